What follows belongs to an exercise in optimizing a design on an open flow for small area and a short achievable clock period; a production flow would make more cautious choices. RTL that was checked went through simulation tests only; none was proved equivalent to the original. Runs are listed by start time; runs that overlapped did not see each other's results, and the first one shown may already differ from the original design. Not every run is shown, and edits may drop behaviour that the tests do not exercise. Function not checked in runs 3, 5 to 7, 19, 27, 28, 30, 32, 36 and 37: the RTL went through the layout flow alone.

$ cat flow/design.v
module clk_ctrl
(
	input				wire				clk_i					,
	input				wire				rstn_i				,	
	input				wire	[15:0]	freq						,
	output			reg				dds1_o					,
	output			reg				dds_o						
);
reg	[31:0]	cnt;
wire	[63:0]	add;
assign add =freq*32'd4294967295/16'd30000;
always@(posedge clk_i or negedge rstn_i)
	if(rstn_i ==1'b0)
		cnt <=32'd0;
	else
		cnt <=cnt +add; 
always@(posedge clk_i or negedge rstn_i)
	if(rstn_i ==1'b0)
		dds_o <=1'b0;
	else if(cnt >=32'd2147483648)
		dds_o <=1'b1;
	else
		dds_o <=1'b0;		
reg	[31:0]	cnt1;
wire	[63:0]	add1;
assign add1 =(freq/8'd36)*32'd4294967295/16'd3000;
always@(posedge clk_i or negedge rstn_i)
	if(rstn_i ==1'b0)
		cnt1 <=32'd0;
	else
		cnt1 <=cnt1 +add1; 
always@(posedge clk_i or negedge rstn_i)
	if(rstn_i ==1'b0)
		dds1_o <=1'b0;
	else if(cnt1 >=32'd2147483648)
		dds1_o <=1'b1;
	else
		dds1_o <=1'b0;		
endmodule
$ cat flow/run.sh
#!/bin/bash
# synth_recipe.tcl (not shown) runs the flow's synth.tcl, then flattens the netlist and writes it again
# the make line also repeats each setting of config.mk as NAME=value (left out here)
make -C /OpenROAD-flow-scripts/flow DESIGN_CONFIG=/design/flow/config.mk WORK_HOME=/design/flow/orfs CLKGATE_MAP_FILE= SYNTH_SCRIPT=/design/flow/synth_recipe.tcl finish
$ cat flow/config.mk
export PLATFORM = sky130hd
export DESIGN_NAME = clk_ctrl
export DESIGN_NICKNAME = clk_ctrl
export VERILOG_FILES = /design/flow/design.v
export SDC_FILE = /design/flow/constraint.sdc
export NUM_CORES = 4
export LEC_CHECK = 0
export CAP_MARGIN = 20
export CORE_MARGIN = 2
export CORE_UTILIZATION = 40
export SLEW_MARGIN = 20
$ cat flow/constraint.sdc
create_clock -name core_clock -period 70.0 [get_ports {clk_i}]
set_input_delay 14.0000 -clock core_clock [delete_from_list [all_inputs] [get_ports {clk_i}]]
set_output_delay 14.0000 -clock core_clock [all_outputs]
set_load 0.01 [all_outputs]
==> results of run 1 <==
synth_stat cells, types with 70 or more instances:
cell type / number
a21oi_1: 513
o21ai_0: 346
fa_1: 260
o21bai_1: 98
inv_1: 539
nand3_1: 202
mux2i_1: 104
o21a_1: 70
xor2_1: 150
o21ai_1: 95
o211ai_1: 92
nand2_1: 525
a31oi_1: 97
nor2_1: 516
buf_6: 82
ha_1: 395
nor3_1: 203
xnor2_1: 390
a211oi_1: 75
how the worst min path moves through the flow:
stage,to,cells past startpoint
finish,dds1_o,0
global route,dds1_o,0
CTS,dds1_o,0
floorplan,dds1_o,1
global placement,dds1_o,0
detailed placement,dds1_o,0
per-layer routing:
layer  global-route usage  wire length [um]  vias to the layer above
li1                     -                 -                    26800
met1                0.298             75500                    26800
met2                0.373             78500                     1329
met3               0.0150              6490                      153
met4               0.0414              2820                        0
met5                    0                 0                        -
layout make-up:
cell class                 count  area [um^2]
clock buffer                   9          225
inverter                     582         2280
antenna                        2         5.00
multi-input combinational   6202        51100
tap                         1876         2350
timing repair buffer         386         2970
sequential                    66         1650
clock inverter                 7         60.1
fill                       14000        78400
sequential cells by signal, summed over array words and instances, names as in the netlist:
signal and flops:
cnt 32, cnt1 32, dds_o 1, dds1_o 1
kinds of logic after synthesis:
kind of cell             Yosys count
multiplexers                     174
buffers and inverters            828
adder cells (fa/ha/maj)          703
AO/OA/AOI/OAI                   2530
flip-flops                        66
XOR/XNOR                         592
AND/OR/NAND/NOR                 2200
cells in the final DEF, fill, tap and decap left out, types with 47 or more instances in the layout:
master and instances:
a211oi_1 60, a21o_1 66, a21oi_1 485, a21oi_2 79
a31oi_1 95, buf_4 364, dfrtp_1 66, fa_1 257
ha_1 393, inv_1 538, mux2i_1 94, nand2_1 520
nand3_1 200, nand4_1 64, nor2_1 507, nor3_1 192
o211ai_1 92, o21a_1 65, o21ai_0 331, o21ai_1 98
o21bai_1 92, o31ai_1 56, or2_2 47, or3_1 49
xnor2_1 371, xnor2_2 47, xor2_1 140
worst max-delay path: cells and delay by family:
family / cells / cell delay, ns
xor gates and xnor gates: 14 / 2.73
AOI/OAI and AO/OA: 126 / 26.22
adders and majority gates: 14 / 5.44
and+or+nand+nor: 62 / 13.31
buffers and inverters: 30 / 4.24
muxes: 6 / 1.78
through the flow:
| step | hold slack, ns | std cells | setup TNS (ns) | setup slack [ns] | util |
|---|---|---|---|---|---|
| final | 0.403 | 9130 | 0 | 2.40 | 0.436 |
| after global routing | 0.418 | 9129 | -2.40 | -0.652 | 0.436 |
| after detailed placement | 0.384 | 8998 | -8.03 | -1.41 | 0.416 |
| after global placement | 0.387 | 8998 | -0.414 | -0.238 | 0.416 |
| after CTS | 0.401 | 9022 | 0 | 0.0830 | 0.420 |
| after floorplan | 0.449 | 7093 | 0 | 0.759 | - |
what timing repair did:
action | 4_1_cts | 5_1_grt
pin swaps | 4 | 112
gates resized for setup | 29 | 285
setup endpoints to repair | 9 | 46
buffers inserted | 8 | 103
gates cloned | 0 | 3
==> impl_metrics.env, run 1 <==
export IMPL_status="finished clean"
export IMPL_postSynthCellCount=7093
export IMPL_hold_start="cnt1[31]"
export IMPL_worstPathRequired_ns=70.27
export IMPL_grt_pass1_vias=51200
export IMPL_cp_arrival_ns=67.87
export IMPL_ys_ff_latch=66
export IMPL_portBuffers=19
export IMPL_period_needed_ns=67.60
export IMPL_cp_endpoint="cnt1[30]"
export IMPL_grt_overflow_total=0
export IMPL_r2r_cells=31
export IMPL_ctsHoldBuffers=0
export IMPL_post_route_period_util=0.966
export IMPL_finalSetupViolations=0
export IMPL_synth_fa_ha_area_frac=0.191
export IMPL_clkLatencyLatePin_ns=0.40
export IMPL_synthDistinctLibCells=223
export IMPL_cts_htree_levels=3
export IMPL_synth_xor_area_frac=0.102
export IMPL_critPathMostFrequentCell="a21oi_1"
export IMPL_dp_hpwl_um=131000
export IMPL_r2r_start="cnt[0]"
export IMPL_synth_edf_count=0
export IMPL_worstSetupStartpointType="primary input"
export IMPL_grt_max_degree=55
export IMPL_ant_nets=0
export IMPL_area_delta_synth_final_pct=8.75
export IMPL_post_drt_wl_per_cell_um=17.9
export IMPL_synthFlopType="dfrtp_1"
export IMPL_grt_pass1_wl_um=263000
export IMPL_path_clk_slew_ns=0.07
export IMPL_maxCapViolations=0
export IMPL_via_per_inst=6.03
export IMPL_muxShareOfSynthArea=0.0354
export IMPL_syn_nets=7766
export IMPL_max_freq_mhz=14.8
export IMPL_clock_skew_final_ns=0.0262
export IMPL_crit_slowest_cell="fa_2"
export IMPL_vias=55100
export IMPL_crit_path_max_fanout=9
export IMPL_cts_root_buf="clkbuf_16"
export IMPL_drc=0
export IMPL_synth_top_area_cell="fa_1"
export IMPL_track_usage=0.217
export IMPL_r2r_slack_ns=63.42
export IMPL_drt_pass1_iterations=6
export IMPL_drv_slew=0
export IMPL_io_pins=20
export IMPL_drive_above_1_share=0.220
export IMPL_critPathMaxStageDelay_ns=0.59
export IMPL_die_h_um=377
export IMPL_cts_sinks=66
export IMPL_fin_nets=7920
export IMPL_initial_core_util=0.401
export IMPL_routed_wl_um=163000
export IMPL_rsz0062_at_grt="true"
export IMPL_synth_warnings=1
export IMPL_synth_top_family_by_area="compound AO/OA/AOI/OAI gates"
export IMPL_rows=137
export IMPL_final_cell_area_mm2=0.0607
export IMPL_r2r_end="cnt[30]"
export IMPL_hold_class="flop to flop"
export IMPL_startpoint="freq[4]"
export IMPL_synth_compound_area_share=0.351
export IMPL_slew_headroom=0.248
export IMPL_antenna_found_initial=2
export IMPL_yosysSeqAreaShare=0.0296
export IMPL_clk_path_buf_depth=2
export IMPL_cp_end_kind="flop"
export IMPL_place_congestion=0.990
export IMPL_async_flop_share=1.00
export IMPL_cts_buffers=9
export IMPL_drt_iter0_markers=4154
export IMPL_synth_simple_area_share=0.207
export IMPL_fp_dieArea_mm2=0.142
export IMPL_core_mm2=0.139
export IMPL_cts_tree="yes"
export IMPL_worst_slew_pin_slew_ns=1.12
export IMPL_post_synth_cell_area_avg_um2=7.86
export IMPL_yosysTopAreaCellShare=0.0933
export IMPL_syn_cell_area_mm2=0.0558
export IMPL_ys_top_cells_by_area="fa_1, ha_1, xnor2_1"
export IMPL_criticalPathCategory="primary input to flop"
export IMPL_dpl_cell_area_mm2=0.0578
export IMPL_hold_viol=0
export IMPL_die_width_um=377
Power of run 1 is left out: the tool's default activity adds up to more than one toggle a clock period on the data nets, which glitch-free logic cannot reach.
==> run 2, diff against run 1 <==
==> flow/design.v (replaced) <==
module clk_ctrl
(
	input  wire        clk_i,
	input  wire        rstn_i,
	input  wire [15:0] freq,
	output wire        dds1_o,
	output wire        dds_o
);
reg  [15:0] fr;
reg  [31:0] cnt;
reg  [31:0] cnt1;
wire [31:0] cnt_n;
wire [31:0] cnt1_n;
wire [10:0] gq;
always @(posedge clk_i or negedge rstn_i)
	if (rstn_i == 1'b0) begin
		fr   <= 16'd0;
		cnt  <= 32'd0;
		cnt1 <= 32'd0;
	end else begin
		fr   <= freq;
		cnt  <= cnt_n;
		cnt1 <= cnt1_n;
	end
assign dds_o  = cnt[31];
assign dds1_o = cnt1[31];
wire as_1;
wire ac_2;
wire as_3;
wire ac_4;
wire as_5;
wire ac_6;
wire as_7;
wire ac_8;
wire as_9;
wire ac_10;
wire as_11;
wire ac_12;
wire as_13;
wire ac_14;
wire as_15;
wire ac_16;
wire as_17;
wire ac_18;
wire as_19;
wire ac_20;
wire as_21;
wire ac_22;
wire as_23;
wire ac_24;
wire as_25;
wire ac_26;
wire as_27;
wire ac_28;
wire as_29;
wire ac_30;
wire as_31;
wire ac_32;
wire as_33;
wire ac_34;
wire as_35;
wire ac_36;
wire as_37;
wire ac_38;
wire as_39;
wire ac_40;
wire as_41;
wire ac_42;
wire as_43;
wire ac_44;
wire as_45;
wire ac_46;
wire as_47;
wire ac_48;
wire as_49;
wire ac_50;
wire as_51;
wire ac_52;
wire as_53;
wire ac_54;
wire as_55;
wire ac_56;
wire as_57;
wire ac_58;
wire as_59;
wire ac_60;
wire as_61;
wire ac_62;
wire as_63;
wire ac_64;
wire as_65;
wire ac_66;
wire as_67;
wire ac_68;
wire as_69;
wire ac_70;
wire as_71;
wire ac_72;
wire as_73;
wire ac_74;
wire as_75;
wire ac_76;
wire as_77;
wire ac_78;
wire as_79;
wire ac_80;
wire as_81;
wire ac_82;
wire as_83;
wire ac_84;
wire as_85;
wire ac_86;
wire as_87;
wire ac_88;
wire as_89;
wire ac_90;
wire as_91;
wire ac_92;
wire as_93;
wire ac_94;
wire as_95;
wire ac_96;
wire as_97;
wire ac_98;
wire as_99;
wire ac_100;
wire as_101;
wire ac_102;
wire as_103;
wire ac_104;
wire as_105;
wire ac_106;
wire as_107;
wire ac_108;
wire as_109;
wire ac_110;
wire as_111;
wire ac_112;
wire as_113;
wire ac_114;
wire as_115;
wire ac_116;
wire as_117;
wire ac_118;
wire as_119;
wire ac_120;
wire as_121;
wire ac_122;
wire as_123;
wire ac_124;
wire as_125;
wire ac_126;
wire as_127;
wire ac_128;
wire as_129;
wire ac_130;
wire as_131;
wire ac_132;
wire as_133;
wire ac_134;
wire as_135;
wire ac_136;
wire as_137;
wire ac_138;
wire as_139;
wire ac_140;
wire as_141;
wire ac_142;
wire as_143;
wire ac_144;
wire as_145;
wire ac_146;
wire as_147;
wire ac_148;
wire as_149;
wire ac_150;
wire as_151;
wire ac_152;
wire as_153;
wire ac_154;
wire as_155;
wire ac_156;
wire as_157;
wire ac_158;
wire as_159;
wire ac_160;
wire as_161;
wire ac_162;
wire as_163;
wire ac_164;
wire as_165;
wire ac_166;
wire as_167;
wire ac_168;
wire as_169;
wire ac_170;
wire as_171;
wire ac_172;
wire as_173;
wire ac_174;
wire as_175;
wire ac_176;
wire as_177;
wire ac_178;
wire as_179;
wire ac_180;
wire as_181;
wire ac_182;
wire as_183;
wire ac_184;
wire as_185;
wire ac_186;
wire as_187;
wire ac_188;
wire as_189;
wire ac_190;
wire as_191;
wire ac_192;
wire as_193;
wire ac_194;
wire as_195;
wire ac_196;
wire as_197;
wire ac_198;
wire as_199;
wire ac_200;
wire as_201;
wire ac_202;
wire as_203;
wire ac_204;
wire as_205;
wire ac_206;
wire as_207;
wire ac_208;
wire as_209;
wire ac_210;
wire as_211;
wire ac_212;
wire as_213;
wire ac_214;
wire as_215;
wire ac_216;
wire as_217;
wire ac_218;
wire as_219;
wire ac_220;
wire as_221;
wire ac_222;
wire as_223;
wire ac_224;
wire as_225;
wire ac_226;
wire as_227;
wire ac_228;
wire as_229;
wire ac_230;
wire as_231;
wire ac_232;
wire as_233;
wire ac_234;
wire as_235;
wire ac_236;
wire as_237;
wire ac_238;
wire as_239;
wire ac_240;
wire as_241;
wire ac_242;
wire as_243;
wire ac_244;
wire as_245;
wire ac_246;
wire as_247;
wire ac_248;
wire as_249;
wire ac_250;
wire as_251;
wire ac_252;
wire as_253;
wire ac_254;
wire as_255;
wire ac_256;
wire as_257;
wire ac_258;
wire as_259;
wire ac_260;
wire as_261;
wire ac_262;
wire as_263;
wire ac_264;
wire as_265;
wire ac_266;
wire as_267;
wire ac_268;
wire as_269;
wire ac_270;
wire as_271;
wire ac_272;
wire as_273;
wire ac_274;
wire as_275;
wire ac_276;
wire as_277;
wire ac_278;
wire as_279;
wire ac_280;
wire as_281;
wire ac_282;
wire as_283;
wire ac_284;
wire as_285;
wire ac_286;
wire as_287;
wire ac_288;
wire as_289;
wire ac_290;
wire as_291;
wire ac_292;
wire as_293;
wire ac_294;
wire as_295;
wire ac_296;
wire as_297;
wire ac_298;
wire as_299;
wire ac_300;
wire as_301;
wire ac_302;
wire as_303;
wire ac_304;
wire as_305;
wire ac_306;
wire as_307;
wire ac_308;
wire as_309;
wire ac_310;
wire as_311;
wire ac_312;
wire as_313;
wire ac_314;
wire as_315;
wire ac_316;
wire as_317;
wire ac_318;
wire as_319;
wire ac_320;
wire as_321;
wire ac_322;
wire as_323;
wire ac_324;
wire as_325;
wire ac_326;
wire as_327;
wire ac_328;
wire as_329;
wire ac_330;
wire as_331;
wire ac_332;
wire as_333;
wire ac_334;
wire as_335;
wire ac_336;
wire as_337;
wire ac_338;
wire as_339;
wire ac_340;
wire as_341;
wire ac_342;
wire as_343;
wire ac_344;
wire as_345;
wire ac_346;
wire as_347;
wire ac_348;
wire as_349;
wire ac_350;
wire as_351;
wire ac_352;
wire as_353;
wire ac_354;
wire as_355;
wire ac_356;
wire as_357;
wire ac_358;
wire as_359;
wire ac_360;
wire as_361;
wire ac_362;
wire as_363;
wire ac_364;
wire as_365;
wire ac_366;
wire as_367;
wire ac_368;
wire as_369;
wire ac_370;
wire as_371;
wire ac_372;
wire as_373;
wire ac_374;
wire as_375;
wire ac_376;
wire as_377;
wire ac_378;
wire as_379;
wire ac_380;
wire as_381;
wire ac_382;
wire as_383;
wire ac_384;
wire as_385;
wire ac_386;
wire as_387;
wire ac_388;
wire as_389;
wire ac_390;
wire as_391;
wire ac_392;
wire as_393;
wire ac_394;
wire as_395;
wire ac_396;
wire as_397;
wire ac_398;
wire as_399;
wire ac_400;
wire as_401;
wire ac_402;
wire as_403;
wire ac_404;
wire as_405;
wire ac_406;
wire as_407;
wire ac_408;
wire qs_409;
wire qc_410;
wire qs_411;
wire qc_412;
wire qs_413;
wire qc_414;
wire qs_415;
wire qc_416;
wire qs_417;
wire qc_418;
wire qs_419;
wire qc_420;
wire qs_421;
wire qc_422;
wire qs_423;
wire qc_424;
wire qs_425;
wire qc_426;
wire qs_427;
wire qc_428;
wire qs_429;
wire qc_430;
wire qs_431;
wire qc_432;
wire qs_433;
wire qc_434;
wire qs_435;
wire qc_436;
wire qs_437;
wire qc_438;
wire qs_439;
wire qc_440;
wire qs_441;
wire qc_442;
wire qs_443;
wire qc_444;
wire qs_445;
wire qc_446;
wire qs_447;
wire qc_448;
wire qs_449;
wire qc_450;
wire qs_451;
wire qc_452;
wire qs_453;
wire qc_454;
wire qs_455;
wire qc_456;
wire qs_457;
wire qc_458;
wire qs_459;
wire qc_460;
wire qs_461;
wire qc_462;
wire qs_463;
wire qc_464;
wire qs_465;
wire qc_466;
wire qs_467;
wire qc_468;
wire qs_469;
wire qc_470;
wire qs_471;
wire qc_472;
wire qs_473;
wire qc_474;
wire qs_475;
wire qc_476;
wire qs_477;
wire qc_478;
wire qs_479;
wire qc_480;
wire qs_481;
wire qc_482;
wire qs_483;
wire qc_484;
wire qs_485;
wire qc_486;
wire qs_487;
wire qc_488;
wire qs_489;
wire qc_490;
wire qs_491;
wire qc_492;
wire qs_493;
wire qc_494;
wire qs_495;
wire qc_496;
wire qs_497;
wire qc_498;
wire qs_499;
wire qc_500;
wire qs_501;
wire qc_502;
wire qs_503;
wire qc_504;
wire qs_505;
wire qc_506;
wire qs_507;
wire qc_508;
wire qs_509;
wire qc_510;
wire qs_511;
wire qc_512;
wire qs_513;
wire qc_514;
wire qs_515;
wire qc_516;
wire qs_517;
wire qc_518;
wire qs_519;
wire qc_520;
wire bs_521;
wire bc_522;
wire bs_523;
wire bc_524;
wire bs_525;
wire bc_526;
wire bs_527;
wire bc_528;
wire bs_529;
wire bc_530;
wire bs_531;
wire bc_532;
wire bs_533;
wire bc_534;
wire bs_535;
wire bc_536;
wire bs_537;
wire bc_538;
wire bs_539;
wire bc_540;
wire bs_541;
wire bc_542;
wire bs_543;
wire bc_544;
wire bs_545;
wire bc_546;
wire bs_547;
wire bc_548;
wire bs_549;
wire bc_550;
wire bs_551;
wire bc_552;
wire bs_553;
wire bc_554;
wire bs_555;
wire bc_556;
wire bs_557;
wire bc_558;
wire bs_559;
wire bc_560;
wire bs_561;
wire bc_562;
wire bs_563;
wire bc_564;
wire bs_565;
wire bc_566;
wire bs_567;
wire bc_568;
wire bs_569;
wire bc_570;
wire bs_571;
wire bc_572;
wire bs_573;
wire bc_574;
wire bs_575;
wire bc_576;
wire bs_577;
wire bc_578;
wire bs_579;
wire bc_580;
wire bs_581;
wire bc_582;
wire bs_583;
wire bc_584;
wire bs_585;
wire bc_586;
wire bs_587;
wire bc_588;
wire bs_589;
wire bc_590;
wire bs_591;
wire bc_592;
wire bs_593;
wire bc_594;
wire bs_595;
wire bc_596;
wire bs_597;
wire bc_598;
wire bs_599;
wire bc_600;
wire bs_601;
wire bc_602;
wire bs_603;
wire bc_604;
wire bs_605;
wire bc_606;
wire bs_607;
wire bc_608;
wire bs_609;
wire bc_610;
wire bs_611;
wire bc_612;
wire bs_613;
wire bc_614;
wire bs_615;
wire bc_616;
wire bs_617;
wire bc_618;
wire bs_619;
wire bc_620;
wire bs_621;
wire bc_622;
wire bs_623;
wire bc_624;
wire bs_625;
wire bc_626;
wire bs_627;
wire bc_628;
wire bs_629;
wire bc_630;
wire bs_631;
wire bc_632;
wire bs_633;
wire bc_634;
wire bs_635;
wire bc_636;
wire bs_637;
wire bc_638;
wire bs_639;
wire bc_640;
wire bs_641;
wire bc_642;
wire bs_643;
wire bc_644;
wire bs_645;
wire bc_646;
wire bs_647;
wire bc_648;
wire bs_649;
wire bc_650;
wire bs_651;
wire bc_652;
wire bs_653;
wire bc_654;
wire bs_655;
wire bc_656;
wire bs_657;
wire bc_658;
wire bs_659;
wire bc_660;
wire bs_661;
wire bc_662;
wire bs_663;
wire bc_664;
wire bs_665;
wire bc_666;
wire bs_667;
wire bc_668;
wire bs_669;
wire bc_670;
wire bs_671;
wire bc_672;
wire bs_673;
wire bc_674;
wire bs_675;
wire bc_676;
wire bs_677;
wire bc_678;
wire bs_679;
wire bc_680;
wire bs_681;
wire bc_682;
wire bs_683;
wire bc_684;
wire bs_685;
wire bc_686;
wire bs_687;
wire bc_688;
wire bs_689;
wire bc_690;
wire bs_691;
wire bc_692;
wire bs_693;
wire bc_694;
wire bs_695;
wire bc_696;
wire bs_697;
wire bc_698;
wire bs_699;
wire bc_700;
wire bs_701;
wire bc_702;
wire bs_703;
wire bc_704;
wire bs_705;
wire bc_706;
wire bs_707;
wire bc_708;
wire bs_709;
wire bc_710;
wire bs_711;
wire bc_712;
wire bs_713;
wire bc_714;
wire bs_715;
wire bc_716;
wire bs_717;
wire bc_718;
wire bs_719;
wire bc_720;
wire bs_721;
wire bc_722;
wire bs_723;
wire bc_724;
wire bs_725;
wire bc_726;
wire bs_727;
wire bc_728;
wire bs_729;
wire bc_730;
wire bs_731;
wire bc_732;
wire bs_733;
wire bc_734;
wire bs_735;
wire bc_736;
wire bs_737;
wire bc_738;
wire bs_739;
wire bc_740;
wire bs_741;
wire bc_742;
wire bs_743;
wire bc_744;
wire bs_745;
wire bc_746;
wire bs_747;
wire bc_748;
wire bs_749;
wire bc_750;
wire bs_751;
wire bc_752;
wire ark_753;
wire ark_754;
wire ark_755;
wire ark_756;
wire ark_757;
wire ark_758;
wire ark_759;
wire ark_760;
wire ark_761;
wire ark_762;
wire ark_763;
wire ark_764;
wire ark_765;
wire ars_766;
wire arc_767;
wire ars_768;
wire arc_769;
wire ars_770;
wire arc_771;
wire ars_772;
wire arc_773;
wire ars_774;
wire arc_775;
wire ars_776;
wire arc_777;
wire ars_778;
wire arc_779;
wire ars_780;
wire arc_781;
wire ars_782;
wire arc_783;
wire ars_784;
wire arc_785;
wire ars_786;
wire arc_787;
wire ars_788;
wire arc_789;
wire ars_790;
wire arc_791;
wire ars_792;
wire arc_793;
wire ars_794;
wire arc_795;
wire ars_796;
wire arc_797;
wire ars_798;
wire arc_799;
wire ars_800;
wire arc_801;
wire ars_802;
wire arc_803;
wire ars_804;
wire arc_805;
wire ars_806;
wire arc_807;
wire ars_808;
wire arc_809;
wire ars_810;
wire arc_811;
wire ars_812;
wire arc_813;
wire ars_814;
wire arc_815;
wire ars_816;
wire arc_817;
wire ars_818;
wire arc_819;
wire ars_820;
wire arc_821;
wire ars_822;
wire arc_823;
wire ars_824;
wire arc_825;
wire ars_826;
wire arc_827;
wire ars_828;
wire arc_829;
wire qrk_830;
wire qrk_831;
wire qrk_832;
wire qrk_833;
wire qrk_834;
wire qrk_835;
wire qrk_836;
wire qrs_837;
wire qrc_838;
wire qrs_839;
wire qrc_840;
wire qrs_841;
wire qrc_842;
wire qrs_843;
wire qrc_844;
wire qrs_845;
wire qrc_846;
wire qrs_847;
wire qrc_848;
wire qrs_849;
wire qrc_850;
wire qrs_851;
wire qrc_852;
wire qrs_853;
wire qrc_854;
wire qrs_855;
wire qrc_856;
wire qrs_857;
wire qrc_858;
wire brk_859;
wire brk_860;
wire brk_861;
wire brk_862;
wire brk_863;
wire brk_864;
wire brk_865;
wire brk_866;
wire brk_867;
wire brk_868;
wire brs_869;
wire brc_870;
wire brs_871;
wire brc_872;
wire brs_873;
wire brc_874;
wire brs_875;
wire brc_876;
wire brs_877;
wire brc_878;
wire brs_879;
wire brc_880;
wire brs_881;
wire brc_882;
wire brs_883;
wire brc_884;
wire brs_885;
wire brc_886;
wire brs_887;
wire brc_888;
wire brs_889;
wire brc_890;
wire brs_891;
wire brc_892;
wire brs_893;
wire brc_894;
wire brs_895;
wire brc_896;
wire brs_897;
wire brc_898;
wire brs_899;
wire brc_900;
wire brs_901;
wire brc_902;
wire brs_903;
wire brc_904;
wire brs_905;
wire brc_906;
wire brs_907;
wire brc_908;
wire brs_909;
wire brc_910;
wire brs_911;
wire brc_912;
wire brs_913;
wire brc_914;
wire brs_915;
wire brc_916;
wire brs_917;
wire brc_918;
wire brs_919;
wire brc_920;
wire brs_921;
wire brc_922;
wire brs_923;
wire brc_924;
wire brs_925;
wire brc_926;
wire brs_927;
wire brc_928;
wire brs_929;
wire brc_930;
wire brs_931;
wire brc_932;
assign as_1 = 1'b1 ^ fr[15];
assign ac_2 = 1'b1 & fr[15];
assign as_3 = fr[0] ^ fr[2];
assign ac_4 = fr[0] & fr[2];
assign as_5 = fr[1] ^ fr[3] ^ fr[8];
assign ac_6 = (fr[1] & fr[3]) | (fr[1] & fr[8]) | (fr[3] & fr[8]);
assign as_7 = fr[2] ^ fr[4] ^ fr[9];
assign ac_8 = (fr[2] & fr[4]) | (fr[2] & fr[9]) | (fr[4] & fr[9]);
assign as_9 = fr[10] ^ fr[3] ^ fr[5];
assign ac_10 = (fr[10] & fr[3]) | (fr[10] & fr[5]) | (fr[3] & fr[5]);
assign as_11 = cnt[0] ^ fr[11] ^ fr[4];
assign ac_12 = (cnt[0] & fr[11]) | (cnt[0] & fr[4]) | (fr[11] & fr[4]);
assign as_13 = fr[6] ^ ~fr[13];
assign ac_14 = fr[6] & ~fr[13];
assign as_15 = cnt[1] ^ fr[12] ^ fr[5];
assign ac_16 = (cnt[1] & fr[12]) | (cnt[1] & fr[5]) | (fr[12] & fr[5]);
assign as_17 = fr[7] ^ ~fr[0] ^ ~fr[10];
assign ac_18 = (fr[7] & ~fr[0]) | (fr[7] & ~fr[10]) | (~fr[0] & ~fr[10]);
assign as_19 = cnt[2] ^ fr[13] ^ fr[6];
assign ac_20 = (cnt[2] & fr[13]) | (cnt[2] & fr[6]) | (fr[13] & fr[6]);
assign as_21 = fr[8] ^ ~fr[11] ^ ~fr[15];
assign ac_22 = (fr[8] & ~fr[11]) | (fr[8] & ~fr[15]) | (~fr[11] & ~fr[15]);
assign as_23 = 1'b1 ^ cnt[3] ^ fr[14];
assign ac_24 = (1'b1 & cnt[3]) | (1'b1 & fr[14]) | (cnt[3] & fr[14]);
assign as_25 = fr[7] ^ fr[9] ^ ~fr[12];
assign ac_26 = (fr[7] & fr[9]) | (fr[7] & ~fr[12]) | (fr[9] & ~fr[12]);
assign as_27 = 1'b1 ^ cnt[4] ^ fr[10];
assign ac_28 = (1'b1 & cnt[4]) | (1'b1 & fr[10]) | (cnt[4] & fr[10]);
assign as_29 = fr[15] ^ fr[8] ^ ~fr[13];
assign ac_30 = (fr[15] & fr[8]) | (fr[15] & ~fr[13]) | (fr[8] & ~fr[13]);
assign as_31 = 1'b1 ^ cnt[5] ^ fr[11];
assign ac_32 = (1'b1 & cnt[5]) | (1'b1 & fr[11]) | (cnt[5] & fr[11]);
assign as_33 = fr[9] ^ ~fr[14];
assign ac_34 = fr[9] & ~fr[14];
assign as_35 = 1'b1 ^ cnt[6] ^ fr[0];
assign ac_36 = (1'b1 & cnt[6]) | (1'b1 & fr[0]) | (cnt[6] & fr[0]);
assign as_37 = fr[10] ^ fr[12] ^ ~fr[15];
assign ac_38 = (fr[10] & fr[12]) | (fr[10] & ~fr[15]) | (fr[12] & ~fr[15]);
assign as_39 = cnt[7] ^ fr[11] ^ fr[13];
assign ac_40 = (cnt[7] & fr[11]) | (cnt[7] & fr[13]) | (fr[11] & fr[13]);
assign as_41 = cnt[8] ^ fr[12] ^ fr[14];
assign ac_42 = (cnt[8] & fr[12]) | (cnt[8] & fr[14]) | (fr[12] & fr[14]);
assign as_43 = cnt[9] ^ fr[13] ^ fr[15];
assign ac_44 = (cnt[9] & fr[13]) | (cnt[9] & fr[15]) | (fr[13] & fr[15]);
assign as_45 = cnt[10] ^ fr[14];
assign ac_46 = cnt[10] & fr[14];
assign as_47 = cnt[11] ^ fr[15];
assign ac_48 = cnt[11] & fr[15];
assign as_49 = 1'b1 ^ cnt[12] ^ fr[6];
assign ac_50 = (1'b1 & cnt[12]) | (1'b1 & fr[6]) | (cnt[12] & fr[6]);
assign as_51 = cnt[13] ^ fr[7];
assign ac_52 = cnt[13] & fr[7];
assign as_53 = cnt[14] ^ fr[0] ^ fr[8];
assign ac_54 = (cnt[14] & fr[0]) | (cnt[14] & fr[8]) | (fr[0] & fr[8]);
assign as_55 = 1'b1 ^ cnt[15] ^ fr[1];
assign ac_56 = (1'b1 & cnt[15]) | (1'b1 & fr[1]) | (cnt[15] & fr[1]);
assign as_57 = 1'b1 ^ cnt[16] ^ fr[10];
assign ac_58 = (1'b1 & cnt[16]) | (1'b1 & fr[10]) | (cnt[16] & fr[10]);
assign as_59 = cnt[17] ^ fr[0];
assign ac_60 = cnt[17] & fr[0];
assign as_61 = 1'b1 ^ cnt[18] ^ fr[12];
assign ac_62 = (1'b1 & cnt[18]) | (1'b1 & fr[12]) | (cnt[18] & fr[12]);
assign as_63 = 1'b1 ^ cnt[19] ^ fr[13];
assign ac_64 = (1'b1 & cnt[19]) | (1'b1 & fr[13]) | (cnt[19] & fr[13]);
assign as_65 = 1'b1 ^ cnt[20] ^ fr[14];
assign ac_66 = (1'b1 & cnt[20]) | (1'b1 & fr[14]) | (cnt[20] & fr[14]);
assign as_67 = 1'b1 ^ cnt[21] ^ fr[15];
assign ac_68 = (1'b1 & cnt[21]) | (1'b1 & fr[15]) | (cnt[21] & fr[15]);
assign as_69 = 1'b1 ^ cnt[22];
assign ac_70 = 1'b1 & cnt[22];
assign as_71 = 1'b1 ^ cnt[23];
assign ac_72 = 1'b1 & cnt[23];
assign as_73 = 1'b1 ^ fr[0] ^ fr[13];
assign ac_74 = (1'b1 & fr[0]) | (1'b1 & fr[13]) | (fr[0] & fr[13]);
assign as_75 = fr[14] ^ fr[1] ^ ~fr[3];
assign ac_76 = (fr[14] & fr[1]) | (fr[14] & ~fr[3]) | (fr[1] & ~fr[3]);
assign as_77 = fr[2] ^ ~fr[0] ^ ~fr[4];
assign ac_78 = (fr[2] & ~fr[0]) | (fr[2] & ~fr[4]) | (~fr[0] & ~fr[4]);
assign as_79 = ~fr[6] ^ ~fr[8];
assign ac_80 = ~fr[6] & ~fr[8];
assign as_81 = fr[3] ^ ~fr[1] ^ ~fr[5];
assign ac_82 = (fr[3] & ~fr[1]) | (fr[3] & ~fr[5]) | (~fr[1] & ~fr[5]);
assign as_83 = ~fr[7] ^ ~fr[9] ^ ac_2;
assign ac_84 = (~fr[7] & ~fr[9]) | (~fr[7] & ac_2) | (~fr[9] & ac_2);
assign as_85 = fr[4] ^ ~fr[10] ^ ~fr[2];
assign ac_86 = (fr[4] & ~fr[10]) | (fr[4] & ~fr[2]) | (~fr[10] & ~fr[2]);
assign as_87 = ~fr[6] ^ ~fr[8];
assign ac_88 = ~fr[6] & ~fr[8];
assign as_89 = fr[0] ^ fr[5] ^ ~fr[11];
assign ac_90 = (fr[0] & fr[5]) | (fr[0] & ~fr[11]) | (fr[5] & ~fr[11]);
assign as_91 = ~fr[3] ^ ~fr[7] ^ ~fr[9];
assign ac_92 = (~fr[3] & ~fr[7]) | (~fr[3] & ~fr[9]) | (~fr[7] & ~fr[9]);
assign as_93 = fr[1] ^ fr[6] ^ ~fr[10];
assign ac_94 = (fr[1] & fr[6]) | (fr[1] & ~fr[10]) | (fr[6] & ~fr[10]);
assign as_95 = ~fr[12] ^ ~fr[4] ^ ~fr[8];
assign ac_96 = (~fr[12] & ~fr[4]) | (~fr[12] & ~fr[8]) | (~fr[4] & ~fr[8]);
assign as_97 = fr[7] ^ ~fr[11] ^ ~fr[13];
assign ac_98 = (fr[7] & ~fr[11]) | (fr[7] & ~fr[13]) | (~fr[11] & ~fr[13]);
assign as_99 = ~fr[5] ^ ~fr[9] ^ as_3;
assign ac_100 = (~fr[5] & ~fr[9]) | (~fr[5] & as_3) | (~fr[9] & as_3);
assign as_101 = ~fr[10] ^ ~fr[12] ^ ~fr[14];
assign ac_102 = (~fr[10] & ~fr[12]) | (~fr[10] & ~fr[14]) | (~fr[12] & ~fr[14]);
assign as_103 = ~fr[6] ^ ac_4 ^ as_5;
assign ac_104 = (~fr[6] & ac_4) | (~fr[6] & as_5) | (ac_4 & as_5);
assign as_105 = ~fr[11] ^ ~fr[13] ^ ~fr[15];
assign ac_106 = (~fr[11] & ~fr[13]) | (~fr[11] & ~fr[15]) | (~fr[13] & ~fr[15]);
assign as_107 = ~fr[7] ^ ac_6 ^ as_7;
assign ac_108 = (~fr[7] & ac_6) | (~fr[7] & as_7) | (ac_6 & as_7);
assign as_109 = ~fr[0] ^ ~fr[12] ^ ~fr[14];
assign ac_110 = (~fr[0] & ~fr[12]) | (~fr[0] & ~fr[14]) | (~fr[12] & ~fr[14]);
assign as_111 = ~fr[8] ^ ac_8 ^ as_9;
assign ac_112 = (~fr[8] & ac_8) | (~fr[8] & as_9) | (ac_8 & as_9);
assign as_113 = ~fr[15] ^ ~fr[1] ^ ~fr[9];
assign ac_114 = (~fr[15] & ~fr[1]) | (~fr[15] & ~fr[9]) | (~fr[1] & ~fr[9]);
assign as_115 = as_13 ^ ac_10 ^ as_11;
assign ac_116 = (as_13 & ac_10) | (as_13 & as_11) | (ac_10 & as_11);
assign as_117 = ~fr[14] ^ ~fr[2] ^ ac_14;
assign ac_118 = (~fr[14] & ~fr[2]) | (~fr[14] & ac_14) | (~fr[2] & ac_14);
assign as_119 = ac_12 ^ as_15 ^ as_17;
assign ac_120 = (ac_12 & as_15) | (ac_12 & as_17) | (as_15 & as_17);
assign as_121 = ~fr[1] ^ ~fr[3] ^ ac_16;
assign ac_122 = (~fr[1] & ~fr[3]) | (~fr[1] & ac_16) | (~fr[3] & ac_16);
assign as_123 = ac_18 ^ as_19 ^ as_21;
assign ac_124 = (ac_18 & as_19) | (ac_18 & as_21) | (as_19 & as_21);
assign as_125 = ~fr[2] ^ ~fr[4] ^ ac_20;
assign ac_126 = (~fr[2] & ~fr[4]) | (~fr[2] & ac_20) | (~fr[4] & ac_20);
assign as_127 = ac_22 ^ as_23 ^ as_25;
assign ac_128 = (ac_22 & as_23) | (ac_22 & as_25) | (as_23 & as_25);
assign as_129 = ~fr[3] ^ ~fr[5] ^ ac_24;
assign ac_130 = (~fr[3] & ~fr[5]) | (~fr[3] & ac_24) | (~fr[5] & ac_24);
assign as_131 = ac_26 ^ as_27 ^ as_29;
assign ac_132 = (ac_26 & as_27) | (ac_26 & as_29) | (as_27 & as_29);
assign as_133 = ~fr[4] ^ ~fr[6] ^ as_33;
assign ac_134 = (~fr[4] & ~fr[6]) | (~fr[4] & as_33) | (~fr[6] & as_33);
assign as_135 = ac_28 ^ ac_30 ^ as_31;
assign ac_136 = (ac_28 & ac_30) | (ac_28 & as_31) | (ac_30 & as_31);
assign as_137 = ~fr[5] ^ ~fr[7] ^ ac_34;
assign ac_138 = (~fr[5] & ~fr[7]) | (~fr[5] & ac_34) | (~fr[7] & ac_34);
assign as_139 = ac_32 ^ as_35 ^ as_37;
assign ac_140 = (ac_32 & as_35) | (ac_32 & as_37) | (as_35 & as_37);
assign as_141 = fr[1] ^ ~fr[6] ^ ~fr[8];
assign ac_142 = (fr[1] & ~fr[6]) | (fr[1] & ~fr[8]) | (~fr[6] & ~fr[8]);
assign as_143 = ac_36 ^ ac_38 ^ as_39;
assign ac_144 = (ac_36 & ac_38) | (ac_36 & as_39) | (ac_38 & as_39);
assign as_145 = fr[2] ^ ~fr[0] ^ ~fr[7];
assign ac_146 = (fr[2] & ~fr[0]) | (fr[2] & ~fr[7]) | (~fr[0] & ~fr[7]);
assign as_147 = ~fr[9] ^ ac_40 ^ as_41;
assign ac_148 = (~fr[9] & ac_40) | (~fr[9] & as_41) | (ac_40 & as_41);
assign as_149 = fr[3] ^ ~fr[10] ^ ~fr[1];
assign ac_150 = (fr[3] & ~fr[10]) | (fr[3] & ~fr[1]) | (~fr[10] & ~fr[1]);
assign as_151 = ~fr[8] ^ ac_42 ^ as_43;
assign ac_152 = (~fr[8] & ac_42) | (~fr[8] & as_43) | (ac_42 & as_43);
assign as_153 = fr[4] ^ ~fr[11] ^ ~fr[2];
assign ac_154 = (fr[4] & ~fr[11]) | (fr[4] & ~fr[2]) | (~fr[11] & ~fr[2]);
assign as_155 = ~fr[9] ^ as_45 ^ ac_44;
assign ac_156 = (~fr[9] & as_45) | (~fr[9] & ac_44) | (as_45 & ac_44);
assign as_157 = fr[5] ^ ~fr[10] ^ ~fr[12];
assign ac_158 = (fr[5] & ~fr[10]) | (fr[5] & ~fr[12]) | (~fr[10] & ~fr[12]);
assign as_159 = ~fr[3] ^ ac_46 ^ as_47;
assign ac_160 = (~fr[3] & ac_46) | (~fr[3] & as_47) | (ac_46 & as_47);
assign as_161 = ~fr[0] ^ ~fr[11] ^ ~fr[13];
assign ac_162 = (~fr[0] & ~fr[11]) | (~fr[0] & ~fr[13]) | (~fr[11] & ~fr[13]);
assign as_163 = ~fr[4] ^ ac_48 ^ as_49;
assign ac_164 = (~fr[4] & ac_48) | (~fr[4] & as_49) | (ac_48 & as_49);
assign as_165 = ~fr[12] ^ ~fr[14] ^ ~fr[1];
assign ac_166 = (~fr[12] & ~fr[14]) | (~fr[12] & ~fr[1]) | (~fr[14] & ~fr[1]);
assign as_167 = ~fr[5] ^ as_51 ^ ac_50;
assign ac_168 = (~fr[5] & as_51) | (~fr[5] & ac_50) | (as_51 & ac_50);
assign as_169 = ~fr[13] ^ ~fr[15] ^ ~fr[2];
assign ac_170 = (~fr[13] & ~fr[15]) | (~fr[13] & ~fr[2]) | (~fr[15] & ~fr[2]);
assign as_171 = ~fr[6] ^ ac_52 ^ as_53;
assign ac_172 = (~fr[6] & ac_52) | (~fr[6] & as_53) | (ac_52 & as_53);
assign as_173 = fr[9] ^ ~fr[14] ^ ~fr[3];
assign ac_174 = (fr[9] & ~fr[14]) | (fr[9] & ~fr[3]) | (~fr[14] & ~fr[3]);
assign as_175 = ~fr[7] ^ ac_54 ^ as_55;
assign ac_176 = (~fr[7] & ac_54) | (~fr[7] & as_55) | (ac_54 & as_55);
assign as_177 = fr[2] ^ ~fr[15] ^ ~fr[4];
assign ac_178 = (fr[2] & ~fr[15]) | (fr[2] & ~fr[4]) | (~fr[15] & ~fr[4]);
assign as_179 = ~fr[8] ^ ac_56 ^ as_57;
assign ac_180 = (~fr[8] & ac_56) | (~fr[8] & as_57) | (ac_56 & as_57);
assign as_181 = fr[11] ^ fr[3] ^ ~fr[5];
assign ac_182 = (fr[11] & fr[3]) | (fr[11] & ~fr[5]) | (fr[3] & ~fr[5]);
assign as_183 = ~fr[9] ^ as_59 ^ ac_58;
assign ac_184 = (~fr[9] & as_59) | (~fr[9] & ac_58) | (as_59 & ac_58);
assign as_185 = fr[1] ^ fr[4] ^ ~fr[10];
assign ac_186 = (fr[1] & fr[4]) | (fr[1] & ~fr[10]) | (fr[4] & ~fr[10]);
assign as_187 = ~fr[6] ^ ac_60 ^ as_61;
assign ac_188 = (~fr[6] & ac_60) | (~fr[6] & as_61) | (ac_60 & as_61);
assign as_189 = fr[2] ^ fr[5] ^ ~fr[11];
assign ac_190 = (fr[2] & fr[5]) | (fr[2] & ~fr[11]) | (fr[5] & ~fr[11]);
assign as_191 = ~fr[7] ^ ac_62 ^ as_63;
assign ac_192 = (~fr[7] & ac_62) | (~fr[7] & as_63) | (ac_62 & as_63);
assign as_193 = fr[3] ^ fr[6] ^ ~fr[12];
assign ac_194 = (fr[3] & fr[6]) | (fr[3] & ~fr[12]) | (fr[6] & ~fr[12]);
assign as_195 = ~fr[8] ^ ac_64 ^ as_65;
assign ac_196 = (~fr[8] & ac_64) | (~fr[8] & as_65) | (ac_64 & as_65);
assign as_197 = fr[4] ^ fr[7] ^ ~fr[13];
assign ac_198 = (fr[4] & fr[7]) | (fr[4] & ~fr[13]) | (fr[7] & ~fr[13]);
assign as_199 = ~fr[9] ^ ac_66 ^ as_67;
assign ac_200 = (~fr[9] & ac_66) | (~fr[9] & as_67) | (ac_66 & as_67);
assign as_201 = fr[5] ^ fr[8] ^ ~fr[10];
assign ac_202 = (fr[5] & fr[8]) | (fr[5] & ~fr[10]) | (fr[8] & ~fr[10]);
assign as_203 = ~fr[14] ^ as_69 ^ ac_68;
assign ac_204 = (~fr[14] & as_69) | (~fr[14] & ac_68) | (as_69 & ac_68);
assign as_205 = fr[6] ^ fr[9] ^ ~fr[11];
assign ac_206 = (fr[6] & fr[9]) | (fr[6] & ~fr[11]) | (fr[9] & ~fr[11]);
assign as_207 = ~fr[15] ^ ac_70 ^ as_71;
assign ac_208 = (~fr[15] & ac_70) | (~fr[15] & as_71) | (ac_70 & as_71);
assign as_209 = cnt[24] ^ fr[10] ^ fr[7];
assign ac_210 = (cnt[24] & fr[10]) | (cnt[24] & fr[7]) | (fr[10] & fr[7]);
assign as_211 = ~fr[12] ^ ac_72;
assign ac_212 = ~fr[12] & ac_72;
assign as_213 = 1'b1 ^ cnt[25] ^ fr[11];
assign ac_214 = (1'b1 & cnt[25]) | (1'b1 & fr[11]) | (cnt[25] & fr[11]);
assign as_215 = fr[8] ^ ~fr[13];
assign ac_216 = fr[8] & ~fr[13];
assign as_217 = 1'b1 ^ cnt[26] ^ fr[12];
assign ac_218 = (1'b1 & cnt[26]) | (1'b1 & fr[12]) | (cnt[26] & fr[12]);
assign as_219 = fr[9] ^ ~fr[14];
assign ac_220 = fr[9] & ~fr[14];
assign as_221 = 1'b1 ^ cnt[27] ^ fr[10];
assign ac_222 = (1'b1 & cnt[27]) | (1'b1 & fr[10]) | (cnt[27] & fr[10]);
assign as_223 = fr[13] ^ ~fr[15];
assign ac_224 = fr[13] & ~fr[15];
assign as_225 = cnt[28] ^ fr[11];
assign ac_226 = cnt[28] & fr[11];
assign as_227 = 1'b1 ^ cnt[29];
assign ac_228 = 1'b1 & cnt[29];
assign as_229 = fr[11] ^ ~fr[0];
assign ac_230 = fr[11] & ~fr[0];
assign as_231 = fr[12] ^ ~fr[1] ^ ~fr[3];
assign ac_232 = (fr[12] & ~fr[1]) | (fr[12] & ~fr[3]) | (~fr[1] & ~fr[3]);
assign as_233 = ~fr[2] ^ ~fr[4] ^ ~fr[6];
assign ac_234 = (~fr[2] & ~fr[4]) | (~fr[2] & ~fr[6]) | (~fr[4] & ~fr[6]);
assign as_235 = ~fr[5] ^ ~fr[7] ^ ac_74;
assign ac_236 = (~fr[5] & ~fr[7]) | (~fr[5] & ac_74) | (~fr[7] & ac_74);
assign as_237 = as_1 ^ as_79 ^ ac_76;
assign ac_238 = (as_1 & as_79) | (as_1 & ac_76) | (as_79 & ac_76);
assign as_239 = ac_80 ^ ac_78 ^ as_81;
assign ac_240 = (ac_80 & ac_78) | (ac_80 & as_81) | (ac_78 & as_81);
assign as_241 = as_87 ^ ac_82 ^ as_85;
assign ac_242 = (as_87 & ac_82) | (as_87 & as_85) | (ac_82 & as_85);
assign as_243 = ac_88 ^ ac_86 ^ as_89;
assign ac_244 = (ac_88 & ac_86) | (ac_88 & as_89) | (ac_86 & as_89);
assign as_245 = ac_90 ^ ac_92 ^ as_93;
assign ac_246 = (ac_90 & ac_92) | (ac_90 & as_93) | (ac_92 & as_93);
assign as_247 = ac_94 ^ ac_96 ^ as_97;
assign ac_248 = (ac_94 & ac_96) | (ac_94 & as_97) | (ac_96 & as_97);
assign as_249 = ac_98 ^ as_101 ^ ac_100;
assign ac_250 = (ac_98 & as_101) | (ac_98 & ac_100) | (as_101 & ac_100);
assign as_251 = ac_102 ^ as_105 ^ ac_104;
assign ac_252 = (ac_102 & as_105) | (ac_102 & ac_104) | (as_105 & ac_104);
assign as_253 = ac_106 ^ as_109 ^ ac_108;
assign ac_254 = (ac_106 & as_109) | (ac_106 & ac_108) | (as_109 & ac_108);
assign as_255 = ac_110 ^ as_113 ^ ac_112;
assign ac_256 = (ac_110 & as_113) | (ac_110 & ac_112) | (as_113 & ac_112);
assign as_257 = ac_114 ^ as_117 ^ ac_116;
assign ac_258 = (ac_114 & as_117) | (ac_114 & ac_116) | (as_117 & ac_116);
assign as_259 = ac_118 ^ ac_120 ^ as_121;
assign ac_260 = (ac_118 & ac_120) | (ac_118 & as_121) | (ac_120 & as_121);
assign as_261 = ac_122 ^ ac_124 ^ as_125;
assign ac_262 = (ac_122 & ac_124) | (ac_122 & as_125) | (ac_124 & as_125);
assign as_263 = ac_126 ^ ac_128 ^ as_129;
assign ac_264 = (ac_126 & ac_128) | (ac_126 & as_129) | (ac_128 & as_129);
assign as_265 = ac_130 ^ as_133 ^ ac_132;
assign ac_266 = (ac_130 & as_133) | (ac_130 & ac_132) | (as_133 & ac_132);
assign as_267 = ac_134 ^ as_137 ^ ac_136;
assign ac_268 = (ac_134 & as_137) | (ac_134 & ac_136) | (as_137 & ac_136);
assign as_269 = as_141 ^ ac_138 ^ ac_140;
assign ac_270 = (as_141 & ac_138) | (as_141 & ac_140) | (ac_138 & ac_140);
assign as_271 = ac_142 ^ as_145 ^ ac_144;
assign ac_272 = (ac_142 & as_145) | (ac_142 & ac_144) | (as_145 & ac_144);
assign as_273 = ac_146 ^ as_149 ^ ac_148;
assign ac_274 = (ac_146 & as_149) | (ac_146 & ac_148) | (as_149 & ac_148);
assign as_275 = ac_150 ^ as_153 ^ ac_152;
assign ac_276 = (ac_150 & as_153) | (ac_150 & ac_152) | (as_153 & ac_152);
assign as_277 = ac_154 ^ as_157 ^ ac_156;
assign ac_278 = (ac_154 & as_157) | (ac_154 & ac_156) | (as_157 & ac_156);
assign as_279 = ac_158 ^ as_161 ^ ac_160;
assign ac_280 = (ac_158 & as_161) | (ac_158 & ac_160) | (as_161 & ac_160);
assign as_281 = ac_162 ^ as_165 ^ ac_164;
assign ac_282 = (ac_162 & as_165) | (ac_162 & ac_164) | (as_165 & ac_164);
assign as_283 = ac_166 ^ as_169 ^ ac_168;
assign ac_284 = (ac_166 & as_169) | (ac_166 & ac_168) | (as_169 & ac_168);
assign as_285 = ac_170 ^ as_173 ^ ac_172;
assign ac_286 = (ac_170 & as_173) | (ac_170 & ac_172) | (as_173 & ac_172);
assign as_287 = ac_174 ^ as_177 ^ ac_176;
assign ac_288 = (ac_174 & as_177) | (ac_174 & ac_176) | (as_177 & ac_176);
assign as_289 = ac_178 ^ as_181 ^ ac_180;
assign ac_290 = (ac_178 & as_181) | (ac_178 & ac_180) | (as_181 & ac_180);
assign as_291 = ac_182 ^ as_185 ^ ac_184;
assign ac_292 = (ac_182 & as_185) | (ac_182 & ac_184) | (as_185 & ac_184);
assign as_293 = ac_186 ^ as_189 ^ ac_188;
assign ac_294 = (ac_186 & as_189) | (ac_186 & ac_188) | (as_189 & ac_188);
assign as_295 = ac_190 ^ as_193 ^ ac_192;
assign ac_296 = (ac_190 & as_193) | (ac_190 & ac_192) | (as_193 & ac_192);
assign as_297 = ac_194 ^ as_197 ^ ac_196;
assign ac_298 = (ac_194 & as_197) | (ac_194 & ac_196) | (as_197 & ac_196);
assign as_299 = ac_198 ^ as_201 ^ ac_200;
assign ac_300 = (ac_198 & as_201) | (ac_198 & ac_200) | (as_201 & ac_200);
assign as_301 = ac_202 ^ as_205 ^ ac_204;
assign ac_302 = (ac_202 & as_205) | (ac_202 & ac_204) | (as_205 & ac_204);
assign as_303 = ac_206 ^ as_209 ^ as_211;
assign ac_304 = (ac_206 & as_209) | (ac_206 & as_211) | (as_209 & as_211);
assign as_305 = as_215 ^ ac_210 ^ ac_212;
assign ac_306 = (as_215 & ac_210) | (as_215 & ac_212) | (ac_210 & ac_212);
assign as_307 = ac_216 ^ as_219 ^ ac_214;
assign ac_308 = (ac_216 & as_219) | (ac_216 & ac_214) | (as_219 & ac_214);
assign as_309 = ac_220 ^ as_223 ^ ac_218;
assign ac_310 = (ac_220 & as_223) | (ac_220 & ac_218) | (as_223 & ac_218);
assign as_311 = fr[14] ^ ac_224 ^ as_225;
assign ac_312 = (fr[14] & ac_224) | (fr[14] & as_225) | (ac_224 & as_225);
assign as_313 = fr[12] ^ fr[15] ^ ac_226;
assign ac_314 = (fr[12] & fr[15]) | (fr[12] & ac_226) | (fr[15] & ac_226);
assign as_315 = 1'b1 ^ cnt[30] ^ fr[13];
assign ac_316 = (1'b1 & cnt[30]) | (1'b1 & fr[13]) | (cnt[30] & fr[13]);
assign as_317 = 1'b1 ^ cnt[31];
assign ac_318 = 1'b1 & cnt[31];
assign as_319 = ~fr[2] ^ ~fr[4];
assign ac_320 = ~fr[2] & ~fr[4];
assign as_321 = ~fr[5] ^ ac_230 ^ as_231;
assign ac_322 = (~fr[5] & ac_230) | (~fr[5] & as_231) | (ac_230 & as_231);
assign as_323 = ac_232 ^ as_233 ^ as_73;
assign ac_324 = (ac_232 & as_233) | (ac_232 & as_73) | (as_233 & as_73);
assign as_325 = ac_234 ^ as_75 ^ as_235;
assign ac_326 = (ac_234 & as_75) | (ac_234 & as_235) | (as_75 & as_235);
assign as_327 = as_77 ^ ac_236 ^ as_237;
assign ac_328 = (as_77 & ac_236) | (as_77 & as_237) | (ac_236 & as_237);
assign as_329 = as_83 ^ ac_238 ^ as_239;
assign ac_330 = (as_83 & ac_238) | (as_83 & as_239) | (ac_238 & as_239);
assign as_331 = ac_84 ^ ac_240 ^ as_241;
assign ac_332 = (ac_84 & ac_240) | (ac_84 & as_241) | (ac_240 & as_241);
assign as_333 = as_91 ^ ac_242 ^ as_243;
assign ac_334 = (as_91 & ac_242) | (as_91 & as_243) | (ac_242 & as_243);
assign as_335 = as_95 ^ ac_244 ^ as_245;
assign ac_336 = (as_95 & ac_244) | (as_95 & as_245) | (ac_244 & as_245);
assign as_337 = as_99 ^ ac_246 ^ as_247;
assign ac_338 = (as_99 & ac_246) | (as_99 & as_247) | (ac_246 & as_247);
assign as_339 = ac_248 ^ as_103 ^ as_249;
assign ac_340 = (ac_248 & as_103) | (ac_248 & as_249) | (as_103 & as_249);
assign as_341 = as_107 ^ ac_250 ^ as_251;
assign ac_342 = (as_107 & ac_250) | (as_107 & as_251) | (ac_250 & as_251);
assign as_343 = as_111 ^ ac_252 ^ as_253;
assign ac_344 = (as_111 & ac_252) | (as_111 & as_253) | (ac_252 & as_253);
assign as_345 = as_115 ^ ac_254 ^ as_255;
assign ac_346 = (as_115 & ac_254) | (as_115 & as_255) | (ac_254 & as_255);
assign as_347 = as_119 ^ ac_256 ^ as_257;
assign ac_348 = (as_119 & ac_256) | (as_119 & as_257) | (ac_256 & as_257);
assign as_349 = as_123 ^ ac_258 ^ as_259;
assign ac_350 = (as_123 & ac_258) | (as_123 & as_259) | (ac_258 & as_259);
assign as_351 = as_127 ^ ac_260 ^ as_261;
assign ac_352 = (as_127 & ac_260) | (as_127 & as_261) | (ac_260 & as_261);
assign as_353 = as_131 ^ ac_262 ^ as_263;
assign ac_354 = (as_131 & ac_262) | (as_131 & as_263) | (ac_262 & as_263);
assign as_355 = as_135 ^ ac_264 ^ as_265;
assign ac_356 = (as_135 & ac_264) | (as_135 & as_265) | (ac_264 & as_265);
assign as_357 = as_139 ^ ac_266 ^ as_267;
assign ac_358 = (as_139 & ac_266) | (as_139 & as_267) | (ac_266 & as_267);
assign as_359 = as_143 ^ ac_268 ^ as_269;
assign ac_360 = (as_143 & ac_268) | (as_143 & as_269) | (ac_268 & as_269);
assign as_361 = as_147 ^ ac_270 ^ as_271;
assign ac_362 = (as_147 & ac_270) | (as_147 & as_271) | (ac_270 & as_271);
assign as_363 = as_151 ^ ac_272 ^ as_273;
assign ac_364 = (as_151 & ac_272) | (as_151 & as_273) | (ac_272 & as_273);
assign as_365 = as_155 ^ ac_274 ^ as_275;
assign ac_366 = (as_155 & ac_274) | (as_155 & as_275) | (ac_274 & as_275);
assign as_367 = as_159 ^ ac_276 ^ as_277;
assign ac_368 = (as_159 & ac_276) | (as_159 & as_277) | (ac_276 & as_277);
assign as_369 = as_163 ^ as_279 ^ ac_278;
assign ac_370 = (as_163 & as_279) | (as_163 & ac_278) | (as_279 & ac_278);
assign as_371 = as_167 ^ ac_280 ^ as_281;
assign ac_372 = (as_167 & ac_280) | (as_167 & as_281) | (ac_280 & as_281);
assign as_373 = as_171 ^ ac_282 ^ as_283;
assign ac_374 = (as_171 & ac_282) | (as_171 & as_283) | (ac_282 & as_283);
assign as_375 = as_175 ^ ac_284 ^ as_285;
assign ac_376 = (as_175 & ac_284) | (as_175 & as_285) | (ac_284 & as_285);
assign as_377 = as_179 ^ ac_286 ^ as_287;
assign ac_378 = (as_179 & ac_286) | (as_179 & as_287) | (ac_286 & as_287);
assign as_379 = as_183 ^ ac_288 ^ as_289;
assign ac_380 = (as_183 & ac_288) | (as_183 & as_289) | (ac_288 & as_289);
assign as_381 = as_187 ^ ac_290 ^ as_291;
assign ac_382 = (as_187 & ac_290) | (as_187 & as_291) | (ac_290 & as_291);
assign as_383 = as_191 ^ ac_292 ^ as_293;
assign ac_384 = (as_191 & ac_292) | (as_191 & as_293) | (ac_292 & as_293);
assign as_385 = as_195 ^ ac_294 ^ as_295;
assign ac_386 = (as_195 & ac_294) | (as_195 & as_295) | (ac_294 & as_295);
assign as_387 = as_199 ^ ac_296 ^ as_297;
assign ac_388 = (as_199 & ac_296) | (as_199 & as_297) | (ac_296 & as_297);
assign as_389 = as_203 ^ ac_298 ^ as_299;
assign ac_390 = (as_203 & ac_298) | (as_203 & as_299) | (ac_298 & as_299);
assign as_391 = as_207 ^ ac_300 ^ as_301;
assign ac_392 = (as_207 & ac_300) | (as_207 & as_301) | (ac_300 & as_301);
assign as_393 = ac_208 ^ as_303 ^ ac_302;
assign ac_394 = (ac_208 & as_303) | (ac_208 & ac_302) | (as_303 & ac_302);
assign as_395 = as_213 ^ ac_304 ^ as_305;
assign ac_396 = (as_213 & ac_304) | (as_213 & as_305) | (ac_304 & as_305);
assign as_397 = as_217 ^ ac_306 ^ as_307;
assign ac_398 = (as_217 & ac_306) | (as_217 & as_307) | (ac_306 & as_307);
assign as_399 = as_221 ^ ac_308 ^ as_309;
assign ac_400 = (as_221 & ac_308) | (as_221 & as_309) | (ac_308 & as_309);
assign as_401 = ac_222 ^ ac_310 ^ as_311;
assign ac_402 = (ac_222 & ac_310) | (ac_222 & as_311) | (ac_310 & as_311);
assign as_403 = as_227 ^ ac_312 ^ as_313;
assign ac_404 = (as_227 & ac_312) | (as_227 & as_313) | (ac_312 & as_313);
assign as_405 = ac_228 ^ as_315 ^ ac_314;
assign ac_406 = (ac_228 & as_315) | (ac_228 & ac_314) | (as_315 & ac_314);
assign as_407 = fr[14] ^ as_317 ^ ac_316;
assign ac_408 = (fr[14] & as_317) | (fr[14] & ac_316) | (as_317 & ac_316);
assign qs_409 = 1'b1 ^ fr[0];
assign qc_410 = 1'b1 & fr[0];
assign qs_411 = 1'b1 ^ fr[13];
assign qc_412 = 1'b1 & fr[13];
assign qs_413 = 1'b1 ^ fr[14];
assign qc_414 = 1'b1 & fr[14];
assign qs_415 = 1'b1 ^ fr[15];
assign qc_416 = 1'b1 & fr[15];
assign qs_417 = fr[10] ^ fr[15] ^ fr[4];
assign qc_418 = (fr[10] & fr[15]) | (fr[10] & fr[4]) | (fr[15] & fr[4]);
assign qs_419 = fr[11] ^ fr[5] ^ ~fr[14];
assign qc_420 = (fr[11] & fr[5]) | (fr[11] & ~fr[14]) | (fr[5] & ~fr[14]);
assign qs_421 = fr[12] ^ fr[6] ^ ~fr[15];
assign qc_422 = (fr[12] & fr[6]) | (fr[12] & ~fr[15]) | (fr[6] & ~fr[15]);
assign qs_423 = ~fr[3] ^ ~fr[9];
assign qc_424 = ~fr[3] & ~fr[9];
assign qs_425 = fr[1] ^ fr[7] ^ ~fr[10];
assign qc_426 = (fr[1] & fr[7]) | (fr[1] & ~fr[10]) | (fr[7] & ~fr[10]);
assign qs_427 = ~fr[4] ^ qc_410 ^ qs_411;
assign qc_428 = (~fr[4] & qc_410) | (~fr[4] & qs_411) | (qc_410 & qs_411);
assign qs_429 = fr[2] ^ fr[8] ^ ~fr[11];
assign qc_430 = (fr[2] & fr[8]) | (fr[2] & ~fr[11]) | (fr[8] & ~fr[11]);
assign qs_431 = ~fr[5] ^ qc_412 ^ qs_413;
assign qc_432 = (~fr[5] & qc_412) | (~fr[5] & qs_413) | (qc_412 & qs_413);
assign qs_433 = fr[3] ^ fr[9] ^ ~fr[12];
assign qc_434 = (fr[3] & fr[9]) | (fr[3] & ~fr[12]) | (fr[9] & ~fr[12]);
assign qs_435 = ~fr[6] ^ qc_414 ^ qs_415;
assign qc_436 = (~fr[6] & qc_414) | (~fr[6] & qs_415) | (qc_414 & qs_415);
assign qs_437 = 1'b1 ^ fr[10] ^ fr[4];
assign qc_438 = (1'b1 & fr[10]) | (1'b1 & fr[4]) | (fr[10] & fr[4]);
assign qs_439 = ~fr[13] ^ ~fr[7] ^ qc_416;
assign qc_440 = (~fr[13] & ~fr[7]) | (~fr[13] & qc_416) | (~fr[7] & qc_416);
assign qs_441 = 1'b1 ^ fr[11] ^ fr[5];
assign qc_442 = (1'b1 & fr[11]) | (1'b1 & fr[5]) | (fr[11] & fr[5]);
assign qs_443 = ~fr[14] ^ ~fr[8];
assign qc_444 = ~fr[14] & ~fr[8];
assign qs_445 = 1'b1 ^ fr[12] ^ fr[6];
assign qc_446 = (1'b1 & fr[12]) | (1'b1 & fr[6]) | (fr[12] & fr[6]);
assign qs_447 = ~fr[15] ^ ~fr[9];
assign qc_448 = ~fr[15] & ~fr[9];
assign qs_449 = fr[13] ^ fr[7];
assign qc_450 = fr[13] & fr[7];
assign qs_451 = 1'b1 ^ fr[14];
assign qc_452 = 1'b1 & fr[14];
assign qs_453 = 1'b1 ^ fr[15];
assign qc_454 = 1'b1 & fr[15];
assign qs_455 = ~fr[13] ^ ~fr[1];
assign qc_456 = ~fr[13] & ~fr[1];
assign qs_457 = ~fr[2] ^ ~fr[8] ^ qc_418;
assign qc_458 = (~fr[2] & ~fr[8]) | (~fr[2] & qc_418) | (~fr[8] & qc_418);
assign qs_459 = qs_409 ^ qs_423 ^ qc_420;
assign qc_460 = (qs_409 & qs_423) | (qs_409 & qc_420) | (qs_423 & qc_420);
assign qs_461 = qc_424 ^ qc_422 ^ qs_425;
assign qc_462 = (qc_424 & qc_422) | (qc_424 & qs_425) | (qc_422 & qs_425);
assign qs_463 = qc_426 ^ qs_429 ^ qc_428;
assign qc_464 = (qc_426 & qs_429) | (qc_426 & qc_428) | (qs_429 & qc_428);
assign qs_465 = qc_430 ^ qs_433 ^ qc_432;
assign qc_466 = (qc_430 & qs_433) | (qc_430 & qc_432) | (qs_433 & qc_432);
assign qs_467 = qc_434 ^ qs_437 ^ qc_436;
assign qc_468 = (qc_434 & qs_437) | (qc_434 & qc_436) | (qs_437 & qc_436);
assign qs_469 = qs_443 ^ qc_438 ^ qs_441;
assign qc_470 = (qs_443 & qc_438) | (qs_443 & qs_441) | (qc_438 & qs_441);
assign qs_471 = qc_444 ^ qs_447 ^ qc_442;
assign qc_472 = (qc_444 & qs_447) | (qc_444 & qc_442) | (qs_447 & qc_442);
assign qs_473 = ~fr[10] ^ qc_448 ^ qs_449;
assign qc_474 = (~fr[10] & qc_448) | (~fr[10] & qs_449) | (qc_448 & qs_449);
assign qs_475 = fr[8] ^ ~fr[11] ^ qc_450;
assign qc_476 = (fr[8] & ~fr[11]) | (fr[8] & qc_450) | (~fr[11] & qc_450);
assign qs_477 = fr[9] ^ ~fr[12] ^ qc_452;
assign qc_478 = (fr[9] & ~fr[12]) | (fr[9] & qc_452) | (~fr[12] & qc_452);
assign qs_479 = 1'b1 ^ fr[10] ^ ~fr[13];
assign qc_480 = (1'b1 & fr[10]) | (1'b1 & ~fr[13]) | (fr[10] & ~fr[13]);
assign qs_481 = 1'b1 ^ fr[11];
assign qc_482 = 1'b1 & fr[11];
assign qs_483 = 1'b1 ^ fr[12];
assign qc_484 = 1'b1 & fr[12];
assign qs_485 = ~fr[7] ^ qs_455;
assign qc_486 = ~fr[7] & qs_455;
assign qs_487 = qc_456 ^ qs_419 ^ qs_457;
assign qc_488 = (qc_456 & qs_419) | (qc_456 & qs_457) | (qs_419 & qs_457);
assign qs_489 = qs_421 ^ qc_458 ^ qs_459;
assign qc_490 = (qs_421 & qc_458) | (qs_421 & qs_459) | (qc_458 & qs_459);
assign qs_491 = qc_460 ^ qs_427 ^ qs_461;
assign qc_492 = (qc_460 & qs_427) | (qc_460 & qs_461) | (qs_427 & qs_461);
assign qs_493 = qs_431 ^ qc_462 ^ qs_463;
assign qc_494 = (qs_431 & qc_462) | (qs_431 & qs_463) | (qc_462 & qs_463);
assign qs_495 = qs_435 ^ qc_464 ^ qs_465;
assign qc_496 = (qs_435 & qc_464) | (qs_435 & qs_465) | (qc_464 & qs_465);
assign qs_497 = qs_439 ^ qc_466 ^ qs_467;
assign qc_498 = (qs_439 & qc_466) | (qs_439 & qs_467) | (qc_466 & qs_467);
assign qs_499 = qc_440 ^ qs_469 ^ qc_468;
assign qc_500 = (qc_440 & qs_469) | (qc_440 & qc_468) | (qs_469 & qc_468);
assign qs_501 = qs_445 ^ qc_470 ^ qs_471;
assign qc_502 = (qs_445 & qc_470) | (qs_445 & qs_471) | (qc_470 & qs_471);
assign qs_503 = qc_446 ^ qc_472 ^ qs_473;
assign qc_504 = (qc_446 & qc_472) | (qc_446 & qs_473) | (qc_472 & qs_473);
assign qs_505 = qs_451 ^ qc_474 ^ qs_475;
assign qc_506 = (qs_451 & qc_474) | (qs_451 & qs_475) | (qc_474 & qs_475);
assign qs_507 = qs_453 ^ qc_476 ^ qs_477;
assign qc_508 = (qs_453 & qc_476) | (qs_453 & qs_477) | (qc_476 & qs_477);
assign qs_509 = qc_454 ^ qs_479 ^ qc_478;
assign qc_510 = (qc_454 & qs_479) | (qc_454 & qc_478) | (qs_479 & qc_478);
assign qs_511 = ~fr[14] ^ qs_481 ^ qc_480;
assign qc_512 = (~fr[14] & qs_481) | (~fr[14] & qc_480) | (qs_481 & qc_480);
assign qs_513 = ~fr[15] ^ qc_482 ^ qs_483;
assign qc_514 = (~fr[15] & qc_482) | (~fr[15] & qs_483) | (qc_482 & qs_483);
assign qs_515 = fr[13] ^ qc_484;
assign qc_516 = fr[13] & qc_484;
assign qs_517 = 1'b1 ^ fr[14];
assign qc_518 = 1'b1 & fr[14];
assign qs_519 = 1'b1 ^ fr[15];
assign qc_520 = 1'b1 & fr[15];
assign bs_521 = 1'b1 ^ cnt1[13];
assign bc_522 = 1'b1 & cnt1[13];
assign bs_523 = 1'b1 ^ cnt1[3];
assign bc_524 = 1'b1 & cnt1[3];
assign bs_525 = 1'b1 ^ cnt1[4] ^ gq[10];
assign bc_526 = (1'b1 & cnt1[4]) | (1'b1 & gq[10]) | (cnt1[4] & gq[10]);
assign bs_527 = cnt1[5] ^ gq[2];
assign bc_528 = cnt1[5] & gq[2];
assign bs_529 = cnt1[6] ^ gq[3];
assign bc_530 = cnt1[6] & gq[3];
assign bs_531 = cnt1[7] ^ gq[0] ^ gq[4];
assign bc_532 = (cnt1[7] & gq[0]) | (cnt1[7] & gq[4]) | (gq[0] & gq[4]);
assign bs_533 = cnt1[8] ^ gq[1] ^ gq[5];
assign bc_534 = (cnt1[8] & gq[1]) | (cnt1[8] & gq[5]) | (gq[1] & gq[5]);
assign bs_535 = 1'b1 ^ cnt1[9] ^ gq[2];
assign bc_536 = (1'b1 & cnt1[9]) | (1'b1 & gq[2]) | (cnt1[9] & gq[2]);
assign bs_537 = 1'b1 ^ cnt1[10] ^ gq[3];
assign bc_538 = (1'b1 & cnt1[10]) | (1'b1 & gq[3]) | (cnt1[10] & gq[3]);
assign bs_539 = cnt1[11] ^ gq[4] ^ gq[8];
assign bc_540 = (cnt1[11] & gq[4]) | (cnt1[11] & gq[8]) | (gq[4] & gq[8]);
assign bs_541 = cnt1[12] ^ gq[5] ^ gq[9];
assign bc_542 = (cnt1[12] & gq[5]) | (cnt1[12] & gq[9]) | (gq[5] & gq[9]);
assign bs_543 = gq[10] ^ gq[6] ^ ~gq[0];
assign bc_544 = (gq[10] & gq[6]) | (gq[10] & ~gq[0]) | (gq[6] & ~gq[0]);
assign bs_545 = ~gq[2] ^ ~gq[8];
assign bc_546 = ~gq[2] & ~gq[8];
assign bs_547 = cnt1[14] ^ gq[7] ^ ~gq[1];
assign bc_548 = (cnt1[14] & gq[7]) | (cnt1[14] & ~gq[1]) | (gq[7] & ~gq[1]);
assign bs_549 = ~gq[3] ^ ~gq[9] ^ bc_522;
assign bc_550 = (~gq[3] & ~gq[9]) | (~gq[3] & bc_522) | (~gq[9] & bc_522);
assign bs_551 = cnt1[15] ^ gq[8] ^ ~gq[10];
assign bc_552 = (cnt1[15] & gq[8]) | (cnt1[15] & ~gq[10]) | (gq[8] & ~gq[10]);
assign bs_553 = ~gq[2] ^ ~gq[4];
assign bc_554 = ~gq[2] & ~gq[4];
assign bs_555 = 1'b1 ^ cnt1[16] ^ gq[9];
assign bc_556 = (1'b1 & cnt1[16]) | (1'b1 & gq[9]) | (cnt1[16] & gq[9]);
assign bs_557 = ~gq[3] ^ ~gq[5];
assign bc_558 = ~gq[3] & ~gq[5];
assign bs_559 = cnt1[17] ^ gq[10] ^ ~gq[0];
assign bc_560 = (cnt1[17] & gq[10]) | (cnt1[17] & ~gq[0]) | (gq[10] & ~gq[0]);
assign bs_561 = ~gq[4] ^ ~gq[6];
assign bc_562 = ~gq[4] & ~gq[6];
assign bs_563 = cnt1[18] ^ ~gq[1] ^ ~gq[5];
assign bc_564 = (cnt1[18] & ~gq[1]) | (cnt1[18] & ~gq[5]) | (~gq[1] & ~gq[5]);
assign bs_565 = 1'b1 ^ cnt1[19] ^ ~gq[0];
assign bc_566 = (1'b1 & cnt1[19]) | (1'b1 & ~gq[0]) | (cnt1[19] & ~gq[0]);
assign bs_567 = ~gq[2] ^ ~gq[6];
assign bc_568 = ~gq[2] & ~gq[6];
assign bs_569 = cnt1[20] ^ ~gq[1] ^ ~gq[3];
assign bc_570 = (cnt1[20] & ~gq[1]) | (cnt1[20] & ~gq[3]) | (~gq[1] & ~gq[3]);
assign bs_571 = ~gq[7] ^ ~gq[9];
assign bc_572 = ~gq[7] & ~gq[9];
assign bs_573 = cnt1[21] ^ gq[0] ^ ~gq[10];
assign bc_574 = (cnt1[21] & gq[0]) | (cnt1[21] & ~gq[10]) | (gq[0] & ~gq[10]);
assign bs_575 = ~gq[2] ^ ~gq[4] ^ ~gq[8];
assign bc_576 = (~gq[2] & ~gq[4]) | (~gq[2] & ~gq[8]) | (~gq[4] & ~gq[8]);
assign bs_577 = 1'b1 ^ cnt1[22] ^ gq[1];
assign bc_578 = (1'b1 & cnt1[22]) | (1'b1 & gq[1]) | (cnt1[22] & gq[1]);
assign bs_579 = ~gq[3] ^ ~gq[5] ^ ~gq[9];
assign bc_580 = (~gq[3] & ~gq[5]) | (~gq[3] & ~gq[9]) | (~gq[5] & ~gq[9]);
assign bs_581 = 1'b1 ^ cnt1[23] ^ gq[2];
assign bc_582 = (1'b1 & cnt1[23]) | (1'b1 & gq[2]) | (cnt1[23] & gq[2]);
assign bs_583 = ~gq[10] ^ ~gq[4] ^ ~gq[6];
assign bc_584 = (~gq[10] & ~gq[4]) | (~gq[10] & ~gq[6]) | (~gq[4] & ~gq[6]);
assign bs_585 = cnt1[24] ^ gq[3] ^ ~gq[5];
assign bc_586 = (cnt1[24] & gq[3]) | (cnt1[24] & ~gq[5]) | (gq[3] & ~gq[5]);
assign bs_587 = 1'b1 ^ cnt1[25] ^ gq[4];
assign bc_588 = (1'b1 & cnt1[25]) | (1'b1 & gq[4]) | (cnt1[25] & gq[4]);
assign bs_589 = 1'b1 ^ cnt1[26] ^ gq[5];
assign bc_590 = (1'b1 & cnt1[26]) | (1'b1 & gq[5]) | (cnt1[26] & gq[5]);
assign bs_591 = 1'b1 ^ cnt1[27] ^ gq[6];
assign bc_592 = (1'b1 & cnt1[27]) | (1'b1 & gq[6]) | (cnt1[27] & gq[6]);
assign bs_593 = 1'b1 ^ ~gq[3];
assign bc_594 = 1'b1 & ~gq[3];
assign bs_595 = ~gq[4] ^ ~gq[6];
assign bc_596 = ~gq[4] & ~gq[6];
assign bs_597 = gq[0] ^ ~gq[10] ^ ~gq[5];
assign bc_598 = (gq[0] & ~gq[10]) | (gq[0] & ~gq[5]) | (~gq[10] & ~gq[5]);
assign bs_599 = 1'b1 ^ gq[1] ^ ~gq[6];
assign bc_600 = (1'b1 & gq[1]) | (1'b1 & ~gq[6]) | (gq[1] & ~gq[6]);
assign bs_601 = 1'b1 ^ gq[2] ^ ~gq[7];
assign bc_602 = (1'b1 & gq[2]) | (1'b1 & ~gq[7]) | (gq[2] & ~gq[7]);
assign bs_603 = 1'b1 ^ gq[3] ^ ~gq[10];
assign bc_604 = (1'b1 & gq[3]) | (1'b1 & ~gq[10]) | (gq[3] & ~gq[10]);
assign bs_605 = 1'b1 ^ gq[4] ^ ~gq[0];
assign bc_606 = (1'b1 & gq[4]) | (1'b1 & ~gq[0]) | (gq[4] & ~gq[0]);
assign bs_607 = 1'b1 ^ gq[5] ^ ~gq[10];
assign bc_608 = (1'b1 & gq[5]) | (1'b1 & ~gq[10]) | (gq[5] & ~gq[10]);
assign bs_609 = cnt1[0] ^ gq[6];
assign bc_610 = cnt1[0] & gq[6];
assign bs_611 = 1'b1 ^ cnt1[1] ^ gq[7];
assign bc_612 = (1'b1 & cnt1[1]) | (1'b1 & gq[7]) | (cnt1[1] & gq[7]);
assign bs_613 = 1'b1 ^ cnt1[2] ^ gq[8];
assign bc_614 = (1'b1 & cnt1[2]) | (1'b1 & gq[8]) | (cnt1[2] & gq[8]);
assign bs_615 = gq[0] ^ gq[9] ^ ~gq[5];
assign bc_616 = (gq[0] & gq[9]) | (gq[0] & ~gq[5]) | (gq[9] & ~gq[5]);
assign bs_617 = gq[1] ^ ~gq[6] ^ bc_524;
assign bc_618 = (gq[1] & ~gq[6]) | (gq[1] & bc_524) | (~gq[6] & bc_524);
assign bs_619 = ~gq[0] ^ ~gq[7] ^ bs_527;
assign bc_620 = (~gq[0] & ~gq[7]) | (~gq[0] & bs_527) | (~gq[7] & bs_527);
assign bs_621 = ~gq[1] ^ ~gq[8] ^ bc_528;
assign bc_622 = (~gq[1] & ~gq[8]) | (~gq[1] & bc_528) | (~gq[8] & bc_528);
assign bs_623 = ~gq[2] ^ ~gq[9] ^ bc_530;
assign bc_624 = (~gq[2] & ~gq[9]) | (~gq[2] & bc_530) | (~gq[9] & bc_530);
assign bs_625 = ~gq[10] ^ ~gq[3] ^ bc_532;
assign bc_626 = (~gq[10] & ~gq[3]) | (~gq[10] & bc_532) | (~gq[3] & bc_532);
assign bs_627 = gq[6] ^ ~gq[4] ^ bc_534;
assign bc_628 = (gq[6] & ~gq[4]) | (gq[6] & bc_534) | (~gq[4] & bc_534);
assign bs_629 = gq[7] ^ ~gq[5] ^ bc_536;
assign bc_630 = (gq[7] & ~gq[5]) | (gq[7] & bc_536) | (~gq[5] & bc_536);
assign bs_631 = ~gq[0] ^ ~gq[6] ^ bc_538;
assign bc_632 = (~gq[0] & ~gq[6]) | (~gq[0] & bc_538) | (~gq[6] & bc_538);
assign bs_633 = ~gq[1] ^ ~gq[7] ^ bc_540;
assign bc_634 = (~gq[1] & ~gq[7]) | (~gq[1] & bc_540) | (~gq[7] & bc_540);
assign bs_635 = bs_521 ^ bs_545 ^ bc_542;
assign bc_636 = (bs_521 & bs_545) | (bs_521 & bc_542) | (bs_545 & bc_542);
assign bs_637 = bc_546 ^ bc_544 ^ bs_547;
assign bc_638 = (bc_546 & bc_544) | (bc_546 & bs_547) | (bc_544 & bs_547);
assign bs_639 = bs_553 ^ bc_548 ^ bs_551;
assign bc_640 = (bs_553 & bc_548) | (bs_553 & bs_551) | (bc_548 & bs_551);
assign bs_641 = bc_554 ^ bs_557 ^ bc_552;
assign bc_642 = (bc_554 & bs_557) | (bc_554 & bc_552) | (bs_557 & bc_552);
assign bs_643 = bc_558 ^ bs_561 ^ bc_556;
assign bc_644 = (bc_558 & bs_561) | (bc_558 & bc_556) | (bs_561 & bc_556);
assign bs_645 = ~gq[7] ^ bc_562 ^ bc_560;
assign bc_646 = (~gq[7] & bc_562) | (~gq[7] & bc_560) | (bc_562 & bc_560);
assign bs_647 = ~gq[8] ^ bs_567 ^ bc_564;
assign bc_648 = (~gq[8] & bs_567) | (~gq[8] & bc_564) | (bs_567 & bc_564);
assign bs_649 = bc_568 ^ bs_571 ^ bc_566;
assign bc_650 = (bc_568 & bs_571) | (bc_568 & bc_566) | (bs_571 & bc_566);
assign bs_651 = bc_572 ^ bc_570 ^ bs_573;
assign bc_652 = (bc_572 & bc_570) | (bc_572 & bs_573) | (bc_570 & bs_573);
assign bs_653 = bc_574 ^ bc_576 ^ bs_577;
assign bc_654 = (bc_574 & bc_576) | (bc_574 & bs_577) | (bc_576 & bs_577);
assign bs_655 = bc_578 ^ bc_580 ^ bs_581;
assign bc_656 = (bc_578 & bc_580) | (bc_578 & bs_581) | (bc_580 & bs_581);
assign bs_657 = ~gq[7] ^ bc_582 ^ bc_584;
assign bc_658 = (~gq[7] & bc_582) | (~gq[7] & bc_584) | (bc_582 & bc_584);
assign bs_659 = ~gq[6] ^ ~gq[8] ^ bc_586;
assign bc_660 = (~gq[6] & ~gq[8]) | (~gq[6] & bc_586) | (~gq[8] & bc_586);
assign bs_661 = ~gq[7] ^ ~gq[9] ^ bc_588;
assign bc_662 = (~gq[7] & ~gq[9]) | (~gq[7] & bc_588) | (~gq[9] & bc_588);
assign bs_663 = ~gq[10] ^ ~gq[8] ^ bc_590;
assign bc_664 = (~gq[10] & ~gq[8]) | (~gq[10] & bc_590) | (~gq[8] & bc_590);
assign bs_665 = cnt1[28] ^ gq[7] ^ ~gq[9];
assign bc_666 = (cnt1[28] & gq[7]) | (cnt1[28] & ~gq[9]) | (gq[7] & ~gq[9]);
assign bs_667 = 1'b1 ^ cnt1[29] ^ gq[8];
assign bc_668 = (1'b1 & cnt1[29]) | (1'b1 & gq[8]) | (cnt1[29] & gq[8]);
assign bs_669 = ~gq[1] ^ ~gq[3];
assign bc_670 = ~gq[1] & ~gq[3];
assign bs_671 = ~gq[2] ^ ~gq[4] ^ ~gq[7];
assign bc_672 = (~gq[2] & ~gq[4]) | (~gq[2] & ~gq[7]) | (~gq[4] & ~gq[7]);
assign bs_673 = ~gq[5] ^ ~gq[8] ^ bs_593;
assign bc_674 = (~gq[5] & ~gq[8]) | (~gq[5] & bs_593) | (~gq[8] & bs_593);
assign bs_675 = ~gq[9] ^ bc_594 ^ bs_595;
assign bc_676 = (~gq[9] & bc_594) | (~gq[9] & bs_595) | (bc_594 & bs_595);
assign bs_677 = ~gq[7] ^ bc_596 ^ bs_597;
assign bc_678 = (~gq[7] & bc_596) | (~gq[7] & bs_597) | (bc_596 & bs_597);
assign bs_679 = ~gq[8] ^ bc_598 ^ bs_599;
assign bc_680 = (~gq[8] & bc_598) | (~gq[8] & bs_599) | (bc_598 & bs_599);
assign bs_681 = ~gq[9] ^ bc_600 ^ bs_601;
assign bc_682 = (~gq[9] & bc_600) | (~gq[9] & bs_601) | (bc_600 & bs_601);
assign bs_683 = ~gq[8] ^ bc_602 ^ bs_603;
assign bc_684 = (~gq[8] & bc_602) | (~gq[8] & bs_603) | (bc_602 & bs_603);
assign bs_685 = ~gq[9] ^ bc_604 ^ bs_605;
assign bc_686 = (~gq[9] & bc_604) | (~gq[9] & bs_605) | (bc_604 & bs_605);
assign bs_687 = ~gq[1] ^ bc_606 ^ bs_607;
assign bc_688 = (~gq[1] & bc_606) | (~gq[1] & bs_607) | (bc_606 & bs_607);
assign bs_689 = ~gq[2] ^ bs_609 ^ bc_608;
assign bc_690 = (~gq[2] & bs_609) | (~gq[2] & bc_608) | (bs_609 & bc_608);
assign bs_691 = ~gq[3] ^ bc_610 ^ bs_611;
assign bc_692 = (~gq[3] & bc_610) | (~gq[3] & bs_611) | (bc_610 & bs_611);
assign bs_693 = ~gq[4] ^ bc_612 ^ bs_613;
assign bc_694 = (~gq[4] & bc_612) | (~gq[4] & bs_613) | (bc_612 & bs_613);
assign bs_695 = bs_523 ^ bc_614 ^ bs_615;
assign bc_696 = (bs_523 & bc_614) | (bs_523 & bs_615) | (bc_614 & bs_615);
assign bs_697 = bc_616 ^ bs_525 ^ bs_617;
assign bc_698 = (bc_616 & bs_525) | (bc_616 & bs_617) | (bs_525 & bs_617);
assign bs_699 = bc_526 ^ bc_618 ^ bs_619;
assign bc_700 = (bc_526 & bc_618) | (bc_526 & bs_619) | (bc_618 & bs_619);
assign bs_701 = bs_529 ^ bc_620 ^ bs_621;
assign bc_702 = (bs_529 & bc_620) | (bs_529 & bs_621) | (bc_620 & bs_621);
assign bs_703 = bs_531 ^ bc_622 ^ bs_623;
assign bc_704 = (bs_531 & bc_622) | (bs_531 & bs_623) | (bc_622 & bs_623);
assign bs_705 = bs_533 ^ bc_624 ^ bs_625;
assign bc_706 = (bs_533 & bc_624) | (bs_533 & bs_625) | (bc_624 & bs_625);
assign bs_707 = bs_535 ^ bc_626 ^ bs_627;
assign bc_708 = (bs_535 & bc_626) | (bs_535 & bs_627) | (bc_626 & bs_627);
assign bs_709 = bs_537 ^ bc_628 ^ bs_629;
assign bc_710 = (bs_537 & bc_628) | (bs_537 & bs_629) | (bc_628 & bs_629);
assign bs_711 = bs_539 ^ bc_630 ^ bs_631;
assign bc_712 = (bs_539 & bc_630) | (bs_539 & bs_631) | (bc_630 & bs_631);
assign bs_713 = bs_541 ^ bc_632 ^ bs_633;
assign bc_714 = (bs_541 & bc_632) | (bs_541 & bs_633) | (bc_632 & bs_633);
assign bs_715 = bs_543 ^ bc_634 ^ bs_635;
assign bc_716 = (bs_543 & bc_634) | (bs_543 & bs_635) | (bc_634 & bs_635);
assign bs_717 = bs_549 ^ bc_636 ^ bs_637;
assign bc_718 = (bs_549 & bc_636) | (bs_549 & bs_637) | (bc_636 & bs_637);
assign bs_719 = bc_550 ^ bc_638 ^ bs_639;
assign bc_720 = (bc_550 & bc_638) | (bc_550 & bs_639) | (bc_638 & bs_639);
assign bs_721 = bs_555 ^ bc_640 ^ bs_641;
assign bc_722 = (bs_555 & bc_640) | (bs_555 & bs_641) | (bc_640 & bs_641);
assign bs_723 = bs_559 ^ bc_642 ^ bs_643;
assign bc_724 = (bs_559 & bc_642) | (bs_559 & bs_643) | (bc_642 & bs_643);
assign bs_725 = bs_563 ^ bc_644 ^ bs_645;
assign bc_726 = (bs_563 & bc_644) | (bs_563 & bs_645) | (bc_644 & bs_645);
assign bs_727 = bs_565 ^ bc_646 ^ bs_647;
assign bc_728 = (bs_565 & bc_646) | (bs_565 & bs_647) | (bc_646 & bs_647);
assign bs_729 = bs_569 ^ bc_648 ^ bs_649;
assign bc_730 = (bs_569 & bc_648) | (bs_569 & bs_649) | (bc_648 & bs_649);
assign bs_731 = bs_575 ^ bc_650 ^ bs_651;
assign bc_732 = (bs_575 & bc_650) | (bs_575 & bs_651) | (bc_650 & bs_651);
assign bs_733 = bs_579 ^ bc_652 ^ bs_653;
assign bc_734 = (bs_579 & bc_652) | (bs_579 & bs_653) | (bc_652 & bs_653);
assign bs_735 = bs_583 ^ bc_654 ^ bs_655;
assign bc_736 = (bs_583 & bc_654) | (bs_583 & bs_655) | (bc_654 & bs_655);
assign bs_737 = bs_585 ^ bc_656 ^ bs_657;
assign bc_738 = (bs_585 & bc_656) | (bs_585 & bs_657) | (bc_656 & bs_657);
assign bs_739 = bs_587 ^ bc_658 ^ bs_659;
assign bc_740 = (bs_587 & bc_658) | (bs_587 & bs_659) | (bc_658 & bs_659);
assign bs_741 = bs_589 ^ bc_660 ^ bs_661;
assign bc_742 = (bs_589 & bc_660) | (bs_589 & bs_661) | (bc_660 & bs_661);
assign bs_743 = bs_591 ^ bc_662 ^ bs_663;
assign bc_744 = (bs_591 & bc_662) | (bs_591 & bs_663) | (bc_662 & bs_663);
assign bs_745 = bc_592 ^ bs_665 ^ bc_664;
assign bc_746 = (bc_592 & bs_665) | (bc_592 & bc_664) | (bs_665 & bc_664);
assign bs_747 = ~gq[10] ^ bc_666 ^ bs_667;
assign bc_748 = (~gq[10] & bc_666) | (~gq[10] & bs_667) | (bc_666 & bs_667);
assign bs_749 = cnt1[30] ^ gq[9] ^ bc_668;
assign bc_750 = (cnt1[30] & gq[9]) | (cnt1[30] & bc_668) | (gq[9] & bc_668);
assign bs_751 = 1'b1 ^ cnt1[31] ^ gq[10];
assign bc_752 = (1'b1 & cnt1[31]) | (1'b1 & gq[10]) | (cnt1[31] & gq[10]);
assign ark_753 = as_229 & as_319;
assign ark_754 = (ac_320 & as_321) | (ac_320 & ark_753) | (as_321 & ark_753);
assign ark_755 = (ac_322 & as_323) | (ac_322 & ark_754) | (as_323 & ark_754);
assign ark_756 = (ac_324 & as_325) | (ac_324 & ark_755) | (as_325 & ark_755);
assign ark_757 = (ac_326 & as_327) | (ac_326 & ark_756) | (as_327 & ark_756);
assign ark_758 = (ac_328 & as_329) | (ac_328 & ark_757) | (as_329 & ark_757);
assign ark_759 = (ac_330 & as_331) | (ac_330 & ark_758) | (as_331 & ark_758);
assign ark_760 = (ac_332 & as_333) | (ac_332 & ark_759) | (as_333 & ark_759);
assign ark_761 = (ac_334 & as_335) | (ac_334 & ark_760) | (as_335 & ark_760);
assign ark_762 = (ac_336 & as_337) | (ac_336 & ark_761) | (as_337 & ark_761);
assign ark_763 = (ac_338 & as_339) | (ac_338 & ark_762) | (as_339 & ark_762);
assign ark_764 = (ac_340 & as_341) | (ac_340 & ark_763) | (as_341 & ark_763);
assign ark_765 = (ac_342 & as_343) | (ac_342 & ark_764) | (as_343 & ark_764);
assign ars_766 = ac_344 ^ as_345 ^ ark_765;
assign arc_767 = (ac_344 & as_345) | (ac_344 & ark_765) | (as_345 & ark_765);
assign cnt_n[0] = ars_766;
assign ars_768 = ac_346 ^ as_347 ^ arc_767;
assign arc_769 = (ac_346 & as_347) | (ac_346 & arc_767) | (as_347 & arc_767);
assign cnt_n[1] = ars_768;
assign ars_770 = ac_348 ^ as_349 ^ arc_769;
assign arc_771 = (ac_348 & as_349) | (ac_348 & arc_769) | (as_349 & arc_769);
assign cnt_n[2] = ars_770;
assign ars_772 = ac_350 ^ as_351 ^ arc_771;
assign arc_773 = (ac_350 & as_351) | (ac_350 & arc_771) | (as_351 & arc_771);
assign cnt_n[3] = ars_772;
assign ars_774 = ac_352 ^ as_353 ^ arc_773;
assign arc_775 = (ac_352 & as_353) | (ac_352 & arc_773) | (as_353 & arc_773);
assign cnt_n[4] = ars_774;
assign ars_776 = ac_354 ^ as_355 ^ arc_775;
assign arc_777 = (ac_354 & as_355) | (ac_354 & arc_775) | (as_355 & arc_775);
assign cnt_n[5] = ars_776;
assign ars_778 = ac_356 ^ as_357 ^ arc_777;
assign arc_779 = (ac_356 & as_357) | (ac_356 & arc_777) | (as_357 & arc_777);
assign cnt_n[6] = ars_778;
assign ars_780 = ac_358 ^ as_359 ^ arc_779;
assign arc_781 = (ac_358 & as_359) | (ac_358 & arc_779) | (as_359 & arc_779);
assign cnt_n[7] = ars_780;
assign ars_782 = ac_360 ^ as_361 ^ arc_781;
assign arc_783 = (ac_360 & as_361) | (ac_360 & arc_781) | (as_361 & arc_781);
assign cnt_n[8] = ars_782;
assign ars_784 = ac_362 ^ as_363 ^ arc_783;
assign arc_785 = (ac_362 & as_363) | (ac_362 & arc_783) | (as_363 & arc_783);
assign cnt_n[9] = ars_784;
assign ars_786 = ac_364 ^ as_365 ^ arc_785;
assign arc_787 = (ac_364 & as_365) | (ac_364 & arc_785) | (as_365 & arc_785);
assign cnt_n[10] = ars_786;
assign ars_788 = ac_366 ^ as_367 ^ arc_787;
assign arc_789 = (ac_366 & as_367) | (ac_366 & arc_787) | (as_367 & arc_787);
assign cnt_n[11] = ars_788;
assign ars_790 = ac_368 ^ as_369 ^ arc_789;
assign arc_791 = (ac_368 & as_369) | (ac_368 & arc_789) | (as_369 & arc_789);
assign cnt_n[12] = ars_790;
assign ars_792 = ac_370 ^ as_371 ^ arc_791;
assign arc_793 = (ac_370 & as_371) | (ac_370 & arc_791) | (as_371 & arc_791);
assign cnt_n[13] = ars_792;
assign ars_794 = ac_372 ^ as_373 ^ arc_793;
assign arc_795 = (ac_372 & as_373) | (ac_372 & arc_793) | (as_373 & arc_793);
assign cnt_n[14] = ars_794;
assign ars_796 = ac_374 ^ as_375 ^ arc_795;
assign arc_797 = (ac_374 & as_375) | (ac_374 & arc_795) | (as_375 & arc_795);
assign cnt_n[15] = ars_796;
assign ars_798 = ac_376 ^ as_377 ^ arc_797;
assign arc_799 = (ac_376 & as_377) | (ac_376 & arc_797) | (as_377 & arc_797);
assign cnt_n[16] = ars_798;
assign ars_800 = ac_378 ^ as_379 ^ arc_799;
assign arc_801 = (ac_378 & as_379) | (ac_378 & arc_799) | (as_379 & arc_799);
assign cnt_n[17] = ars_800;
assign ars_802 = ac_380 ^ as_381 ^ arc_801;
assign arc_803 = (ac_380 & as_381) | (ac_380 & arc_801) | (as_381 & arc_801);
assign cnt_n[18] = ars_802;
assign ars_804 = ac_382 ^ as_383 ^ arc_803;
assign arc_805 = (ac_382 & as_383) | (ac_382 & arc_803) | (as_383 & arc_803);
assign cnt_n[19] = ars_804;
assign ars_806 = ac_384 ^ as_385 ^ arc_805;
assign arc_807 = (ac_384 & as_385) | (ac_384 & arc_805) | (as_385 & arc_805);
assign cnt_n[20] = ars_806;
assign ars_808 = ac_386 ^ as_387 ^ arc_807;
assign arc_809 = (ac_386 & as_387) | (ac_386 & arc_807) | (as_387 & arc_807);
assign cnt_n[21] = ars_808;
assign ars_810 = ac_388 ^ as_389 ^ arc_809;
assign arc_811 = (ac_388 & as_389) | (ac_388 & arc_809) | (as_389 & arc_809);
assign cnt_n[22] = ars_810;
assign ars_812 = ac_390 ^ as_391 ^ arc_811;
assign arc_813 = (ac_390 & as_391) | (ac_390 & arc_811) | (as_391 & arc_811);
assign cnt_n[23] = ars_812;
assign ars_814 = ac_392 ^ as_393 ^ arc_813;
assign arc_815 = (ac_392 & as_393) | (ac_392 & arc_813) | (as_393 & arc_813);
assign cnt_n[24] = ars_814;
assign ars_816 = as_395 ^ ac_394 ^ arc_815;
assign arc_817 = (as_395 & ac_394) | (as_395 & arc_815) | (ac_394 & arc_815);
assign cnt_n[25] = ars_816;
assign ars_818 = ac_396 ^ as_397 ^ arc_817;
assign arc_819 = (ac_396 & as_397) | (ac_396 & arc_817) | (as_397 & arc_817);
assign cnt_n[26] = ars_818;
assign ars_820 = ac_398 ^ as_399 ^ arc_819;
assign arc_821 = (ac_398 & as_399) | (ac_398 & arc_819) | (as_399 & arc_819);
assign cnt_n[27] = ars_820;
assign ars_822 = ac_400 ^ as_401 ^ arc_821;
assign arc_823 = (ac_400 & as_401) | (ac_400 & arc_821) | (as_401 & arc_821);
assign cnt_n[28] = ars_822;
assign ars_824 = as_403 ^ ac_402 ^ arc_823;
assign arc_825 = (as_403 & ac_402) | (as_403 & arc_823) | (ac_402 & arc_823);
assign cnt_n[29] = ars_824;
assign ars_826 = ac_404 ^ as_405 ^ arc_825;
assign arc_827 = (ac_404 & as_405) | (ac_404 & arc_825) | (as_405 & arc_825);
assign cnt_n[30] = ars_826;
assign ars_828 = as_407 ^ ac_406 ^ arc_827;
assign arc_829 = (as_407 & ac_406) | (as_407 & arc_827) | (ac_406 & arc_827);
assign cnt_n[31] = ars_828;
assign qrk_830 = qs_417 & qs_485;
assign qrk_831 = (qc_486 & qs_487) | (qc_486 & qrk_830) | (qs_487 & qrk_830);
assign qrk_832 = (qc_488 & qs_489) | (qc_488 & qrk_831) | (qs_489 & qrk_831);
assign qrk_833 = (qc_490 & qs_491) | (qc_490 & qrk_832) | (qs_491 & qrk_832);
assign qrk_834 = (qc_492 & qs_493) | (qc_492 & qrk_833) | (qs_493 & qrk_833);
assign qrk_835 = (qc_494 & qs_495) | (qc_494 & qrk_834) | (qs_495 & qrk_834);
assign qrk_836 = (qc_496 & qs_497) | (qc_496 & qrk_835) | (qs_497 & qrk_835);
assign qrs_837 = qc_498 ^ qs_499 ^ qrk_836;
assign qrc_838 = (qc_498 & qs_499) | (qc_498 & qrk_836) | (qs_499 & qrk_836);
assign gq[0] = qrs_837;
assign qrs_839 = qs_501 ^ qc_500 ^ qrc_838;
assign qrc_840 = (qs_501 & qc_500) | (qs_501 & qrc_838) | (qc_500 & qrc_838);
assign gq[1] = qrs_839;
assign qrs_841 = qc_502 ^ qs_503 ^ qrc_840;
assign qrc_842 = (qc_502 & qs_503) | (qc_502 & qrc_840) | (qs_503 & qrc_840);
assign gq[2] = qrs_841;
assign qrs_843 = qs_505 ^ qc_504 ^ qrc_842;
assign qrc_844 = (qs_505 & qc_504) | (qs_505 & qrc_842) | (qc_504 & qrc_842);
assign gq[3] = qrs_843;
assign qrs_845 = qc_506 ^ qs_507 ^ qrc_844;
assign qrc_846 = (qc_506 & qs_507) | (qc_506 & qrc_844) | (qs_507 & qrc_844);
assign gq[4] = qrs_845;
assign qrs_847 = qc_508 ^ qs_509 ^ qrc_846;
assign qrc_848 = (qc_508 & qs_509) | (qc_508 & qrc_846) | (qs_509 & qrc_846);
assign gq[5] = qrs_847;
assign qrs_849 = qs_511 ^ qc_510 ^ qrc_848;
assign qrc_850 = (qs_511 & qc_510) | (qs_511 & qrc_848) | (qc_510 & qrc_848);
assign gq[6] = qrs_849;
assign qrs_851 = qc_512 ^ qs_513 ^ qrc_850;
assign qrc_852 = (qc_512 & qs_513) | (qc_512 & qrc_850) | (qs_513 & qrc_850);
assign gq[7] = qrs_851;
assign qrs_853 = qs_515 ^ qc_514 ^ qrc_852;
assign qrc_854 = (qs_515 & qc_514) | (qs_515 & qrc_852) | (qc_514 & qrc_852);
assign gq[8] = qrs_853;
assign qrs_855 = qs_517 ^ qc_516 ^ qrc_854;
assign qrc_856 = (qs_517 & qc_516) | (qs_517 & qrc_854) | (qc_516 & qrc_854);
assign gq[9] = qrs_855;
assign qrs_857 = qc_518 ^ qs_519 ^ qrc_856;
assign qrc_858 = (qc_518 & qs_519) | (qc_518 & qrc_856) | (qs_519 & qrc_856);
assign gq[10] = qrs_857;
assign brk_859 = ~gq[6] & bs_669;
assign brk_860 = (bc_670 & bs_671) | (bc_670 & brk_859) | (bs_671 & brk_859);
assign brk_861 = (bc_672 & bs_673) | (bc_672 & brk_860) | (bs_673 & brk_860);
assign brk_862 = (bc_674 & bs_675) | (bc_674 & brk_861) | (bs_675 & brk_861);
assign brk_863 = (bc_676 & bs_677) | (bc_676 & brk_862) | (bs_677 & brk_862);
assign brk_864 = (bc_678 & bs_679) | (bc_678 & brk_863) | (bs_679 & brk_863);
assign brk_865 = (bc_680 & bs_681) | (bc_680 & brk_864) | (bs_681 & brk_864);
assign brk_866 = (bc_682 & bs_683) | (bc_682 & brk_865) | (bs_683 & brk_865);
assign brk_867 = (bc_684 & bs_685) | (bc_684 & brk_866) | (bs_685 & brk_866);
assign brk_868 = (bc_686 & bs_687) | (bc_686 & brk_867) | (bs_687 & brk_867);
assign brs_869 = bc_688 ^ bs_689 ^ brk_868;
assign brc_870 = (bc_688 & bs_689) | (bc_688 & brk_868) | (bs_689 & brk_868);
assign cnt1_n[0] = brs_869;
assign brs_871 = bc_690 ^ bs_691 ^ brc_870;
assign brc_872 = (bc_690 & bs_691) | (bc_690 & brc_870) | (bs_691 & brc_870);
assign cnt1_n[1] = brs_871;
assign brs_873 = bc_692 ^ bs_693 ^ brc_872;
assign brc_874 = (bc_692 & bs_693) | (bc_692 & brc_872) | (bs_693 & brc_872);
assign cnt1_n[2] = brs_873;
assign brs_875 = bc_694 ^ bs_695 ^ brc_874;
assign brc_876 = (bc_694 & bs_695) | (bc_694 & brc_874) | (bs_695 & brc_874);
assign cnt1_n[3] = brs_875;
assign brs_877 = bc_696 ^ bs_697 ^ brc_876;
assign brc_878 = (bc_696 & bs_697) | (bc_696 & brc_876) | (bs_697 & brc_876);
assign cnt1_n[4] = brs_877;
assign brs_879 = bc_698 ^ bs_699 ^ brc_878;
assign brc_880 = (bc_698 & bs_699) | (bc_698 & brc_878) | (bs_699 & brc_878);
assign cnt1_n[5] = brs_879;
assign brs_881 = bs_701 ^ bc_700 ^ brc_880;
assign brc_882 = (bs_701 & bc_700) | (bs_701 & brc_880) | (bc_700 & brc_880);
assign cnt1_n[6] = brs_881;
assign brs_883 = bc_702 ^ bs_703 ^ brc_882;
assign brc_884 = (bc_702 & bs_703) | (bc_702 & brc_882) | (bs_703 & brc_882);
assign cnt1_n[7] = brs_883;
assign brs_885 = bc_704 ^ bs_705 ^ brc_884;
assign brc_886 = (bc_704 & bs_705) | (bc_704 & brc_884) | (bs_705 & brc_884);
assign cnt1_n[8] = brs_885;
assign brs_887 = bc_706 ^ bs_707 ^ brc_886;
assign brc_888 = (bc_706 & bs_707) | (bc_706 & brc_886) | (bs_707 & brc_886);
assign cnt1_n[9] = brs_887;
assign brs_889 = bc_708 ^ bs_709 ^ brc_888;
assign brc_890 = (bc_708 & bs_709) | (bc_708 & brc_888) | (bs_709 & brc_888);
assign cnt1_n[10] = brs_889;
assign brs_891 = bc_710 ^ bs_711 ^ brc_890;
assign brc_892 = (bc_710 & bs_711) | (bc_710 & brc_890) | (bs_711 & brc_890);
assign cnt1_n[11] = brs_891;
assign brs_893 = bc_712 ^ bs_713 ^ brc_892;
assign brc_894 = (bc_712 & bs_713) | (bc_712 & brc_892) | (bs_713 & brc_892);
assign cnt1_n[12] = brs_893;
assign brs_895 = bc_714 ^ bs_715 ^ brc_894;
assign brc_896 = (bc_714 & bs_715) | (bc_714 & brc_894) | (bs_715 & brc_894);
assign cnt1_n[13] = brs_895;
assign brs_897 = bc_716 ^ bs_717 ^ brc_896;
assign brc_898 = (bc_716 & bs_717) | (bc_716 & brc_896) | (bs_717 & brc_896);
assign cnt1_n[14] = brs_897;
assign brs_899 = bc_718 ^ bs_719 ^ brc_898;
assign brc_900 = (bc_718 & bs_719) | (bc_718 & brc_898) | (bs_719 & brc_898);
assign cnt1_n[15] = brs_899;
assign brs_901 = bc_720 ^ bs_721 ^ brc_900;
assign brc_902 = (bc_720 & bs_721) | (bc_720 & brc_900) | (bs_721 & brc_900);
assign cnt1_n[16] = brs_901;
assign brs_903 = bc_722 ^ bs_723 ^ brc_902;
assign brc_904 = (bc_722 & bs_723) | (bc_722 & brc_902) | (bs_723 & brc_902);
assign cnt1_n[17] = brs_903;
assign brs_905 = bc_724 ^ bs_725 ^ brc_904;
assign brc_906 = (bc_724 & bs_725) | (bc_724 & brc_904) | (bs_725 & brc_904);
assign cnt1_n[18] = brs_905;
assign brs_907 = bc_726 ^ bs_727 ^ brc_906;
assign brc_908 = (bc_726 & bs_727) | (bc_726 & brc_906) | (bs_727 & brc_906);
assign cnt1_n[19] = brs_907;
assign brs_909 = bc_728 ^ bs_729 ^ brc_908;
assign brc_910 = (bc_728 & bs_729) | (bc_728 & brc_908) | (bs_729 & brc_908);
assign cnt1_n[20] = brs_909;
assign brs_911 = bc_730 ^ bs_731 ^ brc_910;
assign brc_912 = (bc_730 & bs_731) | (bc_730 & brc_910) | (bs_731 & brc_910);
assign cnt1_n[21] = brs_911;
assign brs_913 = bc_732 ^ bs_733 ^ brc_912;
assign brc_914 = (bc_732 & bs_733) | (bc_732 & brc_912) | (bs_733 & brc_912);
assign cnt1_n[22] = brs_913;
assign brs_915 = bc_734 ^ bs_735 ^ brc_914;
assign brc_916 = (bc_734 & bs_735) | (bc_734 & brc_914) | (bs_735 & brc_914);
assign cnt1_n[23] = brs_915;
assign brs_917 = bc_736 ^ bs_737 ^ brc_916;
assign brc_918 = (bc_736 & bs_737) | (bc_736 & brc_916) | (bs_737 & brc_916);
assign cnt1_n[24] = brs_917;
assign brs_919 = bc_738 ^ bs_739 ^ brc_918;
assign brc_920 = (bc_738 & bs_739) | (bc_738 & brc_918) | (bs_739 & brc_918);
assign cnt1_n[25] = brs_919;
assign brs_921 = bc_740 ^ bs_741 ^ brc_920;
assign brc_922 = (bc_740 & bs_741) | (bc_740 & brc_920) | (bs_741 & brc_920);
assign cnt1_n[26] = brs_921;
assign brs_923 = bc_742 ^ bs_743 ^ brc_922;
assign brc_924 = (bc_742 & bs_743) | (bc_742 & brc_922) | (bs_743 & brc_922);
assign cnt1_n[27] = brs_923;
assign brs_925 = bc_744 ^ bs_745 ^ brc_924;
assign brc_926 = (bc_744 & bs_745) | (bc_744 & brc_924) | (bs_745 & brc_924);
assign cnt1_n[28] = brs_925;
assign brs_927 = bs_747 ^ bc_746 ^ brc_926;
assign brc_928 = (bs_747 & bc_746) | (bs_747 & brc_926) | (bc_746 & brc_926);
assign cnt1_n[29] = brs_927;
assign brs_929 = bc_748 ^ bs_749 ^ brc_928;
assign brc_930 = (bc_748 & bs_749) | (bc_748 & brc_928) | (bs_749 & brc_928);
assign cnt1_n[30] = brs_929;
assign brs_931 = bs_751 ^ bc_750 ^ brc_930;
assign brc_932 = (bs_751 & bc_750) | (bs_751 & brc_930) | (bc_750 & brc_930);
assign cnt1_n[31] = brs_931;
endmodule
==> impl_metrics.env, run 2 <==
export IMPL_status="finished clean"
export IMPL_diodes=0
export IMPL_crit_slowest_cell="dfrtp_1"
export IMPL_grtUsageMet1=0.246
export IMPL_ys_ff_latch=80
export IMPL_core_mm2=0.0296
export IMPL_via_per_inst=4.51
export IMPL_final_setup_tns_ns=0
export IMPL_dp_hpwl_um=20100
export IMPL_post_route_period_util=0.313
export IMPL_drv_slew=0
export IMPL_cp_arrival_ns=22.18
export IMPL_hold_class="flop to flop"
export IMPL_final_cell_mix="inv_1, fa_1, dfrtp_1"
export IMPL_max_freq_mhz=45.7
export IMPL_synth_commonest_cells="inv_1, fa_1, dfrtp_1"
export IMPL_r2r_cells=66
export IMPL_r2r_start="fr[3]"
export IMPL_post_drt_wl_per_cell_um=17.9
export IMPL_cts_sinks=80
export IMPL_dp_cells=1380
export IMPL_rsz0062_at_grt="false"
export IMPL_cts_root_buf="clkbuf_16"
export IMPL_ant_nets=0
export IMPL_place_congestion=0.828
export IMPL_grt_max_degree=51
export IMPL_period_needed_ns=21.89
export IMPL_hold_viol=0
export IMPL_r2r_slack_ns=48.11
export IMPL_drt_pass1_iterations=4
export IMPL_reg_top3="cnt1 x32, cnt x32, fr x16"
export IMPL_cp_endpoint="cnt1[31]"
export IMPL_critPathMostFrequentCell="fa_1"
export IMPL_cts_htree_levels=3
export IMPL_postSynthCellCount=957
export IMPL_worst_slew_pin_slew_ns=0.837
export IMPL_synth_edf_count=0
export IMPL_use_met2=0.322
export IMPL_die_width_um=177
export IMPL_synthDistinctLibCells=37
export IMPL_path_clk_slew_ns=0.06
export IMPL_rows=63
export IMPL_slew_headroom=0.442
export IMPL_clk_path_buf_depth=2
export IMPL_synthFlopType="dfrtp_1"
export IMPL_async_flop_share=1.00
export IMPL_nFillCells=2799
export IMPL_worst_hold_slack_ns=0.482
export IMPL_yosysSeqAreaShare=0.167
export IMPL_initial_core_util=0.405
export IMPL_synth_top_area_cell="fa_1"
export IMPL_drt_iter0_markers=287
export IMPL_fin_nets=1454
export IMPL_grt_use_met3=0.0309
export IMPL_syn_nets=1410
export IMPL_synth_warnings=1
export IMPL_finalSetupViolations=0
export IMPL_criticalPathCategory="flop to flop"
export IMPL_drive_above_1_share=0.0338
export IMPL_portBuffers=19
export IMPL_syn_cell_area_mm2=0.0120
export IMPL_crit_path_max_fanout=11
export IMPL_area_delta_synth_final_pct=9.19
export IMPL_critPathMaxStageDelay_ns=0.76
export IMPL_routed_wl_um=25000
export IMPL_hold_depth=1
export IMPL_track_usage=0.185
export IMPL_r2r_end="cnt1[31]"
export IMPL_ctsHoldBuffers=0
export IMPL_antenna_found_initial=0
export IMPL_busiest_layer="met2"
export IMPL_startpoint="fr[3]"
export IMPL_maxCapViolations=0
export IMPL_clock_skew_final_ns=0.00822
export IMPL_grt_pass1_wl_um=42800
export IMPL_worstPathRequired_ns=70.28
export IMPL_postCtsResizedCells=0
export IMPL_ys_top_cells_by_area="fa_1, dfrtp_1, inv_1"
export IMPL_cp_end_kind="flop"
export IMPL_cts_setup_buffers=0
export IMPL_worstSetupStartpointType="flop"
export IMPL_yosysTopAreaCellShare=0.593
export IMPL_clkLatencyLatePin_ns=0.36
export IMPL_cts_tree="yes"
export IMPL_synth_most_common_cell="inv_1"
export IMPL_die_h_um=177
export IMPL_io_pins=20
export IMPL_instances_no_fill=1396
export IMPL_hold_start="cnt[31]"
export IMPL_layout_commonest_cell="inv_1"
export IMPL_drc=0
export IMPL_vias=6300
export IMPL_fp_dieArea_mm2=0.0314
export IMPL_post_synth_cell_area_avg_um2=12.5
export IMPL_cts_buffers=9
export IMPL_grt_pass1_vias=7773
export IMPL_grt_overflow_total=0
[run 2: cell count changes after synthesis, sizes merged, moves of 120 or more]
| cell | before | now |
|---|---|---|
| nand2 | 543 | 3 |
| xor2 | 166 | 1 |
| inv | 575 | 368 |
| xnor2 | 425 | 7 |
| nor3 | 223 | 1 |
| a21oi | 579 | 4 |
| nor2 | 562 | 5 |
| o21ai | 479 | 3 |
| buf | 130 | 0 |
| ha | 395 | 79 |
| a31oi | 122 | 2 |
| nand3 | 205 | 5 |
[run 2: kinds of logic after synthesis]
logic type / after synthesis / share of synthesized area
xor+xnor: 8 / 0.00583
buf+inv: 368 / 0.115
fa+ha+maj: 438 / 0.678
flops: 80 / 0.167
compound gates: 31 / 0.0190
simple gates: 32 / 0.0151
[run 2: per-stage QoR]
step                setup slack, ns  cell area (um^2)  utilization
global placement              48.34             12800        0.432
detailed placement            48.10             12800        0.432
global route                  47.20             13100        0.442
floorplan                     48.61             12000            -
CTS                           48.09             13100        0.442
finish                        48.11             13100        0.442
[run 2: how the worst min path moves through the flow]
stage,end,slack [ns]
after CTS,cnt[31],0.48
final,cnt[31],0.48
after global placement,cnt[31],0.47
after detailed placement,cnt[31],0.47
after global routing,cnt[31],0.51
after floorplan,cnt[31],0.51
[run 2: metal layers]
layer	vias to the layer above	part of all wire	routed length (um)
li1	2740	-	-
met1	3442	0.43	10800
met2	97	0.53	13300
met3	21	0.030	747
met4	0	0.011	274
met5	-	0	0
[run 2: final cells by class]
class                      instances  area (um^2)  share of cell area
clock inverter                     5         80.1             0.00611
sequential                        80         2000               0.153
tap                              390          488              0.0372
timing repair buffer              33          293              0.0223
multi-input combinational        509         8630               0.658
inverter                         368         1380               0.105
clock buffer                      11          243              0.0185
[run 2: critical path: cells and delay by family, from the launching register on]
family / cells / cell delay, ns
compound gates: 3 / 0.40
xor+xnor: 4 / 0.64
buf+inv: 6 / 0.85
simple gates: 4 / 0.57
flops: 1 / 0.76
fa+ha+maj: 49 / 18.59
Power of run 2 is left out for the same reason.
## Run 3: large edit since run 2, in outline
flow/design.v: 1966 -> 2761 lines; modules unchanged: 0
  clk_ctrl: edited, 1966 -> 2761 lines, not shown
==> impl_metrics.env, run 3 <==
export IMPL_grt_max_degree=67
export IMPL_hold_start="cnt1[31]"
export IMPL_drt_iter0_markers=353
export IMPL_rows=65
export IMPL_diodes=0
export IMPL_place_congestion=0.827
export IMPL_cts_sinks=87
export IMPL_cp_end_kind="flop"
export IMPL_postCtsResizedCells=0
export IMPL_crit_buf_inv=11
export IMPL_rsz0062_at_grt="false"
export IMPL_ctsHoldBuffers=0
export IMPL_core_mm2=0.0316
export IMPL_nFillCells=2916
export IMPL_vias=7096
export IMPL_dp_hpwl_um=22800
export IMPL_clk_path_buf_depth=2
export IMPL_synth_edf_count=0
export IMPL_grt_pass1_vias=8577
export IMPL_r2r_start="fr[14]"
export IMPL_r2r_cells=50
export IMPL_ant_nets=0
export IMPL_grt_pass1_wl_um=48000
export IMPL_drt_pass1_iterations=4
export IMPL_critPathMaxStageDelay_ns=0.88
export IMPL_clock_skew_final_ns=0.00774
export IMPL_synth_most_common_cell="inv_1"
export IMPL_cts_buffers=9
export IMPL_postSynthCellCount=1087
export IMPL_drive_above_1_share=0.0546
export IMPL_crit_path_max_fanout=12
export IMPL_synth_warnings=1
export IMPL_cts_setup_buffers=0
export IMPL_post_route_period_util=0.225
export IMPL_fp_dieArea_mm2=0.0336
export IMPL_final_cell_mix="inv_1, fa_1, ha_1"
export IMPL_r2r_slack_ns=54.28
export IMPL_path_delay_family="adder cells"
export IMPL_finalSetupViolations=0
export IMPL_criticalPathCategory="flop to flop"
export IMPL_synth_commonest_cells="inv_1, fa_1, ha_1"
export IMPL_max_freq_mhz=63.6
export IMPL_worstPathRequired_ns=70.24
export IMPL_status="finished clean"
export IMPL_area_delta_synth_final_pct=8.59
export IMPL_syn_nets=1552
export IMPL_fin_nets=1596
export IMPL_cts_tree="yes"
export IMPL_cts_htree_levels=3
export IMPL_track_usage=0.192
export IMPL_ys_ff_latch=87
export IMPL_syn_cell_area_mm2=0.0129
export IMPL_clkLatencyLatePin_ns=0.37
export IMPL_critPathMostFrequentCell="fa_1"
export IMPL_post_synth_cell_area_avg_um2=11.8
export IMPL_period_needed_ns=15.72
export IMPL_die_h_um=183
export IMPL_synthDistinctLibCells=36
export IMPL_reg_top3="cnt1 x32, cnt x32, fr x16"
export IMPL_r2r_end="dds1"
export IMPL_worstSetupStartpointType="flop"
export IMPL_slew_headroom=0.372
export IMPL_synthFlopType="dfrtp_1"
export IMPL_die_width_um=183
export IMPL_worst_slew_pin_slew_ns=0.942
export IMPL_initial_core_util=0.406
export IMPL_io_pins=20
export IMPL_cts_root_buf="clkbuf_16"
export IMPL_cp_arrival_ns=15.96
export IMPL_antenna_found_initial=0
export IMPL_hold_depth=3
export IMPL_path_clk_slew_ns=0.06
export IMPL_crit_slowest_cell="dfrtp_1"
export IMPL_synth_top_area_cell="fa_1"
export IMPL_async_flop_share=1.00
export IMPL_yosysTopAreaCellShare=0.557
export IMPL_yosysSeqAreaShare=0.172
export IMPL_portBuffers=19
export IMPL_drc=0
export IMPL_hold_viol=0
export IMPL_via_per_inst=4.61
export IMPL_hold_class="flop to flop"
export IMPL_layout_commonest_cell="inv_1"
export IMPL_maxCapViolations=0
export IMPL_drv_slew=0
export IMPL_final_setup_tns_ns=0
export IMPL_post_drt_wl_per_cell_um=18.3
export IMPL_routed_wl_um=28200
export IMPL_min_delay_worst_endpoint="cnt1[31]"
export IMPL_grt_overflow_total=0
export IMPL_ys_top_cells_by_area="fa_1, inv_1, dfrtp_1"
-- run 3: final cells by class --
cell class | instances | area, um^2 | area share
timing repair buffer | 33 | 293 | 0.0210
clock buffer | 12 | 236 | 0.0169
inverter | 453 | 1700 | 0.122
multi-input combinational | 547 | 8940 | 0.641
clock inverter | 4 | 72.6 | 0.00520
tap | 402 | 503 | 0.0360
sequential | 87 | 2210 | 0.159
-- run 3: worst reg2reg max path: cells and delay by family, from the launching register on --
kind / cells / cell delay [ns]
compound gates: 2 / 0.25
xor+xnor: 3 / 0.48
fa+ha+maj: 28 / 11.18
buf+inv: 11 / 1.51
flops: 1 / 0.88
simple gates: 6 / 1.31
-- run 3: worst max-delay path by stage --
stage,startpoint,end,slack (ns),cells after the start
floorplan,fr[5],dds1,54.88,50
global placement,fr[14],dds1,54.46,50
detailed placement,fr[14],dds1,54.23,50
CTS,fr[14],dds1,54.24,50
global route,fr[14],dds1,53.54,50
finish,fr[14],dds1,54.28,50
-- run 3: routing by layer --
layer  track usage  share of wire  up-vias
met5             0              0        -
met3        0.0332          0.039       23
met1         0.269           0.46     3862
li1              -              -     3091
met4        0.0429          0.013        0
met2         0.316           0.49      120
-- run 3: stage by stage --
stage	area (um^2)	setup slack [ns]	hold slack, ns	cells	util
3_5_place_dp	13700	54.23	0.782	1522	0.432
2_1_floorplan	12900	54.88	0.680	1087	-
5_1_grt	14000	53.54	0.807	1538	0.441
3_3_place_gp	13700	54.46	0.781	1522	0.432
6_report	14000	54.28	0.791	1538	0.441
4_1_cts	14000	54.24	0.797	1538	0.441
-- run 3: kinds of logic after synthesis --
group,after synthesis,share of synthesized area
buffers and inverters,453,0.132
adders and majority gates,453,0.649
DFF,87,0.172
and+or+nand+nor,50,0.0204
AOI/OAI and AO/OA,32,0.0181
xor gates and xnor gates,12,0.00817
Power of run 3 is left out for the same reason.
--- run 4: outline of the changes from run 3 ---
flow/design.v: 2761 -> 2402 lines; modules unchanged: 0
  clk_ctrl: edited, 2761 -> 2398 lines, not shown
  cc_fa: new, 4 lines
==> module cc_fa as of run 4 <==
module cc_fa (input wire a, input wire b, input wire c, output wire s, output wire co);
assign s  = a ^ b ^ c;
assign co = (a & b) | (a & c) | (b & c);
endmodule
--- a/flow/config.mk
+++ b/flow/config.mk
@@ -9,3 +9,4 @@
 export CORE_MARGIN = 2
 export CORE_UTILIZATION = 40
 export SLEW_MARGIN = 20
+export SYNTH_HIERARCHICAL = 1
==> impl_metrics.env, run 4 <==
export IMPL_postSynthCellCount=878
export IMPL_io_pins=20
export IMPL_synth_top_area_cell="fa_1"
export IMPL_routed_wl_um=24400
export IMPL_drc=0
export IMPL_worst_slew_pin_slew_ns=0.950
export IMPL_path_delay_family="buffers and inverters"
export IMPL_drive_above_1_share=0.0761
export IMPL_portBuffers=19
export IMPL_vias=6222
export IMPL_layout_commonest_cell="fa_1"
export IMPL_status="finished clean"
export IMPL_final_cell_area_mm2=0.0132
export IMPL_grt_overflow_total=0
export IMPL_cts_buffers=9
export IMPL_reg_top3="cnt1 x32, cnt x32, fr x16"
export IMPL_yosysSeqAreaShare=0.184
export IMPL_synthFlopType="dfrtp_1"
export IMPL_ant_nets=0
export IMPL_final_cell_mix="fa_1, inv_1, ha_1"
export IMPL_worstSetupStartpointType="flop"
export IMPL_yosysTopAreaCellShare=0.604
export IMPL_drt_iter0_markers=223
export IMPL_criticalPathCategory="flop to output port"
export IMPL_dp_hpwl_um=19000
export IMPL_fp_dieArea_mm2=0.0315
export IMPL_crit_slowest_cell="clkdlybuf4s50_1"
export IMPL_finalSetupViolations=0
export IMPL_slew_headroom=0.367
export IMPL_synth_edf_count=0
export IMPL_die_h_um=177
export IMPL_path_clk_slew_ns=0.06
export IMPL_die_width_um=177
export IMPL_fin_nets=1389
export IMPL_cts_sinks=87
export IMPL_async_flop_share=1.00
export IMPL_ctsHoldBuffers=0
export IMPL_synth_commonest_cells="fa_1, inv_1, ha_1"
export IMPL_grt_pass1_vias=7479
export IMPL_cp_arrival_ns=1.21
export IMPL_drt_pass1_iterations=4
export IMPL_synth_warnings=7
export IMPL_place_congestion=0.827
export IMPL_cts_htree_levels=3
export IMPL_cts_tree="yes"
export IMPL_cp_end_kind="output port"
export IMPL_grt_max_degree=57
export IMPL_hold_class="flop to flop"
export IMPL_diodes=0
export IMPL_crit_buf_inv=1
export IMPL_cts_setup_buffers=0
export IMPL_synthDistinctLibCells=38
export IMPL_worstPathRequired_ns=56.00
export IMPL_postCtsResizedCells=0
export IMPL_critPathMaxStageDelay_ns=0.53
export IMPL_clkLatencyLatePin_ns=0.36
export IMPL_cts_root_buf="clkbuf_16"
export IMPL_ys_top_cells_by_area="fa_1, dfrtp_1, inv_1"
export IMPL_syn_cell_area_mm2=0.0120
export IMPL_synth_most_common_cell="fa_1"
export IMPL_dpl_cell_area_mm2=0.0129
export IMPL_initial_core_util=0.406
export IMPL_drv_slew=0
export IMPL_post_drt_wl_per_cell_um=18.4
export IMPL_area_delta_synth_final_pct=9.30
export IMPL_rows=63
export IMPL_cp_cell_sequence="clkdlybuf4s50_1"
export IMPL_clk_path_buf_depth=2
export IMPL_rsz0062_at_grt="false"
export IMPL_grt_pass1_wl_um=41900
export IMPL_period_needed_ns=15.21
export IMPL_antenna_found_initial=0
export IMPL_post_route_period_util=0.217
export IMPL_ys_ff_latch=87
export IMPL_maxCapViolations=0
export IMPL_crit_path_max_fanout=1
export IMPL_max_freq_mhz=65.7
export IMPL_track_usage=0.181
export IMPL_hold_viol=0
export IMPL_final_setup_tns_ns=0
export IMPL_post_synth_cell_area_avg_um2=13.7
export IMPL_via_per_inst=4.70
export IMPL_syn_nets=1339
export IMPL_clock_skew_final_ns=0.0114
export IMPL_core_mm2=0.0296
## run 4: worst paths after layout
| path | start | depth (start not counted) | to | slack, ns |
|---|---|---|---|---|
| hold / removal | cnt1[29] | 2 | cnt1[30] | 0.81 |
| setup / recovery | dds | 1 | dds_o | 54.79 |
| hold reg to reg | cnt1[29] | 2 | cnt1[30] | 0.81 |
| max in group asynchronous | rstn_i | 2 | fr[6] | 55.27 |
| min in group asynchronous | rstn_i | 1 | dds1 | 13.59 |
| setup reg to reg | fr[11] | 43 | dds1 | 55.58 |
## run 4: kinds of logic after synthesis
family,Yosys count,synth area share
AND/OR/NAND/NOR,33,0.0167
XOR/XNOR,2,0.00146
buffers and inverters,268,0.0836
adder cells (fa/ha/maj),449,0.693
flip-flops,87,0.184
AO/OA/AOI/OAI,39,0.0216
## run 4: cell type report
type / count / area, um^2
Fill cell: 2753 / 16500
Multi-Input combinational cell: 523 / 8810
Sequential cell: 87 / 2210
Inverter: 268 / 1010
Tap cell: 390 / 488
Timing Repair Buffer: 39 / 338
Clock buffer: 13 / 250
Clock inverter: 3 / 42.5
## run 4: per-layer routing
| layer | GRT usage | wire length (um) |
|---|---|---|
| met1 | 0.269 | 11400 |
| met2 | 0.283 | 11800 |
| met3 | 0.0221 | 830 |
| met4 | 0.0464 | 380 |
| met5 | 0 | 0 |
## run 4: through the flow
stage | util | hold WS (ns) | setup slack (ns) | std cells
final | 0.444 | 0.806 | 54.79 | 1323
after global routing | 0.444 | 0.874 | 54.74 | 1323
after CTS | 0.444 | 0.822 | 54.77 | 1323
after detailed placement | 0.434 | 0.810 | 54.82 | 1307
after global placement | 0.434 | 0.786 | 54.84 | 1307
after floorplan | - | 0.754 | 55.62 | 878
## run 4: modules after synthesis (local to each module, per instance)
module    flops+latches  cells inside  times used  cell area, um^2
cc_fa                 0             1         363             20.0
clk_ctrl             87           515           1             4770
Power of run 4 is left out for the same reason.
## Run 5: large edit since run 4, in outline
flow/design.v: 2402 -> 2203 lines; modules unchanged: 1
  clk_ctrl: edited, 2398 -> 2199 lines, not shown
==> impl_metrics.env, run 5 <==
export IMPL_synth_most_common_cell="fa_1"
export IMPL_cts_buffers=9
export IMPL_regArea_mm2=0.00219
export IMPL_worst_slew_pin_slew_ns=0.791
export IMPL_period_needed_ns=15.28
export IMPL_area_delta_synth_final_pct=8.51
export IMPL_crit_path_max_fanout=10
export IMPL_status="finished clean"
export IMPL_cts_sinks=87
export IMPL_drv_slew=0
export IMPL_criticalPathCategory="flop to flop"
export IMPL_crit_slowest_cell="fa_1"
export IMPL_cts_htree_levels=3
export IMPL_dp_hpwl_um=19800
export IMPL_nFillCells=2506
export IMPL_clock_skew_final_ns=0.00928
export IMPL_grt_pass1_vias=7084
export IMPL_postCtsResizedCells=0
export IMPL_final_cell_mix="fa_1, inv_1, ha_1"
export IMPL_grt_max_degree=48
export IMPL_maxCapViolations=0
export IMPL_synth_edf_count=0
export IMPL_diodes=0
export IMPL_post_route_period_util=0.218
export IMPL_ys_ff_latch=87
export IMPL_core_mm2=0.0276
export IMPL_synth_commonest_cells="fa_1, inv_1, ha_1"
export IMPL_vias=5848
export IMPL_hold_class="flop to flop"
export IMPL_cts_tree="yes"
export IMPL_syn_cell_area_mm2=0.0111
export IMPL_portBuffers=19
export IMPL_synth_warnings=7
export IMPL_track_usage=0.189
export IMPL_clkLatencyLatePin_ns=0.37
export IMPL_cts_setup_buffers=0
export IMPL_async_flop_share=1.00
export IMPL_routed_wl_um=23700
export IMPL_syn_nets=1260
export IMPL_place_congestion=0.870
export IMPL_multi_input_area_mm2=0.00796
export IMPL_hold_viol=0
export IMPL_drt_iter0_markers=225
export IMPL_layout_commonest_cell="fa_1"
export IMPL_pre_cts_ws_ns=54.73
export IMPL_ctsHoldBuffers=0
export IMPL_fin_ws_ns=54.72
export IMPL_initial_core_util=0.403
export IMPL_critPathMostFrequentCell="fa_1"
export IMPL_via_per_inst=4.68
export IMPL_drive_above_1_share=0.0333
export IMPL_clk_path_buf_depth=2
export IMPL_worstSetupStartpointType="flop"
export IMPL_cts_root_buf="clkbuf_16"
export IMPL_fin_nets=1291
export IMPL_synth_top_area_cell="fa_1"
export IMPL_max_freq_mhz=65.4
export IMPL_synthDistinctLibCells=35
export IMPL_slew_headroom=0.472
export IMPL_rows=61
export IMPL_post_drt_wl_per_cell_um=19.0
export IMPL_grt_pass1_wl_um=40400
export IMPL_worstPathRequired_ns=70.30
export IMPL_path_clk_slew_ns=0.07
export IMPL_fp_dieArea_mm2=0.0291
export IMPL_yosysSeqAreaShare=0.197
export IMPL_final_setup_tns_ns=0
export IMPL_critPathMaxStageDelay_ns=0.89
export IMPL_cp_arrival_ns=15.58
export IMPL_rsz0062_at_grt="false"
export IMPL_yosysTopAreaCellShare=0.558
export IMPL_io_pins=20
export IMPL_ys_top_cells_by_area="fa_1, dfrtp_1, ha_1"
export IMPL_grt_overflow_total=0
export IMPL_drt_pass1_iterations=5
export IMPL_post_synth_cell_area_avg_um2=13.3
export IMPL_antenna_found_initial=0
export IMPL_reg_top3="cnt1 x32, cnt x32, fr x16"
export IMPL_cp_end_kind="flop"
export IMPL_drc=0
export IMPL_die_h_um=171
export IMPL_postSynthCellCount=835
export IMPL_synthFlopType="dfrtp_1"
export IMPL_finalSetupViolations=0
export IMPL_die_width_um=171
export IMPL_ant_nets=0
==> run 5: changes by cell type after synthesis, sizes merged, moves of 5 or more <==
cell	change
dfrtp	+20
dfstp	-20
fa	-53
ha	+17
inv	-10
nand4	+5
==> run 5: per-stage QoR <==
step / std cells / area [um^2] / hold slack (ns) / util
finish: 1249 / 12100 / 0.848 / 0.438
global route: 1249 / 12100 / 0.903 / 0.438
CTS: 1249 / 12100 / 0.865 / 0.438
detailed placement: 1233 / 11800 / 0.835 / 0.428
global placement: 1233 / 11800 / 0.854 / 0.428
floorplan: 835 / 11100 / 0.765 / -
==> run 5: worst max-delay path: cells and delay by family (launching register included) <==
family,cells,cell delay [ns]
xor+xnor,1,0.17
flops,1,0.79
compound gates,3,0.24
simple gates,5,0.89
buf+inv,3,0.76
fa+ha+maj,31,12.36
==> run 5: kinds of logic (layout without fill, tap and decap cells) <==
| logic type | count (synthesis) | count (layout) | synth area share |
|---|---|---|---|
| compound gates | 35 | 35 | 0.0218 |
| xor+xnor | 2 | 2 | 0.00158 |
| flops | 87 | 87 | 0.197 |
| fa+ha+maj | 413 | 413 | 0.673 |
| simple gates | 40 | 40 | 0.0191 |
| buf+inv | 258 | 294 | 0.0871 |
==> run 5: modules after synthesis (local to each module, per instance) <==
module	flops+latches	cells inside	times used
clk_ctrl	87	525	1
cc_fa	0	1	310
==> run 5: layout make-up <==
cell class / instances / share of cell area
Inverter: 258 / 0.0803
Timing Repair Buffer: 20 / 0.0162
Sequential cell: 87 / 0.182
Clock buffer: 12 / 0.0204
Multi-Input combinational cell: 490 / 0.660
Clock inverter: 4 / 0.00259
Tap cell: 378 / 0.0392
==> run 5: worst paths after layout <==
check | slack, ns | startpoint | cells after the start | end
worst min-delay path | 0.85 | cnt[30] | 2 | cnt[31]
worst min register to register | 0.85 | cnt[30] | 2 | cnt[31]
worst max register to register | 54.72 | fr[11] | 43 | dds1
worst max-delay path | 54.72 | fr[11] | 43 | dds1
min in group asynchronous | 13.63 | rstn_i | 1 | cnt1[22]
max in group asynchronous | 55.35 | rstn_i | 2 | pa[0]
==> run 5: layer usage <==
metal  vias up  GRT usage  routed length, um
met5         -          0                  0
met2       131      0.290              11100
met3        28     0.0352               1340
li1       2544          -                  -
met1      3145      0.278              10900
met4         0     0.0528                392
Power of run 5 is left out for the same reason.
==> run 6: too many edits to list; what changed since run 5 <==
flow/design.v: 2203 -> 2189 lines; modules unchanged: 1
  clk_ctrl: edited, 2199 -> 2185 lines, not shown
==> impl_metrics.env, run 6 <==
export IMPL_synth_most_common_cell="fa_1"
export IMPL_grt_overflow_total=0
export IMPL_drt_iter0_markers=262
export IMPL_worstPathRequired_ns=56.00
export IMPL_drive_above_1_share=0.0718
export IMPL_fin_util=0.442
export IMPL_critPathMaxStageDelay_ns=0.53
export IMPL_drt_pass1_iterations=4
export IMPL_reg_top3="cnt1 x32, cnt x32, fr x16"
export IMPL_die_width_um=171
export IMPL_drc=0
export IMPL_synth_top_family_by_area="adder cells"
export IMPL_synth_top_area_cell="fa_1"
export IMPL_rsz0062_at_grt="false"
export IMPL_track_usage=0.189
export IMPL_clkLatencyLatePin_ns=0.36
export IMPL_status="finished clean"
export IMPL_clk_path_buf_depth=2
export IMPL_syn_nets=1233
export IMPL_crit_slowest_cell="clkdlybuf4s50_1"
export IMPL_muxShareOfSynthArea=0
export IMPL_drv_slew=0
export IMPL_final_setup_tns_ns=0
export IMPL_crit_buf_inv=1
export IMPL_synth_edf_count=0
export IMPL_yosysSeqAreaShare=0.202
export IMPL_worstSetupStartpointType="flop"
export IMPL_worst_slew_pin_slew_ns=0.741
export IMPL_max_freq_mhz=65.7
export IMPL_slew_headroom=0.505
export IMPL_cts_htree_levels=3
export IMPL_synthFlopType="dfrtp_1"
export IMPL_diodes=0
export IMPL_synth_simple_area_share=0.0284
export IMPL_layout_commonest_cell="fa_1"
export IMPL_rows=61
export IMPL_grt_max_degree=53
export IMPL_path_delay_family="buffers and inverters"
export IMPL_io_pins=20
export IMPL_cts_buffers=9
export IMPL_cp_cell_sequence="clkdlybuf4s50_1"
export IMPL_cts_root_buf="clkbuf_16"
export IMPL_die_h_um=171
export IMPL_final_cell_mix="fa_1, inv_1, ha_1"
export IMPL_ys_ff_latch=89
export IMPL_fin_nets=1268
export IMPL_routed_wl_um=24100
export IMPL_hold_class="flop to flop"
export IMPL_yosysTopAreaCellShare=0.568
export IMPL_post_drt_wl_per_cell_um=19.6
export IMPL_clock_skew_final_ns=0.00868
export IMPL_postCtsResizedCells=0
export IMPL_synth_commonest_cells="fa_1, inv_1, ha_1"
export IMPL_antenna_found_initial=0
export IMPL_ctsHoldBuffers=0
export IMPL_initial_core_util=0.404
export IMPL_area_delta_synth_final_pct=9.24
export IMPL_crit_path_max_fanout=1
export IMPL_synth_fa_ha_area_frac=0.676
export IMPL_portBuffers=19
export IMPL_cts_sinks=89
export IMPL_ant_nets=0
export IMPL_synthDistinctLibCells=40
export IMPL_period_needed_ns=15.21
export IMPL_postSynthCellCount=810
export IMPL_vias=5853
export IMPL_grt_pass1_vias=7126
export IMPL_maxCapViolations=0
export IMPL_async_flop_share=1.00
export IMPL_fp_dieArea_mm2=0.0294
export IMPL_post_route_period_util=0.217
export IMPL_grt_pass1_wl_um=40200
export IMPL_path_clk_slew_ns=0.07
export IMPL_cp_arrival_ns=1.21
export IMPL_cts_setup_buffers=0
export IMPL_cts_tree="yes"
export IMPL_synth_warnings=7
export IMPL_cp_end_kind="output port"
export IMPL_place_congestion=0.819
export IMPL_syn_cell_area_mm2=0.0112
export IMPL_finalSetupViolations=0
export IMPL_dp_hpwl_um=19600
export IMPL_synth_compound_area_share=0.0201
export IMPL_synth_xor_area_frac=0.00156
export IMPL_via_per_inst=4.77
export IMPL_criticalPathCategory="flop to output port"
export IMPL_ys_top_cells_by_area="fa_1, dfrtp_1, ha_1"
export IMPL_core_mm2=0.0277
export IMPL_post_synth_cell_area_avg_um2=13.8
export IMPL_hold_viol=0
## run 6: cell families (layout without fill, tap and decap cells)
kind of cell,count (synthesis),in the layout
fa+ha+maj,416,416
xor+xnor,2,2
flops,89,89
buf+inv,215,255
compound gates,31,31
simple gates,57,57
## run 6: layer usage
layer	up-vias	part of all wire	GRT usage
met1	3239	0.46	0.277
li1	2489	-	-
met5	-	0	0
met2	103	0.47	0.295
met3	22	0.054	0.0345
met4	0	0.013	0.0424
## run 6: path summary, 6_finish.rpt
check,slack [ns],depth (start not counted),from,to
worst max-delay path,54.79,1,dds,dds_o
worst min-delay path,0.82,2,cnt[29],cnt[30]
max in group asynchronous,55.27,2,rstn_i,cnt1[16]
worst max register to register,55.26,41,fr[0],dds
worst min register to register,0.82,2,cnt[29],cnt[30]
min in group asynchronous,13.61,1,rstn_i,cnt1[31]
## run 6: area by class of cell
cell class / instances / area (um^2)
fillers: 2490 / 15500
multi-input cells: 506 / 8130
flip-flops and latches: 89 / 2260
inverters: 215 / 807
well taps: 378 / 473
clock buffers: 10 / 239
repair buffers: 24 / 225
clock inverters: 6 / 97.6
## run 6: through the flow
step / cell area, um^2 / hold WS [ns] / setup WS, ns / instances
2_1_floorplan: 11200 / 0.765 / 55.62 / 810
3_3_place_gp: 11900 / 0.795 / 54.81 / 1212
3_5_place_dp: 11900 / 0.807 / 54.78 / 1212
4_1_cts: 12200 / 0.824 / 54.76 / 1228
5_1_grt: 12200 / 0.881 / 54.71 / 1228
6_report: 12200 / 0.817 / 54.79 / 1228
## run 6: per-module statistics from Yosys (local to each module, per instance)
module,area (um^2),copies in the design,cells inside
cc_fa,20.0,318,1
clk_ctrl,4830,1,492
Power of run 6 is left out for the same reason.
--- run 7: outline of the changes from run 6 ---
flow/design.v: 2189 -> 2155 lines; modules unchanged: 1
  clk_ctrl: edited, 2185 -> 2151 lines, shown in part
==> module clk_ctrl, changes in run 7, first 65 of 3248 lines <==
@@ -9,18 +9,18 @@
 reg  [15:0] fr;
 reg  [31:0] cnt;      
 reg  [31:0] cnt1;     
-reg  [2:0]  pa;       
+reg  [1:0]  pa;       
 reg  [3:0]  pb;       
 reg         dds;
 reg         dds1;
 wire [31:0] cnt_n;
 wire [31:0] cnt1_n;
-wire [2:0]  pa_n;
+wire [1:0]  pa_n;
 wire [3:0]  pb_n;
 wire        dds_n;
 wire        dds1_n;
 wire [10:0] gq;       
-localparam [31:0] CNT_INV  = 32'h000ff7fe;
+localparam [31:0] CNT_INV  = 32'h0006fffe;
 localparam [31:0] CNT1_INV = 32'h01fe0000;
 always @(posedge clk_i or negedge rstn_i)
 	if (rstn_i == 1'b0) begin
@@ -222,143 +222,143 @@
 wire ac_178;
 wire as_179;
 wire ac_180;
-wire as_181;
-wire ac_182;
-wire as_183;
-wire ac_184;
+wire n_181;
+wire as_182;
+wire ac_183;
+wire n_184;
 wire as_185;
 wire ac_186;
-wire as_187;
-wire ac_188;
-wire as_189;
-wire ac_190;
-wire as_191;
-wire ac_192;
-wire as_193;
-wire ac_194;
-wire n_195;
-wire as_196;
-wire ac_197;
-wire n_198;
-wire as_199;
-wire ac_200;
-wire n_201;
-wire as_202;
-wire ac_203;
+wire n_187;
+wire as_188;
+wire ac_189;
+wire as_190;
+wire ac_191;
+wire as_192;
+wire ac_193;
+wire n_194;
+wire as_195;
+wire ac_196;
+wire n_197;
+wire as_198;
==> impl_metrics.env, run 7 <==
export IMPL_status="finished clean"
export IMPL_postCtsResizedCells=0
export IMPL_cts_buffers=9
export IMPL_via_per_inst=4.87
export IMPL_synth_fa_ha_area_frac=0.678
export IMPL_cts_sinks=88
export IMPL_drt_iter0_markers=344
export IMPL_worstSetupStartpointType="flop"
export IMPL_fp_dieArea_mm2=0.0289
export IMPL_synth_commonest_cells="fa_1, inv_1, ha_1"
export IMPL_final_cell_mix="fa_1, inv_1, ha_1"
export IMPL_cts_setup_buffers=0
export IMPL_area_delta_synth_final_pct=9.22
export IMPL_period_needed_ns=15.56
export IMPL_max_freq_mhz=64.3
export IMPL_diodes=0
export IMPL_layout_commonest_cell="fa_1"
export IMPL_synth_simple_area_share=0.0220
export IMPL_die_h_um=170
export IMPL_worst_hold_slack_ns=0.836
export IMPL_regArea_mm2=0.00223
export IMPL_portBuffers=19
export IMPL_worstPathRequired_ns=70.27
export IMPL_cp_arrival_ns=15.84
export IMPL_drv_slew=0
export IMPL_dp_hpwl_um=19900
export IMPL_final_setup_tns_ns=0
export IMPL_critPathMaxStageDelay_ns=0.51
export IMPL_async_flop_share=1.00
export IMPL_antenna_found_initial=0
export IMPL_postSynthCellCount=796
export IMPL_crit_slowest_cell="fa_1"
export IMPL_maxCapViolations=0
export IMPL_ant_nets=0
export IMPL_reg_top3="cnt1 x32, cnt x32, fr x16"
export IMPL_hold_class="flop to flop"
export IMPL_rsz0062_at_grt="false"
export IMPL_multi_input_area_mm2=0.00796
export IMPL_drive_above_1_share=0.0656
export IMPL_yosysTopAreaCellShare=0.572
export IMPL_ys_top_cells_by_area="fa_1, dfrtp_1, ha_1"
export IMPL_hold_viol=0
export IMPL_track_usage=0.190
export IMPL_grt_max_degree=74
export IMPL_grt_overflow_total=0
export IMPL_drc=0
export IMPL_path_clk_slew_ns=0.08
export IMPL_synth_top_family_by_area="adder cells"
export IMPL_fin_nets=1253
export IMPL_finalSetupViolations=0
export IMPL_routed_wl_um=23800
export IMPL_cts_tree="yes"
export IMPL_synth_warnings=7
export IMPL_synth_top_area_cell="fa_1"
export IMPL_drt_pass1_iterations=6
export IMPL_cts_root_buf="clkbuf_16"
export IMPL_muxShareOfSynthArea=0
export IMPL_grt_pass1_vias=6879
export IMPL_syn_cell_area_mm2=0.0110
export IMPL_nFillCells=2486
export IMPL_post_route_period_util=0.222
export IMPL_post_synth_cell_area_avg_um2=13.8
export IMPL_cts_htree_levels=3
export IMPL_die_width_um=170
export IMPL_clkLatencyLatePin_ns=0.36
export IMPL_clock_skew_final_ns=0.0147
export IMPL_ctsHoldBuffers=0
export IMPL_io_pins=20
export IMPL_synthFlopType="dfrtp_1"
export IMPL_slew_headroom=0.453
export IMPL_synth_edf_count=0
export IMPL_criticalPathCategory="flop to flop"
export IMPL_critPathMostFrequentCell="fa_1"
export IMPL_yosysSeqAreaShare=0.203
export IMPL_clk_path_buf_depth=2
export IMPL_synth_xor_area_frac=0.00159
export IMPL_synth_compound_area_share=0.0210
export IMPL_cp_end_kind="flop"
export IMPL_rows=60
export IMPL_synthDistinctLibCells=39
export IMPL_core_mm2=0.0270
export IMPL_ys_ff_latch=88
export IMPL_initial_core_util=0.408
export IMPL_syn_nets=1215
export IMPL_post_drt_wl_per_cell_um=20.2
export IMPL_place_congestion=0.870
export IMPL_vias=5746
export IMPL_synth_most_common_cell="fa_1"
export IMPL_crit_path_max_fanout=6
export IMPL_worst_slew_pin_slew_ns=0.820
export IMPL_grt_pass1_wl_um=40100
==> run 7: cell count changes in the layout (fill, tap and decap cells not counted), sizes merged, moves of 3 or more <==
cell	change
a22oi	-3
inv	+4
a21oi	+4
nor3	-6
nand2b	-4
maj3	-3
fa	-3
buf	+3
o211ai	-3
==> run 7: metrics by stage <==
| step | worst slack, ns | std cells | cell area [um^2] | util |
|---|---|---|---|---|
| after detailed placement | 54.50 | 1163 | 11700 | 0.432 |
| after CTS | 54.45 | 1179 | 12000 | 0.444 |
| after global routing | 53.88 | 1180 | 12000 | 0.445 |
| final | 54.44 | 1180 | 12000 | 0.445 |
| after global placement | 54.76 | 1163 | 11700 | 0.432 |
| after floorplan | 55.06 | 796 | 11000 | - |
==> run 7: worst paths after layout <==
kind                       startpoint  endpoint  slack, ns  depth (start not counted)
setup reg to reg                fr[1]       dds      54.44                         45
max in group asynchronous      rstn_i    cnt[7]      55.54                          3
min in group asynchronous      rstn_i  cnt1[26]      13.49                          1
hold / removal                cnt[30]   cnt[31]       0.84                          2
setup / recovery                fr[1]       dds      54.44                         45
hold reg to reg               cnt[30]   cnt[31]       0.84                          2
==> run 7: critical path: cells and delay by family, from the launching register on <==
family	cells	cell delay [ns]
xor gates and xnor gates	1	0.19
buffers and inverters	3	0.28
DFF	1	0.44
adders and majority gates	36	13.55
and+or+nand+nor	4	0.97
AOI/OAI and AO/OA	1	0.07
==> run 7: per-module statistics from Yosys (local to each module, per instance) <==
module | flops+latches | copies in the design | cell area, um^2 | cells inside
cc_fa | 0 | 315 | 20.0 | 1
clk_ctrl | 88 | 1 | 4710 | 481
==> run 7: metal layers <==
| metal | GRT usage | vias to the layer above | wire [um] |
|---|---|---|---|
| met5 | 0 | - | 0 |
| met4 | 0.0383 | 0 | 243 |
| met3 | 0.0281 | 17 | 1180 |
| met2 | 0.297 | 111 | 11500 |
| met1 | 0.287 | 3172 | 10900 |
| li1 | - | 2446 | - |
==> run 7: kinds of logic after synthesis <==
family	count (synthesis)
and+or+nand+nor	43
AOI/OAI and AO/OA	34
buffers and inverters	220
adders and majority gates	409
DFF	88
xor gates and xnor gates	2
==> run 7: layout make-up <==
cell class / count / share of cell area
well taps: 341 / 0.0355
repair buffers: 27 / 0.0223
clock inverters: 6 / 0.00770
clock buffers: 10 / 0.0190
inverters: 220 / 0.0686
multi-input cells: 488 / 0.661
flip-flops and latches: 88 / 0.186
Power of run 7 is left out for the same reason.
## Run 8: large edit since run 7, in outline
flow/design.v: 2155 -> 1795 lines; modules unchanged: 1
  clk_ctrl: edited, 2151 -> 1787 lines, not shown
  cc_ha: new, 4 lines
==> module cc_ha as of run 8 <==
module cc_ha (input wire a, input wire b, output wire s, output wire co);
assign s  = a ^ b;
assign co = a & b;
endmodule
==> impl_metrics.env, run 8 <==
export IMPL_status="finished clean"
export IMPL_postCtsResizedCells=0
export IMPL_min_delay_worst_endpoint="cnt1[31]"
export IMPL_cts_sinks=89
export IMPL_cp_arrival_ns=1.22
export IMPL_drc=0
export IMPL_cp_end_kind="output port"
export IMPL_die_h_um=168
export IMPL_final_cell_mix="fa_1, dfrtp_1, ha_1"
export IMPL_r2r_end="dds1"
export IMPL_synth_commonest_cells="fa_1, dfrtp_1, ha_1"
export IMPL_r2r_slack_ns=54.97
export IMPL_criticalPathCategory="flop to output port"
export IMPL_via_per_inst=5.39
export IMPL_crit_path_max_fanout=1
export IMPL_drv_slew=0
export IMPL_die_width_um=168
export IMPL_layout_commonest_cell="fa_1"
export IMPL_synth_top_area_cell="fa_1"
export IMPL_syn_nets=1067
export IMPL_crit_buf_inv=1
export IMPL_cts_root_buf="clkbuf_16"
export IMPL_period_needed_ns=15.22
export IMPL_core_mm2=0.0267
export IMPL_cts_tree="yes"
export IMPL_synthDistinctLibCells=39
export IMPL_grt_max_degree=47
export IMPL_fin_util=0.439
export IMPL_ant_nets=0
export IMPL_clock_skew_final_ns=0.0131
export IMPL_routed_wl_um=24600
export IMPL_met2_length_um=12100
export IMPL_wl_met1_um=10600
export IMPL_ctsHoldBuffers=0
export IMPL_slew_headroom=0.493
export IMPL_crit_slowest_cell="clkdlybuf4s50_1"
export IMPL_reg_top3="cnt1 x32, cnt x32, fr x16"
export IMPL_final_setup_tns_ns=0
export IMPL_synthFlopType="dfrtp_1"
export IMPL_ys_top_cells_by_area="fa_1, dfrtp_1, ha_1"
export IMPL_drt_iter0_markers=310
export IMPL_cp_cell_sequence="clkdlybuf4s50_1"
export IMPL_cts_htree_levels=3
export IMPL_worst_slew_pin_slew_ns=0.759
export IMPL_ys_ff_latch=89
export IMPL_synth_most_common_cell="fa_1"
export IMPL_path_delay_family="buffers and inverters"
export IMPL_synth_edf_count=0
export IMPL_r2r_cells=40
export IMPL_dp_hpwl_um=20300
export IMPL_rsz0062_at_grt="false"
export IMPL_grt_pass1_wl_um=41700
export IMPL_vias=5505
export IMPL_grt_pass1_vias=7038
export IMPL_r2r_start="fr[15]"
export IMPL_post_drt_wl_per_cell_um=24.1
export IMPL_fp_dieArea_mm2=0.0283
export IMPL_async_flop_share=1.00
export IMPL_drive_above_1_share=0.0456
export IMPL_yosysTopAreaCellShare=0.651
export IMPL_hold_depth=2
export IMPL_worstSetupStartpointType="flop"
export IMPL_post_route_period_util=0.217
export IMPL_yosysSeqAreaShare=0.206
export IMPL_maxCapViolations=0
export IMPL_io_pins=20
export IMPL_clkLatencyLatePin_ns=0.36
export IMPL_worstPathRequired_ns=56.00
export IMPL_portBuffers=19
export IMPL_initial_core_util=0.404
export IMPL_track_usage=0.199
export IMPL_grt_overflow_total=0
export IMPL_diodes=0
export IMPL_critPathMaxStageDelay_ns=0.53
export IMPL_post_synth_cell_area_avg_um2=16.8
export IMPL_highest_layer="met4"
export IMPL_cts_setup_buffers=0
export IMPL_postSynthCellCount=643
export IMPL_synth_warnings=7
export IMPL_antenna_found_initial=0
export IMPL_drt_pass1_iterations=5
export IMPL_finalSetupViolations=0
export IMPL_cts_buffers=9
export IMPL_wl_met3_um=1300
export IMPL_area_delta_synth_final_pct=8.73
export IMPL_clk_path_buf_depth=2
export IMPL_hold_start="cnt1[31]"
export IMPL_fin_nets=1099
export IMPL_hold_class="flop to flop"
export IMPL_path_clk_slew_ns=0.08
export IMPL_syn_cell_area_mm2=0.0108
export IMPL_hold_viol=0
export IMPL_rows=60
export IMPL_max_freq_mhz=65.7
export IMPL_place_congestion=0.881
export IMPL_nFillCells=2358
## run 8: cell count changes after synthesis, sizes merged, moves of 5 or more
| cell | delta |
|---|---|
| o211ai | +7 |
| maj3 | -6 |
| fa | +36 |
| nor3 | +5 |
| nand3 | +5 |
| dfstp | -25 |
| nor2 | +7 |
| nand4 | +5 |
| inv | -175 |
| dfrtp | +26 |
| ha | -31 |
## run 8: cell type report
type                            instances  area, um^2  share of cell area
Multi-Input combinational cell        508        8400               0.715
Clock buffer                           10         239              0.0204
Clock inverter                          6        73.8             0.00629
Inverter                               46         173              0.0147
Timing Repair Buffer                   21         203              0.0173
Sequential cell                        89        2230               0.190
Tap cell                              341         427              0.0363
## run 8: worst register-to-register path: cells and delay by family, from the launching register on
| kind | cells | cell delay (ns) |
|---|---|---|
| AND/OR/NAND/NOR | 5 | 0.62 |
| AO/OA/AOI/OAI | 4 | 0.71 |
| XOR/XNOR | 1 | 0.14 |
| flip-flops | 1 | 0.74 |
| adder cells (fa/ha/maj) | 28 | 11.76 |
| buffers and inverters | 2 | 0.98 |
## run 8: layer usage
layer  vias up  GRT usage
met5         -          0
met4         0     0.0543
met3        39     0.0357
met2       154      0.312
met1      3163      0.290
li1       2149          -
## run 8: worst max-delay path by stage
stage,startpoint,to,slack (ns),depth (start not counted)
global placement,rstn_i,cnt1[4],54.86,2
detailed placement,rstn_i,cnt1[17],54.81,2
CTS,dds,dds_o,54.76,1
finish,dds1,dds1_o,54.78,1
global route,fr[15],dds1,54.35,40
floorplan,dds1,dds1_o,55.62,0
## run 8: logic make-up (layout without fill, tap and decap cells)
family,after synthesis,in the layout,synth area share
flip-flops,89,89,0.206
adder cells (fa/ha/maj),408,408,0.717
buffers and inverters,46,83,0.0160
XOR/XNOR,2,2,0.00162
AO/OA/AOI/OAI,45,45,0.0335
AND/OR/NAND/NOR,53,53,0.0260
## run 8: per-module statistics from Yosys (local to each module, per instance)
module | flops+latches | cells
cc_fa | 0 | 1
cc_ha | 0 | 1
clk_ctrl | 89 | 239
## run 8: metrics by stage
step,area (um^2),worst slack (ns),hold slack [ns],cells
detailed placement,11400,54.81,0.849,1005
global route,11700,54.35,0.909,1021
floorplan,10800,55.62,0.753,643
finish,11700,54.78,0.855,1021
global placement,11400,54.86,0.829,1005
CTS,11700,54.76,0.876,1021
Power of run 8 is left out for the same reason.
--- run 9: outline of the changes from run 8 ---
flow/design.v: 1795 -> 1769 lines; modules unchanged: 2
  clk_ctrl: edited, 1787 -> 1761 lines, not shown
==> impl_metrics.env, run 9 <==
export IMPL_rows=59
export IMPL_initial_core_util=0.405
export IMPL_cp_depth=1
export IMPL_area_delta_synth_final_pct=8.58
export IMPL_core_mm2=0.0260
export IMPL_cp_arrival_ns=1.25
export IMPL_yosysSeqAreaShare=0.214
export IMPL_cts_htree_levels=3
export IMPL_die_h_um=166
export IMPL_place_congestion=0.876
export IMPL_ctsHoldBuffers=0
export IMPL_critPathMaxStageDelay_ns=0.54
export IMPL_synth_top_area_cell="fa_1"
export IMPL_cts_sinks=90
export IMPL_ant_nets=0
export IMPL_fin_nets=1071
export IMPL_grt_max_degree=50
export IMPL_post_route_period_util=0.218
export IMPL_status="finished clean"
export IMPL_post_synth_cell_area_avg_um2=16.9
export IMPL_clock_skew_final_ns=0.0118
export IMPL_synth_commonest_cells="fa_1, dfrtp_1, ha_1"
export IMPL_synth_simple_area_share=0.0187
export IMPL_post_drt_wl_per_cell_um=23.9
export IMPL_hold_start="cnt1[31]"
export IMPL_drc=0
export IMPL_finalSetupViolations=0
export IMPL_postSynthCellCount=623
export IMPL_grt_pass1_vias=6781
export IMPL_worstPathRequired_ns=56.00
export IMPL_ys_top_cells_by_area="fa_1, dfrtp_1, ha_1"
export IMPL_synthDistinctLibCells=28
export IMPL_synth_warnings=7
export IMPL_routed_wl_um=23800
export IMPL_track_usage=0.194
export IMPL_clkLatencyLatePin_ns=0.37
export IMPL_dp_hpwl_um=19600
export IMPL_synth_most_common_cell="fa_1"
export IMPL_nFillCells=2301
export IMPL_diodes=0
export IMPL_fp_dieArea_mm2=0.0276
export IMPL_final_setup_tns_ns=0
export IMPL_synth_top_family_by_area="adder cells"
export IMPL_slew_headroom=0.462
export IMPL_cts_setup_buffers=0
export IMPL_startpoint="dds1"
export IMPL_synth_fa_ha_area_frac=0.723
export IMPL_fin_util=0.440
export IMPL_hold_class="flop to flop"
export IMPL_cp_cell_sequence="clkdlybuf4s50_1"
export IMPL_layout_commonest_cell="fa_1"
export IMPL_cts_tree="yes"
export IMPL_postCtsResizedCells=0
export IMPL_hold_depth=2
export IMPL_max_freq_mhz=65.6
export IMPL_criticalPathCategory="flop to output port"
export IMPL_dpl_cell_area_mm2=0.0111
export IMPL_synth_compound_area_share=0.0269
export IMPL_crit_path_max_fanout=1
export IMPL_crit_slowest_cell="clkdlybuf4s50_1"
export IMPL_pre_cts_ws_ns=54.82
export IMPL_final_cell_mix="fa_1, dfrtp_1, ha_1"
export IMPL_cts_buffers=9
export IMPL_fin_ws_ns=54.75
export IMPL_drt_pass1_iterations=4
export IMPL_die_width_um=166
export IMPL_synthFlopType="dfrtp_1"
export IMPL_syn_cell_area_mm2=0.0105
export IMPL_drive_above_1_share=0.0288
export IMPL_path_clk_slew_ns=0.07
export IMPL_drt_iter0_markers=396
export IMPL_muxShareOfSynthArea=0
export IMPL_reg_top3="cnt1 x32, cnt x32, fr x16"
export IMPL_rsz0062_at_grt="false"
export IMPL_final_cell_area_mm2=0.0114
export IMPL_yosysTopAreaCellShare=0.652
export IMPL_path_delay_family="buffers and inverters"
export IMPL_portBuffers=19
export IMPL_synth_xor_area_frac=0.00166
export IMPL_period_needed_ns=15.25
export IMPL_ys_ff_latch=90
export IMPL_r2r_cells=38
export IMPL_clk_path_buf_depth=2
export IMPL_vias=5296
export IMPL_r2r_start="fr[14]"
export IMPL_grt_overflow_total=0
export IMPL_worstSetupStartpointType="flop"
export IMPL_crit_buf_inv=1
export IMPL_via_per_inst=5.33
export IMPL_cp_end_kind="output port"
export IMPL_hold_viol=0
export IMPL_maxCapViolations=0
export IMPL_antenna_found_initial=0
export IMPL_grt_pass1_wl_um=39700
export IMPL_drv_slew=0
export IMPL_io_pins=20
export IMPL_syn_nets=1040
export IMPL_async_flop_share=1.00
export IMPL_synth_edf_count=0
export IMPL_cts_root_buf="clkbuf_16"
export IMPL_worst_slew_pin_slew_ns=0.806
[run 9: final timing paths]
path	end	slack, ns
min in group asynchronous	cnt1[20]	13.63
setup / recovery	dds1_o	54.75
setup reg to reg	dds1	55.46
max in group asynchronous	cnt1[22]	55.25
hold reg to reg	cnt1[31]	0.86
hold / removal	cnt1[31]	0.86
[run 9: logic make-up (layout without fill, tap and decap cells)]
kind of cell               Yosys count  in the layout
DFF                                 90             90
xor gates and xnor gates             2              2
AOI/OAI and AO/OA                   43             43
and+or+nand+nor                     41             41
buffers and inverters               44             80
adders and majority gates          403            403
[run 9: cell type report]
class | count | area (um^2) | area share
clock inverter | 4 | 52.6 | 0.00460
multi-input combinational | 489 | 8110 | 0.709
timing repair buffer | 20 | 195 | 0.0171
inverter | 44 | 165 | 0.0144
clock buffer | 12 | 236 | 0.0207
tap | 335 | 419 | 0.0367
sequential | 90 | 2250 | 0.197
[run 9: Yosys stat by module (local to each module, per instance)]
| module | copies in the design | cell area [um^2] | cells | flip-flops and latches |
|---|---|---|---|---|
| cc_ha | 54 | 12.5 | 1 | 0 |
| cc_fa | 343 | 20.0 | 1 | 0 |
| clk_ctrl | 1 | 2980 | 226 | 90 |
[run 9: stage by stage]
step                      std cells  hold slack [ns]
after floorplan                 623            0.753
after global placement          978            0.847
after detailed placement        978            0.840
after CTS                       994            0.866
after global routing            994            0.897
final                           994            0.855
[run 9: layer usage]
layer  share of wire  global-route usage  wire length (um)  vias up
li1                -                   -                 -     2069
met1            0.42               0.278             10000     3029
met2            0.50               0.312             11900      170
met3           0.062              0.0360              1480       28
met4           0.016              0.0487               386        0
met5               0                   0                 0        -
Power of run 9 is left out for the same reason.
==> run 10, diff against run 9 <==
--- a/flow/config.mk
+++ b/flow/config.mk
@@ -8,5 +8,6 @@
 export CAP_MARGIN = 20
 export CORE_MARGIN = 2
 export CORE_UTILIZATION = 40
+export CTS_BUF_LIST = sky130_fd_sc_hd__clkbuf_8
 export SLEW_MARGIN = 20
 export SYNTH_HIERARCHICAL = 1
==> impl_metrics.env, run 10 <==
export IMPL_synth_compound_area_share=0.0269
export IMPL_synth_simple_area_share=0.0187
export IMPL_layout_commonest_cell="fa_1"
export IMPL_synth_top_area_cell="fa_1"
export IMPL_antenna_found_initial=0
export IMPL_hold_start="cnt1[31]"
export IMPL_period_needed_ns=15.28
export IMPL_min_delay_worst_endpoint="cnt1[31]"
export IMPL_dp_hpwl_um=19600
export IMPL_cts_root_buf="clkbuf_8"
export IMPL_busiest_layer="met2"
export IMPL_async_flop_share=1.00
export IMPL_die_width_um=166
export IMPL_muxShareOfSynthArea=0
export IMPL_place_congestion=0.876
export IMPL_drc=0
export IMPL_cts_buffers=9
export IMPL_portBuffers=19
export IMPL_area_delta_synth_final_pct=7.62
export IMPL_finalSetupViolations=0
export IMPL_worstPathRequired_ns=56.00
export IMPL_synth_edf_count=0
export IMPL_drt_iter0_markers=418
export IMPL_synth_top_family_by_area="adder cells"
export IMPL_maxCapViolations=0
export IMPL_post_route_period_util=0.218
export IMPL_r2r_cells=38
export IMPL_synthDistinctLibCells=28
export IMPL_synth_most_common_cell="fa_1"
export IMPL_hold_depth=2
export IMPL_rows=59
export IMPL_worst_hold_slack_ns=0.860
export IMPL_critPathMaxStageDelay_ns=0.54
export IMPL_path_delay_family="buffers and inverters"
export IMPL_r2r_slack_ns=55.46
export IMPL_grt_overflow_total=0
export IMPL_drt_pass1_iterations=6
export IMPL_core_mm2=0.0260
export IMPL_postCtsResizedCells=0
export IMPL_clk_path_buf_depth=2
export IMPL_cts_tree="yes"
export IMPL_grt_pass1_vias=6758
export IMPL_drive_above_1_share=0.0288
export IMPL_r2r_end="dds1"
export IMPL_vias=5294
export IMPL_worst_slew_pin_slew_ns=0.816
export IMPL_clkLatencyLatePin_ns=0.40
export IMPL_cts_sinks=90
export IMPL_synth_xor_area_frac=0.00166
export IMPL_cts_htree_levels=3
export IMPL_initial_core_util=0.405
export IMPL_ys_top_cells_by_area="fa_1, dfrtp_1, ha_1"
export IMPL_crit_path_max_fanout=1
export IMPL_diodes=0
export IMPL_die_h_um=166
export IMPL_ant_nets=0
export IMPL_post_drt_wl_per_cell_um=23.8
export IMPL_yosysSeqAreaShare=0.214
export IMPL_path_clk_slew_ns=0.10
export IMPL_yosysTopAreaCellShare=0.652
export IMPL_nFillCells=2317
export IMPL_final_setup_tns_ns=0
export IMPL_syn_nets=1040
export IMPL_hold_class="flop to flop"
export IMPL_cp_arrival_ns=1.28
export IMPL_reg_top3="cnt1 x32, cnt x32, fr x16"
export IMPL_synth_fa_ha_area_frac=0.723
export IMPL_fin_util=0.436
export IMPL_via_per_inst=5.33
export IMPL_crit_slowest_cell="clkdlybuf4s50_1"
export IMPL_final_cell_mix="fa_1, dfrtp_1, ha_1"
export IMPL_r2r_start="fr[14]"
export IMPL_status="finished clean"
export IMPL_worstSetupStartpointType="flop"
export IMPL_synth_warnings=7
export IMPL_drv_slew=0
export IMPL_routed_wl_um=23700
export IMPL_synthFlopType="dfrtp_1"
export IMPL_postSynthCellCount=623
export IMPL_grtUsageMet1=0.277
export IMPL_io_pins=20
export IMPL_use_met2=0.311
export IMPL_rsz0062_at_grt="false"
export IMPL_slew_headroom=0.455
export IMPL_ys_ff_latch=90
export IMPL_hold_viol=0
export IMPL_post_synth_cell_area_avg_um2=16.9
export IMPL_track_usage=0.193
export IMPL_max_freq_mhz=65.5
export IMPL_synth_commonest_cells="fa_1, dfrtp_1, ha_1"
export IMPL_fp_dieArea_mm2=0.0276
export IMPL_cp_end_kind="output port"
export IMPL_cp_cell_sequence="clkdlybuf4s50_1"
export IMPL_crit_buf_inv=1
export IMPL_fin_nets=1071
export IMPL_syn_cell_area_mm2=0.0105
export IMPL_clock_skew_final_ns=0.0228
export IMPL_grt_use_met3=0.0343
export IMPL_grt_pass1_wl_um=39600
export IMPL_cts_setup_buffers=0
export IMPL_grt_max_degree=50
export IMPL_ctsHoldBuffers=0
export IMPL_criticalPathCategory="flop to output port"
## run 10: cell types whose count changed in the layout (fill, tap and decap cells not counted)
cell | previous run | this run
clkbuf_16 | 9 | 0
inv_1 | 44 | 47
clkbuf_8 | 0 | 9
clkbuf_1 | 3 | 0
## run 10: routing by layer
layer	wire length [um]	part of all wire
met1	9840	0.42
met2	11900	0.50
met4	341	0.014
met5	0	0
met3	1650	0.070
## run 10: final cells by class
class,instances,area (um^2),area share
Clock buffer,9,124,0.0109
Multi-Input combinational cell,489,8110,0.716
Clock inverter,7,63.8,0.00563
Timing Repair Buffer,20,195,0.0172
Sequential cell,90,2250,0.199
Tap cell,335,419,0.0370
Inverter,44,165,0.0146
## run 10: stage by stage
stage / std cells / worst slack (ns) / area [um^2]
final: 994 / 54.72 / 11300
after CTS: 994 / 54.70 / 11300
after global routing: 994 / 54.69 / 11300
after floorplan: 623 / 55.62 / 10500
after detailed placement: 978 / 54.82 / 11100
after global placement: 978 / 54.89 / 11100
## run 10: how the worst max path moves through the flow
stage | startpoint | endpoint | cells after the start
2_1_floorplan | dds1 | dds1_o | 0
3_3_place_gp | rstn_i | cnt1[22] | 2
3_5_place_dp | rstn_i | cnt1[22] | 2
4_1_cts | dds1 | dds1_o | 1
5_1_grt | dds1 | dds1_o | 1
6_report | dds1 | dds1_o | 1
## run 10: logic make-up (layout without fill, tap and decap cells)
logic type,count (synthesis),count (layout)
AO/OA/AOI/OAI,43,43
XOR/XNOR,2,2
adder cells (fa/ha/maj),403,403
buffers and inverters,44,80
flip-flops,90,90
AND/OR/NAND/NOR,41,41
## run 10: per-module statistics from Yosys, one instance, submodules excluded
module    flops+latches  area [um^2]  cells  copies in the design
cc_fa                 0         20.0      1                   343
cc_ha                 0         12.5      1                    54
clk_ctrl             90         2980    226                     1
Power of run 10 is left out for the same reason.
==> run 11, diff against run 10 <==
==> flow/flow/run.sh (new file) <==
#!/bin/bash
# The standard layout (standard.sh, all ORFS steps unchanged), except that the
# port buffers that buffer_ports inserts are plain sky130_fd_sc_hd__buf_1 cells
# instead of the delay buffers it picks by default. Every port is still buffered.
set -euo pipefail
export BUFFER_PORTS_ARGS="-buffer_cell sky130_fd_sc_hd__buf_1"
bash standard.sh finish > standard_make.log 2>&1
==> flow/standard.sh (new file) <==
#!/bin/bash
# synth_recipe.tcl (not shown) runs the flow's synth.tcl, then flattens the netlist and writes it again
# the make line also repeats each setting of config.mk as NAME=value (left out here)
make -C /OpenROAD-flow-scripts/flow DESIGN_CONFIG=/design/flow/config.mk WORK_HOME=/design/flow/orfs CLKGATE_MAP_FILE= SYNTH_SCRIPT=/design/flow/synth_recipe.tcl "${@:-finish}"
--- a/flow/config.mk
+++ b/flow/config.mk
@@ -8,6 +8,5 @@
 export CAP_MARGIN = 20
 export CORE_MARGIN = 2
 export CORE_UTILIZATION = 40
-export CTS_BUF_LIST = sky130_fd_sc_hd__clkbuf_8
 export SLEW_MARGIN = 20
 export SYNTH_HIERARCHICAL = 1
removed: flow/run.sh
==> impl_metrics.env, run 11 <==
export IMPL_post_route_period_util=0.212
export IMPL_grt_pass1_wl_um=39400
export IMPL_clk_path_buf_depth=2
export IMPL_met2_length_um=11800
export IMPL_syn_nets=1040
export IMPL_criticalPathCategory="flop to output port"
export IMPL_postSynthCellCount=623
export IMPL_hold_viol=0
export IMPL_drt_pass1_iterations=7
export IMPL_grt_pass1_vias=6719
export IMPL_worstPathRequired_ns=56.00
export IMPL_maxCapViolations=0
export IMPL_rsz0062_at_grt="false"
export IMPL_worstSetupStartpointType="flop"
export IMPL_muxShareOfSynthArea=0
export IMPL_synth_warnings=7
export IMPL_slew_headroom=0.479
export IMPL_postCtsResizedCells=0
export IMPL_synth_commonest_cells="fa_1, dfrtp_1, ha_1"
export IMPL_ant_nets=0
export IMPL_finalSetupViolations=0
export IMPL_vias=5261
export IMPL_path_clk_slew_ns=0.07
export IMPL_drive_above_1_share=0.0348
export IMPL_dp_hpwl_um=19300
export IMPL_cts_setup_buffers=0
export IMPL_fp_dieArea_mm2=0.0276
export IMPL_final_setup_tns_ns=0
export IMPL_diodes=0
export IMPL_synth_top_family_by_area="adder cells"
export IMPL_drt_iter0_markers=300
export IMPL_via_per_inst=5.29
export IMPL_async_flop_share=1.00
export IMPL_hold_class="flop to flop"
export IMPL_worst_slew_pin_slew_ns=0.781
export IMPL_cts_tree="yes"
export IMPL_cp_arrival_ns=0.84
export IMPL_nFillCells=2326
export IMPL_crit_path_max_fanout=1
export IMPL_ctsHoldBuffers=0
export IMPL_rows=59
export IMPL_grt_max_degree=48
export IMPL_yosysSeqAreaShare=0.214
export IMPL_wl_met3_um=1170
export IMPL_yosysTopAreaCellShare=0.652
export IMPL_status="finished clean"
export IMPL_wl_met1_um=10100
export IMPL_cts_root_buf="clkbuf_16"
export IMPL_path_delay_family="flip-flops"
export IMPL_post_synth_cell_area_avg_um2=16.9
export IMPL_fin_nets=1072
export IMPL_ys_ff_latch=90
export IMPL_clkLatencyLatePin_ns=0.36
export IMPL_layout_commonest_cell="fa_1"
export IMPL_post_drt_wl_per_cell_um=23.5
export IMPL_syn_cell_area_mm2=0.0105
export IMPL_track_usage=0.191
export IMPL_critPathMaxStageDelay_ns=0.36
export IMPL_routed_wl_um=23400
export IMPL_grt_overflow_total=0
export IMPL_synthDistinctLibCells=28
export IMPL_synth_xor_area_frac=0.00166
export IMPL_drc=0
export IMPL_synth_fa_ha_area_frac=0.723
export IMPL_period_needed_ns=14.84
export IMPL_place_congestion=0.877
export IMPL_synth_top_area_cell="fa_1"
export IMPL_die_width_um=166
export IMPL_core_mm2=0.0260
export IMPL_reg_top3="cnt1 x32, cnt x32, fr x16"
export IMPL_antenna_found_initial=0
export IMPL_ys_top_cells_by_area="fa_1, dfrtp_1, ha_1"
export IMPL_highest_layer="met4"
export IMPL_io_pins=20
export IMPL_cts_htree_levels=3
export IMPL_synth_edf_count=0
export IMPL_cts_sinks=90
export IMPL_synthFlopType="dfrtp_1"
export IMPL_synth_compound_area_share=0.0269
export IMPL_clock_skew_final_ns=0.0107
export IMPL_synth_most_common_cell="fa_1"
export IMPL_portBuffers=19
export IMPL_crit_buf_inv=1
export IMPL_area_delta_synth_final_pct=7.64
export IMPL_cp_end_kind="output port"
export IMPL_initial_core_util=0.405
export IMPL_max_freq_mhz=67.4
export IMPL_crit_slowest_cell="dfrtp_1"
export IMPL_drv_slew=0
export IMPL_cts_buffers=9
export IMPL_synth_simple_area_share=0.0187
export IMPL_cp_cell_sequence="buf_1"
export IMPL_final_cell_mix="fa_1, dfrtp_1, ha_1"
export IMPL_die_h_um=166
-- run 11: cells by family (layout without fill, tap and decap cells) --
group / Yosys count / after routing
buffers and inverters: 44 / 81
and+or+nand+nor: 41 / 41
DFF: 90 / 90
adders and majority gates: 403 / 403
AOI/OAI and AO/OA: 43 / 43
xor gates and xnor gates: 2 / 2
-- run 11: per-module statistics from Yosys (local to each module, per instance) --
module,area (um^2),flops+latches,cells,times used
cc_fa,20.0,0,1,343
clk_ctrl,2980,90,226,1
cc_ha,12.5,0,1,54
-- run 11: worst paths after layout --
kind / to / start / slack, ns / cells past startpoint
max in group asynchronous: cnt[10] / rstn_i / 55.23 / 2
min reg2reg: cnt1[31] / cnt1[31] / 0.82 / 2
min: cnt1[31] / cnt1[31] / 0.82 / 2
max: dds1_o / dds1 / 55.16 / 1
max reg2reg: dds / fr[0] / 55.55 / 36
min in group asynchronous: cnt1[30] / rstn_i / 13.69 / 1
-- run 11: layout make-up --
cell class | count | area [um^2] | area share
clock inverters | 5 | 42.5 | 0.00375
repair buffers | 21 | 90.1 | 0.00795
multi-input cells | 489 | 8110 | 0.716
flip-flops and latches | 90 | 2250 | 0.199
inverters | 44 | 165 | 0.0146
clock buffers | 11 | 253 | 0.0223
well taps | 335 | 419 | 0.0370
-- run 11: stage by stage --
stage	utilization	setup slack (ns)	instances	instance area, um^2	hold WS [ns]
2_1_floorplan	-	55.62	623	10500	0.753
3_3_place_gp	0.425	54.82	979	11000	0.790
3_5_place_dp	0.425	54.77	979	11000	0.795
4_1_cts	0.436	55.14	995	11300	0.824
5_1_grt	0.436	54.93	995	11300	0.895
6_report	0.436	55.16	995	11300	0.817
-- run 11: per-layer routing --
metal,track usage,vias to the layer above
met4,0.0427,0
met5,0,-
met1,0.272,3020
met2,0.305,142
met3,0.0450,20
li1,-,2079
Power of run 11 is left out for the same reason.
==> run 12, diff against run 11 <==
==> flow/flow/run.sh (replaced) <==
#!/bin/bash
# The standard layout (standard.sh, all ORFS steps unchanged), except that the
# port buffers that buffer_ports inserts are plain sky130_fd_sc_hd__buf_2 cells
# instead of the delay buffers it picks by default. Every port is still buffered.
set -euo pipefail
export BUFFER_PORTS_ARGS="-buffer_cell sky130_fd_sc_hd__buf_2"
bash standard.sh finish > standard_make.log 2>&1
--- a/flow/config.mk
+++ b/flow/config.mk
@@ -8,5 +8,6 @@
 export CAP_MARGIN = 20
 export CORE_MARGIN = 2
 export CORE_UTILIZATION = 40
+export CTS_BUF_LIST = sky130_fd_sc_hd__clkbuf_8
 export SLEW_MARGIN = 20
 export SYNTH_HIERARCHICAL = 1
==> impl_metrics.env, run 12 <==
export IMPL_r2r_slack_ns=55.51
export IMPL_slew_headroom=0.431
export IMPL_area_delta_synth_final_pct=7.00
export IMPL_synth_edf_count=0
export IMPL_synth_most_common_cell="fa_1"
export IMPL_initial_core_util=0.405
export IMPL_grt_overflow_total=0
export IMPL_post_synth_cell_area_avg_um2=16.9
export IMPL_path_delay_family="flip-flops"
export IMPL_cp_depth=1
export IMPL_cts_buffers=9
export IMPL_antenna_found_initial=0
export IMPL_final_cell_mix="fa_1, dfrtp_1, ha_1"
export IMPL_drive_above_1_share=0.0607
export IMPL_synth_commonest_cells="fa_1, dfrtp_1, ha_1"
export IMPL_cp_end_kind="output port"
export IMPL_cts_root_buf="clkbuf_8"
export IMPL_cts_tree="yes"
export IMPL_routed_wl_um=23800
export IMPL_clock_skew_final_ns=0.0152
export IMPL_hold_class="flop to flop"
export IMPL_hold_depth=2
export IMPL_worst_slew_pin_slew_ns=0.852
export IMPL_cp_cell_sequence="buf_2"
export IMPL_clk_path_buf_depth=2
export IMPL_maxCapViolations=0
export IMPL_hold_viol=0
export IMPL_status="finished clean"
export IMPL_synth_top_area_cell="fa_1"
export IMPL_post_drt_wl_per_cell_um=23.9
export IMPL_rows=59
export IMPL_core_mm2=0.0260
export IMPL_crit_path_max_fanout=1
export IMPL_clkLatencyLatePin_ns=0.40
export IMPL_cts_htree_levels=3
export IMPL_drt_pass1_iterations=4
export IMPL_ctsHoldBuffers=0
export IMPL_ys_top_cells_by_area="fa_1, dfrtp_1, ha_1"
export IMPL_fin_nets=1071
export IMPL_finalSetupViolations=0
export IMPL_post_route_period_util=0.213
export IMPL_syn_cell_area_mm2=0.0105
export IMPL_via_per_inst=5.34
export IMPL_criticalPathCategory="flop to output port"
export IMPL_worst_hold_slack_ns=0.809
export IMPL_ys_ff_latch=90
export IMPL_rsz0062_at_grt="false"
export IMPL_layout_commonest_cell="fa_1"
export IMPL_crit_buf_inv=1
export IMPL_final_cell_area_mm2=0.0113
export IMPL_grt_pass1_wl_um=40100
export IMPL_final_setup_tns_ns=0
export IMPL_place_congestion=0.881
export IMPL_die_h_um=166
export IMPL_period_needed_ns=14.90
export IMPL_synthFlopType="dfrtp_1"
export IMPL_critPathMaxStageDelay_ns=0.37
export IMPL_io_pins=20
export IMPL_max_freq_mhz=67.1
export IMPL_dp_hpwl_um=19500
export IMPL_drv_slew=0
export IMPL_vias=5310
export IMPL_die_width_um=166
export IMPL_grt_max_degree=50
export IMPL_dpl_cell_area_mm2=0.0111
export IMPL_reg_top3="cnt1 x32, cnt x32, fr x16"
export IMPL_cts_setup_buffers=0
export IMPL_postCtsResizedCells=0
export IMPL_yosysSeqAreaShare=0.214
export IMPL_track_usage=0.194
export IMPL_yosysTopAreaCellShare=0.652
export IMPL_async_flop_share=1.00
export IMPL_fp_dieArea_mm2=0.0276
export IMPL_grt_pass1_vias=6854
export IMPL_worstPathRequired_ns=56.00
export IMPL_crit_slowest_cell="dfrtp_1"
export IMPL_path_clk_slew_ns=0.10
export IMPL_postSynthCellCount=623
export IMPL_syn_nets=1040
export IMPL_portBuffers=19
export IMPL_worstSetupStartpointType="flop"
export IMPL_drt_iter0_markers=318
export IMPL_cts_sinks=90
export IMPL_ant_nets=0
export IMPL_synthDistinctLibCells=28
export IMPL_diodes=0
export IMPL_cp_arrival_ns=0.90
export IMPL_synth_warnings=7
export IMPL_r2r_cells=36
export IMPL_drc=0
run 12: cell families after synthesis:
logic type,after synthesis,share of synthesized area
adder cells (fa/ha/maj),403,0.723
AO/OA/AOI/OAI,43,0.0269
XOR/XNOR,2,0.00166
flip-flops,90,0.214
AND/OR/NAND/NOR,41,0.0187
buffers and inverters,44,0.0157
run 12: per-module statistics from Yosys, one instance, submodules excluded:
module	flip-flops and latches	copies in the design	area (um^2)	cells inside
clk_ctrl	90	1	2980	226
cc_fa	0	343	20.0	1
cc_ha	0	54	12.5	1
run 12: worst paths after layout:
kind,start,endpoint
worst max-delay path,dds,dds_o
worst min-delay path,cnt1[31],cnt1[31]
worst max register to register,fr[0],dds
worst min register to register,cnt1[31],cnt1[31]
max in group asynchronous,rstn_i,cnt1[22]
min in group asynchronous,rstn_i,cnt1[18]
run 12: layer usage:
| metal | up-vias | GRT usage | share of wire |
|---|---|---|---|
| li1 | 2069 | - | - |
| met1 | 3051 | 0.274 | 0.41 |
| met2 | 160 | 0.310 | 0.50 |
| met3 | 30 | 0.0450 | 0.066 |
| met4 | 0 | 0.0476 | 0.020 |
| met5 | - | 0 | 0 |
run 12: layout make-up:
type	count	area (um^2)
Clock buffer	9	124
Fill cell	2301	14700
Timing Repair Buffer	20	105
Tap cell	335	419
Multi-Input combinational cell	489	8110
Clock inverter	7	88.8
Sequential cell	90	2250
Inverter	44	165
run 12: metrics by stage:
step	cells	setup slack (ns)	util
finish	994	55.10	0.433
global placement	978	54.85	0.425
CTS	994	55.08	0.433
global route	994	54.76	0.433
floorplan	623	55.62	-
detailed placement	978	54.80	0.425
Power of run 12 is left out for the same reason.
==> run 13, diff against run 12 <==
==> flow/flow/run.sh (replaced) <==
#!/bin/bash
# The standard layout (standard.sh, all ORFS steps unchanged), except that the
# port buffers that buffer_ports inserts are plain sky130_fd_sc_hd__buf_1 cells
# instead of the delay buffers it picks by default. Every port is still buffered.
set -euo pipefail
export BUFFER_PORTS_ARGS="-buffer_cell sky130_fd_sc_hd__buf_1"
bash standard.sh finish > standard_make.log 2>&1
==> impl_metrics.env, run 13 <==
export IMPL_status="finished clean"
export IMPL_cts_htree_levels=3
export IMPL_track_usage=0.191
export IMPL_drc=0
export IMPL_pre_cts_ws_ns=54.77
export IMPL_synth_top_family_by_area="adder cells"
export IMPL_synth_fa_ha_area_frac=0.723
export IMPL_cp_end_kind="output port"
export IMPL_async_flop_share=1.00
export IMPL_worst_slew_pin_slew_ns=0.797
export IMPL_hold_class="flop to flop"
export IMPL_post_synth_cell_area_avg_um2=16.9
export IMPL_fin_nets=1072
export IMPL_drt_iter0_markers=291
export IMPL_path_clk_slew_ns=0.10
export IMPL_io_pins=20
export IMPL_synth_most_common_cell="fa_1"
export IMPL_cts_buffers=9
export IMPL_ys_top_cells_by_area="fa_1, dfrtp_1, ha_1"
export IMPL_yosysTopAreaCellShare=0.652
export IMPL_clk_path_buf_depth=2
export IMPL_fp_dieArea_mm2=0.0276
export IMPL_path_delay_family="flip-flops"
export IMPL_dp_hpwl_um=19300
export IMPL_drive_above_1_share=0.0348
export IMPL_synth_xor_area_frac=0.00166
export IMPL_die_h_um=166
export IMPL_grt_pass1_vias=6720
export IMPL_synth_edf_count=0
export IMPL_synthFlopType="dfrtp_1"
export IMPL_critPathMaxStageDelay_ns=0.38
export IMPL_cp_cell_sequence="buf_1"
export IMPL_ctsHoldBuffers=0
export IMPL_crit_slowest_cell="dfrtp_1"
export IMPL_rsz0062_at_grt="false"
export IMPL_area_delta_synth_final_pct=6.68
export IMPL_cts_setup_buffers=0
export IMPL_worstPathRequired_ns=56.00
export IMPL_grt_max_degree=48
export IMPL_syn_cell_area_mm2=0.0105
export IMPL_grt_overflow_total=0
export IMPL_rows=59
export IMPL_cts_root_buf="clkbuf_8"
export IMPL_synth_commonest_cells="fa_1, dfrtp_1, ha_1"
export IMPL_cts_sinks=90
export IMPL_hold_viol=0
export IMPL_criticalPathCategory="flop to output port"
export IMPL_portBuffers=19
export IMPL_synth_warnings=7
export IMPL_via_per_inst=5.25
export IMPL_postSynthCellCount=623
export IMPL_routed_wl_um=23300
export IMPL_drv_slew=0
export IMPL_drt_pass1_iterations=6
export IMPL_clock_skew_final_ns=0.0232
export IMPL_ys_ff_latch=90
export IMPL_layout_commonest_cell="fa_1"
export IMPL_initial_core_util=0.405
export IMPL_post_drt_wl_per_cell_um=23.4
export IMPL_slew_headroom=0.468
export IMPL_finalSetupViolations=0
export IMPL_syn_nets=1040
export IMPL_final_setup_tns_ns=0
export IMPL_antenna_found_initial=0
export IMPL_core_mm2=0.0260
export IMPL_cts_tree="yes"
export IMPL_worstSetupStartpointType="flop"
export IMPL_synthDistinctLibCells=28
export IMPL_reg_top3="cnt1 x32, cnt x32, fr x16"
export IMPL_final_cell_mix="fa_1, dfrtp_1, ha_1"
export IMPL_ant_nets=0
export IMPL_maxCapViolations=0
export IMPL_crit_buf_inv=1
export IMPL_synth_top_area_cell="fa_1"
export IMPL_synth_compound_area_share=0.0269
export IMPL_yosysSeqAreaShare=0.214
export IMPL_vias=5222
export IMPL_crit_path_max_fanout=1
export IMPL_muxShareOfSynthArea=0
export IMPL_fin_ws_ns=55.12
export IMPL_diodes=0
export IMPL_synth_simple_area_share=0.0187
export IMPL_max_freq_mhz=67.2
export IMPL_clkLatencyLatePin_ns=0.40
export IMPL_cp_arrival_ns=0.88
export IMPL_post_route_period_util=0.213
export IMPL_die_width_um=166
export IMPL_place_congestion=0.877
export IMPL_grt_pass1_wl_um=39300
export IMPL_postCtsResizedCells=0
export IMPL_period_needed_ns=14.88
[run 13: cell counts after synthesis]
Identical to the previous run, type by type.
[run 13: final cells by class]
cell class	count	area, um^2
Fill cell	2328	14800
Multi-Input combinational cell	489	8110
Sequential cell	90	2250
Tap cell	335	419
Inverter	44	165
Clock buffer	11	151
Timing Repair Buffer	21	90.1
Clock inverter	5	42.5
[run 13: cell families after synthesis]
kind of cell               after synthesis
buffers and inverters                   44
AOI/OAI and AO/OA                       43
and+or+nand+nor                         41
DFF                                     90
xor gates and xnor gates                 2
adders and majority gates              403
[run 13: per-module statistics from Yosys, one instance, submodules excluded]
| module | times used | cell area [um^2] | cells | flops+latches |
|---|---|---|---|---|
| clk_ctrl | 1 | 2980 | 226 | 90 |
| cc_fa | 343 | 20.0 | 1 | 0 |
| cc_ha | 54 | 12.5 | 1 | 0 |
[run 13: per-stage QoR]
stage | utilization | hold WS [ns] | instances | cell area, um^2
after floorplan | - | 0.753 | 623 | 10500
after global placement | 0.425 | 0.790 | 979 | 11000
after detailed placement | 0.425 | 0.795 | 979 | 11000
after CTS | 0.432 | 0.831 | 995 | 11200
after global routing | 0.432 | 0.904 | 995 | 11200
final | 0.432 | 0.824 | 995 | 11200
[run 13: metal layers]
layer / track usage / share of wire / routed length (um)
met1: 0.271 / 0.42 / 9870
met2: 0.305 / 0.50 / 11700
met3: 0.0455 / 0.055 / 1280
met4: 0.0416 / 0.016 / 382
met5: 0 / 0 / 0
[run 13: worst paths after layout]
path                             to  slack, ns  depth (start not counted)  startpoint
min in group asynchronous  cnt1[30]      13.64                          1      rstn_i
max reg2reg                     dds      55.56                         36       fr[0]
min                        cnt1[31]       0.82                          2    cnt1[31]
max in group asynchronous   cnt[10]      55.28                          2      rstn_i
min reg2reg                cnt1[31]       0.82                          2    cnt1[31]
max                           dds_o      55.12                          1         dds
Power of run 13 is left out for the same reason.
==> run 14, diff against run 13 <==
--- a/flow/config.mk
+++ b/flow/config.mk
@@ -5,6 +5,7 @@
 export SDC_FILE = /design/flow/constraint.sdc
 export NUM_CORES = 4
 export LEC_CHECK = 0
+export ABC_AREA = 1
 export CAP_MARGIN = 20
 export CORE_MARGIN = 2
 export CORE_UTILIZATION = 40
==> impl_metrics.env, run 14 <==
export IMPL_vias=5383
export IMPL_synthDistinctLibCells=28
export IMPL_place_congestion=0.874
export IMPL_syn_nets=1095
export IMPL_muxShareOfSynthArea=0
export IMPL_highest_layer="met4"
export IMPL_clk_path_buf_depth=2
export IMPL_syn_cell_area_mm2=0.0106
export IMPL_synth_commonest_cells="fa_1, dfrtp_1, nand2_1"
export IMPL_grt_pass1_vias=6724
export IMPL_drt_pass1_iterations=4
export IMPL_ys_ff_latch=90
export IMPL_hold_depth=2
export IMPL_cp_arrival_ns=0.89
export IMPL_cts_buffers=9
export IMPL_antenna_found_initial=0
export IMPL_slew_headroom=0.423
export IMPL_fin_util=0.437
export IMPL_synth_edf_count=0
export IMPL_ant_nets=0
export IMPL_hold_class="flop to flop"
export IMPL_crit_slowest_cell="dfrtp_1"
export IMPL_r2r_end="dds"
export IMPL_worstSetupStartpointType="flop"
export IMPL_path_delay_family="flip-flops"
export IMPL_synth_top_family_by_area="adder cells"
export IMPL_worstPathRequired_ns=56.00
export IMPL_via_per_inst=5.11
export IMPL_hold_start="cnt1[31]"
export IMPL_die_h_um=167
export IMPL_reg_top3="cnt1 x32, cnt x32, fr x16"
export IMPL_max_freq_mhz=67.1
export IMPL_hold_viol=0
export IMPL_wl_met3_um=1370
export IMPL_track_usage=0.188
export IMPL_ys_top_cells_by_area="fa_1, dfrtp_1, ha_1"
export IMPL_cts_setup_buffers=0
export IMPL_diodes=0
export IMPL_wl_met1_um=10000
export IMPL_initial_core_util=0.408
export IMPL_drt_iter0_markers=285
export IMPL_cts_root_buf="clkbuf_8"
export IMPL_pre_cts_ws_ns=54.70
export IMPL_fin_nets=1130
export IMPL_io_pins=20
export IMPL_grt_overflow_total=0
export IMPL_worst_slew_pin_slew_ns=0.865
export IMPL_drv_slew=0
export IMPL_synth_compound_area_share=0.0121
export IMPL_fp_dieArea_mm2=0.0279
export IMPL_async_flop_share=1.00
export IMPL_drive_above_1_share=0.0348
export IMPL_r2r_slack_ns=55.65
export IMPL_portBuffers=19
export IMPL_yosysTopAreaCellShare=0.646
export IMPL_period_needed_ns=14.89
export IMPL_cts_htree_levels=3
export IMPL_critPathMaxStageDelay_ns=0.38
export IMPL_clock_skew_final_ns=0.0193
export IMPL_synth_top_area_cell="fa_1"
export IMPL_yosysSeqAreaShare=0.212
export IMPL_criticalPathCategory="flop to output port"
export IMPL_cp_cell_sequence="buf_1"
export IMPL_drc=0
export IMPL_min_delay_worst_endpoint="cnt1[31]"
export IMPL_layout_commonest_cell="fa_1"
export IMPL_area_delta_synth_final_pct=6.98
export IMPL_path_clk_slew_ns=0.11
export IMPL_postSynthCellCount=678
export IMPL_core_mm2=0.0261
export IMPL_fin_ws_ns=55.11
export IMPL_maxCapViolations=0
export IMPL_post_route_period_util=0.213
export IMPL_ctsHoldBuffers=0
export IMPL_synth_simple_area_share=0.0419
export IMPL_dpl_cell_area_mm2=0.0112
export IMPL_rsz0062_at_grt="false"
export IMPL_postCtsResizedCells=0
export IMPL_r2r_cells=38
export IMPL_final_cell_area_mm2=0.0114
export IMPL_synth_warnings=7
export IMPL_crit_path_max_fanout=1
export IMPL_finalSetupViolations=0
export IMPL_r2r_start="fr[0]"
export IMPL_status="finished clean"
export IMPL_die_width_um=167
export IMPL_met2_length_um=11000
export IMPL_synth_xor_area_frac=0.00165
export IMPL_grt_pass1_wl_um=38900
export IMPL_post_drt_wl_per_cell_um=21.8
export IMPL_cts_sinks=90
export IMPL_synthFlopType="dfrtp_1"
export IMPL_final_setup_tns_ns=0
export IMPL_post_synth_cell_area_avg_um2=15.7
export IMPL_rows=59
export IMPL_crit_buf_inv=1
export IMPL_synth_most_common_cell="fa_1"
export IMPL_cts_tree="yes"
export IMPL_dp_hpwl_um=19400
export IMPL_final_cell_mix="fa_1, dfrtp_1, nand2_1"
export IMPL_cp_end_kind="output port"
export IMPL_grt_max_degree=61
export IMPL_clkLatencyLatePin_ns=0.39
export IMPL_synth_fa_ha_area_frac=0.711
export IMPL_routed_wl_um=23000
run 14: cell types whose count changed after synthesis, sizes merged, moves of 4 or more:
cell | before | now
maj3 | 4 | 0
a22oi | 4 | 0
inv | 44 | 59
nor2 | 10 | 25
nand2 | 11 | 61
o22ai | 7 | 1
run 14: cells by family after synthesis:
| kind of cell | Yosys count |
|---|---|
| flip-flops | 90 |
| buffers and inverters | 60 |
| XOR/XNOR | 2 |
| adder cells (fa/ha/maj) | 399 |
| AO/OA/AOI/OAI | 20 |
| AND/OR/NAND/NOR | 107 |
run 14: layout make-up:
cell class / count / area, um^2
timing repair buffer: 24 / 113
fill: 2332 / 14700
sequential: 90 / 2250
inverter: 60 / 225
multi-input combinational: 528 / 8160
clock buffer: 10 / 138
clock inverter: 6 / 72.6
tap: 335 / 419
run 14: Yosys stat by module, one instance, submodules excluded:
module	times used	cells
cc_fa	343	1
cc_ha	54	1
clk_ctrl	1	281
run 14: through the flow:
stage	hold slack, ns	std cells
final	0.825	1053
after global routing	0.875	1053
after CTS	0.836	1053
after detailed placement	0.799	1037
after global placement	0.816	1037
after floorplan	0.754	678
run 14: worst max-delay path by stage:
stage          startpoint     end  cells past startpoint
6_report              dds   dds_o                      1
5_1_grt            rstn_i  cnt[0]                      2
4_1_cts               dds   dds_o                      1
3_5_place_dp       rstn_i  cnt[3]                      2
3_3_place_gp       rstn_i  cnt[0]                      2
2_1_floorplan        dds1  dds1_o                      0
run 14: metal layers:
layer | up-vias | track usage
li1 | 2176 | -
met1 | 3039 | 0.279
met2 | 142 | 0.286
met3 | 26 | 0.0390
met4 | 0 | 0.0510
met5 | - | 0
Power of run 14 is left out for the same reason.
==> run 15, diff against run 14 <==
==> flow/config.mk (replaced) <==
export PLATFORM = sky130hd
export DESIGN_NAME = clk_ctrl
export DESIGN_NICKNAME = clk_ctrl
export VERILOG_FILES = /design/flow/design.v
export SDC_FILE = /design/flow/constraint.sdc
export NUM_CORES = 4
export LEC_CHECK = 0
export CAP_MARGIN = 20
export CORE_MARGIN = 2
export CORE_UTILIZATION = 40
export CTS_BUF_LIST = sky130_fd_sc_hd__clkbuf_16
export CTS_CLUSTER_SIZE = 30
export SLEW_MARGIN = 20
export SYNTH_HIERARCHICAL = 1
==> impl_metrics.env, run 15 <==
export IMPL_track_usage=0.191
export IMPL_slew_headroom=0.471
export IMPL_ctsHoldBuffers=0
export IMPL_cp_arrival_ns=0.84
export IMPL_finalSetupViolations=0
export IMPL_cts_sinks=90
export IMPL_worst_slew_pin_slew_ns=0.792
export IMPL_hold_class="flop to flop"
export IMPL_place_congestion=0.877
export IMPL_worstPathRequired_ns=56.00
export IMPL_crit_path_max_fanout=1
export IMPL_synthFlopType="dfrtp_1"
export IMPL_synth_top_area_cell="fa_1"
export IMPL_criticalPathCategory="flop to output port"
export IMPL_synth_fa_ha_area_frac=0.723
export IMPL_crit_slowest_cell="dfrtp_1"
export IMPL_postCtsResizedCells=0
export IMPL_crit_buf_inv=1
export IMPL_routed_wl_um=23400
export IMPL_layout_commonest_cell="fa_1"
export IMPL_via_per_inst=5.27
export IMPL_worstSetupStartpointType="flop"
export IMPL_r2r_start="fr[0]"
export IMPL_rsz0062_at_grt="false"
export IMPL_ys_ff_latch=90
export IMPL_synth_warnings=7
export IMPL_fin_nets=1072
export IMPL_yosysSeqAreaShare=0.214
export IMPL_synth_top_family_by_area="adder cells"
export IMPL_nFillCells=2330
export IMPL_reg_top3="cnt1 x32, cnt x32, fr x16"
export IMPL_area_delta_synth_final_pct=7.45
export IMPL_path_clk_slew_ns=0.07
export IMPL_syn_cell_area_mm2=0.0105
export IMPL_die_h_um=166
export IMPL_post_synth_cell_area_avg_um2=16.9
export IMPL_rows=59
export IMPL_cts_setup_buffers=0
export IMPL_post_route_period_util=0.212
export IMPL_ant_nets=0
export IMPL_diodes=0
export IMPL_max_freq_mhz=67.4
export IMPL_ys_top_cells_by_area="fa_1, dfrtp_1, ha_1"
export IMPL_syn_nets=1040
export IMPL_pre_cts_ws_ns=54.77
export IMPL_synth_compound_area_share=0.0269
export IMPL_async_flop_share=1.00
export IMPL_startpoint="dds1"
export IMPL_path_delay_family="flip-flops"
export IMPL_drc=0
export IMPL_hold_start="cnt1[31]"
export IMPL_final_cell_mix="fa_1, dfrtp_1, ha_1"
export IMPL_synth_edf_count=0
export IMPL_cp_end_kind="output port"
export IMPL_initial_core_util=0.405
export IMPL_post_drt_wl_per_cell_um=23.5
export IMPL_maxCapViolations=0
export IMPL_grt_pass1_wl_um=39400
export IMPL_yosysTopAreaCellShare=0.652
export IMPL_hold_viol=0
export IMPL_io_pins=20
export IMPL_grt_overflow_total=0
export IMPL_critPathMaxStageDelay_ns=0.36
export IMPL_final_setup_tns_ns=0
export IMPL_cts_root_buf="clkbuf_16"
export IMPL_die_width_um=166
export IMPL_synthDistinctLibCells=28
export IMPL_cts_htree_levels=3
export IMPL_cts_buffers=9
export IMPL_period_needed_ns=14.84
export IMPL_synth_most_common_cell="fa_1"
export IMPL_dp_hpwl_um=19300
export IMPL_synth_commonest_cells="fa_1, dfrtp_1, ha_1"
export IMPL_drive_above_1_share=0.0318
export IMPL_fin_ws_ns=55.16
export IMPL_synth_xor_area_frac=0.00166
export IMPL_vias=5244
export IMPL_portBuffers=19
export IMPL_cp_cell_sequence="buf_1"
export IMPL_grt_pass1_vias=6719
export IMPL_clkLatencyLatePin_ns=0.36
export IMPL_worst_hold_slack_ns=0.818
export IMPL_drt_iter0_markers=309
export IMPL_status="finished clean"
export IMPL_muxShareOfSynthArea=0
export IMPL_cts_tree="yes"
export IMPL_postSynthCellCount=623
export IMPL_synth_simple_area_share=0.0187
export IMPL_antenna_found_initial=0
export IMPL_clock_skew_final_ns=0.0111
export IMPL_drt_pass1_iterations=6
export IMPL_grt_max_degree=48
export IMPL_core_mm2=0.0260
export IMPL_drv_slew=0
export IMPL_fp_dieArea_mm2=0.0276
export IMPL_clk_path_buf_depth=2
run 15: cell count changes after synthesis, moves of 4 or more:
cell and delta:
nand2_1 -49, nor2_1 -15, inv_1 -14, o22ai_1 +6, a22oi_1 +4, maj3_2 +4
run 15: modules after synthesis (local to each module, per instance):
module	cells	times used	flops+latches
cc_fa	1	343	0
cc_ha	1	54	0
clk_ctrl	226	1	90
run 15: final cells by class:
type | instances | area [um^2] | share of cell area
inverters | 44 | 165 | 0.0146
multi-input cells | 489 | 8110 | 0.717
repair buffers | 21 | 90.1 | 0.00796
well taps | 335 | 419 | 0.0371
clock buffers | 9 | 225 | 0.0199
clock inverters | 7 | 50.0 | 0.00442
flip-flops and latches | 90 | 2250 | 0.199
run 15: cells by family (layout without fill, tap and decap cells):
logic type	Yosys count	after routing
XOR/XNOR	2	2
flip-flops	90	90
AO/OA/AOI/OAI	43	43
AND/OR/NAND/NOR	41	41
adder cells (fa/ha/maj)	403	403
buffers and inverters	44	81
run 15: through the flow:
stage,area [um^2],utilization,cells
3_5_place_dp,11000,0.425,979
5_1_grt,11300,0.435,995
4_1_cts,11300,0.435,995
6_report,11300,0.435,995
3_3_place_gp,11000,0.425,979
2_1_floorplan,10500,-,623
run 15: final timing paths:
path,end,slack (ns),cells after the start
max in group asynchronous,cnt[10],55.24,2
worst min-delay path,cnt1[31],0.82,2
min in group asynchronous,cnt1[30],13.69,1
worst max-delay path,dds1_o,55.16,1
worst max register to register,dds,55.55,36
worst min register to register,cnt1[31],0.82,2
run 15: metal layers:
| layer | vias to the layer above | GRT usage | part of all wire |
|---|---|---|---|
| met4 | 0 | 0.0427 | 0.016 |
| met5 | - | 0 | 0 |
| met3 | 24 | 0.0434 | 0.053 |
| li1 | 2077 | - | - |
| met1 | 3001 | 0.273 | 0.42 |
| met2 | 142 | 0.306 | 0.51 |
Power of run 15 is left out for the same reason.
==> run 16, diff against run 15 <==
--- a/flow/config.mk
+++ b/flow/config.mk
@@ -8,7 +8,7 @@
 export CAP_MARGIN = 20
 export CORE_MARGIN = 2
 export CORE_UTILIZATION = 40
-export CTS_BUF_LIST = sky130_fd_sc_hd__clkbuf_16
+export CTS_BUF_LIST = sky130_fd_sc_hd__clkbuf_8
 export CTS_CLUSTER_SIZE = 30
 export SLEW_MARGIN = 20
 export SYNTH_HIERARCHICAL = 1
==> impl_metrics.env, run 16 <==
export IMPL_path_delay_family="flip-flops"
export IMPL_post_synth_cell_area_avg_um2=16.9
export IMPL_max_freq_mhz=67.2
export IMPL_grt_pass1_vias=6720
export IMPL_criticalPathCategory="flop to output port"
export IMPL_synthFlopType="dfrtp_1"
export IMPL_crit_path_max_fanout=1
export IMPL_via_per_inst=5.25
export IMPL_syn_cell_area_mm2=0.0105
export IMPL_postSynthCellCount=623
export IMPL_cts_buffers=9
export IMPL_cts_htree_levels=3
export IMPL_drt_pass1_iterations=6
export IMPL_status="finished clean"
export IMPL_drive_above_1_share=0.0348
export IMPL_io_pins=20
export IMPL_fp_dieArea_mm2=0.0276
export IMPL_hold_class="flop to flop"
export IMPL_syn_nets=1040
export IMPL_period_needed_ns=14.88
export IMPL_layout_commonest_cell="fa_1"
export IMPL_place_congestion=0.877
export IMPL_critPathMaxStageDelay_ns=0.38
export IMPL_post_drt_wl_per_cell_um=23.4
export IMPL_core_mm2=0.0260
export IMPL_worstSetupStartpointType="flop"
export IMPL_drt_iter0_markers=291
export IMPL_die_h_um=166
export IMPL_diodes=0
export IMPL_slew_headroom=0.468
export IMPL_drv_slew=0
export IMPL_worst_slew_pin_slew_ns=0.797
export IMPL_worstPathRequired_ns=56.00
export IMPL_track_usage=0.191
export IMPL_yosysSeqAreaShare=0.214
export IMPL_cp_end_kind="output port"
export IMPL_clkLatencyLatePin_ns=0.40
export IMPL_grt_max_degree=48
export IMPL_yosysTopAreaCellShare=0.652
export IMPL_clk_path_buf_depth=2
export IMPL_rsz0062_at_grt="false"
export IMPL_synth_top_area_cell="fa_1"
export IMPL_grt_overflow_total=0
export IMPL_async_flop_share=1.00
export IMPL_ys_top_cells_by_area="fa_1, dfrtp_1, ha_1"
export IMPL_finalSetupViolations=0
export IMPL_cts_sinks=90
export IMPL_synth_most_common_cell="fa_1"
export IMPL_drc=0
export IMPL_vias=5222
export IMPL_cts_tree="yes"
export IMPL_cp_cell_sequence="buf_1"
export IMPL_dp_hpwl_um=19300
export IMPL_cts_setup_buffers=0
export IMPL_crit_buf_inv=1
export IMPL_ant_nets=0
export IMPL_grt_pass1_wl_um=39300
export IMPL_maxCapViolations=0
export IMPL_post_route_period_util=0.213
export IMPL_postCtsResizedCells=0
export IMPL_synth_commonest_cells="fa_1, dfrtp_1, ha_1"
export IMPL_final_cell_mix="fa_1, dfrtp_1, ha_1"
export IMPL_rows=59
export IMPL_antenna_found_initial=0
export IMPL_synth_warnings=7
export IMPL_portBuffers=19
export IMPL_fin_nets=1072
export IMPL_area_delta_synth_final_pct=6.68
export IMPL_cp_arrival_ns=0.88
export IMPL_routed_wl_um=23300
export IMPL_hold_viol=0
export IMPL_final_setup_tns_ns=0
export IMPL_clock_skew_final_ns=0.0232
export IMPL_reg_top3="cnt1 x32, cnt x32, fr x16"
export IMPL_ys_ff_latch=90
export IMPL_ctsHoldBuffers=0
export IMPL_cts_root_buf="clkbuf_8"
export IMPL_path_clk_slew_ns=0.10
export IMPL_crit_slowest_cell="dfrtp_1"
export IMPL_die_width_um=166
export IMPL_synthDistinctLibCells=28
export IMPL_synth_edf_count=0
export IMPL_initial_core_util=0.405
[run 16: tightest hold or removal path, stage by stage (launching register included)]
cell     delay, ns
dfrtp_1       0.37
fa_1          0.21
fa_1          0.21
[run 16: cell families after synthesis]
kind of cell,after synthesis,synth area share
xor gates and xnor gates,2,0.00166
and+or+nand+nor,41,0.0187
adders and majority gates,403,0.723
buffers and inverters,44,0.0157
DFF,90,0.214
AOI/OAI and AO/OA,43,0.0269
[run 16: area by class of cell]
type	count	area, um^2
fill	2328	14800
multi-input combinational	489	8110
sequential	90	2250
tap	335	419
inverter	44	165
clock buffer	11	151
timing repair buffer	21	90.1
clock inverter	5	42.5
[run 16: modules after synthesis (local to each module, per instance)]
module / flip-flops and latches / cells inside / times used / area, um^2
clk_ctrl: 90 / 226 / 1 / 2980
cc_fa: 0 / 1 / 343 / 20.0
cc_ha: 0 / 1 / 54 / 12.5
[run 16: worst paths after layout]
path                       cells past startpoint       end  slack, ns      from
max in group asynchronous                      2   cnt[10]      55.28    rstn_i
min in group asynchronous                      1  cnt1[30]      13.64    rstn_i
setup / recovery                               1     dds_o      55.12       dds
hold / removal                                 2  cnt1[31]       0.82  cnt1[31]
hold reg to reg                                2  cnt1[31]       0.82  cnt1[31]
setup reg to reg                              36       dds      55.56     fr[0]
[run 16: stage by stage]
step           hold slack, ns  cells  instance area, um^2  setup WS (ns)  utilization
2_1_floorplan           0.753    623                10500          55.62            -
3_3_place_gp            0.790    979                11000          54.82        0.425
3_5_place_dp            0.795    979                11000          54.77        0.425
4_1_cts                 0.831    995                11200          55.10        0.432
5_1_grt                 0.904    995                11200          54.91        0.432
6_report                0.824    995                11200          55.12        0.432
[run 16: routing by layer]
layer  vias to the layer above  wire length (um)  GRT usage
met5                         -                 0          0
met4                         0               382     0.0416
met3                        24              1280     0.0455
met2                       138             11700      0.305
met1                      2986              9870      0.271
li1                       2074                 -          -
Power of run 16 is left out for the same reason.
==> run 17, diff against run 16 <==
--- a/flow/config.mk
+++ b/flow/config.mk
@@ -9,6 +9,6 @@
 export CORE_MARGIN = 2
 export CORE_UTILIZATION = 40
 export CTS_BUF_LIST = sky130_fd_sc_hd__clkbuf_8
-export CTS_CLUSTER_SIZE = 30
+export CTS_CLUSTER_DIAMETER = 100
 export SLEW_MARGIN = 20
 export SYNTH_HIERARCHICAL = 1
==> impl_metrics.env, run 17 <==
export IMPL_cp_arrival_ns=0.88
export IMPL_drive_above_1_share=0.0348
export IMPL_final_cell_mix="fa_1, dfrtp_1, ha_1"
export IMPL_area_delta_synth_final_pct=6.68
export IMPL_crit_path_max_fanout=1
export IMPL_die_width_um=166
export IMPL_track_usage=0.191
export IMPL_rows=59
export IMPL_postSynthCellCount=623
export IMPL_synthFlopType="dfrtp_1"
export IMPL_drt_iter0_markers=291
export IMPL_portBuffers=19
export IMPL_period_needed_ns=14.88
export IMPL_clk_path_buf_depth=2
export IMPL_layout_commonest_cell="fa_1"
export IMPL_criticalPathCategory="flop to output port"
export IMPL_hold_class="flop to flop"
export IMPL_crit_buf_inv=1
export IMPL_io_pins=20
export IMPL_post_synth_cell_area_avg_um2=16.9
export IMPL_synth_top_family_by_area="adder cells"
export IMPL_synth_simple_area_share=0.0187
export IMPL_cts_tree="yes"
export IMPL_path_clk_slew_ns=0.10
export IMPL_ant_nets=0
export IMPL_slew_headroom=0.468
export IMPL_cts_root_buf="clkbuf_8"
export IMPL_fp_dieArea_mm2=0.0276
export IMPL_synthDistinctLibCells=28
export IMPL_die_h_um=166
export IMPL_ys_ff_latch=90
export IMPL_grt_pass1_wl_um=39300
export IMPL_fin_nets=1072
export IMPL_cts_setup_buffers=0
export IMPL_drt_pass1_iterations=6
export IMPL_initial_core_util=0.405
export IMPL_finalSetupViolations=0
export IMPL_synth_compound_area_share=0.0269
export IMPL_postCtsResizedCells=0
export IMPL_muxShareOfSynthArea=0
export IMPL_drc=0
export IMPL_hold_viol=0
export IMPL_final_setup_tns_ns=0
export IMPL_yosysSeqAreaShare=0.214
export IMPL_vias=5222
export IMPL_cts_htree_levels=3
export IMPL_worst_slew_pin_slew_ns=0.797
export IMPL_rsz0062_at_grt="false"
export IMPL_critPathMaxStageDelay_ns=0.38
export IMPL_antenna_found_initial=0
export IMPL_cts_sinks=90
export IMPL_worstSetupStartpointType="flop"
export IMPL_drv_slew=0
export IMPL_async_flop_share=1.00
export IMPL_ctsHoldBuffers=0
export IMPL_nFillCells=2328
export IMPL_synth_warnings=7
export IMPL_place_congestion=0.877
export IMPL_synth_edf_count=0
export IMPL_r2r_start="fr[0]"
export IMPL_grt_overflow_total=0
export IMPL_cts_buffers=9
export IMPL_max_freq_mhz=67.2
export IMPL_maxCapViolations=0
export IMPL_grt_pass1_vias=6720
export IMPL_via_per_inst=5.25
export IMPL_worstPathRequired_ns=56.00
export IMPL_cp_cell_sequence="buf_1"
export IMPL_reg_top3="cnt1 x32, cnt x32, fr x16"
export IMPL_yosysTopAreaCellShare=0.652
export IMPL_post_route_period_util=0.213
export IMPL_path_delay_family="flip-flops"
export IMPL_grt_max_degree=48
export IMPL_synth_most_common_cell="fa_1"
export IMPL_synth_top_area_cell="fa_1"
export IMPL_status="finished clean"
export IMPL_dp_hpwl_um=19300
export IMPL_clock_skew_final_ns=0.0232
export IMPL_syn_cell_area_mm2=0.0105
export IMPL_synth_commonest_cells="fa_1, dfrtp_1, ha_1"
export IMPL_synth_fa_ha_area_frac=0.723
export IMPL_diodes=0
export IMPL_instances_no_fill=995
export IMPL_crit_slowest_cell="dfrtp_1"
export IMPL_synth_xor_area_frac=0.00166
export IMPL_core_mm2=0.0260
export IMPL_routed_wl_um=23300
export IMPL_post_drt_wl_per_cell_um=23.4
export IMPL_startpoint="dds"
export IMPL_dp_cells=979
export IMPL_ys_top_cells_by_area="fa_1, dfrtp_1, ha_1"
export IMPL_hold_start="cnt1[31]"
export IMPL_clkLatencyLatePin_ns=0.40
export IMPL_cp_end_kind="output port"
export IMPL_syn_nets=1040
==> run 17: kinds of logic after synthesis <==
kind of cell,count (synthesis)
fa+ha+maj,403
flops,90
buf+inv,44
compound gates,43
simple gates,41
xor+xnor,2
==> run 17: cell type report <==
class                           count  area (um^2)  area share
Multi-Input combinational cell    489         8110       0.722
Sequential cell                    90         2250       0.201
Tap cell                          335          419      0.0373
Inverter                           44          165      0.0147
Clock buffer                       11          151      0.0135
Timing Repair Buffer               21         90.1     0.00802
Clock inverter                      5         42.5     0.00379
==> run 17: per-module statistics from Yosys, one instance, submodules excluded <==
module | cells inside | times used | flops+latches | cell area [um^2]
cc_fa | 1 | 343 | 0 | 20.0
cc_ha | 1 | 54 | 0 | 12.5
clk_ctrl | 226 | 1 | 90 | 2980
==> run 17: worst reg2reg max path: cells and delay by family, from the launching register on <==
| family | cells | cell delay (ns) |
|---|---|---|
| xor+xnor | 1 | 0.14 |
| flops | 1 | 0.48 |
| buf+inv | 1 | 0.43 |
| compound gates | 2 | 0.71 |
| simple gates | 2 | 0.21 |
| fa+ha+maj | 30 | 12.34 |
==> run 17: worst paths after layout <==
kind,slack [ns],cells past startpoint,end
setup / recovery,55.12,1,dds_o
hold / removal,0.82,2,cnt1[31]
setup reg to reg,55.56,36,dds
hold reg to reg,0.82,2,cnt1[31]
max in group asynchronous,55.28,2,cnt[10]
min in group asynchronous,13.64,1,cnt1[30]
==> run 17: per-stage QoR <==
stage	cell area [um^2]	utilization	setup WS [ns]	hold slack (ns)
5_1_grt	11200	0.432	54.91	0.904
4_1_cts	11200	0.432	55.10	0.831
2_1_floorplan	10500	-	55.62	0.753
6_report	11200	0.432	55.12	0.824
3_3_place_gp	11000	0.425	54.82	0.790
3_5_place_dp	11000	0.425	54.77	0.795
==> run 17: layer usage <==
metal  up-vias  global-route usage  routed length [um]
met4         0              0.0416                 382
met3        24              0.0455                1280
met2       138               0.305               11700
met5         -                   0                   0
li1       2074                   -                   -
met1      2986               0.271                9870
Power of run 17 is left out for the same reason.
==> run 18, diff against run 17 <==
==> flow/config.mk (replaced) <==
export PLATFORM = sky130hd
export DESIGN_NAME = clk_ctrl
export DESIGN_NICKNAME = clk_ctrl
export VERILOG_FILES = /design/flow/design.v
export SDC_FILE = /design/flow/constraint.sdc
export NUM_CORES = 4
export LEC_CHECK = 0
export CAP_MARGIN = 0
export CORE_MARGIN = 2
export CORE_UTILIZATION = 40
export CTS_BUF_LIST = sky130_fd_sc_hd__clkbuf_8
export SLEW_MARGIN = 0
export SYNTH_HIERARCHICAL = 1
==> impl_metrics.env, run 18 <==
export IMPL_die_width_um=166
export IMPL_pre_cts_ws_ns=54.77
export IMPL_synth_top_family_by_area="adder cells"
export IMPL_area_delta_synth_final_pct=6.68
export IMPL_rows=59
export IMPL_clkLatencyLatePin_ns=0.40
export IMPL_hold_class="flop to flop"
export IMPL_grt_overflow_total=0
export IMPL_final_setup_tns_ns=0
export IMPL_cts_sinks=90
export IMPL_drv_slew=0
export IMPL_hold_start="cnt1[31]"
export IMPL_initial_core_util=0.405
export IMPL_track_usage=0.191
export IMPL_antenna_found_initial=0
export IMPL_cts_htree_levels=3
export IMPL_cts_setup_buffers=0
export IMPL_synthDistinctLibCells=28
export IMPL_status="finished clean"
export IMPL_post_synth_cell_area_avg_um2=16.9
export IMPL_reg_top3="cnt1 x32, cnt x32, fr x16"
export IMPL_fin_nets=1072
export IMPL_clk_path_buf_depth=2
export IMPL_core_mm2=0.0260
export IMPL_muxShareOfSynthArea=0
export IMPL_synth_top_area_cell="fa_1"
export IMPL_postCtsResizedCells=0
export IMPL_portBuffers=19
export IMPL_synth_most_common_cell="fa_1"
export IMPL_ys_ff_latch=90
export IMPL_criticalPathCategory="flop to output port"
export IMPL_fp_dieArea_mm2=0.0276
export IMPL_clock_skew_final_ns=0.0232
export IMPL_crit_path_max_fanout=1
export IMPL_grt_pass1_wl_um=39300
export IMPL_rsz0062_at_grt="false"
export IMPL_r2r_start="fr[0]"
export IMPL_cp_end_kind="output port"
export IMPL_die_h_um=166
export IMPL_slew_headroom=0.468
export IMPL_cp_cell_sequence="buf_1"
export IMPL_worstSetupStartpointType="flop"
export IMPL_finalSetupViolations=0
export IMPL_drc=0
export IMPL_async_flop_share=1.00
export IMPL_worstPathRequired_ns=56.00
export IMPL_path_clk_slew_ns=0.10
export IMPL_vias=5222
export IMPL_synth_commonest_cells="fa_1, dfrtp_1, ha_1"
export IMPL_crit_slowest_cell="dfrtp_1"
export IMPL_maxCapViolations=0
export IMPL_synthFlopType="dfrtp_1"
export IMPL_nFillCells=2328
export IMPL_cp_arrival_ns=0.88
export IMPL_crit_buf_inv=1
export IMPL_layout_commonest_cell="fa_1"
export IMPL_startpoint="dds"
export IMPL_ant_nets=0
export IMPL_drive_above_1_share=0.0348
export IMPL_postSynthCellCount=623
export IMPL_yosysTopAreaCellShare=0.652
export IMPL_ctsHoldBuffers=0
export IMPL_synth_fa_ha_area_frac=0.723
export IMPL_period_needed_ns=14.88
export IMPL_ys_top_cells_by_area="fa_1, dfrtp_1, ha_1"
export IMPL_grt_pass1_vias=6720
export IMPL_via_per_inst=5.25
export IMPL_synth_edf_count=0
export IMPL_cts_buffers=9
export IMPL_synth_warnings=7
export IMPL_drt_iter0_markers=291
export IMPL_post_drt_wl_per_cell_um=23.4
export IMPL_io_pins=20
export IMPL_grt_max_degree=48
export IMPL_routed_wl_um=23300
export IMPL_syn_cell_area_mm2=0.0105
export IMPL_path_delay_family="flip-flops"
export IMPL_drt_pass1_iterations=6
export IMPL_critPathMaxStageDelay_ns=0.38
export IMPL_diodes=0
export IMPL_final_cell_mix="fa_1, dfrtp_1, ha_1"
export IMPL_synth_xor_area_frac=0.00166
export IMPL_worst_slew_pin_slew_ns=0.797
export IMPL_syn_nets=1040
export IMPL_place_congestion=0.877
export IMPL_dp_hpwl_um=19300
export IMPL_cts_root_buf="clkbuf_8"
export IMPL_synth_compound_area_share=0.0269
export IMPL_yosysSeqAreaShare=0.214
export IMPL_max_freq_mhz=67.2
export IMPL_post_route_period_util=0.213
export IMPL_synth_simple_area_share=0.0187
export IMPL_fin_ws_ns=55.12
export IMPL_cts_tree="yes"
export IMPL_hold_viol=0
[run 18: final cells by class]
cell class,count,area [um^2],area share
inverters,44,165,0.0147
well taps,335,419,0.0373
clock buffers,11,151,0.0135
flip-flops and latches,90,2250,0.201
clock inverters,5,42.5,0.00379
multi-input cells,489,8110,0.722
repair buffers,21,90.1,0.00802
[run 18: stage by stage]
stage / util / area (um^2) / instances / hold slack [ns]
final: 0.432 / 11200 / 995 / 0.824
after global placement: 0.425 / 11000 / 979 / 0.790
after global routing: 0.432 / 11200 / 995 / 0.904
after CTS: 0.432 / 11200 / 995 / 0.831
after floorplan: - / 10500 / 623 / 0.753
after detailed placement: 0.425 / 11000 / 979 / 0.795
[run 18: logic make-up after synthesis]
logic type	count (synthesis)
xor gates and xnor gates	2
buffers and inverters	44
and+or+nand+nor	41
adders and majority gates	403
DFF	90
AOI/OAI and AO/OA	43
[run 18: tightest hold or removal path: cells and delay by family (launching register included)]
kind / cells / cell delay (ns)
flops: 1 / 0.37
fa+ha+maj: 2 / 0.42
[run 18: per-module statistics from Yosys (local to each module, per instance)]
| module | cells inside | flip-flops and latches |
|---|---|---|
| clk_ctrl | 226 | 90 |
| cc_fa | 1 | 0 |
| cc_ha | 1 | 0 |
[run 18: worst paths after layout]
| check | end | slack (ns) | cells after the start |
|---|---|---|---|
| worst max-delay path | dds_o | 55.12 | 1 |
| worst min-delay path | cnt1[31] | 0.82 | 2 |
| worst min register to register | cnt1[31] | 0.82 | 2 |
| max in group asynchronous | cnt[10] | 55.28 | 2 |
| worst max register to register | dds | 55.56 | 36 |
| min in group asynchronous | cnt1[30] | 13.64 | 1 |
[run 18: per-layer routing]
metal	up-vias	track usage	part of all wire
met5	-	0	0
met4	0	0.0416	0.016
met2	138	0.305	0.50
met1	2986	0.271	0.42
li1	2074	-	-
met3	24	0.0455	0.055
Power of run 18 is left out for the same reason.
## Run 19: large edit since run 18, in outline
flow/design.v: 1769 -> 1741 lines; modules unchanged: 2
  clk_ctrl: edited, 1761 -> 1733 lines, not shown
--- a/flow/config.mk
+++ b/flow/config.mk
@@ -5,9 +5,9 @@
 export SDC_FILE = /design/flow/constraint.sdc
 export NUM_CORES = 4
 export LEC_CHECK = 0
-export CAP_MARGIN = 0
+export CAP_MARGIN = 20
 export CORE_MARGIN = 2
 export CORE_UTILIZATION = 40
 export CTS_BUF_LIST = sky130_fd_sc_hd__clkbuf_8
-export SLEW_MARGIN = 0
+export SLEW_MARGIN = 20
 export SYNTH_HIERARCHICAL = 1
==> impl_metrics.env, run 19 <==
export IMPL_finalSetupViolations=0
export IMPL_final_setup_tns_ns=0
export IMPL_crit_buf_inv=1
export IMPL_drc=0
export IMPL_fin_nets=1061
export IMPL_synth_commonest_cells="fa_1, dfrtp_1, ha_1"
export IMPL_cts_tree="yes"
export IMPL_post_synth_cell_area_avg_um2=17.0
export IMPL_crit_slowest_cell="dfrtp_1"
export IMPL_cts_buffers=9
export IMPL_io_pins=20
export IMPL_cp_arrival_ns=0.92
export IMPL_max_freq_mhz=67.0
export IMPL_yosysSeqAreaShare=0.216
export IMPL_reg_top3="cnt1 x32, cnt x32, fr x16"
export IMPL_worstPathRequired_ns=56.00
export IMPL_drt_iter0_markers=308
export IMPL_synth_most_common_cell="fa_1"
export IMPL_synth_top_area_cell="fa_1"
export IMPL_hold_viol=0
export IMPL_clk_path_buf_depth=2
export IMPL_status="finished clean"
export IMPL_grt_pass1_vias=6779
export IMPL_via_per_inst=5.35
export IMPL_layout_commonest_cell="fa_1"
export IMPL_place_congestion=0.936
export IMPL_area_delta_synth_final_pct=7.20
export IMPL_hold_class="flop to flop"
export IMPL_synth_warnings=7
export IMPL_cp_cell_sequence="buf_1"
export IMPL_ys_ff_latch=90
export IMPL_synthDistinctLibCells=28
export IMPL_cts_setup_buffers=0
export IMPL_final_cell_mix="fa_1, dfrtp_1, ha_1"
export IMPL_clkLatencyLatePin_ns=0.41
export IMPL_cts_sinks=90
export IMPL_portBuffers=19
export IMPL_cts_htree_levels=3
export IMPL_initial_core_util=0.403
export IMPL_grt_pass1_wl_um=40800
export IMPL_critPathMaxStageDelay_ns=0.40
export IMPL_worst_slew_pin_slew_ns=0.866
export IMPL_ctsHoldBuffers=0
export IMPL_routed_wl_um=24400
export IMPL_path_delay_family="flip-flops"
export IMPL_fin_ws_ns=55.08
export IMPL_pre_cts_ws_ns=54.67
export IMPL_drt_pass1_iterations=4
export IMPL_ys_top_cells_by_area="fa_1, dfrtp_1, ha_1"
export IMPL_drive_above_1_share=0.0322
export IMPL_maxCapViolations=0
export IMPL_post_route_period_util=0.213
export IMPL_cts_root_buf="clkbuf_8"
export IMPL_fp_dieArea_mm2=0.0273
export IMPL_crit_path_max_fanout=1
export IMPL_rsz0062_at_grt="false"
export IMPL_clock_skew_final_ns=0.0216
export IMPL_die_h_um=165
export IMPL_synthFlopType="dfrtp_1"
export IMPL_dp_hpwl_um=20400
export IMPL_syn_nets=1027
export IMPL_yosysTopAreaCellShare=0.648
export IMPL_async_flop_share=1.00
export IMPL_track_usage=0.209
export IMPL_die_width_um=165
export IMPL_synth_edf_count=0
export IMPL_slew_headroom=0.423
export IMPL_postCtsResizedCells=0
export IMPL_syn_cell_area_mm2=0.0104
export IMPL_postSynthCellCount=614
export IMPL_post_drt_wl_per_cell_um=24.7
export IMPL_ant_nets=0
export IMPL_period_needed_ns=14.92
export IMPL_path_clk_slew_ns=0.11
export IMPL_grt_overflow_total=0
export IMPL_worstSetupStartpointType="flop"
export IMPL_antenna_found_initial=0
export IMPL_cp_end_kind="output port"
export IMPL_rows=59
export IMPL_core_mm2=0.0258
export IMPL_grt_max_degree=63
export IMPL_drv_slew=0
export IMPL_diodes=0
export IMPL_criticalPathCategory="flop to output port"
export IMPL_vias=5283
run 19: cell types whose count changed in the layout (fill, tap and decap cells not counted), moves of 4 or more:
cell,before,now
nand2_1,11,4
maj3_1,0,6
o22ai_1,7,3
maj3_2,4,0
fa_1,343,337
run 19: through the flow:
| step | util | instances | cell area (um^2) | hold WS [ns] |
|---|---|---|---|---|
| finish | 0.432 | 988 | 11200 | 0.847 |
| global route | 0.432 | 988 | 11200 | 0.897 |
| CTS | 0.432 | 988 | 11200 | 0.862 |
| detailed placement | 0.423 | 972 | 10900 | 0.826 |
| global placement | 0.423 | 972 | 10900 | 0.792 |
| floorplan | - | 614 | 10400 | 0.753 |
run 19: area by class of cell:
cell class              instances  area (um^2)
fillers                      2303        14700
multi-input cells             477         7980
flip-flops and latches         90         2250
well taps                     335          419
inverters                      47          176
clock buffers                   9          124
repair buffers                 23          105
clock inverters                 7          101
run 19: path summary, 6_finish.rpt:
path                          start  depth (start not counted)       end  slack [ns]
min in group asynchronous    rstn_i                          1    fr[15]       13.57
setup reg to reg              fr[0]                         40       dds       55.40
setup / recovery                dds                          1     dds_o       55.08
max in group asynchronous    rstn_i                          2   cnt[22]       55.22
hold reg to reg            cnt1[31]                          2  cnt1[31]        0.85
hold / removal             cnt1[31]                          2  cnt1[31]        0.85
run 19: worst min-delay path: cells and delay by family (launching register included):
family                   cells  cell delay [ns]
adder cells (fa/ha/maj)      2             0.43
flip-flops                   1             0.38
run 19: cell families (layout without fill, tap and decap cells):
family / count (synthesis) / after routing / share of synthesized area
compound gates: 41 / 41 / 0.0255
xor+xnor: 2 / 2 / 0.00168
fa+ha+maj: 401 / 401 / 0.723
buf+inv: 47 / 86 / 0.0169
flops: 90 / 90 / 0.216
simple gates: 33 / 33 / 0.0161
run 19: per-module statistics from Yosys, one instance, submodules excluded:
| module | cells inside | flops+latches |
|---|---|---|
| cc_ha | 1 | 0 |
| clk_ctrl | 221 | 90 |
| cc_fa | 1 | 0 |
run 19: layer usage:
| metal | vias to the layer above | wire [um] | GRT usage |
|---|---|---|---|
| met5 | - | 0 | 0 |
| met4 | 0 | 501 | 0.0650 |
| met3 | 31 | 1220 | 0.0442 |
| met2 | 125 | 12200 | 0.326 |
| met1 | 3090 | 10500 | 0.299 |
| li1 | 2037 | - | - |
Power of run 19 is left out for the same reason.
==> run 20, diff against run 19 <==
--- a/flow/design.v
+++ b/flow/design.v
@@ -10,13 +10,13 @@
 reg  [31:0] cnt;      
 reg  [31:0] cnt1;     
 reg  [2:0]  pa;       
-reg  [4:0]  pb;       
+reg  [3:0]  pb;       
 reg         dds;
 reg         dds1;
 wire [31:0] cnt_n;
 wire [31:0] cnt1_n;
 wire [2:0]  pa_n;
-wire [4:0]  pb_n;
+wire [3:0]  pb_n;
 wire        dds_n;
 wire        dds1_n;
 wire [10:0] gq;       
@@ -1039,7 +1039,6 @@
 wire dc_931;
 wire dc_932;
 wire dc_933;
-wire dc_934;
 assign n_1 = ~fr[0];
 assign n_2 = ~fr[1];
 assign n_3 = ~fr[2];
@@ -1402,37 +1401,37 @@
 cc_ha ubs_591 (.a(cnt1[3]), .b(gq[0]), .s(bs_591), .co(bc_592));
 cc_fa ubs_593 (.a(cnt1[4]), .b(gq[1]), .c(n_584), .s(bs_593), .co(bc_594));
 cc_fa ubs_595 (.a(cnt1[5]), .b(n_578), .c(gq[2]), .s(bs_595), .co(bc_596));
-cc_fa ubs_597 (.a(cnt1[6]), .b(pb[1]), .c(n_579), .s(bs_597), .co(bc_598));
+cc_ha ubs_597 (.a(cnt1[6]), .b(n_579), .s(bs_597), .co(bc_598));
 cc_fa ubs_599 (.a(cnt1[7]), .b(gq[0]), .c(n_580), .s(bs_599), .co(bc_600));
-cc_fa ubs_601 (.a(cnt1[8]), .b(gq[1]), .c(n_581), .s(bs_601), .co(bc_602));
-cc_ha ubs_603 (.a(cnt1[9]), .b(gq[2]), .s(bs_603), .co(bc_604));
-cc_fa ubs_605 (.a(cnt1[10]), .b(gq[3]), .c(n_583), .s(bs_605), .co(bc_606));
-cc_fa ubs_607 (.a(cnt1[11]), .b(n_578), .c(gq[4]), .s(bs_607), .co(bc_608));
-cc_ha ubs_609 (.a(n_584), .b(gq[7]), .s(bs_609), .co(bc_610));
-cc_fa ubs_611 (.a(cnt1[12]), .b(pb[2]), .c(n_579), .s(bs_611), .co(bc_612));
-cc_fa ubs_613 (.a(gq[5]), .b(n_585), .c(gq[9]), .s(bs_613), .co(bc_614));
-cc_fa ubs_615 (.a(cnt1[13]), .b(n_578), .c(n_580), .s(bs_615), .co(bc_616));
-cc_fa ubs_617 (.a(gq[6]), .b(n_586), .c(n_588), .s(bs_617), .co(bc_618));
-cc_fa ubs_619 (.a(cnt1[14]), .b(n_579), .c(n_581), .s(bs_619), .co(bc_620));
-cc_fa ubs_621 (.a(gq[7]), .b(n_587), .c(gq[10]), .s(bs_621), .co(bc_622));
-cc_fa ubs_623 (.a(cnt1[15]), .b(n_580), .c(n_582), .s(bs_623), .co(bc_624));
-cc_ha ubs_625 (.a(gq[8]), .b(n_588), .s(bs_625), .co(bc_626));
-cc_fa ubs_627 (.a(cnt1[16]), .b(n_581), .c(n_583), .s(bs_627), .co(bc_628));
-cc_fa ubs_629 (.a(cnt1[17]), .b(n_578), .c(n_582), .s(bs_629), .co(bc_630));
-cc_ha ubs_631 (.a(n_584), .b(gq[9]), .s(bs_631), .co(bc_632));
-cc_fa ubs_633 (.a(cnt1[18]), .b(pb[3]), .c(n_579), .s(bs_633), .co(bc_634));
-cc_ha ubs_635 (.a(n_583), .b(n_585), .s(bs_635), .co(bc_636));
-cc_fa ubs_637 (.a(cnt1[19]), .b(n_578), .c(n_580), .s(bs_637), .co(bc_638));
-cc_ha ubs_639 (.a(n_584), .b(gq[8]), .s(bs_639), .co(bc_640));
+cc_fa ubs_601 (.a(cnt1[8]), .b(pb[1]), .c(gq[1]), .s(bs_601), .co(bc_602));
+cc_ha ubs_603 (.a(n_581), .b(gq[5]), .s(bs_603), .co(bc_604));
+cc_fa ubs_605 (.a(cnt1[9]), .b(gq[2]), .c(n_582), .s(bs_605), .co(bc_606));
+cc_fa ubs_607 (.a(cnt1[10]), .b(gq[3]), .c(n_583), .s(bs_607), .co(bc_608));
+cc_fa ubs_609 (.a(cnt1[11]), .b(n_578), .c(gq[4]), .s(bs_609), .co(bc_610));
+cc_ha ubs_611 (.a(n_584), .b(gq[7]), .s(bs_611), .co(bc_612));
+cc_fa ubs_613 (.a(cnt1[12]), .b(n_579), .c(gq[5]), .s(bs_613), .co(bc_614));
+cc_ha ubs_615 (.a(n_585), .b(gq[9]), .s(bs_615), .co(bc_616));
+cc_fa ubs_617 (.a(cnt1[13]), .b(n_578), .c(n_580), .s(bs_617), .co(bc_618));
+cc_fa ubs_619 (.a(gq[6]), .b(n_586), .c(n_588), .s(bs_619), .co(bc_620));
+cc_fa ubs_621 (.a(cnt1[14]), .b(n_579), .c(n_581), .s(bs_621), .co(bc_622));
+cc_fa ubs_623 (.a(gq[7]), .b(n_587), .c(gq[10]), .s(bs_623), .co(bc_624));
+cc_fa ubs_625 (.a(cnt1[15]), .b(n_580), .c(n_582), .s(bs_625), .co(bc_626));
+cc_ha ubs_627 (.a(gq[8]), .b(n_588), .s(bs_627), .co(bc_628));
+cc_fa ubs_629 (.a(cnt1[16]), .b(pb[2]), .c(n_581), .s(bs_629), .co(bc_630));
+cc_ha ubs_631 (.a(n_583), .b(n_587), .s(bs_631), .co(bc_632));
+cc_fa ubs_633 (.a(cnt1[17]), .b(n_578), .c(n_582), .s(bs_633), .co(bc_634));
+cc_fa ubs_635 (.a(n_584), .b(gq[9]), .c(gq[10]), .s(bs_635), .co(bc_636));
+cc_fa ubs_637 (.a(cnt1[18]), .b(n_579), .c(n_583), .s(bs_637), .co(bc_638));
+cc_fa ubs_639 (.a(cnt1[19]), .b(n_578), .c(n_580), .s(bs_639), .co(bc_640));
 cc_fa ubs_641 (.a(cnt1[20]), .b(n_579), .c(n_581), .s(bs_641), .co(bc_642));
-cc_fa ubs_643 (.a(n_585), .b(n_586), .c(n_587), .s(bs_643), .co(bc_644));
+cc_ha ubs_643 (.a(n_585), .b(n_586), .s(bs_643), .co(bc_644));
 cc_fa ubs_645 (.a(cnt1[21]), .b(gq[0]), .c(n_580), .s(bs_645), .co(bc_646));
 cc_fa ubs_647 (.a(n_582), .b(n_586), .c(n_588), .s(bs_647), .co(bc_648));
 cc_fa ubs_649 (.a(cnt1[22]), .b(gq[1]), .c(n_581), .s(bs_649), .co(bc_650));
 cc_ha ubs_651 (.a(n_583), .b(gq[9]), .s(bs_651), .co(bc_652));
 cc_fa ubs_653 (.a(cnt1[23]), .b(gq[2]), .c(n_582), .s(bs_653), .co(bc_654));
 cc_fa ubs_655 (.a(n_584), .b(n_587), .c(gq[10]), .s(bs_655), .co(bc_656));
-cc_fa ubs_657 (.a(cnt1[24]), .b(pb[4]), .c(gq[3]), .s(bs_657), .co(bc_658));
+cc_fa ubs_657 (.a(cnt1[24]), .b(pb[3]), .c(gq[3]), .s(bs_657), .co(bc_658));
 cc_fa ubs_659 (.a(n_583), .b(n_585), .c(n_588), .s(bs_659), .co(bc_660));
 cc_fa ubs_661 (.a(cnt1[25]), .b(gq[4]), .c(n_584), .s(bs_661), .co(bc_662));
 cc_fa ubs_663 (.a(cnt1[26]), .b(gq[5]), .c(n_585), .s(bs_663), .co(bc_664));
@@ -1454,19 +1453,19 @@
 cc_fa ubs_695 (.a(bs_595), .b(bc_594), .c(n_585), .s(bs_695), .co(bc_696));
 cc_fa ubs_697 (.a(bs_597), .b(bc_596), .c(gq[3]), .s(bs_697), .co(bc_698));
 cc_fa ubs_699 (.a(bc_598), .b(bs_599), .c(gq[4]), .s(bs_699), .co(bc_700));
-cc_fa ubs_701 (.a(bc_600), .b(bs_601), .c(gq[5]), .s(bs_701), .co(bc_702));
-cc_fa ubs_703 (.a(bs_603), .b(n_582), .c(bc_602), .s(bs_703), .co(bc_704));
-cc_fa ubs_705 (.a(bc_604), .b(gq[6]), .c(bs_605), .s(bs_705), .co(bc_706));
-cc_fa ubs_707 (.a(bs_607), .b(bc_606), .c(gq[8]), .s(bs_707), .co(bc_708));
-cc_fa ubs_709 (.a(bs_611), .b(bc_608), .c(bc_610), .s(bs_709), .co(bc_710));
-cc_fa ubs_711 (.a(bc_612), .b(bs_615), .c(bc_614), .s(bs_711), .co(bc_712));
-cc_fa ubs_713 (.a(bc_616), .b(bs_619), .c(bc_618), .s(bs_713), .co(bc_714));
-cc_fa ubs_715 (.a(bc_620), .b(bs_623), .c(bc_622), .s(bs_715), .co(bc_716));
-cc_fa ubs_717 (.a(bc_624), .b(bs_627), .c(n_587), .s(bs_717), .co(bc_718));
-cc_fa ubs_719 (.a(bs_629), .b(bc_628), .c(bs_631), .s(bs_719), .co(bc_720));
-cc_fa ubs_721 (.a(bs_633), .b(bc_630), .c(bs_635), .s(bs_721), .co(bc_722));
-cc_fa ubs_723 (.a(bc_634), .b(bs_637), .c(bc_636), .s(bs_723), .co(bc_724));
-cc_fa ubs_725 (.a(bc_638), .b(bs_641), .c(bc_640), .s(bs_725), .co(bc_726));
+cc_fa ubs_701 (.a(bs_601), .b(bc_600), .c(bs_603), .s(bs_701), .co(bc_702));
+cc_fa ubs_703 (.a(bc_602), .b(bs_605), .c(bc_604), .s(bs_703), .co(bc_704));
+cc_fa ubs_705 (.a(bc_606), .b(gq[6]), .c(bs_607), .s(bs_705), .co(bc_706));
+cc_fa ubs_707 (.a(bs_609), .b(bc_608), .c(gq[8]), .s(bs_707), .co(bc_708));
+cc_fa ubs_709 (.a(bc_610), .b(bs_613), .c(bc_612), .s(bs_709), .co(bc_710));
+cc_fa ubs_711 (.a(bs_617), .b(bc_614), .c(bc_616), .s(bs_711), .co(bc_712));
+cc_fa ubs_713 (.a(bc_618), .b(bs_621), .c(bc_620), .s(bs_713), .co(bc_714));
+cc_fa ubs_715 (.a(bc_622), .b(bs_625), .c(bc_624), .s(bs_715), .co(bc_716));
+cc_fa ubs_717 (.a(bs_629), .b(bc_626), .c(bs_631), .s(bs_717), .co(bc_718));
+cc_fa ubs_719 (.a(bc_630), .b(bs_633), .c(bc_632), .s(bs_719), .co(bc_720));
+cc_fa ubs_721 (.a(bc_634), .b(bs_637), .c(n_585), .s(bs_721), .co(bc_722));
+cc_fa ubs_723 (.a(bs_639), .b(bc_638), .c(n_584), .s(bs_723), .co(bc_724));
+cc_fa ubs_725 (.a(bc_640), .b(bs_641), .c(bs_643), .s(bs_725), .co(bc_726));
 cc_fa ubs_727 (.a(bs_645), .b(bc_642), .c(bc_644), .s(bs_727), .co(bc_728));
 cc_fa ubs_729 (.a(bc_646), .b(bs_649), .c(bs_651), .s(bs_729), .co(bc_730));
 cc_fa ubs_731 (.a(bc_650), .b(bs_653), .c(bc_652), .s(bs_731), .co(bc_732));
@@ -1495,20 +1494,20 @@
 cc_fa ubs_777 (.a(bs_697), .b(n_586), .c(bc_696), .s(bs_777), .co(bc_778));
 cc_fa ubs_779 (.a(bc_698), .b(bs_699), .c(n_587), .s(bs_779), .co(bc_780));
 cc_fa ubs_781 (.a(bc_700), .b(bs_701), .c(n_588), .s(bs_781), .co(bc_782));
-cc_fa ubs_783 (.a(bs_703), .b(bc_702), .c(n_584), .s(bs_783), .co(bc_784));
+cc_fa ubs_783 (.a(n_584), .b(bc_702), .c(bs_703), .s(bs_783), .co(bc_784));
 cc_fa ubs_785 (.a(bc_704), .b(n_585), .c(bs_705), .s(bs_785), .co(bc_786));
-cc_fa ubs_787 (.a(bc_706), .b(bs_609), .c(bs_707), .s(bs_787), .co(bc_788));
-cc_fa ubs_789 (.a(bc_708), .b(bs_709), .c(bs_613), .s(bs_789), .co(bc_790));
-cc_fa ubs_791 (.a(bc_710), .b(bs_617), .c(bs_711), .s(bs_791), .co(bc_792));
-cc_fa ubs_793 (.a(bc_712), .b(bs_621), .c(bs_713), .s(bs_793), .co(bc_794));
-cc_fa ubs_795 (.a(bs_625), .b(bc_714), .c(bs_715), .s(bs_795), .co(bc_796));
-cc_fa ubs_797 (.a(bs_717), .b(bc_626), .c(bc_716), .s(bs_797), .co(bc_798));
-cc_fa ubs_799 (.a(bc_718), .b(gq[10]), .c(bs_719), .s(bs_799), .co(bc_800));
-cc_fa ubs_801 (.a(bs_721), .b(bc_632), .c(bc_720), .s(bs_801), .co(bc_802));
-cc_fa ubs_803 (.a(bs_639), .b(bc_722), .c(bs_723), .s(bs_803), .co(bc_804));
-cc_fa ubs_805 (.a(bc_724), .b(bs_725), .c(bs_643), .s(bs_805), .co(bc_806));
-cc_fa ubs_807 (.a(bc_726), .b(bs_647), .c(bs_727), .s(bs_807), .co(bc_808));
-cc_fa ubs_809 (.a(bc_648), .b(bc_728), .c(bs_729), .s(bs_809), .co(bc_810));
+cc_fa ubs_787 (.a(bc_706), .b(bs_611), .c(bs_707), .s(bs_787), .co(bc_788));
+cc_fa ubs_789 (.a(bc_708), .b(bs_709), .c(bs_615), .s(bs_789), .co(bc_790));
+cc_fa ubs_791 (.a(bc_710), .b(bs_711), .c(bs_619), .s(bs_791), .co(bc_792));
+cc_fa ubs_793 (.a(bc_712), .b(bs_623), .c(bs_713), .s(bs_793), .co(bc_794));
+cc_fa ubs_795 (.a(bs_627), .b(bc_714), .c(bs_715), .s(bs_795), .co(bc_796));
+cc_fa ubs_797 (.a(bc_628), .b(bs_717), .c(bc_716), .s(bs_797), .co(bc_798));
+cc_fa ubs_799 (.a(bc_718), .b(bs_719), .c(bs_635), .s(bs_799), .co(bc_800));
+cc_fa ubs_801 (.a(bs_721), .b(bc_720), .c(bc_636), .s(bs_801), .co(bc_802));
+cc_fa ubs_803 (.a(bs_723), .b(gq[8]), .c(bc_722), .s(bs_803), .co(bc_804));
+cc_fa ubs_805 (.a(bc_724), .b(n_587), .c(bs_725), .s(bs_805), .co(bc_806));
+cc_fa ubs_807 (.a(bc_726), .b(bs_727), .c(bs_647), .s(bs_807), .co(bc_808));
+cc_fa ubs_809 (.a(bc_728), .b(bc_648), .c(bs_729), .s(bs_809), .co(bc_810));
 cc_fa ubs_811 (.a(bc_730), .b(bs_731), .c(bs_655), .s(bs_811), .co(bc_812));
 cc_fa ubs_813 (.a(bc_732), .b(bs_659), .c(bs_733), .s(bs_813), .co(bc_814));
 cc_fa ubs_815 (.a(bs_735), .b(bc_660), .c(bc_734), .s(bs_815), .co(bc_816));
@@ -1560,19 +1559,19 @@
 cc_fa ubrs_871 (.a(bc_770), .b(bs_771), .c(brc_870), .s(brs_871), .co(brc_872));
 cc_fa ubrs_873 (.a(bc_772), .b(bs_773), .c(brc_872), .s(brs_873), .co(brc_874));
 cc_fa ubrs_875 (.a(bc_774), .b(bs_775), .c(brc_874), .s(brs_875), .co(brc_876));
-cc_ha ubrs_877 (.a(bs_777), .b(bc_776), .s(brs_877), .co(brc_878));
+cc_fa ubrs_877 (.a(bs_777), .b(bc_776), .c(brc_876), .s(brs_877), .co(brc_878));
 cc_fa ubrs_879 (.a(bc_778), .b(bs_779), .c(brc_878), .s(brs_879), .co(brc_880));
-cc_fa ubrs_881 (.a(bc_780), .b(bs_781), .c(brc_880), .s(brs_881), .co(brc_882));
+cc_ha ubrs_881 (.a(bc_780), .b(bs_781), .s(brs_881), .co(brc_882));
 cc_fa ubrs_883 (.a(bs_783), .b(bc_782), .c(brc_882), .s(brs_883), .co(brc_884));
 cc_fa ubrs_885 (.a(bc_784), .b(bs_785), .c(brc_884), .s(brs_885), .co(brc_886));
 cc_fa ubrs_887 (.a(bc_786), .b(bs_787), .c(brc_886), .s(brs_887), .co(brc_888));
-cc_ha ubrs_889 (.a(bc_788), .b(bs_789), .s(brs_889), .co(brc_890));
+cc_fa ubrs_889 (.a(bc_788), .b(bs_789), .c(brc_888), .s(brs_889), .co(brc_890));
 cc_fa ubrs_891 (.a(bc_790), .b(bs_791), .c(brc_890), .s(brs_891), .co(brc_892));
 cc_fa ubrs_893 (.a(bc_792), .b(bs_793), .c(brc_892), .s(brs_893), .co(brc_894));
 cc_fa ubrs_895 (.a(bc_794), .b(bs_795), .c(brc_894), .s(brs_895), .co(brc_896));
-cc_fa ubrs_897 (.a(bc_796), .b(bs_797), .c(brc_896), .s(brs_897), .co(brc_898));
+cc_ha ubrs_897 (.a(bc_796), .b(bs_797), .s(brs_897), .co(brc_898));
 cc_fa ubrs_899 (.a(bs_799), .b(bc_798), .c(brc_898), .s(brs_899), .co(brc_900));
-cc_ha ubrs_901 (.a(bc_800), .b(bs_801), .s(brs_901), .co(brc_902));
+cc_fa ubrs_901 (.a(bc_800), .b(bs_801), .c(brc_900), .s(brs_901), .co(brc_902));
 cc_fa ubrs_903 (.a(bs_803), .b(bc_802), .c(brc_902), .s(brs_903), .co(brc_904));
 cc_fa ubrs_905 (.a(bc_804), .b(bs_805), .c(brc_904), .s(brs_905), .co(brc_906));
 cc_fa ubrs_907 (.a(bc_806), .b(bs_807), .c(brc_906), .s(brs_907), .co(brc_908));
@@ -1654,10 +1653,9 @@
 assign pa_n[1] = arc_423;
 assign pa_n[2] = arc_445;
 assign pb_n[0] = bfG_863;
-assign pb_n[1] = brc_876;
-assign pb_n[2] = brc_888;
-assign pb_n[3] = brc_900;
-assign pb_n[4] = brc_912;
+assign pb_n[1] = brc_880;
+assign pb_n[2] = brc_896;
+assign pb_n[3] = brc_912;
 assign tA_0 = cnt_n[0];
 assign tB_0 = cnt1_n[0];
 assign tA_1 = cnt_n[1];
@@ -1725,11 +1723,10 @@
 assign dc_929 = (pa_n[0] & 1'b0 & (&{tA_1,tA_2,tA_3,tA_4,tA_5,tA_6,tA_7,tA_8,tA_9,tA_10})) | ((pa_n[0] | 1'b0) & (&{tA_0,tA_1,tA_2,tA_3,tA_4,tA_5,tA_6,tA_7,tA_8,tA_9,tA_10}));
 assign dc_930 = (pa_n[1] & dc_929 & (&{tA_12,tA_13,tA_14,tA_15,tA_16,tA_17,tA_18,tA_19,tA_20,tA_21})) | ((pa_n[1] | dc_929) & (&{tA_11,tA_12,tA_13,tA_14,tA_15,tA_16,tA_17,tA_18,tA_19,tA_20,tA_21}));
 assign dds_n = tA_31 ^ (((pa_n[2] ^ dc_930) & (&{tA_22,tA_23,tA_24,tA_25,tA_26,tA_27,tA_28,tA_29,tA_30})) | (pa_n[2] & dc_930 & (&{tA_23,tA_24,tA_25,tA_26,tA_27,tA_28,tA_29,tA_30})));
-assign dc_931 = (pb_n[0] & 1'b0 & (&{tB_1,tB_2,tB_3,tB_4,tB_5})) | ((pb_n[0] | 1'b0) & (&{tB_0,tB_1,tB_2,tB_3,tB_4,tB_5}));
-assign dc_932 = (pb_n[1] & dc_931 & (&{tB_7,tB_8,tB_9,tB_10,tB_11})) | ((pb_n[1] | dc_931) & (&{tB_6,tB_7,tB_8,tB_9,tB_10,tB_11}));
-assign dc_933 = (pb_n[2] & dc_932 & (&{tB_13,tB_14,tB_15,tB_16,tB_17})) | ((pb_n[2] | dc_932) & (&{tB_12,tB_13,tB_14,tB_15,tB_16,tB_17}));
-assign dc_934 = (pb_n[3] & dc_933 & (&{tB_19,tB_20,tB_21,tB_22,tB_23})) | ((pb_n[3] | dc_933) & (&{tB_18,tB_19,tB_20,tB_21,tB_22,tB_23}));
-assign dds1_n = tB_31 ^ (((pb_n[4] ^ dc_934) & (&{tB_24,tB_25,tB_26,tB_27,tB_28,tB_29,tB_30})) | (pb_n[4] & dc_934 & (&{tB_25,tB_26,tB_27,tB_28,tB_29,tB_30})));
+assign dc_931 = (pb_n[0] & 1'b0 & (&{tB_1,tB_2,tB_3,tB_4,tB_5,tB_6,tB_7})) | ((pb_n[0] | 1'b0) & (&{tB_0,tB_1,tB_2,tB_3,tB_4,tB_5,tB_6,tB_7}));
+assign dc_932 = (pb_n[1] & dc_931 & (&{tB_9,tB_10,tB_11,tB_12,tB_13,tB_14,tB_15})) | ((pb_n[1] | dc_931) & (&{tB_8,tB_9,tB_10,tB_11,tB_12,tB_13,tB_14,tB_15}));
+assign dc_933 = (pb_n[2] & dc_932 & (&{tB_17,tB_18,tB_19,tB_20,tB_21,tB_22,tB_23})) | ((pb_n[2] | dc_932) & (&{tB_16,tB_17,tB_18,tB_19,tB_20,tB_21,tB_22,tB_23}));
+assign dds1_n = tB_31 ^ (((pb_n[3] ^ dc_933) & (&{tB_24,tB_25,tB_26,tB_27,tB_28,tB_29,tB_30})) | (pb_n[3] & dc_933 & (&{tB_25,tB_26,tB_27,tB_28,tB_29,tB_30})));
 endmodule
 module cc_ha (input wire a, input wire b, output wire s, output wire co);
 assign s  = a ^ b;
==> impl_metrics.env, run 20 <==
export IMPL_worstPathRequired_ns=56.00
export IMPL_ctsHoldBuffers=0
export IMPL_fp_dieArea_mm2=0.0273
export IMPL_instances_no_fill=977
export IMPL_crit_buf_inv=1
export IMPL_area_delta_synth_final_pct=6.43
export IMPL_reg_top3="cnt1 x32, cnt x32, fr x16"
export IMPL_worstSetupStartpointType="flop"
export IMPL_grt_max_degree=52
export IMPL_vias=5243
export IMPL_die_h_um=165
export IMPL_postSynthCellCount=610
export IMPL_drt_pass1_iterations=4
export IMPL_fin_ws_ns=55.11
export IMPL_worst_slew_pin_slew_ns=0.817
export IMPL_path_delay_family="flip-flops"
export IMPL_io_pins=20
export IMPL_hold_start="cnt1[31]"
export IMPL_die_width_um=165
export IMPL_clk_path_buf_depth=2
export IMPL_post_synth_cell_area_avg_um2=17.0
export IMPL_routed_wl_um=23600
export IMPL_max_freq_mhz=67.1
export IMPL_post_drt_wl_per_cell_um=24.2
export IMPL_grt_pass1_vias=6787
export IMPL_regArea_mm2=0.00223
export IMPL_synth_most_common_cell="fa_1"
export IMPL_dp_cells=963
export IMPL_nFillCells=2180
export IMPL_path_clk_slew_ns=0.10
export IMPL_drt_iter0_markers=285
export IMPL_finalSetupViolations=0
export IMPL_syn_cell_area_mm2=0.0104
export IMPL_yosysTopAreaCellShare=0.649
export IMPL_initial_core_util=0.410
export IMPL_via_per_inst=5.37
export IMPL_hold_class="flop to flop"
export IMPL_drive_above_1_share=0.0371
export IMPL_postCtsResizedCells=0
export IMPL_synth_edf_count=0
export IMPL_synthFlopType="dfrtp_1"
export IMPL_slew_headroom=0.455
export IMPL_drc=0
export IMPL_synthDistinctLibCells=30
export IMPL_r2r_start="fr[0]"
export IMPL_cts_tree="yes"
export IMPL_clkLatencyLatePin_ns=0.39
export IMPL_hold_viol=0
export IMPL_antenna_found_initial=0
export IMPL_synth_commonest_cells="fa_1, dfrtp_1, ha_1"
export IMPL_synth_top_area_cell="fa_1"
export IMPL_criticalPathCategory="flop to output port"
export IMPL_ant_nets=0
export IMPL_status="finished clean"
export IMPL_core_mm2=0.0253
export IMPL_worst_hold_slack_ns=0.827
export IMPL_final_cell_mix="fa_1, dfrtp_1, ha_1"
export IMPL_startpoint="dds1"
export IMPL_drv_slew=0
export IMPL_layout_commonest_cell="fa_1"
export IMPL_cts_sinks=89
export IMPL_clock_skew_final_ns=0.0160
export IMPL_track_usage=0.202
export IMPL_syn_nets=1023
export IMPL_pre_cts_ws_ns=54.74
export IMPL_cp_arrival_ns=0.89
export IMPL_fin_nets=1057
export IMPL_rsz0062_at_grt="false"
export IMPL_r2r_slack_ns=55.33
export IMPL_synth_warnings=7
export IMPL_post_route_period_util=0.213
export IMPL_grt_pass1_wl_um=39600
export IMPL_maxCapViolations=0
export IMPL_dp_hpwl_um=19500
export IMPL_critPathMaxStageDelay_ns=0.38
export IMPL_cts_htree_levels=3
export IMPL_multi_input_area_mm2=0.00800
export IMPL_ys_ff_latch=89
export IMPL_cp_end_kind="output port"
export IMPL_async_flop_share=1.00
export IMPL_cts_buffers=9
export IMPL_period_needed_ns=14.89
export IMPL_final_setup_tns_ns=0
export IMPL_ys_top_cells_by_area="fa_1, dfrtp_1, ha_1"
export IMPL_cts_root_buf="clkbuf_8"
export IMPL_place_congestion=0.900
export IMPL_cp_cell_sequence="buf_1"
export IMPL_grt_overflow_total=0
export IMPL_yosysSeqAreaShare=0.214
export IMPL_crit_slowest_cell="dfrtp_1"
export IMPL_crit_path_max_fanout=1
export IMPL_cts_setup_buffers=0
export IMPL_diodes=0
export IMPL_rows=58
export IMPL_portBuffers=19
[run 20: changes by cell type in the layout (fill, tap and decap cells not counted), moves of 3 or more]
cell	change
a2111oi_0	-3
maj3_1	-6
nand3_1	+3
nor2_1	-6
nor3_1	+5
o2111ai_1	+3
o21ai_0	-6
o22a_1	+3
o22ai_1	+3
[run 20: path summary, 6_finish.rpt]
| check | to | depth (start not counted) |
|---|---|---|
| hold / removal | cnt1[31] | 2 |
| setup / recovery | dds1_o | 1 |
| min in group asynchronous | cnt1[18] | 1 |
| hold reg to reg | cnt1[31] | 2 |
| setup reg to reg | dds | 38 |
| max in group asynchronous | pa[1] | 2 |
[run 20: final cells by class]
class                           instances  share of cell area
Sequential cell                        89               0.201
Multi-Input combinational cell        477               0.723
Tap cell                              330              0.0373
Clock inverter                          5             0.00238
Timing Repair Buffer                   23             0.00951
Clock buffer                            9              0.0112
Inverter                               44              0.0149
[run 20: kinds of logic (layout without fill, tap and decap cells)]
family                   count (synthesis)  in the layout  share of synthesized area
adder cells (fa/ha/maj)                395            395                      0.719
buffers and inverters                   44             81                     0.0159
AND/OR/NAND/NOR                         42             42                     0.0224
flip-flops                              89             89                      0.214
AO/OA/AOI/OAI                           38             38                     0.0264
XOR/XNOR                                 2              2                    0.00169
[run 20: routing by layer]
layer | GRT usage | routed length [um] | up-vias
li1 | - | - | 2030
met1 | 0.273 | 9570 | 2985
met2 | 0.321 | 11600 | 188
met3 | 0.0617 | 1980 | 40
met4 | 0.0569 | 505 | 0
met5 | 0 | 0 | -
[run 20: modules after synthesis, one instance, submodules excluded]
module / cells inside / times used
cc_fa: 1 / 337
cc_ha: 1 / 56
clk_ctrl: 217 / 1
[run 20: through the flow]
stage,util,area (um^2)
floorplan,-,10400
global placement,0.431,10900
detailed placement,0.431,10900
CTS,0.437,11100
global route,0.437,11100
finish,0.437,11100
Power of run 20 is left out for the same reason.
==> run 21, diff against run 20 <==
==> flow/flow/run.sh (replaced) <==
#!/bin/bash
# The standard layout (standard.sh, all ORFS steps unchanged), except:
#  - the port buffers that buffer_ports inserts are plain sky130_fd_sc_hd__buf_1 cells
#    instead of the delay buffers it picks by default (every port is still buffered);
#  - clock tree synthesis arguments: -sink_clustering_enable -repair_clock_nets -buf_list sky130_fd_sc_hd__clkbuf_8 -root_buf sky130_fd_sc_hd__clkbuf_16 -sink_clustering_size 30 -sink_clustering_max_diameter 300
set -euo pipefail
export BUFFER_PORTS_ARGS="-buffer_cell sky130_fd_sc_hd__buf_1"
export CTS_ARGS="-sink_clustering_enable -repair_clock_nets -buf_list sky130_fd_sc_hd__clkbuf_8 -root_buf sky130_fd_sc_hd__clkbuf_16 -sink_clustering_size 30 -sink_clustering_max_diameter 300"
bash standard.sh finish > standard_make.log 2>&1
==> impl_metrics.env, run 21 <==
export IMPL_status="finished clean"
export IMPL_max_freq_mhz=67.3
export IMPL_syn_nets=1023
export IMPL_track_usage=0.203
export IMPL_drc=0
export IMPL_rows=58
export IMPL_post_drt_wl_per_cell_um=24.2
export IMPL_fp_dieArea_mm2=0.0273
export IMPL_area_delta_synth_final_pct=7.41
export IMPL_fin_ws_ns=55.15
export IMPL_regArea_mm2=0.00223
export IMPL_post_route_period_util=0.212
export IMPL_ant_nets=0
export IMPL_post_synth_cell_area_avg_um2=17.0
export IMPL_postSynthCellCount=610
export IMPL_dp_hpwl_um=19500
export IMPL_r2r_slack_ns=55.34
export IMPL_cts_sinks=89
export IMPL_drive_above_1_share=0.0371
export IMPL_initial_core_util=0.410
export IMPL_multi_input_area_mm2=0.00800
export IMPL_routed_wl_um=23700
export IMPL_drv_slew=0
export IMPL_final_cell_area_mm2=0.0112
export IMPL_yosysSeqAreaShare=0.214
export IMPL_nFillCells=2169
export IMPL_crit_path_max_fanout=1
export IMPL_hold_class="flop to flop"
export IMPL_path_delay_family="flip-flops"
export IMPL_hold_viol=0
export IMPL_grt_max_degree=52
export IMPL_worstSetupStartpointType="flop"
export IMPL_synth_edf_count=0
export IMPL_worstPathRequired_ns=56.00
export IMPL_cts_htree_levels=3
export IMPL_instances_no_fill=977
export IMPL_cts_root_buf="clkbuf_16"
export IMPL_ys_top_cells_by_area="fa_1, dfrtp_1, ha_1"
export IMPL_io_pins=20
export IMPL_clock_skew_final_ns=0.00893
export IMPL_pre_cts_ws_ns=54.74
export IMPL_r2r_start="fr[0]"
export IMPL_finalSetupViolations=0
export IMPL_crit_buf_inv=1
export IMPL_vias=5215
export IMPL_reg_top3="cnt1 x32, cnt x32, fr x16"
export IMPL_diodes=0
export IMPL_worst_slew_pin_slew_ns=0.790
export IMPL_hold_start="cnt1[31]"
export IMPL_synth_warnings=7
export IMPL_r2r_end="dds"
export IMPL_period_needed_ns=14.85
export IMPL_layout_commonest_cell="fa_1"
export IMPL_antenna_found_initial=0
export IMPL_core_mm2=0.0253
export IMPL_rsz0062_at_grt="false"
export IMPL_ctsHoldBuffers=0
export IMPL_hold_depth=2
export IMPL_crit_slowest_cell="dfrtp_1"
export IMPL_r2r_cells=38
export IMPL_synth_top_area_cell="fa_1"
export IMPL_synthDistinctLibCells=30
export IMPL_die_width_um=165
export IMPL_cts_setup_buffers=0
export IMPL_cp_cell_sequence="buf_1"
export IMPL_via_per_inst=5.34
export IMPL_cts_buffers=9
export IMPL_path_clk_slew_ns=0.07
export IMPL_synth_commonest_cells="fa_1, dfrtp_1, ha_1"
export IMPL_cp_end_kind="output port"
export IMPL_final_cell_mix="fa_1, dfrtp_1, ha_1"
export IMPL_clk_path_buf_depth=2
export IMPL_grt_pass1_wl_um=39700
export IMPL_postCtsResizedCells=0
export IMPL_dp_cells=963
export IMPL_async_flop_share=1.00
export IMPL_slew_headroom=0.473
export IMPL_die_h_um=165
export IMPL_synth_most_common_cell="fa_1"
export IMPL_maxCapViolations=0
export IMPL_critPathMaxStageDelay_ns=0.37
export IMPL_portBuffers=19
export IMPL_cts_tree="yes"
export IMPL_drt_iter0_markers=289
export IMPL_criticalPathCategory="flop to output port"
export IMPL_cp_arrival_ns=0.85
export IMPL_dpl_cell_area_mm2=0.0109
export IMPL_grt_overflow_total=0
export IMPL_final_setup_tns_ns=0
export IMPL_clkLatencyLatePin_ns=0.36
export IMPL_syn_cell_area_mm2=0.0104
export IMPL_place_congestion=0.900
export IMPL_yosysTopAreaCellShare=0.649
export IMPL_min_delay_worst_endpoint="cnt1[31]"
export IMPL_grt_pass1_vias=6824
export IMPL_ys_ff_latch=89
export IMPL_fin_nets=1057
export IMPL_synthFlopType="dfrtp_1"
export IMPL_drt_pass1_iterations=4
run 21: per-layer routing:
| layer | track usage | wire length [um] | share of wire |
|---|---|---|---|
| met1 | 0.272 | 9730 | 0.41 |
| met2 | 0.323 | 11600 | 0.49 |
| met3 | 0.0599 | 1790 | 0.076 |
| met4 | 0.0644 | 571 | 0.024 |
| met5 | 0 | 0 | 0 |
run 21: cell families (layout without fill, tap and decap cells):
kind of cell,after synthesis,after routing,synth area share
AO/OA/AOI/OAI,38,38,0.0264
XOR/XNOR,2,2,0.00169
adder cells (fa/ha/maj),395,395,0.719
buffers and inverters,44,81,0.0159
flip-flops,89,89,0.214
AND/OR/NAND/NOR,42,42,0.0224
run 21: how the worst max path moves through the flow:
stage | from | endpoint | slack, ns | depth (start not counted)
after detailed placement | rstn_i | cnt1[10] | 54.74 | 2
after global placement | rstn_i | cnt1[10] | 54.80 | 2
after global routing | fr[0] | dds | 54.91 | 38
after CTS | rstn_i | pa[1] | 55.12 | 2
after floorplan | dds1 | dds1_o | 55.62 | 0
final | dds1 | dds1_o | 55.15 | 1
run 21: cell type report:
cell class	instances	area share
timing repair buffer	23	0.00942
clock buffer	9	0.0202
tap	330	0.0370
inverter	44	0.0148
clock inverter	5	0.00235
sequential	89	0.200
multi-input combinational	477	0.717
run 21: stage by stage:
stage                     utilization  hold slack (ns)
after global routing            0.441            0.891
after floorplan                     -            0.753
after global placement          0.431            0.793
final                           0.441            0.820
after CTS                       0.441            0.840
after detailed placement        0.431            0.814
run 21: per-module statistics from Yosys, one instance, submodules excluded:
module    times used  flops+latches  area, um^2  cells
cc_ha             56              0        12.5      1
cc_fa            337              0        20.0      1
clk_ctrl           1             89        2940    217
Power of run 21 is left out for the same reason.
==> run 22, diff against run 21 <==
==> flow/flow/run.sh (replaced) <==
#!/bin/bash
# The standard layout (standard.sh, all ORFS steps unchanged), except:
#  - the port buffers that buffer_ports inserts are plain sky130_fd_sc_hd__buf_1 cells
#    instead of the delay buffers it picks by default (every port is still buffered);
#  - clock tree synthesis arguments: -sink_clustering_enable -repair_clock_nets -buf_list sky130_fd_sc_hd__clkbuf_16 -root_buf sky130_fd_sc_hd__clkbuf_16 -sink_clustering_size 45 -sink_clustering_max_diameter 400
set -euo pipefail
export BUFFER_PORTS_ARGS="-buffer_cell sky130_fd_sc_hd__buf_1"
export CTS_ARGS="-sink_clustering_enable -repair_clock_nets -buf_list sky130_fd_sc_hd__clkbuf_16 -root_buf sky130_fd_sc_hd__clkbuf_16 -sink_clustering_size 45 -sink_clustering_max_diameter 400"
bash standard.sh finish > standard_make.log 2>&1
==> impl_metrics.env, run 22 <==
export IMPL_instances_no_fill=977
export IMPL_postSynthCellCount=610
export IMPL_cts_tree="yes"
export IMPL_final_setup_tns_ns=0
export IMPL_path_clk_slew_ns=0.07
export IMPL_fin_nets=1057
export IMPL_worstPathRequired_ns=56.00
export IMPL_crit_slowest_cell="dfrtp_1"
export IMPL_fp_dieArea_mm2=0.0273
export IMPL_r2r_start="fr[0]"
export IMPL_crit_buf_inv=1
export IMPL_period_needed_ns=14.85
export IMPL_startpoint="dds1"
export IMPL_pre_cts_ws_ns=54.74
export IMPL_crit_path_max_fanout=1
export IMPL_ant_nets=0
export IMPL_critPathMaxStageDelay_ns=0.37
export IMPL_nFillCells=2169
export IMPL_maxCapViolations=0
export IMPL_track_usage=0.203
export IMPL_regArea_mm2=0.00223
export IMPL_drt_pass1_iterations=4
export IMPL_finalSetupViolations=0
export IMPL_die_width_um=165
export IMPL_yosysSeqAreaShare=0.214
export IMPL_cp_end_kind="output port"
export IMPL_synthFlopType="dfrtp_1"
export IMPL_clkLatencyLatePin_ns=0.36
export IMPL_io_pins=20
export IMPL_synth_top_area_cell="fa_1"
export IMPL_initial_core_util=0.410
export IMPL_worstSetupStartpointType="flop"
export IMPL_final_cell_mix="fa_1, dfrtp_1, ha_1"
export IMPL_syn_nets=1023
export IMPL_final_cell_area_mm2=0.0112
export IMPL_drt_iter0_markers=289
export IMPL_dp_hpwl_um=19500
export IMPL_hold_start="cnt1[31]"
export IMPL_die_h_um=165
export IMPL_routed_wl_um=23700
export IMPL_synth_edf_count=0
export IMPL_rsz0062_at_grt="false"
export IMPL_place_congestion=0.900
export IMPL_post_route_period_util=0.212
export IMPL_grt_max_degree=52
export IMPL_core_mm2=0.0253
export IMPL_cts_buffers=9
export IMPL_r2r_end="dds"
export IMPL_post_drt_wl_per_cell_um=24.2
export IMPL_synth_warnings=7
export IMPL_rows=58
export IMPL_ys_ff_latch=89
export IMPL_status="finished clean"
export IMPL_grt_pass1_wl_um=39700
export IMPL_grt_overflow_total=0
export IMPL_hold_class="flop to flop"
export IMPL_syn_cell_area_mm2=0.0104
export IMPL_criticalPathCategory="flop to output port"
export IMPL_drc=0
export IMPL_synth_most_common_cell="fa_1"
export IMPL_cts_htree_levels=3
export IMPL_via_per_inst=5.34
export IMPL_portBuffers=19
export IMPL_clock_skew_final_ns=0.00893
export IMPL_ys_top_cells_by_area="fa_1, dfrtp_1, ha_1"
export IMPL_vias=5215
export IMPL_drive_above_1_share=0.0371
export IMPL_synthDistinctLibCells=30
export IMPL_ctsHoldBuffers=0
export IMPL_layout_commonest_cell="fa_1"
export IMPL_multi_input_area_mm2=0.00800
export IMPL_clk_path_buf_depth=2
export IMPL_cp_endpoint="dds1_o"
export IMPL_grt_pass1_vias=6824
export IMPL_hold_viol=0
export IMPL_cp_arrival_ns=0.85
export IMPL_drv_slew=0
export IMPL_cts_setup_buffers=0
export IMPL_dp_cells=963
export IMPL_cp_depth=1
export IMPL_cts_sinks=89
export IMPL_antenna_found_initial=0
export IMPL_worst_slew_pin_slew_ns=0.790
export IMPL_cts_root_buf="clkbuf_16"
export IMPL_synth_commonest_cells="fa_1, dfrtp_1, ha_1"
export IMPL_fin_ws_ns=55.15
export IMPL_slew_headroom=0.473
export IMPL_post_synth_cell_area_avg_um2=17.0
export IMPL_cp_cell_sequence="buf_1"
export IMPL_reg_top3="cnt1 x32, cnt x32, fr x16"
export IMPL_r2r_cells=38
export IMPL_path_delay_family="flip-flops"
export IMPL_area_delta_synth_final_pct=7.41
export IMPL_diodes=0
export IMPL_r2r_slack_ns=55.34
export IMPL_dpl_cell_area_mm2=0.0109
export IMPL_yosysTopAreaCellShare=0.649
export IMPL_postCtsResizedCells=0
export IMPL_async_flop_share=1.00
export IMPL_max_freq_mhz=67.3
run 22: cell counts after synthesis:
No cell type changed its count.
run 22: how the worst min path moves through the flow:
stage	to	slack, ns	cells after the start
2_1_floorplan	cnt1[31]	0.75	2
3_3_place_gp	cnt1[31]	0.79	2
3_5_place_dp	cnt1[31]	0.81	2
4_1_cts	cnt1[31]	0.84	2
5_1_grt	cnt1[31]	0.89	2
6_report	cnt1[31]	0.82	2
run 22: cells by family after synthesis:
family                     share of synthesized area
buffers and inverters                         0.0159
and+or+nand+nor                               0.0224
adders and majority gates                      0.719
AOI/OAI and AO/OA                             0.0264
DFF                                            0.214
xor gates and xnor gates                     0.00169
run 22: per-module statistics from Yosys, one instance, submodules excluded:
module / cells / flops+latches / copies in the design
clk_ctrl: 217 / 89 / 1
cc_ha: 1 / 0 / 56
cc_fa: 1 / 0 / 337
run 22: worst reg2reg max path, delay by kind of cell, from the launching register on:
kind,cells,cell delay [ns]
adders and majority gates,30,12.35
and+or+nand+nor,4,0.77
DFF,1,0.48
buffers and inverters,1,0.39
AOI/OAI and AO/OA,2,0.38
xor gates and xnor gates,1,0.16
run 22: area by class of cell:
type	instances	share of cell area
Sequential cell	89	0.200
Timing Repair Buffer	23	0.00942
Tap cell	330	0.0370
Clock inverter	5	0.00235
Multi-Input combinational cell	477	0.717
Clock buffer	9	0.0202
Inverter	44	0.0148
run 22: stage by stage:
step	hold slack, ns	util
2_1_floorplan	0.753	-
3_3_place_gp	0.793	0.431
3_5_place_dp	0.814	0.431
4_1_cts	0.840	0.441
5_1_grt	0.891	0.441
6_report	0.820	0.441
run 22: layer usage:
layer,GRT usage,up-vias,wire length [um]
met1,0.272,2965,9730
met4,0.0644,0,571
met3,0.0599,40,1790
met5,0,-,0
li1,-,2032,-
met2,0.323,178,11600
Power of run 22 is left out for the same reason.
==> run 23: too many edits to list; what changed since run 22 <==
flow/design.v: 1738 -> 1711 lines; modules unchanged: 2
  clk_ctrl: edited, 1730 -> 1703 lines, shown in part
==> module clk_ctrl, changes in run 23, first 56 of 1453 lines <==
@@ -395,10 +395,10 @@
 wire ac_351;
 wire as_352;
 wire ac_353;
-wire as_354;
-wire ac_355;
-wire as_356;
-wire ac_357;
+wire afg_354;
+wire afp_355;
+wire afg_356;
+wire afp_357;
 wire afg_358;
 wire afp_359;
 wire afg_360;
@@ -415,12 +415,12 @@
 wire afp_371;
 wire afg_372;
 wire afp_373;
-wire afg_374;
-wire afp_375;
-wire afg_376;
-wire afp_377;
-wire afg_378;
-wire afp_379;
+wire afG_374;
+wire afP_375;
+wire afG_376;
+wire afP_377;
+wire afG_378;
+wire afP_379;
 wire afG_380;
 wire afP_381;
 wire afG_382;
@@ -437,12 +437,12 @@
 wire afP_393;
 wire afG_394;
 wire afP_395;
-wire afG_396;
-wire afP_397;
-wire afG_398;
-wire afP_399;
-wire afG_400;
-wire afP_401;
+wire ars_396;
+wire arc_397;
+wire ars_398;
+wire arc_399;
+wire ars_400;
+wire arc_401;
 wire ars_402;
 wire arc_403;
 wire ars_404;
@@ -501,12 +501,12 @@
 wire arc_457;
 wire ars_458;
==> flow/flow/run.sh (replaced) <==
#!/bin/bash
# The standard layout (standard.sh, all ORFS steps unchanged), except that the
# port buffers that buffer_ports inserts are plain sky130_fd_sc_hd__buf_1 cells
# instead of the delay buffers it picks by default. Every port is still buffered.
set -euo pipefail
export BUFFER_PORTS_ARGS="-buffer_cell sky130_fd_sc_hd__buf_1"
bash standard.sh finish > standard_make.log 2>&1
==> impl_metrics.env, run 23 <==
export IMPL_die_h_um=165
export IMPL_postSynthCellCount=603
export IMPL_cts_htree_levels=3
export IMPL_synth_commonest_cells="fa_1, dfrtp_1, ha_1"
export IMPL_path_clk_slew_ns=0.10
export IMPL_worst_slew_pin_slew_ns=0.776
export IMPL_layout_commonest_cell="fa_1"
export IMPL_grt_overflow_total=0
export IMPL_period_needed_ns=14.88
export IMPL_hold_depth=2
export IMPL_diodes=0
export IMPL_worstPathRequired_ns=56.00
export IMPL_crit_buf_inv=1
export IMPL_multi_input_area_mm2=0.00793
export IMPL_path_delay_family="flip-flops"
export IMPL_cts_setup_buffers=0
export IMPL_cts_root_buf="clkbuf_8"
export IMPL_synthFlopType="dfrtp_1"
export IMPL_r2r_end="dds1"
export IMPL_cp_arrival_ns=0.88
export IMPL_status="finished clean"
export IMPL_maxCapViolations=0
export IMPL_die_width_um=165
export IMPL_fin_nets=1044
export IMPL_yosysTopAreaCellShare=0.659
export IMPL_final_setup_tns_ns=0
export IMPL_synth_warnings=7
export IMPL_criticalPathCategory="flop to output port"
export IMPL_drt_iter0_markers=255
export IMPL_slew_headroom=0.482
export IMPL_clk_path_buf_depth=2
export IMPL_synth_edf_count=0
export IMPL_r2r_cells=40
export IMPL_async_flop_share=1.00
export IMPL_busiest_layer="met2"
export IMPL_grt_pass1_vias=6649
export IMPL_antenna_found_initial=0
export IMPL_synth_most_common_cell="fa_1"
export IMPL_postCtsResizedCells=0
export IMPL_r2r_slack_ns=55.56
export IMPL_vias=5175
export IMPL_regArea_mm2=0.00223
export IMPL_hold_viol=0
export IMPL_post_synth_cell_area_avg_um2=17.1
export IMPL_crit_path_max_fanout=1
export IMPL_syn_nets=1011
export IMPL_hold_class="flop to flop"
export IMPL_grt_max_degree=47
export IMPL_place_congestion=0.917
export IMPL_use_met2=0.329
export IMPL_rows=58
export IMPL_ant_nets=0
export IMPL_max_freq_mhz=67.2
export IMPL_grtUsageMet1=0.294
export IMPL_synth_top_area_cell="fa_1"
export IMPL_drive_above_1_share=0.0375
export IMPL_ctsHoldBuffers=0
export IMPL_critPathMaxStageDelay_ns=0.37
export IMPL_area_delta_synth_final_pct=7.05
export IMPL_initial_core_util=0.409
export IMPL_clock_skew_final_ns=0.0164
export IMPL_drc=0
export IMPL_cts_buffers=9
export IMPL_grt_use_met3=0.0422
export IMPL_cp_cell_sequence="buf_1"
export IMPL_grt_pass1_wl_um=40000
export IMPL_cts_tree="yes"
export IMPL_core_mm2=0.0253
export IMPL_clkLatencyLatePin_ns=0.39
export IMPL_reg_top3="cnt1 x32, cnt x32, fr x16"
export IMPL_routed_wl_um=23800
export IMPL_ys_ff_latch=89
export IMPL_hold_start="cnt1[31]"
export IMPL_track_usage=0.205
export IMPL_drv_slew=0
export IMPL_dp_hpwl_um=19700
export IMPL_final_cell_mix="fa_1, dfrtp_1, ha_1"
export IMPL_via_per_inst=5.34
export IMPL_drt_pass1_iterations=4
export IMPL_fp_dieArea_mm2=0.0271
export IMPL_post_route_period_util=0.213
export IMPL_cp_end_kind="output port"
export IMPL_min_delay_worst_endpoint="cnt1[31]"
export IMPL_yosysSeqAreaShare=0.216
export IMPL_synthDistinctLibCells=31
export IMPL_finalSetupViolations=0
export IMPL_post_drt_wl_per_cell_um=24.6
export IMPL_crit_slowest_cell="dfrtp_1"
export IMPL_rsz0062_at_grt="false"
export IMPL_syn_cell_area_mm2=0.0103
export IMPL_ys_top_cells_by_area="fa_1, dfrtp_1, ha_1"
export IMPL_io_pins=20
export IMPL_nFillCells=2242
export IMPL_r2r_start="fr[15]"
export IMPL_portBuffers=19
export IMPL_worstSetupStartpointType="flop"
export IMPL_cts_sinks=89
-- run 23: layout make-up --
cell class / instances / area share
multi-input combinational: 469 / 0.717
sequential: 89 / 0.202
timing repair buffer: 22 / 0.00883
tap: 330 / 0.0374
clock inverter: 6 / 0.00849
inverter: 45 / 0.0153
clock buffer: 9 / 0.0112
-- run 23: stage by stage --
stage / instances / setup WS [ns] / area (um^2) / hold WS, ns / util
6_report: 970 / 55.12 / 11000 / 0.817 / 0.438
4_1_cts: 970 / 55.10 / 11000 / 0.832 / 0.438
3_3_place_gp: 955 / 54.82 / 10800 / 0.781 / 0.429
5_1_grt: 970 / 54.80 / 11000 / 0.889 / 0.438
3_5_place_dp: 955 / 54.75 / 10800 / 0.808 / 0.429
2_1_floorplan: 603 / 55.62 / 10300 / 0.753 / -
-- run 23: per-module statistics from Yosys, one instance, submodules excluded --
module	flops+latches	cell area [um^2]
clk_ctrl	89	2910
cc_fa	0	20.0
cc_ha	0	12.5
-- run 23: kinds of logic after synthesis --
logic type	synth area share
xor+xnor	0.00170
fa+ha+maj	0.723
compound gates	0.0246
simple gates	0.0184
buf+inv	0.0164
flops	0.216
-- run 23: worst max-delay path by stage --
stage | depth (start not counted) | end | startpoint
after floorplan | 0 | dds1_o | dds1
after global placement | 2 | cnt[0] | rstn_i
after detailed placement | 2 | cnt[4] | rstn_i
after CTS | 1 | dds1_o | dds1
after global routing | 40 | dds1 | fr[15]
final | 1 | dds1_o | dds1
-- run 23: routing by layer --
| metal | wire (um) | up-vias | part of all wire |
|---|---|---|---|
| met1 | 9960 | 2976 | 0.42 |
| met2 | 11800 | 179 | 0.50 |
| met4 | 398 | 0 | 0.017 |
| li1 | - | 1993 | - |
| met5 | 0 | - | 0 |
| met3 | 1610 | 27 | 0.068 |
Power of run 23 is left out for the same reason.
==> run 24, diff against run 23 <==
==> flow/flow/run.sh (replaced) <==
#!/bin/bash
# The standard layout (standard.sh, all ORFS steps unchanged), except:
#  - the port buffers that buffer_ports inserts are plain sky130_fd_sc_hd__buf_1 cells
#    instead of the delay buffers it picks by default (every port is still buffered);
#  - clock tree synthesis with clkbuf_8 buffers and without dummy loads.
set -euo pipefail
export BUFFER_PORTS_ARGS="-buffer_cell sky130_fd_sc_hd__buf_1"
export CTS_ARGS="-sink_clustering_enable -repair_clock_nets -buf_list sky130_fd_sc_hd__clkbuf_8 -dont_use_dummy_load"
bash standard.sh finish > standard_make.log 2>&1
==> impl_metrics.env, run 24 <==
export IMPL_max_freq_mhz=67.3
export IMPL_clock_skew_final_ns=0.0293
export IMPL_nFillCells=2249
export IMPL_post_synth_cell_area_avg_um2=17.1
export IMPL_final_cell_mix="fa_1, dfrtp_1, ha_1"
export IMPL_cp_cell_sequence="buf_1"
export IMPL_ys_top_cells_by_area="fa_1, dfrtp_1, ha_1"
export IMPL_drt_pass1_iterations=4
export IMPL_synthFlopType="dfrtp_1"
export IMPL_dp_hpwl_um=19700
export IMPL_die_width_um=165
export IMPL_cts_buffers=9
export IMPL_final_setup_tns_ns=0
export IMPL_synth_top_area_cell="fa_1"
export IMPL_reg_top3="cnt1 x32, cnt x32, fr x16"
export IMPL_slew_headroom=0.471
export IMPL_rsz0062_at_grt="false"
export IMPL_fp_dieArea_mm2=0.0271
export IMPL_ctsHoldBuffers=0
export IMPL_criticalPathCategory="flop to output port"
export IMPL_critPathMaxStageDelay_ns=0.36
export IMPL_antenna_found_initial=0
export IMPL_syn_cell_area_mm2=0.0103
export IMPL_rows=58
export IMPL_place_congestion=0.917
export IMPL_cts_tree="yes"
export IMPL_die_h_um=165
export IMPL_drc=0
export IMPL_core_mm2=0.0253
export IMPL_synth_commonest_cells="fa_1, dfrtp_1, ha_1"
export IMPL_pre_cts_ws_ns=54.75
export IMPL_regArea_mm2=0.00223
export IMPL_track_usage=0.204
export IMPL_clkLatencyLatePin_ns=0.39
export IMPL_maxCapViolations=0
export IMPL_worstPathRequired_ns=56.00
export IMPL_crit_slowest_cell="dfrtp_1"
export IMPL_async_flop_share=1.00
export IMPL_routed_wl_um=23600
export IMPL_crit_buf_inv=1
export IMPL_worstSetupStartpointType="flop"
export IMPL_path_delay_family="flip-flops"
export IMPL_synth_most_common_cell="fa_1"
export IMPL_post_route_period_util=0.212
export IMPL_layout_commonest_cell="fa_1"
export IMPL_cts_sinks=89
export IMPL_fin_ws_ns=55.13
export IMPL_drive_above_1_share=0.0284
export IMPL_grt_overflow_total=0
export IMPL_status="finished clean"
export IMPL_yosysTopAreaCellShare=0.659
export IMPL_postCtsResizedCells=0
export IMPL_period_needed_ns=14.87
export IMPL_synth_edf_count=0
export IMPL_fin_util=0.434
export IMPL_cp_arrival_ns=0.87
export IMPL_fin_nets=1044
export IMPL_cts_setup_buffers=0
export IMPL_diodes=0
export IMPL_clk_path_buf_depth=2
export IMPL_synth_warnings=7
export IMPL_cts_root_buf="clkbuf_8"
export IMPL_worst_slew_pin_slew_ns=0.792
export IMPL_grt_max_degree=47
export IMPL_vias=5111
export IMPL_syn_nets=1011
export IMPL_hold_class="flop to flop"
export IMPL_cts_htree_levels=3
export IMPL_post_drt_wl_per_cell_um=24.5
export IMPL_r2r_slack_ns=55.53
export IMPL_hold_viol=0
export IMPL_drv_slew=0
export IMPL_ant_nets=0
export IMPL_cp_end_kind="output port"
export IMPL_finalSetupViolations=0
export IMPL_io_pins=20
export IMPL_synthDistinctLibCells=31
export IMPL_yosysSeqAreaShare=0.216
export IMPL_portBuffers=19
export IMPL_area_delta_synth_final_pct=6.15
export IMPL_grt_pass1_wl_um=39800
export IMPL_grt_pass1_vias=6639
export IMPL_drt_iter0_markers=284
export IMPL_path_clk_slew_ns=0.09
export IMPL_initial_core_util=0.409
export IMPL_ys_ff_latch=89
export IMPL_via_per_inst=5.30
export IMPL_postSynthCellCount=603
export IMPL_multi_input_area_mm2=0.00793
export IMPL_crit_path_max_fanout=1
## run 24: Yosys stat by module (local to each module, per instance)
module	cells inside	copies in the design
cc_fa	1	340
cc_ha	1	48
clk_ctrl	215	1
## run 24: metal layers
metal / global-route usage / vias up / share of wire
li1: - / 1987 / -
met1: 0.293 / 2930 / 0.41
met2: 0.326 / 170 / 0.50
met3: 0.0432 / 24 / 0.074
met4: 0.0451 / 0 / 0.016
met5: 0 / - / 0
## run 24: cell type report
| type | instances | share of cell area |
|---|---|---|
| clock buffers | 9 | 0.0113 |
| flip-flops and latches | 89 | 0.203 |
| well taps | 330 | 0.0377 |
| inverters | 45 | 0.0154 |
| multi-input cells | 469 | 0.723 |
| repair buffers | 22 | 0.00891 |
## run 24: path summary, 6_finish.rpt
check,startpoint,cells after the start,endpoint
min in group asynchronous,rstn_i,1,cnt1[22]
hold / removal,cnt1[31],2,cnt1[31]
max in group asynchronous,rstn_i,2,cnt[26]
setup / recovery,dds1,1,dds1_o
setup reg to reg,fr[15],40,dds1
hold reg to reg,cnt1[31],2,cnt1[31]
## run 24: through the flow
stage / area (um^2) / hold WS, ns / cells
5_1_grt: 11000 / 0.886 / 964
3_5_place_dp: 10800 / 0.808 / 955
6_report: 11000 / 0.817 / 964
2_1_floorplan: 10300 / 0.753 / 603
4_1_cts: 11000 / 0.829 / 964
3_3_place_gp: 10800 / 0.781 / 955
## run 24: logic make-up after synthesis
group           count (synthesis)  synth area share
simple gates                   35            0.0184
flops                          89             0.216
buf+inv                        45            0.0164
compound gates                 39            0.0246
xor+xnor                        2           0.00170
fa+ha+maj                     393             0.723
Power of run 24 is left out for the same reason.
==> run 25, diff against run 24 <==
--- a/flow/config.mk
+++ b/flow/config.mk
@@ -7,7 +7,7 @@
 export LEC_CHECK = 0
 export CAP_MARGIN = 20
 export CORE_MARGIN = 2
-export CORE_UTILIZATION = 40
+export CORE_UTILIZATION = 55
 export CTS_BUF_LIST = sky130_fd_sc_hd__clkbuf_8
 export SLEW_MARGIN = 20
 export SYNTH_HIERARCHICAL = 1
==> impl_metrics.env, run 25 <==
export IMPL_postSynthCellCount=603
export IMPL_path_clk_slew_ns=0.10
export IMPL_drc=0
export IMPL_track_usage=0.267
export IMPL_crit_path_max_fanout=1
export IMPL_ys_ff_latch=89
export IMPL_final_cell_area_mm2=0.0108
export IMPL_reg_top3="cnt1 x32, cnt x32, fr x16"
export IMPL_cts_buffers=9
export IMPL_synth_edf_count=0
export IMPL_drt_pass1_iterations=4
export IMPL_worstPathRequired_ns=56.00
export IMPL_clk_path_buf_depth=2
export IMPL_layout_commonest_cell="fa_1"
export IMPL_crit_buf_inv=1
export IMPL_period_needed_ns=14.89
export IMPL_drt_iter0_markers=256
export IMPL_finalSetupViolations=0
export IMPL_grtUsageMet1=0.402
export IMPL_maxCapViolations=0
export IMPL_cts_setup_buffers=0
export IMPL_hold_viol=0
export IMPL_ant_nets=0
export IMPL_io_pins=20
export IMPL_worst_slew_pin_slew_ns=0.848
export IMPL_fp_dieArea_mm2=0.0199
export IMPL_synth_top_area_cell="fa_1"
export IMPL_area_delta_synth_final_pct=5.06
export IMPL_final_setup_tns_ns=0
export IMPL_synthDistinctLibCells=31
export IMPL_routed_wl_um=22500
export IMPL_cp_cell_sequence="buf_1"
export IMPL_clock_skew_final_ns=0.0296
export IMPL_grt_pass1_wl_um=37800
export IMPL_syn_cell_area_mm2=0.0103
export IMPL_ctsHoldBuffers=0
export IMPL_portBuffers=19
export IMPL_max_freq_mhz=67.1
export IMPL_die_width_um=141
export IMPL_criticalPathCategory="flop to output port"
export IMPL_rows=50
export IMPL_r2r_slack_ns=55.73
export IMPL_grt_pass1_vias=6593
export IMPL_busiest_layer="met2"
export IMPL_synthFlopType="dfrtp_1"
export IMPL_grt_max_degree=65
export IMPL_async_flop_share=1.00
export IMPL_cts_tree="yes"
export IMPL_synth_commonest_cells="fa_1, dfrtp_1, ha_1"
export IMPL_post_drt_wl_per_cell_um=25.9
export IMPL_grt_use_met3=0.0632
export IMPL_dp_hpwl_um=18900
export IMPL_initial_core_util=0.555
export IMPL_status="finished clean"
export IMPL_via_per_inst=5.84
export IMPL_worstSetupStartpointType="flop"
export IMPL_core_mm2=0.0186
export IMPL_post_route_period_util=0.213
export IMPL_rsz0062_at_grt="false"
export IMPL_critPathMaxStageDelay_ns=0.38
export IMPL_slew_headroom=0.434
export IMPL_fin_nets=1045
export IMPL_postCtsResizedCells=0
export IMPL_synth_warnings=7
export IMPL_yosysSeqAreaShare=0.216
export IMPL_dpl_cell_area_mm2=0.0107
export IMPL_drv_slew=0
export IMPL_vias=5075
export IMPL_antenna_found_initial=0
export IMPL_die_h_um=141
export IMPL_post_synth_cell_area_avg_um2=17.1
export IMPL_synth_most_common_cell="fa_1"
export IMPL_crit_slowest_cell="dfrtp_1"
export IMPL_use_met2=0.410
export IMPL_path_delay_family="flip-flops"
export IMPL_place_congestion=0.891
export IMPL_ys_top_cells_by_area="fa_1, dfrtp_1, ha_1"
export IMPL_final_cell_mix="fa_1, dfrtp_1, ha_1"
export IMPL_cp_end_kind="output port"
export IMPL_drive_above_1_share=0.0299
export IMPL_cts_root_buf="clkbuf_8"
export IMPL_hold_class="flop to flop"
export IMPL_cts_sinks=89
export IMPL_diodes=0
export IMPL_yosysTopAreaCellShare=0.659
export IMPL_clkLatencyLatePin_ns=0.39
export IMPL_cp_arrival_ns=0.89
export IMPL_syn_nets=1011
export IMPL_cts_htree_levels=3
export IMPL_grt_overflow_total=0
## run 25: cell counts after synthesis
Identical to the previous run, type by type.
## run 25: Yosys stat by module (local to each module, per instance)
| module | cells inside | flops+latches |
|---|---|---|
| clk_ctrl | 215 | 89 |
| cc_fa | 1 | 0 |
| cc_ha | 1 | 0 |
## run 25: per-stage QoR
stage	cells	util	setup WS, ns	hold slack [ns]
global placement	860	0.577	54.78	0.787
global route	869	0.584	54.98	0.884
floorplan	603	-	55.62	0.753
detailed placement	860	0.577	54.73	0.821
CTS	869	0.584	55.08	0.856
finish	869	0.584	55.11	0.828
## run 25: final timing paths
path	from	end	depth (start not counted)
setup / recovery	dds	dds_o	1
hold / removal	cnt1[31]	cnt1[31]	2
setup reg to reg	fr[15]	dds1	40
hold reg to reg	cnt1[31]	cnt1[31]	2
max in group asynchronous	rstn_i	cnt[16]	2
min in group asynchronous	rstn_i	cnt1[8]	1
## run 25: worst min-delay path, cell delays in order (launching register included)
cell     delay [ns]
dfrtp_1        0.37
fa_1           0.21
fa_1           0.20
## run 25: logic make-up after synthesis
kind of cell / after synthesis / share of synthesized area
xor gates and xnor gates: 2 / 0.00170
and+or+nand+nor: 35 / 0.0184
DFF: 89 / 0.216
buffers and inverters: 45 / 0.0164
AOI/OAI and AO/OA: 39 / 0.0246
adders and majority gates: 393 / 0.723
## run 25: final cells by class
type	instances	area, um^2
inverter	45	169
sequential	89	2230
multi-input combinational	469	7930
clock buffer	9	124
fill	1426	7740
timing repair buffer	23	105
tap	234	293
## run 25: layer usage
| layer | vias to the layer above | part of all wire |
|---|---|---|
| met1 | 2919 | 0.43 |
| met4 | 0 | 0.012 |
| met2 | 149 | 0.49 |
| li1 | 1986 | - |
| met5 | - | 0 |
| met3 | 21 | 0.067 |
Power of run 25 is left out for the same reason.
==> run 26, diff against run 25 <==
--- a/flow/config.mk
+++ b/flow/config.mk
@@ -7,7 +7,7 @@
 export LEC_CHECK = 0
 export CAP_MARGIN = 20
 export CORE_MARGIN = 2
-export CORE_UTILIZATION = 55
+export CORE_UTILIZATION = 70
 export CTS_BUF_LIST = sky130_fd_sc_hd__clkbuf_8
 export SLEW_MARGIN = 20
 export SYNTH_HIERARCHICAL = 1
==> impl_metrics.env, run 26 <==
export IMPL_syn_nets=1011
export IMPL_syn_cell_area_mm2=0.0103
export IMPL_path_delay_family="flip-flops"
export IMPL_clkLatencyLatePin_ns=0.40
export IMPL_reg_top3="cnt1 x32, cnt x32, fr x16"
export IMPL_drv_slew=0
export IMPL_drt_iter0_markers=269
export IMPL_grt_pass1_vias=6624
export IMPL_crit_buf_inv=1
export IMPL_track_usage=0.330
export IMPL_clk_path_buf_depth=2
export IMPL_cp_cell_sequence="buf_1"
export IMPL_synth_top_area_cell="fa_1"
export IMPL_fp_dieArea_mm2=0.0157
export IMPL_post_synth_cell_area_avg_um2=17.1
export IMPL_finalSetupViolations=0
export IMPL_diodes=0
export IMPL_synth_fa_ha_area_frac=0.723
export IMPL_synth_commonest_cells="fa_1, dfrtp_1, ha_1"
export IMPL_max_freq_mhz=67.1
export IMPL_ctsHoldBuffers=0
export IMPL_core_mm2=0.0145
export IMPL_grt_max_degree=50
export IMPL_worstSetupStartpointType="flop"
export IMPL_synth_top_family_by_area="adder cells"
export IMPL_final_setup_tns_ns=0
export IMPL_final_cell_mix="fa_1, dfrtp_1, ha_1"
export IMPL_die_h_um=125
export IMPL_rows=44
export IMPL_cts_tree="yes"
export IMPL_vias=5147
export IMPL_place_congestion=0.900
export IMPL_worst_slew_pin_slew_ns=0.777
export IMPL_yosysSeqAreaShare=0.216
export IMPL_yosysTopAreaCellShare=0.659
export IMPL_maxCapViolations=0
export IMPL_ys_ff_latch=89
export IMPL_synthDistinctLibCells=31
export IMPL_slew_headroom=0.481
export IMPL_hold_viol=0
export IMPL_grt_pass1_wl_um=37200
export IMPL_rsz0062_at_grt="false"
export IMPL_die_width_um=125
export IMPL_crit_path_max_fanout=1
export IMPL_synth_most_common_cell="fa_1"
export IMPL_synth_edf_count=0
export IMPL_routed_wl_um=21800
export IMPL_hold_class="flop to flop"
export IMPL_ant_nets=0
export IMPL_synth_xor_area_frac=0.00170
export IMPL_layout_commonest_cell="fa_1"
export IMPL_post_route_period_util=0.213
export IMPL_cts_sinks=89
export IMPL_portBuffers=19
export IMPL_initial_core_util=0.713
export IMPL_cts_htree_levels=3
export IMPL_post_drt_wl_per_cell_um=26.6
export IMPL_ys_top_cells_by_area="fa_1, dfrtp_1, ha_1"
export IMPL_hold_depth=2
export IMPL_synthFlopType="dfrtp_1"
export IMPL_worstPathRequired_ns=56.00
export IMPL_synth_warnings=7
export IMPL_area_delta_synth_final_pct=4.45
export IMPL_postCtsResizedCells=0
export IMPL_crit_slowest_cell="dfrtp_1"
export IMPL_via_per_inst=6.28
export IMPL_critPathMaxStageDelay_ns=0.38
export IMPL_drive_above_1_share=0.0299
export IMPL_drt_pass1_iterations=6
export IMPL_grt_overflow_total=0
export IMPL_cts_setup_buffers=0
export IMPL_r2r_cells=41
export IMPL_dp_hpwl_um=18300
export IMPL_criticalPathCategory="flop to output port"
export IMPL_io_pins=20
export IMPL_synth_compound_area_share=0.0246
export IMPL_fin_nets=1045
export IMPL_synth_simple_area_share=0.0184
export IMPL_muxShareOfSynthArea=0
export IMPL_period_needed_ns=14.91
export IMPL_postSynthCellCount=603
export IMPL_cp_depth=1
export IMPL_cts_root_buf="clkbuf_8"
export IMPL_cp_arrival_ns=0.91
export IMPL_cts_buffers=9
export IMPL_async_flop_share=1.00
export IMPL_cp_end_kind="output port"
export IMPL_clock_skew_final_ns=0.0326
export IMPL_path_clk_slew_ns=0.09
export IMPL_drc=0
export IMPL_antenna_found_initial=0
export IMPL_status="finished clean"
## run 26: cell counts after synthesis
No cell type changed its count.
## run 26: per-module statistics from Yosys, one instance, submodules excluded
| module | cell area (um^2) | copies in the design | flip-flops and latches | cells inside |
|---|---|---|---|---|
| cc_fa | 20.0 | 340 | 0 | 1 |
| cc_ha | 12.5 | 48 | 0 | 1 |
| clk_ctrl | 2910 | 1 | 89 | 215 |
## run 26: logic make-up (layout without fill, tap and decap cells)
group / Yosys count / in the layout
buffers and inverters: 45 / 77
adder cells (fa/ha/maj): 393 / 393
XOR/XNOR: 2 / 2
AND/OR/NAND/NOR: 35 / 35
flip-flops: 89 / 89
AO/OA/AOI/OAI: 39 / 39
## run 26: worst paths after layout
path | to | startpoint | slack (ns)
worst max-delay path | dds_o | dds | 55.09
worst min-delay path | cnt1[31] | cnt1[31] | 0.81
worst max register to register | dds1 | fr[15] | 55.57
worst min register to register | cnt1[31] | cnt1[31] | 0.81
max in group asynchronous | fr[1] | rstn_i | 55.27
min in group asynchronous | cnt1[19] | rstn_i | 13.61
## run 26: final cells by class
cell class / count / area (um^2)
Fill cell: 913 / 3700
Timing Repair Buffer: 23 / 105
Multi-Input combinational cell: 469 / 7930
Sequential cell: 89 / 2230
Clock buffer: 9 / 124
Tap cell: 184 / 230
Inverter: 45 / 169
## run 26: stage by stage
stage / util / instances / hold WS [ns] / area (um^2) / setup slack [ns]
6_report: 0.745 / 819 / 0.812 / 10800 / 55.09
5_1_grt: 0.745 / 819 / 0.865 / 10800 / 54.89
4_1_cts: 0.745 / 819 / 0.819 / 10800 / 55.07
3_5_place_dp: 0.736 / 810 / 0.784 / 10700 / 54.78
3_3_place_gp: 0.736 / 810 / 0.786 / 10700 / 54.84
2_1_floorplan: - / 603 / 0.753 / 10300 / 55.62
## run 26: metal layers
| metal | vias to the layer above | wire length [um] | track usage | share of wire |
|---|---|---|---|---|
| li1 | 1989 | - | - | - |
| met1 | 2920 | 8740 | 0.483 | 0.40 |
| met2 | 211 | 10700 | 0.502 | 0.49 |
| met3 | 27 | 2010 | 0.109 | 0.092 |
| met4 | 0 | 382 | 0.0817 | 0.018 |
| met5 | - | 0 | 0 | 0 |
Power of run 26 is left out for the same reason.
==> run 27: too many edits to list; what changed since run 26 <==
flow/design.v: 1711 -> 1642 lines; modules unchanged: 2
  clk_ctrl: edited, 1703 -> 1634 lines, shown in part
==> module clk_ctrl, changes in run 27, first 51 of 1600 lines <==
@@ -10,13 +10,13 @@
 reg  [31:0] cnt;      
 reg  [31:0] cnt1;     
 reg  [2:0]  pa;       
-reg  [3:0]  pb;       
+reg  [2:0]  pb;       
 reg         dds;
 reg         dds1;
 wire [31:0] cnt_n;
 wire [31:0] cnt1_n;
 wire [2:0]  pa_n;
-wire [3:0]  pb_n;
+wire [2:0]  pb_n;
 wire        dds_n;
 wire        dds1_n;
 wire [10:0] gq;       
@@ -403,18 +403,18 @@
 wire afp_359;
 wire afg_360;
 wire afp_361;
-wire afg_362;
-wire afp_363;
-wire afg_364;
-wire afp_365;
-wire afg_366;
-wire afp_367;
-wire afg_368;
-wire afp_369;
-wire afg_370;
-wire afp_371;
-wire afg_372;
-wire afp_373;
+wire afG_362;
+wire afP_363;
+wire afG_364;
+wire afP_365;
+wire afG_366;
+wire afP_367;
+wire afG_368;
+wire afP_369;
+wire afG_370;
+wire afP_371;
+wire afG_372;
+wire afP_373;
 wire afG_374;
 wire afP_375;
 wire afG_376;
@@ -425,18 +425,18 @@
 wire afP_381;
 wire afG_382;
 wire afP_383;
--- a/flow/config.mk
+++ b/flow/config.mk
@@ -7,7 +7,7 @@
 export LEC_CHECK = 0
 export CAP_MARGIN = 20
 export CORE_MARGIN = 2
-export CORE_UTILIZATION = 70
+export CORE_UTILIZATION = 40
 export CTS_BUF_LIST = sky130_fd_sc_hd__clkbuf_8
 export SLEW_MARGIN = 20
 export SYNTH_HIERARCHICAL = 1
==> impl_metrics.env, run 27 <==
export IMPL_path_delay_family="flip-flops"
export IMPL_pre_cts_ws_ns=54.74
export IMPL_ys_ff_latch=88
export IMPL_synth_top_area_cell="fa_1"
export IMPL_muxShareOfSynthArea=0
export IMPL_r2r_start="fr[13]"
export IMPL_hold_start="cnt1[31]"
export IMPL_rows=58
export IMPL_synth_xor_area_frac=0.00173
export IMPL_die_width_um=163
export IMPL_slew_headroom=0.477
export IMPL_synth_fa_ha_area_frac=0.730
export IMPL_synth_simple_area_share=0.0178
export IMPL_yosysTopAreaCellShare=0.690
export IMPL_worstPathRequired_ns=56.00
export IMPL_cts_setup_buffers=0
export IMPL_final_setup_tns_ns=0
export IMPL_post_drt_wl_per_cell_um=24.3
export IMPL_layout_commonest_cell="fa_1"
export IMPL_grt_pass1_wl_um=38900
export IMPL_postCtsResizedCells=0
export IMPL_syn_nets=968
export IMPL_ys_top_cells_by_area="fa_1, dfrtp_1, ha_1"
export IMPL_fin_ws_ns=55.11
export IMPL_synthDistinctLibCells=28
export IMPL_worstSetupStartpointType="flop"
export IMPL_hold_depth=2
export IMPL_drt_pass1_iterations=4
export IMPL_portBuffers=19
export IMPL_area_delta_synth_final_pct=6.34
export IMPL_cts_tree="yes"
export IMPL_synth_edf_count=0
export IMPL_post_synth_cell_area_avg_um2=17.8
export IMPL_postSynthCellCount=570
export IMPL_worst_slew_pin_slew_ns=0.784
export IMPL_criticalPathCategory="flop to output port"
export IMPL_synth_commonest_cells="fa_1, dfrtp_1, inv_1"
export IMPL_synth_most_common_cell="fa_1"
export IMPL_async_flop_share=1.00
export IMPL_clk_path_buf_depth=2
export IMPL_grt_overflow_total=0
export IMPL_period_needed_ns=14.89
export IMPL_cts_sinks=88
export IMPL_drc=0
export IMPL_maxCapViolations=0
export IMPL_io_pins=20
export IMPL_grt_pass1_vias=6531
export IMPL_final_cell_mix="fa_1, dfrtp_1, inv_1"
export IMPL_finalSetupViolations=0
export IMPL_status="finished clean"
export IMPL_cts_buffers=9
export IMPL_yosysSeqAreaShare=0.217
export IMPL_ant_nets=0
export IMPL_place_congestion=0.881
export IMPL_path_clk_slew_ns=0.10
export IMPL_fp_dieArea_mm2=0.0266
export IMPL_instances_no_fill=932
export IMPL_clkLatencyLatePin_ns=0.39
export IMPL_critPathMaxStageDelay_ns=0.38
export IMPL_crit_buf_inv=1
export IMPL_cp_arrival_ns=0.89
export IMPL_die_h_um=163
export IMPL_dp_cells=923
export IMPL_synth_top_family_by_area="adder cells"
export IMPL_startpoint="dds1"
export IMPL_drive_above_1_share=0.0316
export IMPL_min_delay_worst_endpoint="cnt1[31]"
export IMPL_max_freq_mhz=67.2
export IMPL_nFillCells=2241
export IMPL_r2r_slack_ns=56.52
export IMPL_cp_end_kind="output port"
export IMPL_clock_skew_final_ns=0.0322
export IMPL_hold_class="flop to flop"
export IMPL_core_mm2=0.0250
export IMPL_ctsHoldBuffers=0
export IMPL_r2r_cells=38
export IMPL_via_per_inst=5.17
export IMPL_r2r_end="dds1"
export IMPL_crit_path_max_fanout=1
export IMPL_grt_max_degree=50
export IMPL_syn_cell_area_mm2=0.0101
export IMPL_dp_hpwl_um=19100
export IMPL_antenna_found_initial=0
export IMPL_reg_top3="cnt1 x32, cnt x32, fr x16"
export IMPL_cts_root_buf="clkbuf_8"
export IMPL_drt_iter0_markers=249
export IMPL_synthFlopType="dfrtp_1"
export IMPL_cp_cell_sequence="buf_1"
export IMPL_initial_core_util=0.404
export IMPL_synth_compound_area_share=0.0158
export IMPL_hold_viol=0
export IMPL_vias=4820
export IMPL_routed_wl_um=22700
export IMPL_fin_nets=1002
export IMPL_cts_htree_levels=3
export IMPL_synth_warnings=7
export IMPL_diodes=0
export IMPL_track_usage=0.203
export IMPL_rsz0062_at_grt="false"
export IMPL_post_route_period_util=0.213
export IMPL_crit_slowest_cell="dfrtp_1"
export IMPL_drv_slew=0
run 27: how the worst max path moves through the flow:
stage | to | slack, ns | depth (start not counted)
finish | dds1_o | 55.11 | 1
global placement | cnt1[6] | 54.79 | 2
global route | cnt[17] | 55.01 | 2
floorplan | dds1_o | 55.62 | 0
detailed placement | cnt1[8] | 54.74 | 2
CTS | dds1_o | 55.09 | 1
run 27: through the flow:
| stage | cell area, um^2 | hold WS, ns | util |
|---|---|---|---|
| floorplan | 10100 | 0.764 | - |
| global placement | 10600 | 0.799 | 0.425 |
| detailed placement | 10600 | 0.806 | 0.425 |
| CTS | 10800 | 0.842 | 0.430 |
| global route | 10800 | 0.887 | 0.430 |
| finish | 10800 | 0.823 | 0.430 |
run 27: cell type report:
type	count	area, um^2	share of cell area
timing repair buffer	23	105	0.00976
tap	330	413	0.0383
multi-input combinational	437	7750	0.720
clock buffer	9	124	0.0115
sequential	88	2200	0.205
inverter	45	169	0.0157
run 27: modules after synthesis (local to each module, per instance):
module	cells inside	flops+latches
cc_ha	1	0
cc_fa	1	0
clk_ctrl	192	88
run 27: routing by layer:
metal | share of wire | track usage
met4 | 0.013 | 0.0442
met3 | 0.047 | 0.0419
met1 | 0.42 | 0.287
met2 | 0.52 | 0.330
met5 | 0 | 0
run 27: logic make-up (layout without fill, tap and decap cells):
logic type / Yosys count / in the layout
AO/OA/AOI/OAI: 22 / 22
adder cells (fa/ha/maj): 382 / 382
XOR/XNOR: 2 / 2
AND/OR/NAND/NOR: 31 / 31
buffers and inverters: 45 / 77
flip-flops: 88 / 88
Power of run 27 is left out for the same reason.
## Run 28: large edit since run 27, in outline
flow/design.v: 1642 -> 1645 lines; modules unchanged: 2
  clk_ctrl: edited, 1634 -> 1637 lines, not shown
==> impl_metrics.env, run 28 <==
export IMPL_vias=4778
export IMPL_synthDistinctLibCells=26
export IMPL_drive_above_1_share=0.0270
export IMPL_cts_htree_levels=3
export IMPL_ys_top_cells_by_area="fa_1, dfrtp_1, ha_1"
export IMPL_clkLatencyLatePin_ns=0.39
export IMPL_cp_end_kind="output port"
export IMPL_io_pins=20
export IMPL_critPathMaxStageDelay_ns=0.38
export IMPL_path_delay_family="flip-flops"
export IMPL_post_route_period_util=0.213
export IMPL_postSynthCellCount=563
export IMPL_synth_warnings=7
export IMPL_finalSetupViolations=0
export IMPL_dp_cells=914
export IMPL_final_setup_tns_ns=0
export IMPL_criticalPathCategory="flop to output port"
export IMPL_crit_buf_inv=1
export IMPL_grt_overflow_total=0
export IMPL_slew_headroom=0.427
export IMPL_portBuffers=19
export IMPL_drv_slew=0
export IMPL_die_width_um=163
export IMPL_yosysSeqAreaShare=0.219
export IMPL_layout_commonest_cell="fa_1"
export IMPL_area_delta_synth_final_pct=6.26
export IMPL_synthFlopType="dfrtp_1"
export IMPL_yosysTopAreaCellShare=0.694
export IMPL_ctsHoldBuffers=0
export IMPL_cts_setup_buffers=0
export IMPL_period_needed_ns=14.90
export IMPL_hold_class="flop to flop"
export IMPL_cp_arrival_ns=0.90
export IMPL_clock_skew_final_ns=0.0394
export IMPL_crit_slowest_cell="dfrtp_1"
export IMPL_core_mm2=0.0250
export IMPL_post_synth_cell_area_avg_um2=17.9
export IMPL_synth_top_area_cell="fa_1"
export IMPL_ant_nets=0
export IMPL_cts_buffers=9
export IMPL_cts_sinks=88
export IMPL_cts_root_buf="clkbuf_8"
export IMPL_via_per_inst=5.18
export IMPL_rsz0062_at_grt="false"
export IMPL_grt_max_degree=78
export IMPL_post_drt_wl_per_cell_um=24.3
export IMPL_routed_wl_um=22400
export IMPL_fp_dieArea_mm2=0.0265
export IMPL_worst_slew_pin_slew_ns=0.859
export IMPL_nFillCells=2261
export IMPL_fin_nets=993
export IMPL_path_clk_slew_ns=0.11
export IMPL_dp_hpwl_um=18600
export IMPL_hold_viol=0
export IMPL_syn_nets=961
export IMPL_worstPathRequired_ns=56.00
export IMPL_max_freq_mhz=67.1
export IMPL_async_flop_share=1.00
export IMPL_final_cell_mix="fa_1, dfrtp_1, inv_1"
export IMPL_synth_edf_count=0
export IMPL_synth_commonest_cells="fa_1, dfrtp_1, inv_1"
export IMPL_pre_cts_ws_ns=54.75
export IMPL_die_h_um=163
export IMPL_maxCapViolations=0
export IMPL_reg_top3="cnt1 x32, cnt x32, fr x16"
export IMPL_cp_cell_sequence="buf_1"
export IMPL_cts_tree="yes"
export IMPL_antenna_found_initial=0
export IMPL_rows=58
export IMPL_instances_no_fill=923
export IMPL_multi_input_area_mm2=0.00770
export IMPL_fin_ws_ns=55.10
export IMPL_postCtsResizedCells=0
export IMPL_ys_ff_latch=88
export IMPL_place_congestion=0.900
export IMPL_status="finished clean"
export IMPL_drt_iter0_markers=288
export IMPL_drc=0
export IMPL_regArea_mm2=0.00220
export IMPL_drt_pass1_iterations=4
export IMPL_grt_pass1_wl_um=37300
export IMPL_fin_util=0.429
export IMPL_initial_core_util=0.403
export IMPL_worstSetupStartpointType="flop"
export IMPL_syn_cell_area_mm2=0.0101
export IMPL_crit_path_max_fanout=1
export IMPL_grt_pass1_vias=6447
export IMPL_track_usage=0.196
export IMPL_synth_most_common_cell="fa_1"
export IMPL_diodes=0
export IMPL_clk_path_buf_depth=2
run 28: changes by cell type in the layout (fill, tap and decap cells not counted), moves of 2 or more:
cell / previous run / this run
o211a_1: 2 / 0
o211ai_1: 3 / 1
o22ai_1: 1 / 3
a2111oi_2: 2 / 0
buf_4: 4 / 1
nand4_1: 13 / 11
a32oi_1: 0 / 2
run 28: per-layer routing:
| layer | vias up | part of all wire | GRT usage |
|---|---|---|---|
| met5 | - | 0 | 0 |
| met4 | 0 | 0.015 | 0.0390 |
| met3 | 26 | 0.061 | 0.0514 |
| met2 | 137 | 0.50 | 0.310 |
| met1 | 2806 | 0.42 | 0.278 |
| li1 | 1809 | - | - |
run 28: Yosys stat by module (local to each module, per instance):
| module | times used | cells | flops+latches | area (um^2) |
|---|---|---|---|---|
| cc_ha | 29 | 1 | 0 | 12.5 |
| cc_fa | 349 | 1 | 0 | 20.0 |
| clk_ctrl | 1 | 185 | 88 | 2720 |
run 28: path summary, 6_finish.rpt:
path	from	end	slack (ns)	cells past startpoint
worst max-delay path	dds1	dds1_o	55.10	1
worst min-delay path	cnt1[31]	cnt1[31]	0.82	2
worst max register to register	fr[1]	dds	56.53	37
worst min register to register	cnt1[31]	cnt1[31]	0.82	2
max in group asynchronous	rstn_i	cnt1[21]	55.54	2
min in group asynchronous	rstn_i	pa[0]	13.48	1
run 28: layout make-up:
type | instances | area share
inverters | 45 | 0.0158
flip-flops and latches | 88 | 0.206
clock buffers | 9 | 0.0116
well taps | 330 | 0.0386
multi-input cells | 430 | 0.720
repair buffers | 21 | 0.00877
run 28: stage by stage:
stage / instance area (um^2) / hold slack, ns
after global routing: 10700 / 0.897
after detailed placement: 10600 / 0.809
after floorplan: 10100 / 0.764
final: 10700 / 0.820
after global placement: 10600 / 0.795
after CTS: 10700 / 0.841
run 28: cells by family after synthesis:
| family | count (synthesis) | share of synthesized area |
|---|---|---|
| adder cells (fa/ha/maj) | 382 | 0.734 |
| AO/OA/AOI/OAI | 19 | 0.0133 |
| flip-flops | 88 | 0.219 |
| XOR/XNOR | 2 | 0.00174 |
| AND/OR/NAND/NOR | 27 | 0.0152 |
| buffers and inverters | 45 | 0.0168 |
Power of run 28 is left out for the same reason.
==> run 29: too many edits to list; what changed since run 28 <==
flow/design.v: 1645 -> 1645 lines; modules unchanged: 2
  clk_ctrl: edited, 1637 -> 1637 lines, not shown
==> impl_metrics.env, run 29 <==
export IMPL_crit_buf_inv=1
export IMPL_cts_buffers=9
export IMPL_postCtsResizedCells=0
export IMPL_cp_depth=1
export IMPL_grt_pass1_wl_um=39600
export IMPL_cts_setup_buffers=0
export IMPL_fp_dieArea_mm2=0.0267
export IMPL_place_congestion=0.936
export IMPL_rsz0062_at_grt="false"
export IMPL_criticalPathCategory="flop to output port"
export IMPL_track_usage=0.208
export IMPL_drt_iter0_markers=291
export IMPL_ant_nets=0
export IMPL_cp_cell_sequence="buf_1"
export IMPL_antenna_found_initial=0
export IMPL_core_mm2=0.0250
export IMPL_synth_commonest_cells="fa_1, dfrtp_1, inv_1"
export IMPL_ctsHoldBuffers=0
export IMPL_worstPathRequired_ns=56.00
export IMPL_final_cell_mix="fa_1, dfrtp_1, inv_1"
export IMPL_die_width_um=163
export IMPL_cp_arrival_ns=0.88
export IMPL_async_flop_share=1.00
export IMPL_hold_viol=0
export IMPL_synthFlopType="dfrtp_1"
export IMPL_worst_slew_pin_slew_ns=0.777
export IMPL_diodes=0
export IMPL_post_drt_wl_per_cell_um=25.2
export IMPL_hold_depth=2
export IMPL_grt_max_degree=58
export IMPL_max_freq_mhz=67.2
export IMPL_synth_warnings=7
export IMPL_synth_most_common_cell="fa_1"
export IMPL_final_setup_tns_ns=0
export IMPL_nFillCells=2222
export IMPL_crit_slowest_cell="dfrtp_1"
export IMPL_clkLatencyLatePin_ns=0.39
export IMPL_postSynthCellCount=577
export IMPL_post_synth_cell_area_avg_um2=17.6
export IMPL_hold_class="flop to flop"
export IMPL_ys_top_cells_by_area="fa_1, dfrtp_1, ha_1"
export IMPL_drive_above_1_share=0.0344
export IMPL_synthDistinctLibCells=30
export IMPL_slew_headroom=0.482
export IMPL_initial_core_util=0.406
export IMPL_routed_wl_um=23700
export IMPL_cts_sinks=89
export IMPL_grt_pass1_vias=6583
export IMPL_reg_top3="cnt1 x32, cnt x32, fr x16"
export IMPL_crit_path_max_fanout=1
export IMPL_maxCapViolations=0
export IMPL_critPathMaxStageDelay_ns=0.37
export IMPL_portBuffers=19
export IMPL_cts_htree_levels=3
export IMPL_dp_hpwl_um=19400
export IMPL_ys_ff_latch=89
export IMPL_path_clk_slew_ns=0.10
export IMPL_yosysSeqAreaShare=0.219
export IMPL_clock_skew_final_ns=0.0402
export IMPL_grt_overflow_total=0
export IMPL_drv_slew=0
export IMPL_yosysTopAreaCellShare=0.688
export IMPL_cts_tree="yes"
export IMPL_r2r_cells=39
export IMPL_worstSetupStartpointType="flop"
export IMPL_drt_pass1_iterations=4
export IMPL_cp_end_kind="output port"
export IMPL_synth_edf_count=0
export IMPL_rows=58
export IMPL_clk_path_buf_depth=2
export IMPL_via_per_inst=5.25
export IMPL_period_needed_ns=14.88
export IMPL_finalSetupViolations=0
export IMPL_path_delay_family="flip-flops"
export IMPL_drc=0
export IMPL_worst_hold_slack_ns=0.877
export IMPL_status="finished clean"
export IMPL_syn_cell_area_mm2=0.0102
export IMPL_synth_top_area_cell="fa_1"
export IMPL_vias=4933
export IMPL_syn_nets=975
export IMPL_layout_commonest_cell="fa_1"
export IMPL_fin_util=0.432
export IMPL_fin_nets=1010
export IMPL_area_delta_synth_final_pct=6.39
export IMPL_post_route_period_util=0.213
export IMPL_cts_root_buf="clkbuf_8"
export IMPL_io_pins=20
export IMPL_die_h_um=163
==> run 29: logic make-up after synthesis <==
group	share of synthesized area
buffers and inverters	0.0174
xor gates and xnor gates	0.00172
AOI/OAI and AO/OA	0.0129
adders and majority gates	0.729
and+or+nand+nor	0.0198
DFF	0.219
==> run 29: worst paths after layout <==
check / start / to / slack (ns)
hold / removal: cnt1[31] / cnt1[31] / 0.88
setup reg to reg: fr[0] / dds / 55.97
hold reg to reg: cnt1[31] / cnt1[31] / 0.88
min in group asynchronous: rstn_i / cnt1[18] / 13.59
max in group asynchronous: rstn_i / pa[1] / 55.20
setup / recovery: dds / dds_o / 55.12
==> run 29: stage by stage <==
step	setup slack (ns)	instance area, um^2	cells
after CTS	55.10	10800	940
after detailed placement	54.75	10700	931
after global placement	54.81	10700	931
final	55.12	10800	940
after global routing	54.99	10800	940
after floorplan	55.62	10200	577
==> run 29: area by class of cell <==
cell class,instances,area [um^2],share of cell area
clock buffer,9,124,0.0115
inverter,47,176,0.0163
multi-input combinational,441,7760,0.718
sequential,89,2230,0.206
tap,330,413,0.0382
timing repair buffer,24,113,0.0104
==> run 29: routing by layer <==
metal	share of wire	routed length [um]	track usage	up-vias
li1	-	-	-	1852
met1	0.41	9700	0.292	2884
met2	0.50	11900	0.331	164
met3	0.068	1620	0.0505	33
met4	0.017	392	0.0507	0
met5	0	0	0	-
==> run 29: modules after synthesis, one instance, submodules excluded <==
module    cells  cell area, um^2
cc_ha         1             12.5
clk_ctrl    199             2810
cc_fa         1             20.0
Power of run 29 is left out for the same reason.
--- run 30: outline of the changes from run 29 ---
flow/design.v: 1645 -> 1645 lines; modules unchanged: 2
  clk_ctrl: edited, 1637 -> 1637 lines, shown in part
==> module clk_ctrl, changes in run 30, first 76 of 831 lines <==
@@ -391,18 +391,18 @@
 wire ac_347;
 wire as_348;
 wire ac_349;
-wire as_350;
-wire ac_351;
-wire as_352;
-wire ac_353;
+wire afg_350;
+wire afp_351;
+wire afg_352;
+wire afp_353;
 wire afg_354;
 wire afp_355;
 wire afg_356;
 wire afp_357;
-wire afg_358;
-wire afp_359;
-wire afg_360;
-wire afp_361;
+wire afG_358;
+wire afP_359;
+wire afG_360;
+wire afP_361;
 wire afG_362;
 wire afP_363;
 wire afG_364;
@@ -421,10 +421,10 @@
 wire afP_377;
 wire afG_378;
 wire afP_379;
-wire afG_380;
-wire afP_381;
-wire afG_382;
-wire afP_383;
+wire ars_380;
+wire arc_381;
+wire ars_382;
+wire arc_383;
 wire ars_384;
 wire arc_385;
 wire ars_386;
@@ -826,8 +826,8 @@
 wire bc_782;
 wire bs_783;
 wire bc_784;
-wire bs_785;
-wire bc_786;
+wire bfg_785;
+wire bfp_786;
 wire bfg_787;
 wire bfp_788;
 wire bfg_789;
@@ -838,8 +838,8 @@
 wire bfp_794;
 wire bfg_795;
 wire bfp_796;
-wire bfg_797;
-wire bfp_798;
+wire bfG_797;
+wire bfP_798;
 wire bfG_799;
 wire bfP_800;
 wire bfG_801;
@@ -856,8 +856,8 @@
 wire bfP_812;
 wire bfG_813;
 wire bfP_814;
-wire bfG_815;
-wire bfP_816;
+wire brs_815;
+wire brc_816;
 wire brs_817;
 wire brc_818;
 wire brs_819;
@@ -1064,176 +1064,176 @@
==> impl_metrics.env, run 30 <==
export IMPL_worst_hold_slack_ns=0.816
export IMPL_yosysSeqAreaShare=0.217
export IMPL_fp_dieArea_mm2=0.0264
export IMPL_slew_headroom=0.383
export IMPL_area_delta_synth_final_pct=6.39
export IMPL_r2r_slack_ns=56.88
export IMPL_rsz0062_at_grt="false"
export IMPL_synth_commonest_cells="fa_1, dfrtp_1, inv_1"
export IMPL_status="finished clean"
export IMPL_grt_pass1_vias=6168
export IMPL_hold_class="flop to flop"
export IMPL_synth_top_area_cell="fa_1"
export IMPL_cts_tree="yes"
export IMPL_crit_path_max_fanout=1
export IMPL_criticalPathCategory="flop to output port"
export IMPL_synth_edf_count=0
export IMPL_maxCapViolations=0
export IMPL_post_route_period_util=0.212
export IMPL_synth_xor_area_frac=0.00174
export IMPL_cp_cell_sequence="buf_1"
export IMPL_via_per_inst=5.12
export IMPL_worstPathRequired_ns=56.00
export IMPL_ctsHoldBuffers=0
export IMPL_cts_sinks=87
export IMPL_ys_top_cells_by_area="fa_1, dfrtp_1, ha_1"
export IMPL_syn_cell_area_mm2=0.0101
export IMPL_grt_max_degree=48
export IMPL_synth_compound_area_share=0.0123
export IMPL_vias=4757
export IMPL_layout_commonest_cell="fa_1"
export IMPL_crit_buf_inv=1
export IMPL_dp_hpwl_um=18400
export IMPL_clk_path_buf_depth=2
export IMPL_path_delay_family="flip-flops"
export IMPL_die_h_um=163
export IMPL_drt_iter0_markers=234
export IMPL_reg_top3="cnt1 x32, cnt x32, fr x16"
export IMPL_die_width_um=163
export IMPL_r2r_end="dds"
export IMPL_post_drt_wl_per_cell_um=24.0
export IMPL_cts_buffers=9
export IMPL_dp_cells=920
export IMPL_synth_top_family_by_area="adder cells"
export IMPL_synthFlopType="dfrtp_1"
export IMPL_fin_util=0.430
export IMPL_diodes=0
export IMPL_core_mm2=0.0249
export IMPL_drt_pass1_iterations=4
export IMPL_synth_most_common_cell="fa_1"
export IMPL_path_clk_slew_ns=0.09
export IMPL_worstSetupStartpointType="flop"
export IMPL_grt_overflow_total=0
export IMPL_place_congestion=0.891
export IMPL_synthDistinctLibCells=25
export IMPL_yosysTopAreaCellShare=0.695
export IMPL_cp_end_kind="output port"
export IMPL_instances_no_fill=929
export IMPL_muxShareOfSynthArea=0
export IMPL_critPathMaxStageDelay_ns=0.38
export IMPL_cts_root_buf="clkbuf_8"
export IMPL_cts_htree_levels=3
export IMPL_antenna_found_initial=0
export IMPL_post_synth_cell_area_avg_um2=17.7
export IMPL_finalSetupViolations=0
export IMPL_fin_nets=999
export IMPL_clock_skew_final_ns=0.0203
export IMPL_drc=0
export IMPL_initial_core_util=0.404
export IMPL_drv_slew=0
export IMPL_drive_above_1_share=0.0267
export IMPL_hold_depth=2
export IMPL_ys_ff_latch=87
export IMPL_io_pins=20
export IMPL_synth_warnings=7
export IMPL_worst_slew_pin_slew_ns=0.924
export IMPL_async_flop_share=1.00
export IMPL_track_usage=0.197
export IMPL_hold_viol=0
export IMPL_cp_arrival_ns=0.87
export IMPL_ant_nets=0
export IMPL_postSynthCellCount=567
export IMPL_min_delay_worst_endpoint="cnt1[31]"
export IMPL_clkLatencyLatePin_ns=0.38
export IMPL_nFillCells=2195
export IMPL_routed_wl_um=22300
export IMPL_synth_simple_area_share=0.0182
export IMPL_syn_nets=965
export IMPL_hold_start="cnt1[31]"
export IMPL_r2r_cells=37
export IMPL_postCtsResizedCells=0
export IMPL_final_cell_mix="fa_1, dfrtp_1, inv_1"
export IMPL_cts_setup_buffers=0
export IMPL_rows=58
export IMPL_synth_fa_ha_area_frac=0.735
export IMPL_r2r_start="fr[0]"
export IMPL_period_needed_ns=14.87
export IMPL_max_freq_mhz=67.2
export IMPL_crit_slowest_cell="dfrtp_1"
export IMPL_final_setup_tns_ns=0
export IMPL_portBuffers=19
export IMPL_grt_pass1_wl_um=37000
## run 30: worst max path at each step
stage,startpoint,endpoint,slack (ns),cells after the start
2_1_floorplan,dds1,dds1_o,55.62,0
3_3_place_gp,rstn_i,fr[0],54.83,2
3_5_place_dp,rstn_i,fr[2],54.80,2
4_1_cts,dds,dds_o,55.11,1
5_1_grt,rstn_i,fr[1],55.08,2
6_report,dds1,dds1_o,55.13,1
## run 30: Yosys stat by module (local to each module, per instance)
module	cell area [um^2]	flops+latches	times used	cells inside
cc_fa	20.0	0	349	1
cc_ha	12.5	0	29	1
clk_ctrl	2700	87	1	189
## run 30: final cells by class
class                   instances  area, um^2  share of cell area
inverters                      44         165              0.0154
repair buffers                 23         105             0.00983
flip-flops and latches         87        2180               0.204
clock buffers                   9         124              0.0116
well taps                     330         413              0.0386
multi-input cells             436        7710               0.721
## run 30: worst reg2reg max path: cells and delay by family, from the launching register on
family / cells / cell delay [ns]
simple gates: 4 / 0.58
xor+xnor: 1 / 0.17
buf+inv: 1 / 0.41
flops: 1 / 0.48
compound gates: 2 / 0.16
fa+ha+maj: 29 / 11.23
## run 30: per-layer routing
| layer | up-vias | track usage | share of wire |
|---|---|---|---|
| met5 | - | 0 | 0 |
| met4 | 0 | 0.0406 | 0.017 |
| met3 | 28 | 0.0456 | 0.061 |
| met2 | 137 | 0.306 | 0.49 |
| met1 | 2779 | 0.288 | 0.43 |
| li1 | 1813 | - | - |
## run 30: cell families after synthesis
family	Yosys count
flops	87
simple gates	34
xor+xnor	2
fa+ha+maj	381
buf+inv	44
compound gates	19
## run 30: stage by stage
| stage | worst slack, ns | cell area, um^2 |
|---|---|---|
| final | 55.13 | 10700 |
| after global placement | 54.83 | 10600 |
| after detailed placement | 54.80 | 10600 |
| after CTS | 55.11 | 10700 |
| after floorplan | 55.62 | 10100 |
| after global routing | 55.08 | 10700 |
Power of run 30 is left out for the same reason.
==> run 31: too many edits to list; what changed since run 30 <==
flow/design.v: 1645 -> 1642 lines; modules unchanged: 2
  clk_ctrl: edited, 1637 -> 1634 lines, not shown
==> impl_metrics.env, run 31 <==
export IMPL_worst_slew_pin_slew_ns=0.879
export IMPL_cts_sinks=86
export IMPL_grt_max_degree=52
export IMPL_crit_path_max_fanout=1
export IMPL_antenna_found_initial=0
export IMPL_ctsHoldBuffers=0
export IMPL_postSynthCellCount=561
export IMPL_grt_pass1_vias=6269
export IMPL_fin_nets=992
export IMPL_ys_top_cells_by_area="fa_1, dfrtp_1, ha_1"
export IMPL_drc=0
export IMPL_max_freq_mhz=67.1
export IMPL_async_flop_share=1.00
export IMPL_period_needed_ns=14.90
export IMPL_area_delta_synth_final_pct=6.26
export IMPL_criticalPathCategory="flop to output port"
export IMPL_track_usage=0.195
export IMPL_portBuffers=19
export IMPL_diodes=0
export IMPL_dp_hpwl_um=18300
export IMPL_drt_iter0_markers=222
export IMPL_cts_htree_levels=3
export IMPL_place_congestion=0.886
export IMPL_synth_warnings=7
export IMPL_io_pins=20
export IMPL_synth_edf_count=0
export IMPL_crit_slowest_cell="dfrtp_1"
export IMPL_instances_no_fill=916
export IMPL_path_delay_family="flip-flops"
export IMPL_initial_core_util=0.409
export IMPL_crit_buf_inv=1
export IMPL_yosysSeqAreaShare=0.215
export IMPL_fp_dieArea_mm2=0.0263
export IMPL_yosysTopAreaCellShare=0.698
export IMPL_rsz0062_at_grt="false"
export IMPL_critPathMaxStageDelay_ns=0.39
export IMPL_post_route_period_util=0.213
export IMPL_syn_nets=959
export IMPL_grt_overflow_total=0
export IMPL_cts_buffers=9
export IMPL_finalSetupViolations=0
export IMPL_via_per_inst=5.16
export IMPL_ant_nets=0
export IMPL_die_width_um=162
export IMPL_status="finished clean"
export IMPL_drv_slew=0
export IMPL_cp_arrival_ns=0.90
export IMPL_postCtsResizedCells=0
export IMPL_grt_pass1_wl_um=37100
export IMPL_grt_use_met3=0.0386
export IMPL_clk_path_buf_depth=2
export IMPL_cp_cell_sequence="buf_1"
export IMPL_path_clk_slew_ns=0.09
export IMPL_hold_class="flop to flop"
export IMPL_worstPathRequired_ns=56.00
export IMPL_cp_end_kind="output port"
export IMPL_synthDistinctLibCells=24
export IMPL_core_mm2=0.0245
export IMPL_grtUsageMet1=0.287
export IMPL_fin_util=0.435
export IMPL_slew_headroom=0.413
export IMPL_post_synth_cell_area_avg_um2=17.8
export IMPL_worst_hold_slack_ns=0.831
export IMPL_final_cell_mix="fa_1, dfrtp_1, inv_1"
export IMPL_busiest_layer="met2"
export IMPL_syn_cell_area_mm2=0.0100
export IMPL_drt_pass1_iterations=4
export IMPL_final_setup_tns_ns=0
export IMPL_synth_commonest_cells="fa_1, dfrtp_1, inv_1"
export IMPL_cts_setup_buffers=0
export IMPL_routed_wl_um=21900
export IMPL_drive_above_1_share=0.0253
export IMPL_cts_tree="yes"
export IMPL_ys_ff_latch=86
export IMPL_rows=57
export IMPL_worstSetupStartpointType="flop"
export IMPL_maxCapViolations=0
export IMPL_layout_commonest_cell="fa_1"
export IMPL_dp_cells=907
export IMPL_reg_top3="cnt1 x32, cnt x32, fr x16"
export IMPL_synth_top_area_cell="fa_1"
export IMPL_use_met2=0.302
export IMPL_synth_most_common_cell="fa_1"
export IMPL_die_h_um=162
export IMPL_synthFlopType="dfrtp_1"
export IMPL_clock_skew_final_ns=0.0254
export IMPL_vias=4727
export IMPL_hold_viol=0
export IMPL_post_drt_wl_per_cell_um=23.9
export IMPL_clkLatencyLatePin_ns=0.38
export IMPL_cts_root_buf="clkbuf_8"
## run 31: cell types whose count changed in the layout (fill, tap and decap cells not counted)
cell,previous run,this run
a21oi_1,6,5
buf_4,4,3
dfrtp_1,87,86
nand2_1,9,7
nand3_1,4,2
nand4_1,9,11
nor2_1,2,1
nor4_1,1,0
## run 31: metal layers
metal,vias up,routed length (um)
met1,2765,9700
met5,-,0
met2,147,10600
met4,0,333
met3,27,1230
li1,1788,-
## run 31: worst paths after layout
kind                           from  slack [ns]  depth (start not counted)        to
max                            dds1       55.10                          1    dds1_o
max reg2reg                  fr[11]       56.22                         39      dds1
min reg2reg                cnt1[31]        0.83                          2  cnt1[31]
min in group asynchronous    rstn_i       13.60                          1       dds
max in group asynchronous    rstn_i       55.28                          2     fr[2]
min                        cnt1[31]        0.83                          2  cnt1[31]
## run 31: tightest hold or removal path, stage by stage (launching register included)
cell	delay (ns)
dfrtp_1	0.37
fa_1	0.21
fa_1	0.21
## run 31: cells by family (layout without fill, tap and decap cells)
| kind of cell | after synthesis | in the layout | synth area share |
|---|---|---|---|
| AND/OR/NAND/NOR | 30 | 30 | 0.0168 |
| AO/OA/AOI/OAI | 18 | 18 | 0.0119 |
| adder cells (fa/ha/maj) | 381 | 381 | 0.738 |
| flip-flops | 86 | 86 | 0.215 |
| XOR/XNOR | 2 | 2 | 0.00175 |
| buffers and inverters | 44 | 75 | 0.0165 |
## run 31: per-stage QoR
stage | setup WS (ns) | area [um^2]
finish | 55.10 | 10600
global route | 55.01 | 10600
CTS | 55.07 | 10600
detailed placement | 54.78 | 10500
global placement | 54.84 | 10500
floorplan | 55.62 | 10000
## run 31: layout make-up
type                    count  area (um^2)
clock buffers               9          124
fillers                  2135        13800
inverters                  44          165
multi-input cells         431         7690
flip-flops and latches     86         2150
well taps                 324          405
repair buffers             22         97.6
## run 31: modules after synthesis, one instance, submodules excluded
module | times used | flops+latches | cells inside | area [um^2]
clk_ctrl | 1 | 86 | 183 | 2660
cc_ha | 29 | 0 | 1 | 12.5
cc_fa | 349 | 0 | 1 | 20.0
Power of run 31 is left out for the same reason.
--- run 32: outline of the changes from run 31 ---
flow/design.v: 1642 -> 1639 lines; modules unchanged: 2
  clk_ctrl: edited, 1634 -> 1631 lines, shown in part
==> module clk_ctrl, changes in run 32, first 71 of 408 lines <==
@@ -9,13 +9,13 @@
 reg  [15:0] fr;
 reg  [31:0] cnt;      
 reg  [31:0] cnt1;     
-reg  [2:0]  pa;       
+reg  [1:0]  pa;       
 reg  [2:0]  pb;       
 reg         dds;
 reg         dds1;
 wire [31:0] cnt_n;
 wire [31:0] cnt1_n;
-wire [2:0]  pa_n;
+wire [1:0]  pa_n;
 wire [2:0]  pb_n;
 wire        dds_n;
 wire        dds1_n;
@@ -385,20 +385,20 @@
 wire ac_341;
 wire as_342;
 wire ac_343;
-wire as_344;
-wire ac_345;
-wire as_346;
-wire ac_347;
-wire as_348;
-wire ac_349;
+wire afg_344;
+wire afp_345;
+wire afg_346;
+wire afp_347;
+wire afg_348;
+wire afp_349;
 wire afg_350;
 wire afp_351;
-wire afg_352;
-wire afp_353;
-wire afg_354;
-wire afp_355;
-wire afg_356;
-wire afp_357;
+wire afG_352;
+wire afP_353;
+wire afG_354;
+wire afP_355;
+wire afG_356;
+wire afP_357;
 wire afG_358;
 wire afP_359;
 wire afG_360;
@@ -415,12 +415,12 @@
 wire afP_371;
 wire afG_372;
 wire afP_373;
-wire afG_374;
-wire afP_375;
-wire afG_376;
-wire afP_377;
-wire afG_378;
-wire afP_379;
+wire ars_374;
+wire arc_375;
+wire ars_376;
+wire arc_377;
+wire ars_378;
+wire arc_379;
 wire ars_380;
 wire arc_381;
 wire ars_382;
@@ -983,7 +983,6 @@
 wire dc_875;
 wire dc_876;
==> impl_metrics.env, run 32 <==
export IMPL_status="finished clean"
export IMPL_die_width_um=162
export IMPL_synth_edf_count=0
export IMPL_finalSetupViolations=0
export IMPL_place_congestion=0.840
export IMPL_post_drt_wl_per_cell_um=23.5
export IMPL_hold_start="cnt1[31]"
export IMPL_dp_hpwl_um=17800
export IMPL_fin_nets=990
export IMPL_syn_nets=954
export IMPL_layout_commonest_cell="fa_1"
export IMPL_initial_core_util=0.408
export IMPL_ys_top_cells_by_area="fa_1, dfrtp_1, ha_1"
export IMPL_clk_path_buf_depth=2
export IMPL_path_clk_slew_ns=0.09
export IMPL_ant_nets=0
export IMPL_ys_ff_latch=85
export IMPL_crit_slowest_cell="fa_1"
export IMPL_cts_sinks=85
export IMPL_async_flop_share=1.00
export IMPL_portBuffers=19
export IMPL_cts_root_buf="clkbuf_8"
export IMPL_grt_pass1_vias=6242
export IMPL_hold_class="flop to flop"
export IMPL_clock_skew_final_ns=0.0222
export IMPL_r2r_cells=40
export IMPL_cp_arrival_ns=15.37
export IMPL_drv_slew=0
export IMPL_max_freq_mhz=66.2
export IMPL_postCtsResizedCells=0
export IMPL_cts_htree_levels=3
export IMPL_maxCapViolations=0
export IMPL_grt_pass1_wl_um=36500
export IMPL_r2r_end="dds"
export IMPL_hold_viol=0
export IMPL_die_h_um=162
export IMPL_area_delta_synth_final_pct=6.52
export IMPL_final_setup_tns_ns=0
export IMPL_critPathMaxStageDelay_ns=0.90
export IMPL_cts_buffers=9
export IMPL_synthFlopType="dfrtp_1"
export IMPL_startpoint="fr[0]"
export IMPL_clkLatencyLatePin_ns=0.37
export IMPL_grt_max_degree=48
export IMPL_worst_slew_pin_slew_ns=0.769
export IMPL_drt_pass1_iterations=4
export IMPL_slew_headroom=0.487
export IMPL_drive_above_1_share=0.0305
export IMPL_crit_path_max_fanout=7
export IMPL_io_pins=20
export IMPL_synth_warnings=7
export IMPL_drc=0
export IMPL_cp_endpoint="dds"
export IMPL_post_route_period_util=0.216
export IMPL_cp_end_kind="flop"
export IMPL_routed_wl_um=21500
export IMPL_diodes=0
export IMPL_r2r_start="fr[0]"
export IMPL_worstSetupStartpointType="flop"
export IMPL_post_synth_cell_area_avg_um2=17.9
export IMPL_grt_overflow_total=0
export IMPL_cts_setup_buffers=0
export IMPL_final_cell_mix="fa_1, dfrtp_1, inv_1"
export IMPL_syn_cell_area_mm2=0.00996
export IMPL_dp_cells=906
export IMPL_instances_no_fill=915
export IMPL_postSynthCellCount=557
export IMPL_synth_most_common_cell="fa_1"
export IMPL_yosysTopAreaCellShare=0.701
export IMPL_synthDistinctLibCells=26
export IMPL_synth_commonest_cells="fa_1, dfrtp_1, inv_1"
export IMPL_fp_dieArea_mm2=0.0262
export IMPL_ctsHoldBuffers=0
export IMPL_criticalPathCategory="flop to flop"
export IMPL_worstPathRequired_ns=70.27
export IMPL_yosysSeqAreaShare=0.214
export IMPL_synth_top_area_cell="fa_1"
export IMPL_drt_iter0_markers=264
export IMPL_rows=57
export IMPL_via_per_inst=5.11
export IMPL_vias=4675
export IMPL_period_needed_ns=15.10
export IMPL_reg_top3="cnt1 x32, cnt x32, fr x16"
export IMPL_cts_tree="yes"
export IMPL_critPathMostFrequentCell="fa_1"
export IMPL_r2r_slack_ns=54.90
export IMPL_rsz0062_at_grt="false"
export IMPL_track_usage=0.191
export IMPL_core_mm2=0.0244
export IMPL_antenna_found_initial=0
[run 32: changes by cell type in the layout (fill, tap and decap cells not counted), sizes merged]
cell   before  now
dfrtp      86   85
buf        21   24
ha         31   30
a21oi       5    4
xnor2       0    1
and4        0    1
xor2        2    1
nor3        4    3
nand4      11   10
[run 32: cells by family after synthesis]
kind of cell	share of synthesized area
adder cells (fa/ha/maj)	0.740
flip-flops	0.214
buffers and inverters	0.0166
AND/OR/NAND/NOR	0.0166
AO/OA/AOI/OAI	0.0114
XOR/XNOR	0.00176
[run 32: through the flow]
step	cell area [um^2]	worst slack, ns	util	hold WS [ns]
after detailed placement	10500	54.82	0.430	0.797
after CTS	10600	54.83	0.435	0.831
after global placement	10500	54.86	0.430	0.801
final	10600	54.90	0.435	0.817
after global routing	10600	54.25	0.435	0.890
after floorplan	9960	55.62	-	0.764
[run 32: area by class of cell]
class | count | area, um^2
timing repair buffer | 25 | 120
clock buffer | 9 | 124
multi-input combinational | 428 | 7670
inverter | 44 | 165
tap | 324 | 405
fill | 2142 | 13800
sequential | 85 | 2130
[run 32: worst min path at each step]
stage,slack [ns],endpoint,depth (start not counted)
detailed placement,0.80,cnt1[31],2
global placement,0.80,cnt1[31],2
CTS,0.83,cnt1[31],2
floorplan,0.76,cnt1[31],2
finish,0.82,cnt1[31],2
global route,0.89,cnt1[31],2
[run 32: Yosys stat by module (local to each module, per instance)]
module    cells  flops+latches
cc_ha         1              0
cc_fa         1              0
clk_ctrl    179             85
[run 32: critical path: cells and delay by family, from the launching register on]
kind	cells	cell delay, ns
simple gates	3	0.46
xor+xnor	1	0.14
flops	1	0.47
buf+inv	1	0.42
fa+ha+maj	35	13.53
[run 32: layer usage]
metal / share of wire / GRT usage / routed length [um] / up-vias
li1: - / - / - / 1777
met1: 0.43 / 0.268 / 9190 / 2771
met2: 0.51 / 0.314 / 11000 / 102
met3: 0.046 / 0.0396 / 983 / 25
met4: 0.015 / 0.0426 / 312 / 0
met5: 0 / 0 / 0 / -
Power of run 32 is left out for the same reason.
==> run 33, diff against run 32 <==
--- a/flow/design.v
+++ b/flow/design.v
@@ -385,16 +385,16 @@
 wire ac_341;
 wire as_342;
 wire ac_343;
-wire afg_344;
-wire afp_345;
+wire as_344;
+wire ac_345;
 wire afg_346;
 wire afp_347;
 wire afg_348;
 wire afp_349;
 wire afg_350;
 wire afp_351;
-wire afG_352;
-wire afP_353;
+wire afg_352;
+wire afp_353;
 wire afG_354;
 wire afP_355;
 wire afG_356;
@@ -415,8 +415,8 @@
 wire afP_371;
 wire afG_372;
 wire afP_373;
-wire ars_374;
-wire arc_375;
+wire afG_374;
+wire afP_375;
 wire ars_376;
 wire arc_377;
 wire ars_378;
@@ -1121,117 +1121,117 @@
 cc_fa uas_238 (.a(p3s_17), .b(as_236), .c(ac_231), .s(as_238), .co(ac_239));
 cc_fa uas_240 (.a(n_55), .b(as_238), .c(p3s_47), .s(as_240), .co(ac_241));
 cc_fa uas_242 (.a(ac_233), .b(as_240), .c(ac_235), .s(as_242), .co(ac_243));
-cc_fa uas_244 (.a(cnt[14]), .b(n_14), .c(pa[1]), .s(as_244), .co(ac_245));
-cc_fa uas_246 (.a(as_244), .b(ac_237), .c(p3s_19), .s(as_246), .co(ac_247));
-cc_fa uas_248 (.a(as_246), .b(ac_239), .c(n_56), .s(as_248), .co(ac_249));
-cc_fa uas_250 (.a(as_248), .b(p3c_48), .c(n_64), .s(as_250), .co(ac_251));
-cc_fa uas_252 (.a(ac_241), .b(as_250), .c(ac_243), .s(as_252), .co(ac_253));
-cc_fa uas_254 (.a(cnt[15]), .b(n_15), .c(ac_245), .s(as_254), .co(ac_255));
-cc_fa uas_256 (.a(as_254), .b(ac_247), .c(p3s_21), .s(as_256), .co(ac_257));
-cc_fa uas_258 (.a(as_256), .b(ac_249), .c(n_57), .s(as_258), .co(ac_259));
-cc_fa uas_260 (.a(as_258), .b(n_65), .c(ac_251), .s(as_260), .co(ac_261));
-cc_fa uas_262 (.a(cnt[16]), .b(fr[15]), .c(ac_255), .s(as_262), .co(ac_263));
-cc_fa uas_264 (.a(as_262), .b(ac_257), .c(p3s_23), .s(as_264), .co(ac_265));
-cc_fa uas_266 (.a(as_264), .b(ac_259), .c(n_58), .s(as_266), .co(ac_267));
+cc_fa uas_244 (.a(cnt[14]), .b(n_14), .c(ac_237), .s(as_244), .co(ac_245));
+cc_fa uas_246 (.a(p3s_19), .b(as_244), .c(ac_239), .s(as_246), .co(ac_247));
+cc_fa uas_248 (.a(n_56), .b(as_246), .c(p3c_48), .s(as_248), .co(ac_249));
+cc_fa uas_250 (.a(n_64), .b(ac_241), .c(as_248), .s(as_250), .co(ac_251));
+cc_fa uas_252 (.a(cnt[15]), .b(n_15), .c(ac_245), .s(as_252), .co(ac_253));
+cc_fa uas_254 (.a(p3s_21), .b(as_252), .c(ac_247), .s(as_254), .co(ac_255));
+cc_fa uas_256 (.a(n_57), .b(as_254), .c(n_65), .s(as_256), .co(ac_257));
+cc_fa uas_258 (.a(ac_249), .b(as_256), .c(ac_251), .s(as_258), .co(ac_259));
+cc_fa uas_260 (.a(cnt[16]), .b(fr[15]), .c(pa[1]), .s(as_260), .co(ac_261));
+cc_fa uas_262 (.a(as_260), .b(ac_253), .c(p3s_23), .s(as_262), .co(ac_263));
+cc_fa uas_264 (.a(as_262), .b(ac_255), .c(n_58), .s(as_264), .co(ac_265));
+cc_fa uas_266 (.a(as_264), .b(ac_257), .c(ac_259), .s(as_266), .co(ac_267));
 cc_fa uas_268 (.a(cnt[17]), .b(fr[0]), .c(n_16), .s(as_268), .co(ac_269));
-cc_fa uas_270 (.a(as_268), .b(ac_263), .c(ac_265), .s(as_270), .co(ac_271));
+cc_fa uas_270 (.a(ac_261), .b(as_268), .c(ac_263), .s(as_270), .co(ac_271));
 cc_fa uas_272 (.a(p3s_25), .b(as_270), .c(n_59), .s(as_272), .co(ac_273));
-cc_fa uas_274 (.a(cnt[18]), .b(fr[1]), .c(ac_269), .s(as_274), .co(ac_275));
-cc_fa uas_276 (.a(as_274), .b(ac_271), .c(p3s_27), .s(as_276), .co(ac_277));
-cc_fa uas_278 (.a(as_276), .b(ac_273), .c(p3s_39), .s(as_278), .co(ac_279));
-cc_fa uas_280 (.a(cnt[19]), .b(fr[2]), .c(ac_275), .s(as_280), .co(ac_281));
-cc_fa uas_282 (.a(as_280), .b(ac_277), .c(p3s_29), .s(as_282), .co(ac_283));
-cc_fa uas_284 (.a(as_282), .b(n_60), .c(ac_279), .s(as_284), .co(ac_285));
-cc_fa uas_286 (.a(cnt[20]), .b(fr[3]), .c(ac_281), .s(as_286), .co(ac_287));
-cc_fa uas_288 (.a(as_286), .b(ac_283), .c(p3s_31), .s(as_288), .co(ac_289));
-cc_fa uas_290 (.a(as_288), .b(n_61), .c(ac_285), .s(as_290), .co(ac_291));
-cc_fa uas_292 (.a(cnt[21]), .b(fr[4]), .c(ac_287), .s(as_292), .co(ac_293));
-cc_fa uas_294 (.a(as_292), .b(ac_289), .c(p3s_33), .s(as_294), .co(ac_295));
-cc_fa uas_296 (.a(as_294), .b(n_62), .c(ac_291), .s(as_296), .co(ac_297));
-cc_fa uas_298 (.a(cnt[22]), .b(fr[5]), .c(ac_293), .s(as_298), .co(ac_299));
-cc_fa uas_300 (.a(as_298), .b(ac_295), .c(p3s_35), .s(as_300), .co(ac_301));
-cc_fa uas_302 (.a(as_300), .b(n_63), .c(p3s_47), .s(as_302), .co(ac_303));
-cc_fa uas_304 (.a(cnt[23]), .b(fr[6]), .c(ac_299), .s(as_304), .co(ac_305));
-cc_fa uas_306 (.a(as_304), .b(p3s_37), .c(ac_301), .s(as_306), .co(ac_307));
-cc_fa uas_308 (.a(as_306), .b(p3c_48), .c(n_64), .s(as_308), .co(ac_309));
-cc_fa uas_310 (.a(cnt[24]), .b(fr[7]), .c(ac_305), .s(as_310), .co(ac_311));
-cc_fa uas_312 (.a(as_310), .b(p3s_39), .c(ac_307), .s(as_312), .co(ac_313));
-cc_fa uas_314 (.a(as_312), .b(n_65), .c(ac_309), .s(as_314), .co(ac_315));
-cc_fa uas_316 (.a(cnt[25]), .b(fr[8]), .c(ac_311), .s(as_316), .co(ac_317));
-cc_fa uas_318 (.a(as_316), .b(n_61), .c(ac_313), .s(as_318), .co(ac_319));
-cc_fa uas_320 (.a(cnt[26]), .b(fr[9]), .c(ac_317), .s(as_320), .co(ac_321));
-cc_fa uas_322 (.a(as_320), .b(p3s_41), .c(n_62), .s(as_322), .co(ac_323));
-cc_fa uas_324 (.a(cnt[27]), .b(fr[10]), .c(ac_321), .s(as_324), .co(ac_325));
-cc_fa uas_326 (.a(as_324), .b(p3s_43), .c(ac_323), .s(as_326), .co(ac_327));
-cc_fa uas_328 (.a(cnt[28]), .b(fr[11]), .c(ac_325), .s(as_328), .co(ac_329));
-cc_fa uas_330 (.a(as_328), .b(p3s_45), .c(n_64), .s(as_330), .co(ac_331));
-cc_fa uas_332 (.a(cnt[29]), .b(fr[12]), .c(ac_329), .s(as_332), .co(ac_333));
-cc_fa uas_334 (.a(as_332), .b(n_65), .c(p3s_47), .s(as_334), .co(ac_335));
-cc_fa uas_336 (.a(cnt[30]), .b(n_14), .c(ac_333), .s(as_336), .co(ac_337));
-cc_fa uas_338 (.a(as_336), .b(p3c_48), .c(ac_335), .s(as_338), .co(ac_339));
-cc_fa uas_340 (.a(cnt[31]), .b(fr[13]), .c(n_15), .s(as_340), .co(ac_341));
-cc_fa uas_342 (.a(as_340), .b(ac_337), .c(ac_339), .s(as_342), .co(ac_343));
-assign afg_344 = p3s_29 & as_72;
-assign afp_345 = p3s_29 | as_72;
-assign afg_346 = p3s_33 & as_82;
-assign afp_347 = p3s_33 | as_82;
-assign afg_348 = ac_87 & as_90;
-assign afp_349 = ac_87 | as_90;
-assign afg_350 = ac_103 & as_108;
-assign afp_351 = ac_103 | as_108;
-assign afG_352 = 1'b0 | (as_68 & 1'b0);
-assign afP_353 = as_68 & p3s_19;
-assign afG_354 = 1'b0 | (as_78 & afg_344);
-assign afP_355 = as_78 & afp_345;
-assign afG_356 = 1'b0 | (as_86 & afg_346);
-assign afP_357 = as_86 & afp_347;
-assign afG_358 = 1'b0 | (as_96 & afg_348);
-assign afP_359 = as_96 & afp_349;
-assign afG_360 = afg_350 | (afp_351 & 1'b0);
-assign afP_361 = afp_351 & as_102;
-assign afG_362 = 1'b0 | (as_124 & 1'b0);
-assign afP_363 = as_124 & as_116;
-assign afG_364 = afG_354 | (afP_355 & afG_352);
-assign afP_365 = afP_355 & afP_353;
-assign afG_366 = afG_358 | (afP_359 & afG_356);
-assign afP_367 = afP_359 & afP_357;
-assign afG_368 = afG_362 | (afP_363 & afG_360);
-assign afP_369 = afP_363 & afP_361;
-assign afG_370 = afG_366 | (afP_367 & afG_364);
-assign afP_371 = afP_367 & afP_365;
-assign afG_372 = afG_368 | (afP_369 & afG_370);
-assign afP_373 = afP_369 & afP_371;
-cc_fa uars_374 (.a(ac_125), .b(as_132), .c(afG_372), .s(ars_374), .co(arc_375));
-cc_fa uars_376 (.a(as_140), .b(ac_133), .c(arc_375), .s(ars_376), .co(arc_377));
-cc_ha uars_378 (.a(as_150), .b(arc_377), .s(ars_378), .co(arc_379));
-cc_ha uars_380 (.a(as_160), .b(arc_379), .s(ars_380), .co(arc_381));
-cc_fa uars_382 (.a(as_168), .b(ac_161), .c(arc_381), .s(ars_382), .co(arc_383));
-cc_fa uars_384 (.a(ac_169), .b(as_176), .c(arc_383), .s(ars_384), .co(arc_385));
-cc_ha uars_386 (.a(as_186), .b(arc_385), .s(ars_386), .co(arc_387));
-cc_fa uars_388 (.a(as_194), .b(ac_187), .c(arc_387), .s(ars_388), .co(arc_389));
-cc_fa uars_390 (.a(as_202), .b(ac_195), .c(arc_389), .s(ars_390), .co(arc_391));
-cc_fa uars_392 (.a(as_208), .b(as_210), .c(arc_391), .s(ars_392), .co(arc_393));
-cc_fa uars_394 (.a(as_216), .b(as_218), .c(arc_393), .s(ars_394), .co(arc_395));
-cc_fa uars_396 (.a(ac_219), .b(as_226), .c(arc_395), .s(ars_396), .co(arc_397));
-cc_fa uars_398 (.a(ac_227), .b(as_234), .c(arc_397), .s(ars_398), .co(arc_399));
-cc_ha uars_400 (.a(as_242), .b(arc_399), .s(ars_400), .co(arc_401));
-cc_ha uars_402 (.a(as_260), .b(ac_253), .s(ars_402), .co(arc_403));
-cc_fa uars_404 (.a(as_266), .b(ac_261), .c(arc_403), .s(ars_404), .co(arc_405));
-cc_fa uars_406 (.a(ac_267), .b(as_272), .c(arc_405), .s(ars_406), .co(arc_407));
-cc_ha uars_408 (.a(as_278), .b(arc_407), .s(ars_408), .co(arc_409));
-cc_fa uars_410 (.a(p3s_41), .b(as_284), .c(arc_409), .s(ars_410), .co(arc_411));
-cc_fa uars_412 (.a(p3s_43), .b(as_290), .c(arc_411), .s(ars_412), .co(arc_413));
-cc_fa uars_414 (.a(p3s_45), .b(as_296), .c(arc_413), .s(ars_414), .co(arc_415));
-cc_fa uars_416 (.a(ac_297), .b(as_302), .c(arc_415), .s(ars_416), .co(arc_417));
-cc_fa uars_418 (.a(ac_303), .b(as_308), .c(arc_417), .s(ars_418), .co(arc_419));
-cc_ha uars_420 (.a(as_314), .b(arc_419), .s(ars_420), .co(arc_421));
-cc_fa uars_422 (.a(as_318), .b(ac_315), .c(arc_421), .s(ars_422), .co(arc_423));
-cc_fa uars_424 (.a(ac_319), .b(as_322), .c(arc_423), .s(ars_424), .co(arc_425));
-cc_fa uars_426 (.a(n_63), .b(as_326), .c(arc_425), .s(ars_426), .co(arc_427));
-cc_fa uars_428 (.a(ac_327), .b(as_330), .c(arc_427), .s(ars_428), .co(arc_429));
-cc_fa uars_430 (.a(ac_331), .b(as_334), .c(arc_429), .s(ars_430), .co(arc_431));
-cc_ha uars_432 (.a(as_338), .b(arc_431), .s(ars_432), .co(arc_433));
-cc_ha uars_434 (.a(as_342), .b(arc_433), .s(ars_434), .co(arc_435));
+cc_fa uas_274 (.a(ac_265), .b(as_272), .c(ac_267), .s(as_274), .co(ac_275));
+cc_fa uas_276 (.a(cnt[18]), .b(fr[1]), .c(ac_269), .s(as_276), .co(ac_277));
+cc_fa uas_278 (.a(as_276), .b(ac_271), .c(p3s_27), .s(as_278), .co(ac_279));
+cc_fa uas_280 (.a(as_278), .b(ac_273), .c(p3s_39), .s(as_280), .co(ac_281));
+cc_fa uas_282 (.a(cnt[19]), .b(fr[2]), .c(ac_277), .s(as_282), .co(ac_283));
+cc_fa uas_284 (.a(as_282), .b(ac_279), .c(p3s_29), .s(as_284), .co(ac_285));
+cc_fa uas_286 (.a(as_284), .b(n_60), .c(ac_281), .s(as_286), .co(ac_287));
+cc_fa uas_288 (.a(cnt[20]), .b(fr[3]), .c(ac_283), .s(as_288), .co(ac_289));
+cc_fa uas_290 (.a(as_288), .b(ac_285), .c(p3s_31), .s(as_290), .co(ac_291));
+cc_fa uas_292 (.a(as_290), .b(n_61), .c(ac_287), .s(as_292), .co(ac_293));
+cc_fa uas_294 (.a(cnt[21]), .b(fr[4]), .c(ac_289), .s(as_294), .co(ac_295));
+cc_fa uas_296 (.a(as_294), .b(ac_291), .c(p3s_33), .s(as_296), .co(ac_297));
+cc_fa uas_298 (.a(as_296), .b(n_62), .c(ac_293), .s(as_298), .co(ac_299));
+cc_fa uas_300 (.a(cnt[22]), .b(fr[5]), .c(ac_295), .s(as_300), .co(ac_301));
+cc_fa uas_302 (.a(as_300), .b(ac_297), .c(p3s_35), .s(as_302), .co(ac_303));
+cc_fa uas_304 (.a(as_302), .b(n_63), .c(p3s_47), .s(as_304), .co(ac_305));
+cc_fa uas_306 (.a(cnt[23]), .b(fr[6]), .c(ac_301), .s(as_306), .co(ac_307));
+cc_fa uas_308 (.a(as_306), .b(p3s_37), .c(ac_303), .s(as_308), .co(ac_309));
+cc_fa uas_310 (.a(as_308), .b(p3c_48), .c(n_64), .s(as_310), .co(ac_311));
+cc_fa uas_312 (.a(cnt[24]), .b(fr[7]), .c(ac_307), .s(as_312), .co(ac_313));
+cc_fa uas_314 (.a(as_312), .b(p3s_39), .c(ac_309), .s(as_314), .co(ac_315));
+cc_fa uas_316 (.a(as_314), .b(n_65), .c(ac_311), .s(as_316), .co(ac_317));
+cc_fa uas_318 (.a(cnt[25]), .b(fr[8]), .c(ac_313), .s(as_318), .co(ac_319));
+cc_fa uas_320 (.a(as_318), .b(n_61), .c(ac_315), .s(as_320), .co(ac_321));
+cc_fa uas_322 (.a(cnt[26]), .b(fr[9]), .c(ac_319), .s(as_322), .co(ac_323));
+cc_fa uas_324 (.a(as_322), .b(p3s_41), .c(n_62), .s(as_324), .co(ac_325));
+cc_fa uas_326 (.a(cnt[27]), .b(fr[10]), .c(ac_323), .s(as_326), .co(ac_327));
+cc_fa uas_328 (.a(as_326), .b(p3s_43), .c(ac_325), .s(as_328), .co(ac_329));
+cc_fa uas_330 (.a(cnt[28]), .b(fr[11]), .c(ac_327), .s(as_330), .co(ac_331));
+cc_fa uas_332 (.a(as_330), .b(p3s_45), .c(n_64), .s(as_332), .co(ac_333));
+cc_fa uas_334 (.a(cnt[29]), .b(fr[12]), .c(ac_331), .s(as_334), .co(ac_335));
+cc_fa uas_336 (.a(as_334), .b(n_65), .c(p3s_47), .s(as_336), .co(ac_337));
+cc_fa uas_338 (.a(cnt[30]), .b(n_14), .c(ac_335), .s(as_338), .co(ac_339));
+cc_fa uas_340 (.a(as_338), .b(p3c_48), .c(ac_337), .s(as_340), .co(ac_341));
+cc_fa uas_342 (.a(cnt[31]), .b(fr[13]), .c(n_15), .s(as_342), .co(ac_343));
+cc_fa uas_344 (.a(as_342), .b(ac_339), .c(ac_341), .s(as_344), .co(ac_345));
+assign afg_346 = p3s_29 & as_72;
+assign afp_347 = p3s_29 | as_72;
+assign afg_348 = p3s_33 & as_82;
+assign afp_349 = p3s_33 | as_82;
+assign afg_350 = ac_87 & as_90;
+assign afp_351 = ac_87 | as_90;
+assign afg_352 = ac_103 & as_108;
+assign afp_353 = ac_103 | as_108;
+assign afG_354 = 1'b0 | (as_68 & 1'b0);
+assign afP_355 = as_68 & p3s_19;
+assign afG_356 = 1'b0 | (as_78 & afg_346);
+assign afP_357 = as_78 & afp_347;
+assign afG_358 = 1'b0 | (as_86 & afg_348);
+assign afP_359 = as_86 & afp_349;
+assign afG_360 = 1'b0 | (as_96 & afg_350);
+assign afP_361 = as_96 & afp_351;
+assign afG_362 = afg_352 | (afp_353 & 1'b0);
+assign afP_363 = afp_353 & as_102;
+assign afG_364 = 1'b0 | (as_124 & 1'b0);
+assign afP_365 = as_124 & as_116;
+assign afG_366 = afG_356 | (afP_357 & afG_354);
+assign afP_367 = afP_357 & afP_355;
+assign afG_368 = afG_360 | (afP_361 & afG_358);
+assign afP_369 = afP_361 & afP_359;
+assign afG_370 = afG_364 | (afP_365 & afG_362);
+assign afP_371 = afP_365 & afP_363;
+assign afG_372 = afG_368 | (afP_369 & afG_366);
+assign afP_373 = afP_369 & afP_367;
+assign afG_374 = afG_370 | (afP_371 & afG_372);
+assign afP_375 = afP_371 & afP_373;
+cc_fa uars_376 (.a(ac_125), .b(as_132), .c(afG_374), .s(ars_376), .co(arc_377));
+cc_fa uars_378 (.a(as_140), .b(ac_133), .c(arc_377), .s(ars_378), .co(arc_379));
+cc_ha uars_380 (.a(as_150), .b(arc_379), .s(ars_380), .co(arc_381));
+cc_ha uars_382 (.a(as_160), .b(arc_381), .s(ars_382), .co(arc_383));
+cc_fa uars_384 (.a(as_168), .b(ac_161), .c(arc_383), .s(ars_384), .co(arc_385));
+cc_fa uars_386 (.a(ac_169), .b(as_176), .c(arc_385), .s(ars_386), .co(arc_387));
+cc_ha uars_388 (.a(as_186), .b(arc_387), .s(ars_388), .co(arc_389));
+cc_fa uars_390 (.a(as_194), .b(ac_187), .c(arc_389), .s(ars_390), .co(arc_391));
+cc_fa uars_392 (.a(as_202), .b(ac_195), .c(arc_391), .s(ars_392), .co(arc_393));
+cc_fa uars_394 (.a(as_208), .b(as_210), .c(arc_393), .s(ars_394), .co(arc_395));
+cc_fa uars_396 (.a(as_216), .b(as_218), .c(arc_395), .s(ars_396), .co(arc_397));
+cc_fa uars_398 (.a(ac_219), .b(as_226), .c(arc_397), .s(ars_398), .co(arc_399));
+cc_fa uars_400 (.a(ac_227), .b(as_234), .c(arc_399), .s(ars_400), .co(arc_401));
+cc_ha uars_402 (.a(as_242), .b(arc_401), .s(ars_402), .co(arc_403));
+cc_fa uars_404 (.a(as_250), .b(ac_243), .c(arc_403), .s(ars_404), .co(arc_405));
+cc_ha uars_406 (.a(as_258), .b(arc_405), .s(ars_406), .co(arc_407));
+cc_ha uars_408 (.a(as_280), .b(ac_275), .s(ars_408), .co(arc_409));
+cc_fa uars_410 (.a(p3s_41), .b(as_286), .c(arc_409), .s(ars_410), .co(arc_411));
+cc_fa uars_412 (.a(p3s_43), .b(as_292), .c(arc_411), .s(ars_412), .co(arc_413));
+cc_fa uars_414 (.a(p3s_45), .b(as_298), .c(arc_413), .s(ars_414), .co(arc_415));
+cc_fa uars_416 (.a(ac_299), .b(as_304), .c(arc_415), .s(ars_416), .co(arc_417));
+cc_fa uars_418 (.a(ac_305), .b(as_310), .c(arc_417), .s(ars_418), .co(arc_419));
+cc_ha uars_420 (.a(as_316), .b(arc_419), .s(ars_420), .co(arc_421));
+cc_fa uars_422 (.a(as_320), .b(ac_317), .c(arc_421), .s(ars_422), .co(arc_423));
+cc_fa uars_424 (.a(ac_321), .b(as_324), .c(arc_423), .s(ars_424), .co(arc_425));
+cc_fa uars_426 (.a(n_63), .b(as_328), .c(arc_425), .s(ars_426), .co(arc_427));
+cc_fa uars_428 (.a(ac_329), .b(as_332), .c(arc_427), .s(ars_428), .co(arc_429));
+cc_fa uars_430 (.a(ac_333), .b(as_336), .c(arc_429), .s(ars_430), .co(arc_431));
+cc_ha uars_432 (.a(as_340), .b(arc_431), .s(ars_432), .co(arc_433));
+cc_ha uars_434 (.a(as_344), .b(arc_433), .s(ars_434), .co(arc_435));
 cc_fa uqs_436 (.a(fr[12]), .b(n_16), .c(n_4), .s(qs_436), .co(qc_437));
 cc_fa uqs_438 (.a(fr[6]), .b(n_10), .c(qs_436), .s(qs_438), .co(qc_439));
 cc_fa uqs_440 (.a(n_11), .b(n_5), .c(fr[7]), .s(qs_440), .co(qc_441));
@@ -1490,24 +1490,24 @@
 cc_fa ubrs_869 (.a(bs_773), .b(bc_770), .c(brc_868), .s(brs_869), .co(brc_870));
 cc_ha ubrs_871 (.a(bs_777), .b(brc_870), .s(brs_871), .co(brc_872));
 cc_fa ubrs_873 (.a(bs_779), .b(bc_778), .c(brc_872), .s(brs_873), .co(brc_874));
-assign cnt_n[0] = ars_374;
-assign cnt_n[1] = ars_376;
-assign cnt_n[2] = ars_378;
-assign cnt_n[3] = ars_380;
-assign cnt_n[4] = ars_382;
-assign cnt_n[5] = ars_384;
-assign cnt_n[6] = ars_386;
-assign cnt_n[7] = ars_388;
-assign cnt_n[8] = ars_390;
-assign cnt_n[9] = ars_392;
-assign cnt_n[10] = ars_394;
-assign cnt_n[11] = ars_396;
-assign cnt_n[12] = ars_398;
-assign cnt_n[13] = ars_400;
-assign cnt_n[14] = as_252;
-assign cnt_n[15] = ars_402;
-assign cnt_n[16] = ars_404;
-assign cnt_n[17] = ars_406;
+assign cnt_n[0] = ars_376;
+assign cnt_n[1] = ars_378;
+assign cnt_n[2] = ars_380;
+assign cnt_n[3] = ars_382;
+assign cnt_n[4] = ars_384;
+assign cnt_n[5] = ars_386;
+assign cnt_n[6] = ars_388;
+assign cnt_n[7] = ars_390;
+assign cnt_n[8] = ars_392;
+assign cnt_n[9] = ars_394;
+assign cnt_n[10] = ars_396;
+assign cnt_n[11] = ars_398;
+assign cnt_n[12] = ars_400;
+assign cnt_n[13] = ars_402;
+assign cnt_n[14] = ars_404;
+assign cnt_n[15] = ars_406;
+assign cnt_n[16] = as_266;
+assign cnt_n[17] = as_274;
 assign cnt_n[18] = ars_408;
 assign cnt_n[19] = ars_410;
 assign cnt_n[20] = ars_412;
@@ -1555,7 +1555,7 @@
 assign cnt1_n[30] = brs_871;
 assign cnt1_n[31] = brs_873;
 assign pa_n[0] = 1'b0;
-assign pa_n[1] = arc_401;
+assign pa_n[1] = arc_407;
 assign pb_n[0] = 1'b0;
 assign pb_n[1] = brc_832;
 assign pb_n[2] = brc_854;
@@ -1623,8 +1623,8 @@
 assign tB_30 = cnt1_n[30];
 assign tA_31 = cnt_n[31];
 assign tB_31 = cnt1_n[31];
-assign dc_875 = (1'b0 & 1'b0 & (&{tA_1,tA_2,tA_3,tA_4,tA_5,tA_6,tA_7,tA_8,tA_9,tA_10,tA_11,tA_12,tA_13})) | ((1'b0 | 1'b0) & (&{tA_0,tA_1,tA_2,tA_3,tA_4,tA_5,tA_6,tA_7,tA_8,tA_9,tA_10,tA_11,tA_12,tA_13}));
-assign dds_n = tA_31 ^ (((pa_n[1] ^ dc_875) & (&{tA_14,tA_15,tA_16,tA_17,tA_18,tA_19,tA_20,tA_21,tA_22,tA_23,tA_24,tA_25,tA_26,tA_27,tA_28,tA_29,tA_30})) | (pa_n[1] & dc_875 & (&{tA_15,tA_16,tA_17,tA_18,tA_19,tA_20,tA_21,tA_22,tA_23,tA_24,tA_25,tA_26,tA_27,tA_28,tA_29,tA_30})));
+assign dc_875 = (1'b0 & 1'b0 & (&{tA_1,tA_2,tA_3,tA_4,tA_5,tA_6,tA_7,tA_8,tA_9,tA_10,tA_11,tA_12,tA_13,tA_14,tA_15})) | ((1'b0 | 1'b0) & (&{tA_0,tA_1,tA_2,tA_3,tA_4,tA_5,tA_6,tA_7,tA_8,tA_9,tA_10,tA_11,tA_12,tA_13,tA_14,tA_15}));
+assign dds_n = tA_31 ^ (((pa_n[1] ^ dc_875) & (&{tA_16,tA_17,tA_18,tA_19,tA_20,tA_21,tA_22,tA_23,tA_24,tA_25,tA_26,tA_27,tA_28,tA_29,tA_30})) | (pa_n[1] & dc_875 & (&{tA_17,tA_18,tA_19,tA_20,tA_21,tA_22,tA_23,tA_24,tA_25,tA_26,tA_27,tA_28,tA_29,tA_30})));
 assign dc_876 = (1'b0 & 1'b0 & (&{tB_1,tB_2,tB_3,tB_4,tB_5,tB_6,tB_7,tB_8,tB_9,tB_10})) | ((1'b0 | 1'b0) & (&{tB_0,tB_1,tB_2,tB_3,tB_4,tB_5,tB_6,tB_7,tB_8,tB_9,tB_10}));
 assign dc_877 = (pb_n[1] & dc_876 & (&{tB_12,tB_13,tB_14,tB_15,tB_16,tB_17,tB_18,tB_19,tB_20,tB_21})) | ((pb_n[1] | dc_876) & (&{tB_11,tB_12,tB_13,tB_14,tB_15,tB_16,tB_17,tB_18,tB_19,tB_20,tB_21}));
 assign dds1_n = tB_31 ^ (((pb_n[2] ^ dc_877) & (&{tB_22,tB_23,tB_24,tB_25,tB_26,tB_27,tB_28,tB_29,tB_30})) | (pb_n[2] & dc_877 & (&{tB_23,tB_24,tB_25,tB_26,tB_27,tB_28,tB_29,tB_30})));
==> impl_metrics.env, run 33 <==
export IMPL_criticalPathCategory="flop to output port"
export IMPL_synth_most_common_cell="fa_1"
export IMPL_drive_above_1_share=0.0322
export IMPL_synth_top_area_cell="fa_1"
export IMPL_synth_edf_count=0
export IMPL_cts_htree_levels=3
export IMPL_critPathMaxStageDelay_ns=0.38
export IMPL_crit_slowest_cell="dfrtp_1"
export IMPL_startpoint="dds"
export IMPL_ys_top_cells_by_area="fa_1, dfrtp_1, ha_1"
export IMPL_portBuffers=19
export IMPL_final_cell_area_mm2=0.0106
export IMPL_diodes=0
export IMPL_syn_cell_area_mm2=0.00996
export IMPL_yosysSeqAreaShare=0.214
export IMPL_post_route_period_util=0.213
export IMPL_slew_headroom=0.478
export IMPL_async_flop_share=1.00
export IMPL_path_delay_family="flip-flops"
export IMPL_clock_skew_final_ns=0.0180
export IMPL_grt_pass1_vias=6237
export IMPL_worst_hold_slack_ns=0.836
export IMPL_hold_depth=2
export IMPL_initial_core_util=0.408
export IMPL_cts_setup_buffers=0
export IMPL_maxCapViolations=0
export IMPL_grt_overflow_total=0
export IMPL_cts_root_buf="clkbuf_8"
export IMPL_cp_cell_sequence="buf_1"
export IMPL_max_freq_mhz=67.1
export IMPL_cp_endpoint="dds_o"
export IMPL_postCtsResizedCells=0
export IMPL_drv_slew=0
export IMPL_area_delta_synth_final_pct=6.52
export IMPL_cp_arrival_ns=0.90
export IMPL_final_setup_tns_ns=0
export IMPL_synthFlopType="dfrtp_1"
export IMPL_finalSetupViolations=0
export IMPL_hold_viol=0
export IMPL_routed_wl_um=21100
export IMPL_antenna_found_initial=0
export IMPL_drt_iter0_markers=260
export IMPL_synthDistinctLibCells=25
export IMPL_worstSetupStartpointType="flop"
export IMPL_yosysTopAreaCellShare=0.702
export IMPL_reg_top3="cnt1 x32, cnt x32, fr x16"
export IMPL_core_mm2=0.0244
export IMPL_r2r_end="dds"
export IMPL_via_per_inst=5.11
export IMPL_syn_nets=953
export IMPL_drc=0
export IMPL_clkLatencyLatePin_ns=0.38
export IMPL_dpl_cell_area_mm2=0.0105
export IMPL_post_synth_cell_area_avg_um2=17.9
export IMPL_postSynthCellCount=556
export IMPL_cts_buffers=9
export IMPL_drt_pass1_iterations=6
export IMPL_ctsHoldBuffers=0
export IMPL_layout_commonest_cell="fa_1"
export IMPL_cts_tree="yes"
export IMPL_r2r_start="fr[0]"
export IMPL_cts_sinks=85
export IMPL_final_cell_mix="fa_1, dfrtp_1, inv_1"
export IMPL_worstPathRequired_ns=56.00
export IMPL_crit_path_max_fanout=1
export IMPL_vias=4675
export IMPL_grt_max_degree=44
export IMPL_io_pins=20
export IMPL_path_clk_slew_ns=0.09
export IMPL_synth_warnings=7
export IMPL_synth_commonest_cells="fa_1, dfrtp_1, inv_1"
export IMPL_hold_class="flop to flop"
export IMPL_fin_nets=989
export IMPL_ant_nets=0
export IMPL_rows=57
export IMPL_rsz0062_at_grt="false"
export IMPL_r2r_slack_ns=55.78
export IMPL_place_congestion=0.868
export IMPL_fp_dieArea_mm2=0.0262
export IMPL_worst_slew_pin_slew_ns=0.782
export IMPL_ys_ff_latch=85
export IMPL_dp_hpwl_um=17300
export IMPL_cp_depth=1
export IMPL_die_width_um=162
export IMPL_period_needed_ns=14.90
export IMPL_die_h_um=162
export IMPL_fin_util=0.435
export IMPL_r2r_cells=37
export IMPL_post_drt_wl_per_cell_um=23.1
export IMPL_clk_path_buf_depth=2
export IMPL_cp_end_kind="output port"
export IMPL_track_usage=0.190
export IMPL_grt_pass1_wl_um=36000
export IMPL_status="finished clean"
export IMPL_crit_buf_inv=1
export IMPL_nFillCells=2160
[run 33: through the flow]
stage                     std cells  setup WS, ns
after global placement          905         54.85
after CTS                       914         55.08
after detailed placement        905         54.83
after global routing            914         55.06
final                           914         55.10
after floorplan                 556         55.62
[run 33: kinds of logic after synthesis]
group                    count (synthesis)  share of synthesized area
AND/OR/NAND/NOR                         28                     0.0165
adder cells (fa/ha/maj)                380                      0.740
flip-flops                              85                      0.214
AO/OA/AOI/OAI                           17                     0.0114
XOR/XNOR                                 2                    0.00176
buffers and inverters                   44                     0.0166
[run 33: cell type report]
cell class / count / area, um^2 / share of cell area
Inverter: 44 / 165 / 0.0156
Timing Repair Buffer: 25 / 120 / 0.0113
Tap cell: 324 / 405 / 0.0382
Clock buffer: 9 / 124 / 0.0117
Sequential cell: 85 / 2130 / 0.200
Multi-Input combinational cell: 427 / 7670 / 0.723
[run 33: worst min-delay path by stage]
stage | endpoint | startpoint | slack [ns]
3_5_place_dp | cnt1[31] | cnt1[31] | 0.81
2_1_floorplan | cnt1[31] | cnt1[31] | 0.76
4_1_cts | cnt1[31] | cnt1[31] | 0.85
3_3_place_gp | cnt1[31] | cnt1[31] | 0.80
5_1_grt | cnt1[31] | cnt1[31] | 0.89
6_report | cnt1[31] | cnt1[31] | 0.84
[run 33: worst register-to-register path: cells and delay by family (launching register included)]
family,cells,cell delay [ns]
buffers and inverters,1,0.41
adders and majority gates,33,12.63
xor gates and xnor gates,1,0.17
DFF,1,0.51
and+or+nand+nor,2,0.44
[run 33: Yosys stat by module (local to each module, per instance)]
| module | cells | area, um^2 |
|---|---|---|
| clk_ctrl | 178 | 2610 |
| cc_ha | 1 | 12.5 |
| cc_fa | 1 | 20.0 |
[run 33: metal layers]
metal | vias to the layer above | GRT usage | wire (um)
met2 | 118 | 0.301 | 10500
met5 | - | 0 | 0
met1 | 2752 | 0.269 | 8990
met4 | 0 | 0.0563 | 433
met3 | 28 | 0.0406 | 1110
li1 | 1777 | - | -
Power of run 33 is left out for the same reason.
==> run 34: too many edits to list; what changed since run 33 <==
flow/design.v: 1639 -> 1636 lines; modules unchanged: 2
  clk_ctrl: edited, 1631 -> 1628 lines, not shown
==> impl_metrics.env, run 34 <==
export IMPL_status="finished clean"
export IMPL_synthFlopType="dfrtp_1"
export IMPL_r2r_cells=36
export IMPL_grt_overflow_total=0
export IMPL_cts_tree="yes"
export IMPL_cts_htree_levels=3
export IMPL_synth_warnings=7
export IMPL_die_h_um=161
export IMPL_cts_sinks=84
export IMPL_postCtsResizedCells=0
export IMPL_synth_edf_count=0
export IMPL_crit_path_max_fanout=1
export IMPL_maxCapViolations=0
export IMPL_place_congestion=0.872
export IMPL_vias=4569
export IMPL_layout_commonest_cell="fa_1"
export IMPL_drt_pass1_iterations=4
export IMPL_hold_class="flop to flop"
export IMPL_synth_most_common_cell="fa_1"
export IMPL_path_clk_slew_ns=0.08
export IMPL_yosysSeqAreaShare=0.213
export IMPL_ant_nets=0
export IMPL_core_mm2=0.0242
export IMPL_ctsHoldBuffers=0
export IMPL_diodes=0
export IMPL_syn_nets=937
export IMPL_cts_root_buf="clkbuf_8"
export IMPL_area_delta_synth_final_pct=6.44
export IMPL_worstPathRequired_ns=56.00
export IMPL_async_flop_share=1.00
export IMPL_crit_slowest_cell="dfrtp_1"
export IMPL_cp_cell_sequence="buf_1"
export IMPL_ys_ff_latch=84
export IMPL_cts_buffers=9
export IMPL_worstSetupStartpointType="flop"
export IMPL_io_pins=20
export IMPL_cp_arrival_ns=0.86
export IMPL_grt_max_degree=49
export IMPL_post_drt_wl_per_cell_um=23.6
export IMPL_finalSetupViolations=0
export IMPL_dp_hpwl_um=17400
export IMPL_die_width_um=161
export IMPL_post_synth_cell_area_avg_um2=18.2
export IMPL_postSynthCellCount=541
export IMPL_critPathMaxStageDelay_ns=0.36
export IMPL_slew_headroom=0.421
export IMPL_hold_viol=0
export IMPL_crit_buf_inv=1
export IMPL_r2r_end="dds1"
export IMPL_clk_path_buf_depth=2
export IMPL_syn_cell_area_mm2=0.00986
export IMPL_grt_pass1_vias=6107
export IMPL_cp_end_kind="output port"
export IMPL_r2r_slack_ns=55.49
export IMPL_synthDistinctLibCells=25
export IMPL_synth_top_area_cell="fa_1"
export IMPL_drive_above_1_share=0.0262
export IMPL_fp_dieArea_mm2=0.0259
export IMPL_r2r_start="fr[13]"
export IMPL_yosysTopAreaCellShare=0.709
export IMPL_ys_top_cells_by_area="fa_1, dfrtp_1, ha_1"
export IMPL_antenna_found_initial=0
export IMPL_grt_pass1_wl_um=35500
export IMPL_fin_nets=971
export IMPL_clock_skew_final_ns=0.0246
export IMPL_max_freq_mhz=67.3
export IMPL_reg_top3="cnt1 x32, cnt x32, fr x16"
export IMPL_final_setup_tns_ns=0
export IMPL_via_per_inst=5.09
export IMPL_worst_slew_pin_slew_ns=0.868
export IMPL_cts_setup_buffers=0
export IMPL_rsz0062_at_grt="false"
export IMPL_nFillCells=2187
export IMPL_post_route_period_util=0.212
export IMPL_initial_core_util=0.407
export IMPL_portBuffers=19
export IMPL_track_usage=0.190
export IMPL_criticalPathCategory="flop to output port"
export IMPL_fin_util=0.433
export IMPL_hold_depth=2
export IMPL_period_needed_ns=14.86
export IMPL_drt_iter0_markers=248
export IMPL_min_delay_worst_endpoint="cnt1[31]"
export IMPL_final_cell_mix="fa_1, dfrtp_1, inv_1"
export IMPL_hold_start="cnt1[31]"
export IMPL_path_delay_family="flip-flops"
export IMPL_rows=57
export IMPL_drc=0
export IMPL_clkLatencyLatePin_ns=0.39
export IMPL_routed_wl_um=21200
export IMPL_synth_commonest_cells="fa_1, dfrtp_1, inv_1"
export IMPL_drv_slew=0
-- run 34: cell count changes after synthesis, moves of 2 or more --
cell,before,now
nand2_1,7,2
nand3_1,2,0
nand4_1,10,8
nor4_1,0,2
o21ai_0,4,2
-- run 34: cells by family after synthesis --
group           Yosys count  share of synthesized area
flops                    84                      0.213
xor+xnor                  2                    0.00178
simple gates             16                    0.00952
fa+ha+maj               381                      0.749
buf+inv                  44                     0.0168
compound gates           14                    0.00990
-- run 34: routing by layer --
metal / part of all wire / wire (um) / vias up / GRT usage
met3: 0.049 / 1030 / 30 / 0.0339
li1: - / - / 1722 / -
met4: 0.016 / 332 / 0 / 0.0455
met2: 0.50 / 10700 / 106 / 0.311
met1: 0.43 / 9170 / 2711 / 0.269
met5: 0 / 0 / - / 0
-- run 34: through the flow --
stage	setup WS [ns]	cell area [um^2]	hold slack, ns	std cells
after CTS	55.12	10500	0.880	897
after detailed placement	54.81	10400	0.852	888
after global routing	54.92	10500	0.932	897
after floorplan	55.62	9860	0.764	541
final	55.14	10500	0.851	897
after global placement	54.86	10400	0.796	888
-- run 34: worst min-delay path, cell delays in order (launching register included) --
cell	delay [ns]
dfrtp_1	0.36
fa_1	0.22
fa_1	0.22
-- run 34: worst max-delay path by stage --
stage	from	endpoint	slack (ns)	depth (start not counted)
after CTS	dds1	dds1_o	55.12	1
after floorplan	dds1	dds1_o	55.62	0
after detailed placement	rstn_i	cnt1[26]	54.81	2
final	dds	dds_o	55.14	1
after global routing	fr[13]	dds1	54.92	36
after global placement	rstn_i	cnt1[26]	54.86	2
-- run 34: final cells by class --
type | instances | area (um^2) | area share
inverters | 44 | 165 | 0.0157
well taps | 324 | 405 | 0.0386
clock buffers | 9 | 124 | 0.0118
multi-input cells | 413 | 7590 | 0.723
flip-flops and latches | 84 | 2100 | 0.200
repair buffers | 23 | 105 | 0.0100
-- run 34: modules after synthesis, one instance, submodules excluded --
module    cells inside  area (um^2)  times used
cc_ha                1         12.5          29
cc_fa                1         20.0         349
clk_ctrl           163         2510           1
Power of run 34 is left out for the same reason.
==> run 35, diff against run 34 <==
==> flow/flow/run.sh (replaced) <==
#!/bin/bash
# The standard layout (standard.sh, all ORFS steps unchanged), except:
#  - the port buffers that buffer_ports inserts are plain sky130_fd_sc_hd__buf_1 cells
#    instead of the delay buffers it picks by default (every port is still buffered);
#  - clock tree synthesis arguments: -sink_clustering_enable -repair_clock_nets -buf_list {sky130_fd_sc_hd__clkbuf_4 sky130_fd_sc_hd__clkbuf_8} -dont_use_dummy_load
set -euo pipefail
export BUFFER_PORTS_ARGS="-buffer_cell sky130_fd_sc_hd__buf_1"
export CTS_ARGS="-sink_clustering_enable -repair_clock_nets -buf_list {sky130_fd_sc_hd__clkbuf_4 sky130_fd_sc_hd__clkbuf_8} -dont_use_dummy_load"
bash standard.sh finish > standard_make.log 2>&1
==> impl_metrics.env, run 35 <==
export IMPL_antenna_found_initial=0
export IMPL_ctsHoldBuffers=0
export IMPL_post_drt_wl_per_cell_um=23.6
export IMPL_crit_slowest_cell="dfrtp_1"
export IMPL_drv_slew=0
export IMPL_synth_warnings=7
export IMPL_yosysSeqAreaShare=0.213
export IMPL_instances_no_fill=897
export IMPL_multi_input_area_mm2=0.00759
export IMPL_final_cell_mix="fa_1, dfrtp_1, inv_1"
export IMPL_grt_max_degree=49
export IMPL_ys_top_cells_by_area="fa_1, dfrtp_1, ha_1"
export IMPL_grt_pass1_vias=6107
export IMPL_crit_buf_inv=1
export IMPL_yosysTopAreaCellShare=0.709
export IMPL_cp_cell_sequence="buf_1"
export IMPL_drc=0
export IMPL_worstPathRequired_ns=56.00
export IMPL_grt_pass1_wl_um=35500
export IMPL_vias=4569
export IMPL_final_setup_tns_ns=0
export IMPL_crit_path_max_fanout=1
export IMPL_diodes=0
export IMPL_path_delay_family="flip-flops"
export IMPL_hold_viol=0
export IMPL_ys_ff_latch=84
export IMPL_fin_ws_ns=55.14
export IMPL_regArea_mm2=0.00210
export IMPL_routed_wl_um=21200
export IMPL_nFillCells=2187
export IMPL_rsz0062_at_grt="false"
export IMPL_initial_core_util=0.407
export IMPL_period_needed_ns=14.86
export IMPL_syn_cell_area_mm2=0.00986
export IMPL_path_clk_slew_ns=0.08
export IMPL_status="finished clean"
export IMPL_synth_edf_count=0
export IMPL_cts_tree="yes"
export IMPL_synthDistinctLibCells=25
export IMPL_clk_path_buf_depth=2
export IMPL_fp_dieArea_mm2=0.0259
export IMPL_reg_top3="cnt1 x32, cnt x32, fr x16"
export IMPL_drt_pass1_iterations=4
export IMPL_dp_cells=888
export IMPL_pre_cts_ws_ns=54.81
export IMPL_post_route_period_util=0.212
export IMPL_clkLatencyLatePin_ns=0.39
export IMPL_grt_overflow_total=0
export IMPL_cts_sinks=84
export IMPL_syn_nets=937
export IMPL_via_per_inst=5.09
export IMPL_critPathMaxStageDelay_ns=0.36
export IMPL_clock_skew_final_ns=0.0246
export IMPL_area_delta_synth_final_pct=6.44
export IMPL_post_synth_cell_area_avg_um2=18.2
export IMPL_dp_hpwl_um=17400
export IMPL_portBuffers=19
export IMPL_worst_slew_pin_slew_ns=0.868
export IMPL_rows=57
export IMPL_postCtsResizedCells=0
export IMPL_finalSetupViolations=0
export IMPL_synth_top_area_cell="fa_1"
export IMPL_drt_iter0_markers=248
export IMPL_hold_class="flop to flop"
export IMPL_synthFlopType="dfrtp_1"
export IMPL_synth_commonest_cells="fa_1, dfrtp_1, inv_1"
export IMPL_slew_headroom=0.421
export IMPL_worstSetupStartpointType="flop"
export IMPL_cts_setup_buffers=0
export IMPL_fin_nets=971
export IMPL_die_h_um=161
export IMPL_place_congestion=0.872
export IMPL_cts_buffers=9
export IMPL_io_pins=20
export IMPL_drive_above_1_share=0.0262
export IMPL_core_mm2=0.0242
export IMPL_async_flop_share=1.00
export IMPL_synth_most_common_cell="fa_1"
export IMPL_cp_end_kind="output port"
export IMPL_max_freq_mhz=67.3
export IMPL_postSynthCellCount=541
export IMPL_cts_htree_levels=3
export IMPL_criticalPathCategory="flop to output port"
export IMPL_maxCapViolations=0
export IMPL_ant_nets=0
export IMPL_cp_arrival_ns=0.86
export IMPL_layout_commonest_cell="fa_1"
export IMPL_cts_root_buf="clkbuf_8"
export IMPL_track_usage=0.190
export IMPL_die_width_um=161
-- run 35: routing by layer --
layer  track usage  routed length, um  vias to the layer above
met5             0                  0                        -
met4        0.0455                332                        0
met3        0.0339               1030                       30
met2         0.311              10700                      106
met1         0.269               9170                     2711
li1              -                  -                     1722
-- run 35: modules after synthesis, one instance, submodules excluded --
module    area (um^2)  times used
clk_ctrl         2510           1
cc_fa            20.0         349
cc_ha            12.5          29
-- run 35: cell families after synthesis --
logic type               count (synthesis)  synth area share
adder cells (fa/ha/maj)                381             0.749
buffers and inverters                   44            0.0168
AND/OR/NAND/NOR                         16           0.00952
XOR/XNOR                                 2           0.00178
AO/OA/AOI/OAI                           14           0.00990
flip-flops                              84             0.213
-- run 35: path summary, 6_finish.rpt --
| check | from | to | slack (ns) | depth (start not counted) |
|---|---|---|---|---|
| min in group asynchronous | rstn_i | cnt[0] | 13.60 | 1 |
| max in group asynchronous | rstn_i | cnt1[24] | 55.30 | 2 |
| min reg2reg | cnt1[31] | cnt1[31] | 0.85 | 2 |
| min | cnt1[31] | cnt1[31] | 0.85 | 2 |
| max reg2reg | fr[13] | dds1 | 55.49 | 36 |
| max | dds | dds_o | 55.14 | 1 |
-- run 35: cell type report --
cell class	instances	share of cell area
tap	324	0.0386
multi-input combinational	413	0.723
timing repair buffer	23	0.0100
inverter	44	0.0157
sequential	84	0.200
clock buffer	9	0.0118
-- run 35: per-stage QoR --
| step | hold slack (ns) | util | area [um^2] |
|---|---|---|---|
| 2_1_floorplan | 0.764 | - | 9860 |
| 3_3_place_gp | 0.796 | 0.428 | 10400 |
| 4_1_cts | 0.880 | 0.433 | 10500 |
| 6_report | 0.851 | 0.433 | 10500 |
| 3_5_place_dp | 0.852 | 0.428 | 10400 |
| 5_1_grt | 0.932 | 0.433 | 10500 |
Power of run 35 is left out for the same reason.
--- run 36: outline of the changes from run 35 ---
flow/design.v: 1636 -> 1636 lines; modules unchanged: 2
  clk_ctrl: edited, 1628 -> 1628 lines, not shown
==> flow/flow/run.sh (replaced) <==
#!/bin/bash
# The standard layout (standard.sh, all ORFS steps unchanged), except:
#  - the port buffers that buffer_ports inserts are plain sky130_fd_sc_hd__buf_1 cells
#    instead of the delay buffers it picks by default (every port is still buffered);
#  - clock tree synthesis with clkbuf_8 buffers and without dummy loads.
set -euo pipefail
export BUFFER_PORTS_ARGS="-buffer_cell sky130_fd_sc_hd__buf_1"
export CTS_ARGS="-sink_clustering_enable -repair_clock_nets -buf_list sky130_fd_sc_hd__clkbuf_8 -dont_use_dummy_load"
bash standard.sh finish > standard_make.log 2>&1
==> impl_metrics.env, run 36 <==
export IMPL_synthFlopType="dfrtp_1"
export IMPL_cts_root_buf="clkbuf_8"
export IMPL_drv_slew=0
export IMPL_synth_commonest_cells="fa_1, dfrtp_1, inv_1"
export IMPL_rows=57
export IMPL_fp_dieArea_mm2=0.0259
export IMPL_hold_viol=0
export IMPL_syn_nets=937
export IMPL_cp_arrival_ns=0.86
export IMPL_final_setup_tns_ns=0
export IMPL_yosysSeqAreaShare=0.213
export IMPL_ctsHoldBuffers=0
export IMPL_post_synth_cell_area_avg_um2=18.2
export IMPL_worst_slew_pin_slew_ns=0.851
export IMPL_clock_skew_final_ns=0.0226
export IMPL_core_mm2=0.0242
export IMPL_fin_nets=972
export IMPL_cts_setup_buffers=0
export IMPL_drt_pass1_iterations=7
export IMPL_async_flop_share=1.00
export IMPL_cts_sinks=84
export IMPL_syn_cell_area_mm2=0.00985
export IMPL_hold_class="flop to flop"
export IMPL_max_freq_mhz=67.3
export IMPL_clkLatencyLatePin_ns=0.38
export IMPL_cp_cell_sequence="buf_1"
export IMPL_layout_commonest_cell="fa_1"
export IMPL_rsz0062_at_grt="false"
export IMPL_cts_tree="yes"
export IMPL_ys_ff_latch=84
export IMPL_crit_path_max_fanout=1
export IMPL_synth_top_family_by_area="adder cells"
export IMPL_period_needed_ns=14.86
export IMPL_vias=4585
export IMPL_die_width_um=161
export IMPL_status="finished clean"
export IMPL_cts_htree_levels=3
export IMPL_cp_end_kind="output port"
export IMPL_postCtsResizedCells=0
export IMPL_synth_compound_area_share=0.00990
export IMPL_io_pins=20
export IMPL_via_per_inst=5.11
export IMPL_crit_buf_inv=1
export IMPL_finalSetupViolations=0
export IMPL_diodes=0
export IMPL_drc=0
export IMPL_grt_overflow_total=0
export IMPL_yosysTopAreaCellShare=0.709
export IMPL_cts_buffers=9
export IMPL_grt_max_degree=47
export IMPL_drive_above_1_share=0.0279
export IMPL_clk_path_buf_depth=2
export IMPL_critPathMaxStageDelay_ns=0.37
export IMPL_synth_edf_count=0
export IMPL_muxShareOfSynthArea=0
export IMPL_synth_simple_area_share=0.00927
export IMPL_post_drt_wl_per_cell_um=23.7
export IMPL_synth_top_area_cell="fa_1"
export IMPL_synth_xor_area_frac=0.00178
export IMPL_crit_slowest_cell="dfrtp_1"
export IMPL_place_congestion=0.883
export IMPL_ys_top_cells_by_area="fa_1, dfrtp_1, ha_1"
export IMPL_die_h_um=161
export IMPL_synth_fa_ha_area_frac=0.749
export IMPL_ant_nets=0
export IMPL_slew_headroom=0.432
export IMPL_reg_top3="cnt1 x32, cnt x32, fr x16"
export IMPL_worstPathRequired_ns=56.00
export IMPL_synthDistinctLibCells=26
export IMPL_track_usage=0.192
export IMPL_drt_iter0_markers=215
export IMPL_initial_core_util=0.406
export IMPL_portBuffers=19
export IMPL_worstSetupStartpointType="flop"
export IMPL_area_delta_synth_final_pct=6.51
export IMPL_grt_pass1_vias=6214
export IMPL_post_route_period_util=0.212
export IMPL_dp_hpwl_um=17600
export IMPL_grt_pass1_wl_um=36400
export IMPL_maxCapViolations=0
export IMPL_final_cell_mix="fa_1, dfrtp_1, inv_1"
export IMPL_path_delay_family="flip-flops"
export IMPL_postSynthCellCount=541
export IMPL_synth_most_common_cell="fa_1"
export IMPL_routed_wl_um=21300
export IMPL_antenna_found_initial=0
export IMPL_criticalPathCategory="flop to output port"
export IMPL_synth_warnings=7
export IMPL_path_clk_slew_ns=0.07
[run 36: cell types whose count changed after synthesis, sizes merged]
cell / change
nand4: -2
nand3: +2
[run 36: final cells by class]
type	instances	area, um^2
flip-flops and latches	84	2100
multi-input cells	413	7590
repair buffers	24	113
fillers	2199	13800
clock buffers	9	124
well taps	324	405
inverters	44	165
[run 36: kinds of logic (layout without fill, tap and decap cells)]
kind of cell               after synthesis  after routing
adders and majority gates              381            381
DFF                                     84             84
buffers and inverters                   44             77
and+or+nand+nor                         16             16
AOI/OAI and AO/OA                       14             14
xor gates and xnor gates                 2              2
[run 36: per-module statistics from Yosys (local to each module, per instance)]
module | flops+latches | copies in the design
clk_ctrl | 84 | 1
cc_fa | 0 | 349
cc_ha | 0 | 29
[run 36: path summary, 6_finish.rpt]
| check | start | to | slack (ns) | depth (start not counted) |
|---|---|---|---|---|
| min in group asynchronous | rstn_i | cnt[0] | 13.61 | 1 |
| max reg2reg | fr[13] | dds1 | 55.50 | 40 |
| min | cnt1[31] | cnt1[31] | 0.81 | 2 |
| min reg2reg | cnt1[31] | cnt1[31] | 0.81 | 2 |
| max | dds1 | dds1_o | 55.14 | 1 |
| max in group asynchronous | rstn_i | cnt1[16] | 55.36 | 2 |
[run 36: metrics by stage]
step / area [um^2] / hold slack (ns) / utilization / instances / setup slack, ns
after floorplan: 9850 / 0.764 / - / 541 / 55.62
after global placement: 10400 / 0.795 / 0.428 / 889 / 54.88
after detailed placement: 10400 / 0.799 / 0.428 / 889 / 54.84
after CTS: 10500 / 0.829 / 0.433 / 898 / 55.11
after global routing: 10500 / 0.876 / 0.433 / 898 / 54.86
final: 10500 / 0.814 / 0.433 / 898 / 55.14
[run 36: per-layer routing]
layer  global-route usage  vias up  wire [um]
li1                     -     1726          -
met1                0.274     2711       9220
met2                0.311      126      10600
met3               0.0364       22       1090
met4               0.0463        0        354
met5                    0        -          0
Power of run 36 is left out for the same reason.
==> run 37: too many edits to list; what changed since run 36 <==
flow/design.v: 1636 -> 1636 lines; modules unchanged: 2
  clk_ctrl: edited, 1628 -> 1628 lines, shown in part
==> module clk_ctrl, changes in run 37, first 41 of 367 lines <==
@@ -383,16 +383,16 @@
 wire ac_339;
 wire as_340;
 wire ac_341;
-wire as_342;
-wire ac_343;
+wire afg_342;
+wire afp_343;
 wire afg_344;
 wire afp_345;
 wire afg_346;
 wire afp_347;
 wire afg_348;
 wire afp_349;
-wire afg_350;
-wire afp_351;
+wire afG_350;
+wire afP_351;
 wire afG_352;
 wire afP_353;
 wire afG_354;
@@ -413,8 +413,8 @@
 wire afP_369;
 wire afG_370;
 wire afP_371;
-wire afG_372;
-wire afP_373;
+wire ars_372;
+wire arc_373;
 wire ars_374;
 wire arc_375;
 wire ars_376;
@@ -1124,113 +1124,113 @@
 cc_fa uas_246 (.a(p3s_19), .b(as_244), .c(ac_239), .s(as_246), .co(ac_247));
 cc_fa uas_248 (.a(n_56), .b(as_246), .c(p3c_48), .s(as_248), .co(ac_249));
 cc_fa uas_250 (.a(n_64), .b(ac_241), .c(as_248), .s(as_250), .co(ac_251));
-cc_fa uas_252 (.a(cnt[15]), .b(n_15), .c(ac_245), .s(as_252), .co(ac_253));
-cc_fa uas_254 (.a(p3s_21), .b(as_252), .c(ac_247), .s(as_254), .co(ac_255));
-cc_fa uas_256 (.a(n_57), .b(as_254), .c(n_65), .s(as_256), .co(ac_257));
-cc_fa uas_258 (.a(ac_249), .b(as_256), .c(ac_251), .s(as_258), .co(ac_259));
+cc_fa uas_252 (.a(cnt[15]), .b(n_15), .c(pa[1]), .s(as_252), .co(ac_253));
==> impl_metrics.env, run 37 <==
export IMPL_grt_overflow_total=0
export IMPL_hold_start="cnt1[31]"
export IMPL_synth_xor_area_frac=0.00178
export IMPL_max_freq_mhz=67.2
export IMPL_hold_viol=0
export IMPL_cts_tree="yes"
export IMPL_area_delta_synth_final_pct=6.50
export IMPL_cp_end_kind="output port"
export IMPL_fin_nets=976
export IMPL_synth_warnings=7
export IMPL_hold_class="flop to flop"
export IMPL_routed_wl_um=21100
export IMPL_status="finished clean"
export IMPL_met2_length_um=10300
export IMPL_final_setup_tns_ns=0
export IMPL_final_cell_mix="fa_1, dfrtp_1, inv_1"
export IMPL_die_h_um=161
export IMPL_synth_top_family_by_area="adder cells"
export IMPL_post_drt_wl_per_cell_um=23.4
export IMPL_ctsHoldBuffers=0
export IMPL_r2r_slack_ns=55.91
export IMPL_post_route_period_util=0.213
export IMPL_ys_ff_latch=84
export IMPL_synth_edf_count=0
export IMPL_ys_top_cells_by_area="fa_1, dfrtp_1, ha_1"
export IMPL_antenna_found_initial=0
export IMPL_synth_most_common_cell="fa_1"
export IMPL_multi_input_area_mm2=0.00760
export IMPL_cts_htree_levels=3
export IMPL_track_usage=0.191
export IMPL_synth_compound_area_share=0.00926
export IMPL_io_pins=20
export IMPL_die_width_um=161
export IMPL_initial_core_util=0.407
export IMPL_wl_met3_um=1440
export IMPL_r2r_end="dds"
export IMPL_rows=57
export IMPL_postCtsResizedCells=0
export IMPL_fp_dieArea_mm2=0.0259
export IMPL_cts_sinks=84
export IMPL_highest_layer="met4"
export IMPL_synth_simple_area_share=0.0122
export IMPL_diodes=0
export IMPL_period_needed_ns=14.89
export IMPL_path_clk_slew_ns=0.08
export IMPL_synth_commonest_cells="fa_1, dfrtp_1, inv_1"
export IMPL_clock_skew_final_ns=0.0288
export IMPL_grt_max_degree=46
export IMPL_regArea_mm2=0.00210
export IMPL_synth_fa_ha_area_frac=0.747
export IMPL_portBuffers=19
export IMPL_via_per_inst=5.11
export IMPL_criticalPathCategory="flop to output port"
export IMPL_dp_hpwl_um=17400
export IMPL_finalSetupViolations=0
export IMPL_synthDistinctLibCells=26
export IMPL_layout_commonest_cell="fa_1"
export IMPL_wl_met1_um=8820
export IMPL_rsz0062_at_grt="false"
export IMPL_worstSetupStartpointType="flop"
export IMPL_syn_cell_area_mm2=0.00987
export IMPL_core_mm2=0.0242
export IMPL_vias=4611
export IMPL_r2r_start="fr[0]"
export IMPL_muxShareOfSynthArea=0
export IMPL_postSynthCellCount=545
export IMPL_slew_headroom=0.427
export IMPL_yosysSeqAreaShare=0.213
export IMPL_grt_pass1_wl_um=36100
export IMPL_syn_nets=941
export IMPL_final_cell_area_mm2=0.0105
export IMPL_hold_depth=2
export IMPL_cts_setup_buffers=0
export IMPL_synth_top_area_cell="fa_1"
export IMPL_drt_pass1_iterations=4
export IMPL_cts_root_buf="clkbuf_8"
export IMPL_crit_path_max_fanout=1
export IMPL_critPathMaxStageDelay_ns=0.39
export IMPL_place_congestion=0.876
export IMPL_yosysTopAreaCellShare=0.708
export IMPL_clkLatencyLatePin_ns=0.38
export IMPL_cp_cell_sequence="buf_1"
export IMPL_grt_pass1_vias=6102
export IMPL_drive_above_1_share=0.0277
export IMPL_drt_iter0_markers=303
export IMPL_r2r_cells=40
export IMPL_clk_path_buf_depth=2
export IMPL_reg_top3="cnt1 x32, cnt x32, fr x16"
export IMPL_min_delay_worst_endpoint="cnt1[31]"
export IMPL_cp_arrival_ns=0.89
export IMPL_crit_slowest_cell="dfrtp_1"
export IMPL_cts_buffers=9
export IMPL_path_delay_family="flip-flops"
export IMPL_synthFlopType="dfrtp_1"
export IMPL_dpl_cell_area_mm2=0.0104
export IMPL_worst_slew_pin_slew_ns=0.859
export IMPL_maxCapViolations=0
export IMPL_crit_buf_inv=1
export IMPL_async_flop_share=1.00
export IMPL_drc=0
export IMPL_drv_slew=0
export IMPL_post_synth_cell_area_avg_um2=18.1
export IMPL_nFillCells=2190
export IMPL_ant_nets=0
export IMPL_worstPathRequired_ns=56.00
## run 37: Yosys stat by module (local to each module, per instance)
module | area (um^2) | copies in the design | cells | flops+latches
cc_fa | 20.0 | 349 | 1 | 0
cc_ha | 12.5 | 29 | 1 | 0
clk_ctrl | 2520 | 1 | 167 | 84
## run 37: area by class of cell
cell class / count / share of cell area
Timing Repair Buffer: 24 / 0.0107
Clock buffer: 9 / 0.0118
Tap cell: 324 / 0.0386
Sequential cell: 84 / 0.200
Multi-Input combinational cell: 417 / 0.723
Inverter: 44 / 0.0157
## run 37: cell families (layout without fill, tap and decap cells)
| logic type | Yosys count | in the layout |
|---|---|---|
| DFF | 84 | 84 |
| and+or+nand+nor | 22 | 22 |
| adders and majority gates | 380 | 380 |
| xor gates and xnor gates | 2 | 2 |
| AOI/OAI and AO/OA | 13 | 13 |
| buffers and inverters | 44 | 77 |
## run 37: layer usage
metal,global-route usage,vias to the layer above
met5,0,-
met4,0.0572,0
met3,0.0429,39
met2,0.296,133
met1,0.275,2706
li1,-,1733
## run 37: worst reg2reg max path: cells and delay by family (launching register included)
kind / cells / cell delay [ns]
adders and majority gates: 32 / 12.28
DFF: 1 / 0.49
xor gates and xnor gates: 1 / 0.11
buffers and inverters: 1 / 0.45
and+or+nand+nor: 5 / 0.56
AOI/OAI and AO/OA: 1 / 0.13
## run 37: worst max-delay path by stage
| stage | start | endpoint | slack [ns] | cells past startpoint |
|---|---|---|---|---|
| after global routing | rstn_i | cnt1[8] | 55.06 | 2 |
| final | dds1 | dds1_o | 55.11 | 1 |
| after floorplan | dds1 | dds1_o | 55.62 | 0 |
| after global placement | rstn_i | cnt1[24] | 54.86 | 2 |
| after detailed placement | rstn_i | cnt1[20] | 54.81 | 2 |
| after CTS | dds | dds_o | 55.09 | 1 |
## run 37: per-stage QoR
stage / instances / worst slack, ns / hold slack, ns / utilization
floorplan: 545 / 55.62 / 0.765 / -
global placement: 893 / 54.86 / 0.803 / 0.428
detailed placement: 893 / 54.81 / 0.837 / 0.428
CTS: 902 / 55.09 / 0.867 / 0.433
global route: 902 / 55.06 / 0.888 / 0.433
finish: 902 / 55.11 / 0.843 / 0.433
Power of run 37 is left out for the same reason.

==> static timing again, ports no longer ideal <==
Ports are ideal in the flow. The routed layouts listed here were re-timed in OpenROAD.
Step 1: set_driving_cell puts a clkbuf_16 on clk_i and a buf_2 on each other input, an assumption about the parent block.
Step 2 also shifts input and output timing later by t, the mid clock arrival at the registers, as if the neighbouring blocks saw the same clock.
a / b / c = ideal / step 1 / step 2; a / b = the first two.
| run | t (ns) | setup slack, ns | worst hold slack (ns) | worst setup path at the end | worst data-port slew with drivers (ns) |
|---|---|---|---|---|---|
| run 1 | 0.463 | 2.401 / 2.407 / 1.945 | 0.403 / 0.403 / 0.403 | input to register | 0.21 |
| run 2 | 0.410 | 48.105 / 48.105 / 48.105 | 0.482 / 0.482 / 0.482 | register to register | 0.03 |
| run 3 | 0.412 | 54.279 / 54.279 / 54.279 | 0.791 / 0.791 / 0.791 | register to register | 0.05 |
| run 4 | 0.396 | 54.789 / 54.747 / 54.883 | 0.806 / 0.806 / 0.806 | input, reset recovery | 0.03 |
| run 5 | 0.410 | 54.715 / 54.715 / 54.715 | 0.848 / 0.848 / 0.848 | register to register | 0.03 |
| run 6 | 0.401 | 54.785 / 54.740 / 54.891 | 0.817 / 0.817 / 0.817 | input, reset recovery | 0.04 |
| run 7 | 0.395 | 54.438 / 54.438 / 54.438 | 0.836 / 0.836 / 0.836 | register to register | 0.04 |
| run 8 | 0.397 | 54.777 / 54.728 / 54.832 | 0.855 / 0.855 / 0.855 | input, reset recovery | 0.05 |
| run 9 | 0.409 | 54.751 / 54.703 / 54.861 | 0.855 / 0.855 / 0.855 | input, reset recovery | 0.03 |
| run 10 | 0.431 | 54.722 / 54.676 / 54.884 | 0.860 / 0.860 / 0.860 | input, reset recovery | 0.03 |
| run 11 | 0.400 | 55.161 / 55.115 / 54.850 | 0.817 / 0.817 / 0.817 | input, reset recovery | 0.03 |
| run 12 | 0.436 | 55.103 / 55.061 / 54.873 | 0.809 / 0.809 / 0.809 | input, reset recovery | 0.03 |
| run 13 | 0.430 | 55.118 / 55.076 / 54.867 | 0.824 / 0.824 / 0.824 | input, reset recovery | 0.03 |
| run 14 | 0.422 | 55.105 / 55.062 / 54.825 | 0.825 / 0.825 / 0.825 | input, reset recovery | 0.03 |
| run 15 | 0.401 | 55.161 / 55.115 / 54.857 | 0.818 / 0.818 / 0.818 | input, reset recovery | 0.03 |
| run 16 | 0.430 | 55.118 / 55.076 / 54.867 | 0.824 / 0.824 / 0.824 | input, reset recovery | 0.03 |
| run 17 | 0.430 | 55.118 / 55.076 / 54.867 | 0.824 / 0.824 / 0.824 | input, reset recovery | 0.03 |
| run 18 | 0.430 | 55.118 / 55.076 / 54.867 | 0.824 / 0.824 / 0.824 | input, reset recovery | 0.03 |
| run 19 | 0.444 | 55.079 / 55.032 / 54.801 | 0.847 / 0.847 / 0.847 | input, reset recovery | 0.04 |
| run 20 | 0.421 | 55.105 / 55.066 / 54.772 | 0.827 / 0.827 / 0.827 | input, reset recovery | 0.06 |
| run 21 | 0.399 | 55.150 / 55.104 / 54.782 | 0.820 / 0.820 / 0.820 | input, reset recovery | 0.06 |
| run 22 | 0.399 | 55.150 / 55.104 / 54.782 | 0.820 / 0.820 / 0.820 | input, reset recovery | 0.06 |
| run 23 | 0.420 | 55.118 / 55.081 / 54.793 | 0.817 / 0.817 / 0.817 | input, reset recovery | 0.05 |
| run 24 | 0.417 | 55.133 / 55.096 / 54.812 | 0.817 / 0.817 / 0.817 | input, reset recovery | 0.05 |
| run 25 | 0.414 | 55.107 / 55.064 / 54.822 | 0.828 / 0.828 / 0.828 | input, reset recovery | 0.04 |
| run 26 | 0.425 | 55.092 / 55.053 / 54.809 | 0.812 / 0.812 / 0.812 | input, reset recovery | 0.07 |
| run 27 | 0.416 | 55.114 / 55.068 / 54.835 | 0.823 / 0.823 / 0.823 | input, reset recovery | 0.03 |
| run 28 | 0.409 | 55.102 / 55.066 / 55.141 | 0.820 / 0.820 / 0.820 | input, reset recovery | 0.04 |
| run 29 | 0.416 | 55.118 / 55.075 / 54.797 | 0.877 / 0.877 / 0.877 | input, reset recovery | 0.05 |
| run 30 | 0.413 | 55.126 / 55.081 / 54.884 | 0.816 / 0.816 / 0.816 | input, reset recovery | 0.04 |
| run 31 | 0.408 | 55.104 / 55.061 / 54.888 | 0.831 / 0.831 / 0.831 | input, reset recovery | 0.04 |
| run 32 | 0.403 | 54.900 / 54.900 / 54.900 | 0.817 / 0.817 / 0.817 | register to register | 0.05 |
| run 33 | 0.416 | 55.105 / 55.064 / 54.906 | 0.836 / 0.836 / 0.836 | input, reset recovery | 0.04 |
| run 34 | 0.415 | 55.136 / 55.095 / 54.896 | 0.851 / 0.851 / 0.851 | input, reset recovery | 0.04 |
| run 35 | 0.415 | 55.136 / 55.095 / 54.896 | 0.851 / 0.851 / 0.851 | input, reset recovery | 0.04 |
| run 36 | 0.409 | 55.138 / 55.096 / 54.957 | 0.814 / 0.814 / 0.814 | input, reset recovery | 0.04 |
| run 37 | 0.402 | 55.113 / 55.073 / 54.926 | 0.843 / 0.843 / 0.843 | input, reset recovery | 0.04 |
After both steps every run listed still meets setup and hold. The setup slack of run 1, which loses most, moves by +0.006 ns with the drivers and by -0.456 ns with both steps. The worst setup slack also covers recovery checks on asynchronous resets.
